This design comes from an exercise in tuning for small area, a short achievable clock period and few clock cycles per item on the open sky130 flow, not from production work. Where RTL was checked, it was by simulation tests only, not by an equivalence proof against the original. The runs stand in the order in which they began. Some may have run side by side, so a run need not build on the results above it, and the first need not be the original design. Some runs may be left out. An edit can pass the tests and still lose a function that they never use. Function not checked in runs 5, 6, 8, 9, 16 and 18: the RTL went through the layout flow alone. Power is estimated from default activity; no workload was simulated.

### design/flow/config.mk
export PLATFORM = sky130hd
export DESIGN_NAME = tv_div
export DESIGN_NICKNAME = tv_div
export VERILOG_FILES = /design/flow/design.v
export SDC_FILE = /design/flow/constraint.sdc
export NUM_CORES = 4
export LEC_CHECK = 0
export CAP_MARGIN = 20
export CORE_MARGIN = 2
export CORE_UTILIZATION = 40
export SLEW_MARGIN = 20
### design/flow/constraint.sdc
create_clock -name core_clock -period 7.5 [get_ports {clk}]
set_input_delay 1.5000 -clock core_clock [delete_from_list [all_inputs] [get_ports {clk}]]
set_output_delay 1.5000 -clock core_clock [all_outputs]
set_load 0.01 [all_outputs]
### design/flow/design.v
localparam XLEN = 32;
localparam XLEN_BYTES = XLEN / 8;
localparam RESET_VECTOR = 32'h00000000;
localparam INSTR_LEN = 32;
localparam INSTR_LEN_BYTES = INSTR_LEN / 8;
localparam DATA_LEN = XLEN;
localparam DATA_LEN_BYTES = DATA_LEN / 8;
localparam INSTR_MEM_WIDTH = XLEN;
localparam INSTR_MEM_DEPTH = 1024;
localparam INSTR_MEM_ADDR_WIDTH = $clog2(INSTR_MEM_DEPTH * INSTR_MEM_WIDTH / 8);
localparam INSTR_MEM_TAG_WIDTH = XLEN;
localparam DATA_MEM_WIDTH = XLEN;
localparam DATA_MEM_DEPTH = 1024;
localparam DATA_MEM_ADDR_WIDTH = $clog2(DATA_MEM_DEPTH * DATA_MEM_WIDTH / 8);
localparam REG_FILE_DEPTH = 32;
localparam REG_FILE_ADDR_WIDTH = $clog2(REG_FILE_DEPTH);
typedef struct packed {
  logic [31:0]             instr;
  logic [XLEN-1:0]         instr_tag;
  logic [4:0]              rs1_addr;
  logic [4:0]              rs2_addr;
  logic [XLEN-1:0]         imm;
  logic                    imm_valid;
  logic [4:0]              rd_addr;
  logic [$clog2(XLEN)-1:0] shamt;
  logic                    predicted_taken;
  logic alu;
  logic rs1;
  logic rs2;
  logic imm12;
  logic rd;
  logic shimm5;
  logic imm20;
  logic pc;
  logic load;
  logic store;
  logic lsu;
  logic add;
  logic sub;
  logic land;
  logic lor;
  logic lxor;
  logic sll;
  logic sra;
  logic srl;
  logic slt;
  logic unsign;
  logic condbr;
  logic beq;
  logic bne;
  logic bge;
  logic blt;
  logic jal;
  logic by;
  logic half;
  logic word;
  logic mul;
  logic rs1_sign;
  logic rs2_sign;
  logic low;
  logic div;
  logic rem;
  logic mac;
  logic macrst;
  logic nop;
  logic legal;
} idu0_out_t;
typedef struct packed {
  logic alu;
  logic rs1;
  logic rs2;
  logic imm12;
  logic rd;
  logic shimm5;
  logic imm20;
  logic pc;
  logic load;
  logic store;
  logic lsu;
  logic add;
  logic sub;
  logic land;
  logic lor;
  logic lxor;
  logic sll;
  logic sra;
  logic srl;
  logic slt;
  logic unsign;
  logic condbr;
  logic beq;
  logic bne;
  logic bge;
  logic blt;
  logic jal;
  logic by;
  logic half;
  logic word;
  logic mul;
  logic rs1_sign;
  logic rs2_sign;
  logic low;
  logic div;
  logic rem;
  logic mac;
  logic macrst;
  logic nop;
  logic legal;
} decode_out_t;
typedef struct packed {
  logic [31:0]             instr;
  logic [XLEN-1:0]         instr_tag;
  logic [XLEN-1:0]         rs1_data;
  logic [XLEN-1:0]         rs2_data;
  logic [4:0]              rs1_addr;
  logic [4:0]              rs2_addr;
  logic [XLEN-1:0]         imm;
  logic                    imm_valid;
  logic [4:0]              rd_addr;
  logic [$clog2(XLEN)-1:0] shamt;
  logic                    predicted_taken;
  logic alu;
  logic rs1;
  logic rs2;
  logic imm12;
  logic rd;
  logic shimm5;
  logic imm20;
  logic pc;
  logic load;
  logic store;
  logic lsu;
  logic add;
  logic sub;
  logic land;
  logic lor;
  logic lxor;
  logic sll;
  logic sra;
  logic srl;
  logic slt;
  logic unsign;
  logic condbr;
  logic beq;
  logic bne;
  logic bge;
  logic blt;
  logic jal;
  logic by;
  logic half;
  logic word;
  logic mul;
  logic rs1_sign;
  logic rs2_sign;
  logic low;
  logic div;
  logic rem;
  logic mac;
  logic macrst;
  logic nop;
  logic legal;
} idu1_out_t;
typedef struct packed {
  logic [31:0] instr;
  logic [XLEN-1:0] instr_tag;
  logic [4:0] rs1_addr;
  logic [4:0] rs2_addr;
  logic [4:0] rd_addr;
  logic mul;
  logic mac;
  logic macrst;
  logic alu;
  logic div;
  logic lsu;
} last_issued_instr_t;
typedef enum logic [2:0] {
  LSU_IDLE,
  LSU_LOAD_1,
  LSU_LOAD_2,
  LSU_DONE
} lsu_state_t;
module dff #(
    parameter int WIDTH = 1
) (
    input logic [WIDTH-1:0] din,
    input logic             clk,
    output logic [WIDTH-1:0] dout
);
  always_ff @(posedge clk) begin
    dout[WIDTH-1:0] <= din[WIDTH-1:0];
  end
endmodule
module dff_rst #(
    parameter int WIDTH = 1,
    parameter logic [WIDTH-1:0] RESET_VAL = 0
) (
    input logic [WIDTH-1:0] din,
    input logic             clk,
    input logic             rst_n,
    output logic [WIDTH-1:0] dout
);
  always_ff @(posedge clk) begin
    if (!rst_n) dout[WIDTH-1:0] <= RESET_VAL[WIDTH-1:0];
    else dout[WIDTH-1:0] <= din[WIDTH-1:0];
  end
endmodule
module dff_rst_flush #(
    parameter int WIDTH = 1,
    parameter logic [WIDTH-1:0] RESET_VAL = 0
) (
    input logic [WIDTH-1:0] din,
    input logic             clk,
    input logic             rst_n,
    input logic             flush,
    output logic [WIDTH-1:0] dout
);
  logic [WIDTH-1:0] din_i;
  logic [WIDTH-1:0] dout_i;
  assign din_i[WIDTH-1:0] = (flush) ? RESET_VAL[WIDTH-1:0] : din[WIDTH-1:0];
  assign dout[WIDTH-1:0]  = (flush) ? RESET_VAL[WIDTH-1:0] : dout_i[WIDTH-1:0];
  dff_rst_en #(WIDTH, RESET_VAL) dff_rst_inst (
      .din(din_i[WIDTH-1:0]),
      .clk(clk),
      .rst_n(rst_n),
      .en(~flush),
      .dout(dout_i[WIDTH-1:0])
  );
endmodule
module dff_rst_vector #(
    parameter int WIDTH = 1,
    parameter logic [WIDTH-1:0] RESET_VAL = 0
) (
    input  logic [WIDTH-1:0] din,
    input  logic             clk,
    input  logic             rst_n,
    input  logic [WIDTH-1:0] reset_val,
    output logic [WIDTH-1:0] dout
);
  always_ff @(posedge clk) begin
    if (!rst_n) dout[WIDTH-1:0] <= reset_val[WIDTH-1:0];
    else dout[WIDTH-1:0] <= din[WIDTH-1:0];
  end
endmodule
module dff_rst_en #(
    parameter int WIDTH = 1,
    parameter logic [WIDTH-1:0] RESET_VAL = 0
) (
    input logic [WIDTH-1:0] din,
    input logic             clk,
    input logic             rst_n,
    input logic             en,
    output logic [WIDTH-1:0] dout
);
  dff_rst #(WIDTH, RESET_VAL) dff_rst_inst (
      .din((en) ? din[WIDTH-1:0] : dout[WIDTH-1:0]),
      .*
  );
endmodule
module dff_rst_en_flush #(
    parameter int WIDTH = 1,
    parameter logic [WIDTH-1:0] RESET_VAL = 0
) (
    input logic [WIDTH-1:0] din,
    input logic             clk,
    input logic             rst_n,
    input logic             en,
    input logic             flush,
    output logic [WIDTH-1:0] dout
);
  logic [WIDTH-1:0] din_i;
  logic [WIDTH-1:0] dout_i;
  assign din_i[WIDTH-1:0] = (flush) ? RESET_VAL[WIDTH-1:0] : din[WIDTH-1:0];
  assign dout[WIDTH-1:0]  = (flush) ? RESET_VAL[WIDTH-1:0] : dout_i[WIDTH-1:0];
  dff_rst_en #(WIDTH, RESET_VAL) dff_rst_en_inst (
      .din  (din_i[WIDTH-1:0]),
      .clk  (clk),
      .rst_n(rst_n),
      .en   (en),
      .dout (dout_i[WIDTH-1:0])
  );
endmodule
module dff_rst_en_vector #(
    parameter int WIDTH = 1,
    parameter logic [WIDTH-1:0] RESET_VAL = 0
) (
    input logic [WIDTH-1:0] din,
    input logic             clk,
    input logic             rst_n,
    input logic [WIDTH-1:0] reset_val,
    input logic             en,
    output logic [WIDTH-1:0] dout
);
  dff_rst_vector #(WIDTH, RESET_VAL) dff_rst_inst (
      .din((en) ? din[WIDTH-1:0] : dout[WIDTH-1:0]),
      .*
  );
endmodule
module pc #(
    parameter int PC_WIDTH = 32,
    parameter logic [PC_WIDTH-1:0] INC_AMOUNT = 4
) (
    input logic                  clk,
    input logic                  rst_n,
    input logic [PC_WIDTH-1:0]   reset_vector,
    input logic                  load,
    input logic                  inc,
    input logic                  stall,
    input logic                  predict_take_branch,
    input logic [PC_WIDTH-1:0]   predict_target_pc_in,
    input  logic [PC_WIDTH-1:0] pc_in,
    output logic [PC_WIDTH-1:0] pc_out,
    output logic                pc_out_valid
);
    logic [PC_WIDTH-1:0] pc_d, pc_q;
    logic update_pc;
    dff_rst_en_vector #(PC_WIDTH) pc_dff (
        .clk      (clk),
        .rst_n    (rst_n),
        .reset_val(reset_vector[PC_WIDTH-1:0]),
        .en       (update_pc),
        .din      (pc_d[PC_WIDTH-1:0]),
        .dout     (pc_q[PC_WIDTH-1:0])
    );
    logic [PC_WIDTH-1:0] last_pc;
    always_ff @(posedge clk) begin
        if (!rst_n) begin
            last_pc <= 'b0;
        end else if (!stall) begin
            last_pc <= pc_q;
        end
    end
  always_comb begin
        pc_out_valid = 1'b1;  
        if (load) begin
            update_pc = 1'b1;
            pc_d = pc_in;
        end else if (stall) begin
            update_pc = 1'b0;
            pc_d = 'b0;  
        end else if (predict_take_branch) begin
            update_pc = 1'b1;
            pc_d = predict_target_pc_in + 4;
        end else if (inc) begin
            update_pc = 1'b1;
            pc_d = pc_q + INC_AMOUNT;
        end else begin
            update_pc = 1'b0;
            pc_d = 'b0;  
            pc_out_valid = 1'b0;
        end
    end
    assign pc_out[PC_WIDTH-1:0] = (stall) ? last_pc[PC_WIDTH-1:0] : pc_q[PC_WIDTH-1:0];
endmodule
module twoscomp #(
    parameter WIDTH = 32
) (
    input logic [WIDTH-1:0] din,
    output logic [WIDTH-1:0] dout
);
  logic [WIDTH-1:1] dout_temp;   
  genvar i;
  for (i = 1; i < WIDTH; i++) begin : flip_after_first_one
    assign dout_temp[i] = (|din[i-1:0]) ? ~din[i] : din[i];
  end : flip_after_first_one
  assign dout[WIDTH-1:0] = {dout_temp[WIDTH-1:1], din[0]};
endmodule   
module div (
    input logic clk,    
    input logic rst_n,  
    input logic dec_tlu_fast_div_disable,   
    input idu1_out_t dp,   
    input logic flush_lower,   
    output logic valid_ff_e1,    
    output logic finish_early,   
    output logic finish,         
    output logic div_stall,      
    output logic [    31:0] out,             
    output logic [     4:0] out_addr,
    output logic            out_valid,
    output logic [XLEN-1:0] instr_tag_out,
    output logic [    31:0] instr_out
);
  logic run_in, run_state;
  logic [5:0] count_in, count;
  logic [32:0] m_ff;
  logic        qff_enable;
  logic        aff_enable;
  logic [32:0] q_in, q_ff;
  logic [32:0] a_in, a_ff;
  logic [32:0] m_eff;
  logic [32:0] a_shift;
  logic dividend_neg_ff, divisor_neg_ff;
  logic [31:0] dividend_comp;
  logic [31:0] dividend_eff;
  logic [31:0] q_ff_comp;
  logic [31:0] q_ff_eff;
  logic [31:0] a_ff_comp;
  logic [31:0] a_ff_eff;
  logic sign_ff, sign_eff;
  logic        rem_ff;
  logic        add;
  logic [32:0] a_eff;
  logic [64:0] a_eff_shift;
  logic        rem_correct;
  logic        flush_lower_ff;
  logic        valid_e1;
  logic smallnum_case, smallnum_case_ff;
  logic [3:0] smallnum, smallnum_ff;
  logic m_already_comp;
  logic [31:0] dividend;
  logic [31:0] divisor;
  assign dividend = dp.rs1_data;
  assign divisor  = dp.rs2_data;
  dff_rst #(1) flush_any_ff (
      .*,
      .din (flush_lower),
      .dout(flush_lower_ff)
  );
  dff_rst #(1) e1val_ff (
      .*,
      .din (dp.legal & dp.div & ~flush_lower_ff),
      .dout(valid_ff_e1)
  );
  dff_rst #(1) runff (
      .*,
      .din (run_in),
      .dout(run_state)
  );
  dff_rst #(6) countff (
      .*,
      .din (count_in[5:0]),
      .dout(count[5:0])
  );
  dff_rst_en #(4) miscf (
      .*,
      .din ({dividend[31], divisor[31], sign_eff, dp.rem}),
      .dout({dividend_neg_ff, divisor_neg_ff, sign_ff, rem_ff}),
      .en  (dp.legal & dp.div)
  );
  dff_rst #(5) smallnumff (
      .*,
      .din ({smallnum_case, smallnum[3:0]}),
      .dout({smallnum_case_ff, smallnum_ff[3:0]})
  );
  dff_rst_en #(33) mff (
      .*,
      .en  (dp.legal & dp.div),
      .din ({~dp.unsign & divisor[31], divisor[31:0]}),
      .dout(m_ff[32:0])
  );
  dff_rst_en #(33) qff (
      .*,
      .en  (qff_enable),
      .din (q_in[32:0]),
      .dout(q_ff[32:0])
  );
  dff_rst_en #(33) aff (
      .*,
      .en  (aff_enable),
      .din (a_in[32:0]),
      .dout(a_ff[32:0])
  );
  twoscomp #(32) dividend_c (
      .din (q_ff[31:0]),
      .dout(dividend_comp[31:0])
  );
  twoscomp #(32) q_ff_c (
      .din (q_ff[31:0]),
      .dout(q_ff_comp[31:0])
  );
  twoscomp #(32) a_ff_c (
      .din (a_ff[31:0]),
      .dout(a_ff_comp[31:0])
  );
  dff_rst_en #(5) out_addr_ff (
      .*,
      .en  (dp.legal & dp.div),
      .din (dp.rd_addr),
      .dout(out_addr)
  );
  dff_rst_en #(XLEN + INSTR_LEN) instr_tag_ff (
      .*,
      .en  (dp.legal & dp.div),
      .din ({dp.instr_tag, dp.instr}),
      .dout({instr_tag_out, instr_out})
  );
  assign valid_e1 = valid_ff_e1 & ~flush_lower_ff;
  assign smallnum_case           = ((q_ff[31:4] == 28'b0) & (m_ff[31:4] == 28'b0) & (m_ff[31:0] != 32'b0) & ~rem_ff & valid_e1 & ~dec_tlu_fast_div_disable) |
                                    ((q_ff[31:0] == 32'b0) &                         (m_ff[31:0] != 32'b0) & ~rem_ff & valid_e1 & ~dec_tlu_fast_div_disable);
  assign smallnum[3] = (q_ff[3] & ~m_ff[3] & ~m_ff[2] & ~m_ff[1]);
  assign smallnum[2]             = ( q_ff[3] &                                  ~m_ff[3] & ~m_ff[2] &            ~m_ff[0]) |
                                    ( q_ff[2] &                                  ~m_ff[3] & ~m_ff[2] & ~m_ff[1]           ) |
                                    ( q_ff[3] &  q_ff[2] &                       ~m_ff[3] & ~m_ff[2]                      );
  assign smallnum[1]             = ( q_ff[2] &                                  ~m_ff[3] & ~m_ff[2] &            ~m_ff[0]) |
                                    (                       q_ff[1] &            ~m_ff[3] & ~m_ff[2] & ~m_ff[1]           ) |
                                    ( q_ff[3] &                                  ~m_ff[3] &            ~m_ff[1] & ~m_ff[0]) |
                                    ( q_ff[3] & ~q_ff[2] &                       ~m_ff[3] & ~m_ff[2] &  m_ff[1] &  m_ff[0]) |
                                    (~q_ff[3] &  q_ff[2] &  q_ff[1] &            ~m_ff[3] & ~m_ff[2]                      ) |
                                    ( q_ff[3] &  q_ff[2] &                       ~m_ff[3] &                       ~m_ff[0]) |
                                    ( q_ff[3] &  q_ff[2] &                       ~m_ff[3] &  m_ff[2] & ~m_ff[1]           ) |
                                    ( q_ff[3] &             q_ff[1] & ~m_ff[3] &                       ~m_ff[1]           ) |
                                    ( q_ff[3] &  q_ff[2] &  q_ff[1] &            ~m_ff[3] &  m_ff[2]                      );
  assign smallnum[0]             = (            q_ff[2] &  q_ff[1] &  q_ff[0] & ~m_ff[3] &            ~m_ff[1]           ) |
                                    ( q_ff[3] & ~q_ff[2] &  q_ff[0] &            ~m_ff[3] &             m_ff[1] &  m_ff[0]) |
                                    (            q_ff[2] &                       ~m_ff[3] &            ~m_ff[1] & ~m_ff[0]) |
                                    (                       q_ff[1] &            ~m_ff[3] & ~m_ff[2] &            ~m_ff[0]) |
                                    (                                  q_ff[0] & ~m_ff[3] & ~m_ff[2] & ~m_ff[1]           ) |
                                    (~q_ff[3] &  q_ff[2] & ~q_ff[1] &            ~m_ff[3] & ~m_ff[2] &  m_ff[1] &  m_ff[0]) |
                                    (~q_ff[3] &  q_ff[2] &  q_ff[1] &            ~m_ff[3] &                       ~m_ff[0]) |
                                    ( q_ff[3] &                                             ~m_ff[2] & ~m_ff[1] & ~m_ff[0]) |
                                    ( q_ff[3] & ~q_ff[2] &                       ~m_ff[3] &  m_ff[2] &  m_ff[1]           ) |
                                    (~q_ff[3] &  q_ff[2] &  q_ff[1] &            ~m_ff[3] &  m_ff[2] & ~m_ff[1]           ) |
                                    (~q_ff[3] &  q_ff[2] &             q_ff[0] & ~m_ff[3] &            ~m_ff[1]           ) |
                                    ( q_ff[3] & ~q_ff[2] & ~q_ff[1] &            ~m_ff[3] &  m_ff[2] &             m_ff[0]) |
                                    (           ~q_ff[2] &  q_ff[1] &  q_ff[0] & ~m_ff[3] & ~m_ff[2]                      ) |
                                    ( q_ff[3] &  q_ff[2] &                                             ~m_ff[1] & ~m_ff[0]) |
                                    ( q_ff[3] &             q_ff[1] &                       ~m_ff[2] &            ~m_ff[0]) |
                                    (~q_ff[3] &  q_ff[2] &  q_ff[1] &  q_ff[0] & ~m_ff[3] &  m_ff[2]                      ) |
                                    ( q_ff[3] &  q_ff[2] &                        m_ff[3] & ~m_ff[2]                      ) |
                                    ( q_ff[3] &             q_ff[1] &             m_ff[3] & ~m_ff[2] & ~m_ff[1]           ) |
                                    ( q_ff[3] &                        q_ff[0] &            ~m_ff[2] & ~m_ff[1]           ) |
                                    ( q_ff[3] &            ~q_ff[1] &            ~m_ff[3] &  m_ff[2] &  m_ff[1] &  m_ff[0]) |
                                    ( q_ff[3] &  q_ff[2] &  q_ff[1] &             m_ff[3] &                       ~m_ff[0]) |
                                    ( q_ff[3] &  q_ff[2] &  q_ff[1] &             m_ff[3] &            ~m_ff[1]           ) |
                                    ( q_ff[3] &  q_ff[2] &             q_ff[0] &  m_ff[3] &            ~m_ff[1]           ) |
                                    ( q_ff[3] & ~q_ff[2] &  q_ff[1] &            ~m_ff[3] &             m_ff[1]           ) |
                                    ( q_ff[3] &             q_ff[1] &  q_ff[0] &            ~m_ff[2]                      ) |
                                    ( q_ff[3] &  q_ff[2] &  q_ff[1] &  q_ff[0] &  m_ff[3]                                 );
  logic [ 4:0] a_cls;
  logic [ 4:0] b_cls;
  logic [ 5:0] shortq;
  logic [ 5:0] shortq_shift;
  logic [ 5:0] shortq_shift_ff;
  logic        shortq_enable;
  logic        shortq_enable_ff;
  logic [32:0] short_dividend;
  assign short_dividend[31:0] = q_ff[31:0];
  assign short_dividend[32]   = sign_ff & q_ff[31];
  logic [3:0] shortq_raw;
  logic [3:0] shortq_shift_xx;
  assign a_cls[4:3] = 2'b0;
  assign a_cls[2]                =  (~short_dividend[32] & (short_dividend[31:24] != {8{1'b0}})) | ( short_dividend[32] & (short_dividend[31:23] != {9{1'b1}}));
  assign a_cls[1]                =  (~short_dividend[32] & (short_dividend[23:16] != {8{1'b0}})) | ( short_dividend[32] & (short_dividend[22:15] != {8{1'b1}}));
  assign a_cls[0]                =  (~short_dividend[32] & (short_dividend[15:08] != {8{1'b0}})) | ( short_dividend[32] & (short_dividend[14:07] != {8{1'b1}}));
  assign b_cls[4:3] = 2'b0;
  assign b_cls[2]                =  (~m_ff[32]           & (          m_ff[31:24] != {8{1'b0}})) | ( m_ff[32]           & (          m_ff[31:24] != {8{1'b1}}));
  assign b_cls[1]                =  (~m_ff[32]           & (          m_ff[23:16] != {8{1'b0}})) | ( m_ff[32]           & (          m_ff[23:16] != {8{1'b1}}));
  assign b_cls[0]                =  (~m_ff[32]           & (          m_ff[15:08] != {8{1'b0}})) | ( m_ff[32]           & (          m_ff[15:08] != {8{1'b1}}));
  assign shortq_raw[3] = ((a_cls[2:1] == 2'b01) & (b_cls[2] == 1'b1)) |   
      ( (a_cls[2:0] == 3'b001) & (b_cls[2]   == 1'b1  ) ) |
                                    ( (a_cls[2:0] == 3'b000) & (b_cls[2]   == 1'b1  ) ) |
                                    ( (a_cls[2:0] == 3'b001) & (b_cls[2:1] == 2'b01 ) ) |
                                    ( (a_cls[2:0] == 3'b000) & (b_cls[2:1] == 2'b01 ) ) |
                                    ( (a_cls[2:0] == 3'b000) & (b_cls[2:0] == 3'b001) );
  assign shortq_raw[2] = ((a_cls[2] == 1'b1) & (b_cls[2] == 1'b1)) |   
      ( (a_cls[2:1] == 2'b01 ) & (b_cls[2:1] == 2'b01 ) ) |
                                    ( (a_cls[2:0] == 3'b001) & (b_cls[2:0] == 3'b001) ) |
                                    ( (a_cls[2:0] == 3'b000) & (b_cls[2:0] == 3'b000) );
  assign shortq_raw[1] = ((a_cls[2] == 1'b1) & (b_cls[2:1] == 2'b01)) |   
      ( (a_cls[2:1] == 2'b01 ) & (b_cls[2:0] == 3'b001) ) |
                                    ( (a_cls[2:0] == 3'b001) & (b_cls[2:0] == 3'b000) );
  assign shortq_raw[0] = ((a_cls[2] == 1'b1) & (b_cls[2:0] == 3'b001)) |   
      ((a_cls[2:1] == 2'b01) & (b_cls[2:0] == 3'b000));
  assign shortq_enable = valid_ff_e1 & (m_ff[31:0] != 32'b0) & (shortq_raw[3:0] != 4'b0);
  assign shortq_shift[3:0] = ({4{shortq_enable}} & shortq_raw[3:0]);
  dff #(5) i_shortq_ff (
      .*,
      .din ({shortq_enable, shortq_shift[3:0]}),
      .dout({shortq_enable_ff, shortq_shift_xx[3:0]})
  );
  assign shortq_shift_ff[5:0] = ({6{shortq_shift_xx[3]}} & 6'b01_1111) |   
      ({6{shortq_shift_xx[2]}} & 6'b01_1000) |   
      ({6{shortq_shift_xx[1]}} & 6'b01_0000) |   
      ({6{shortq_shift_xx[0]}} & 6'b00_1000);   
  dff #(1) out_valid_ff (
      .*,
      .din (finish),
      .dout(out_valid)
  );
  assign div_stall = run_state;
  assign run_in = (dp.legal & dp.div | run_state) & ~finish & ~flush_lower_ff;
  assign count_in[5:0]           = {6{run_state & ~finish & ~flush_lower_ff & ~shortq_enable}} & (count[5:0] + shortq_shift_ff[5:0] + 6'd1);
  assign finish_early = smallnum_case;
  assign finish                  = (smallnum_case | ((~rem_ff) ? (count[5:0] == 6'd32) : (count[5:0] == 6'd33))) & ~flush_lower & ~flush_lower_ff;
  assign sign_eff = ~dp.unsign & (divisor[31:0] != 32'b0);
  assign q_in[32:0]              = ({33{~run_state                                   }} &  {1'b0,dividend[31:0]}) |
                                    ({33{ run_state &  (valid_ff_e1 | shortq_enable_ff)}} &  ({dividend_eff[31:0], ~a_in[32]} << shortq_shift_ff[5:0])) |
                                    ({33{ run_state & ~(valid_ff_e1 | shortq_enable_ff)}} &  {q_ff[31:0], ~a_in[32]});
  assign qff_enable = dp.legal & dp.div | (run_state & ~shortq_enable);
  assign dividend_eff[31:0] = (sign_ff & dividend_neg_ff) ? dividend_comp[31:0] : q_ff[31:0];
  assign m_eff[32:0] = (add) ? m_ff[32:0] : ~m_ff[32:0];
  assign a_eff_shift[64:0] = {33'b0, dividend_eff[31:0]} << shortq_shift_ff[5:0];
  assign a_eff[32:0]             = ({33{ rem_correct                    }} &  a_ff[32:0]           ) |
                                    ({33{~rem_correct & ~shortq_enable_ff}} & {a_ff[31:0], q_ff[32]}) |
                                    ({33{~rem_correct &  shortq_enable_ff}} &  a_eff_shift[64:32]   );
  assign a_shift[32:0] = {33{run_state}} & a_eff[32:0];
  assign a_in[32:0] = {33{run_state}} & (a_shift[32:0] + m_eff[32:0] + {32'b0, ~add});
  assign aff_enable = dp.legal & dp.div | (run_state & ~shortq_enable & (count[5:0] != 6'd33)) | rem_correct;
  assign m_already_comp = (divisor_neg_ff & sign_ff);
  assign add = (a_ff[32] | rem_correct) ^ m_already_comp;
  assign rem_correct = (count[5:0] == 6'd33) & rem_ff & a_ff[32];
  assign q_ff_eff[31:0]          = (sign_ff & (dividend_neg_ff ^ divisor_neg_ff)) ? q_ff_comp[31:0] : q_ff[31:0];
  assign a_ff_eff[31:0] = (sign_ff & dividend_neg_ff) ? a_ff_comp[31:0] : a_ff[31:0];
  assign out[31:0]               = ({32{ smallnum_case_ff          }} & {28'b0, smallnum_ff[3:0]}) |
                                    ({32{                     rem_ff}} &  a_ff_eff[31:0]          ) |
                                    ({32{~smallnum_case_ff & ~rem_ff}} &  q_ff_eff[31:0]          );
endmodule
module tv_div (
    input  logic        clk,
    input  logic        rst_n,
    input  logic        start,          
    input  logic        op_unsigned,    
    input  logic        op_rem,         
    input  logic [31:0] dividend,
    input  logic [31:0] divisor,
    output logic        busy,
    output logic        result_valid,
    output logic [31:0] result
);
  idu1_out_t dp;
  always_comb begin
    dp          = '0;
    dp.legal    = start;
    dp.div      = start;
    dp.unsign   = op_unsigned;
    dp.rem      = op_rem;
    dp.rs1_data = dividend;
    dp.rs2_data = divisor;
  end
  div div_inst (
      .clk                     (clk),
      .rst_n                   (rst_n),
      .dp                      (dp),
      .dec_tlu_fast_div_disable(1'b0),
      .flush_lower             (1'b0),
      .out                     (result),
      .out_addr                (),
      .out_valid               (result_valid),
      .finish                  (),
      .finish_early            (),
      .valid_ff_e1             (),
      .instr_out               (),
      .instr_tag_out           (),
      .div_stall               (busy)
  );
endmodule
### design/flow/run.sh
#!/bin/bash
# synth_recipe.tcl (not shown) runs the flow's synth.tcl, then flattens the netlist and writes it again
# the make line also repeats each setting of config.mk as NAME=value (left out here)
make -C /OpenROAD-flow-scripts/flow DESIGN_CONFIG=/design/flow/config.mk WORK_HOME=/design/flow/orfs CLKGATE_MAP_FILE= SYNTH_SCRIPT=/design/flow/synth_recipe.tcl finish
==> results of run 1 <==
cell usage in the layout (no fill, tap or decap), drive strengths merged, types with 27 or more instances in the layout:
master / count
dfxtp: 121
nor3: 38
buf: 31
nor4: 30
o22ai: 31
nand2: 135
a221oi: 27
mux2i: 45
xor2: 87
inv: 44
o21ai: 103
a211oi: 33
ha: 46
a21oi: 111
xnor2: 56
nor2: 190
clkdlybuf4s50: 101
worst max-delay path: cells and delay by family (launching register included):
family / cells / cell delay, ns
compound gates: 9 / 2.53
fa+ha+maj: 3 / 0.84
mux: 2 / 0.44
buf+inv: 4 / 0.80
simple gates: 5 / 1.70
flops: 1 / 0.44
power by group:
part           switching, mW  total (mW)  internal, mW
sequential             0.100       0.792         0.691
clock                  0.356       0.878         0.522
combinational          0.569       0.943         0.375
total                   1.02        2.61          1.59
per-layer routing:
layer / routed length [um] / share of wire, %
met3: 3909 / 8.8
met1: 19340 / 44
met2: 19430 / 44
met4: 1722 / 3.9
met5: 0 / 0
through the flow:
step                std cells  total power, mW  setup WS, ns  utilization, %
detailed placement       1908            1.722        0.8845           45.37
global route             1938            2.731        0.1922           47.57
floorplan                1533            1.390         2.446               -
CTS                      1938            2.594        0.8403           47.57
global placement         1908            1.720         1.096           45.37
finish                   1938            2.613        0.6683           47.57
cells by family (layout without fill, tap and decap cells):
kind of cell,count (synthesis),count (layout)
AND/OR/NAND/NOR,528,528
flip-flops,121,121
buffers and inverters,170,203
adder cells (fa/ha/maj),48,48
multiplexers,48,48
XOR/XNOR,144,144
AO/OA/AOI/OAI,474,474
sequential cells by signal, indices dropped and copies added (netlist names):
| register | count |
|---|---|
| div_inst.aff.dff_rst_inst.dout | 33 |
| div_inst.countff.dout | 6 |
| div_inst.e1val_ff.dout | 1 |
| div_inst.i_shortq_ff.dout | 5 |
| div_inst.mff.dff_rst_inst.dout | 33 |
| div_inst.miscf.dff_rst_inst.dout | 3 |
| div_inst.out_valid_ff.dout | 1 |
| div_inst.qff.dff_rst_inst.dout | 33 |
| div_inst.runff.dout | 1 |
| div_inst.smallnumff.dout | 5 |
cell type report:
class | instances | area (um^2)
Sequential cell | 121 | 2422
Clock buffer | 17 | 425.4
Clock inverter | 13 | 168.9
Tap cell | 372 | 465.4
Fill cell | 2795 | 14210
Timing Repair Buffer | 132 | 1241
Inverter | 41 | 153.9
Multi-Input combinational cell | 1242 | 8014
worst paths after layout:
kind                                                   startpoint                           endpoint  slack [ns]  cells after the start
worst min register to register  div_inst.aff.dff_rst_inst.dout[1]  div_inst.aff.dff_rst_inst.dout[1]        0.47                      2
worst max register to register  div_inst.qff.dff_rst_inst.dout[1]  div_inst.qff.dff_rst_inst.dout[0]        0.67                     23
worst max-delay path            div_inst.qff.dff_rst_inst.dout[1]  div_inst.qff.dff_rst_inst.dout[0]        0.67                     23
worst min-delay path            div_inst.aff.dff_rst_inst.dout[1]  div_inst.aff.dff_rst_inst.dout[1]        0.47                      2
==> run_results.csv, run 1 <==
group,metric,value,unit
yosys,syn_nets,1650,
clock_tree,holdBufCountCts,0,
global_routing,antenna_found_initial,0,
timing,whs,0.4659,ns
clock_tree,cts.sinks,121,
yosys,netlist_area,11100,um^2
detailed_routing,viasPerCell,6.232,
clock_tree,root_buffer,"clkbuf_16",
worst_setup_path,crit_chain,"inv_1, ha_1, or3b_2, inv_1, nand4_2, inv_1, ha_1, mux4_2, o2111ai_1, a31oi_1, nor2_1, o21bai_1, inv_1, fa_1, nand2b_1, a21oi_1, o21ai_0, a31oi_1, a22oi_1, mux2i_1, nor2_1, o311ai_0, a21oi_1",
timing,finalSetupViolCount,0,
placed_design,placement.io_buffers,102,
clock_tree,clk_pin_slew_worst_paths,0.06,ns
timing,rsz0062_at_grt,"false",
worst_setup_path,cp.arrival,7.19,ns
final_layout,drive_above_1_share,5.619,%
global_routing,grt_pass1_vias,11180,
global_routing,busiest_layer,"met2",
worst_setup_path,start_kind,"register",
worst_setup_path,path_max_fanout,13,
timing,period_share,91.09,%
floorplanning,ios,103,
global_routing,grt_pass1_wl,67210,um
yosys,yosysTopAreaCell,"dfxtp_1",
power,power.density,202.7,nW/um^2
timing,tightest_slew,1.094,ns
yosys,syn_inst,1533,
yosys,synth_most_common_cell,"nor2_1",
yosys,muxShareOfSynthArea,4.463,%
flow_run,max_cap_viol_count,0,
worst_setup_path,cpPeakStageDelay,0.52,ns
yosys,synth_edf_count,0,
detailed_routing,firstDrtPassIters,7,
global_routing,grt_overflow_total,0,
yosys,synthAdderAreaFrac,5.545,%
clock_tree,cts_tree,"done",
clock_tree,worstSkewPairLatency,0.44,ns
global_routing,grt_max_degree,71,
global_routing,use_met1,41.11,%
worst_setup_path,cp-end-kind,"register",
timing,skew,0.01510,ns
clock_tree,cts_made_buffers,17,
timing,fin_tns_setup,0,ns
detailed_routing,drt_wl_total,44410,um
global_routing,met3_usage,6.223,%
placed_design,hpwl,33870,um
clock_tree,cts_buffer_depth,2,
yosys,synth_top_family_by_area,"compound AO/OA/AOI/OAI gates",
clock_tree,ctsResizeCount,0,
final_layout,nNetsFinal,1672,
floorplanning,initial_core_util,40.96,%
power,peakVddDrop,0.0001513,V
timing,maxSlewHeadroom,27.07,%
detailed_routing,drcViolationCount,0,
yosys,ys.flop_type,"dfxtp_1",
global_routing,grt_usage,30.37,%
yosys,synthArstFlopShare,0,%
yosys,synth_top_cell_area_share,21.82,%
yosys,synth.avg_cell_area,7.242,um^2
timing,finalMaxSlewViolations,0,
yosys,synthTopCellsByArea,"dfxtp_1 (22%), xor2_1 (6.9%), nor2_1 (6.4%), ha_1 (5.2%), a21oi_1 (5.0%)",
clock_tree,h-tree-depth,4,
min_path,hp-class,"register to register",
floorplanning,dieArea,29100,um^2
floorplanning,dieHeight,170.6,um
yosys,ys_seq_elements,121,
timing,hold_viol,0,
floorplanning,die_w,170.6,um
worst_setup_path,critPathMostFrequentCell,"inv_1",
yosys,netlist_top_cells_count,"nor2_1 (189), nand2_1 (135), dfxtp_1 (121)",
detailed_routing,drt_iter0_markers,1546,
yosys,synth_compound_area_share,28.11,%
yosys,ys.warnings.count,10,
yosys,yosysSeqAreaShare,21.82,%
placed_design,place_congestion,0.9822,
yosys,synth_xor_area_share,11.48,%
detailed_routing,vias,12080,
floorplanning,rows,60,
placed_design,place_area,12300,um^2
power,p_leak,4.862,nW
worst_setup_path,crit_path_top_delay_cell,"or3b_2",
detailed_routing,wl_per_cell,22.91,um
yosys,yosys.area_share.simple,22.47,%
timing,timing.fmax,146.4,MHz
timing,fin_crit,6.832,ns
final_layout,final_area,12890,um^2
clock_tree,post_cts_buffers,0,
final_layout,antennaDiodeCount,0,
worst_setup_path,crit_type,"register to register",
detailed_routing,antenna_left,0,
global_routing,grt.met2_usage,47.19,%
floorplanning,core_area,27100,um^2
final_layout,area_growth,16.12,%
run_status,status,"finished clean",
yosys,synth_cell_types,81,
worst_setup_path,crit_required,7.86,ns
Testbench counts, summed over its fixed seeds: cycles 34,879, divides 2,400.
==> run 2, diff against run 1 <==
==> design/flow/design.v (replaced) <==
localparam XLEN = 32;
localparam XLEN_BYTES = XLEN / 8;
localparam RESET_VECTOR = 32'h00000000;
localparam INSTR_LEN = 32;
localparam INSTR_LEN_BYTES = INSTR_LEN / 8;
localparam DATA_LEN = XLEN;
localparam DATA_LEN_BYTES = DATA_LEN / 8;
localparam INSTR_MEM_WIDTH = XLEN;
localparam INSTR_MEM_DEPTH = 1024;
localparam INSTR_MEM_ADDR_WIDTH = $clog2(INSTR_MEM_DEPTH * INSTR_MEM_WIDTH / 8);
localparam INSTR_MEM_TAG_WIDTH = XLEN;
localparam DATA_MEM_WIDTH = XLEN;
localparam DATA_MEM_DEPTH = 1024;
localparam DATA_MEM_ADDR_WIDTH = $clog2(DATA_MEM_DEPTH * DATA_MEM_WIDTH / 8);
localparam REG_FILE_DEPTH = 32;
localparam REG_FILE_ADDR_WIDTH = $clog2(REG_FILE_DEPTH);
typedef struct packed {
  logic [31:0]             instr;
  logic [XLEN-1:0]         instr_tag;
  logic [4:0]              rs1_addr;
  logic [4:0]              rs2_addr;
  logic [XLEN-1:0]         imm;
  logic                    imm_valid;
  logic [4:0]              rd_addr;
  logic [$clog2(XLEN)-1:0] shamt;
  logic                    predicted_taken;
  logic alu;
  logic rs1;
  logic rs2;
  logic imm12;
  logic rd;
  logic shimm5;
  logic imm20;
  logic pc;
  logic load;
  logic store;
  logic lsu;
  logic add;
  logic sub;
  logic land;
  logic lor;
  logic lxor;
  logic sll;
  logic sra;
  logic srl;
  logic slt;
  logic unsign;
  logic condbr;
  logic beq;
  logic bne;
  logic bge;
  logic blt;
  logic jal;
  logic by;
  logic half;
  logic word;
  logic mul;
  logic rs1_sign;
  logic rs2_sign;
  logic low;
  logic div;
  logic rem;
  logic mac;
  logic macrst;
  logic nop;
  logic legal;
} idu0_out_t;
typedef struct packed {
  logic alu;
  logic rs1;
  logic rs2;
  logic imm12;
  logic rd;
  logic shimm5;
  logic imm20;
  logic pc;
  logic load;
  logic store;
  logic lsu;
  logic add;
  logic sub;
  logic land;
  logic lor;
  logic lxor;
  logic sll;
  logic sra;
  logic srl;
  logic slt;
  logic unsign;
  logic condbr;
  logic beq;
  logic bne;
  logic bge;
  logic blt;
  logic jal;
  logic by;
  logic half;
  logic word;
  logic mul;
  logic rs1_sign;
  logic rs2_sign;
  logic low;
  logic div;
  logic rem;
  logic mac;
  logic macrst;
  logic nop;
  logic legal;
} decode_out_t;
typedef struct packed {
  logic [31:0]             instr;
  logic [XLEN-1:0]         instr_tag;
  logic [XLEN-1:0]         rs1_data;
  logic [XLEN-1:0]         rs2_data;
  logic [4:0]              rs1_addr;
  logic [4:0]              rs2_addr;
  logic [XLEN-1:0]         imm;
  logic                    imm_valid;
  logic [4:0]              rd_addr;
  logic [$clog2(XLEN)-1:0] shamt;
  logic                    predicted_taken;
  logic alu;
  logic rs1;
  logic rs2;
  logic imm12;
  logic rd;
  logic shimm5;
  logic imm20;
  logic pc;
  logic load;
  logic store;
  logic lsu;
  logic add;
  logic sub;
  logic land;
  logic lor;
  logic lxor;
  logic sll;
  logic sra;
  logic srl;
  logic slt;
  logic unsign;
  logic condbr;
  logic beq;
  logic bne;
  logic bge;
  logic blt;
  logic jal;
  logic by;
  logic half;
  logic word;
  logic mul;
  logic rs1_sign;
  logic rs2_sign;
  logic low;
  logic div;
  logic rem;
  logic mac;
  logic macrst;
  logic nop;
  logic legal;
} idu1_out_t;
typedef struct packed {
  logic [31:0] instr;
  logic [XLEN-1:0] instr_tag;
  logic [4:0] rs1_addr;
  logic [4:0] rs2_addr;
  logic [4:0] rd_addr;
  logic mul;
  logic mac;
  logic macrst;
  logic alu;
  logic div;
  logic lsu;
} last_issued_instr_t;
typedef enum logic [2:0] {
  LSU_IDLE,
  LSU_LOAD_1,
  LSU_LOAD_2,
  LSU_DONE
} lsu_state_t;
module dff #(
    parameter int WIDTH = 1
) (
    input logic [WIDTH-1:0] din,
    input logic             clk,
    output logic [WIDTH-1:0] dout
);
  always_ff @(posedge clk) begin
    dout[WIDTH-1:0] <= din[WIDTH-1:0];
  end
endmodule
module dff_rst #(
    parameter int WIDTH = 1,
    parameter logic [WIDTH-1:0] RESET_VAL = 0
) (
    input logic [WIDTH-1:0] din,
    input logic             clk,
    input logic             rst_n,
    output logic [WIDTH-1:0] dout
);
  always_ff @(posedge clk) begin
    if (!rst_n) dout[WIDTH-1:0] <= RESET_VAL[WIDTH-1:0];
    else dout[WIDTH-1:0] <= din[WIDTH-1:0];
  end
endmodule
module dff_rst_flush #(
    parameter int WIDTH = 1,
    parameter logic [WIDTH-1:0] RESET_VAL = 0
) (
    input logic [WIDTH-1:0] din,
    input logic             clk,
    input logic             rst_n,
    input logic             flush,
    output logic [WIDTH-1:0] dout
);
  logic [WIDTH-1:0] din_i;
  logic [WIDTH-1:0] dout_i;
  assign din_i[WIDTH-1:0] = (flush) ? RESET_VAL[WIDTH-1:0] : din[WIDTH-1:0];
  assign dout[WIDTH-1:0]  = (flush) ? RESET_VAL[WIDTH-1:0] : dout_i[WIDTH-1:0];
  dff_rst_en #(WIDTH, RESET_VAL) dff_rst_inst (
      .din(din_i[WIDTH-1:0]),
      .clk(clk),
      .rst_n(rst_n),
      .en(~flush),
      .dout(dout_i[WIDTH-1:0])
  );
endmodule
module dff_rst_vector #(
    parameter int WIDTH = 1,
    parameter logic [WIDTH-1:0] RESET_VAL = 0
) (
    input  logic [WIDTH-1:0] din,
    input  logic             clk,
    input  logic             rst_n,
    input  logic [WIDTH-1:0] reset_val,
    output logic [WIDTH-1:0] dout
);
  always_ff @(posedge clk) begin
    if (!rst_n) dout[WIDTH-1:0] <= reset_val[WIDTH-1:0];
    else dout[WIDTH-1:0] <= din[WIDTH-1:0];
  end
endmodule
module dff_rst_en #(
    parameter int WIDTH = 1,
    parameter logic [WIDTH-1:0] RESET_VAL = 0
) (
    input logic [WIDTH-1:0] din,
    input logic             clk,
    input logic             rst_n,
    input logic             en,
    output logic [WIDTH-1:0] dout
);
  dff_rst #(WIDTH, RESET_VAL) dff_rst_inst (
      .din((en) ? din[WIDTH-1:0] : dout[WIDTH-1:0]),
      .*
  );
endmodule
module dff_rst_en_flush #(
    parameter int WIDTH = 1,
    parameter logic [WIDTH-1:0] RESET_VAL = 0
) (
    input logic [WIDTH-1:0] din,
    input logic             clk,
    input logic             rst_n,
    input logic             en,
    input logic             flush,
    output logic [WIDTH-1:0] dout
);
  logic [WIDTH-1:0] din_i;
  logic [WIDTH-1:0] dout_i;
  assign din_i[WIDTH-1:0] = (flush) ? RESET_VAL[WIDTH-1:0] : din[WIDTH-1:0];
  assign dout[WIDTH-1:0]  = (flush) ? RESET_VAL[WIDTH-1:0] : dout_i[WIDTH-1:0];
  dff_rst_en #(WIDTH, RESET_VAL) dff_rst_en_inst (
      .din  (din_i[WIDTH-1:0]),
      .clk  (clk),
      .rst_n(rst_n),
      .en   (en),
      .dout (dout_i[WIDTH-1:0])
  );
endmodule
module dff_rst_en_vector #(
    parameter int WIDTH = 1,
    parameter logic [WIDTH-1:0] RESET_VAL = 0
) (
    input logic [WIDTH-1:0] din,
    input logic             clk,
    input logic             rst_n,
    input logic [WIDTH-1:0] reset_val,
    input logic             en,
    output logic [WIDTH-1:0] dout
);
  dff_rst_vector #(WIDTH, RESET_VAL) dff_rst_inst (
      .din((en) ? din[WIDTH-1:0] : dout[WIDTH-1:0]),
      .*
  );
endmodule
module pc #(
    parameter int PC_WIDTH = 32,
    parameter logic [PC_WIDTH-1:0] INC_AMOUNT = 4
) (
    input logic                  clk,
    input logic                  rst_n,
    input logic [PC_WIDTH-1:0]   reset_vector,
    input logic                  load,
    input logic                  inc,
    input logic                  stall,
    input logic                  predict_take_branch,
    input logic [PC_WIDTH-1:0]   predict_target_pc_in,
    input  logic [PC_WIDTH-1:0] pc_in,
    output logic [PC_WIDTH-1:0] pc_out,
    output logic                pc_out_valid
);
    logic [PC_WIDTH-1:0] pc_d, pc_q;
    logic update_pc;
    dff_rst_en_vector #(PC_WIDTH) pc_dff (
        .clk      (clk),
        .rst_n    (rst_n),
        .reset_val(reset_vector[PC_WIDTH-1:0]),
        .en       (update_pc),
        .din      (pc_d[PC_WIDTH-1:0]),
        .dout     (pc_q[PC_WIDTH-1:0])
    );
    logic [PC_WIDTH-1:0] last_pc;
    always_ff @(posedge clk) begin
        if (!rst_n) begin
            last_pc <= 'b0;
        end else if (!stall) begin
            last_pc <= pc_q;
        end
    end
  always_comb begin
        pc_out_valid = 1'b1;  
        if (load) begin
            update_pc = 1'b1;
            pc_d = pc_in;
        end else if (stall) begin
            update_pc = 1'b0;
            pc_d = 'b0;  
        end else if (predict_take_branch) begin
            update_pc = 1'b1;
            pc_d = predict_target_pc_in + 4;
        end else if (inc) begin
            update_pc = 1'b1;
            pc_d = pc_q + INC_AMOUNT;
        end else begin
            update_pc = 1'b0;
            pc_d = 'b0;  
            pc_out_valid = 1'b0;
        end
    end
    assign pc_out[PC_WIDTH-1:0] = (stall) ? last_pc[PC_WIDTH-1:0] : pc_q[PC_WIDTH-1:0];
endmodule
module twoscomp #(
    parameter WIDTH = 32
) (
    input logic [WIDTH-1:0] din,
    output logic [WIDTH-1:0] dout
);
  logic [WIDTH-1:1] dout_temp;   
  genvar i;
  for (i = 1; i < WIDTH; i++) begin : flip_after_first_one
    assign dout_temp[i] = (|din[i-1:0]) ? ~din[i] : din[i];
  end : flip_after_first_one
  assign dout[WIDTH-1:0] = {dout_temp[WIDTH-1:1], din[0]};
endmodule   
module tv_div (
    input  logic        clk,
    input  logic        rst_n,
    input  logic        start,          
    input  logic        op_unsigned,    
    input  logic        op_rem,         
    input  logic [31:0] dividend,
    input  logic [31:0] divisor,
    output logic        busy,
    output logic        result_valid,
    output logic [31:0] result
);
  localparam int M  = 2;            
  localparam int LM = $clog2(M);
  localparam int DW = 32 + M - 1;   
  localparam logic [1:0] S_IDLE = 2'd0, S_ALIGN = 2'd1, S_ITER = 2'd2, S_DONE = 2'd3;
  logic [1:0]    state;
  logic [31:0]   r, q;
  logic [DW-1:0] d;
  logic [4:0]    cnt;
  logic          rem, neg;
  function automatic logic [5:0] lzc32(input logic [31:0] x);
    lzc32 = 6'd32;
    for (int i = 0; i < 32; i++) if (x[i]) lzc32 = 6'(31 - i);
  endfunction
  wire align = (state == S_ALIGN);
  wire iter  = (state == S_ITER);
  logic [31:0]   rs   [0:M];
  logic [M-1:0]  g;
  logic [DW:0]   diff [0:M-1];
  logic [5:0]    lz_r, lz_d;
  logic [5:0]    sh;
  logic          dz, lt, same;
  assign lz_r = lzc32(r);
  assign lz_d = lzc32(d[31:0]);
  assign sh   = lz_d - lz_r;          
  assign dz   = lz_d[5];              
  assign same = (lz_r == lz_d);
  always_comb begin
    rs[0] = r;
    for (int j = 0; j < M; j++) begin
      diff[j] = {1'b0, {(DW - 32){1'b0}}, rs[j]} - {1'b0, (d >> j)};
      if (j == 0) g[M-1-j] = ~diff[j][DW] & (iter | (align & same));
      else        g[M-1-j] = ~diff[j][DW] & iter;
      rs[j+1] = g[M-1-j] ? diff[j][31:0] : rs[j];
    end
  end
  assign lt = diff[0][DW];            
  wire done0  = align & lt;           
  wire signed_op = ~op_unsigned;
  assign busy         = (state == S_ITER) | (align & ~lt);
  assign result_valid = (state == S_DONE) | done0;
  wire cap = start & ~busy;
  wire [31:0] abs_a = (signed_op & dividend[31]) ? 32'(-dividend) : dividend;
  wire [31:0] abs_b = (signed_op & divisor[31]) ? 32'(-divisor) : divisor;
  logic [5:0] sh_pad;
  assign sh_pad = sh | 6'(M - 1);
  always_ff @(posedge clk) begin
    if (!rst_n) state <= S_IDLE;
    else begin
      case (state)
        S_ALIGN: state <= lt ? (cap ? S_ALIGN : S_IDLE) : ((dz | same) ? S_DONE : S_ITER);
        S_ITER:  state <= (cnt == 5'd0) ? S_DONE : S_ITER;
        default: state <= cap ? S_ALIGN : S_IDLE;
      endcase
    end
  end
  always_ff @(posedge clk) begin
    cnt <= align ? 5'(sh_pad >> LM) : cnt - 5'd1;
    if (cap) begin
      r   <= abs_a;
      d   <= DW'(abs_b);
      rem <= op_rem;
      neg <= signed_op & (op_rem ? dividend[31] : (dividend[31] ^ divisor[31]));
    end else begin
      r <= rs[M];
      d <= align ? (DW'(d[31:0]) << sh_pad[4:0]) : (d >> M);
      if (align & dz & ~rem) neg <= 1'b0;
    end
    q <= align ? {{31{dz}}, dz | g[M-1]} : {q[31-M:0], g};
  end
  wire [31:0] x = rem ? r : (align ? 32'd0 : q);
  assign result = neg ? -x : x;
endmodule
==> run 2 against run 1 <==
Effect of this change: critical path depth grew 4; non-clock buffer count grew 12; final cell count grew 13%; core utilization shrank 0.50 points; flip-flop and latch count shrank 15; critical endpoint is now r[12].
==> run_results.csv, run 2 <==
group,metric,value,unit
run_status,status,"finished clean",
final_layout,layout_common_cells,"nand2_1 (195), a21oi_1 (177), o21ai_0 (152)",
timing,fin_tns_setup,0,ns
timing,finalMaxSlewViolations,0,
timing,fin_crit,7.038,ns
clock_tree,clk_pin_slew_worst_paths,0.08,ns
global_routing,grt_overflow_total,0,
detailed_routing,firstDrtPassIters,5,
yosys,muxShareOfSynthArea,3.625,%
clock_tree,root_buffer,"clkbuf_16",
timing,period_share,93.84,%
yosys,synth_top_family_by_area,"compound AO/OA/AOI/OAI gates",
placed_design,place_congestion,0.9910,
yosys,netlist_top_cells_count,"nand2_1 (195), a21oi_1 (177), o21ai_0 (152)",
clock_tree,cts_buffer_depth,2,
placed_design,placedCellCount,2179,
clock_tree,cts_tree,"done",
floorplanning,core_area,29870,um^2
clock_tree,cts.sinks,106,
detailed_routing,vias,13450,
global_routing,grt_usage,29.11,%
floorplanning,rows,63,
yosys,synth_cell_types,79,
worst_setup_path,path_max_fanout,29,
global_routing,grt_pass1_vias,12070,
timing,tightest_slew,1.092,ns
yosys,netlist_area,12220,um^2
detailed_routing,wl_per_cell,21.28,um
yosys,yosys.area_share.simple,21.73,%
detailed_routing,drt_iter0_markers,1584,
placed_design,hpwl,37190,um
final_layout,antennaDiodeCount,0,
clock_tree,h-tree-depth,3,
yosys,ys.warnings.count,3,
yosys,yosysSeqAreaShare,17.53,%
final_layout,finalNonFillerCells,2195,
floorplanning,dieHeight,178.8,um
final_layout,largest_register_ffs,33,
yosys,syn_nets,1884,
placed_design,placement.io_buffers,102,
yosys,synthTopCellsByArea,"dfxtp_1 (17%), ha_1 (7.9%), a21oi_1 (7.3%), xnor2_1 (6.5%), o21ai_0 (6.2%)",
yosys,synth_most_common_cell,"nand2_1",
final_layout,reg_top3,"d x33, q x32, r x32",
detailed_routing,viasPerCell,6.127,
flow_run,max_cap_viol_count,0,
detailed_routing,drcViolationCount,0,
yosys,synth_top_cell_area_share,17.04,%
yosys,synth_compound_area_share,32.64,%
floorplanning,initial_core_util,40.90,%
worst_setup_path,cp.arrival,7.29,ns
yosys,synthAdderAreaFrac,8.377,%
global_routing,antenna_found_initial,0,
worst_setup_path,crit_required,7.76,ns
floorplanning,dieArea,31960,um^2
final_layout,area_growth,15.07,%
global_routing,grt_pass1_wl,71500,um
yosys,synth_edf_count,2,
final_layout,nNetsFinal,1949,
timing,skew,0.01385,ns
final_layout,drive_above_1_share,6.150,%
global_routing,grt_max_degree,52,
worst_setup_path,crit_type,"register to register",
detailed_routing,drt_wl_total,46720,um
timing,rsz0062_at_grt,"false",
yosys,ys.flop_type,"dfxtp_1",
timing,finalSetupViolCount,0,
timing,whs,0.4325,ns
timing,maxSlewHeadroom,27.02,%
yosys,yosysTopAreaCell,"dfxtp_1",
yosys,synth_xor_area_share,10.47,%
floorplanning,die_w,178.8,um
yosys,synthArstFlopShare,0,%
clock_tree,worstSkewPairLatency,0.37,ns
yosys,ys_seq_elements,106,
timing,timing.fmax,142.1,MHz
clock_tree,post_cts_buffers,0,
detailed_routing,antenna_left,0,
worst_setup_path,start_kind,"register",
yosys,synth.avg_cell_area,7.042,um^2
min_path,hp-class,"register to register",
yosys,syn_inst,1735,
final_layout,top_register,"d",
worst_setup_path,cp-end-kind,"register",
final_layout,layout_commonest_cell,"nand2_1",
timing,hold_viol,0,
floorplanning,ios,103,
clock_tree,cts_made_buffers,9,
-- run 2: cell count changes after synthesis, moves of 31 or more --
cell and delta:
nand2_1 +60, xor2_1 -31, clkbuf_1 -31, a21oi_1 +67
nor2_1 -47, inv_1 +50, o21ai_0 +64, ha_1 +31
xnor2_1 +34
-- run 2: layout make-up --
class,count,area [um^2]
fill,3106,15820
clock inverter,6,48.80
tap,390,488.0
inverter,91,341.6
multi-input combinational,1448,9439
clock buffer,10,239.0
sequential,106,2142
timing repair buffer,144,1361
-- run 2: cells by family (layout without fill, tap and decap cells) --
| group | Yosys count | in the layout |
|---|---|---|
| xor+xnor | 146 | 146 |
| flops | 106 | 106 |
| compound gates | 621 | 621 |
| mux | 37 | 37 |
| buf+inv | 181 | 251 |
| simple gates | 564 | 564 |
| fa+ha+maj | 80 | 80 |
-- run 2: worst paths after layout --
path	from	end	slack [ns]	depth (start not counted)
hold reg to reg	q[18]	q[20]	0.43	2
hold / removal	q[18]	q[20]	0.43	2
setup / recovery	d[3]	r[12]	0.46	27
setup reg to reg	d[3]	r[12]	0.46	27
-- run 2: per-stage QoR --
stage / utilization [%] / setup WS [ns] / cell area (um^2)
after floorplan: - / 1.371 / 12220
after detailed placement: 46.03 / 0.5524 / 13750
after global placement: 46.03 / 0.6468 / 13750
after CTS: 46.99 / 0.5111 / 14040
final: 47.06 / 0.4623 / 14060
after global routing: 47.06 / 0.02354 / 14060
-- run 2: repair_timing --
action                     4_1_cts  5_1_grt
setup endpoints to repair        0        6
hold buffers                     0        0
resized for setup                0        3
-- run 2: routing by layer --
| metal | routed length [um] | part of all wire (%) | global-route usage [%] | vias up |
|---|---|---|---|---|
| met1 | 22960 | 49 | 45.16 | 6306 |
| met5 | 0 | 0 | 0 | - |
| met2 | 18650 | 40 | 41.09 | 573 |
| met3 | 4442 | 9.5 | 5.768 | 45 |
| met4 | 666 | 1.4 | 5.352 | 0 |
| li1 | - | - | - | 6525 |
-- run 2: critical path, cell delays in order (launching register included) --
cell and delay, ns:
dfxtp_1 0.47, o311ai_0 0.18, a311oi_1 0.36, o311ai_0 0.16, a311oi_1 0.31, o311ai_0 0.19
a311oi_1 0.39, nor3_1 0.11, o31a_1 0.26, ha_1 0.30, and4_1 0.17, and3_1 0.26
a21oi_1 0.10, buf_4 0.24, o21ai_0 0.26, o21a_1 0.17, ha_1 0.17, inv_1 0.06
fa_1 0.42, a211oi_1 0.32, o21ai_0 0.22, a21oi_1 0.30, o41ai_2 0.14, a211oi_1 0.38
o31a_1 0.25, buf_12 0.19, nand2_1 0.17, o221a_2 0.35
Testbench counts for the RTL of run 2, summed over its fixed seeds: cycles 10,373, divides 2,400.
Power of run 2 is not shown: default switching activity piles up to over one toggle a cycle in this logic, so the estimate is an artifact.
==> run 3, diff against run 2 <==
--- a/design/flow/config.mk
+++ b/design/flow/config.mk
@@ -5,7 +5,9 @@
 export SDC_FILE = /design/flow/constraint.sdc
 export NUM_CORES = 4
 export LEC_CHECK = 0
+export ABC_AREA = 1
 export CAP_MARGIN = 20
 export CORE_MARGIN = 2
 export CORE_UTILIZATION = 40
+export SETUP_SLACK_MARGIN = 3.5
 export SLEW_MARGIN = 20
==> run 3 against run 2 <==
Effect of this change: worst hold slack improved by 0.025 ns; area after synthesis fell by 1.6%; final area rose by 14%; non-clock buffer count rose by 102; final cell count rose by 17%; clock skew fell by 0.0039 ns; synthesized cell count rose by 15%; highest routed layer unchanged; global-route usage rose by 1.2 points; critical path depth rose by 21; core utilization rose by 6.8 points.
==> run_results.csv, run 3 <==
group,metric,value,unit
run_status,status,"finished clean",
yosys,yosysTopAreaCell,"dfxtp_1",
final_layout,area_growth,32.74,%
yosys,syn_nets,2144,
placed_design,placedCellCount,2425,
placed_design,placement.io_buffers,102,
clock_tree,root_buffer,"clkbuf_16",
global_routing,grt_max_degree,78,
yosys,synthTopCellsByArea,"dfxtp_1 (17%), nand2_1 (14%), o21ai_0 (11%), ha_1 (8.0%), inv_1 (8.0%)",
detailed_routing,viasPerCell,5.558,
final_layout,top_register,"d",
worst_setup_path,cp.arrival,6.02,ns
final_layout,reg_top3,"d x33, q x32, r x32",
detailed_routing,drcViolationCount,0,
clock_tree,worstSkewPairLatency,0.37,ns
timing,timing.fmax,173.2,MHz
timing,period_share,77.00,%
final_layout,largest_register_ffs,33,
final_layout,drive_above_1_share,18.56,%
global_routing,grt_pass1_vias,13100,
yosys,synth.avg_cell_area,6.026,um^2
yosys,netlist_area,12020,um^2
clock_tree,cts_tree,"done",
floorplanning,ios,103,
worst_setup_path,critPathMostFrequentCell,"buf_6",
timing,fin_crit,5.775,ns
final_layout,nNetsFinal,2334,
yosys,synth_edf_count,2,
timing,fin_tns_setup,0,ns
worst_setup_path,crit_type,"register to register",
yosys,ys_seq_elements,106,
final_layout,layout_common_cells,"nand2_1 (408), inv_1 (244), o21ai_0 (194)",
timing,finalSetupViolCount,0,
min_path,hp-class,"register to register",
worst_setup_path,cpPeakStageDelay,0.38,ns
floorplanning,rows,63,
global_routing,grt_pass1_wl,73440,um
yosys,yosysSeqAreaShare,17.82,%
yosys,synthArstFlopShare,0,%
detailed_routing,drt_wl_total,48830,um
clock_tree,cts.sinks,106,
floorplanning,core_area,29640,um^2
worst_setup_path,path_max_fanout,5,
detailed_routing,drt_iter0_markers,1925,
clock_tree,h-tree-depth,3,
detailed_routing,vias,14330,
flow_run,max_cap_viol_count,0,
placed_design,place_congestion,0.9457,
yosys,ys.flop_type,"dfxtp_1",
floorplanning,dieArea,31460,um^2
timing,tightest_slew,0.8747,ns
yosys,synth_most_common_cell,"nand2_1",
worst_setup_path,cp-end-kind,"register",
final_layout,finalNonFillerCells,2579,
yosys,synth_cell_types,55,
worst_setup_path,crit_path_top_delay_cell,"dfxtp_4",
yosys,netlist_top_cells_count,"nand2_1 (435), o21ai_0 (274), inv_1 (255)",
yosys,ys.warnings.count,3,
worst_setup_path,path_buf_inv,16,
clock_tree,cts_buffer_depth,2,
timing,finalMaxSlewViolations,0,
detailed_routing,firstDrtPassIters,8,
yosys,syn_inst,1995,
global_routing,antenna_found_initial,1,
worst_setup_path,cp_top_family,"buffers and inverters",
timing,skew,0.009939,ns
yosys,synth_top_cell_area_share,17.32,%
timing,rsz0062_at_grt,"true",
timing,maxSlewHeadroom,41.54,%
timing,hold_viol,0,
floorplanning,initial_core_util,40.56,%
global_routing,grt_overflow_total,0,
timing,whs,0.4577,ns
detailed_routing,antenna_left,0,
floorplanning,dieHeight,177.4,um
placed_design,hpwl,33500,um
clock_tree,clk_pin_slew_worst_paths,0.07,ns
clock_tree,cts_made_buffers,9,
floorplanning,die_w,177.4,um
global_routing,grt_usage,30.26,%
worst_setup_path,start_kind,"register",
worst_setup_path,crit_required,7.75,ns
detailed_routing,wl_per_cell,18.93,um
final_layout,layout_commonest_cell,"nand2_1",
-- run 3: cell types whose count changed in the layout (fill, tap and decap cells not counted), sizes merged, moves of 41 or more --
cell   delta
a21oi    -68
buf      +98
inv     +173
nand2   +245
nor2     +53
o21ai   +198
xor2     +41
-- run 3: timing repair --
item | in CTS | in global routing
pin swaps | 76 | 36
hold buffers | 0 | 0
endpoints found under the setup margin | 103 | 97
cloned | 17 | 1
resized for setup | 263 | 144
setup buffers | 100 | 21
-- run 3: layer usage --
| metal | global-route usage (%) | vias to the layer above | wire length (um) |
|---|---|---|---|
| met3 | 4.670 | 116 | 4968 |
| li1 | - | 6941 | - |
| met5 | 0 | - | 0 |
| met2 | 45.38 | 771 | 20140 |
| met4 | 9.904 | 0 | 1677 |
| met1 | 43.98 | 6505 | 22040 |
-- run 3: metrics by stage --
step | setup WS [ns] | utilization [%] | instance area (um^2)
2_1_floorplan | 2.225 | - | 12150
3_3_place_gp | 1.132 | 45.16 | 13380
3_5_place_dp | 0.9283 | 45.16 | 13380
4_1_cts | 1.936 | 52.30 | 15500
5_1_grt | 1.256 | 53.85 | 15960
6_report | 1.725 | 53.85 | 15960
-- run 3: area by class of cell --
type / instances / area, um^2
diodes: 1 / 2.502
fillers: 3026 / 13680
inverters: 264 / 1047
well taps: 390 / 488.0
repair inverters: 7 / 75.07
multi-input cells: 1551 / 9412
repair buffers: 246 / 2475
clock buffers: 12 / 256.5
clock inverters: 2 / 37.54
flip-flops and latches: 106 / 2166
-- run 3: worst paths after layout --
kind,to,cells past startpoint,from,slack [ns]
hold reg to reg,q[12],2,q[10],0.46
setup reg to reg,r[4],48,d[1],1.73
setup / recovery,r[4],48,d[1],1.73
hold / removal,q[12],2,q[10],0.46
-- run 3: kinds of logic (layout without fill, tap and decap cells) --
family	after synthesis	after routing	share of synthesized area, %
compound gates	559	559	25.31
simple gates	760	761	26.13
other cells	0	1	0
mux	4	4	0.3330
flops	106	106	17.82
fa+ha+maj	80	80	8.513
buf+inv	339	531	11.12
xor+xnor	147	147	10.77
-- run 3: tightest hold or removal path: stages (launching register included) --
cell and delay, ns:
dfxtp_1 0.30, inv_1 0.05, o21ai_0 0.06
Power of run 3 is left out for the same reason.
==> run 4, diff against run 3 <==
--- a/design/flow/config.mk
+++ b/design/flow/config.mk
@@ -5,7 +5,6 @@
 export SDC_FILE = /design/flow/constraint.sdc
 export NUM_CORES = 4
 export LEC_CHECK = 0
-export ABC_AREA = 1
 export CAP_MARGIN = 20
 export CORE_MARGIN = 2
 export CORE_UTILIZATION = 40
==> run 4 against run 3 <==
Effect of this change: still clean; first-iteration DRC count down 8.5%; sequential share of layout area down 0.74 points; core utilization up 3.5 points; synthesized cell count down 13%; maximum frequency down 4.3%; flip-flop and latch count unchanged; setup slack worse by 0.26 ns; critical path depth down 21; final cell count down 8.5%; final area up 7.3%; clock skew up 0.0060 ns; highest routed layer is now met5.
==> run_results.csv, run 4 <==
group,metric,value,unit
run_status,status,"finished clean",
final_layout,reg_top3,"d x33, q x32, r x32",
timing,rsz0062_at_grt,"true",
yosys,synth_cell_types,79,
timing,finalSetupViolCount,0,
final_layout,layout_commonest_cell,"nand2_1",
yosys,netlist_top_cells_count,"nand2_1 (195), a21oi_1 (177), o21ai_0 (152)",
timing,fin_crit,6.035,ns
placed_design,place_congestion,0.9943,
placed_design,hpwl,38430,um
global_routing,grt_pass1_vias,13200,
floorplanning,dieArea,31960,um^2
floorplanning,ios,103,
flow_run,max_cap_viol_count,0,
clock_tree,h-tree-depth,3,
worst_setup_path,crit_required,7.78,ns
worst_setup_path,crit_path_top_delay_cell,"or4_1",
clock_tree,worstSkewPairLatency,0.37,ns
worst_setup_path,crit_type,"register to register",
global_routing,grt_usage,32.85,%
placed_design,placement.io_buffers,102,
final_layout,top_register,"d",
clock_tree,root_buffer,"clkbuf_16",
yosys,netlist_area,12220,um^2
yosys,ys_seq_elements,106,
timing,hold_viol,0,
yosys,syn_nets,1884,
final_layout,largest_register_ffs,33,
final_layout,final_area,17130,um^2
floorplanning,core_area,29870,um^2
timing,timing.fmax,165.7,MHz
yosys,ys.flop_type,"dfxtp_1",
yosys,synth.avg_cell_area,7.042,um^2
yosys,synthArstFlopShare,0,%
worst_setup_path,start_kind,"register",
final_layout,layout_common_cells,"nand2_1 (182), a21oi_1 (155), buf_4 (128)",
clock_tree,cts_tree,"done",
floorplanning,dieHeight,178.8,um
worst_setup_path,path_max_fanout,6,
global_routing,antenna_found_initial,2,
yosys,yosysTopAreaCell,"dfxtp_1",
final_layout,area_growth,40.16,%
placed_design,placedCellCount,2166,
worst_setup_path,cpPeakStageDelay,0.49,ns
timing,period_share,80.46,%
yosys,synth_most_common_cell,"nand2_1",
timing,skew,0.01589,ns
detailed_routing,firstDrtPassIters,5,
floorplanning,rows,63,
floorplanning,initial_core_util,40.90,%
timing,fin_tns_setup,0,ns
global_routing,grt_pass1_wl,80070,um
detailed_routing,viasPerCell,6.319,
detailed_routing,drt_iter0_markers,1761,
placed_design,place_area,13880,um^2
min_path,hp-class,"register to register",
final_layout,drive_above_1_share,26.05,%
global_routing,grt_overflow_total,0,
yosys,synth_edf_count,2,
detailed_routing,drcViolationCount,0,
final_layout,nNetsFinal,2113,
timing,maxSlewHeadroom,28.04,%
final_layout,finalNonFillerCells,2359,
worst_setup_path,cp.arrival,6.31,ns
worst_setup_path,cp-end-kind,"register",
yosys,synthTopCellsByArea,"dfxtp_1 (17%), ha_1 (7.9%), a21oi_1 (7.3%), xnor2_1 (6.5%), o21ai_0 (6.2%)",
clock_tree,cts.sinks,106,
floorplanning,die_w,178.8,um
yosys,ys.warnings.count,3,
detailed_routing,wl_per_cell,22.96,um
timing,tightest_slew,1.077,ns
yosys,syn_inst,1735,
clock_tree,clk_pin_slew_worst_paths,0.07,ns
detailed_routing,drt_wl_total,54160,um
clock_tree,cts_buffer_depth,2,
timing,finalMaxSlewViolations,0,
final_layout,antennaDiodeCount,0,
detailed_routing,antenna_left,0,
detailed_routing,vias,14910,
yosys,yosysSeqAreaShare,17.53,%
global_routing,grt_max_degree,55,
clock_tree,cts_made_buffers,9,
yosys,synth_top_cell_area_share,17.04,%
-- run 4: changes by cell type after synthesis, moves of 20 or more --
cell and change:
a21o_1 +27, a21oi_1 +68, inv_1 -166, mux2i_1 +20, nand2_1 -240, nand3_1 -26
nor2_1 -50, nor4_1 +24, o21ai_0 -122, o21ai_1 -69, xnor2_1 +40, xor2_1 -40
-- run 4: cell type report --
cell class	count	area, um^2
well taps	390	488.0
inverters	91	365.4
fillers	2727	12750
repair buffers	304	2897
multi-input cells	1452	10890
clock buffers	10	239.0
clock inverters	6	48.80
flip-flops and latches	106	2197
-- run 4: logic make-up after synthesis --
kind of cell,synth area share [%]
AO/OA/AOI/OAI,32.64
flip-flops,17.53
XOR/XNOR,10.47
adder cells (fa/ha/maj),8.377
multiplexers,3.625
buffers and inverters,5.632
AND/OR/NAND/NOR,21.73
-- run 4: path summary, 6_finish.rpt --
path	start	endpoint	slack [ns]	cells past startpoint
setup / recovery	d[0]	r[31]	1.47	27
hold / removal	q[28]	q[30]	0.44	2
hold reg to reg	q[28]	q[30]	0.44	2
setup reg to reg	d[0]	r[31]	1.47	27
-- run 4: through the flow --
| stage | util (%) | setup slack (ns) | hold WS, ns |
|---|---|---|---|
| floorplan | - | 2.036 | 0.4092 |
| global placement | 46.46 | 0.7636 | 0.4206 |
| finish | 57.32 | 1.465 | 0.4397 |
| detailed placement | 46.46 | 0.6416 | 0.4232 |
| global route | 57.32 | 1.274 | 0.4639 |
| CTS | 53.95 | 1.650 | 0.4411 |
-- run 4: worst max-delay path: cells and delay by family (launching register included) --
family	cells	cell delay, ns
DFF	1	0.36
adders and majority gates	2	0.48
AOI/OAI and AO/OA	13	2.51
muxes	1	0.31
and+or+nand+nor	9	1.98
buffers and inverters	2	0.31
-- run 4: what timing repair did --
item / in CTS / in global routing
pin swaps: 77 / 56
cloned: 8 / 0
setup buffers: 110 / 59
hold buffers: 0 / 0
gates resized for setup: 359 / 127
setup endpoints to repair: 99 / 98
hold endpoints to repair: 0 / 0
-- run 4: routing by layer --
| layer | GRT usage, % | share of wire, % |
|---|---|---|
| met1 | 48.37 | 45 |
| met2 | 49.13 | 42 |
| met3 | 5.047 | 9.7 |
| met4 | 9.383 | 3.1 |
| met5 | 0 | 0.015 |
Power of run 4 is left out for the same reason.
==> run 5, diff against run 4 <==
--- a/design/flow/design.v
+++ b/design/flow/design.v
@@ -386,8 +386,29 @@
   logic [4:0]    cnt;
   logic          rem, neg;
   function automatic logic [5:0] lzc32(input logic [31:0] x);
-    lzc32 = 6'd32;
-    for (int i = 0; i < 32; i++) if (x[i]) lzc32 = 6'(31 - i);
+    logic [15:0] v1; logic [15:0] c1;
+    logic [7:0]  v2; logic [1:0] c2 [8];
+    logic [3:0]  v3; logic [2:0] c3 [4];
+    logic [1:0]  v4; logic [3:0] c4 [2];
+    logic [4:0]  c5;
+    for (int i = 0; i < 16; i++) begin
+      v1[i] = x[2*i+1] | x[2*i];
+      c1[i] = ~x[2*i+1];
+    end
+    for (int i = 0; i < 8; i++) begin
+      v2[i] = v1[2*i+1] | v1[2*i];
+      c2[i] = v1[2*i+1] ? {1'b0, c1[2*i+1]} : {1'b1, c1[2*i]};
+    end
+    for (int i = 0; i < 4; i++) begin
+      v3[i] = v2[2*i+1] | v2[2*i];
+      c3[i] = v2[2*i+1] ? {1'b0, c2[2*i+1]} : {1'b1, c2[2*i]};
+    end
+    for (int i = 0; i < 2; i++) begin
+      v4[i] = v3[2*i+1] | v3[2*i];
+      c4[i] = v3[2*i+1] ? {1'b0, c3[2*i+1]} : {1'b1, c3[2*i]};
+    end
+    c5 = v4[1] ? {1'b0, c4[1]} : {1'b1, c4[0]};
+    lzc32 = (v4[1] | v4[0]) ? {1'b0, c5} : 6'd32;
   endfunction
   wire align = (state == S_ALIGN);
   wire iter  = (state == S_ITER);
--- a/design/flow/config.mk
+++ b/design/flow/config.mk
@@ -5,8 +5,8 @@
 export SDC_FILE = /design/flow/constraint.sdc
 export NUM_CORES = 4
 export LEC_CHECK = 0
+export ABC_AREA = 1
 export CAP_MARGIN = 20
 export CORE_MARGIN = 2
 export CORE_UTILIZATION = 40
-export SETUP_SLACK_MARGIN = 3.5
 export SLEW_MARGIN = 20
==> run 5 against run 4 <==
Effect of this change: via count is 12% higher; critical path depth is 5 higher; global-route usage is 1.9 points higher; clock skew hardly changed; final area is 10% lower; first-iteration DRC count is 18% higher; clock-buffer cell count is 1 lower; final cell count is 27% higher; largest cell class unchanged.
==> run_results.csv, run 5 <==
group,metric,value,unit
yosys,synthArstFlopShare,0,%
yosys,netlist_top_cells_count,"nand2_1 (819), inv_1 (320), nor2_1 (228)",
worst_setup_path,crit_required,7.72,ns
global_routing,grt_pass1_vias,15260,
clock_tree,cts.sinks,106,
timing,maxSlewHeadroom,27.73,%
final_layout,layout_common_cells,"nand2_1 (819), inv_1 (320), nor2_1 (227)",
detailed_routing,wl_per_cell,21.20,um
clock_tree,ctsResizeCount,0,
placed_design,placement.io_buffers,102,
placed_design,placedCellCount,2986,
floorplanning,die_w,189.3,um
timing,period_share,86.51,%
final_layout,reg_top3,"d x33, q x32, r x32",
timing,skew,0.01584,ns
detailed_routing,vias,16750,
flow_run,max_cap_viol_count,0,
yosys,ys.flop_type,"dfxtp_1",
yosys,synth_edf_count,2,
clock_tree,h-tree-depth,3,
yosys,ys_seq_elements,106,
clock_tree,cts_made_buffers,9,
timing,finalSetupViolCount,0,
placed_design,place_congestion,1.071,
floorplanning,dieArea,35830,um^2
worst_setup_path,cp-end-kind,"register",
yosys,syn_inst,2495,
clock_tree,root_buffer,"clkbuf_16",
run_status,status,"finished clean",
detailed_routing,firstDrtPassIters,7,
yosys,synth.avg_cell_area,5.504,um^2
final_layout,antennaDiodeCount,0,
timing,fin_crit,6.489,ns
floorplanning,initial_core_util,40.75,%
floorplanning,rows,67,
worst_setup_path,cp.arrival,6.71,ns
timing,whs,0.4496,ns
timing,tightest_slew,1.082,ns
yosys,yosysTopAreaCell,"nand2_1",
placed_design,hpwl,52220,um
detailed_routing,antenna_left,0,
global_routing,grt_overflow_total,0,
yosys,synthTopCellsByArea,"nand2_1 (22%), dfxtp_1 (15%), inv_1 (8.7%), nand3_1 (8.2%), ha_1 (7.0%)",
timing,rsz0062_at_grt,"false",
detailed_routing,drt_iter0_markers,2084,
worst_setup_path,crit_path_top_delay_cell,"dfxtp_1",
worst_setup_path,crit_type,"register to register",
timing,timing.fmax,154.1,MHz
final_layout,drive_above_1_share,2.703,%
global_routing,grt_usage,34.75,%
floorplanning,ios,103,
clock_tree,cts_tree,"done",
detailed_routing,viasPerCell,5.582,
yosys,synth_cell_types,53,
yosys,ys.warnings.count,9,
worst_setup_path,start_kind,"register",
clock_tree,cts_buffer_depth,2,
timing,fin_tns_setup,0,ns
worst_setup_path,critPathMostFrequentCell,"nand2_1",
final_layout,area_growth,11.98,%
global_routing,grt_pass1_wl,94120,um
worst_setup_path,path_max_fanout,34,
timing,hold_viol,0,
detailed_routing,drcViolationCount,0,
global_routing,grt_max_degree,65,
final_layout,layout_commonest_cell,"nand2_1",
clock_tree,clk_pin_slew_worst_paths,0.09,ns
yosys,synth_most_common_cell,"nand2_1",
min_path,hp-class,"register to register",
clock_tree,holdBufCountCts,0,
detailed_routing,drt_wl_total,63610,um
floorplanning,core_area,33700,um^2
yosys,synth_top_cell_area_share,22.39,%
floorplanning,dieHeight,189.3,um
clock_tree,worstSkewPairLatency,0.37,ns
yosys,yosysSeqAreaShare,15.60,%
yosys,netlist_area,13730,um^2
final_layout,largest_register_ffs,33,
final_layout,finalNonFillerCells,3001,
worst_setup_path,cpPeakStageDelay,0.55,ns
final_layout,top_register,"d",
yosys,syn_nets,2644,
clock_tree,post_cts_buffers,0,
global_routing,antenna_found_initial,1,
timing,finalMaxSlewViolations,0,
final_layout,nNetsFinal,2698,
run 5: worst max-delay path: cells and delay by family, from the launching register on:
kind,cells,cell delay (ns)
adders and majority gates,3,1.12
DFF,1,0.55
AOI/OAI and AO/OA,2,0.37
buffers and inverters,5,0.83
and+or+nand+nor,22,3.46
run 5: kinds of logic (layout without fill, tap and decap cells):
family,count (synthesis),count (layout),synth area share [%]
AND/OR/NAND/NOR,1382,1382,41.95
AO/OA/AOI/OAI,410,410,16.18
buffers and inverters,406,464,11.73
XOR/XNOR,109,109,6.952
flip-flops,106,106,15.60
adder cells (fa/ha/maj),80,80,7.453
multiplexers,2,2,0.1458
run 5: metal layers:
metal,vias up,part of all wire [%],GRT usage [%]
li1,8119,-,-
met1,7710,47,52.10
met2,853,41,50.89
met3,67,9.8,6.395
met4,2,2.4,7.692
met5,-,0.12,1.374
run 5: area by class of cell:
type / count / area (um^2)
tap: 448 / 560.5
sequential: 106 / 2142
inverter: 327 / 1227
clock buffer: 9 / 225.2
timing repair buffer: 122 / 1171
fill: 3788 / 18320
clock inverter: 6 / 51.30
multi-input combinational: 1983 / 10000
run 5: through the flow:
stage | area (um^2) | worst slack (ns) | util [%]
6_report | 15380 | 1.011 | 45.63
5_1_grt | 15380 | 0.7292 | 45.63
2_1_floorplan | 13730 | 3.150 | -
3_3_place_gp | 15100 | 1.178 | 44.81
4_1_cts | 15380 | 1.161 | 45.63
3_5_place_dp | 15100 | 1.221 | 44.81
run 5: path summary, 6_finish.rpt:
kind                            slack [ns]  endpoint  start  cells after the start
worst max-delay path                  1.01     r[19]  r[25]                     32
worst min-delay path                  0.45     q[26]  q[24]                      2
worst max register to register        1.01     r[19]  r[25]                     32
worst min register to register        0.45     q[26]  q[24]                      2
Power of run 5 is left out for the same reason.
==> run 6, diff against run 5 <==
--- a/design/flow/config.mk
+++ b/design/flow/config.mk
@@ -5,7 +5,6 @@
 export SDC_FILE = /design/flow/constraint.sdc
 export NUM_CORES = 4
 export LEC_CHECK = 0
-export ABC_AREA = 1
 export CAP_MARGIN = 20
 export CORE_MARGIN = 2
 export CORE_UTILIZATION = 40
==> run 6 against run 5 <==
Effect of this change: wire length shrank 30%; flip-flop and latch count unchanged; critical path depth fell by 6; maximum frequency decreased by 6.3%; final area is 9.2% lower; first-iteration DRC count decreased by 48%; clock-buffer cell count unchanged; worst hold slack got worse by 0.0044 ns; highest routed layer is now met4.
==> run_results.csv, run 6 <==
group,metric,value,unit
run_status,status,"finished clean",
clock_tree,h-tree-depth,3,
global_routing,grt_pass1_wl,68680,um
yosys,syn_inst,1707,
yosys,ys.warnings.count,9,
placed_design,place_congestion,0.9417,
floorplanning,rows,64,
detailed_routing,antenna_left,0,
final_layout,largest_register_ffs,33,
detailed_routing,viasPerCell,6.044,
worst_setup_path,timing.rr.end,"r[11]",
yosys,synth.avg_cell_area,7.216,um^2
detailed_routing,wl_per_cell,20.74,um
floorplanning,die_w,179.5,um
timing,timing.fmax,144.3,MHz
global_routing,met3_usage,3.079,%
final_layout,layout_common_cells,"nand2_1 (204), a21oi_1 (168), nor2_1 (152)",
yosys,ys_seq_elements,106,
clock_tree,cts_made_buffers,9,
global_routing,grt.met2_usage,40.54,%
yosys,syn_nets,1856,
floorplanning,dieHeight,179.5,um
final_layout,area_growth,13.40,%
final_layout,drive_above_1_share,5.669,%
timing,fin_crit,6.928,ns
final_layout,reg_top3,"d x33, q x32, r x32",
flow_run,max_cap_viol_count,0,
min_path,worst_hold_startpoint,"q[20]",
yosys,netlist_area,12320,um^2
yosys,yosysSeqAreaShare,17.39,%
worst_setup_path,path_max_fanout,15,
yosys,synth_most_common_cell,"nand2_1",
yosys,yosysTopAreaCell,"dfxtp_1",
yosys,synth_top_cell_area_share,16.90,%
timing,tightest_slew,1.106,ns
detailed_routing,firstDrtPassIters,6,
global_routing,busiest_layer,"met2",
detailed_routing,drt_wl_total,44790,um
worst_setup_path,cp.arrival,7.15,ns
worst_setup_path,ff2ff_setup_slack,0.57,ns
global_routing,use_met1,39.92,%
worst_setup_path,crit_type,"register to register",
placed_design,placement.io_buffers,102,
yosys,netlist_top_cells_count,"nand2_1 (205), a21oi_1 (168), nor2_1 (152)",
yosys,synth_edf_count,2,
clock_tree,root_buffer,"clkbuf_16",
timing,maxSlewHeadroom,25.91,%
min_path,hold_depth,2,
timing,finalMaxSlewViolations,0,
worst_setup_path,start_kind,"register",
clock_tree,ctsResizeCount,0,
yosys,ys.flop_type,"dfxtp_1",
global_routing,grt_max_degree,56,
global_routing,antenna_found_initial,0,
global_routing,grt_pass1_vias,12010,
global_routing,grt_usage,26.77,%
floorplanning,initial_core_util,40.48,%
detailed_routing,drt_iter0_markers,1087,
floorplanning,ios,103,
timing,period_share,92.37,%
yosys,synthArstFlopShare,0,%
detailed_routing,drcViolationCount,0,
min_path,hp-class,"register to register",
final_layout,top_register,"d",
min_path,hold-path-endpoint,"q[22]",
detailed_routing,vias,13060,
timing,hold_viol,0,
worst_setup_path,timing.rr.start,"d[7]",
timing,skew,0.01183,ns
timing,rsz0062_at_grt,"false",
yosys,synth_cell_types,87,
global_routing,grt_overflow_total,0,
clock_tree,cts.sinks,106,
yosys,synthTopCellsByArea,"dfxtp_1 (17%), ha_1 (7.8%), a21oi_1 (6.8%), xnor2_1 (6.8%), nand2_1 (6.2%)",
final_layout,antennaDiodeCount,0,
final_layout,layout_commonest_cell,"nand2_1",
floorplanning,core_area,30430,um^2
final_layout,nNetsFinal,1908,
worst_setup_path,crit_required,7.73,ns
clock_tree,cts_buffer_depth,2,
timing,finalSetupViolCount,0,
worst_setup_path,cp-end-kind,"register",
timing,fin_tns_setup,0,ns
clock_tree,post_cts_buffers,0,
worst_setup_path,rr_worst_depth,26,
clock_tree,clk_pin_slew_worst_paths,0.08,ns
floorplanning,dieArea,32210,um^2
clock_tree,holdBufCountCts,0,
clock_tree,worstSkewPairLatency,0.37,ns
clock_tree,cts_tree,"done",
placed_design,hpwl,35690,um
==> run 6: cell types whose count changed after synthesis, moves of 50 or more <==
cell / change
o21ai_0: -50
inv_1: -238
mux2i_1: +53
nand3_1: -187
nand2_1: -614
nor2_1: -76
==> run 6: how the worst max path moves through the flow <==
stage / start / endpoint / slack, ns / depth (start not counted)
after detailed placement: d[7] / r[11] / 0.82 / 26
final: d[7] / r[11] / 0.57 / 26
after global routing: d[7] / r[11] / 0.21 / 26
after CTS: d[7] / r[11] / 0.78 / 26
after floorplan: rem / result[30] / 1.99 / 15
after global placement: d[6] / r[3] / 1.01 / 26
==> run 6: stage by stage <==
step / hold slack [ns] / util [%] / std cells / cell area, um^2 / worst slack, ns
CTS: 0.4472 / 45.85 / 2159 / 13950 / 0.7769
global route: 0.4633 / 45.90 / 2160 / 13970 / 0.2055
detailed placement: 0.4282 / 44.91 / 2143 / 13660 / 0.8231
global placement: 0.4262 / 44.91 / 2143 / 13660 / 1.014
floorplan: 0.4092 / - / 1707 / 12320 / 1.992
finish: 0.4452 / 45.90 / 2160 / 13970 / 0.5722
==> run 6: critical path, cell delays in order (launching register included) <==
cell      delay (ns)
dfxtp_1         0.35
nor4_1          0.88
a221oi_1        0.21
o221a_2         0.29
nor2_1          0.11
o21ai_0         0.13
and3_1          0.25
a31oi_1         0.19
ha_1            0.25
and4_1          0.18
a41o_1          0.24
a21bo_2         0.42
mux2_2          0.39
ha_1            0.19
inv_1           0.07
fa_1            0.20
a21oi_1         0.09
nor2_1          0.17
o211ai_1        0.17
a21oi_1         0.33
o21ai_1         0.20
o21ai_1         0.17
buf_4           0.19
and2_1          0.44
buf_4           0.36
mux2i_1         0.22
mux2i_1         0.09
==> run 6: per-layer routing <==
metal  share of wire, %  vias to the layer above
li1                   -                     6323
met1                 47                     6142
met2                 43                      545
met3                8.2                       46
met4                2.2                        0
met5                  0                        -
==> run 6: cells by family after synthesis <==
family          after synthesis  share of synthesized area [%]
compound gates              545                          28.10
xor+xnor                    151                          10.74
fa+ha+maj                    80                          8.309
buf+inv                     166                          5.556
flops                       106                          17.39
mux                          82                          7.456
simple gates                577                          22.46
==> run 6: area by class of cell <==
cell class,count,area (um^2)
Multi-Input combinational cell,1435,9514
Timing Repair Buffer,124,1219
Clock inverter,7,61.31
Tap cell,396,495.5
Clock buffer,9,225.2
Sequential cell,106,2142
Inverter,83,311.5
Fill cell,3153,16460
Power of run 6 is left out for the same reason.
==> run 7, diff against run 6 <==
--- a/design/flow/design.v
+++ b/design/flow/design.v
@@ -410,6 +410,14 @@
     c5 = v4[1] ? {1'b0, c4[1]} : {1'b1, c4[0]};
     lzc32 = (v4[1] | v4[0]) ? {1'b0, c5} : 6'd32;
   endfunction
+  function automatic logic [31:0] cneg32(input logic [31:0] x, input logic s);
+    logic [31:0] o [6];   
+    o[0] = x;
+    for (int k = 0; k < 5; k++)
+      for (int i = 0; i < 32; i++)
+        o[k+1][i] = ((i >> k) & 1) ? (o[k][i] | o[k][((i >> k) << k) - 1]) : o[k][i];
+    cneg32 = x ^ ({32{s}} & {o[5][30:0], 1'b0});
+  endfunction
   wire align = (state == S_ALIGN);
   wire iter  = (state == S_ITER);
   logic [31:0]   rs   [0:M];
@@ -438,8 +446,8 @@
   assign busy         = (state == S_ITER) | (align & ~lt);
   assign result_valid = (state == S_DONE) | done0;
   wire cap = start & ~busy;
-  wire [31:0] abs_a = (signed_op & dividend[31]) ? 32'(-dividend) : dividend;
-  wire [31:0] abs_b = (signed_op & divisor[31]) ? 32'(-divisor) : divisor;
+  wire [31:0] abs_a = cneg32(dividend, signed_op & dividend[31]);
+  wire [31:0] abs_b = cneg32(divisor, signed_op & divisor[31]);
   logic [5:0] sh_pad;
   assign sh_pad = sh | 6'(M - 1);
   always_ff @(posedge clk) begin
@@ -464,8 +472,9 @@
       d <= align ? (DW'(d[31:0]) << sh_pad[4:0]) : (d >> M);
       if (align & dz & ~rem) neg <= 1'b0;
     end
-    q <= align ? {{31{dz}}, dz | g[M-1]} : {q[31-M:0], g};
+    if (cap) q <= 32'd0;
+    else     q <= {q[31-M:0], align ? {{(M-1){1'b0}}, g[M-1]} : g} | {32{align & dz}};
   end
-  wire [31:0] x = rem ? r : (align ? 32'd0 : q);
-  assign result = neg ? -x : x;
+  wire [31:0] x = rem ? r : q;
+  assign result = cneg32(x, neg);
 endmodule
--- a/design/flow/config.mk
+++ b/design/flow/config.mk
@@ -5,6 +5,7 @@
 export SDC_FILE = /design/flow/constraint.sdc
 export NUM_CORES = 4
 export LEC_CHECK = 0
+export ABC_AREA = 1
 export CAP_MARGIN = 20
 export CORE_MARGIN = 2
 export CORE_UTILIZATION = 40
==> run 7 against run 6 <==
Effect of this change: highest routed layer unchanged; largest cell class unchanged; clock skew up 0.0024 ns; critical path type unchanged; still clean on timing, DRC and antenna; global-route usage is 4.5 points higher; sequential share of layout area fell by 1.3 points; clock-buffer cell count is 1 higher.
==> run_results.csv, run 7 <==
group,metric,value,unit
run_status,status,"finished clean",
final_layout,seqCellArea,2142,um^2
worst_setup_path,timing.rr.start,"d[1]",
floorplanning,ios,103,
floorplanning,core_area,33700,um^2
yosys,yosysSeqAreaShare,15.58,%
worst_setup_path,crit_required,7.77,ns
placed_design,placement.io_buffers,102,
floorplanning,dieHeight,189.4,um
timing,maxSlewHeadroom,30.61,%
clock_tree,cts_buffer_depth,2,
min_path,worst_hold_startpoint,"q[5]",
min_path,hold-path-endpoint,"q[7]",
yosys,synthTopCellsByArea,"nand2_1 (23%), dfxtp_1 (15%), inv_1 (9.4%), nand3_1 (6.8%), ha_1 (6.6%)",
global_routing,antenna_found_initial,2,
timing,hold_viol,0,
clock_tree,holdBufCountCts,0,
worst_setup_path,timing.rr.end,"r[2]",
clock_tree,clk_pin_slew_worst_paths,0.08,ns
final_layout,drive_above_1_share,4.673,%
final_layout,reg_top3,"d x33, q x32, r x32",
detailed_routing,vias,15760,
timing,finalMaxSlewViolations,0,
final_layout,nFillCells,3782,
floorplanning,rows,67,
worst_setup_path,path_buf_inv,3,
worst_setup_path,critPathMostFrequentCell,"nand2_1",
worst_setup_path,cpPeakStageDelay,0.60,ns
yosys,ys.warnings.count,12,
final_layout,layout_commonest_cell,"nand2_1",
worst_setup_path,path_max_fanout,35,
clock_tree,root_buffer,"clkbuf_16",
detailed_routing,drt_iter0_markers,1328,
final_layout,area_growth,11.29,%
clock_tree,h-tree-depth,3,
yosys,synth_top_cell_area_share,22.90,%
yosys,ys.flop_type,"dfxtp_1",
timing,fin_crit,5.694,ns
detailed_routing,viasPerCell,5.300,
worst_setup_path,crit_type,"register to register",
final_layout,layout_common_cells,"nand2_1 (839), inv_1 (345), nor2_1 (202)",
yosys,yosysTopAreaCell,"nand2_1",
global_routing,grt_pass1_wl,85340,um
final_layout,top_register,"d",
timing,fin_tns_setup,0,ns
worst_setup_path,cp.arrival,5.97,ns
yosys,synth_edf_count,2,
clock_tree,ctsResizeCount,0,
detailed_routing,firstDrtPassIters,6,
flow_run,max_cap_viol_count,0,
yosys,syn_inst,2468,
worst_setup_path,cp_top_family,"simple AND/OR/NAND/NOR gates",
final_layout,largest_register_ffs,33,
yosys,synth.avg_cell_area,5.571,um^2
final_layout,multi_input_area,9788,um^2
clock_tree,cts_made_buffers,9,
worst_setup_path,start_kind,"register",
global_routing,grt_pass1_vias,15220,
global_routing,grt_max_degree,76,
floorplanning,dieArea,35870,um^2
worst_setup_path,ff2ff_setup_slack,1.81,ns
detailed_routing,drcViolationCount,0,
min_path,hp-class,"register to register",
placed_design,place_congestion,1.072,
timing,timing.fmax,175.6,MHz
timing,period_share,75.92,%
floorplanning,initial_core_util,40.80,%
timing,finalSetupViolCount,0,
final_layout,nNetsFinal,2665,
worst_setup_path,rr_worst_depth,32,
yosys,netlist_top_cells_count,"nand2_1 (839), inv_1 (345), nor2_1 (203)",
floorplanning,die_w,189.4,um
yosys,synth_most_common_cell,"nand2_1",
min_path,hold_depth,2,
global_routing,grt_overflow_total,0,
worst_setup_path,cp-end-kind,"register",
yosys,netlist_area,13750,um^2
global_routing,grt_usage,31.30,%
placed_design,hpwl,46590,um
timing,skew,0.01422,ns
clock_tree,post_cts_buffers,0,
detailed_routing,drt_wl_total,56360,um
yosys,syn_nets,2613,
clock_tree,cts_tree,"done",
detailed_routing,wl_per_cell,18.95,um
worst_setup_path,crit_path_top_delay_cell,"dfxtp_1",
yosys,ys_seq_elements,106,
timing,tightest_slew,1.040,ns
clock_tree,cts.sinks,106,
yosys,synth_cell_types,57,
yosys,synthArstFlopShare,0,%
detailed_routing,antenna_left,0,
timing,rsz0062_at_grt,"false",
clock_tree,worstSkewPairLatency,0.39,ns
==> run 7: changes by cell type after synthesis, moves of 31 or more <==
cell     before  now
a21o_1       36    5
a21oi_1     168  104
inv_1        82  345
mux2i_1      55    2
nand2_1     205  839
nand3_1      38  186
nor2_1      152  203
o21ai_0     128  172
xnor2_1      96   39
==> run 7: worst min-delay path, cell delays in order (launching register included) <==
cell and delay (ns):
dfxtp_1 0.33, o21ai_0 0.08, inv_1 0.05
==> run 7: layout make-up <==
cell class,count,area share [%]
inverter,371,9.101
clock inverter,6,0.3352
timing repair buffer,116,7.359
antenna,1,0.01635
sequential,106,14.00
multi-input combinational,1916,63.97
clock buffer,10,1.562
tap,448,3.663
==> run 7: cell families after synthesis <==
logic type | after synthesis | synth area share [%]
XOR/XNOR | 120 | 7.699
flip-flops | 106 | 15.58
AND/OR/NAND/NOR | 1340 | 41.06
buffers and inverters | 446 | 13.25
adder cells (fa/ha/maj) | 76 | 7.080
multiplexers | 3 | 0.2275
AO/OA/AOI/OAI | 377 | 15.11
==> run 7: how the worst max path moves through the flow <==
stage	start	end	slack [ns]	depth (start not counted)
floorplan	d[14]	r[14]	3.20	35
CTS	d[1]	r[29]	1.86	33
detailed placement	d[1]	r[29]	1.92	33
global placement	d[11]	r[29]	1.91	33
global route	r[13]	r[29]	1.32	35
finish	d[1]	r[2]	1.81	32
==> run 7: per-stage QoR <==
stage               cell area [um^2]  hold WS [ns]  utilization [%]  worst slack (ns)  cells
floorplan                      13750        0.4411                -             3.197   2468
global placement               15010        0.4643            44.54             1.906   2957
detailed placement             15010        0.4597            44.54             1.920   2957
CTS                            15300        0.4879            45.40             1.856   2973
global route                   15300        0.5086            45.40             1.320   2973
finish                         15300        0.4885            45.41             1.806   2974
==> run 7: metal layers <==
layer | track usage (%) | routed length (um) | vias to the layer above | share of wire [%]
met1 | 34.87 | 22530 | 7178 | 40
li1 | - | - | 7924 | -
met2 | 56.18 | 27510 | 509 | 49
met5 | 0 | 0 | - | 0
met4 | 17.14 | 3246 | 0 | 5.8
met3 | 5.728 | 3074 | 150 | 5.5
Testbench counts for the RTL of run 7, summed over its fixed seeds: cycles 10,373, divides 2,400.
Power of run 7 is left out for the same reason.
==> run 8, diff against run 7 <==
--- a/design/flow/design.v
+++ b/design/flow/design.v
@@ -376,7 +376,7 @@
     output logic        result_valid,
     output logic [31:0] result
 );
-  localparam int M  = 2;            
+  localparam int M  = 1;            
   localparam int LM = $clog2(M);
   localparam int DW = 32 + M - 1;   
   localparam logic [1:0] S_IDLE = 2'd0, S_ALIGN = 2'd1, S_ITER = 2'd2, S_DONE = 2'd3;
==> run 8 against run 7 <==
Effect of this change: sequential share of layout area grew 5.9 points; non-clock buffer count fell by 1; core utilization increased by 0.70 points; maximum frequency up 13%; via count fell by 25%; worst hold slack got worse by 0.013 ns; critical path depth is 11 lower; register-to-register slack improved by 0.65 ns; synthesized cell count is 27% lower.
==> run_results.csv, run 8 <==
group,metric,value,unit
worst_setup_path,cp.arrival,5.24,ns
yosys,synthTopCellsByArea,"nand2_1 (21%), dfxtp_1 (13%), edfxtp_1 (9.9%), o21ai_0 (7.8%), inv_1 (7.4%)",
timing,hold_viol,0,
clock_tree,clk_pin_slew_worst_paths,0.08,ns
timing,period_share,67.19,%
detailed_routing,antenna_left,0,
global_routing,use_met1,39.70,%
detailed_routing,drt_wl_total,37410,um
timing,timing.fmax,198.4,MHz
yosys,synth_top_cell_area_share,20.58,%
yosys,synth_most_common_cell,"nand2_1",
global_routing,grt_pass1_vias,10580,
worst_setup_path,cpPeakStageDelay,0.71,ns
floorplanning,die_w,169.0,um
worst_setup_path,crit_chain,"nor2_1, nand2_1, nor2_1, nand2_2, clkinv_1, nand2_2, inv_2, o2111ai_1, nand2_1, ha_1, inv_1, fa_1, xnor2_2, buf_4, clkinv_1, nand3_1, nand2_1, o21ai_0, o22ai_1, nand2_1, o21ai_0",
yosys,synth_cell_types,48,
detailed_routing,viasPerCell,5.322,
timing,rsz0062_at_grt,"false",
worst_setup_path,path_buf_inv,5,
flow_run,max_cap_viol_count,0,
final_layout,drive_above_1_share,3.690,%
timing,maxSlewHeadroom,39.96,%
floorplanning,dieHeight,169.0,um
final_layout,area_growth,13.77,%
min_path,hp-class,"register to register",
global_routing,grt_max_degree,70,
placed_design,hpwl,30040,um
yosys,synthArstFlopShare,0,%
final_layout,layout_common_cells,"nand2_1 (597), inv_1 (215), o21ai_0 (170)",
floorplanning,dieArea,28560,um^2
detailed_routing,vias,11770,
worst_setup_path,crit_path_top_delay_cell,"clkinv_1",
global_routing,busiest_layer,"met1",
yosys,ys.flop_type,"dfxtp_1",
global_routing,grt.met2_usage,38.31,%
final_layout,reg_top3,"d x32, q x32, r x32",
final_layout,nNetsFinal,1977,
final_layout,antennaDiodeCount,0,
worst_setup_path,path_max_fanout,38,
final_layout,nFillCells,2927,
clock_tree,cts.sinks,105,
floorplanning,rows,60,
worst_setup_path,ff2ff_setup_slack,2.46,ns
yosys,syn_inst,1805,
worst_setup_path,crit_type,"register to register",
timing,finalMaxSlewViolations,0,
global_routing,grt_usage,26.02,%
yosys,yosysSeqAreaShare,22.61,%
yosys,synth_edf_count,36,
worst_setup_path,start_kind,"register",
clock_tree,h-tree-depth,3,
clock_tree,post_cts_buffers,0,
floorplanning,ios,103,
clock_tree,cts_buffer_depth,2,
placed_design,place_congestion,1.016,
timing,skew,0.01235,ns
detailed_routing,firstDrtPassIters,5,
global_routing,grt_overflow_total,0,
worst_setup_path,critPathMostFrequentCell,"nand2_1",
timing,fin_tns_setup,0,ns
global_routing,grt_pass1_wl,58550,um
worst_setup_path,cp-end-kind,"register",
detailed_routing,drt_iter0_markers,1356,
global_routing,antenna_found_initial,1,
timing,finalSetupViolCount,0,
yosys,ys.warnings.count,12,
clock_tree,cts_made_buffers,9,
detailed_routing,drcViolationCount,0,
yosys,syn_nets,1917,
clock_tree,worstSkewPairLatency,0.36,ns
detailed_routing,wl_per_cell,16.92,um
global_routing,met3_usage,3.577,%
placed_design,placement.io_buffers,102,
clock_tree,root_buffer,"clkbuf_16",
timing,tightest_slew,0.8996,ns
floorplanning,core_area,26880,um^2
clock_tree,cts_tree,"done",
timing,fin_crit,5.039,ns
run_status,status,"finished clean",
yosys,synth.avg_cell_area,6.033,um^2
yosys,netlist_top_cells_count,"nand2_1 (597), inv_1 (215), o21ai_0 (170)",
floorplanning,initial_core_util,40.52,%
worst_setup_path,cp_top_family,"buffers and inverters",
yosys,ys_seq_elements,105,
clock_tree,holdBufCountCts,0,
yosys,netlist_area,10890,um^2
final_layout,layout_commonest_cell,"nand2_1",
yosys,yosysTopAreaCell,"nand2_1",
worst_setup_path,crit_required,7.70,ns
clock_tree,ctsResizeCount,0,
-- run 8: cell count changes after synthesis, sizes merged, moves of 19 or more --
cell,before,now
a21oi,105,82
dfxtp,104,69
edfxtp,2,36
ha,73,41
inv,368,219
nand2,850,611
nand3,193,107
nor2,228,147
o21ai,210,191
-- run 8: layer usage --
metal / wire length, um / vias up / part of all wire [%]
li1: - / 5945 / -
met5: 0 / - / 0
met1: 18210 / 5270 / 49
met3: 3254 / 38 / 8.7
met4: 671 / 0 / 1.8
met2: 15280 / 514 / 41
-- run 8: tightest hold or removal path: cells and delay by family, from the launching register on --
kind                   cells  cell delay (ns)
buffers and inverters      1             0.05
AOI/OAI and AO/OA          1             0.08
DFF                        1             0.32
-- run 8: through the flow --
stage                     setup WS [ns]  instance area, um^2  std cells  utilization [%]  hold slack (ns)
after global placement            2.562                12110       2195            45.06           0.4459
after CTS                         2.555                12390       2211            46.10           0.4790
after floorplan                   3.793                10890       1805                -           0.4411
final                             2.461                12390       2211            46.10           0.4751
after detailed placement          2.568                12110       2195            45.06           0.4590
after global routing              2.194                12390       2211            46.10           0.5024
-- run 8: worst paths after layout --
| check | start | endpoint | cells after the start |
|---|---|---|---|
| hold / removal | q[28] | q[29] | 2 |
| setup reg to reg | r[23] | d[12] | 21 |
| hold reg to reg | q[28] | q[29] | 2 |
| setup / recovery | r[23] | d[12] | 21 |
-- run 8: layout make-up --
type	count	area, um^2	area share, %
Multi-Input combinational cell	1412	7268	58.66
Sequential cell	105	2462	19.87
Timing Repair Buffer	115	1119	9.028
Inverter	222	833.3	6.725
Tap cell	341	426.7	3.443
Clock buffer	11	242.7	1.959
Clock inverter	5	38.79	0.3130
-- run 8: logic make-up after synthesis --
group                    after synthesis  share of synthesized area (%)
AND/OR/NAND/NOR                      906                          34.51
AO/OA/AOI/OAI                        346                          17.58
buffers and inverters                288                          10.72
XOR/XNOR                             109                          8.766
flip-flops                           105                          22.61
adder cells (fa/ha/maj)               43                          5.078
multiplexers                           8                         0.7353
Power of run 8 is left out for the same reason.
==> run 9, diff against run 8 <==
--- a/design/flow/config.mk
+++ b/design/flow/config.mk
@@ -9,4 +9,5 @@
 export CAP_MARGIN = 20
 export CORE_MARGIN = 2
 export CORE_UTILIZATION = 40
+export SETUP_SLACK_MARGIN = 3.0
 export SLEW_MARGIN = 20
==> run 9 against run 8 <==
Effect of this change: clock-buffer cell count is the same; highest routed layer unchanged; first-iteration DRC count fell by 9.7%; synthesized cell count did not move; final cell count grew 0.63%; clock skew down 0.0013 ns; wire length up 1.6%; final area increased by 2.4%; area after synthesis is the same; die area unchanged.
==> run_results.csv, run 9 <==
group,metric,value,unit
worst_setup_path,ff2ff_setup_slack,3.16,ns
timing,finalSetupViolCount,0,
final_layout,reg_top3,"d x32, q x32, r x32",
yosys,synth.avg_cell_area,6.033,um^2
clock_tree,cts.sinks,105,
detailed_routing,vias,11950,
worst_setup_path,cp-end-kind,"output port",
timing,timing.fmax,222.6,MHz
detailed_routing,top_layer_used,"met4",
detailed_routing,met1_length,18120,um
final_layout,area_growth,16.53,%
yosys,ys.warnings.count,12,
clock_tree,h-tree-depth,3,
timing,skew,0.01105,ns
floorplanning,rows,60,
final_layout,drive_above_1_share,5.839,%
timing,maxSlewHeadroom,50.54,%
min_path,hold-path-endpoint,"q[29]",
min_path,worst_hold_startpoint,"q[28]",
final_layout,layout_common_cells,"nand2_1 (595), inv_1 (213), o21ai_0 (163)",
timing,hold_viol,0,
placed_design,hpwl,30040,um
yosys,syn_inst,1805,
clock_tree,cts_tree,"done",
final_layout,utilization,47.22,%
clock_tree,cts_made_buffers,9,
worst_setup_path,crit_required,6.00,ns
yosys,synth_cell_types,48,
global_routing,grt_max_degree,70,
yosys,netlist_area,10890,um^2
floorplanning,initial_core_util,40.52,%
placed_design,placement.io_buffers,102,
detailed_routing,antenna_left,0,
worst_setup_path,cp.arrival,2.99,ns
detailed_routing,drt_iter0_markers,1224,
clock_tree,clk_pin_slew_worst_paths,0.08,ns
global_routing,grt_overflow_total,0,
floorplanning,die_w,169.0,um
timing,rsz0062_at_grt,"true",
detailed_routing,met3_wirelength,3588,um
clock_tree,cts_buffer_depth,2,
worst_setup_path,rr_worst_depth,23,
yosys,synthTopCellsByArea,"nand2_1 (21%), dfxtp_1 (13%), edfxtp_1 (9.9%), o21ai_0 (7.8%), inv_1 (7.4%)",
min_path,hold_depth,2,
final_layout,final_area,12690,um^2
worst_setup_path,crit_type,"register to output port",
detailed_routing,wl_met2,15700,um
yosys,syn_nets,1917,
final_layout,seqCellArea,2466,um^2
yosys,yosysSeqAreaShare,22.61,%
worst_setup_path,timing.rr.end,"d[27]",
floorplanning,core_area,26880,um^2
floorplanning,ios,103,
detailed_routing,viasPerCell,5.372,
final_layout,layout_commonest_cell,"nand2_1",
floorplanning,dieHeight,169.0,um
detailed_routing,firstDrtPassIters,6,
final_layout,nNetsFinal,1991,
yosys,yosysTopAreaCell,"nand2_1",
detailed_routing,drt_wl_total,38020,um
worst_setup_path,start_kind,"register",
timing,finalMaxSlewViolations,0,
yosys,ys_seq_elements,105,
global_routing,antenna_found_initial,0,
detailed_routing,drcViolationCount,0,
global_routing,grt_usage,26.20,%
placed_design,place_congestion,1.016,
yosys,ys.flop_type,"dfxtp_1",
timing,fin_crit,4.492,ns
worst_setup_path,timing.rr.start,"r[23]",
timing,fin_tns_setup,0,ns
timing,period_share,59.89,%
clock_tree,holdBufCountCts,0,
yosys,synth_edf_count,36,
global_routing,grt_pass1_vias,10610,
yosys,synthArstFlopShare,0,%
yosys,netlist_top_cells_count,"nand2_1 (597), inv_1 (215), o21ai_0 (170)",
yosys,synth_most_common_cell,"nand2_1",
final_layout,multi_input_area,7361,um^2
timing,tightest_slew,0.7420,ns
flow_run,max_cap_viol_count,0,
floorplanning,dieArea,28560,um^2
run_status,status,"finished clean",
final_layout,antennaDiodeCount,0,
min_path,hp-class,"register to register",
detailed_routing,wl_per_cell,17.09,um
final_layout,nFillCells,2902,
clock_tree,root_buffer,"clkbuf_16",
placed_design,place_area,12110,um^2
global_routing,grt_pass1_wl,58930,um
clock_tree,worstSkewPairLatency,0.36,ns
yosys,synth_top_cell_area_share,20.58,%
worst_setup_path,path_max_fanout,4,
[run 9: cell type report]
| cell class | count | share of cell area, % |
|---|---|---|
| clock buffers | 11 | 1.913 |
| clock inverters | 5 | 0.3056 |
| inverters | 222 | 6.615 |
| multi-input cells | 1412 | 58.00 |
| flip-flops and latches | 105 | 19.43 |
| well taps | 341 | 3.362 |
| repair buffers | 128 | 10.33 |
| repair inverters | 1 | 0.03944 |
[run 9: per-stage QoR]
step	cells	hold slack (ns)	setup WS, ns
final	2225	0.4750	3.008
after global routing	2225	0.5024	2.866
after CTS	2217	0.4790	2.985
after detailed placement	2195	0.4590	2.568
after global placement	2195	0.4459	2.562
after floorplan	1805	0.4411	3.793
[run 9: worst max-delay path by stage]
stage | cells past startpoint | start | end
final | 13 | r[0] | busy
after global routing | 13 | r[0] | busy
after CTS | 14 | rem | result[30]
after detailed placement | 21 | r[23] | d[12]
after global placement | 21 | r[23] | d[12]
after floorplan | 19 | r[15] | r[0]
[run 9: kinds of logic after synthesis]
group,Yosys count,share of synthesized area [%]
compound gates,346,17.58
xor+xnor,109,8.766
fa+ha+maj,43,5.078
buf+inv,288,10.72
flops,105,22.61
mux,8,0.7353
simple gates,906,34.51
[run 9: timing repair]
| item | 4_1_cts | 5_1_grt |
|---|---|---|
| setup buffers | 5 | 6 |
| gates resized for setup | 12 | 49 |
| setup endpoints to repair | 52 | 89 |
| gates cloned | 1 | 2 |
| pin swaps | 3 | 6 |
[run 9: worst max-delay path: stages, from the launching register on]
cell and delay (ns):
edfxtp_1 0.34, inv_1 0.05, ha_1 0.21, fa_1 0.42, o21ai_2 0.22, nand2_1 0.07, nand2_1 0.13, nand2_1 0.08
nand2_2 0.12, nand2_1 0.12, nand2_4 0.12, nand2_2 0.10, nand2_1 0.10, clkdlybuf4s50_1 0.54
[run 9: routing by layer]
metal,global-route usage (%),vias to the layer above
met5,0,-
met4,6.392,0
met3,3.414,41
met2,38.67,570
met1,40.06,5365
li1,-,5976
Power of run 9 is left out for the same reason.
==> run 10, diff against run 9 <==
--- a/design/flow/design.v
+++ b/design/flow/design.v
@@ -376,7 +376,7 @@
     output logic        result_valid,
     output logic [31:0] result
 );
-  localparam int M  = 1;            
+  localparam int M  = 2;            
   localparam int LM = $clog2(M);
   localparam int DW = 32 + M - 1;   
   localparam logic [1:0] S_IDLE = 2'd0, S_ALIGN = 2'd1, S_ITER = 2'd2, S_DONE = 2'd3;
--- a/design/flow/config.mk
+++ b/design/flow/config.mk
@@ -9,5 +9,5 @@
 export CAP_MARGIN = 20
 export CORE_MARGIN = 2
 export CORE_UTILIZATION = 40
-export SETUP_SLACK_MARGIN = 3.0
+export SETUP_SLACK_MARGIN = 3.5
 export SLEW_MARGIN = 20
==> run 10 against run 9 <==
Effect of this change: highest routed layer is now met5; via count up 45%; worst hold slack better by 0.0041 ns; still clean; final area grew 50%; die area rose by 26%; core utilization grew 9.3 points; largest cell class unchanged; register-to-register slack lost 0.26 ns; maximum frequency down 2.3%; critical path depth increased by 21; setup slack worse by 0.11 ns; flip-flop and latch count is 1 higher.
==> run_results.csv, run 10 <==
group,metric,value,unit
placed_design,place_congestion,0.9909,
floorplanning,die_w,189.4,um
clock_tree,h-tree-depth,3,
timing,tightest_slew,1.068,ns
detailed_routing,drcViolationCount,0,
flow_run,max_cap_viol_count,0,
timing,period_share,61.32,%
final_layout,final_area,19060,um^2
placed_design,placement.io_buffers,102,
worst_setup_path,crit_path_top_delay_cell,"dfxtp_4",
global_routing,grt_pass1_vias,16510,
clock_tree,cts_tree,"done",
global_routing,grt_pass1_wl,95340,um
worst_setup_path,cp-end-kind,"register",
worst_setup_path,path_max_fanout,7,
detailed_routing,firstDrtPassIters,6,
floorplanning,rows,67,
floorplanning,dieHeight,189.4,um
final_layout,top_register,"d",
detailed_routing,vias,17280,
yosys,synth_top_cell_area_share,22.90,%
yosys,netlist_top_cells_count,"nand2_1 (839), inv_1 (345), nor2_1 (203)",
placed_design,place_area,15000,um^2
final_layout,drive_above_1_share,25.97,%
worst_setup_path,start_kind,"register",
final_layout,area_growth,38.60,%
yosys,synth_cell_types,57,
yosys,syn_inst,2468,
yosys,ys_seq_elements,106,
clock_tree,cts.sinks,106,
floorplanning,core_area,33700,um^2
min_path,hp-class,"register to register",
final_layout,nFillCells,3470,
timing,rsz0062_at_grt,"true",
global_routing,grt_overflow_total,0,
timing,skew,0.01802,ns
floorplanning,dieArea,35870,um^2
yosys,synth_edf_count,2,
yosys,synth.avg_cell_area,5.571,um^2
timing,fin_crit,4.599,ns
yosys,synthArstFlopShare,0,%
detailed_routing,drt_iter0_markers,1535,
final_layout,layout_common_cells,"nand2_1 (757), inv_1 (290), nor2_1 (165)",
timing,fin_tns_setup,0,ns
worst_setup_path,critPathMostFrequentCell,"buf_4",
timing,maxSlewHeadroom,28.79,%
timing,timing.fmax,217.4,MHz
worst_setup_path,crit_type,"register to register",
run_status,status,"finished clean",
worst_setup_path,cpPeakStageDelay,0.38,ns
final_layout,nNetsFinal,2847,
yosys,ys.warnings.count,12,
yosys,ys.flop_type,"dfxtp_1",
final_layout,layout_commonest_cell,"nand2_1",
placed_design,hpwl,46370,um
detailed_routing,viasPerCell,5.476,
worst_setup_path,cp.arrival,4.93,ns
yosys,synthTopCellsByArea,"nand2_1 (23%), dfxtp_1 (15%), inv_1 (9.4%), nand3_1 (6.8%), ha_1 (6.6%)",
yosys,synth_most_common_cell,"nand2_1",
global_routing,grt_usage,35.39,%
clock_tree,worstSkewPairLatency,0.40,ns
floorplanning,initial_core_util,40.80,%
timing,setup_ws,2.901,ns
yosys,netlist_area,13750,um^2
final_layout,reg_top3,"d x33, q x32, r x32",
worst_setup_path,crit_required,7.83,ns
clock_tree,cts_buffer_depth,2,
yosys,yosysTopAreaCell,"nand2_1",
floorplanning,ios,103,
yosys,syn_nets,2613,
timing,hold_viol,0,
timing,finalSetupViolCount,0,
global_routing,antenna_found_initial,3,
detailed_routing,wl_per_cell,20.60,um
clock_tree,cts_made_buffers,9,
clock_tree,holdBufCountCts,0,
detailed_routing,antenna_left,0,
final_layout,largest_register_ffs,33,
yosys,yosysSeqAreaShare,15.58,%
clock_tree,root_buffer,"clkbuf_16",
detailed_routing,drt_wl_total,65010,um
global_routing,grt_max_degree,91,
clock_tree,clk_pin_slew_worst_paths,0.09,ns
placed_design,dp_slack,1.407,ns
timing,finalMaxSlewViolations,0,
[run 10: changes by cell type after synthesis, moves of 10 or more]
| cell | change |
|---|---|
| inv_2 | +19 |
| o22ai_1 | -12 |
| nor2_2 | +11 |
| nand2_1 | +242 |
| nand4_1 | +10 |
| o21ai_1 | +14 |
| a21oi_1 | +22 |
| dfxtp_1 | +35 |
| nand3_1 | +83 |
| nor2_1 | +68 |
| edfxtp_1 | -34 |
| inv_1 | +130 |
| ha_1 | +32 |
[run 10: logic make-up (layout without fill, tap and decap cells)]
logic type	after synthesis	after routing	share of synthesized area [%]
buffers and inverters	446	677	13.25
AND/OR/NAND/NOR	1340	1348	41.06
multiplexers	3	3	0.2275
adder cells (fa/ha/maj)	76	76	7.080
AO/OA/AOI/OAI	377	377	15.11
flip-flops	106	106	15.58
XOR/XNOR	120	120	7.699
other	0	1	0
[run 10: area by class of cell]
cell class	count	area (um^2)	area share [%]
Clock inverter	6	47.55	0.2495
Antenna cell	1	2.502	0.01313
Timing Repair Buffer	286	2611	13.70
Timing Repair inverter	4	48.80	0.2561
Sequential cell	106	2293	12.03
Tap cell	448	560.5	2.941
Inverter	371	1519	7.971
Multi-Input combinational cell	1924	11740	61.58
Clock buffer	10	239.0	1.254
[run 10: metrics by stage]
step,hold slack (ns),util [%],cells
6_report,0.4791,56.55,3156
5_1_grt,0.5055,56.55,3156
2_1_floorplan,0.4411,-,2468
3_5_place_dp,0.4613,44.52,2953
4_1_cts,0.4814,53.57,3120
3_3_place_gp,0.4573,44.52,2953
[run 10: timing repair]
action,4_1_cts,5_1_grt
cloned,14,1
setup buffers,137,34
pin swaps,100,99
resized for setup,489,200
endpoints found under the setup margin,96,92
[run 10: path summary, 6_finish.rpt]
| kind | slack (ns) | depth (start not counted) | endpoint | startpoint |
|---|---|---|---|---|
| setup / recovery | 2.90 | 34 | r[0] | r[27] |
| hold / removal | 0.48 | 2 | q[31] | q[29] |
| setup reg to reg | 2.90 | 34 | r[0] | r[27] |
| hold reg to reg | 0.48 | 2 | q[31] | q[29] |
[run 10: critical path, delay by kind of cell, from the launching register on]
family	cells	cell delay, ns
AO/OA/AOI/OAI	1	0.16
AND/OR/NAND/NOR	14	1.53
adder cells (fa/ha/maj)	1	0.34
flip-flops	1	0.38
buffers and inverters	18	2.12
[run 10: per-layer routing]
| layer | vias up | routed length [um] | GRT usage (%) |
|---|---|---|---|
| met5 | - | 47 | 0 |
| met4 | 6 | 4994 | 23.26 |
| met3 | 266 | 4931 | 7.933 |
| met2 | 730 | 29820 | 59.82 |
| met1 | 7928 | 25220 | 40.04 |
| li1 | 8351 | - | - |
Testbench counts for the RTL of run 10, summed over its fixed seeds: cycles 10,373, divides 2,400.
Power of run 10 is left out for the same reason.
==> run 11, diff against run 10 <==
==> design/flow/config.mk (replaced) <==
export PLATFORM = sky130hd
export DESIGN_NAME = tv_div
export DESIGN_NICKNAME = tv_div
export VERILOG_FILES = /design/flow/design.v
export SDC_FILE = /design/flow/constraint.sdc
export NUM_CORES = 4
export LEC_CHECK = 0
export CAP_MARGIN = 20
export CORE_MARGIN = 2
export CORE_UTILIZATION = 40
export SETUP_SLACK_MARGIN = 3.0
export SLEW_MARGIN = 20
==> run 11 against run 10 <==
Effect of this change: still clean on timing, DRC and antenna; clock skew down 0.0042 ns; critical path depth decreased by 6; wire length fell by 36%; setup slack worse by 1.1 ns; sequential share of layout area increased by 2.1 points; flip-flop and latch count did not move; final cell count fell by 32%; global-route usage down 8.9 points; die area fell by 16%; synthesized cell count shrank 36%; register-to-register slack lost 1.1 ns.
==> run_results.csv, run 11 <==
group,metric,value,unit
run_status,status,"finished clean",
detailed_routing,drt_wl_total,41450,um
timing,fin_tns_setup,0,ns
detailed_routing,drcViolationCount,0,
yosys,synthArstFlopShare,0,%
worst_setup_path,crit_path_top_delay_cell,"a221oi_1",
yosys,yosysTopAreaCell,"dfxtp_1",
global_routing,grt_max_degree,64,
min_path,hp-class,"register to register",
yosys,synth_most_common_cell,"nor2_1",
detailed_routing,firstDrtPassIters,6,
yosys,yosysSeqAreaShare,18.53,%
final_layout,final_area,15550,um^2
final_layout,area_growth,34.53,%
global_routing,grt_overflow_total,0,
yosys,synth_xor_area_share,11.44,%
clock_tree,clk_pin_slew_worst_paths,0.08,ns
final_layout,largest_register_ffs,33,
placed_design,hpwl,29610,um
floorplanning,core_area,28550,um^2
timing,rsz0062_at_grt,"true",
final_layout,finalNonFillerCells,2134,
detailed_routing,antenna_left,0,
timing,finalMaxSlewViolations,0,
timing,finalSetupViolCount,0,
clock_tree,root_buffer,"clkbuf_16",
worst_setup_path,cp-end-kind,"register",
floorplanning,dieHeight,174.0,um
yosys,ys.warnings.count,12,
global_routing,grt_pass1_wl,64030,um
floorplanning,die_w,174.0,um
floorplanning,ios,103,
timing,skew,0.01386,ns
final_layout,reg_top3,"d x33, q x32, r x32",
final_layout,top_register,"d",
yosys,ys_seq_elements,106,
yosys,ys.flop_type,"dfxtp_1",
clock_tree,h-tree-depth,3,
final_layout,layout_common_cells,"nor2_1 (208), a21oi_1 (147), nand2_1 (113)",
yosys,synth_cell_types,70,
yosys,netlist_area,11560,um^2
timing,tightest_slew,0.9618,ns
clock_tree,cts.sinks,106,
worst_setup_path,cp.arrival,6.01,ns
yosys,muxShareOfSynthArea,10.06,%
flow_run,max_cap_viol_count,0,
worst_setup_path,rr_worst_depth,28,
min_path,hold_depth,2,
yosys,synth_top_cell_area_share,18.01,%
floorplanning,rows,62,
worst_setup_path,cp_top_family,"compound AO/OA/AOI/OAI gates",
yosys,synthAdderAreaFrac,8.420,%
worst_setup_path,critPathMostFrequentCell,"buf_12",
detailed_routing,drt_iter0_markers,1159,
worst_setup_path,crit_type,"register to register",
final_layout,nFillCells,2751,
global_routing,antenna_found_initial,0,
final_layout,nNetsFinal,1890,
timing,hold_viol,0,
yosys,yosys.area_share.simple,20.92,%
clock_tree,cts_made_buffers,9,
floorplanning,initial_core_util,40.50,%
yosys,syn_nets,1735,
worst_setup_path,path_max_fanout,7,
yosys,synthTopCellsByArea,"dfxtp_1 (18%), ha_1 (7.9%), a21oi_1 (7.0%), nor2_1 (6.9%), xnor2_1 (6.1%)",
placed_design,placedCellCount,2019,
detailed_routing,vias,12560,
clock_tree,cts_buffer_depth,2,
timing,fin_crit,5.726,ns
yosys,syn_inst,1590,
clock_tree,worstSkewPairLatency,0.36,ns
global_routing,grt_usage,26.51,%
detailed_routing,viasPerCell,5.888,
placed_design,place_congestion,0.9375,
final_layout,antennaDiodeCount,0,
worst_setup_path,cpPeakStageDelay,0.43,ns
timing,period_share,76.35,%
floorplanning,dieArea,30280,um^2
final_layout,layout_commonest_cell,"nor2_1",
worst_setup_path,start_kind,"register",
worst_setup_path,critical_path_depth,28,
worst_setup_path,path_buf_inv,7,
final_layout,drive_above_1_share,23.14,%
yosys,netlist_top_cells_count,"nor2_1 (214), a21oi_1 (161), o21ai_0 (128)",
placed_design,placement.io_buffers,102,
yosys,synth_edf_count,2,
placed_design,place_area,13140,um^2
yosys,synth_compound_area_share,25.95,%
detailed_routing,wl_per_cell,19.42,um
timing,maxSlewHeadroom,35.59,%
global_routing,grt_pass1_vias,11820,
clock_tree,cts_tree,"done",
yosys,synth.avg_cell_area,7.271,um^2
yosys,synth_top_family_by_area,"compound AO/OA/AOI/OAI gates",
timing,timing.fmax,174.6,MHz
worst_setup_path,crit_required,7.78,ns
==> run 11: kinds of logic after synthesis <==
logic type	after synthesis
multiplexers	108
AO/OA/AOI/OAI	486
flip-flops	106
buffers and inverters	143
XOR/XNOR	151
AND/OR/NAND/NOR	520
adder cells (fa/ha/maj)	76
==> run 11: worst paths after layout <==
| path | start | endpoint | slack [ns] |
|---|---|---|---|
| setup reg to reg | d[3] | r[0] | 1.77 |
| setup / recovery | d[3] | r[0] | 1.77 |
| hold / removal | q[24] | q[26] | 0.47 |
| hold reg to reg | q[24] | q[26] | 0.47 |
==> run 11: worst register-to-register path: cells and delay by family (launching register included) <==
kind | cells | cell delay, ns
flip-flops | 1 | 0.38
adder cells (fa/ha/maj) | 2 | 0.55
multiplexers | 1 | 0.34
buffers and inverters | 7 | 1.08
AND/OR/NAND/NOR | 6 | 1.01
AO/OA/AOI/OAI | 12 | 2.30
==> run 11: layout make-up <==
class / instances / area (um^2) / share of cell area, %
Timing Repair Buffer: 215 / 2241 / 14.41
Tap cell: 384 / 480.5 / 3.089
Clock buffer: 12 / 236.5 / 1.520
Clock inverter: 4 / 52.55 / 0.3379
Multi-Input combinational cell: 1342 / 10060 / 64.70
Sequential cell: 106 / 2201 / 14.15
Inverter: 71 / 279.0 / 1.794
==> run 11: stage by stage <==
step           worst slack [ns]  util (%)  hold WS, ns
3_3_place_gp             0.9628     46.03       0.4524
2_1_floorplan             2.334         -       0.4352
6_report                  1.774     54.48       0.4683
4_1_cts                   1.892     51.81       0.4731
3_5_place_dp             0.9511     46.03       0.4559
5_1_grt                   1.578     54.48       0.4991
==> run 11: what timing repair did <==
action	CTS	global route
gates cloned	10	0
endpoints found under the hold margin	0	0
gates resized for setup	172	140
setup buffers	49	40
hold buffers	0	0
pin swaps	42	43
setup endpoints to repair	125	83
==> run 11: layer usage <==
metal	vias to the layer above	routed length, um	track usage, %
met1	5951	18610	35.00
met3	86	2561	3.521
met2	477	18830	43.81
met5	-	0	0
li1	6050	-	-
met4	0	1449	10.40
Power of run 11 is left out for the same reason.
==> run 12, diff against run 11 <==
--- a/design/flow/config.mk
+++ b/design/flow/config.mk
@@ -5,6 +5,7 @@
 export SDC_FILE = /design/flow/constraint.sdc
 export NUM_CORES = 4
 export LEC_CHECK = 0
+export ABC_AREA = 1
 export CAP_MARGIN = 20
 export CORE_MARGIN = 2
 export CORE_UTILIZATION = 40
==> run 12 against run 11 <==
Effect of this change: core utilization is 0.20 points higher; global-route usage is 6.9 points higher; die area is 18% higher; critical endpoint is now r[1]; maximum frequency is 27% higher; highest routed layer unchanged; worst hold slack better by 0.020 ns; clock skew is 0.00098 ns higher; via count is 34% higher.
==> run_results.csv, run 12 <==
group,metric,value,unit
clock_tree,root_buffer,"clkbuf_16",
yosys,synth_cell_types,57,
yosys,synth_top_cell_area_share,22.90,%
worst_setup_path,crit_type,"register to register",
final_layout,nFillCells,3433,
detailed_routing,wl_per_cell,20.13,um
timing,hold_viol,0,
clock_tree,clk_pin_slew_worst_paths,0.07,ns
timing,period_share,60.29,%
placed_design,placedCellCount,2957,
clock_tree,cts_buffer_depth,2,
yosys,yosys.area_share.simple,41.06,%
yosys,synthAdderAreaFrac,7.080,%
run_status,status,"finished clean",
timing,tightest_slew,0.9261,ns
yosys,synthArstFlopShare,0,%
yosys,synth.avg_cell_area,5.571,um^2
final_layout,finalNonFillerCells,3101,
timing,maxSlewHeadroom,38.19,%
placed_design,place_congestion,1.072,
final_layout,reg_top3,"d x33, q x32, r x32",
final_layout,largest_register_ffs,33,
placed_design,place_area,15010,um^2
floorplanning,die_w,189.4,um
final_layout,utilization,54.69,%
clock_tree,worstSkewPairLatency,0.39,ns
yosys,syn_inst,2468,
final_layout,layout_common_cells,"nand2_1 (780), inv_1 (295), nor2_1 (170)",
timing,rsz0062_at_grt,"true",
detailed_routing,vias,16830,
yosys,synthTopCellsByArea,"nand2_1 (23%), dfxtp_1 (15%), inv_1 (9.4%), nand3_1 (6.8%), ha_1 (6.6%)",
clock_tree,cts.sinks,106,
timing,fin_tns_setup,0,ns
timing,finalSetupViolCount,0,
global_routing,grt_pass1_wl,90490,um
final_layout,drive_above_1_share,23.11,%
global_routing,antenna_found_initial,2,
global_routing,grt_max_degree,76,
yosys,ys_seq_elements,106,
yosys,ys.warnings.count,12,
final_layout,nNetsFinal,2792,
placed_design,hpwl,46590,um
global_routing,grt_pass1_vias,15830,
clock_tree,cts_made_buffers,9,
floorplanning,rows,67,
floorplanning,dieArea,35870,um^2
floorplanning,core_area,33700,um^2
worst_setup_path,path_max_fanout,5,
yosys,syn_nets,2613,
floorplanning,dieHeight,189.4,um
clock_tree,h-tree-depth,3,
global_routing,grt_overflow_total,0,
clock_tree,cts_tree,"done",
worst_setup_path,cpPeakStageDelay,0.38,ns
worst_setup_path,cp.arrival,4.80,ns
timing,fin_crit,4.522,ns
global_routing,grt_usage,33.36,%
clock_tree,holdBufCountCts,0,
final_layout,layout_commonest_cell,"nand2_1",
worst_setup_path,start_kind,"register",
yosys,ys.flop_type,"dfxtp_1",
yosys,synth_compound_area_share,15.11,%
yosys,muxShareOfSynthArea,0.2275,%
floorplanning,initial_core_util,40.80,%
detailed_routing,drcViolationCount,0,
yosys,netlist_top_cells_count,"nand2_1 (839), inv_1 (345), nor2_1 (203)",
detailed_routing,drt_iter0_markers,1527,
detailed_routing,drt_wl_total,62420,um
detailed_routing,antenna_left,0,
worst_setup_path,crit_path_top_delay_cell,"dfxtp_4",
yosys,yosysTopAreaCell,"nand2_1",
detailed_routing,firstDrtPassIters,6,
placed_design,placement.io_buffers,102,
final_layout,top_register,"d",
yosys,synth_xor_area_share,7.699,%
worst_setup_path,critPathMostFrequentCell,"nand2_2",
detailed_routing,viasPerCell,5.427,
final_layout,final_area,18430,um^2
worst_setup_path,crit_required,7.77,ns
timing,timing.fmax,221.2,MHz
worst_setup_path,cp-end-kind,"register",
yosys,synth_edf_count,2,
yosys,synth_top_family_by_area,"simple AND/OR/NAND/NOR gates",
timing,skew,0.01485,ns
timing,finalMaxSlewViolations,0,
floorplanning,ios,103,
final_layout,area_growth,34.03,%
yosys,synth_most_common_cell,"nand2_1",
min_path,hp-class,"register to register",
yosys,yosysSeqAreaShare,15.58,%
yosys,netlist_area,13750,um^2
flow_run,max_cap_viol_count,0,
run 12: worst paths after layout:
kind                            start   end  slack (ns)  cells past startpoint
worst max-delay path             r[7]  r[1]        2.98                     33
worst min-delay path             q[5]  q[7]        0.49                      2
worst max register to register   r[7]  r[1]        2.98                     33
worst min register to register   q[5]  q[7]        0.49                      2
run 12: final cells by class:
class                   instances  area [um^2]  area share (%)
multi-input cells            1920        11500           62.42
flip-flops and latches        106         2300           12.48
repair buffers                238         2276           12.35
inverters                     371         1489           8.079
well taps                     448        560.5           3.042
clock buffers                  10        239.0           1.297
clock inverters                 6        51.30          0.2784
repair inverters                1        7.507         0.04074
diodes                          1        2.502         0.01358
run 12: logic make-up (layout without fill, tap and decap cells):
group	Yosys count	after routing
simple gates	1340	1344
xor+xnor	120	120
mux	3	3
compound gates	377	377
flops	106	106
fa+ha+maj	76	76
buf+inv	446	626
other cells	0	1
run 12: through the flow:
stage | worst slack (ns) | hold WS, ns
floorplan | 3.197 | 0.4411
detailed placement | 1.920 | 0.4597
global placement | 1.906 | 0.4643
finish | 2.978 | 0.4883
CTS | 2.938 | 0.4879
global route | 2.751 | 0.5086
run 12: critical path: cells and delay by family, from the launching register on:
kind | cells | cell delay [ns]
AND/OR/NAND/NOR | 20 | 2.01
buffers and inverters | 7 | 0.74
adder cells (fa/ha/maj) | 3 | 0.73
AO/OA/AOI/OAI | 3 | 0.56
flip-flops | 1 | 0.38
run 12: per-layer routing:
layer | vias up | GRT usage, % | wire [um]
met5 | - | 0 | 0
met4 | 0 | 19.41 | 4213
met3 | 201 | 5.171 | 3541
met2 | 629 | 58.00 | 29550
met1 | 7803 | 38.83 | 25120
li1 | 8196 | - | -
run 12: what timing repair did:
action / in CTS / in global routing
pin swaps: 26 / 106
cloned: 7 / 4
setup buffers: 58 / 58
resized for setup: 227 / 311
hold endpoints to repair: 0 / 0
endpoints found under the setup margin: 84 / 78
Power of run 12 is left out for the same reason.
==> run 13, diff against run 12 <==
--- a/design/flow/config.mk
+++ b/design/flow/config.mk
@@ -8,6 +8,7 @@
 export ABC_AREA = 1
 export CAP_MARGIN = 20
 export CORE_MARGIN = 2
-export CORE_UTILIZATION = 40
+export CORE_UTILIZATION = 60
+export PLACE_DENSITY = 0.7
 export SETUP_SLACK_MARGIN = 3.0
 export SLEW_MARGIN = 20
==> run 13 against run 12 <==
Effect of this change: largest cell class unchanged; final cell count down 6.3%; wire length fell by 5.6%; clock-buffer cell count down 1; die area shrank 33%; flip-flop and latch count did not move; area after synthesis did not move; final area fell by 5.2%; core utilization up 23 points.
==> run_results.csv, run 13 <==
group,metric,value,unit
final_layout,finalNonFillerCells,2907,
final_layout,area_growth,27.10,%
clock_tree,clk_pin_slew_worst_paths,0.09,ns
yosys,ys.warnings.count,12,
global_routing,grt_usage,44.17,%
flow_run,max_cap_viol_count,0,
detailed_routing,drt_iter0_markers,2678,
timing,whs,0.4866,ns
worst_setup_path,crit_type,"register to register",
timing,fin_crit,4.610,ns
final_layout,largest_register_ffs,33,
global_routing,antenna_found_initial,2,
detailed_routing,drt_wl_total,58900,um
detailed_routing,firstDrtPassIters,8,
placed_design,place_congestion,1.096,
detailed_routing,antenna_left,0,
final_layout,multi_input_area,11110,um^2
clock_tree,cts.sinks,106,
final_layout,nFillCells,1743,
worst_setup_path,path_max_fanout,9,
final_layout,reg_top3,"d x33, q x32, r x32",
yosys,synthTopCellsByArea,"nand2_1 (23%), dfxtp_1 (15%), inv_1 (9.4%), nand3_1 (6.8%), ha_1 (6.6%)",
detailed_routing,drcViolationCount,0,
worst_setup_path,start_kind,"register",
floorplanning,initial_core_util,60.91,%
worst_setup_path,cpPeakStageDelay,0.38,ns
worst_setup_path,critPathMostFrequentCell,"nand2_2",
clock_tree,cts_tree,"done",
timing,fin_tns_setup,0,ns
timing,tightest_slew,0.9595,ns
yosys,synth_top_cell_area_share,22.90,%
clock_tree,h-tree-depth,3,
timing,period_share,61.46,%
yosys,synth_cell_types,57,
placed_design,place_area,14780,um^2
placed_design,hpwl,42040,um
yosys,yosysSeqAreaShare,15.58,%
timing,timing.fmax,216.9,MHz
final_layout,seqCellArea,2261,um^2
clock_tree,worstSkewPairLatency,0.37,ns
final_layout,final_area,17480,um^2
final_layout,layout_commonest_cell,"nand2_1",
yosys,syn_nets,2613,
worst_setup_path,crit_path_top_delay_cell,"dfxtp_2",
floorplanning,die_w,155.4,um
yosys,yosysTopAreaCell,"nand2_1",
yosys,synth_most_common_cell,"nand2_1",
final_layout,top_register,"d",
timing,finalMaxSlewViolations,0,
detailed_routing,viasPerCell,6.189,
yosys,syn_inst,2468,
final_layout,drive_above_1_share,19.16,%
yosys,synthArstFlopShare,0,%
floorplanning,dieHeight,155.4,um
final_layout,nNetsFinal,2760,
yosys,ys.flop_type,"dfxtp_1",
final_layout,layout_common_cells,"nand2_1 (783), inv_1 (305), nand3_1 (173)",
yosys,netlist_top_cells_count,"nand2_1 (839), inv_1 (345), nor2_1 (203)",
floorplanning,ios,103,
clock_tree,cts_made_buffers,9,
clock_tree,holdBufCountCts,0,
timing,hold_viol,0,
global_routing,grt_overflow_total,0,
yosys,synth.avg_cell_area,5.571,um^2
clock_tree,root_buffer,"clkbuf_16",
placed_design,placedCellCount,2791,
timing,rsz0062_at_grt,"true",
timing,maxSlewHeadroom,36.03,%
floorplanning,core_area,22570,um^2
yosys,netlist_area,13750,um^2
global_routing,grt_pass1_wl,83460,um
worst_setup_path,cp.arrival,4.86,ns
worst_setup_path,cp-end-kind,"register",
min_path,hp-class,"register to register",
global_routing,grt_max_degree,91,
floorplanning,rows,55,
yosys,ys_seq_elements,106,
placed_design,placement.io_buffers,102,
detailed_routing,vias,17990,
worst_setup_path,crit_required,7.75,ns
detailed_routing,wl_per_cell,20.26,um
timing,skew,0.01606,ns
yosys,synth_edf_count,2,
floorplanning,dieArea,24140,um^2
timing,finalSetupViolCount,0,
global_routing,grt_pass1_vias,15470,
clock_tree,cts_buffer_depth,2,
run_status,status,"finished clean",
-- run 13: cell counts after synthesis --
Identical to the previous run, type by type.
-- run 13: logic make-up after synthesis --
logic type | share of synthesized area [%]
compound gates | 15.11
xor+xnor | 7.699
fa+ha+maj | 7.080
buf+inv | 13.25
flops | 15.58
mux | 0.2275
simple gates | 41.06
-- run 13: worst paths after layout --
check / from / to / slack, ns / depth (start not counted)
worst max-delay path: d[14] / r[18] / 2.89 / 33
worst min register to register: q[1] / q[3] / 0.49 / 2
worst min-delay path: q[1] / q[3] / 0.49 / 2
worst max register to register: d[14] / r[18] / 2.89 / 33
-- run 13: critical path: cells and delay by family (launching register included) --
| family | cells | cell delay (ns) |
|---|---|---|
| buffers and inverters | 5 | 0.52 |
| AO/OA/AOI/OAI | 2 | 0.44 |
| AND/OR/NAND/NOR | 23 | 2.39 |
| adder cells (fa/ha/maj) | 3 | 0.74 |
| flip-flops | 1 | 0.38 |
-- run 13: layout make-up --
type                       instances  share of cell area, %
multi-input combinational       1921                  63.57
sequential                       106                  12.94
timing repair buffer             204                  11.02
inverter                         371                  8.449
tap                              285                  2.041
clock buffer                       9                  1.289
clock inverter                     7                 0.5370
timing repair inverter             2                 0.1289
antenna                            2                0.02864
-- run 13: per-stage QoR --
step	utilization (%)	worst slack (ns)
after CTS	70.68	2.968
after global routing	77.40	2.752
after floorplan	-	3.197
final	77.42	2.890
after detailed placement	65.48	1.707
after global placement	65.48	1.864
-- run 13: timing repair --
| action | CTS | global route |
|---|---|---|
| gates resized for setup | 149 | 294 |
| cloned | 7 | 5 |
| buffers inserted | 32 | 54 |
| pin swaps | 17 | 45 |
| setup endpoints to repair | 59 | 70 |
-- run 13: metal layers --
metal	vias to the layer above	wire length, um	track usage [%]
met4	2	4613	21.71
li1	8129	-	-
met1	8045	21710	58.96
met3	349	8827	11.59
met5	-	13	0
met2	1467	23740	65.93
Power of run 13 is left out for the same reason.
==> run 14, diff against run 13 <==
==> design/flow/flow/run.sh (new file) <==
#!/bin/bash
# The standard layout, with the port buffers made of plain buffers (buf_4) instead of the
# default delay-buffer cell, and the resizer free to pick any cell footprint.
set -euo pipefail
bash standard.sh BUFFER_PORTS_ARGS="-buffer_cell sky130_fd_sc_hd__buf_4" MATCH_CELL_FOOTPRINT=0 finish > make_finish.log 2>&1
==> design/flow/standard.sh (new file) <==
#!/bin/bash
# synth_recipe.tcl (not shown) runs the flow's synth.tcl, then flattens the netlist and writes it again
# the make line also repeats each setting of config.mk as NAME=value (left out here)
make -C /OpenROAD-flow-scripts/flow DESIGN_CONFIG=/design/flow/config.mk WORK_HOME=/design/flow/orfs CLKGATE_MAP_FILE= SYNTH_SCRIPT=/design/flow/synth_recipe.tcl "${@:-finish}"
--- a/design/flow/config.mk
+++ b/design/flow/config.mk
@@ -8,7 +8,6 @@
 export ABC_AREA = 1
 export CAP_MARGIN = 20
 export CORE_MARGIN = 2
-export CORE_UTILIZATION = 60
-export PLACE_DENSITY = 0.7
+export CORE_UTILIZATION = 40
 export SETUP_SLACK_MARGIN = 3.0
 export SLEW_MARGIN = 20
removed: design/flow/run.sh
==> run 14 against run 13 <==
Effect of this change: register-to-register slack improved by 0.06 ns; global-route usage decreased by 9.5 points; still clean; worst hold slack got worse by 0.0081 ns; wire length increased by 9.5%; core utilization is 25 points lower; die area rose by 49%; sequential share of layout area down 0.25 points; clock-buffer cell count increased by 1; first-iteration DRC count down 52%; non-clock buffer count fell by 8.
==> run_results.csv, run 14 <==
group,metric,value,unit
worst_setup_path,start_kind,"register",
worst_setup_path,startpoint,"r[3]",
floorplanning,initial_core_util,40.80,%
global_routing,antenna_found_initial,0,
timing,fin_crit,4.553,ns
timing,finalMaxSlewViolations,0,
detailed_routing,vias,16780,
flow_run,max_cap_viol_count,0,
clock_tree,cts_made_buffers,9,
timing,timing.fmax,219.6,MHz
worst_setup_path,crit_path_top_delay_cell,"dfxtp_2",
yosys,synth_edf_count,2,
final_layout,nNetsFinal,2754,
yosys,synthTopCellsByArea,"nand2_1 (23%), dfxtp_1 (15%), inv_1 (9.4%), nand3_1 (6.8%), ha_1 (6.6%)",
yosys,netlist_area,13750,um^2
timing,skew,0.01540,ns
worst_setup_path,timing.rr.start,"r[3]",
min_path,hp-class,"register to register",
final_layout,antennaDiodeCount,0,
final_layout,finalNonFillerCells,3061,
detailed_routing,viasPerCell,5.482,
yosys,synth_cell_types,57,
yosys,ys.warnings.count,12,
worst_setup_path,cp.arrival,4.88,ns
final_layout,layout_commonest_cell,"nand2_1",
final_layout,drive_above_1_share,23.65,%
timing,tightest_slew,0.9925,ns
yosys,netlist_top_cells_count,"nand2_1 (839), inv_1 (345), nor2_1 (203)",
placed_design,place_congestion,1.027,
clock_tree,root_buffer,"clkbuf_16",
timing,hold_viol,0,
worst_setup_path,path_max_fanout,8,
timing,finalSetupViolCount,0,
worst_setup_path,critPathMostFrequentCell,"nand2_2",
worst_setup_path,cpPeakStageDelay,0.40,ns
yosys,yosysTopAreaCell,"nand2_1",
detailed_routing,wl_per_cell,21.08,um
worst_setup_path,crit_type,"register to register",
global_routing,grt_usage,34.68,%
floorplanning,core_area,33700,um^2
global_routing,grt_pass1_wl,92970,um
clock_tree,worstSkewPairLatency,0.39,ns
global_routing,grt_overflow_total,0,
detailed_routing,drt_iter0_markers,1279,
placed_design,hpwl,48490,um
placed_design,placedCellCount,2955,
floorplanning,die_w,189.4,um
final_layout,reg_top3,"d x33, q x32, r x32",
final_layout,largest_register_ffs,33,
timing,rsz0062_at_grt,"true",
detailed_routing,firstDrtPassIters,6,
clock_tree,cts.sinks,106,
clock_tree,h-tree-depth,3,
worst_setup_path,cp-end-kind,"register",
yosys,synth_xor_area_share,7.699,%
global_routing,grt_pass1_vias,15960,
yosys,synthAdderAreaFrac,7.080,%
floorplanning,dieHeight,189.4,um
yosys,synth_top_family_by_area,"simple AND/OR/NAND/NOR gates",
detailed_routing,drt_wl_total,64520,um
final_layout,layout_common_cells,"nand2_1 (774), inv_1 (312), buf_4 (182)",
detailed_routing,drcViolationCount,0,
timing,fin_tns_setup,0,ns
run_status,status,"finished clean",
yosys,synth_most_common_cell,"nand2_1",
yosys,ys_seq_elements,106,
final_layout,area_growth,28.40,%
timing,period_share,60.70,%
yosys,yosysSeqAreaShare,15.58,%
worst_setup_path,crit_required,7.83,ns
clock_tree,cts_buffer_depth,2,
yosys,syn_inst,2468,
yosys,synth_compound_area_share,15.11,%
floorplanning,ios,103,
yosys,synth.avg_cell_area,5.571,um^2
floorplanning,rows,67,
yosys,muxShareOfSynthArea,0.2275,%
clock_tree,clk_pin_slew_worst_paths,0.08,ns
yosys,ys.flop_type,"dfxtp_1",
detailed_routing,antenna_left,0,
yosys,yosys.area_share.simple,41.06,%
min_path,worst_hold_startpoint,"q[1]",
clock_tree,cts_tree,"done",
yosys,synthArstFlopShare,0,%
floorplanning,dieArea,35870,um^2
yosys,synth_top_cell_area_share,22.90,%
final_layout,top_register,"d",
yosys,syn_nets,2613,
placed_design,placement.io_buffers,102,
global_routing,grt_max_degree,70,
timing,maxSlewHeadroom,33.76,%
==> run 14: changes by cell type in the layout (fill, tap and decap cells not counted), moves of 8 or more <==
cell             delta
nor2_2             -13
ha_1               +15
nand3_2            +33
ha_4               -12
nand2_1             -9
nand3_1            -39
nand2_4            +19
nand2_2             -9
clkdlybuf4s50_1    -80
a21oi_2            +12
a21oi_1            -12
buf_4              +96
dlymetal6s2s_1      -8
inv_2               -8
==> run 14: layout make-up <==
class / count / area [um^2]
multi-input combinational: 1921 / 11390
fill: 3633 / 16050
inverter: 371 / 1470
clock buffer: 10 / 250.2
sequential: 106 / 2240
timing repair inverter: 4 / 73.82
clock inverter: 5 / 60.06
tap: 448 / 560.5
timing repair buffer: 196 / 1613
==> run 14: per-stage QoR <==
step / util, % / setup WS, ns / area [um^2] / hold WS (ns)
global route: 52.39 / 2.693 / 17650 / 0.5036
CTS: 47.34 / 3.001 / 15950 / 0.4774
floorplan: - / 3.197 / 13750 / 0.4411
finish: 52.39 / 2.947 / 17650 / 0.4785
detailed placement: 43.74 / 1.987 / 14740 / 0.4610
global placement: 43.74 / 1.990 / 14740 / 0.4535
==> run 14: timing repair <==
action | CTS | global route
hold buffers | 0 | 0
endpoints found under the setup margin | 54 | 82
resized for setup | 135 | 318
cloned | 12 | 2
pin swaps | 20 | 96
buffers inserted | 33 | 44
==> run 14: critical path, delay by kind of cell (launching register included) <==
kind / cells / cell delay (ns)
fa+ha+maj: 3 / 0.78
simple gates: 23 / 2.44
buf+inv: 4 / 0.35
compound gates: 2 / 0.49
flops: 1 / 0.40
==> run 14: cell families after synthesis <==
logic type	count (synthesis)
XOR/XNOR	120
AND/OR/NAND/NOR	1340
adder cells (fa/ha/maj)	76
flip-flops	106
buffers and inverters	446
multiplexers	3
AO/OA/AOI/OAI	377
==> run 14: worst paths after layout <==
check	to	slack [ns]	cells after the start
setup / recovery	r[15]	2.95	32
hold / removal	q[3]	0.48	2
setup reg to reg	r[15]	2.95	32
hold reg to reg	q[3]	0.48	2
==> run 14: metal layers <==
layer	share of wire [%]	vias to the layer above	track usage [%]	wire (um)
met1	40	7762	40.54	25540
met4	6.7	0	20.96	4322
met5	0	-	0	0
met3	6.2	196	5.023	3997
met2	48	694	59.96	30660
li1	-	8127	-	-
Power of run 14 is left out for the same reason.
==> run 15, diff against run 14 <==
--- a/design/flow/design.v
+++ b/design/flow/design.v
@@ -376,15 +376,13 @@
     output logic        result_valid,
     output logic [31:0] result
 );
-  localparam int M  = 2;            
-  localparam int LM = $clog2(M);
-  localparam int DW = 32 + M - 1;   
   localparam logic [1:0] S_IDLE = 2'd0, S_ALIGN = 2'd1, S_ITER = 2'd2, S_DONE = 2'd3;
-  logic [1:0]    state;
-  logic [31:0]   r, q;
-  logic [DW-1:0] d;
-  logic [4:0]    cnt;
-  logic          rem, neg;
+  logic [1:0]  state;
+  logic [31:0] r, q;
+  logic [34:0] n;        
+  logic        c;
+  logic [4:0]  cnt;
+  logic        rem, neg;
   function automatic logic [5:0] lzc32(input logic [31:0] x);
     logic [15:0] v1; logic [15:0] c1;
     logic [7:0]  v2; logic [1:0] c2 [8];
@@ -420,36 +418,28 @@
   endfunction
   wire align = (state == S_ALIGN);
   wire iter  = (state == S_ITER);
-  logic [31:0]   rs   [0:M];
-  logic [M-1:0]  g;
-  logic [DW:0]   diff [0:M-1];
-  logic [5:0]    lz_r, lz_d;
-  logic [5:0]    sh;
-  logic          dz, lt, same;
-  assign lz_r = lzc32(r);
-  assign lz_d = lzc32(d[31:0]);
-  assign sh   = lz_d - lz_r;          
-  assign dz   = lz_d[5];              
-  assign same = (lz_r == lz_d);
-  always_comb begin
-    rs[0] = r;
-    for (int j = 0; j < M; j++) begin
-      diff[j] = {1'b0, {(DW - 32){1'b0}}, rs[j]} - {1'b0, (d >> j)};
-      if (j == 0) g[M-1-j] = ~diff[j][DW] & (iter | (align & same));
-      else        g[M-1-j] = ~diff[j][DW] & iter;
-      rs[j+1] = g[M-1-j] ? diff[j][31:0] : rs[j];
-    end
-  end
-  assign lt = diff[0][DW];            
-  wire done0  = align & lt;           
   wire signed_op = ~op_unsigned;
-  assign busy         = (state == S_ITER) | (align & ~lt);
-  assign result_valid = (state == S_DONE) | done0;
+  wire [31:0] dm  = ~n[31:0];
+  wire [5:0]  lz_r = lzc32(r);
+  wire [5:0]  lz_d = lzc32(dm);
+  wire [5:0]  sh   = lz_d - lz_r;                  
+  wire        dz   = c & ~|dm;                     
+  wire        same = (lz_r == lz_d);
+  wire [4:0]  sh_odd = (sh[5] ? 5'd31 : sh[4:0]) | 5'd1;    
+  wire [65:0] n_fill = {n, {31{c}}} << sh_odd;     
+  wire [34:0] n_al   = n_fill[65:31];
+  wire [34:0] x0 = {3'b000, r} + n + {34'd0, c};
+  wire        g0 = ~x0[34] & (iter | (align & same));
+  wire [31:0] r1 = g0 ? x0[31:0] : r;
+  wire [34:0] x1 = {3'b000, r1} + {n[34], n[34:1]} + {34'd0, c};
+  wire        g1 = ~x1[34] & iter;
+  wire [31:0] r2 = g1 ? x1[31:0] : r1;
+  wire lt = x0[34];                   
+  assign busy         = iter | (align & ~lt);
+  assign result_valid = (state == S_DONE) | (align & lt);
   wire cap = start & ~busy;
   wire [31:0] abs_a = cneg32(dividend, signed_op & dividend[31]);
-  wire [31:0] abs_b = cneg32(divisor, signed_op & divisor[31]);
-  logic [5:0] sh_pad;
-  assign sh_pad = sh | 6'(M - 1);
+  wire        sb    = signed_op & divisor[31];
   always_ff @(posedge clk) begin
     if (!rst_n) state <= S_IDLE;
     else begin
@@ -461,19 +451,20 @@
     end
   end
   always_ff @(posedge clk) begin
-    cnt <= align ? 5'(sh_pad >> LM) : cnt - 5'd1;
+    cnt <= align ? {1'b0, sh_odd[4:1]} : cnt - 5'd1;
     if (cap) begin
       r   <= abs_a;
-      d   <= DW'(abs_b);
+      n   <= {3'b111, divisor ^ {32{~sb}}};
+      c   <= ~sb;
       rem <= op_rem;
       neg <= signed_op & (op_rem ? dividend[31] : (dividend[31] ^ divisor[31]));
     end else begin
-      r <= rs[M];
-      d <= align ? (DW'(d[31:0]) << sh_pad[4:0]) : (d >> M);
+      r <= r2;
+      n <= align ? n_al : {{2{n[34]}}, n[34:2]};
       if (align & dz & ~rem) neg <= 1'b0;
     end
     if (cap) q <= 32'd0;
-    else     q <= {q[31-M:0], align ? {{(M-1){1'b0}}, g[M-1]} : g} | {32{align & dz}};
+    else     q <= {q[29:0], align ? 2'b00 : {g0, g1}} | {31'd0, align & g0} | {32{align & dz}};
   end
   wire [31:0] x = rem ? r : q;
   assign result = cneg32(x, neg);
==> run 15 against run 14 <==
Effect of this change: final cell count is 9.8% lower; clock-buffer cell count is 1 lower; global-route usage is 1.4 points lower; final area is 1.5% lower; worst hold slack worse by 0.0098 ns; sequential share of layout area is 1.1 points higher; setup slack worse by 0.060 ns; wire length is 7.7% lower; register-to-register slack worse by 0.06 ns; critical endpoint is now r[10]; highest routed layer is now met5.
==> run_results.csv, run 15 <==
group,metric,value,unit
final_layout,top_register,"n",
min_path,hold_depth,2,
timing,timing.fmax,216.8,MHz
timing,finalSetupViolCount,0,
final_layout,multi_input_area,10830,um^2
timing,finalMaxSlewViolations,0,
detailed_routing,drt_iter0_markers,2187,
yosys,synth.avg_cell_area,5.986,um^2
final_layout,largest_register_ffs,35,
run_status,status,"finished clean",
worst_setup_path,crit_type,"register to register",
yosys,synthTopCellsByArea,"nand2_1 (17%), dfxtp_1 (17%), nand3_1 (12%), ha_1 (6.9%), xor2_1 (6.6%)",
floorplanning,rows,65,
detailed_routing,drcViolationCount,0,
yosys,netlist_area,12820,um^2
timing,tightest_slew,0.8553,ns
final_layout,layout_commonest_cell,"nand2_1",
yosys,synth_most_common_cell,"nand2_1",
timing,hold_viol,0,
final_layout,drive_above_1_share,28.27,%
final_layout,seqCellArea,2389,um^2
clock_tree,cts_buffer_depth,2,
final_layout,layout_common_cells,"nand2_1 (502), nand3_1 (285), buf_4 (237)",
clock_tree,cts_tree,"done",
worst_setup_path,timing.rr.start,"n[20]",
global_routing,grt_pass1_vias,14170,
detailed_routing,vias,15960,
clock_tree,cts_made_buffers,9,
final_layout,nFillCells,3139,
yosys,netlist_top_cells_count,"nand2_1 (577), nand3_1 (299), inv_1 (223)",
final_layout,finalNonFillerCells,2762,
yosys,syn_inst,2142,
timing,whs,0.4687,ns
placed_design,place_area,13780,um^2
yosys,syn_nets,2287,
min_path,worst_hold_startpoint,"cnt[4]",
placed_design,place_congestion,1.068,
floorplanning,dieArea,33500,um^2
worst_setup_path,crit_path_top_delay_cell,"dfxtp_4",
global_routing,grt_pass1_wl,84160,um
detailed_routing,antenna_left,0,
timing,skew,0.01693,ns
final_layout,nNetsFinal,2499,
yosys,synth_edf_count,3,
yosys,synthArstFlopShare,0,%
worst_setup_path,ff2ff_setup_slack,2.89,ns
global_routing,antenna_found_initial,0,
worst_setup_path,start_kind,"register",
floorplanning,dieHeight,183.0,um
placed_design,placement.io_buffers,102,
clock_tree,root_buffer,"clkbuf_16",
clock_tree,h-tree-depth,3,
floorplanning,core_area,31560,um^2
flow_run,max_cap_viol_count,0,
yosys,synth_cell_types,55,
detailed_routing,viasPerCell,5.777,
floorplanning,ios,103,
global_routing,grt_max_degree,62,
worst_setup_path,rr_worst_depth,28,
yosys,ys.warnings.count,9,
worst_setup_path,crit_required,7.74,ns
yosys,synth_top_cell_area_share,16.89,%
clock_tree,cts.sinks,109,
final_layout,area_growth,35.60,%
min_path,hp-class,"register to register",
clock_tree,clk_pin_slew_worst_paths,0.09,ns
worst_setup_path,timing.rr.end,"r[10]",
yosys,ys.flop_type,"dfxtp_1",
detailed_routing,firstDrtPassIters,8,
timing,period_share,61.50,%
timing,maxSlewHeadroom,42.85,%
global_routing,grt_usage,33.30,%
floorplanning,die_w,183.0,um
placed_design,hpwl,40210,um
yosys,yosysTopAreaCell,"nand2_1",
timing,fin_crit,4.612,ns
worst_setup_path,cpPeakStageDelay,0.42,ns
final_layout,final_area,17390,um^2
worst_setup_path,path_max_fanout,8,
placed_design,placedCellCount,2585,
detailed_routing,drt_wl_total,59560,um
min_path,hold-path-endpoint,"cnt[4]",
timing,fin_tns_setup,0,ns
clock_tree,worstSkewPairLatency,0.38,ns
yosys,ys_seq_elements,109,
detailed_routing,wl_per_cell,21.56,um
floorplanning,initial_core_util,40.63,%
yosys,yosysSeqAreaShare,17.25,%
timing,rsz0062_at_grt,"true",
final_layout,reg_top3,"n x35, q x32, r x32",
worst_setup_path,cp-end-kind,"register",
global_routing,grt_overflow_total,0,
worst_setup_path,cp.arrival,4.85,ns
run 15: final cells by class:
cell class | instances | share of cell area (%)
inverters | 232 | 5.210
repair inverters | 3 | 0.2375
repair buffers | 270 | 13.90
well taps | 402 | 2.893
flip-flops and latches | 109 | 13.74
multi-input cells | 1729 | 62.26
clock buffers | 9 | 1.295
clock inverters | 7 | 0.4462
diodes | 1 | 0.01439
run 15: critical path, delay by kind of cell (launching register included):
| family | cells | cell delay, ns |
|---|---|---|
| simple gates | 15 | 1.93 |
| compound gates | 7 | 0.92 |
| buf+inv | 4 | 0.64 |
| fa+ha+maj | 2 | 0.56 |
| flops | 1 | 0.42 |
run 15: cell families after synthesis:
kind of cell / synth area share (%)
buffers and inverters: 10.37
XOR/XNOR: 9.836
AND/OR/NAND/NOR: 38.47
AO/OA/AOI/OAI: 15.58
adder cells (fa/ha/maj): 7.709
flip-flops: 17.25
multiplexers: 0.7807
run 15: metrics by stage:
| stage | util (%) | setup WS [ns] |
|---|---|---|
| after floorplan | - | 2.998 |
| after global placement | 43.68 | 1.491 |
| after detailed placement | 43.68 | 1.499 |
| after CTS | 50.92 | 2.992 |
| after global routing | 55.09 | 2.704 |
| final | 55.10 | 2.888 |
run 15: what timing repair did:
| action | CTS | global route |
|---|---|---|
| setup endpoints to repair | 89 | 78 |
| pin swaps | 51 | 93 |
| gates cloned | 11 | 7 |
| resized for setup | 279 | 228 |
| hold buffers | 0 | 0 |
| setup buffers | 89 | 53 |
run 15: worst max-delay path by stage:
stage | startpoint | endpoint | slack, ns
2_1_floorplan | n[15] | r[28] | 3.00
3_3_place_gp | n[6] | r[9] | 1.49
3_5_place_dp | n[6] | r[9] | 1.50
4_1_cts | r[6] | r[9] | 2.99
5_1_grt | n[20] | r[14] | 2.70
6_report | n[20] | r[10] | 2.89
run 15: metal layers:
layer	GRT usage, %	part of all wire [%]	vias up
li1	-	-	7493
met1	46.50	43	7413
met2	47.77	41	885
met3	8.141	11	164
met4	15.62	5.2	2
met5	1.185	0.087	-
Testbench counts for the RTL of run 15, summed over its fixed seeds: cycles 10,379, divides 2,400.
Power of run 15 is not shown: the default activity estimate is doubtful for this run.
==> run 16, diff against run 15 <==
--- a/design/flow/design.v
+++ b/design/flow/design.v
@@ -376,7 +376,7 @@
     output logic        result_valid,
     output logic [31:0] result
 );
-  localparam logic [1:0] S_IDLE = 2'd0, S_ALIGN = 2'd1, S_ITER = 2'd2, S_DONE = 2'd3;
+  localparam logic [1:0] S_IDLE = 2'd0, S_ITER = 2'd1, S_DONE = 2'd2;
   logic [1:0]  state;
   logic [31:0] r, q;
   logic [34:0] n;        
@@ -416,55 +416,60 @@
         o[k+1][i] = ((i >> k) & 1) ? (o[k][i] | o[k][((i >> k) << k) - 1]) : o[k][i];
     cneg32 = x ^ ({32{s}} & {o[5][30:0], 1'b0});
   endfunction
-  wire align = (state == S_ALIGN);
-  wire iter  = (state == S_ITER);
+  wire iter = (state == S_ITER);
   wire signed_op = ~op_unsigned;
-  wire [31:0] dm  = ~n[31:0];
-  wire [5:0]  lz_r = lzc32(r);
-  wire [5:0]  lz_d = lzc32(dm);
-  wire [5:0]  sh   = lz_d - lz_r;                  
-  wire        dz   = c & ~|dm;                     
-  wire        same = (lz_r == lz_d);
-  wire [4:0]  sh_odd = (sh[5] ? 5'd31 : sh[4:0]) | 5'd1;    
-  wire [65:0] n_fill = {n, {31{c}}} << sh_odd;     
-  wire [34:0] n_al   = n_fill[65:31];
+  wire        sa = signed_op & dividend[31];
+  wire        sb = signed_op & divisor[31];
+  wire [31:0] a1 = dividend ^ {32{sa}};            
+  wire [31:0] b1 = divisor  ^ {32{sb}};            
+  wire [31:0] abs_a = cneg32(dividend, sa);
+  wire        dz = ~|divisor;
+  logic [31:0] hi [6];   
+  always_comb begin
+    hi[0] = {1'b0, a1[31:1]};
+    for (int k = 0; k < 5; k++)
+      for (int i = 0; i < 32; i++)
+        hi[k+1][i] = ((~i >> k) & 1) && ((((i >> k) | 1) << k) < 32)
+                     ? (hi[k][i] | hi[k][(((i >> k) | 1) << k)]) : hi[k][i];
+  end
+  wire pa = sa & ~|(hi[5] & ~a1);
+  wire [6:0] t  = 7'(lzc32(b1)) - 7'(lzc32(a1));
+  wire       z  = t[6] & ~((t == 7'h7f) & pa);       
+  wire [4:0] sh1 = t[6] ? 5'd1 : (t[4:0] | 5'd1);
+  wire       sh2 = ~t[6] & t[0] & pa;
+  wire [34:0] n_in  = {3'b111, ~b1};               
+  wire [65:0] n_f   = {n_in, {31{~sb}}} << sh1;    
+  wire [34:0] n_sh  = sh2 ? {n_f[63:31], {2{~sb}}} : n_f[65:31];
+  wire [4:0]  cnt_in = {1'b0, sh1[4:1]} + {4'd0, sh2};    
   wire [34:0] x0 = {3'b000, r} + n + {34'd0, c};
-  wire        g0 = ~x0[34] & (iter | (align & same));
+  wire        g0 = ~x0[34] & iter;
   wire [31:0] r1 = g0 ? x0[31:0] : r;
   wire [34:0] x1 = {3'b000, r1} + {n[34], n[34:1]} + {34'd0, c};
   wire        g1 = ~x1[34] & iter;
   wire [31:0] r2 = g1 ? x1[31:0] : r1;
-  wire lt = x0[34];                   
-  assign busy         = iter | (align & ~lt);
-  assign result_valid = (state == S_DONE) | (align & lt);
-  wire cap = start & ~busy;
-  wire [31:0] abs_a = cneg32(dividend, signed_op & dividend[31]);
-  wire        sb    = signed_op & divisor[31];
+  assign busy         = iter;
+  assign result_valid = (state == S_DONE);
+  wire cap = start & ~iter;
   always_ff @(posedge clk) begin
     if (!rst_n) state <= S_IDLE;
-    else begin
-      case (state)
-        S_ALIGN: state <= lt ? (cap ? S_ALIGN : S_IDLE) : ((dz | same) ? S_DONE : S_ITER);
-        S_ITER:  state <= (cnt == 5'd0) ? S_DONE : S_ITER;
-        default: state <= cap ? S_ALIGN : S_IDLE;
-      endcase
-    end
+    else if (iter) state <= (cnt == 5'd0) ? S_DONE : S_ITER;
+    else           state <= cap ? ((z | dz) ? S_DONE : S_ITER) : S_IDLE;
   end
   always_ff @(posedge clk) begin
-    cnt <= align ? {1'b0, sh_odd[4:1]} : cnt - 5'd1;
     if (cap) begin
       r   <= abs_a;
-      n   <= {3'b111, divisor ^ {32{~sb}}};
+      n   <= n_sh;
       c   <= ~sb;
+      cnt <= cnt_in;
+      q   <= {32{dz}};
       rem <= op_rem;
-      neg <= signed_op & (op_rem ? dividend[31] : (dividend[31] ^ divisor[31]));
+      neg <= signed_op & (op_rem ? dividend[31] : ((dividend[31] ^ divisor[31]) & ~dz));
     end else begin
-      r <= r2;
-      n <= align ? n_al : {{2{n[34]}}, n[34:2]};
-      if (align & dz & ~rem) neg <= 1'b0;
+      r   <= r2;                      
+      q   <= {q[29:0], g0, g1};
+      n   <= {{2{n[34]}}, n[34:2]};
+      cnt <= cnt - 5'd1;
     end
-    if (cap) q <= 32'd0;
-    else     q <= {q[29:0], align ? 2'b00 : {g0, g1}} | {31'd0, align & g0} | {32{align & dz}};
   end
   wire [31:0] x = rem ? r : q;
   assign result = cneg32(x, neg);
==> run 16 against run 15 <==
Effect of this change: critical path type is now input pin to register; sequential share of layout area is 2.2 points lower; flip-flop and latch count stayed put; clock-buffer cell count increased by 2; global-route usage rose by 0.66 points; area after synthesis is 11% higher; final cell count grew 17%; clock skew down 0.0011 ns; die area is 11% higher; worst hold slack worse by 0.024 ns; setup slack got worse by 0.31 ns; non-clock buffer count grew 3; register-to-register slack lost 0.098 ns.
==> run_results.csv, run 16 <==
group,metric,value,unit
min_path,worst_hold_startpoint,"q[29]",
final_layout,reg_top3,"n x35, q x32, r x32",
detailed_routing,firstDrtPassIters,6,
placed_design,place_congestion,0.9752,
final_layout,area_growth,36.59,%
global_routing,grt_pass1_wl,96320,um
placed_design,hpwl,46970,um
detailed_routing,drcViolationCount,0,
floorplanning,dieHeight,192.7,um
yosys,ys.warnings.count,10,
yosys,netlist_area,14240,um^2
yosys,ys_seq_elements,109,
clock_tree,cts_tree,"done",
worst_setup_path,crit_type,"input pin to register",
yosys,ys.flop_type,"dfxtp_1",
power,pwr-share-comb,79.1,%
placed_design,placement.io_buffers,102,
worst_setup_path,path_max_fanout,11,
clock_tree,clk_pin_slew_worst_paths,0.08,ns
global_routing,grt_overflow_total,0,
timing,finalMaxSlewViolations,0,
final_layout,antennaDiodeCount,0,
power,p_leak,9.571,nW
detailed_routing,drt_wl_total,65250,um
timing,maxSlewHeadroom,41.92,%
timing,whs,0.4452,ns
timing,timing.fmax,203.2,MHz
timing,finalSetupViolCount,0,
power,peakVddDrop,0.0001623,V
detailed_routing,met1_length,27270,um
yosys,synthTopCellsByArea,"nand2_1 (24%), dfxtp_1 (15%), nand3_1 (11%), inv_1 (7.4%), ha_1 (6.3%)",
flow_run,max_cap_viol_count,0,
detailed_routing,top_layer_used,"met4",
final_layout,layout_commonest_cell,"nand2_1",
power,p_seq_share,14.7,%
timing,fin_tns_setup,0,ns
floorplanning,dieArea,37120,um^2
floorplanning,ios,103,
run_status,status,"finished clean",
detailed_routing,antenna_left,0,
yosys,synth_top_cell_area_share,23.54,%
detailed_routing,viasPerCell,5.680,
final_layout,nNetsFinal,2911,
worst_setup_path,ff2ff_setup_slack,2.79,ns
timing,period_share,65.63,%
detailed_routing,wl_per_cell,20.20,um
clock_tree,cts_made_buffers,9,
global_routing,grt_max_degree,64,
min_path,hp-class,"register to register",
final_layout,drive_above_1_share,24.38,%
worst_setup_path,start_kind,"input pin",
detailed_routing,vias,18350,
final_layout,layout_common_cells,"nand2_1 (776), nand3_1 (271), inv_1 (260)",
yosys,synth_cell_types,54,
power,swShare,57.08,%
yosys,syn_nets,2700,
power,power.density,404.1,nW/um^2
floorplanning,initial_core_util,40.32,%
floorplanning,die_w,192.7,um
timing,rsz0062_at_grt,"true",
yosys,syn_inst,2554,
global_routing,grt_pass1_vias,16660,
yosys,yosysSeqAreaShare,15.61,%
clock_tree,root_buffer,"clkbuf_16",
worst_setup_path,rr_worst_depth,27,
worst_setup_path,crit_required,7.62,ns
final_layout,top_register,"n",
min_path,hold_depth,2,
worst_setup_path,cp.arrival,5.05,ns
yosys,synth.avg_cell_area,5.575,um^2
worst_setup_path,timing.rr.end,"r[6]",
yosys,yosysTopAreaCell,"nand2_1",
clock_tree,h-tree-depth,3,
min_path,hold-path-endpoint,"q[31]",
final_layout,largest_register_ffs,35,
floorplanning,core_area,35310,um^2
clock_tree,cts_buffer_depth,2,
detailed_routing,wl_met2,29200,um
yosys,synth_edf_count,4,
worst_setup_path,cp-end-kind,"register",
power,switching_power,4.485,mW
power,clkPwrFrac,6.2,%
detailed_routing,met3_wirelength,5035,um
yosys,netlist_top_cells_count,"nand2_1 (893), nand3_1 (316), inv_1 (281)",
timing,fin_crit,4.922,ns
global_routing,antenna_found_initial,0,
global_routing,grt_usage,33.96,%
floorplanning,rows,69,
timing,skew,0.01586,ns
clock_tree,worstSkewPairLatency,0.37,ns
yosys,synth_most_common_cell,"nand2_1",
worst_setup_path,timing.rr.start,"n[9]",
clock_tree,cts.sinks,109,
power,p_int,3.373,mW
timing,hold_viol,0,
detailed_routing,drt_iter0_markers,2168,
yosys,synthArstFlopShare,0,%
timing,tightest_slew,0.8620,ns
## run 16: changes by cell type after synthesis, sizes merged, moves of 12 or more
| cell | before | now |
|---|---|---|
| nand2 | 595 | 901 |
| inv | 230 | 288 |
| xor2 | 97 | 71 |
| clkbuf | 19 | 44 |
| nand3 | 302 | 318 |
| a21oi | 122 | 137 |
| and2 | 0 | 15 |
| buf | 60 | 45 |
| o22ai | 14 | 0 |
| nand3b | 3 | 15 |
## run 16: cell type report
| class | count | area [um^2] |
|---|---|---|
| sequential | 109 | 2241 |
| tap | 461 | 576.8 |
| clock inverter | 4 | 31.28 |
| fill | 3438 | 15860 |
| timing repair inverter | 4 | 30.03 |
| clock buffer | 11 | 242.7 |
| timing repair buffer | 273 | 2679 |
| inverter | 291 | 1179 |
| multi-input combinational | 2077 | 12470 |
## run 16: kinds of logic after synthesis
logic type                 share of synthesized area, %
DFF                                               15.61
xor gates and xnor gates                          7.048
AOI/OAI and AO/OA                                 13.64
buffers and inverters                             10.94
muxes                                            0.3603
and+or+nand+nor                                   45.37
adders and majority gates                         7.030
## run 16: how the worst max path moves through the flow
stage                       startpoint      to  slack [ns]  cells past startpoint
after global placement     op_unsigned   n[34]        1.13                     23
final                      op_unsigned   n[34]        2.58                     24
after detailed placement   op_unsigned   n[34]        1.03                     22
after floorplan           dividend[31]  cnt[1]        2.84                     27
after global routing       op_unsigned    n[2]        2.43                     28
after CTS                  op_unsigned   n[34]        2.82                     30
## run 16: worst max-delay path, stage by stage
cell        delay, ns
buf_12           0.13
clkinv_16        0.09
buf_12           0.13
nand2_8          0.08
buf_12           0.17
xor2_2           0.20
nand2_2          0.12
nor3_4           0.33
nand2_1          0.14
a21oi_2          0.17
a211oi_2         0.07
a22oi_2          0.25
fa_2             0.53
clkinvlp_4       0.13
buf_12           0.16
nand2_8          0.09
nand2_1          0.07
o21ai_1          0.09
nand2_1          0.10
nand2_2          0.05
nand2_1          0.06
o21ai_1          0.06
o21ai_1          0.19
o21ai_1          0.10
## run 16: what timing repair did
action / 4_1_cts / 5_1_grt
hold buffers: 0 / 0
buffers inserted: 114 / 29
pin swaps: 86 / 92
gates cloned: 24 / 4
resized for setup: 331 / 140
endpoints found under the setup margin: 94 / 86
endpoints found under the hold margin: 0 / 0
## run 16: through the flow
step	total power [mW]	instances	util, %	setup WS, ns	area (um^2)
2_1_floorplan	4.557	2554	-	2.843	14510
3_3_place_gp	6.083	3044	43.73	1.127	15440
3_5_place_dp	6.073	3044	43.74	1.031	15440
4_1_cts	7.481	3197	52.71	2.815	18610
5_1_grt	8.411	3230	55.07	2.435	19450
6_report	7.858	3230	55.07	2.578	19450
## run 16: layer usage
metal	up-vias	GRT usage [%]
li1	8727	-
met1	8466	44.18
met2	967	55.65
met3	187	3.983
met4	0	16.41
met5	-	0
## run 16: power by group through the flow
stage / clock network, mW / registers [mW] / logic, mW
after global routing: 0.502 / 1.15 / 6.76
final: 0.484 / 1.16 / 6.22
after detailed placement: 0 / 1.13 / 4.95
after CTS: 0.486 / 1.14 / 5.86
after global placement: 0 / 1.13 / 4.96
after floorplan: 0 / 0.899 / 3.66
==> run 17, diff against run 16 <==
==> design/flow/design.v: back to that of run 15 <==
==> design/flow/flow/run.sh (replaced) <==
#!/bin/bash
# The standard layout, with the port buffers made of plain buffers (buf_2) instead of the
# default delay-buffer cell, and the resizer free to pick any cell footprint.
set -euo pipefail
bash standard.sh BUFFER_PORTS_ARGS="-buffer_cell sky130_fd_sc_hd__buf_2" MATCH_CELL_FOOTPRINT=0 finish > make_finish.log 2>&1
==> run 17 against run 16 <==
Effect of this change: area after synthesis is 9.9% lower; flip-flop and latch count is the same; synthesized cell count shrank 16%; first-iteration DRC count shrank 9.5%; die area fell by 9.7%; setup slack improved by 0.28 ns; final cell count fell by 15%; global-route usage about the same; maximum frequency up 5.9%; critical path type is now register to register; worst hold slack gained 0.022 ns; still clean; clock skew up 0.0057 ns.
==> run_results.csv, run 17 <==
group,metric,value,unit
global_routing,grt_max_degree,63,
flow_run,max_cap_viol_count,0,
global_routing,grt_usage,34.01,%
yosys,synth.avg_cell_area,5.986,um^2
detailed_routing,viasPerCell,5.807,
detailed_routing,wl_per_cell,21.86,um
worst_setup_path,crit_type,"register to register",
yosys,ys_seq_elements,109,
yosys,synthArstFlopShare,0,%
yosys,ys.warnings.count,9,
timing,period_share,61.96,%
final_layout,reg_top3,"n x35, q x32, r x32",
clock_tree,clk_pin_slew_worst_paths,0.09,ns
worst_setup_path,start_kind,"register",
global_routing,grt_pass1_vias,14320,
yosys,synthTopCellsByArea,"nand2_1 (17%), dfxtp_1 (17%), nand3_1 (12%), ha_1 (6.9%), xor2_1 (6.6%)",
timing,rsz0062_at_grt,"true",
worst_setup_path,cpPeakStageDelay,0.42,ns
worst_setup_path,path_max_fanout,13,
final_layout,top_register,"n",
yosys,ys.flop_type,"dfxtp_1",
timing,hold_viol,0,
clock_tree,cts_tree,"done",
detailed_routing,antenna_left,0,
floorplanning,dieHeight,183.0,um
yosys,synth_top_cell_area_share,16.89,%
detailed_routing,vias,15960,
global_routing,antenna_found_initial,2,
clock_tree,cts_made_buffers,9,
yosys,synth_most_common_cell,"nand2_1",
worst_setup_path,crit_required,7.75,ns
floorplanning,dieArea,33500,um^2
timing,finalMaxSlewViolations,0,
timing,finalSetupViolCount,0,
placed_design,placement.io_buffers,102,
clock_tree,cts.sinks,109,
timing,tightest_slew,0.9049,ns
final_layout,layout_commonest_cell,"nand2_1",
final_layout,nNetsFinal,2486,
clock_tree,cts_buffer_depth,2,
clock_tree,worstSkewPairLatency,0.38,ns
global_routing,grt_pass1_wl,85970,um
detailed_routing,firstDrtPassIters,8,
placed_design,hpwl,40510,um
run_status,status,"finished clean",
placed_design,place_congestion,1.009,
min_path,hp-class,"register to register",
final_layout,nFillCells,3127,
timing,fin_crit,4.647,ns
floorplanning,ios,103,
yosys,netlist_area,12820,um^2
global_routing,grt_overflow_total,0,
yosys,yosysSeqAreaShare,17.25,%
floorplanning,rows,65,
yosys,yosysTopAreaCell,"nand2_1",
clock_tree,h-tree-depth,3,
detailed_routing,drt_iter0_markers,1961,
worst_setup_path,crit_path_top_delay_cell,"dfxtp_4",
worst_setup_path,cp.arrival,4.90,ns
yosys,synth_edf_count,3,
floorplanning,die_w,183.0,um
floorplanning,initial_core_util,40.63,%
final_layout,largest_register_ffs,35,
final_layout,seqCellArea,2374,um^2
timing,maxSlewHeadroom,39.53,%
detailed_routing,drcViolationCount,0,
yosys,syn_inst,2142,
detailed_routing,drt_wl_total,60080,um
yosys,netlist_top_cells_count,"nand2_1 (577), nand3_1 (299), inv_1 (223)",
floorplanning,core_area,31560,um^2
timing,skew,0.02153,ns
final_layout,utilization,54.69,%
final_layout,multi_input_area,11060,um^2
yosys,syn_nets,2287,
final_layout,drive_above_1_share,29.97,%
clock_tree,root_buffer,"clkbuf_16",
worst_setup_path,cp-end-kind,"register",
timing,fin_tns_setup,0,ns
timing,timing.fmax,215.2,MHz
final_layout,layout_common_cells,"nand2_1 (492), nand3_1 (272), inv_1 (203)",
final_layout,area_growth,34.58,%
yosys,synth_cell_types,55,
clock_tree,holdBufCountCts,0,
## run 17: changes by cell type after synthesis, sizes merged, moves of 16 or more
cell,delta
xor2,+26
nand2,-306
clkbuf,-25
nand3,-16
inv,-58
## run 17: cells by family after synthesis
family / after synthesis / share of synthesized area [%]
buffers and inverters: 311 / 10.37
xor gates and xnor gates: 144 / 9.836
AOI/OAI and AO/OA: 359 / 15.58
and+or+nand+nor: 1133 / 38.47
adders and majority gates: 76 / 7.709
DFF: 109 / 17.25
muxes: 10 / 0.7807
## run 17: final timing paths
check / startpoint / end / slack, ns / cells past startpoint
worst max-delay path: r[17] / r[9] / 2.85 / 27
worst min-delay path: cnt[4] / cnt[4] / 0.47 / 2
worst max register to register: r[17] / r[9] / 2.85 / 27
worst min register to register: cnt[4] / cnt[4] / 0.47 / 2
## run 17: stage by stage
| stage | instance area, um^2 | instances | hold WS (ns) | setup slack, ns |
|---|---|---|---|---|
| after detailed placement | 13520 | 2584 | 0.4556 | 1.370 |
| after floorplan | 12830 | 2142 | 0.4348 | 2.998 |
| after global placement | 13520 | 2584 | 0.4455 | 1.434 |
| after CTS | 15570 | 2684 | 0.4687 | 2.983 |
| after global routing | 17250 | 2748 | 0.4853 | 2.665 |
| final | 17260 | 2749 | 0.4667 | 2.853 |
## run 17: timing repair
item | CTS | global route
setup buffers | 75 | 59
gates resized for setup | 258 | 306
cloned | 9 | 5
setup endpoints to repair | 95 | 90
pin swaps | 43 | 118
## run 17: worst max-delay path, delay by kind of cell, from the launching register on
family                     cells  cell delay [ns]
AOI/OAI and AO/OA             12             1.74
adders and majority gates      2             0.53
buffers and inverters          6             0.84
DFF                            1             0.42
and+or+nand+nor                7             0.96
## run 17: per-layer routing
layer / vias up / GRT usage (%) / wire length [um]
li1: 7488 / - / -
met1: 7423 / 47.74 / 25320
met2: 881 / 50.24 / 24530
met3: 168 / 6.751 / 6792
met4: 4 / 15.01 / 3410
met5: - / 0 / 23
## run 17: final cells by class
class	instances	area share, %
Multi-Input combinational cell	1727	64.11
Sequential cell	109	13.75
Timing Repair Buffer	260	12.09
Inverter	232	5.235
Tap cell	402	2.915
Clock buffer	9	1.305
Clock inverter	7	0.4495
Timing Repair inverter	2	0.1305
Antenna cell	1	0.01450
Testbench counts for the RTL of run 17, summed over its fixed seeds: cycles 10,379, divides 2,400.
Power of run 17 is not shown: the default activity estimate is doubtful for this run.
==> run 18, diff against run 17 <==
--- a/design/flow/design.v
+++ b/design/flow/design.v
@@ -376,7 +376,7 @@
     output logic        result_valid,
     output logic [31:0] result
 );
-  localparam logic [1:0] S_IDLE = 2'd0, S_ALIGN = 2'd1, S_ITER = 2'd2, S_DONE = 2'd3;
+  localparam logic [1:0] S_IDLE = 2'd0, S_ITER = 2'd1, S_DONE = 2'd2;
   logic [1:0]  state;
   logic [31:0] r, q;
   logic [34:0] n;        
@@ -416,55 +416,50 @@
         o[k+1][i] = ((i >> k) & 1) ? (o[k][i] | o[k][((i >> k) << k) - 1]) : o[k][i];
     cneg32 = x ^ ({32{s}} & {o[5][30:0], 1'b0});
   endfunction
-  wire align = (state == S_ALIGN);
-  wire iter  = (state == S_ITER);
+  wire iter = (state == S_ITER);
   wire signed_op = ~op_unsigned;
-  wire [31:0] dm  = ~n[31:0];
-  wire [5:0]  lz_r = lzc32(r);
-  wire [5:0]  lz_d = lzc32(dm);
-  wire [5:0]  sh   = lz_d - lz_r;                  
-  wire        dz   = c & ~|dm;                     
-  wire        same = (lz_r == lz_d);
-  wire [4:0]  sh_odd = (sh[5] ? 5'd31 : sh[4:0]) | 5'd1;    
-  wire [65:0] n_fill = {n, {31{c}}} << sh_odd;     
-  wire [34:0] n_al   = n_fill[65:31];
+  wire        sa = signed_op & dividend[31];
+  wire        sb = signed_op & divisor[31];
+  wire [31:0] a2 = sa ? {~dividend[30:0], 1'b1} : dividend;
+  wire [31:0] b1 = divisor  ^ {32{sb}};            
+  wire [31:0] abs_a = cneg32(dividend, sa);
+  wire        dz = ~|divisor;
+  wire [6:0] s  = 7'(lzc32(b1)) - 7'(lzc32(a2));
+  wire       z  = s[6];
+  wire [4:0] sh = (s[5] ? 5'd31 : s[4:0]) | 5'd1;
+  wire [34:0] n_in  = {3'b111, ~b1};               
+  wire [65:0] n_f   = {n_in, {31{~sb}}} << sh;     
+  wire [34:0] n_sh  = n_f[65:31];
+  wire [4:0]  cnt_in = {1'b0, sh[4:1]};            
   wire [34:0] x0 = {3'b000, r} + n + {34'd0, c};
-  wire        g0 = ~x0[34] & (iter | (align & same));
+  wire        g0 = ~x0[34] & iter;
   wire [31:0] r1 = g0 ? x0[31:0] : r;
   wire [34:0] x1 = {3'b000, r1} + {n[34], n[34:1]} + {34'd0, c};
   wire        g1 = ~x1[34] & iter;
   wire [31:0] r2 = g1 ? x1[31:0] : r1;
-  wire lt = x0[34];                   
-  assign busy         = iter | (align & ~lt);
-  assign result_valid = (state == S_DONE) | (align & lt);
-  wire cap = start & ~busy;
-  wire [31:0] abs_a = cneg32(dividend, signed_op & dividend[31]);
-  wire        sb    = signed_op & divisor[31];
+  assign busy         = iter;
+  assign result_valid = (state == S_DONE);
+  wire cap = start & ~iter;
   always_ff @(posedge clk) begin
     if (!rst_n) state <= S_IDLE;
-    else begin
-      case (state)
-        S_ALIGN: state <= lt ? (cap ? S_ALIGN : S_IDLE) : ((dz | same) ? S_DONE : S_ITER);
-        S_ITER:  state <= (cnt == 5'd0) ? S_DONE : S_ITER;
-        default: state <= cap ? S_ALIGN : S_IDLE;
-      endcase
-    end
+    else if (iter) state <= (cnt == 5'd0) ? S_DONE : S_ITER;
+    else           state <= cap ? ((z | dz) ? S_DONE : S_ITER) : S_IDLE;
   end
   always_ff @(posedge clk) begin
-    cnt <= align ? {1'b0, sh_odd[4:1]} : cnt - 5'd1;
     if (cap) begin
       r   <= abs_a;
-      n   <= {3'b111, divisor ^ {32{~sb}}};
+      n   <= n_sh;
       c   <= ~sb;
+      cnt <= cnt_in;
+      q   <= {32{dz}};
       rem <= op_rem;
-      neg <= signed_op & (op_rem ? dividend[31] : (dividend[31] ^ divisor[31]));
+      neg <= signed_op & (op_rem ? dividend[31] : ((dividend[31] ^ divisor[31]) & ~dz));
     end else begin
-      r <= r2;
-      n <= align ? n_al : {{2{n[34]}}, n[34:2]};
-      if (align & dz & ~rem) neg <= 1'b0;
+      r   <= r2;                      
+      q   <= {q[29:0], g0, g1};
+      n   <= {{2{n[34]}}, n[34:2]};
+      cnt <= cnt - 5'd1;
     end
-    if (cap) q <= 32'd0;
-    else     q <= {q[29:0], align ? 2'b00 : {g0, g1}} | {31'd0, align & g0} | {32{align & dz}};
   end
   wire [31:0] x = rem ? r : q;
   assign result = cneg32(x, neg);
==> run 18 against run 17 <==
Effect of this change: flip-flop and latch count unchanged; via count increased by 2.4%; synthesized cell count decreased by 2.6%.
==> run_results.csv, run 18 <==
group,metric,value,unit
timing,period_share,64.11,%
global_routing,grt_pass1_vias,14120,
min_path,hp-class,"register to register",
worst_setup_path,crit_path_top_delay_cell,"inv_1",
yosys,netlist_top_cells_count,"nand2_1 (619), nand3_1 (245), inv_1 (205)",
floorplanning,core_area,30590,um^2
global_routing,grt_overflow_total,0,
detailed_routing,vias,16340,
clock_tree,holdBufCountCts,0,
clock_tree,clk_pin_slew_worst_paths,0.09,ns
final_layout,layout_common_cells,"nand2_1 (513), inv_1 (182), buf_4 (159)",
worst_setup_path,rr_worst_depth,26,
floorplanning,dieHeight,180.4,um
clock_tree,cts.sinks,109,
detailed_routing,drt_iter0_markers,1725,
worst_setup_path,cpPeakStageDelay,0.52,ns
final_layout,nFillCells,2687,
timing,fin_crit,4.808,ns
timing,whs,0.4468,ns
yosys,syn_inst,2086,
final_layout,drive_above_1_share,37.97,%
floorplanning,ios,103,
final_layout,top_register,"n",
yosys,ys.warnings.count,9,
clock_tree,root_buffer,"clkbuf_16",
flow_run,max_cap_viol_count,0,
final_layout,area_growth,53.36,%
run_status,status,"finished clean",
final_layout,largest_register_ffs,35,
min_path,hold_depth,2,
yosys,synthArstFlopShare,0,%
final_layout,layout_commonest_cell,"nand2_1",
detailed_routing,drcViolationCount,0,
power,power.density,428.4,nW/um^2
global_routing,antenna_found_initial,2,
worst_setup_path,path_max_fanout,13,
worst_setup_path,cp.arrival,5.06,ns
detailed_routing,drt_wl_total,58250,um
global_routing,grt_max_degree,65,
global_routing,grt_usage,31.18,%
yosys,yosysTopAreaCell,"nand2_1",
final_layout,utilization,62.37,%
timing,hold_viol,0,
yosys,syn_nets,2228,
worst_setup_path,start_kind,"input pin",
clock_tree,worstSkewPairLatency,0.38,ns
timing,timing.fmax,208.0,MHz
floorplanning,rows,64,
final_layout,reg_top3,"n x35, q x32, r x32",
detailed_routing,wl_per_cell,20.97,um
detailed_routing,antenna_left,0,
timing,finalMaxSlewViolations,0,
yosys,synth_most_common_cell,"nand2_1",
yosys,synthTopCellsByArea,"nand2_1 (19%), dfxtp_1 (17%), nand3_1 (9.9%), ha_1 (6.8%), o21ai_0 (6.8%)",
worst_setup_path,cp-end-kind,"register",
timing,rsz0062_at_grt,"true",
power,peakVddDrop,0.0001853,V
floorplanning,die_w,180.4,um
timing,finalSetupViolCount,0,
global_routing,grt_pass1_wl,80830,um
floorplanning,dieArea,32530,um^2
min_path,worst_hold_startpoint,"q[23]",
yosys,netlist_area,12440,um^2
yosys,ys_seq_elements,109,
min_path,hold-path-endpoint,"q[25]",
placed_design,placement.io_buffers,102,
worst_setup_path,cp_top_family,"simple AND/OR/NAND/NOR gates",
yosys,yosysSeqAreaShare,17.86,%
detailed_routing,firstDrtPassIters,8,
clock_tree,h-tree-depth,3,
worst_setup_path,timing.rr.end,"r[14]",
worst_setup_path,ff2ff_setup_slack,2.81,ns
final_layout,nNetsFinal,2518,
detailed_routing,viasPerCell,5.882,
timing,skew,0.01541,ns
worst_setup_path,path_buf_inv,8,
worst_setup_path,crit_required,7.76,ns
power,p_leak,8.803,nW
worst_setup_path,crit_type,"input pin to register",
timing,tightest_slew,1.235,ns
yosys,synth_edf_count,4,
worst_setup_path,timing.rr.start,"n[30]",
timing,maxSlewHeadroom,17.05,%
worst_setup_path,critical_path_depth,22,
floorplanning,initial_core_util,40.67,%
placed_design,place_congestion,0.9781,
clock_tree,cts_tree,"done",
clock_tree,cts_buffer_depth,2,
placed_design,hpwl,35810,um
worst_setup_path,crit_chain,"buf_16, clkinv_8, nor2_4, nand2_1, nand2_1, nor2_2, nand3_4, nor2_4, buf_4, nand2_2, inv_1, ha_1, inv_1, nand2_8, nand3b_4, buf_12, buf_12, clkinv_8, nand3_2, nand3_2, nand3_4, nand3_1",
clock_tree,cts_made_buffers,9,
yosys,ys.flop_type,"dfxtp_1",
yosys,synth_top_cell_area_share,18.68,%
yosys,synth.avg_cell_area,5.964,um^2
timing,fin_tns_setup,0,ns
yosys,synth_cell_types,53,
-- run 18: repair_timing --
action	CTS	global route
buffers inserted	121	79
endpoints found under the setup margin	89	77
cloned	28	21
pin swaps	106	139
gates resized for setup	403	412
-- run 18: routing by layer --
layer / routed length (um) / share of wire, % / track usage (%)
met1: 23220 / 40 / 42.01
met5: 12 / 0.021 / 0
met4: 3232 / 5.5 / 10.55
met3: 5376 / 9.2 / 4.951
met2: 26410 / 45 / 50.66
-- run 18: how the worst max path moves through the flow --
stage / from / endpoint / slack (ns)
after floorplan: op_unsigned / n[34] / 2.90
after global placement: dividend[31] / n[34] / 1.21
after detailed placement: dividend[31] / n[16] / 1.18
after CTS: c / r[21] / 2.98
after global routing: divisor[31] / n[20] / 2.65
final: divisor[31] / n[30] / 2.69
-- run 18: report_power, final --
group | internal [mW] | switching, mW
combinational | 2.75 | 3.70
clock | 0.269 | 0.276
sequential | 0.827 | 0.359
total | 3.84 | 4.33
-- run 18: worst reg2reg max path, stage by stage (launching register included) --
cell and delay (ns):
dfxtp_4 0.39, ha_4 0.27, nand4_1 0.25, nor4_4 0.50, nand2_1 0.15, nand3_2 0.10
nand2_2 0.07, nand3_4 0.17, buf_12 0.14, buf_6 0.17, nand2_1 0.07, o21ai_1 0.15
inv_1 0.08, ha_1 0.21, a21oi_1 0.14, inv_1 0.08, a21oi_2 0.16, o221a_2 0.23
nor2_1 0.05, nor2_2 0.18, nand4_1 0.18, nand2_4 0.17, buf_12 0.20, clkinv_16 0.10
nand2_1 0.06, o21ai_0 0.07, o21ai_1 0.25
-- run 18: logic make-up after synthesis --
family	after synthesis	synth area share, %
AOI/OAI and AO/OA	366	16.19
xor gates and xnor gates	112	8.006
adders and majority gates	73	7.644
buffers and inverters	295	9.907
DFF	109	17.86
muxes	16	1.297
and+or+nand+nor	1115	39.09
-- run 18: stage by stage --
stage / setup slack, ns / total power, mW / instance area, um^2 / std cells
after floorplan: 2.903 / 4.027 / 12520 / 2086
after global placement: 1.208 / 5.050 / 13140 / 2511
after detailed placement: 1.178 / 5.054 / 13140 / 2511
after CTS: 2.980 / 6.748 / 16380 / 2676
after global routing: 2.646 / 8.665 / 19080 / 2777
final: 2.692 / 8.175 / 19080 / 2778
-- run 18: final cells by class --
cell class,instances,area [um^2],area share (%)
Inverter,213,923.4,4.840
Timing Repair Buffer,327,2903,15.21
Antenna cell,1,2.502,0.01312
Clock buffer,9,225.2,1.180
Multi-Input combinational cell,1703,11960,62.66
Tap cell,396,495.5,2.597
Sequential cell,109,2322,12.17
Clock inverter,7,91.34,0.4787
Timing Repair inverter,13,161.4,0.8460
==> run 19, diff against run 18 <==
==> design/flow/design.v: back to that of run 7 <==
==> run 19 against run 18 <==
Effect of this change: setup slack better by 0.32 ns; wire length grew 3.0%; synthesized cell count up 18%; clock skew increased by 0.0050 ns; global-route usage increased by 1.5 points; clock-buffer cell count increased by 1; non-clock buffer count down 140.
==> run_results.csv, run 19 <==
group,metric,value,unit
run_status,status,"finished clean",
floorplanning,dieArea,35870,um^2
worst_setup_path,cp_top_family,"simple AND/OR/NAND/NOR gates",
yosys,ys.warnings.count,12,
placed_design,hpwl,46910,um
yosys,synth_compound_area_share,15.11,%
worst_setup_path,ff2ff_setup_slack,3.01,ns
worst_setup_path,startpoint,"r[8]",
detailed_routing,wl_per_cell,19.67,um
worst_setup_path,rr_worst_depth,32,
worst_setup_path,crit_path_top_delay_cell,"fa_2",
timing,finalMaxSlewViolations,0,
timing,hold_viol,0,
yosys,ys.flop_type,"dfxtp_1",
yosys,synth_cell_types,57,
timing,rsz0062_at_grt,"true",
final_layout,area_growth,22.07,%
yosys,netlist_top_cells_count,"nand2_1 (839), inv_1 (345), nor2_1 (203)",
placed_design,placement.io_buffers,102,
detailed_routing,antenna_left,0,
floorplanning,core_area,33700,um^2
floorplanning,rows,67,
final_layout,largest_register_ffs,33,
yosys,synth.avg_cell_area,5.571,um^2
flow_run,max_cap_viol_count,0,
yosys,synth_edf_count,2,
timing,tightest_slew,0.9545,ns
worst_setup_path,endpoint,"r[8]",
clock_tree,cts_buffer_depth,2,
global_routing,grt_pass1_wl,88320,um
clock_tree,cts_made_buffers,9,
yosys,synthAdderAreaFrac,7.080,%
yosys,yosys.area_share.simple,41.06,%
clock_tree,cts.sinks,106,
min_path,worst_hold_startpoint,"q[5]",
yosys,yosysTopAreaCell,"nand2_1",
yosys,netlist_area,13750,um^2
final_layout,top_register,"d",
worst_setup_path,path_buf_inv,5,
worst_setup_path,critical_path_depth,32,
yosys,synthTopCellsByArea,"nand2_1 (23%), dfxtp_1 (15%), inv_1 (9.4%), nand3_1 (6.8%), ha_1 (6.6%)",
worst_setup_path,crit_type,"register to register",
worst_setup_path,critPathMostFrequentCell,"nand2_2",
global_routing,grt_overflow_total,0,
floorplanning,die_w,189.4,um
worst_setup_path,path_max_fanout,8,
final_layout,antennaDiodeCount,0,
final_layout,nNetsFinal,2743,
clock_tree,cts_tree,"done",
timing,period_share,59.89,%
global_routing,antenna_found_initial,0,
worst_setup_path,start_kind,"register",
detailed_routing,vias,16470,
min_path,hp-class,"register to register",
floorplanning,ios,103,
timing,timing.fmax,222.6,MHz
detailed_routing,drt_wl_total,60010,um
clock_tree,h-tree-depth,3,
worst_setup_path,cp.arrival,4.78,ns
global_routing,grt_pass1_vias,15510,
timing,fin_tns_setup,0,ns
timing,skew,0.02037,ns
placed_design,place_congestion,1.036,
yosys,syn_nets,2613,
detailed_routing,firstDrtPassIters,8,
detailed_routing,viasPerCell,5.398,
clock_tree,holdBufCountCts,0,
worst_setup_path,timing.rr.start,"r[8]",
worst_setup_path,timing.rr.end,"r[8]",
worst_setup_path,cp-end-kind,"register",
yosys,synthArstFlopShare,0,%
yosys,synth_xor_area_share,7.699,%
final_layout,reg_top3,"d x33, q x32, r x32",
clock_tree,root_buffer,"clkbuf_16",
final_layout,layout_commonest_cell,"nand2_1",
timing,finalSetupViolCount,0,
detailed_routing,drcViolationCount,0,
yosys,ys_seq_elements,106,
yosys,syn_inst,2468,
timing,maxSlewHeadroom,36.29,%
detailed_routing,drt_iter0_markers,1478,
yosys,synth_top_family_by_area,"simple AND/OR/NAND/NOR gates",
yosys,muxShareOfSynthArea,0.2275,%
floorplanning,initial_core_util,40.80,%
clock_tree,worstSkewPairLatency,0.40,ns
yosys,synth_most_common_cell,"nand2_1",
global_routing,grt_max_degree,76,
clock_tree,clk_pin_slew_worst_paths,0.08,ns
floorplanning,dieHeight,189.4,um
worst_setup_path,crit_required,7.79,ns
global_routing,grt_usage,32.68,%
yosys,synth_top_cell_area_share,22.90,%
yosys,yosysSeqAreaShare,15.58,%
timing,fin_crit,4.492,ns
worst_setup_path,cpPeakStageDelay,0.38,ns
final_layout,drive_above_1_share,21.05,%
final_layout,layout_common_cells,"nand2_1 (791), inv_1 (314), nor2_1 (172)",
run 19: worst min path at each step:
stage | cells past startpoint | slack (ns) | to
after floorplan | 2 | 0.44 | q[25]
after global placement | 2 | 0.45 | q[31]
after detailed placement | 2 | 0.46 | q[11]
after CTS | 2 | 0.49 | q[28]
after global routing | 2 | 0.52 | q[21]
final | 2 | 0.49 | q[7]
run 19: stage by stage:
step / area (um^2) / util, % / std cells / worst slack [ns] / hold slack, ns
CTS: 15510 / 46.01 / 3009 / 3.003 / 0.4853
finish: 16780 / 49.80 / 3051 / 3.008 / 0.4859
global placement: 14490 / 43.00 / 2956 / 1.505 / 0.4538
global route: 16780 / 49.80 / 3051 / 2.779 / 0.5166
floorplan: 13750 / - / 2468 / 3.197 / 0.4411
detailed placement: 14490 / 43.00 / 2956 / 1.500 / 0.4566
run 19: tightest hold or removal path: stages, from the launching register on:
cell,delay [ns]
dfxtp_1,0.32
o21ai_0,0.08
inv_1,0.05
run 19: area by class of cell:
| type | instances | area [um^2] |
|---|---|---|
| clock buffer | 10 | 239.0 |
| clock inverter | 6 | 57.56 |
| fill | 3699 | 16920 |
| inverter | 371 | 1450 |
| multi-input combinational | 1920 | 10920 |
| sequential | 106 | 2246 |
| tap | 448 | 560.5 |
| timing repair buffer | 187 | 1276 |
| timing repair inverter | 3 | 37.54 |
run 19: metal layers:
metal  GRT usage, %  share of wire (%)
met1          37.63                 39
met2          56.42                 47
met3          5.116                6.5
met4          20.78                7.2
met5              0                  0
run 19: cells by family (layout without fill, tap and decap cells):
family | Yosys count | after routing
AOI/OAI and AO/OA | 377 | 377
DFF | 106 | 106
buffers and inverters | 446 | 577
muxes | 3 | 3
xor gates and xnor gates | 120 | 120
and+or+nand+nor | 1340 | 1344
adders and majority gates | 76 | 76
run 19: timing repair:
action / CTS / global route
pin swaps: 21 / 75
gates resized for setup: 113 / 246
cloned: 8 / 1
setup buffers: 29 / 41
setup endpoints to repair: 65 / 76
Testbench counts for the RTL of run 19, summed over its fixed seeds: cycles 10,373, divides 2,400.
Power of run 19 is not shown: default switching activity piles up to over one toggle a cycle in this logic, so the estimate is an artifact.
==> run 20, diff against run 19 <==
--- a/design/flow/config.mk
+++ b/design/flow/config.mk
@@ -8,6 +8,7 @@
 export ABC_AREA = 1
 export CAP_MARGIN = 20
 export CORE_MARGIN = 2
-export CORE_UTILIZATION = 40
+export CORE_UTILIZATION = 60
+export PLACE_DENSITY = 0.7
 export SETUP_SLACK_MARGIN = 3.0
 export SLEW_MARGIN = 20
==> run 20 against run 19 <==
Effect of this change: area after synthesis did not move; clock skew fell by 0.0057 ns; still clean; wire length fell by 8.2%; global-route usage rose by 10 points; flip-flop and latch count did not move; critical path depth fell by 1; setup slack got worse by 0.20 ns; final area fell by 3.7%; via count rose by 3.9%; die area fell by 33%.
==> run_results.csv, run 20 <==
group,metric,value,unit
floorplanning,initial_core_util,60.91,%
timing,finalMaxSlewViolations,0,
clock_tree,cts.sinks,106,
final_layout,largest_register_ffs,33,
floorplanning,die_w,155.4,um
worst_setup_path,crit_required,7.76,ns
detailed_routing,drt_iter0_markers,2534,
yosys,synth_edf_count,2,
global_routing,grt_max_degree,91,
clock_tree,cts_made_buffers,9,
clock_tree,cts_buffer_depth,2,
floorplanning,rows,55,
global_routing,grt_overflow_total,0,
detailed_routing,drt_wl_total,55110,um
detailed_routing,drcViolationCount,0,
placed_design,placedCellCount,2792,
placed_design,place_congestion,1.076,
min_path,hp-class,"register to register",
timing,period_share,62.62,%
floorplanning,ios,103,
timing,skew,0.01466,ns
timing,maxSlewHeadroom,37.81,%
yosys,netlist_top_cells_count,"nand2_1 (839), inv_1 (345), nor2_1 (203)",
worst_setup_path,path_buf_inv,6,
worst_setup_path,cp-end-kind,"register",
detailed_routing,viasPerCell,5.974,
worst_setup_path,cp.arrival,4.96,ns
final_layout,nNetsFinal,2717,
final_layout,nFillCells,1932,
flow_run,max_cap_viol_count,0,
worst_setup_path,timing.rr.start,"d[1]",
yosys,ys.flop_type,"dfxtp_1",
yosys,ys.warnings.count,12,
worst_setup_path,critPathMostFrequentCell,"nand2_2",
timing,timing.fmax,212.9,MHz
final_layout,top_register,"d",
worst_setup_path,ff2ff_setup_slack,2.80,ns
clock_tree,clk_pin_slew_worst_paths,0.09,ns
placed_design,dp_slack,1.906,ns
global_routing,grt_pass1_vias,14870,
yosys,syn_nets,2613,
final_layout,area_growth,17.59,%
floorplanning,dieHeight,155.4,um
timing,hold_viol,0,
clock_tree,worstSkewPairLatency,0.38,ns
global_routing,grt_pass1_wl,79900,um
yosys,netlist_area,13750,um^2
detailed_routing,antenna_left,0,
yosys,synth_cell_types,57,
worst_setup_path,start_kind,"register",
final_layout,layout_commonest_cell,"nand2_1",
global_routing,antenna_found_initial,0,
min_path,hold_depth,1,
worst_setup_path,crit_path_top_delay_cell,"dfxtp_1",
floorplanning,core_area,22570,um^2
timing,finalSetupViolCount,0,
timing,rsz0062_at_grt,"true",
timing,tightest_slew,0.9328,ns
final_layout,utilization,71.63,%
yosys,synthTopCellsByArea,"nand2_1 (23%), dfxtp_1 (15%), inv_1 (9.4%), nand3_1 (6.8%), ha_1 (6.6%)",
timing,setup_ws,2.804,ns
min_path,worst_hold_startpoint,"cnt[0]",
detailed_routing,wl_met2,22420,um
worst_setup_path,crit_type,"register to register",
worst_setup_path,rr_worst_depth,31,
detailed_routing,firstDrtPassIters,10,
timing,fin_tns_setup,0,ns
final_layout,finalNonFillerCells,2863,
global_routing,grt_usage,42.67,%
floorplanning,dieArea,24140,um^2
yosys,yosysTopAreaCell,"nand2_1",
worst_setup_path,cp_top_family,"simple AND/OR/NAND/NOR gates",
detailed_routing,wl_per_cell,19.25,um
final_layout,reg_top3,"d x33, q x32, r x32",
detailed_routing,vias,17100,
final_layout,layout_common_cells,"nand2_1 (801), inv_1 (320), nor2_1 (177)",
timing,fin_crit,4.696,ns
yosys,synth.avg_cell_area,5.571,um^2
min_path,hold-path-endpoint,"cnt[0]",
detailed_routing,top_layer_used,"met4",
detailed_routing,met3_wirelength,7794,um
worst_setup_path,timing.rr.end,"r[18]",
clock_tree,holdBufCountCts,0,
yosys,synth_most_common_cell,"nand2_1",
placed_design,placement.io_buffers,102,
clock_tree,h-tree-depth,3,
placed_design,hpwl,41110,um
yosys,ys_seq_elements,106,
yosys,synthArstFlopShare,0,%
worst_setup_path,cpPeakStageDelay,0.64,ns
yosys,syn_inst,2468,
detailed_routing,met1_length,21040,um
yosys,synth_top_cell_area_share,22.90,%
yosys,yosysSeqAreaShare,15.58,%
clock_tree,root_buffer,"clkbuf_16",
final_layout,drive_above_1_share,18.82,%
run_status,status,"finished clean",
clock_tree,cts_tree,"done",
worst_setup_path,path_max_fanout,7,
==> run 20: how the worst max path moves through the flow <==
stage               startpoint     to  slack [ns]  depth (start not counted)
floorplan                d[14]  r[14]        3.20                         35
global placement          r[6]   r[4]        2.08                         33
detailed placement        r[6]   r[4]        1.91                         33
CTS                       r[6]  r[22]        3.01                         35
global route              d[1]  r[21]        2.69                         25
finish                    d[1]  r[18]        2.80                         31
==> run 20: final cells by class <==
type | count | area [um^2] | area share, %
multi-input cells | 1921 | 10700 | 66.20
flip-flops and latches | 106 | 2233 | 13.81
clock buffers | 9 | 225.2 | 1.393
repair inverters | 4 | 41.29 | 0.2554
well taps | 285 | 356.6 | 2.206
repair buffers | 159 | 1059 | 6.547
clock inverters | 7 | 88.84 | 0.5495
inverters | 371 | 1458 | 9.016
diodes | 1 | 2.502 | 0.01548
==> run 20: metal layers <==
| layer | up-vias | GRT usage [%] |
|---|---|---|
| met5 | - | 0 |
| met1 | 7541 | 57.62 |
| met4 | 0 | 20.23 |
| met2 | 1270 | 64.41 |
| met3 | 253 | 9.666 |
| li1 | 8040 | - |
==> run 20: stage by stage <==
step / instance area [um^2] / hold WS [ns]
floorplan: 13750 / 0.4411
global placement: 14280 / 0.4486
detailed placement: 14280 / 0.4611
CTS: 15170 / 0.4790
global route: 16170 / 0.5091
finish: 16170 / 0.4811
==> run 20: cells by family after synthesis <==
family / after synthesis / share of synthesized area, %
XOR/XNOR: 120 / 7.699
flip-flops: 106 / 15.58
adder cells (fa/ha/maj): 76 / 7.080
buffers and inverters: 446 / 13.25
multiplexers: 3 / 0.2275
AND/OR/NAND/NOR: 1340 / 41.06
AO/OA/AOI/OAI: 377 / 15.11
==> run 20: what timing repair did <==
item,CTS,global route
cloned,5,8
pin swaps,10,56
setup buffers,27,14
resized for setup,93,205
endpoints found under the setup margin,34,57
Power of run 20 is left out for the same reason.
==> run 21, diff against run 20 <==
==> design/flow/config.mk (replaced) <==
export PLATFORM = sky130hd
export DESIGN_NAME = tv_div
export DESIGN_NICKNAME = tv_div
export VERILOG_FILES = /design/flow/design.v
export SDC_FILE = /design/flow/constraint.sdc
export NUM_CORES = 4
export LEC_CHECK = 0
export ABC_AREA = 1
export CAP_MARGIN = 0
export CORE_MARGIN = 2
export CORE_UTILIZATION = 40
export SETUP_SLACK_MARGIN = 3.0
export SLEW_MARGIN = 0
==> run 21 against run 20 <==
Effect of this change: final cell count rose by 6.6%; global-route usage fell by 10 points; flip-flop and latch count did not move; core utilization fell by 22 points.
==> run_results.csv, run 21 <==
group,metric,value,unit
timing,timing.fmax,222.6,MHz
placed_design,placement.io_buffers,102,
worst_setup_path,path_max_fanout,8,
final_layout,antennaDiodeCount,0,
final_layout,layout_common_cells,"nand2_1 (791), inv_1 (314), nor2_1 (172)",
floorplanning,dieHeight,189.4,um
run_status,status,"finished clean",
global_routing,grt_pass1_vias,15510,
final_layout,reg_top3,"d x33, q x32, r x32",
clock_tree,cts.sinks,106,
yosys,ys_seq_elements,106,
detailed_routing,wl_per_cell,19.67,um
final_layout,largest_register_ffs,33,
timing,skew,0.02037,ns
min_path,hp-class,"register to register",
clock_tree,worstSkewPairLatency,0.40,ns
detailed_routing,viasPerCell,5.398,
min_path,worst_hold_startpoint,"q[5]",
worst_setup_path,cp.arrival,4.78,ns
worst_setup_path,timing.rr.start,"r[8]",
global_routing,antenna_found_initial,0,
clock_tree,cts_buffer_depth,2,
worst_setup_path,cp-end-kind,"register",
detailed_routing,firstDrtPassIters,8,
floorplanning,ios,103,
worst_setup_path,crit_required,7.79,ns
final_layout,final_area,16780,um^2
timing,fin_tns_setup,0,ns
timing,hold_viol,0,
detailed_routing,drt_iter0_markers,1478,
placed_design,hpwl,46910,um
worst_setup_path,timing.rr.end,"r[8]",
detailed_routing,antenna_left,0,
timing,fin_crit,4.492,ns
clock_tree,clk_pin_slew_worst_paths,0.08,ns
final_layout,layout_commonest_cell,"nand2_1",
yosys,synthArstFlopShare,0,%
placed_design,place_congestion,1.036,
detailed_routing,vias,16470,
placed_design,placedCellCount,2956,
floorplanning,rows,67,
final_layout,nNetsFinal,2743,
floorplanning,initial_core_util,40.80,%
global_routing,grt_max_degree,76,
yosys,synth_cell_types,57,
timing,finalMaxSlewViolations,0,
global_routing,grt_pass1_wl,88320,um
clock_tree,cts_tree,"done",
timing,maxSlewHeadroom,36.29,%
worst_setup_path,cpPeakStageDelay,0.38,ns
flow_run,max_cap_viol_count,0,
floorplanning,die_w,189.4,um
clock_tree,root_buffer,"clkbuf_16",
floorplanning,dieArea,35870,um^2
global_routing,grt_usage,32.68,%
yosys,synth_edf_count,2,
yosys,ys.warnings.count,12,
worst_setup_path,crit_type,"register to register",
worst_setup_path,rr_worst_depth,32,
yosys,synthTopCellsByArea,"nand2_1 (23%), dfxtp_1 (15%), inv_1 (9.4%), nand3_1 (6.8%), ha_1 (6.6%)",
clock_tree,cts_made_buffers,9,
placed_design,place_area,14490,um^2
timing,tightest_slew,0.9545,ns
detailed_routing,drcViolationCount,0,
global_routing,grt_overflow_total,0,
yosys,synth_top_cell_area_share,22.90,%
yosys,syn_nets,2613,
clock_tree,holdBufCountCts,0,
min_path,hold-path-endpoint,"q[7]",
yosys,yosysSeqAreaShare,15.58,%
floorplanning,core_area,33700,um^2
min_path,hold_depth,2,
detailed_routing,drt_wl_total,60010,um
yosys,netlist_area,13750,um^2
yosys,ys.flop_type,"dfxtp_1",
yosys,syn_inst,2468,
worst_setup_path,start_kind,"register",
final_layout,area_growth,22.07,%
final_layout,drive_above_1_share,21.05,%
clock_tree,h-tree-depth,3,
worst_setup_path,crit_path_top_delay_cell,"fa_2",
worst_setup_path,critPathMostFrequentCell,"nand2_2",
worst_setup_path,ff2ff_setup_slack,3.01,ns
timing,period_share,59.89,%
yosys,synth.avg_cell_area,5.571,um^2
final_layout,top_register,"d",
yosys,yosysTopAreaCell,"nand2_1",
timing,rsz0062_at_grt,"true",
yosys,synth_most_common_cell,"nand2_1",
final_layout,finalNonFillerCells,3051,
yosys,netlist_top_cells_count,"nand2_1 (839), inv_1 (345), nor2_1 (203)",
timing,finalSetupViolCount,0,
final_layout,utilization,49.80,%
[run 21: cell counts after synthesis]
No cell type changed its count.
[run 21: worst max-delay path by stage]
stage               startpoint  endpoint  slack, ns  depth (start not counted)
finish                    r[8]      r[8]       3.01                         32
CTS                      d[29]      busy       3.00                         12
global placement          d[1]     r[27]       1.50                         34
detailed placement        r[6]     r[31]       1.50                         36
global route             d[11]     r[28]       2.78                         35
floorplan                d[14]     r[14]       3.20                         35
[run 21: cell type report]
| class | instances | area [um^2] |
|---|---|---|
| Fill cell | 3699 | 16920 |
| Multi-Input combinational cell | 1920 | 10920 |
| Sequential cell | 106 | 2246 |
| Inverter | 371 | 1450 |
| Timing Repair Buffer | 187 | 1276 |
| Tap cell | 448 | 560.5 |
| Clock buffer | 10 | 239.0 |
| Clock inverter | 6 | 57.56 |
| Timing Repair inverter | 3 | 37.54 |
[run 21: worst max-delay path, delay by kind of cell (launching register included)]
kind	cells	cell delay [ns]
simple gates	24	2.73
compound gates	1	0.15
flops	1	0.36
fa+ha+maj	2	0.58
buf+inv	5	0.53
[run 21: layer usage]
metal / GRT usage, % / up-vias / wire [um]
met5: 0 / - / 0
met4: 20.78 / 0 / 4342
met3: 5.116 / 199 / 3904
met2: 56.42 / 621 / 28400
met1: 37.63 / 7551 / 23370
li1: - / 8097 / -
[run 21: what timing repair did]
item                                   in CTS  in global routing
gates cloned                                8                  1
resized for setup                         113                246
buffers inserted                           29                 41
setup endpoints to repair                  65                 76
endpoints found under the hold margin       0                  0
pin swaps                                  21                 75
[run 21: logic make-up (layout without fill, tap and decap cells)]
family | after synthesis | count (layout) | synth area share (%)
compound gates | 377 | 377 | 15.11
mux | 3 | 3 | 0.2275
simple gates | 1340 | 1344 | 41.06
buf+inv | 446 | 577 | 13.25
flops | 106 | 106 | 15.58
fa+ha+maj | 76 | 76 | 7.080
xor+xnor | 120 | 120 | 7.699
[run 21: per-stage QoR]
| step | setup slack [ns] | hold WS, ns |
|---|---|---|
| 2_1_floorplan | 3.197 | 0.4411 |
| 3_3_place_gp | 1.505 | 0.4538 |
| 3_5_place_dp | 1.500 | 0.4566 |
| 4_1_cts | 3.003 | 0.4853 |
| 5_1_grt | 2.779 | 0.5166 |
| 6_report | 3.008 | 0.4859 |
Power of run 21 is left out for the same reason.
==> run 22, diff against run 21 <==
--- a/design/flow/config.mk
+++ b/design/flow/config.mk
@@ -6,8 +6,8 @@
 export NUM_CORES = 4
 export LEC_CHECK = 0
 export ABC_AREA = 1
-export CAP_MARGIN = 0
+export CAP_MARGIN = 20
 export CORE_MARGIN = 2
 export CORE_UTILIZATION = 40
-export SETUP_SLACK_MARGIN = 3.0
-export SLEW_MARGIN = 0
+export SETUP_SLACK_MARGIN = 2.5
+export SLEW_MARGIN = 20
==> run 22 against run 21 <==
Effect of this change: sequential share of layout area grew 0.69 points; setup slack lost 0.33 ns; largest cell class unchanged; critical path depth shrank 5; clock-buffer cell count is the same; still clean on timing, DRC and antenna.
==> run_results.csv, run 22 <==
group,metric,value,unit
clock_tree,cts.sinks,106,
floorplanning,dieArea,35870,um^2
yosys,syn_nets,2613,
worst_setup_path,start_kind,"register",
timing,timing.fmax,207.2,MHz
clock_tree,clk_pin_slew_worst_paths,0.09,ns
worst_setup_path,critical_path_depth,27,
yosys,synthArstFlopShare,0,%
worst_setup_path,cp-end-kind,"register",
run_status,status,"finished clean",
detailed_routing,met1_length,23500,um
min_path,hold_depth,2,
timing,maxSlewHeadroom,35.80,%
timing,finalSetupViolCount,0,
detailed_routing,viasPerCell,5.366,
worst_setup_path,path_max_fanout,14,
global_routing,grt_pass1_vias,15260,
placed_design,hpwl,46910,um
timing,whs,0.4839,ns
floorplanning,die_w,189.4,um
detailed_routing,drt_iter0_markers,1432,
worst_setup_path,cp.arrival,5.13,ns
timing,finalMaxSlewViolations,0,
clock_tree,worstSkewPairLatency,0.40,ns
global_routing,grt_max_degree,76,
yosys,synth_cell_types,57,
yosys,synth.avg_cell_area,5.571,um^2
min_path,hp-class,"register to register",
yosys,ys.flop_type,"dfxtp_1",
worst_setup_path,cp_top_family,"simple AND/OR/NAND/NOR gates",
final_layout,top_register,"d",
global_routing,grt_pass1_wl,86390,um
timing,hold_viol,0,
detailed_routing,met3_wirelength,3099,um
worst_setup_path,rr_worst_depth,27,
worst_setup_path,crit_type,"register to register",
yosys,synth_edf_count,2,
timing,tightest_slew,0.9620,ns
detailed_routing,vias,16150,
timing,rsz0062_at_grt,"false",
final_layout,largest_register_ffs,33,
detailed_routing,firstDrtPassIters,6,
final_layout,final_area,15410,um^2
detailed_routing,top_layer_used,"met4",
final_layout,layout_common_cells,"nand2_1 (829), inv_1 (338), nor2_1 (191)",
clock_tree,cts_buffer_depth,2,
detailed_routing,wl_met2,27900,um
placed_design,placement.io_buffers,102,
floorplanning,initial_core_util,40.80,%
floorplanning,ios,103,
detailed_routing,drcViolationCount,0,
final_layout,area_growth,12.11,%
worst_setup_path,path_buf_inv,4,
yosys,yosysSeqAreaShare,15.58,%
clock_tree,h-tree-depth,3,
floorplanning,core_area,33700,um^2
timing,fin_crit,4.826,ns
yosys,netlist_area,13750,um^2
clock_tree,cts_tree,"done",
placed_design,place_area,14490,um^2
worst_setup_path,crit_required,7.80,ns
clock_tree,root_buffer,"clkbuf_16",
floorplanning,rows,67,
worst_setup_path,crit_path_top_delay_cell,"dfxtp_4",
detailed_routing,wl_per_cell,19.36,um
clock_tree,holdBufCountCts,0,
placed_design,place_congestion,1.036,
yosys,yosysTopAreaCell,"nand2_1",
yosys,synthTopCellsByArea,"nand2_1 (23%), dfxtp_1 (15%), inv_1 (9.4%), nand3_1 (6.8%), ha_1 (6.6%)",
yosys,ys_seq_elements,106,
final_layout,drive_above_1_share,12.46,%
final_layout,finalNonFillerCells,3009,
yosys,ys.warnings.count,12,
timing,fin_tns_setup,0,ns
detailed_routing,antenna_left,0,
detailed_routing,drt_wl_total,58240,um
flow_run,max_cap_viol_count,0,
yosys,synth_top_cell_area_share,22.90,%
yosys,netlist_top_cells_count,"nand2_1 (839), inv_1 (345), nor2_1 (203)",
floorplanning,dieHeight,189.4,um
final_layout,antennaDiodeCount,0,
worst_setup_path,critPathMostFrequentCell,"nand2_1",
worst_setup_path,cpPeakStageDelay,0.39,ns
global_routing,grt_overflow_total,0,
timing,skew,0.01882,ns
yosys,syn_inst,2468,
global_routing,antenna_found_initial,0,
placed_design,placedCellCount,2956,
final_layout,reg_top3,"d x33, q x32, r x32",
final_layout,layout_commonest_cell,"nand2_1",
timing,period_share,64.34,%
final_layout,nNetsFinal,2701,
yosys,synth_most_common_cell,"nand2_1",
global_routing,grt_usage,31.92,%
clock_tree,cts_made_buffers,9,
-- run 22: changes by cell type in the layout (fill, tap and decap cells not counted), sizes merged --
| cell | before | now |
|---|---|---|
| clkinv | 6 | 7 |
| inv | 363 | 369 |
| clkinvlp | 11 | 3 |
| buf | 186 | 145 |
-- run 22: final cells by class --
| type | instances | area, um^2 |
|---|---|---|
| fillers | 3839 | 18290 |
| multi-input cells | 1920 | 10010 |
| flip-flops and latches | 106 | 2170 |
| inverters | 371 | 1419 |
| repair buffers | 146 | 935.9 |
| well taps | 448 | 560.5 |
| clock buffers | 10 | 239.0 |
| clock inverters | 6 | 57.56 |
| repair inverters | 2 | 25.02 |
-- run 22: worst reg2reg max path, stage by stage, from the launching register on --
cell and delay [ns]:
dfxtp_4 0.39, nor2_4 0.13, nand2_2 0.10, buf_4 0.15, a21oi_1 0.39, o211ai_1 0.22, ha_1 0.37, nand2_1 0.10
nor4_2 0.18, nand3_2 0.20, buf_4 0.18, buf_4 0.15, nand2_4 0.18, nand3_1 0.16, nand2_1 0.13, ha_1 0.27
a21oi_1 0.21, o21ai_0 0.21, a21oi_1 0.21, nand2_1 0.17, nand2_1 0.16, nand2_1 0.07, nand2_1 0.12, nand3_1 0.09
nand2_1 0.08, inv_1 0.04, nand2_1 0.05, nand2_1 0.04
-- run 22: worst paths after layout --
| path | from | to | slack, ns |
|---|---|---|---|
| worst max-delay path | r[6] | r[29] | 2.67 |
| worst min-delay path | q[26] | q[28] | 0.48 |
| worst max register to register | r[6] | r[29] | 2.67 |
| worst min register to register | q[26] | q[28] | 0.48 |
-- run 22: logic make-up after synthesis --
logic type | count (synthesis) | synth area share (%)
XOR/XNOR | 120 | 7.699
adder cells (fa/ha/maj) | 76 | 7.080
AND/OR/NAND/NOR | 1340 | 41.06
AO/OA/AOI/OAI | 377 | 15.11
flip-flops | 106 | 15.58
buffers and inverters | 446 | 13.25
multiplexers | 3 | 0.2275
-- run 22: through the flow --
step                utilization (%)  setup slack, ns
global route                  45.74            2.483
global placement              43.00            1.505
CTS                           44.23            2.506
finish                        45.74            2.674
detailed placement            43.00            1.500
floorplan                         -            3.197
-- run 22: what timing repair did --
action                     in CTS  in global routing
resized for setup              16                 79
setup endpoints to repair      45                 52
setup buffers                   3                 27
pin swaps                       3                 13
gates cloned                    3                  4
-- run 22: per-layer routing --
layer  track usage, %  vias up
met2            55.90      626
met5                0        -
met1            36.59     7331
met4            19.92        0
met3            4.486      182
li1                 -     8007
Power of run 22 is left out for the same reason.
==> run 23, diff against run 22 <==
--- a/design/flow/config.mk
+++ b/design/flow/config.mk
@@ -9,5 +9,5 @@
 export CAP_MARGIN = 20
 export CORE_MARGIN = 2
 export CORE_UTILIZATION = 40
-export SETUP_SLACK_MARGIN = 2.5
+export SETUP_SLACK_MARGIN = 2.0
 export SLEW_MARGIN = 20
==> run 23 against run 22 <==
Effect of this change: setup slack got worse by 0.38 ns; synthesized cell count did not move; register-to-register slack got worse by 0.38 ns; flip-flop and latch count did not move; final area fell by 3.3%; critical endpoint is now r[13]; area after synthesis did not move; final cell count fell by 1.0%; clock-buffer cell count did not move; sequential share of layout area rose by 0.30 points.
==> run_results.csv, run 23 <==
group,metric,value,unit
yosys,syn_inst,2468,
final_layout,layout_common_cells,"nand2_1 (838), inv_1 (344), nor2_1 (201)",
final_layout,largest_register_ffs,33,
final_layout,layout_commonest_cell,"nand2_1",
yosys,synth.avg_cell_area,5.571,um^2
floorplanning,rows,67,
placed_design,place_congestion,1.036,
placed_design,placement.io_buffers,102,
yosys,synth_compound_area_share,15.11,%
floorplanning,die_w,189.4,um
floorplanning,ios,103,
final_layout,top_register,"d",
timing,finalMaxSlewViolations,0,
clock_tree,holdBufCountCts,0,
final_layout,antennaDiodeCount,0,
global_routing,grt_overflow_total,0,
yosys,synthTopCellsByArea,"nand2_1 (23%), dfxtp_1 (15%), inv_1 (9.4%), nand3_1 (6.8%), ha_1 (6.6%)",
final_layout,utilization,44.22,%
detailed_routing,drcViolationCount,0,
floorplanning,initial_core_util,40.80,%
timing,timing.fmax,192.1,MHz
yosys,ys.flop_type,"dfxtp_1",
yosys,yosysSeqAreaShare,15.58,%
timing,whs,0.4826,ns
global_routing,grt_pass1_wl,85380,um
detailed_routing,antenna_left,0,
global_routing,antenna_found_initial,0,
timing,maxSlewHeadroom,38.11,%
clock_tree,cts_made_buffers,9,
global_routing,grt_max_degree,76,
detailed_routing,viasPerCell,5.333,
clock_tree,cts_buffer_depth,2,
final_layout,drive_above_1_share,9.091,%
min_path,hp-class,"register to register",
yosys,muxShareOfSynthArea,0.2275,%
clock_tree,clk_pin_slew_worst_paths,0.08,ns
global_routing,grt_usage,31.51,%
clock_tree,cts_tree,"done",
worst_setup_path,crit_path_top_delay_cell,"dfxtp_1",
worst_setup_path,ff2ff_setup_slack,2.29,ns
worst_setup_path,crit_type,"register to register",
timing,rsz0062_at_grt,"false",
yosys,netlist_area,13750,um^2
detailed_routing,wl_per_cell,19.26,um
yosys,synthArstFlopShare,0,%
timing,finalSetupViolCount,0,
final_layout,nNetsFinal,2670,
clock_tree,root_buffer,"clkbuf_16",
yosys,synth_most_common_cell,"nand2_1",
placed_design,hpwl,46910,um
yosys,synth_xor_area_share,7.699,%
timing,fin_tns_setup,0,ns
worst_setup_path,path_buf_inv,5,
yosys,yosys.area_share.simple,41.06,%
worst_setup_path,startpoint,"r[6]",
worst_setup_path,critPathMostFrequentCell,"nand2_1",
run_status,status,"finished clean",
timing,tightest_slew,0.9274,ns
worst_setup_path,cp_top_family,"simple AND/OR/NAND/NOR gates",
worst_setup_path,critical_path_depth,33,
worst_setup_path,start_kind,"register",
detailed_routing,drt_wl_total,57360,um
worst_setup_path,rr_worst_depth,33,
detailed_routing,vias,15880,
worst_setup_path,crit_required,7.78,ns
timing,hold_viol,0,
final_layout,finalNonFillerCells,2978,
detailed_routing,firstDrtPassIters,7,
clock_tree,cts.sinks,106,
floorplanning,core_area,33700,um^2
yosys,synth_cell_types,57,
floorplanning,dieArea,35870,um^2
yosys,ys.warnings.count,12,
yosys,yosysTopAreaCell,"nand2_1",
clock_tree,worstSkewPairLatency,0.40,ns
worst_setup_path,endpoint,"r[13]",
floorplanning,dieHeight,189.4,um
flow_run,max_cap_viol_count,0,
worst_setup_path,cp-end-kind,"register",
worst_setup_path,cpPeakStageDelay,0.40,ns
global_routing,grt_pass1_vias,15210,
yosys,syn_nets,2613,
yosys,netlist_top_cells_count,"nand2_1 (839), inv_1 (345), nor2_1 (203)",
yosys,ys_seq_elements,106,
timing,skew,0.01676,ns
yosys,synthAdderAreaFrac,7.080,%
timing,fin_crit,5.206,ns
worst_setup_path,timing.rr.end,"r[13]",
yosys,synth_edf_count,2,
clock_tree,h-tree-depth,3,
placed_design,placedCellCount,2956,
worst_setup_path,timing.rr.start,"r[6]",
timing,period_share,69.41,%
final_layout,reg_top3,"d x33, q x32, r x32",
final_layout,area_growth,8.381,%
yosys,synth_top_family_by_area,"simple AND/OR/NAND/NOR gates",
worst_setup_path,cp.arrival,5.48,ns
worst_setup_path,path_max_fanout,21,
detailed_routing,drt_iter0_markers,1209,
yosys,synth_top_cell_area_share,22.90,%
-- run 23: kinds of logic (layout without fill, tap and decap cells) --
| logic type | Yosys count | count (layout) |
|---|---|---|
| AOI/OAI and AO/OA | 377 | 377 |
| muxes | 3 | 3 |
| DFF | 106 | 106 |
| and+or+nand+nor | 1340 | 1343 |
| xor gates and xnor gates | 120 | 120 |
| adders and majority gates | 76 | 76 |
| buffers and inverters | 446 | 505 |
-- run 23: worst min-delay path by stage --
stage                     startpoint  endpoint  slack [ns]  cells past startpoint
after global placement         q[29]     q[31]        0.45                      2
after global routing           q[19]     q[21]        0.52                      2
final                          q[26]     q[28]        0.48                      2
after floorplan                q[23]     q[25]        0.44                      2
after CTS                      q[26]     q[28]        0.49                      2
after detailed placement        q[9]     q[11]        0.46                      2
-- run 23: worst register-to-register path, delay by kind of cell, from the launching register on --
kind / cells / cell delay, ns
AO/OA/AOI/OAI: 1 / 0.17
flip-flops: 1 / 0.40
AND/OR/NAND/NOR: 24 / 3.33
buffers and inverters: 5 / 0.49
adder cells (fa/ha/maj): 3 / 0.74
-- run 23: repair_timing --
item / 4_1_cts / 5_1_grt
buffers inserted: 0 / 3
cloned: 0 / 3
resized for setup: 7 / 8
endpoints found under the setup margin: 33 / 44
pin swaps: 0 / 3
-- run 23: cell type report --
class	instances	area, um^2
Clock buffer	10	239.0
Tap cell	448	560.5
Inverter	371	1401
Timing Repair Buffer	118	638.1
Fill cell	3872	18800
Sequential cell	106	2142
Clock inverter	6	57.56
Multi-Input combinational cell	1919	9863
-- run 23: per-layer routing --
metal,vias up,part of all wire (%),GRT usage [%]
met1,7179,40,36.02
met3,172,5.5,4.189
met2,592,48,55.56
li1,7939,-,-
met4,0,6.7,19.50
met5,-,0,0
-- run 23: through the flow --
| step | setup slack (ns) | cell area, um^2 |
|---|---|---|
| after floorplan | 3.197 | 13750 |
| after global placement | 1.505 | 14490 |
| after detailed placement | 1.500 | 14490 |
| after CTS | 2.051 | 14810 |
| after global routing | 2.022 | 14900 |
| final | 2.294 | 14900 |
Power of run 23 is left out for the same reason.
==> run 24, diff against run 23 <==
--- a/design/flow/config.mk
+++ b/design/flow/config.mk
@@ -9,5 +9,6 @@
 export CAP_MARGIN = 20
 export CORE_MARGIN = 2
 export CORE_UTILIZATION = 40
-export SETUP_SLACK_MARGIN = 2.0
+export SETUP_SLACK_MARGIN = 3.0
 export SLEW_MARGIN = 20
+export TNS_END_PERCENT = 10
==> run 24 against run 23 <==
Effect of this change: final cell count grew 2.5%; register-to-register slack better by 0.70 ns; die area stayed put; synthesized cell count did not move; global-route usage is 1.1 points higher; via count up 3.5%; critical path depth shrank 13; wire length is 5.3% higher; first-iteration DRC count up 15%; worst hold slack improved by 0.0022 ns; sequential share of layout area down 1.0 points; highest routed layer unchanged.
==> run_results.csv, run 24 <==
group,metric,value,unit
timing,tightest_slew,0.9736,ns
yosys,synth_compound_area_share,15.11,%
yosys,synth_most_common_cell,"nand2_1",
final_layout,nFillCells,3698,
clock_tree,holdBufCountCts,0,
timing,fin_crit,4.510,ns
yosys,muxShareOfSynthArea,0.2275,%
worst_setup_path,cp_top_family,"compound AO/OA/AOI/OAI gates",
yosys,ys.warnings.count,12,
yosys,yosysTopAreaCell,"nand2_1",
yosys,netlist_area,13750,um^2
yosys,netlist_top_cells_count,"nand2_1 (839), inv_1 (345), nor2_1 (203)",
flow_run,max_cap_viol_count,0,
floorplanning,dieArea,35870,um^2
timing,period_share,60.14,%
final_layout,layout_commonest_cell,"nand2_1",
run_status,status,"finished clean",
yosys,synthTopCellsByArea,"nand2_1 (23%), dfxtp_1 (15%), inv_1 (9.4%), nand3_1 (6.8%), ha_1 (6.6%)",
yosys,synth_top_family_by_area,"simple AND/OR/NAND/NOR gates",
yosys,syn_inst,2468,
yosys,synth_edf_count,2,
clock_tree,clk_pin_slew_worst_paths,0.09,ns
floorplanning,initial_core_util,40.80,%
placed_design,place_congestion,1.036,
timing,hold_viol,0,
worst_setup_path,start_kind,"register",
global_routing,grt_overflow_total,0,
detailed_routing,vias,16440,
yosys,yosysSeqAreaShare,15.58,%
placed_design,placedCellCount,2956,
final_layout,finalNonFillerCells,3052,
yosys,synth_top_cell_area_share,22.90,%
yosys,yosys.area_share.simple,41.06,%
yosys,synthArstFlopShare,0,%
floorplanning,core_area,33700,um^2
worst_setup_path,cp.arrival,4.80,ns
timing,timing.fmax,221.7,MHz
clock_tree,cts_made_buffers,9,
worst_setup_path,path_buf_inv,3,
final_layout,largest_register_ffs,33,
detailed_routing,drcViolationCount,0,
final_layout,reg_top3,"d x33, q x32, r x32",
placed_design,hpwl,46910,um
worst_setup_path,crit_type,"register to register",
final_layout,drive_above_1_share,21.05,%
worst_setup_path,crit_path_top_delay_cell,"fa_2",
timing,fin_tns_setup,0,ns
detailed_routing,drt_wl_total,60400,um
floorplanning,rows,67,
clock_tree,cts_buffer_depth,2,
detailed_routing,viasPerCell,5.387,
yosys,synth_cell_types,57,
worst_setup_path,path_max_fanout,34,
global_routing,antenna_found_initial,0,
global_routing,grt_pass1_vias,15490,
global_routing,grt_pass1_wl,88290,um
worst_setup_path,critPathMostFrequentCell,"nand2_1",
worst_setup_path,crit_chain,"nor2_4, nand2_4, o221ai_2, nand2_1, a21oi_2, o21ai_2, nand2_2, o21ai_2, ha_1, fa_2, buf_4, inv_1, nand2_1, o21ai_0, nand2_1, inv_1, o21ai_0, o22ai_1, o21ai_0, nand2_1",
timing,skew,0.02120,ns
clock_tree,cts.sinks,106,
global_routing,grt_max_degree,76,
detailed_routing,antenna_left,0,
timing,setup_ws,2.990,ns
worst_setup_path,cpPeakStageDelay,0.89,ns
yosys,syn_nets,2613,
timing,finalSetupViolCount,0,
final_layout,nNetsFinal,2743,
final_layout,layout_common_cells,"nand2_1 (787), inv_1 (314), nand3_1 (175)",
clock_tree,worstSkewPairLatency,0.40,ns
yosys,ys_seq_elements,106,
detailed_routing,wl_per_cell,19.79,um
timing,finalMaxSlewViolations,0,
detailed_routing,firstDrtPassIters,8,
worst_setup_path,crit_required,7.79,ns
yosys,synth_xor_area_share,7.699,%
global_routing,grt_usage,32.66,%
placed_design,placement.io_buffers,102,
timing,rsz0062_at_grt,"true",
detailed_routing,drt_iter0_markers,1388,
final_layout,area_growth,22.48,%
yosys,synthAdderAreaFrac,7.080,%
clock_tree,h-tree-depth,3,
final_layout,top_register,"d",
worst_setup_path,cp-end-kind,"register",
yosys,synth.avg_cell_area,5.571,um^2
floorplanning,dieHeight,189.4,um
floorplanning,die_w,189.4,um
clock_tree,root_buffer,"clkbuf_16",
clock_tree,cts_tree,"done",
floorplanning,ios,103,
yosys,ys.flop_type,"dfxtp_1",
placed_design,dp_slack,1.500,ns
min_path,hp-class,"register to register",
timing,maxSlewHeadroom,35.02,%
==> run 24: cell counts after synthesis <==
Identical to the previous run, type by type.
==> run 24: worst register-to-register path, stage by stage (launching register included) <==
cell	delay, ns
dfxtp_4	0.38
nor2_4	0.16
nand2_4	0.09
o221ai_2	0.17
nand2_1	0.09
a21oi_2	0.16
o21ai_2	0.11
nand2_2	0.08
o21ai_2	0.06
ha_1	0.25
fa_2	0.89
buf_4	0.42
inv_1	0.24
nand2_1	0.09
o21ai_0	0.11
nand2_1	0.09
inv_1	0.05
o21ai_0	0.60
o22ai_1	0.14
o21ai_0	0.19
nand2_1	0.06
==> run 24: logic make-up after synthesis <==
| logic type | Yosys count |
|---|---|
| xor gates and xnor gates | 120 |
| DFF | 106 |
| and+or+nand+nor | 1340 |
| muxes | 3 |
| buffers and inverters | 446 |
| AOI/OAI and AO/OA | 377 |
| adders and majority gates | 76 |
==> run 24: final timing paths <==
check                           start  cells past startpoint    end  slack, ns
worst max-delay path             r[7]                     20  d[27]       2.99
worst min-delay path            q[26]                      2  q[28]       0.48
worst max register to register   r[7]                     20  d[27]       2.99
worst min register to register  q[26]                      2  q[28]       0.48
==> run 24: metal layers <==
layer / vias to the layer above / part of all wire [%] / global-route usage [%] / wire [um]
met2: 628 / 47 / 56.52 / 28490
li1: 8103 / - / - / -
met5: - / 0 / 0 / 0
met3: 211 / 6.0 / 5.023 / 3611
met4: 0 / 7.1 / 20.54 / 4298
met1: 7499 / 40 / 37.64 / 24000
==> run 24: through the flow <==
stage	hold slack (ns)	utilization (%)	cell area, um^2
2_1_floorplan	0.4411	-	13750
3_3_place_gp	0.4538	43.00	14490
3_5_place_dp	0.4566	43.00	14490
4_1_cts	0.4853	45.97	15490
5_1_grt	0.5166	49.96	16840
6_report	0.4849	49.97	16840
==> run 24: cell type report <==
| class | instances | area [um^2] | share of cell area [%] |
|---|---|---|---|
| Clock buffer | 10 | 239.0 | 1.419 |
| Antenna cell | 1 | 2.502 | 0.01486 |
| Inverter | 371 | 1450 | 8.611 |
| Tap cell | 448 | 560.5 | 3.329 |
| Clock inverter | 6 | 57.56 | 0.3418 |
| Multi-Input combinational cell | 1921 | 10970 | 65.16 |
| Sequential cell | 106 | 2250 | 13.36 |
| Timing Repair Buffer | 186 | 1277 | 7.586 |
| Timing Repair inverter | 3 | 30.03 | 0.1783 |
==> run 24: repair_timing <==
action,4_1_cts,5_1_grt
endpoints found under the setup margin,65,76
gates cloned,8,3
buffers inserted,28,40
resized for setup,110,252
pin swaps,21,64
Power of run 24 is left out for the same reason.
==> run 25, diff against run 24 <==
==> design/flow/design.v: back to that of run 15 <==
--- a/design/flow/config.mk
+++ b/design/flow/config.mk
@@ -9,6 +9,5 @@
 export CAP_MARGIN = 20
 export CORE_MARGIN = 2
 export CORE_UTILIZATION = 40
-export SETUP_SLACK_MARGIN = 3.0
+export SETUP_SLACK_MARGIN = 2.5
 export SLEW_MARGIN = 20
-export TNS_END_PERCENT = 10
==> run 25 against run 24 <==
Effect of this change: still clean on timing, DRC and antenna; synthesized cell count fell by 13%; wire length shrank 9.3%; flip-flop and latch count grew 3; first-iteration DRC count grew 20%; via count decreased by 8.1%; clock-buffer cell count shrank 1; non-clock buffer count is 2 lower; critical path type unchanged.
==> run_results.csv, run 25 <==
group,metric,value,unit
run_status,status,"finished clean",
clock_tree,cts_made_buffers,9,
yosys,synthArstFlopShare,0,%
clock_tree,worstSkewPairLatency,0.38,ns
yosys,syn_nets,2287,
final_layout,seqCellArea,2323,um^2
final_layout,nNetsFinal,2407,
placed_design,hpwl,40720,um
yosys,synth_most_common_cell,"nand2_1",
global_routing,grt_overflow_total,0,
min_path,hp-class,"register to register",
floorplanning,ios,103,
final_layout,layout_common_cells,"nand2_1 (561), nand3_1 (294), inv_1 (216)",
yosys,synth_cell_types,55,
timing,period_share,65.11,%
yosys,ys.flop_type,"dfxtp_1",
clock_tree,cts.sinks,109,
yosys,netlist_top_cells_count,"nand2_1 (577), nand3_1 (299), inv_1 (223)",
final_layout,reg_top3,"n x35, q x32, r x32",
global_routing,grt_pass1_wl,80520,um
yosys,yosysTopAreaCell,"nand2_1",
floorplanning,rows,65,
worst_setup_path,crit_path_top_delay_cell,"o21ai_0",
yosys,ys_seq_elements,109,
detailed_routing,drt_iter0_markers,1672,
timing,finalSetupViolCount,0,
floorplanning,dieArea,33500,um^2
floorplanning,dieHeight,183.0,um
final_layout,area_growth,17.86,%
clock_tree,holdBufCountCts,0,
timing,hold_viol,0,
worst_setup_path,startpoint,"n[8]",
detailed_routing,wl_per_cell,20.52,um
yosys,synth_edf_count,3,
detailed_routing,drt_wl_total,54780,um
clock_tree,root_buffer,"clkbuf_16",
final_layout,layout_commonest_cell,"nand2_1",
global_routing,grt_max_degree,60,
timing,finalMaxSlewViolations,0,
floorplanning,core_area,31560,um^2
timing,maxSlewHeadroom,40.79,%
yosys,synth.avg_cell_area,5.986,um^2
yosys,syn_inst,2142,
clock_tree,h-tree-depth,3,
final_layout,largest_register_ffs,35,
clock_tree,cts_buffer_depth,2,
detailed_routing,antenna_left,0,
timing,timing.fmax,204.8,MHz
global_routing,antenna_found_initial,1,
worst_setup_path,start_kind,"register",
worst_setup_path,path_max_fanout,14,
clock_tree,cts_tree,"done",
final_layout,drive_above_1_share,17.34,%
global_routing,grt_usage,31.79,%
clock_tree,clk_pin_slew_worst_paths,0.09,ns
worst_setup_path,cp.arrival,5.12,ns
worst_setup_path,cp-end-kind,"register",
yosys,synthTopCellsByArea,"nand2_1 (17%), dfxtp_1 (17%), nand3_1 (12%), ha_1 (6.9%), xor2_1 (6.6%)",
detailed_routing,firstDrtPassIters,9,
detailed_routing,drcViolationCount,0,
flow_run,max_cap_viol_count,0,
timing,fin_tns_setup,0,ns
final_layout,top_register,"n",
worst_setup_path,cpPeakStageDelay,0.35,ns
yosys,yosysSeqAreaShare,17.25,%
placed_design,place_congestion,1.011,
final_layout,antennaDiodeCount,0,
global_routing,grt_pass1_vias,13360,
placed_design,placement.io_buffers,102,
worst_setup_path,critPathMostFrequentCell,"nand2_2",
worst_setup_path,crit_required,7.74,ns
final_layout,multi_input_area,9789,um^2
timing,fin_crit,4.883,ns
min_path,worst_hold_startpoint,"cnt[4]",
detailed_routing,viasPerCell,5.658,
detailed_routing,vias,15100,
yosys,netlist_area,12820,um^2
floorplanning,die_w,183.0,um
final_layout,nFillCells,3381,
floorplanning,initial_core_util,40.63,%
yosys,synth_top_cell_area_share,16.89,%
timing,tightest_slew,0.8860,ns
yosys,ys.warnings.count,9,
timing,rsz0062_at_grt,"true",
timing,skew,0.01577,ns
worst_setup_path,ff2ff_setup_slack,2.62,ns
worst_setup_path,crit_type,"register to register",
worst_setup_path,timing.rr.start,"n[8]",
-- run 25: final cells by class --
type	instances	area share, %
Clock buffer	9	1.490
Clock inverter	7	0.4305
Inverter	232	5.928
Multi-Input combinational cell	1725	64.78
Sequential cell	109	15.38
Tap cell	402	3.328
Timing Repair Buffer	184	8.594
Timing Repair inverter	1	0.07452
-- run 25: what timing repair did --
item | 4_1_cts | 5_1_grt
endpoints found under the hold margin | 0 | 0
buffers inserted | 18 | 41
cloned | 4 | 3
endpoints found under the setup margin | 33 | 70
pin swaps | 5 | 32
gates resized for setup | 75 | 145
-- run 25: layer usage --
| layer | part of all wire (%) | wire, um | vias to the layer above | GRT usage [%] |
|---|---|---|---|---|
| li1 | - | - | 7312 | - |
| met1 | 46 | 25060 | 6983 | 46.29 |
| met2 | 42 | 23040 | 716 | 47.86 |
| met3 | 9.5 | 5179 | 89 | 6.116 |
| met4 | 2.7 | 1479 | 2 | 8.000 |
| met5 | 0.024 | 13 | - | 0 |
-- run 25: cells by family after synthesis --
logic type / synth area share (%)
and+or+nand+nor: 38.47
AOI/OAI and AO/OA: 15.58
buffers and inverters: 10.37
xor gates and xnor gates: 9.836
DFF: 17.25
adders and majority gates: 7.709
muxes: 0.7807
-- run 25: worst paths after layout --
kind / end / depth (start not counted)
max: r[17] / 27
min: cnt[4] / 2
max reg2reg: r[17] / 27
min reg2reg: cnt[4] / 2
-- run 25: critical path, delay by kind of cell, from the launching register on --
family,cells,cell delay (ns)
AOI/OAI and AO/OA,8,1.40
adders and majority gates,2,0.56
buffers and inverters,5,0.65
DFF,1,0.34
and+or+nand+nor,12,1.77
-- run 25: per-stage QoR --
step | cell area [um^2] | setup WS [ns] | util, % | instances | hold slack (ns)
detailed placement | 13530 | 1.014 | 42.89 | 2587 | 0.4550
CTS | 14190 | 2.507 | 44.98 | 2625 | 0.4718
global placement | 13530 | 1.090 | 42.89 | 2587 | 0.4455
global route | 15110 | 2.416 | 47.89 | 2669 | 0.4988
floorplan | 12820 | 2.767 | - | 2142 | 0.4348
finish | 15110 | 2.617 | 47.89 | 2669 | 0.4701
Testbench counts for the RTL of run 25, summed over its fixed seeds: cycles 10,379, divides 2,400.
Power of run 25 is not shown: the default activity estimate is doubtful for this run.
==> run 26, diff against run 25 <==
--- a/design/flow/config.mk
+++ b/design/flow/config.mk
@@ -9,5 +9,7 @@
 export CAP_MARGIN = 20
 export CORE_MARGIN = 2
 export CORE_UTILIZATION = 40
+export GPL_ROUTABILITY_DRIVEN = 0
+export GPL_TIMING_DRIVEN = 0
 export SETUP_SLACK_MARGIN = 2.5
 export SLEW_MARGIN = 20
==> run 26 against run 25 <==
Effect of this change: global-route usage is 0.90 points lower; maximum frequency down 2.1%; highest routed layer is now met4; clock skew is 0.0011 ns higher; final cell count grew 2.1%.
==> run_results.csv, run 26 <==
group,metric,value,unit
run_status,status,"finished clean",
yosys,muxShareOfSynthArea,0.7806,%
clock_tree,root_buffer,"clkbuf_16",
timing,rsz0062_at_grt,"true",
worst_setup_path,critPathMostFrequentCell,"nand2_1",
final_layout,drive_above_1_share,18.10,%
timing,finalSetupViolCount,0,
worst_setup_path,crit_path_top_delay_cell,"dfxtp_4",
global_routing,grt_usage,30.89,%
clock_tree,h-tree-depth,3,
timing,maxSlewHeadroom,42.64,%
final_layout,reg_top3,"n x35, q x32, r x32",
yosys,yosysSeqAreaShare,17.25,%
flow_run,max_cap_viol_count,0,
detailed_routing,met3_wirelength,6052,um
detailed_routing,drt_iter0_markers,1981,
final_layout,largest_register_ffs,35,
clock_tree,cts_buffer_depth,2,
detailed_routing,wl_met2,20750,um
clock_tree,cts_tree,"done",
yosys,synthArstFlopShare,0,%
yosys,synthAdderAreaFrac,7.709,%
detailed_routing,antenna_left,0,
detailed_routing,viasPerCell,5.629,
worst_setup_path,path_buf_inv,5,
floorplanning,ios,103,
yosys,synth_edf_count,3,
yosys,syn_nets,2287,
yosys,synth.avg_cell_area,5.986,um^2
clock_tree,cts.sinks,109,
detailed_routing,top_layer_used,"met4",
yosys,synth_xor_area_share,9.836,%
timing,fin_crit,4.985,ns
detailed_routing,drcViolationCount,0,
timing,finalMaxSlewViolations,0,
global_routing,grt_pass1_wl,78180,um
min_path,hp-class,"register to register",
yosys,synth_most_common_cell,"nand2_1",
detailed_routing,drt_wl_total,53190,um
clock_tree,clk_pin_slew_worst_paths,0.08,ns
global_routing,grt_overflow_total,0,
timing,period_share,66.47,%
floorplanning,initial_core_util,40.63,%
worst_setup_path,start_kind,"register",
detailed_routing,vias,15330,
final_layout,nNetsFinal,2462,
clock_tree,worstSkewPairLatency,0.37,ns
global_routing,grt_max_degree,20,
timing,skew,0.01684,ns
worst_setup_path,cp_top_family,"simple AND/OR/NAND/NOR gates",
yosys,yosysTopAreaCell,"nand2_1",
worst_setup_path,crit_type,"register to register",
final_layout,layout_common_cells,"nand2_1 (569), nand3_1 (298), inv_1 (218)",
worst_setup_path,cpPeakStageDelay,0.42,ns
final_layout,top_register,"n",
worst_setup_path,cp.arrival,5.22,ns
yosys,ys.warnings.count,9,
yosys,synth_compound_area_share,15.58,%
worst_setup_path,ff2ff_setup_slack,2.51,ns
yosys,netlist_area,12820,um^2
yosys,syn_inst,2142,
global_routing,antenna_found_initial,1,
detailed_routing,wl_per_cell,19.53,um
detailed_routing,met1_length,22930,um
placed_design,placement.io_buffers,102,
timing,fin_tns_setup,0,ns
global_routing,grt_pass1_vias,13750,
floorplanning,core_area,31560,um^2
timing,timing.fmax,200.6,MHz
yosys,synth_top_family_by_area,"simple AND/OR/NAND/NOR gates",
yosys,netlist_top_cells_count,"nand2_1 (577), nand3_1 (299), inv_1 (223)",
yosys,synth_top_cell_area_share,16.89,%
floorplanning,rows,65,
final_layout,area_growth,17.68,%
floorplanning,die_w,183.0,um
timing,hold_viol,0,
yosys,yosys.area_share.simple,38.47,%
yosys,ys.flop_type,"dfxtp_1",
worst_setup_path,path_max_fanout,10,
final_layout,utilization,47.82,%
yosys,synth_cell_types,55,
yosys,ys_seq_elements,109,
clock_tree,cts_made_buffers,9,
floorplanning,dieArea,33500,um^2
floorplanning,dieHeight,183.0,um
placed_design,hpwl,41400,um
worst_setup_path,crit_required,7.74,ns
final_layout,layout_commonest_cell,"nand2_1",
final_layout,nFillCells,3380,
worst_setup_path,cp-end-kind,"register",
detailed_routing,firstDrtPassIters,8,
timing,tightest_slew,0.8604,ns
timing,setup_ws,2.515,ns
placed_design,dp_slack,1.223,ns
yosys,synthTopCellsByArea,"nand2_1 (17%), dfxtp_1 (17%), nand3_1 (12%), ha_1 (6.9%), xor2_1 (6.6%)",
run 26: cell counts after synthesis:
Identical to the previous run, type by type.
run 26: repair_timing:
action,4_1_cts,5_1_grt
pin swaps,4,22
setup endpoints to repair,33,33
setup buffers,18,44
hold buffers,0,0
resized for setup,91,133
gates cloned,0,0
run 26: through the flow:
stage / std cells / cell area, um^2 / hold slack [ns]
6_report: 2724 / 15090 / 0.4648
5_1_grt: 2723 / 15090 / 0.4922
4_1_cts: 2679 / 14400 / 0.4647
3_5_place_dp: 2646 / 13840 / 0.4519
3_3_place_gp: 2646 / 13840 / 0.4452
2_1_floorplan: 2142 / 12820 / 0.4348
run 26: worst register-to-register path: cells and delay by family, from the launching register on:
kind                     cells  cell delay, ns
adder cells (fa/ha/maj)      2            0.70
buffers and inverters        5            0.69
flip-flops                   1            0.42
AND/OR/NAND/NOR             19            2.56
AO/OA/AOI/OAI                4            0.50
run 26: path summary, 6_finish.rpt:
path / from / to / cells after the start
worst max-delay path: n[24] / r[26] / 30
worst min-delay path: cnt[4] / cnt[4] / 2
worst max register to register: n[24] / r[26] / 30
worst min register to register: cnt[4] / cnt[4] / 2
run 26: layout make-up:
cell class                 instances  area (um^2)  share of cell area, %
multi-input combinational       1722         9559                  63.35
sequential                       109         2371                  15.71
timing repair buffer             164        988.4                  6.551
inverter                         232        882.1                  5.846
tap                              402        503.0                  3.333
buffer                            79        501.7                  3.325
clock buffer                       9        225.2                  1.493
clock inverter                     6        56.30                 0.3731
antenna                            1        2.502                0.01658
run 26: cells by family after synthesis:
logic type | Yosys count
xor+xnor | 144
flops | 109
mux | 10
simple gates | 1133
buf+inv | 311
compound gates | 359
fa+ha+maj | 76
run 26: routing by layer:
| layer | vias to the layer above | track usage [%] |
|---|---|---|
| met5 | - | 0 |
| met2 | 863 | 44.18 |
| met1 | 6877 | 42.64 |
| li1 | 7402 | - |
| met3 | 192 | 7.049 |
| met4 | 0 | 17.12 |
Power of run 26 is not shown: the default activity estimate is doubtful for this run.
==> run 27, diff against run 26 <==
--- a/design/flow/config.mk
+++ b/design/flow/config.mk
@@ -10,6 +10,5 @@
 export CORE_MARGIN = 2
 export CORE_UTILIZATION = 40
 export GPL_ROUTABILITY_DRIVEN = 0
-export GPL_TIMING_DRIVEN = 0
-export SETUP_SLACK_MARGIN = 2.5
+export SETUP_SLACK_MARGIN = 2.8
 export SLEW_MARGIN = 20
==> run 27 against run 26 <==
Effect of this change: still clean; area after synthesis unchanged; flip-flop and latch count unchanged; synthesized cell count unchanged; critical path type unchanged.
==> run_results.csv, run 27 <==
group,metric,value,unit
detailed_routing,firstDrtPassIters,7,
clock_tree,cts_buffer_depth,2,
worst_setup_path,cp-end-kind,"register",
detailed_routing,drt_iter0_markers,2219,
final_layout,final_area,16260,um^2
clock_tree,cts.sinks,109,
global_routing,grt_usage,30.28,%
clock_tree,clk_pin_slew_worst_paths,0.08,ns
final_layout,top_register,"n",
final_layout,seqCellArea,2389,um^2
yosys,muxShareOfSynthArea,0.7806,%
final_layout,reg_top3,"n x35, q x32, r x32",
yosys,synth_edf_count,3,
final_layout,layout_common_cells,"nand2_1 (533), nand3_1 (293), inv_1 (209)",
timing,skew,0.01551,ns
final_layout,nFillCells,3168,
timing,finalSetupViolCount,0,
placed_design,place_area,13500,um^2
clock_tree,h-tree-depth,3,
clock_tree,holdBufCountCts,0,
min_path,hold_depth,1,
final_layout,area_growth,26.78,%
yosys,synth_xor_area_share,9.836,%
yosys,synth_top_family_by_area,"simple AND/OR/NAND/NOR gates",
yosys,ys_seq_elements,109,
floorplanning,rows,65,
yosys,netlist_top_cells_count,"nand2_1 (577), nand3_1 (299), inv_1 (223)",
final_layout,nNetsFinal,2449,
global_routing,grt_overflow_total,0,
final_layout,antennaDiodeCount,0,
worst_setup_path,timing.rr.start,"n[29]",
final_layout,drive_above_1_share,23.86,%
yosys,synth_top_cell_area_share,16.89,%
clock_tree,cts_tree,"done",
global_routing,antenna_found_initial,1,
timing,timing.fmax,209.8,MHz
worst_setup_path,crit_required,7.73,ns
min_path,hold-path-endpoint,"cnt[0]",
global_routing,grt_pass1_vias,13730,
floorplanning,core_area,31560,um^2
final_layout,largest_register_ffs,35,
timing,rsz0062_at_grt,"true",
final_layout,multi_input_area,10480,um^2
yosys,yosysTopAreaCell,"nand2_1",
detailed_routing,vias,15750,
yosys,ys.warnings.count,9,
timing,hold_viol,0,
floorplanning,ios,103,
yosys,yosysSeqAreaShare,17.25,%
placed_design,hpwl,37520,um
floorplanning,dieHeight,183.0,um
timing,fin_tns_setup,0,ns
yosys,syn_inst,2142,
detailed_routing,wl_per_cell,20.30,um
timing,tightest_slew,1.035,ns
min_path,hp-class,"register to register",
yosys,synthTopCellsByArea,"nand2_1 (17%), dfxtp_1 (17%), nand3_1 (12%), ha_1 (6.9%), xor2_1 (6.6%)",
yosys,synth_compound_area_share,15.58,%
global_routing,grt_pass1_wl,78290,um
flow_run,max_cap_viol_count,0,
timing,period_share,63.56,%
yosys,synthArstFlopShare,0,%
yosys,synth_cell_types,55,
clock_tree,root_buffer,"clkbuf_16",
timing,finalMaxSlewViolations,0,
worst_setup_path,start_kind,"register",
yosys,ys.flop_type,"dfxtp_1",
yosys,syn_nets,2287,
yosys,synth_most_common_cell,"nand2_1",
min_path,worst_hold_startpoint,"cnt[0]",
timing,maxSlewHeadroom,30.97,%
yosys,yosys.area_share.simple,38.47,%
worst_setup_path,rr_worst_depth,27,
detailed_routing,drt_wl_total,55040,um
worst_setup_path,timing.rr.end,"r[31]",
yosys,synth.avg_cell_area,5.986,um^2
worst_setup_path,ff2ff_setup_slack,2.73,ns
timing,fin_crit,4.767,ns
yosys,synthAdderAreaFrac,7.709,%
floorplanning,die_w,183.0,um
detailed_routing,drcViolationCount,0,
worst_setup_path,crit_type,"register to register",
floorplanning,dieArea,33500,um^2
clock_tree,cts_made_buffers,9,
worst_setup_path,path_max_fanout,7,
final_layout,layout_commonest_cell,"nand2_1",
floorplanning,initial_core_util,40.63,%
clock_tree,worstSkewPairLatency,0.37,ns
worst_setup_path,cp.arrival,5.00,ns
yosys,netlist_area,12820,um^2
placed_design,placement.io_buffers,102,
run_status,status,"finished clean",
detailed_routing,antenna_left,0,
detailed_routing,viasPerCell,5.809,
global_routing,grt_max_degree,64,
[run 27: changes by cell type in the layout (fill, tap and decap cells not counted), sizes merged]
cell,change
nand2,+6
bufinv,+1
clkinvlp,-1
clkinv,+4
nand3,+1
clkbuf,-12
diode,-1
buf,-11
[run 27: worst max path at each step]
stage	from	depth (start not counted)	slack (ns)	endpoint
4_1_cts	n[12]	31	2.80	r[31]
3_5_place_dp	n[6]	27	1.34	r[17]
2_1_floorplan	n[26]	29	2.87	r[28]
3_3_place_gp	n[6]	27	1.40	r[17]
5_1_grt	r[25]	25	2.52	r[31]
6_report	n[29]	27	2.73	r[31]
[run 27: cells by family after synthesis]
family | Yosys count
flip-flops | 109
adder cells (fa/ha/maj) | 76
XOR/XNOR | 144
AO/OA/AOI/OAI | 359
buffers and inverters | 311
AND/OR/NAND/NOR | 1133
multiplexers | 10
[run 27: final cells by class]
cell class	count	share of cell area, %
clock buffer	11	1.493
clock inverter	5	0.4002
inverter	232	5.503
multi-input combinational	1729	64.47
sequential	109	14.69
tap	402	3.094
timing repair buffer	218	9.968
timing repair inverter	5	0.3772
[run 27: worst max-delay path, cell delays in order, from the launching register on]
cell and delay (ns):
dfxtp_4 0.39, buf_4 0.18, ha_1 0.33, a21oi_1 0.19, o21ai_0 0.15, nand2_1 0.09, o21ai_0 0.08, a21oi_1 0.23
nand4_1 0.28, nand2_4 0.19, buf_12 0.20, nand2_4 0.11, o21ai_1 0.23, inv_1 0.11, ha_4 0.32, nand2_2 0.08
nor2_2 0.17, nand2_2 0.09, nor3_4 0.18, nand3_1 0.11, nand4_1 0.16, nand2_4 0.10, buf_4 0.17, buf_12 0.12
o21ai_1 0.13, inv_1 0.05, nand2_1 0.06, nand2_1 0.09
[run 27: repair_timing]
action	4_1_cts	5_1_grt
cloned	7	9
endpoints found under the setup margin	69	75
buffers inserted	33	64
gates resized for setup	149	257
pin swaps	19	58
[run 27: per-stage QoR]
stage               setup WS (ns)  cells  util [%]  hold slack (ns)
finish                      2.733   2711     51.51           0.4674
CTS                         2.800   2638     46.13           0.4749
global route                2.518   2711     51.51           0.4882
detailed placement          1.338   2582     42.77           0.4532
global placement            1.400   2582     42.77           0.4456
floorplan                   2.866   2142         -           0.4348
[run 27: per-layer routing]
metal	GRT usage [%]	vias up	share of wire (%)	wire, um
li1	-	7397	-	-
met1	43.42	7153	41	22630
met2	44.30	990	41	22430
met3	4.885	205	12	6764
met4	13.66	2	5.8	3200
met5	0	-	0.024	13
Power of run 27 is not shown: the default activity estimate is doubtful for this run.
==> run 28, diff against run 27 <==
--- a/design/flow/config.mk
+++ b/design/flow/config.mk
@@ -10,5 +10,5 @@
 export CORE_MARGIN = 2
 export CORE_UTILIZATION = 40
 export GPL_ROUTABILITY_DRIVEN = 0
-export SETUP_SLACK_MARGIN = 2.8
+export SETUP_SLACK_MARGIN = 2.5
 export SLEW_MARGIN = 20
==> run 28 against run 27 <==
Effect of this change: synthesized cell count did not move; critical path depth increased by 2; die area unchanged; non-clock buffer count is 48 lower; final area shrank 8.8%; worst hold slack improved by 0.011 ns; wire length shrank 7.5%; first-iteration DRC count shrank 18%; area after synthesis did not move; clock skew decreased by 0.0040 ns; clock-buffer cell count fell by 2; critical path type unchanged.
==> run_results.csv, run 28 <==
group,metric,value,unit
floorplanning,dieHeight,183.0,um
floorplanning,ios,103,
detailed_routing,wl_per_cell,19.18,um
timing,rsz0062_at_grt,"false",
placed_design,placedCellCount,2583,
placed_design,placement.io_buffers,102,
worst_setup_path,start_kind,"register",
timing,fin_tns_setup,0,ns
timing,timing.fmax,204.2,MHz
final_layout,finalNonFillerCells,2655,
final_layout,top_register,"n",
yosys,netlist_area,12820,um^2
worst_setup_path,timing.rr.end,"r[8]",
final_layout,nFillCells,3375,
worst_setup_path,cpPeakStageDelay,0.44,ns
worst_setup_path,crit_type,"register to register",
global_routing,antenna_found_initial,0,
final_layout,reg_top3,"n x35, q x32, r x32",
final_layout,layout_commonest_cell,"nand2_1",
yosys,synth_top_cell_area_share,16.89,%
floorplanning,core_area,31560,um^2
worst_setup_path,startpoint,"n[26]",
final_layout,antennaDiodeCount,0,
yosys,synth_edf_count,3,
global_routing,grt_max_degree,84,
yosys,synth_most_common_cell,"nand2_1",
yosys,syn_nets,2287,
clock_tree,clk_pin_slew_worst_paths,0.09,ns
final_layout,layout_common_cells,"nand2_1 (565), nand3_1 (299), inv_1 (219)",
detailed_routing,drt_wl_total,50910,um
clock_tree,cts.sinks,109,
final_layout,largest_register_ffs,35,
final_layout,nNetsFinal,2393,
detailed_routing,firstDrtPassIters,8,
clock_tree,h-tree-depth,3,
yosys,yosysTopAreaCell,"nand2_1",
clock_tree,cts_tree,"done",
yosys,synthArstFlopShare,0,%
worst_setup_path,ff2ff_setup_slack,2.60,ns
floorplanning,initial_core_util,40.63,%
yosys,ys_seq_elements,109,
yosys,syn_inst,2142,
clock_tree,root_buffer,"clkbuf_16",
clock_tree,worstSkewPairLatency,0.37,ns
worst_setup_path,rr_worst_depth,29,
timing,hold_viol,0,
flow_run,max_cap_viol_count,0,
run_status,status,"finished clean",
timing,maxSlewHeadroom,28.85,%
worst_setup_path,cp-end-kind,"register",
timing,finalMaxSlewViolations,0,
final_layout,area_growth,15.68,%
floorplanning,rows,65,
clock_tree,cts_buffer_depth,2,
yosys,synth_cell_types,55,
worst_setup_path,cp.arrival,5.11,ns
floorplanning,dieArea,33500,um^2
min_path,hp-class,"register to register",
clock_tree,cts_made_buffers,9,
timing,skew,0.01153,ns
worst_setup_path,crit_required,7.71,ns
timing,fin_crit,4.898,ns
detailed_routing,drt_iter0_markers,1823,
detailed_routing,viasPerCell,5.672,
detailed_routing,vias,15060,
global_routing,grt_pass1_vias,13560,
global_routing,grt_usage,29.41,%
yosys,yosysSeqAreaShare,17.25,%
final_layout,drive_above_1_share,16.29,%
yosys,synthTopCellsByArea,"nand2_1 (17%), dfxtp_1 (17%), nand3_1 (12%), ha_1 (6.9%), xor2_1 (6.6%)",
yosys,synth.avg_cell_area,5.986,um^2
global_routing,grt_overflow_total,0,
yosys,netlist_top_cells_count,"nand2_1 (577), nand3_1 (299), inv_1 (223)",
timing,tightest_slew,1.067,ns
placed_design,hpwl,37370,um
worst_setup_path,crit_path_top_delay_cell,"dfxtp_4",
timing,finalSetupViolCount,0,
detailed_routing,drcViolationCount,0,
detailed_routing,antenna_left,0,
floorplanning,die_w,183.0,um
worst_setup_path,timing.rr.start,"n[26]",
timing,period_share,65.31,%
yosys,ys.flop_type,"dfxtp_1",
worst_setup_path,path_max_fanout,10,
global_routing,grt_pass1_wl,76320,um
yosys,ys.warnings.count,9,
worst_setup_path,endpoint,"r[8]",
[run 28: worst min-delay path by stage]
stage,startpoint,end,slack [ns],depth (start not counted)
4_1_cts,cnt[4],cnt[4],0.48,2
3_3_place_gp,cnt[4],cnt[4],0.45,2
6_report,q[23],q[25],0.48,2
3_5_place_dp,q[12],q[14],0.46,2
2_1_floorplan,cnt[0],cnt[0],0.43,1
5_1_grt,q[28],q[30],0.50,2
[run 28: logic make-up after synthesis]
group | count (synthesis) | share of synthesized area (%)
AO/OA/AOI/OAI | 359 | 15.58
multiplexers | 10 | 0.7807
XOR/XNOR | 144 | 9.836
adder cells (fa/ha/maj) | 76 | 7.709
AND/OR/NAND/NOR | 1133 | 38.47
flip-flops | 109 | 17.25
buffers and inverters | 311 | 10.37
[run 28: critical path: cells and delay by family (launching register included)]
family / cells / cell delay [ns]
simple gates: 17 / 2.16
fa+ha+maj: 2 / 0.72
flops: 1 / 0.44
compound gates: 5 / 0.71
buf+inv: 5 / 0.68
[run 28: layout make-up]
class / instances / area (um^2) / area share (%)
sequential: 109 / 2327 / 15.69
tap: 402 / 503.0 / 3.391
multi-input combinational: 1725 / 9653 / 65.08
clock buffer: 9 / 225.2 / 1.518
timing repair buffer: 170 / 1162 / 7.836
timing repair inverter: 1 / 11.26 / 0.07592
clock inverter: 7 / 57.56 / 0.3880
inverter: 232 / 893.4 / 6.023
[run 28: per-stage QoR]
step / hold WS [ns] / util, % / setup slack (ns) / cell area, um^2
floorplan: 0.4348 / - / 2.767 / 12820
global placement: 0.4457 / 42.80 / 1.345 / 13500
detailed placement: 0.4595 / 42.80 / 1.236 / 13500
CTS: 0.4784 / 44.58 / 2.444 / 14070
global route: 0.4953 / 47.01 / 2.417 / 14830
finish: 0.4779 / 47.01 / 2.602 / 14830
[run 28: timing repair]
item                       in CTS  in global routing
cloned                          3                  4
pin swaps                       5                 21
hold buffers                    0                  0
setup buffers                  14                 34
setup endpoints to repair      39                 66
resized for setup              64                129
[run 28: layer usage]
layer  GRT usage [%]  wire (um)
met4           13.02       2375
met1           42.52      22380
met2           43.38      21090
met3           3.872       5065
met5               0          0
Power of run 28 is not shown: the default activity estimate is doubtful for this run.
==> run 29, diff against run 28 <==
==> design/flow/design.v: back to that of run 7 <==
==> run 29 against run 28 <==
Effect of this change: flip-flop and latch count fell by 3; register-to-register slack improved by 0.05 ns; maximum frequency rose by 1.1%; clock-buffer cell count rose by 1; core utilization fell by 1.4 points; final cell count rose by 13%; via count rose by 7.9%; area after synthesis rose by 7.2%; sequential share of layout area fell by 1.6 points; global-route usage fell by 0.28 points; critical path depth fell by 1; wire length rose by 5.2%; critical endpoint is now r[23].
==> run_results.csv, run 29 <==
group,metric,value,unit
timing,fin_crit,4.843,ns
floorplanning,rows,67,
worst_setup_path,critPathMostFrequentCell,"nand2_1",
timing,finalSetupViolCount,0,
floorplanning,initial_core_util,40.80,%
yosys,synthArstFlopShare,0,%
floorplanning,dieHeight,189.4,um
yosys,ys.flop_type,"dfxtp_1",
timing,timing.fmax,206.5,MHz
detailed_routing,drt_iter0_markers,1650,
timing,skew,0.01226,ns
clock_tree,cts_tree,"done",
floorplanning,core_area,33700,um^2
yosys,yosysSeqAreaShare,15.58,%
yosys,synth_top_cell_area_share,22.90,%
timing,hold_viol,0,
worst_setup_path,cp.arrival,5.10,ns
detailed_routing,antenna_left,0,
final_layout,layout_commonest_cell,"nand2_1",
worst_setup_path,cp-end-kind,"register",
yosys,synthAdderAreaFrac,7.080,%
global_routing,grt_pass1_vias,15140,
yosys,muxShareOfSynthArea,0.2275,%
placed_design,placement.io_buffers,102,
worst_setup_path,path_max_fanout,6,
yosys,ys.warnings.count,12,
yosys,synth_xor_area_share,7.699,%
detailed_routing,firstDrtPassIters,8,
floorplanning,dieArea,35870,um^2
yosys,synthTopCellsByArea,"nand2_1 (23%), dfxtp_1 (15%), inv_1 (9.4%), nand3_1 (6.8%), ha_1 (6.6%)",
global_routing,grt_overflow_total,0,
timing,maxSlewHeadroom,35.80,%
yosys,synth_edf_count,2,
timing,whs,0.4821,ns
clock_tree,worstSkewPairLatency,0.37,ns
detailed_routing,viasPerCell,5.405,
clock_tree,root_buffer,"clkbuf_16",
global_routing,antenna_found_initial,1,
detailed_routing,vias,16240,
yosys,synth.avg_cell_area,5.571,um^2
yosys,syn_nets,2613,
timing,period_share,64.58,%
run_status,status,"finished clean",
final_layout,top_register,"d",
floorplanning,die_w,189.4,um
global_routing,grt_pass1_wl,81350,um
final_layout,area_growth,11.79,%
yosys,syn_inst,2468,
worst_setup_path,cpPeakStageDelay,0.51,ns
yosys,synth_most_common_cell,"nand2_1",
detailed_routing,wl_per_cell,17.82,um
final_layout,nFillCells,3816,
timing,finalMaxSlewViolations,0,
yosys,netlist_area,13750,um^2
clock_tree,clk_pin_slew_worst_paths,0.08,ns
worst_setup_path,crit_required,7.76,ns
yosys,synth_cell_types,57,
floorplanning,ios,103,
global_routing,grt_max_degree,91,
timing,rsz0062_at_grt,"false",
timing,fin_tns_setup,0,ns
yosys,yosysTopAreaCell,"nand2_1",
final_layout,seqCellArea,2167,um^2
yosys,yosys.area_share.simple,41.06,%
clock_tree,cts_made_buffers,9,
min_path,hp-class,"register to register",
timing,tightest_slew,0.9630,ns
worst_setup_path,crit_type,"register to register",
final_layout,nNetsFinal,2697,
final_layout,antennaDiodeCount,0,
flow_run,max_cap_viol_count,0,
yosys,ys_seq_elements,106,
clock_tree,h-tree-depth,3,
clock_tree,cts_buffer_depth,2,
yosys,synth_top_family_by_area,"simple AND/OR/NAND/NOR gates",
worst_setup_path,crit_path_top_delay_cell,"dfxtp_1",
final_layout,reg_top3,"d x33, q x32, r x32",
detailed_routing,drcViolationCount,0,
final_layout,drive_above_1_share,11.89,%
detailed_routing,drt_wl_total,53560,um
yosys,synth_compound_area_share,15.11,%
global_routing,grt_usage,29.13,%
placed_design,hpwl,42390,um
yosys,netlist_top_cells_count,"nand2_1 (839), inv_1 (345), nor2_1 (203)",
clock_tree,cts.sinks,106,
final_layout,largest_register_ffs,33,
final_layout,layout_common_cells,"nand2_1 (833), inv_1 (336), nor2_1 (191)",
worst_setup_path,start_kind,"register",
final_layout,multi_input_area,10020,um^2
==> run 29: what timing repair did <==
item | 4_1_cts | 5_1_grt
hold buffers | 0 | 0
resized for setup | 21 | 65
cloned | 3 | 3
endpoints found under the setup margin | 44 | 42
buffers inserted | 1 | 27
pin swaps | 3 | 12
==> run 29: layout make-up <==
cell class                 count  share of cell area (%)
clock buffer                  10                   1.490
clock inverter                 6                  0.3744
inverter                     371                   9.231
multi-input combinational   1920                   65.21
sequential                   106                   14.10
tap                          448                   3.647
timing repair buffer         144                   5.950
==> run 29: stage by stage <==
| step | area [um^2] | std cells | setup slack [ns] | util [%] |
|---|---|---|---|---|
| after floorplan | 13750 | 2468 | 3.197 | - |
| after global placement | 14480 | 2955 | 1.787 | 42.98 |
| after CTS | 14890 | 2975 | 2.515 | 44.19 |
| final | 15370 | 3005 | 2.657 | 45.61 |
| after detailed placement | 14480 | 2955 | 1.763 | 42.98 |
| after global routing | 15370 | 3005 | 2.471 | 45.61 |
==> run 29: final timing paths <==
kind / to / startpoint / cells after the start / slack [ns]
hold reg to reg: q[31] / q[29] / 2 / 0.48
hold / removal: q[31] / q[29] / 2 / 0.48
setup / recovery: r[23] / r[8] / 28 / 2.66
setup reg to reg: r[23] / r[8] / 28 / 2.66
==> run 29: layer usage <==
| metal | vias up | part of all wire (%) | track usage (%) |
|---|---|---|---|
| met5 | - | 0 | 0 |
| met3 | 200 | 7.9 | 4.578 |
| li1 | 7993 | - | - |
| met2 | 802 | 46 | 49.97 |
| met4 | 0 | 6.7 | 17.83 |
| met1 | 7248 | 39 | 34.04 |
==> run 29: critical path, delay by kind of cell, from the launching register on <==
kind / cells / cell delay [ns]
adder cells (fa/ha/maj): 2 / 0.58
flip-flops: 1 / 0.51
AO/OA/AOI/OAI: 4 / 1.05
buffers and inverters: 5 / 0.73
AND/OR/NAND/NOR: 17 / 1.86
==> run 29: cell families after synthesis <==
logic type / Yosys count
adder cells (fa/ha/maj): 76
buffers and inverters: 446
XOR/XNOR: 120
multiplexers: 3
AND/OR/NAND/NOR: 1340
flip-flops: 106
AO/OA/AOI/OAI: 377
Testbench counts for the RTL of run 29, summed over its fixed seeds: cycles 10,373, divides 2,400.
Power of run 29 is not shown: default switching activity piles up to over one toggle a cycle in this logic, so the estimate is an artifact.
==> run 30, diff against run 29 <==
==> design/flow/design.v: back to that of run 15 <==
==> design/flow/flow/run.sh (replaced) <==
#!/bin/bash
# The standard layout, with the port buffers made of plain buffers (buf_1) instead of the
# default delay-buffer cell, and the resizer free to pick any cell footprint.
set -euo pipefail
bash standard.sh BUFFER_PORTS_ARGS="-buffer_cell sky130_fd_sc_hd__buf_1" MATCH_CELL_FOOTPRINT=0 finish > make_finish.log 2>&1
==> run 30 against run 29 <==
Effect of this change: via count is 8.6% lower; first-iteration DRC count up 5.2%; register-to-register slack lost 0.03 ns; largest cell class unchanged; die area shrank 6.6%; still clean; clock-buffer cell count rose by 2; core utilization grew 0.79 points; final area down 4.7%; final cell count is 12% lower; flip-flop and latch count increased by 3; synthesized cell count down 13%; worst hold slack got worse by 0.010 ns; sequential share of layout area rose by 1.9 points.
==> run_results.csv, run 30 <==
group,metric,value,unit
placed_design,placement.io_buffers,102,
worst_setup_path,crit_required,7.76,ns
global_routing,grt_pass1_wl,75360,um
yosys,netlist_area,12820,um^2
yosys,synth_edf_count,3,
timing,maxSlewHeadroom,25.40,%
worst_setup_path,start_kind,"register",
floorplanning,die_w,183.0,um
worst_setup_path,cp-end-kind,"register",
timing,finalSetupViolCount,0,
worst_setup_path,path_buf_inv,3,
yosys,yosys.area_share.simple,38.47,%
flow_run,max_cap_viol_count,0,
clock_tree,clk_pin_slew_worst_paths,0.08,ns
global_routing,antenna_found_initial,0,
worst_setup_path,rr_worst_depth,28,
final_layout,area_growth,14.19,%
final_layout,drive_above_1_share,11.02,%
yosys,syn_inst,2142,
min_path,hp-class,"register to register",
yosys,synth_most_common_cell,"nand2_1",
global_routing,grt_overflow_total,0,
clock_tree,cts_made_buffers,9,
yosys,synth_top_family_by_area,"simple AND/OR/NAND/NOR gates",
yosys,muxShareOfSynthArea,0.7806,%
yosys,netlist_top_cells_count,"nand2_1 (577), nand3_1 (299), inv_1 (223)",
floorplanning,dieHeight,183.0,um
yosys,synth_top_cell_area_share,16.89,%
clock_tree,cts.sinks,109,
global_routing,grt_usage,29.22,%
detailed_routing,firstDrtPassIters,6,
timing,period_share,64.94,%
yosys,synth.avg_cell_area,5.986,um^2
final_layout,layout_common_cells,"nand2_1 (567), nand3_1 (297), inv_1 (218)",
final_layout,reg_top3,"n x35, q x32, r x32",
clock_tree,worstSkewPairLatency,0.38,ns
final_layout,largest_register_ffs,35,
worst_setup_path,cp_top_family,"simple AND/OR/NAND/NOR gates",
final_layout,final_area,14640,um^2
timing,rsz0062_at_grt,"false",
global_routing,grt_max_degree,84,
timing,skew,0.01216,ns
yosys,syn_nets,2287,
yosys,synthArstFlopShare,0,%
clock_tree,holdBufCountCts,0,
worst_setup_path,cpPeakStageDelay,0.43,ns
timing,finalMaxSlewViolations,0,
placed_design,place_area,13380,um^2
floorplanning,rows,65,
worst_setup_path,timing.rr.end,"r[26]",
worst_setup_path,crit_path_top_delay_cell,"dfxtp_1",
floorplanning,core_area,31560,um^2
final_layout,nNetsFinal,2390,
clock_tree,root_buffer,"clkbuf_16",
yosys,synthTopCellsByArea,"nand2_1 (17%), dfxtp_1 (17%), nand3_1 (12%), ha_1 (6.9%), xor2_1 (6.6%)",
detailed_routing,antenna_left,0,
detailed_routing,wl_per_cell,18.94,um
floorplanning,dieArea,33500,um^2
min_path,worst_hold_startpoint,"q[28]",
detailed_routing,viasPerCell,5.595,
timing,timing.fmax,205.3,MHz
yosys,yosysTopAreaCell,"nand2_1",
timing,whs,0.4716,ns
yosys,synth_cell_types,55,
worst_setup_path,timing.rr.start,"r[31]",
worst_setup_path,cp.arrival,5.13,ns
clock_tree,cts_buffer_depth,2,
yosys,ys.warnings.count,9,
yosys,synth_compound_area_share,15.58,%
detailed_routing,drt_wl_total,50240,um
final_layout,antennaDiodeCount,0,
final_layout,layout_commonest_cell,"nand2_1",
worst_setup_path,crit_type,"register to register",
clock_tree,h-tree-depth,3,
yosys,synth_xor_area_share,9.836,%
timing,fin_crit,4.870,ns
min_path,hold_depth,2,
floorplanning,initial_core_util,40.63,%
run_status,status,"finished clean",
yosys,synthAdderAreaFrac,7.709,%
yosys,ys_seq_elements,109,
detailed_routing,drcViolationCount,0,
yosys,ys.flop_type,"dfxtp_1",
timing,fin_tns_setup,0,ns
timing,hold_viol,0,
global_routing,grt_pass1_vias,13380,
final_layout,top_register,"n",
detailed_routing,drt_iter0_markers,1735,
min_path,hold-path-endpoint,"q[30]",
yosys,yosysSeqAreaShare,17.25,%
floorplanning,ios,103,
worst_setup_path,path_max_fanout,14,
detailed_routing,vias,14840,
timing,tightest_slew,1.118,ns
clock_tree,cts_tree,"done",
placed_design,hpwl,37450,um
worst_setup_path,ff2ff_setup_slack,2.63,ns
## run 30: cell type report
| type | count | area, um^2 |
|---|---|---|
| clock inverter | 4 | 36.28 |
| sequential | 109 | 2336 |
| tap | 402 | 503.0 |
| fill | 3424 | 16910 |
| clock buffer | 12 | 266.5 |
| timing repair buffer | 168 | 977.2 |
| multi-input combinational | 1724 | 9612 |
| inverter | 232 | 899.6 |
| timing repair inverter | 1 | 11.26 |
## run 30: worst register-to-register path, delay by kind of cell, from the launching register on
family / cells / cell delay, ns
simple gates: 14 / 1.66
compound gates: 8 / 1.39
fa+ha+maj: 2 / 0.68
flops: 1 / 0.43
buf+inv: 3 / 0.39
xor+xnor: 1 / 0.21
## run 30: cell families (layout without fill, tap and decap cells)
group	count (synthesis)	after routing
multiplexers	10	10
AND/OR/NAND/NOR	1133	1135
flip-flops	109	109
XOR/XNOR	144	144
AO/OA/AOI/OAI	359	359
buffers and inverters	311	417
adder cells (fa/ha/maj)	76	76
## run 30: per-stage QoR
stage,worst slack (ns),std cells,util (%)
final,2.630,2652,46.40
after global routing,2.459,2652,46.40
after CTS,2.525,2616,44.29
after detailed placement,1.171,2584,42.41
after global placement,1.294,2584,42.41
after floorplan,2.767,2142,-
## run 30: worst max path at each step
stage	startpoint	slack, ns	depth (start not counted)	to
final	r[31]	2.63	28	r[26]
after global routing	n[26]	2.46	28	r[20]
after CTS	n[8]	2.52	29	r[20]
after detailed placement	n[6]	1.17	28	r[22]
after global placement	n[15]	1.29	28	r[17]
after floorplan	n[26]	2.77	29	r[28]
## run 30: timing repair
item | 4_1_cts | 5_1_grt
setup buffers | 13 | 34
pin swaps | 5 | 17
gates resized for setup | 70 | 116
endpoints found under the setup margin | 42 | 60
gates cloned | 3 | 2
## run 30: metal layers
| layer | wire (um) | share of wire [%] | up-vias | GRT usage, % |
|---|---|---|---|---|
| met2 | 20410 | 41 | 781 | 43.08 |
| li1 | - | - | 7248 | - |
| met5 | 0 | 0 | - | 0 |
| met4 | 2119 | 4.2 | 0 | 11.46 |
| met3 | 5539 | 11 | 119 | 5.322 |
| met1 | 22170 | 44 | 6691 | 41.94 |
Testbench counts for the RTL of run 30, summed over its fixed seeds: cycles 10,379, divides 2,400.
Power of run 30 is not shown: the default activity estimate is doubtful for this run.
==> run 31, diff against run 30 <==
--- a/design/flow/config.mk
+++ b/design/flow/config.mk
@@ -8,7 +8,7 @@
 export ABC_AREA = 1
 export CAP_MARGIN = 20
 export CORE_MARGIN = 2
-export CORE_UTILIZATION = 40
+export CORE_UTILIZATION = 50
 export GPL_ROUTABILITY_DRIVEN = 0
 export SETUP_SLACK_MARGIN = 2.5
 export SLEW_MARGIN = 20
==> run 31 against run 30 <==
Effect of this change: still clean; wire length rose by 1.0%; non-clock buffer count is 16 lower; synthesized cell count stayed put; maximum frequency decreased by 1.2%; worst hold slack worse by 0.0040 ns; setup slack got worse by 0.058 ns; sequential share of layout area rose by 0.13 points.
==> run_results.csv, run 31 <==
group,metric,value,unit
detailed_routing,vias,14890,
worst_setup_path,cpPeakStageDelay,0.45,ns
final_layout,finalNonFillerCells,2565,
yosys,yosysTopAreaCell,"nand2_1",
floorplanning,dieHeight,164.1,um
final_layout,largest_register_ffs,35,
final_layout,layout_common_cells,"nand2_1 (573), nand3_1 (299), inv_1 (220)",
yosys,syn_inst,2142,
detailed_routing,drt_wl_total,50740,um
yosys,synth_most_common_cell,"nand2_1",
clock_tree,cts.sinks,109,
timing,finalSetupViolCount,0,
clock_tree,cts_made_buffers,9,
floorplanning,core_area,25180,um^2
final_layout,final_area,14400,um^2
detailed_routing,top_layer_used,"met4",
final_layout,nFillCells,2637,
floorplanning,dieArea,26940,um^2
yosys,syn_nets,2287,
detailed_routing,firstDrtPassIters,6,
yosys,synth.avg_cell_area,5.986,um^2
yosys,synthArstFlopShare,0,%
timing,setup_ws,2.572,ns
yosys,yosysSeqAreaShare,17.25,%
clock_tree,cts_buffer_depth,2,
worst_setup_path,crit_path_top_delay_cell,"dfxtp_4",
global_routing,grt_pass1_vias,13240,
timing,skew,0.01790,ns
global_routing,grt_overflow_total,0,
clock_tree,clk_pin_slew_worst_paths,0.09,ns
placed_design,placement.io_buffers,102,
global_routing,grt_pass1_wl,75400,um
floorplanning,die_w,164.1,um
final_layout,reg_top3,"n x35, q x32, r x32",
final_layout,area_growth,12.29,%
clock_tree,worstSkewPairLatency,0.38,ns
worst_setup_path,cp.arrival,5.19,ns
final_layout,top_register,"n",
detailed_routing,antenna_left,0,
worst_setup_path,critPathMostFrequentCell,"nand2_1",
clock_tree,h-tree-depth,3,
yosys,ys.flop_type,"dfxtp_1",
global_routing,grt_max_degree,78,
yosys,ys_seq_elements,109,
final_layout,nNetsFinal,2375,
floorplanning,rows,58,
worst_setup_path,path_max_fanout,23,
global_routing,grt_usage,36.74,%
yosys,netlist_top_cells_count,"nand2_1 (577), nand3_1 (299), inv_1 (223)",
detailed_routing,wl_per_cell,19.78,um
timing,tightest_slew,0.8945,ns
timing,fin_tns_setup,0,ns
floorplanning,initial_core_util,50.92,%
min_path,hp-class,"register to register",
floorplanning,ios,103,
final_layout,antennaDiodeCount,0,
placed_design,place_area,13290,um^2
timing,rsz0062_at_grt,"true",
detailed_routing,viasPerCell,5.804,
timing,maxSlewHeadroom,40.37,%
placed_design,hpwl,37600,um
worst_setup_path,crit_required,7.76,ns
yosys,ys.warnings.count,9,
worst_setup_path,cp_top_family,"simple AND/OR/NAND/NOR gates",
detailed_routing,met3_wirelength,5850,um
yosys,synthTopCellsByArea,"nand2_1 (17%), dfxtp_1 (17%), nand3_1 (12%), ha_1 (6.9%), xor2_1 (6.6%)",
clock_tree,holdBufCountCts,0,
worst_setup_path,path_buf_inv,4,
yosys,synth_edf_count,3,
placed_design,placedCellCount,2512,
clock_tree,root_buffer,"clkbuf_16",
worst_setup_path,start_kind,"register",
clock_tree,cts_tree,"done",
detailed_routing,drt_iter0_markers,1878,
timing,finalMaxSlewViolations,0,
worst_setup_path,cp-end-kind,"register",
detailed_routing,drcViolationCount,0,
detailed_routing,met1_length,22350,um
timing,hold_viol,0,
yosys,synth_cell_types,55,
timing,period_share,65.71,%
detailed_routing,wl_met2,20420,um
worst_setup_path,crit_type,"register to register",
yosys,netlist_area,12820,um^2
final_layout,drive_above_1_share,10.11,%
final_layout,layout_commonest_cell,"nand2_1",
global_routing,antenna_found_initial,0,
timing,timing.fmax,202.9,MHz
flow_run,max_cap_viol_count,0,
run_status,status,"finished clean",
timing,fin_crit,4.928,ns
yosys,synth_top_cell_area_share,16.89,%
placed_design,dp_slack,1.123,ns
## run 31: cell counts after synthesis
No cell type changed its count.
## run 31: kinds of logic (layout without fill, tap and decap cells)
kind of cell,count (synthesis),after routing,share of synthesized area [%]
DFF,109,109,17.25
and+or+nand+nor,1133,1136,38.47
adders and majority gates,76,76,7.709
AOI/OAI and AO/OA,359,359,15.58
xor gates and xnor gates,144,144,9.836
buffers and inverters,311,401,10.37
muxes,10,10,0.7807
## run 31: worst reg2reg max path, delay by kind of cell, from the launching register on
kind | cells | cell delay, ns
flops | 1 | 0.45
compound gates | 8 | 1.11
fa+ha+maj | 2 | 0.71
buf+inv | 4 | 0.57
simple gates | 15 | 1.96
## run 31: metal layers
| metal | vias to the layer above | GRT usage [%] |
|---|---|---|
| met1 | 6722 | 52.52 |
| met4 | 0 | 15.23 |
| met5 | - | 0 |
| met3 | 123 | 9.545 |
| met2 | 782 | 51.71 |
| li1 | 7259 | - |
## run 31: what timing repair did
action	in CTS	in global routing
resized for setup	64	99
buffers inserted	9	20
pin swaps	5	15
endpoints found under the setup margin	38	35
gates cloned	2	6
## run 31: metrics by stage
step	hold WS, ns	util, %
after floorplan	0.4348	-
after global placement	0.4473	52.79
after detailed placement	0.4569	52.79
after CTS	0.4662	54.96
after global routing	0.4877	57.17
final	0.4677	57.17
## run 31: final timing paths
| kind | startpoint | end | slack [ns] | cells past startpoint |
|---|---|---|---|---|
| min reg2reg | cnt[4] | cnt[4] | 0.47 | 2 |
| max | n[14] | r[29] | 2.57 | 29 |
| min | cnt[4] | cnt[4] | 0.47 | 2 |
| max reg2reg | n[14] | r[29] | 2.57 | 29 |
## run 31: cell type report
type                    count  area, um^2  area share, %
clock buffers               9       225.2          1.564
clock inverters             7       78.83         0.5475
well taps                 330       412.9          2.868
flip-flops and latches    109        2316          16.09
repair buffers            152       902.1          6.266
multi-input cells        1725        9552          66.34
repair inverters            1       11.26        0.07821
inverters                 232       899.6          6.248
Power of run 31 is not shown: the default activity estimate is doubtful for this run.
==> run 32, diff against run 31 <==
==> design/flow/config.mk (replaced) <==
export PLATFORM = sky130hd
export DESIGN_NAME = tv_div
export DESIGN_NICKNAME = tv_div
export VERILOG_FILES = /design/flow/design.v
export SDC_FILE = /design/flow/constraint.sdc
export NUM_CORES = 4
export LEC_CHECK = 0
export CAP_MARGIN = 20
export CORE_MARGIN = 2
export CORE_UTILIZATION = 40
export GPL_ROUTABILITY_DRIVEN = 0
export SETUP_SLACK_MARGIN = 2.5
export SLEW_MARGIN = 20
==> run 32 against run 31 <==
Effect of this change: clock-buffer cell count is 3 higher; synthesized cell count is 22% lower; register-to-register slack worse by 1.0 ns; critical endpoint is now r[11]; largest cell class unchanged.
==> run_results.csv, run 32 <==
group,metric,value,unit
run_status,status,"finished clean",
clock_tree,cts_tree,"done",
flow_run,max_cap_viol_count,0,
final_layout,area_growth,27.36,%
yosys,netlist_area,12370,um^2
timing,fin_crit,5.943,ns
placed_design,dp_slack,0.5694,ns
global_routing,grt_overflow_total,0,
worst_setup_path,cp_top_family,"simple AND/OR/NAND/NOR gates",
floorplanning,initial_core_util,40.53,%
clock_tree,h-tree-depth,3,
global_routing,antenna_found_initial,0,
clock_tree,root_buffer,"clkbuf_16",
yosys,synthTopCellsByArea,"dfxtp_1 (17%), ha_1 (7.2%), nand2_1 (5.7%), nor2_1 (5.5%), xor2_1 (5.5%)",
placed_design,hpwl,36630,um
yosys,synth_edf_count,3,
final_layout,antennaDiodeCount,0,
final_layout,top_register,"n",
yosys,synth.avg_cell_area,7.379,um^2
yosys,syn_nets,1821,
yosys,synth_most_common_cell,"nand2_1",
timing,setup_ws,1.557,ns
placed_design,placement.io_buffers,102,
floorplanning,ios,103,
timing,tightest_slew,1.151,ns
floorplanning,dieHeight,179.8,um
min_path,hp-class,"register to register",
clock_tree,cts_buffer_depth,2,
detailed_routing,vias,14710,
timing,rsz0062_at_grt,"true",
clock_tree,cts_made_buffers,9,
global_routing,grt_pass1_vias,13310,
timing,fin_tns_setup,0,ns
global_routing,grt_pass1_wl,75860,um
detailed_routing,wl_met2,21930,um
detailed_routing,met1_length,21400,um
yosys,synth_cell_types,96,
detailed_routing,drt_iter0_markers,1918,
worst_setup_path,crit_path_top_delay_cell,"or4_4",
yosys,ys.warnings.count,9,
detailed_routing,viasPerCell,6.484,
floorplanning,rows,64,
detailed_routing,antenna_left,0,
min_path,worst_hold_startpoint,"cnt[0]",
worst_setup_path,crit_type,"register to register",
detailed_routing,top_layer_used,"met4",
global_routing,grt_max_degree,58,
final_layout,utilization,51.62,%
timing,period_share,79.24,%
detailed_routing,met3_wirelength,5954,um
yosys,synthArstFlopShare,0,%
worst_setup_path,critPathMostFrequentCell,"buf_4",
final_layout,nNetsFinal,2013,
timing,finalMaxSlewViolations,0,
worst_setup_path,start_kind,"register",
yosys,yosysSeqAreaShare,17.89,%
final_layout,drive_above_1_share,22.74,%
floorplanning,core_area,30510,um^2
worst_setup_path,startpoint,"n[9]",
clock_tree,worstSkewPairLatency,0.38,ns
floorplanning,die_w,179.8,um
worst_setup_path,cp.arrival,6.22,ns
worst_setup_path,cp-end-kind,"register",
worst_setup_path,path_buf_inv,5,
clock_tree,clk_pin_slew_worst_paths,0.09,ns
worst_setup_path,path_max_fanout,5,
yosys,synth_top_cell_area_share,17.16,%
yosys,netlist_top_cells_count,"nand2_1 (187), nor2_1 (182), o21ai_0 (119)",
detailed_routing,drcViolationCount,0,
yosys,syn_inst,1676,
detailed_routing,drt_wl_total,51700,um
detailed_routing,firstDrtPassIters,9,
worst_setup_path,timing.rr.start,"n[9]",
worst_setup_path,cpPeakStageDelay,0.59,ns
timing,finalSetupViolCount,0,
final_layout,reg_top3,"n x35, q x32, r x32",
detailed_routing,wl_per_cell,22.79,um
floorplanning,dieArea,32340,um^2
worst_setup_path,crit_required,7.77,ns
yosys,ys.flop_type,"dfxtp_1",
timing,skew,0.01650,ns
final_layout,layout_commonest_cell,"nand2_1",
final_layout,layout_common_cells,"nand2_1 (178), nor2_1 (171), buf_4 (135)",
global_routing,grt_usage,29.34,%
timing,timing.fmax,168.3,MHz
yosys,yosysTopAreaCell,"dfxtp_1",
timing,hold_viol,0,
timing,maxSlewHeadroom,23.24,%
clock_tree,cts.sinks,109,
yosys,ys_seq_elements,109,
final_layout,largest_register_ffs,35,
[run 32: cell families after synthesis]
group / share of synthesized area (%)
flops: 17.89
simple gates: 22.35
buf+inv: 4.330
mux: 6.040
compound gates: 31.27
fa+ha+maj: 7.993
xor+xnor: 10.13
[run 32: cell type report]
type / count / area, um^2
tap: 396 / 495.5
clock inverter: 4 / 32.53
multi-input combinational: 1436 / 10690
inverter: 51 / 191.4
clock buffer: 12 / 277.8
fill: 2906 / 14760
sequential: 109 / 2287
timing repair buffer: 261 / 1772
[run 32: worst paths after layout]
path | to | slack [ns] | cells past startpoint
worst max-delay path | r[11] | 1.56 | 25
worst min-delay path | cnt[0] | 0.46 | 1
worst max register to register | r[11] | 1.56 | 25
worst min register to register | cnt[0] | 0.46 | 1
[run 32: repair_timing]
item / in CTS / in global routing
gates resized for setup: 112 / 140
hold buffers: 0 / 0
setup buffers: 46 / 56
pin swaps: 33 / 57
endpoints found under the setup margin: 80 / 79
endpoints found under the hold margin: 0 / 0
gates cloned: 5 / 3
[run 32: through the flow]
stage,std cells,hold slack [ns],instance area [um^2]
2_1_floorplan,1676,0.4332,12530
3_3_place_gp,2143,0.4461,13440
3_5_place_dp,2143,0.4588,13440
4_1_cts,2210,0.4715,14740
5_1_grt,2269,0.4938,15750
6_report,2269,0.4637,15750
[run 32: routing by layer]
layer,global-route usage [%],up-vias
met5,0,-
met4,12.55,0
met3,5.673,191
met2,44.55,948
met1,40.40,6946
li1,-,6628
Power of run 32 is left out: the tool's default activity adds up to more than one toggle a clock period on the data nets, which glitch-free logic cannot reach.
==> run 33, diff against run 32 <==
--- a/design/flow/config.mk
+++ b/design/flow/config.mk
@@ -5,9 +5,10 @@
 export SDC_FILE = /design/flow/constraint.sdc
 export NUM_CORES = 4
 export LEC_CHECK = 0
+export ABC_AREA = 1
 export CAP_MARGIN = 20
 export CORE_MARGIN = 2
 export CORE_UTILIZATION = 40
 export GPL_ROUTABILITY_DRIVEN = 0
-export SETUP_SLACK_MARGIN = 2.5
+export SETUP_SLACK_MARGIN = 2.3
 export SLEW_MARGIN = 20
==> run 33 against run 32 <==
Effect of this change: register-to-register slack improved by 0.89 ns; flip-flop and latch count unchanged; final cell count up 16%; non-clock buffer count is 115 lower; critical path type unchanged.
==> run_results.csv, run 33 <==
group,metric,value,unit
floorplanning,die_w,183.0,um
timing,period_share,67.36,%
worst_setup_path,start_kind,"register",
yosys,synthTopCellsByArea,"nand2_1 (17%), dfxtp_1 (17%), nand3_1 (12%), ha_1 (6.9%), xor2_1 (6.6%)",
detailed_routing,drcViolationCount,0,
final_layout,area_growth,12.31,%
clock_tree,h-tree-depth,3,
yosys,ys.warnings.count,9,
detailed_routing,antenna_left,0,
timing,fin_crit,5.052,ns
worst_setup_path,crit_path_top_delay_cell,"dfxtp_1",
yosys,yosysTopAreaCell,"nand2_1",
yosys,syn_nets,2287,
clock_tree,cts_buffer_depth,2,
yosys,synth_most_common_cell,"nand2_1",
timing,tightest_slew,1.096,ns
worst_setup_path,path_max_fanout,11,
timing,finalMaxSlewViolations,0,
run_status,status,"finished clean",
clock_tree,cts_made_buffers,9,
clock_tree,cts_tree,"done",
floorplanning,rows,65,
final_layout,layout_common_cells,"nand2_1 (573), nand3_1 (299), inv_1 (221)",
timing,maxSlewHeadroom,26.85,%
yosys,ys.flop_type,"dfxtp_1",
detailed_routing,drt_wl_total,49990,um
detailed_routing,vias,14850,
worst_setup_path,cpPeakStageDelay,0.58,ns
yosys,synth.avg_cell_area,5.986,um^2
placed_design,placement.io_buffers,102,
global_routing,grt_overflow_total,0,
final_layout,drive_above_1_share,8.932,%
clock_tree,worstSkewPairLatency,0.38,ns
final_layout,layout_commonest_cell,"nand2_1",
floorplanning,ios,103,
timing,fin_tns_setup,0,ns
global_routing,grt_usage,28.57,%
final_layout,antennaDiodeCount,0,
final_layout,largest_register_ffs,35,
min_path,hp-class,"register to register",
timing,timing.fmax,197.9,MHz
detailed_routing,wl_per_cell,19.01,um
yosys,netlist_top_cells_count,"nand2_1 (577), nand3_1 (299), inv_1 (223)",
clock_tree,root_buffer,"clkbuf_16",
global_routing,grt_pass1_wl,73800,um
timing,skew,0.01169,ns
clock_tree,clk_pin_slew_worst_paths,0.08,ns
final_layout,reg_top3,"n x35, q x32, r x32",
floorplanning,initial_core_util,40.63,%
yosys,netlist_area,12820,um^2
final_layout,nNetsFinal,2368,
worst_setup_path,cp-end-kind,"register",
timing,hold_viol,0,
yosys,synth_edf_count,3,
global_routing,grt_max_degree,84,
yosys,synthArstFlopShare,0,%
yosys,ys_seq_elements,109,
global_routing,grt_pass1_vias,13280,
floorplanning,dieArea,33500,um^2
clock_tree,cts.sinks,109,
floorplanning,core_area,31560,um^2
worst_setup_path,crit_required,7.74,ns
yosys,syn_inst,2142,
worst_setup_path,cp.arrival,5.29,ns
yosys,yosysSeqAreaShare,17.25,%
global_routing,antenna_found_initial,0,
placed_design,hpwl,37450,um
timing,finalSetupViolCount,0,
detailed_routing,firstDrtPassIters,6,
yosys,synth_cell_types,55,
yosys,synth_top_cell_area_share,16.89,%
flow_run,max_cap_viol_count,0,
worst_setup_path,crit_type,"register to register",
detailed_routing,viasPerCell,5.648,
final_layout,top_register,"n",
timing,rsz0062_at_grt,"true",
floorplanning,dieHeight,183.0,um
detailed_routing,drt_iter0_markers,1997,
## run 33: final timing paths
kind	start	end	slack (ns)	cells after the start
worst min register to register	q[28]	q[30]	0.47	2
worst min-delay path	q[28]	q[30]	0.47	2
worst max-delay path	r[23]	r[17]	2.45	28
worst max register to register	r[23]	r[17]	2.45	28
## run 33: final cells by class
cell class	count	area, um^2
fillers	3441	17150
well taps	402	503.0
inverters	232	899.6
repair inverters	1	11.26
multi-input cells	1724	9567
repair buffers	146	825.8
clock inverters	4	36.28
clock buffers	12	266.5
flip-flops and latches	109	2292
## run 33: repair_timing
item,4_1_cts,5_1_grt
pin swaps,1,15
hold buffers,0,0
gates cloned,0,6
buffers inserted,3,21
resized for setup,42,98
setup endpoints to repair,35,33
## run 33: per-stage QoR
step	instances	worst slack (ns)	util, %	cell area, um^2	hold slack, ns
2_1_floorplan	2142	2.767	-	12820	0.4348
3_3_place_gp	2584	1.294	42.41	13380	0.4456
3_5_place_dp	2584	1.171	42.41	13380	0.4550
4_1_cts	2603	2.269	43.69	13790	0.4708
5_1_grt	2630	2.235	45.64	14400	0.4953
6_report	2630	2.448	45.64	14400	0.4711
## run 33: logic make-up (layout without fill, tap and decap cells)
| logic type | after synthesis | count (layout) | synth area share (%) |
|---|---|---|---|
| buf+inv | 311 | 395 | 10.37 |
| xor+xnor | 144 | 144 | 9.836 |
| fa+ha+maj | 76 | 76 | 7.709 |
| flops | 109 | 109 | 17.25 |
| simple gates | 1133 | 1135 | 38.47 |
| mux | 10 | 10 | 0.7807 |
| compound gates | 359 | 359 | 15.58 |
## run 33: worst max-delay path: cells and delay by family (launching register included)
family / cells / cell delay (ns)
and+or+nand+nor: 14 / 1.88
AOI/OAI and AO/OA: 7 / 1.12
buffers and inverters: 5 / 0.67
adders and majority gates: 2 / 0.66
DFF: 1 / 0.58
## run 33: per-layer routing
layer	global-route usage [%]	routed length [um]	vias to the layer above	part of all wire (%)
met2	41.89	20380	791	41
met3	5.064	5603	118	11
li1	-	-	7219	-
met5	0	0	-	0
met1	41.05	22000	6725	44
met4	11.74	2003	0	4.0
Power of run 33 is not shown: the default activity estimate is doubtful for this run.
==> run 34, diff against run 33 <==
--- a/design/flow/config.mk
+++ b/design/flow/config.mk
@@ -10,5 +10,6 @@
 export CORE_MARGIN = 2
 export CORE_UTILIZATION = 40
 export GPL_ROUTABILITY_DRIVEN = 0
-export SETUP_SLACK_MARGIN = 2.3
+export PLACE_DENSITY = 0.75
+export SETUP_SLACK_MARGIN = 2.5
 export SLEW_MARGIN = 20
==> run 34 against run 33 <==
Effect of this change: area after synthesis unchanged; global-route usage decreased by 0.057 points; synthesized cell count unchanged; final cell count increased by 0.34%; final area increased by 0.39%; via count increased by 3.8%; first-iteration DRC count increased by 23%; maximum frequency increased by 0.99%; setup slack improved by 0.050 ns; critical path depth decreased by 1; die area unchanged; largest cell class unchanged; register-to-register slack improved by 0.05 ns.
==> run_results.csv, run 34 <==
group,metric,value,unit
worst_setup_path,path_buf_inv,7,
yosys,syn_inst,2142,
timing,hold_viol,0,
yosys,synth_top_family_by_area,"simple AND/OR/NAND/NOR gates",
clock_tree,clk_pin_slew_worst_paths,0.08,ns
final_layout,top_register,"n",
timing,finalSetupViolCount,0,
yosys,yosysTopAreaCell,"nand2_1",
worst_setup_path,cpPeakStageDelay,0.42,ns
detailed_routing,firstDrtPassIters,6,
final_layout,antennaDiodeCount,0,
global_routing,met3_usage,8.102,%
detailed_routing,viasPerCell,5.839,
worst_setup_path,crit_required,7.71,ns
timing,rsz0062_at_grt,"true",
final_layout,area_growth,12.75,%
placed_design,hpwl,36870,um
placed_design,placement.io_buffers,102,
global_routing,grt_overflow_total,0,
yosys,ys.flop_type,"dfxtp_1",
global_routing,busiest_layer,"met2",
global_routing,grt.met2_usage,42.52,%
global_routing,use_met1,37.71,%
yosys,synth_cell_types,55,
yosys,synth_most_common_cell,"nand2_1",
detailed_routing,vias,15410,
floorplanning,ios,103,
worst_setup_path,crit_path_top_delay_cell,"dfxtp_1",
final_layout,largest_register_ffs,35,
timing,maxSlewHeadroom,32.26,%
worst_setup_path,cp-end-kind,"register",
yosys,muxShareOfSynthArea,0.7806,%
global_routing,grt_pass1_wl,75150,um
clock_tree,cts.sinks,109,
clock_tree,h-tree-depth,3,
floorplanning,initial_core_util,40.63,%
timing,period_share,66.70,%
yosys,netlist_top_cells_count,"nand2_1 (577), nand3_1 (299), inv_1 (223)",
clock_tree,cts_buffer_depth,2,
clock_tree,holdBufCountCts,0,
global_routing,grt_max_degree,79,
final_layout,reg_top3,"n x35, q x32, r x32",
timing,fin_crit,5.003,ns
detailed_routing,antenna_left,0,
worst_setup_path,crit_type,"register to register",
timing,timing.fmax,199.9,MHz
yosys,ys_seq_elements,109,
yosys,netlist_area,12820,um^2
yosys,synth_edf_count,3,
worst_setup_path,path_max_fanout,23,
yosys,yosys.area_share.simple,38.47,%
flow_run,max_cap_viol_count,0,
floorplanning,rows,65,
yosys,synthTopCellsByArea,"nand2_1 (17%), dfxtp_1 (17%), nand3_1 (12%), ha_1 (6.9%), xor2_1 (6.6%)",
global_routing,grt_usage,28.51,%
floorplanning,dieArea,33500,um^2
worst_setup_path,cp.arrival,5.22,ns
global_routing,grt_pass1_vias,13840,
timing,skew,0.01302,ns
detailed_routing,drcViolationCount,0,
final_layout,finalNonFillerCells,2639,
timing,fin_tns_setup,0,ns
run_status,status,"finished clean",
final_layout,nNetsFinal,2377,
floorplanning,core_area,31560,um^2
yosys,synth_compound_area_share,15.58,%
worst_setup_path,start_kind,"register",
clock_tree,worstSkewPairLatency,0.37,ns
timing,finalMaxSlewViolations,0,
global_routing,antenna_found_initial,1,
clock_tree,root_buffer,"clkbuf_16",
yosys,yosysSeqAreaShare,17.25,%
timing,tightest_slew,1.016,ns
placed_design,placedCellCount,2579,
yosys,synth_top_cell_area_share,16.89,%
clock_tree,cts_tree,"done",
yosys,ys.warnings.count,9,
final_layout,drive_above_1_share,10.28,%
yosys,synth.avg_cell_area,5.986,um^2
yosys,syn_nets,2287,
final_layout,layout_commonest_cell,"nand2_1",
worst_setup_path,cp_top_family,"compound AO/OA/AOI/OAI gates",
final_layout,layout_common_cells,"nand2_1 (568), nand3_1 (298), inv_1 (219)",
yosys,synthArstFlopShare,0,%
clock_tree,cts_made_buffers,9,
yosys,synth_xor_area_share,9.836,%
detailed_routing,drt_wl_total,49820,um
min_path,hp-class,"register to register",
yosys,synthAdderAreaFrac,7.709,%
floorplanning,dieHeight,183.0,um
detailed_routing,drt_iter0_markers,2454,
worst_setup_path,critPathMostFrequentCell,"inv_1",
detailed_routing,wl_per_cell,18.88,um
floorplanning,die_w,183.0,um
## run 34: cell counts after synthesis
No cell type changed its count.
## run 34: logic make-up (layout without fill, tap and decap cells)
| kind of cell | Yosys count | after routing |
|---|---|---|
| flip-flops | 109 | 109 |
| XOR/XNOR | 144 | 144 |
| adder cells (fa/ha/maj) | 76 | 76 |
| multiplexers | 10 | 10 |
| AND/OR/NAND/NOR | 1133 | 1134 |
| buffers and inverters | 311 | 405 |
| AO/OA/AOI/OAI | 359 | 359 |
## run 34: cell type report
class                           instances  area (um^2)
Inverter                              232        889.6
Sequential cell                       109         2346
Timing Repair Buffer                  156        845.8
Clock inverter                          5        62.56
Tap cell                              402        503.0
Multi-Input combinational cell       1723         9547
Timing Repair inverter                  1        11.26
Clock buffer                           11        252.7
Fill cell                            3268        17100
## run 34: routing by layer
layer  routed length [um]  part of all wire [%]
met1                19670                    39
met2                20520                    41
met3                 6627                    13
met4                 2998                   6.0
met5                   13                 0.026
## run 34: worst paths after layout
path	to	from	cells after the start	slack, ns
max	r[21]	r[21]	27	2.50
min	cnt[4]	cnt[4]	2	0.47
max reg2reg	r[21]	r[21]	27	2.50
min reg2reg	cnt[4]	cnt[4]	2	0.47
## run 34: repair_timing
item	4_1_cts	5_1_grt
gates cloned	2	0
setup endpoints to repair	48	65
pin swaps	3	22
endpoints found under the hold margin	0	0
gates resized for setup	66	109
setup buffers	7	35
## run 34: worst register-to-register path, cell delays in order (launching register included)
cell	delay (ns)
dfxtp_1	0.42
inv_1	0.15
o21ai_0	0.17
a31oi_1	0.06
o221ai_1	0.17
a21oi_1	0.11
o211ai_1	0.39
o31ai_4	0.17
ha_4	0.31
nand4_4	0.11
o21ai_4	0.19
buf_4	0.17
nand2_8	0.13
o21ai_1	0.37
inv_1	0.09
ha_1	0.34
inv_1	0.05
nor3_1	0.19
inv_1	0.10
nor3_2	0.26
nand3_1	0.10
nand4_1	0.10
nand2_1	0.10
buf_12	0.20
clkinv_8	0.12
o21ai_0	0.11
nand3_1	0.09
o21ai_1	0.09
## run 34: through the flow
stage               setup slack (ns)  instance area (um^2)  hold slack [ns]  utilization [%]
finish                         2.497                 14460           0.4701            45.82
global route                   2.277                 14460           0.4978            45.82
CTS                            2.469                 13870           0.4726            43.96
detailed placement             1.253                 13350           0.4548            42.30
global placement               1.445                 13350           0.4452            42.30
floorplan                      2.767                 12820           0.4348                -
Power of run 34 is not shown: the default activity estimate is doubtful for this run.
==> run 35, diff against run 34 <==
--- a/design/flow/config.mk
+++ b/design/flow/config.mk
@@ -10,6 +10,6 @@
 export CORE_MARGIN = 2
 export CORE_UTILIZATION = 40
 export GPL_ROUTABILITY_DRIVEN = 0
-export PLACE_DENSITY = 0.75
+export PLACE_DENSITY = 0.5
 export SETUP_SLACK_MARGIN = 2.5
 export SLEW_MARGIN = 20
==> run 35 against run 34 <==
Effect of this change: still clean; register-to-register slack improved by 0.18 ns; die area unchanged; clock skew increased by 0.0029 ns; area after synthesis stayed put; global-route usage rose by 2.2 points; core utilization rose by 0.78 points; synthesized cell count stayed put; clock-buffer cell count is 2 lower; maximum frequency increased by 3.7%; highest routed layer is now met4.
==> run_results.csv, run 35 <==
group,metric,value,unit
run_status,status,"finished clean",
timing,hold_viol,0,
floorplanning,die_w,183.0,um
worst_setup_path,cpPeakStageDelay,0.47,ns
clock_tree,clk_pin_slew_worst_paths,0.08,ns
final_layout,multi_input_area,9784,um^2
yosys,syn_inst,2142,
detailed_routing,vias,14690,
yosys,synth_edf_count,3,
clock_tree,cts.sinks,109,
clock_tree,worstSkewPairLatency,0.39,ns
worst_setup_path,start_kind,"register",
yosys,netlist_area,12820,um^2
min_path,hold-path-endpoint,"cnt[4]",
detailed_routing,antenna_left,0,
worst_setup_path,cp-end-kind,"register",
worst_setup_path,crit_type,"register to register",
final_layout,drive_above_1_share,11.03,%
clock_tree,cts_tree,"done",
global_routing,grt_usage,30.72,%
timing,finalSetupViolCount,0,
final_layout,area_growth,14.68,%
placed_design,hpwl,39580,um
final_layout,largest_register_ffs,35,
yosys,synthTopCellsByArea,"nand2_1 (17%), dfxtp_1 (17%), nand3_1 (12%), ha_1 (6.9%), xor2_1 (6.6%)",
yosys,synth_most_common_cell,"nand2_1",
global_routing,grt_max_degree,83,
placed_design,placedCellCount,2587,
yosys,synth_cell_types,55,
timing,maxSlewHeadroom,33.44,%
yosys,syn_nets,2287,
clock_tree,root_buffer,"clkbuf_16",
yosys,synthArstFlopShare,0,%
worst_setup_path,critical_path_depth,29,
floorplanning,core_area,31560,um^2
yosys,synth.avg_cell_area,5.986,um^2
worst_setup_path,cp.arrival,5.06,ns
worst_setup_path,ff2ff_setup_slack,2.68,ns
floorplanning,ios,103,
floorplanning,dieHeight,183.0,um
global_routing,grt_pass1_vias,13120,
detailed_routing,drcViolationCount,0,
worst_setup_path,crit_path_top_delay_cell,"dfxtp_2",
floorplanning,rows,65,
detailed_routing,drt_wl_total,52740,um
final_layout,reg_top3,"n x35, q x32, r x32",
worst_setup_path,cp_top_family,"simple AND/OR/NAND/NOR gates",
min_path,hold_depth,2,
global_routing,grt_overflow_total,0,
yosys,yosysTopAreaCell,"nand2_1",
timing,skew,0.01596,ns
timing,tightest_slew,0.9983,ns
worst_setup_path,timing.rr.end,"r[22]",
yosys,ys_seq_elements,109,
floorplanning,initial_core_util,40.63,%
yosys,synth_top_cell_area_share,16.89,%
final_layout,layout_common_cells,"nand2_1 (567), nand3_1 (298), inv_1 (218)",
final_layout,layout_commonest_cell,"nand2_1",
placed_design,placement.io_buffers,102,
yosys,ys.warnings.count,9,
timing,fin_crit,4.822,ns
final_layout,final_area,14700,um^2
detailed_routing,firstDrtPassIters,6,
clock_tree,h-tree-depth,3,
placed_design,place_area,13410,um^2
timing,period_share,64.29,%
flow_run,max_cap_viol_count,0,
timing,timing.fmax,207.4,MHz
yosys,yosysSeqAreaShare,17.25,%
detailed_routing,wl_per_cell,19.96,um
floorplanning,dieArea,33500,um^2
yosys,netlist_top_cells_count,"nand2_1 (577), nand3_1 (299), inv_1 (223)",
worst_setup_path,path_buf_inv,5,
global_routing,antenna_found_initial,0,
timing,finalMaxSlewViolations,0,
final_layout,nNetsFinal,2379,
timing,fin_tns_setup,0,ns
timing,rsz0062_at_grt,"true",
worst_setup_path,timing.rr.start,"n[24]",
global_routing,grt_pass1_wl,77970,um
min_path,hp-class,"register to register",
final_layout,nFillCells,3474,
detailed_routing,viasPerCell,5.561,
final_layout,finalNonFillerCells,2642,
yosys,ys.flop_type,"dfxtp_1",
detailed_routing,drt_iter0_markers,1908,
min_path,worst_hold_startpoint,"cnt[4]",
worst_setup_path,crit_required,7.74,ns
worst_setup_path,rr_worst_depth,29,
final_layout,top_register,"n",
clock_tree,cts_made_buffers,9,
final_layout,seqCellArea,2290,um^2
clock_tree,cts_buffer_depth,2,
worst_setup_path,path_max_fanout,14,
run 35: cell counts after synthesis:
No cell type changed its count.
run 35: worst reg2reg max path: cells and delay by family (launching register included):
family	cells	cell delay, ns
DFF	1	0.47
buffers and inverters	5	0.72
adders and majority gates	2	0.61
AOI/OAI and AO/OA	8	1.05
and+or+nand+nor	14	1.82
run 35: layout make-up:
class | instances | share of cell area, %
antenna | 1 | 0.01702
clock buffer | 9 | 1.532
clock inverter | 7 | 0.4340
inverter | 232 | 6.144
multi-input combinational | 1724 | 66.54
sequential | 109 | 15.57
tap | 402 | 3.421
timing repair buffer | 157 | 6.263
timing repair inverter | 1 | 0.07658
run 35: repair_timing:
action | CTS | global route
cloned | 3 | 1
hold buffers | 0 | 0
resized for setup | 73 | 118
endpoints found under the hold margin | 0 | 0
setup buffers | 12 | 22
setup endpoints to repair | 33 | 71
pin swaps | 6 | 25
run 35: kinds of logic (layout without fill, tap and decap cells):
logic type / Yosys count / in the layout / share of synthesized area, %
mux: 10 / 10 / 0.7807
xor+xnor: 144 / 144 / 9.836
compound gates: 359 / 359 / 15.58
buf+inv: 311 / 406 / 10.37
other cells: 0 / 1 / 0
flops: 109 / 109 / 17.25
simple gates: 1133 / 1135 / 38.47
fa+ha+maj: 76 / 76 / 7.709
run 35: metal layers:
| layer | track usage, % | wire [um] | vias to the layer above |
|---|---|---|---|
| li1 | - | - | 7247 |
| met1 | 45.98 | 24840 | 6727 |
| met2 | 45.06 | 21770 | 652 |
| met3 | 4.329 | 4583 | 67 |
| met4 | 9.568 | 1548 | 0 |
| met5 | 0 | 0 | - |
run 35: worst max path at each step:
stage / from / endpoint / slack, ns
floorplan: n[26] / r[28] / 2.77
global placement: n[15] / r[28] / 1.16
detailed placement: n[15] / r[28] / 1.07
CTS: n[12] / r[8] / 2.50
global route: n[12] / r[22] / 2.45
finish: n[24] / r[22] / 2.68
run 35: through the flow:
step,hold slack [ns],util [%],setup slack [ns]
2_1_floorplan,0.4348,-,2.767
3_3_place_gp,0.4466,42.49,1.162
4_1_cts,0.4652,44.44,2.501
6_report,0.4647,46.60,2.678
3_5_place_dp,0.4569,42.49,1.072
5_1_grt,0.4815,46.59,2.451
Power of run 35 is not shown: the default activity estimate is doubtful for this run.
==> run 36, diff against run 35 <==
--- a/design/flow/config.mk
+++ b/design/flow/config.mk
@@ -10,6 +10,6 @@
 export CORE_MARGIN = 2
 export CORE_UTILIZATION = 40
 export GPL_ROUTABILITY_DRIVEN = 0
-export PLACE_DENSITY = 0.5
+export PLACE_DENSITY = 0.42
 export SETUP_SLACK_MARGIN = 2.5
 export SLEW_MARGIN = 20
==> run 36 against run 35 <==
Effect of this change: still clean; non-clock buffer count rose by 6; synthesized cell count did not move; worst hold slack improved by 0.0087 ns; core utilization fell by 0.31 points; final area fell by 0.67%; setup slack got worse by 0.051 ns; clock skew barely moved; critical path depth rose by 3; first-iteration DRC count fell by 19%; die area did not move; clock-buffer cell count did not move; critical path type unchanged; critical endpoint is now r[27]; highest routed layer unchanged.
==> run_results.csv, run 36 <==
group,metric,value,unit
timing,fin_tns_setup,0,ns
timing,rsz0062_at_grt,"true",
yosys,syn_nets,2287,
floorplanning,rows,65,
detailed_routing,firstDrtPassIters,6,
detailed_routing,viasPerCell,5.561,
worst_setup_path,cp.arrival,5.18,ns
final_layout,final_area,14610,um^2
floorplanning,ios,103,
timing,tightest_slew,0.9227,ns
worst_setup_path,path_max_fanout,19,
worst_setup_path,critPathMostFrequentCell,"nand2_1",
detailed_routing,drcViolationCount,0,
global_routing,grt_pass1_wl,79740,um
final_layout,nFillCells,3510,
min_path,worst_hold_startpoint,"q[26]",
final_layout,multi_input_area,9588,um^2
yosys,yosysTopAreaCell,"nand2_1",
floorplanning,core_area,31560,um^2
final_layout,nNetsFinal,2385,
timing,maxSlewHeadroom,38.27,%
yosys,synth.avg_cell_area,5.986,um^2
worst_setup_path,crit_path_top_delay_cell,"dfxtp_1",
detailed_routing,top_layer_used,"met4",
placed_design,place_area,13400,um^2
timing,whs,0.4734,ns
placed_design,placement.io_buffers,102,
clock_tree,cts_tree,"done",
worst_setup_path,crit_required,7.80,ns
placed_design,hpwl,40300,um
timing,hold_viol,0,
yosys,ys_seq_elements,109,
final_layout,top_register,"n",
yosys,ys.warnings.count,9,
floorplanning,dieHeight,183.0,um
floorplanning,initial_core_util,40.63,%
detailed_routing,wl_met2,22640,um
clock_tree,holdBufCountCts,0,
clock_tree,clk_pin_slew_worst_paths,0.09,ns
worst_setup_path,crit_type,"register to register",
run_status,status,"finished clean",
yosys,synth_cell_types,55,
final_layout,area_growth,13.91,%
worst_setup_path,startpoint,"n[13]",
detailed_routing,antenna_left,0,
yosys,netlist_top_cells_count,"nand2_1 (577), nand3_1 (299), inv_1 (223)",
timing,skew,0.01561,ns
worst_setup_path,cp-end-kind,"register",
final_layout,antennaDiodeCount,0,
global_routing,antenna_found_initial,0,
yosys,synth_top_cell_area_share,16.89,%
timing,finalSetupViolCount,0,
clock_tree,root_buffer,"clkbuf_16",
yosys,synth_most_common_cell,"nand2_1",
worst_setup_path,cpPeakStageDelay,0.34,ns
yosys,synth_edf_count,3,
final_layout,seqCellArea,2316,um^2
detailed_routing,met1_length,25050,um
detailed_routing,drt_iter0_markers,1554,
detailed_routing,met3_wirelength,4913,um
detailed_routing,wl_per_cell,20.26,um
min_path,hp-class,"register to register",
yosys,ys.flop_type,"dfxtp_1",
final_layout,layout_commonest_cell,"nand2_1",
clock_tree,cts.sinks,109,
flow_run,max_cap_viol_count,0,
worst_setup_path,start_kind,"register",
clock_tree,h-tree-depth,3,
floorplanning,dieArea,33500,um^2
clock_tree,worstSkewPairLatency,0.39,ns
global_routing,grt_usage,31.48,%
global_routing,grt_pass1_vias,13130,
final_layout,layout_common_cells,"nand2_1 (573), nand3_1 (299), inv_1 (219)",
clock_tree,cts_buffer_depth,2,
final_layout,largest_register_ffs,35,
detailed_routing,drt_wl_total,53620,um
clock_tree,cts_made_buffers,9,
global_routing,grt_overflow_total,0,
final_layout,drive_above_1_share,10.47,%
final_layout,reg_top3,"n x35, q x32, r x32",
global_routing,grt_max_degree,68,
timing,timing.fmax,205.2,MHz
yosys,yosysSeqAreaShare,17.25,%
worst_setup_path,timing.rr.start,"n[13]",
timing,period_share,64.98,%
yosys,syn_inst,2142,
timing,fin_crit,4.873,ns
yosys,netlist_area,12820,um^2
yosys,synthArstFlopShare,0,%
detailed_routing,vias,14720,
yosys,synthTopCellsByArea,"nand2_1 (17%), dfxtp_1 (17%), nand3_1 (12%), ha_1 (6.9%), xor2_1 (6.6%)",
timing,finalMaxSlewViolations,0,
floorplanning,die_w,183.0,um
==> run 36: worst max-delay path: cells and delay by family (launching register included) <==
family | cells | cell delay [ns]
buffers and inverters | 9 | 1.14
AND/OR/NAND/NOR | 17 | 2.10
flip-flops | 1 | 0.34
adder cells (fa/ha/maj) | 2 | 0.56
AO/OA/AOI/OAI | 4 | 0.59
==> run 36: routing by layer <==
metal	vias up	global-route usage (%)
met5	-	0
li1	7261	-
met2	639	47.20
met1	6769	46.64
met4	0	7.712
met3	50	5.203
==> run 36: layout make-up <==
class,count,share of cell area [%]
multi-input combinational,1724,65.65
sequential,109,15.86
timing repair buffer,163,6.948
inverter,232,6.091
tap,402,3.444
clock buffer,9,1.542
clock inverter,7,0.3941
timing repair inverter,1,0.07710
==> run 36: kinds of logic after synthesis <==
logic type,count (synthesis),share of synthesized area (%)
buffers and inverters,311,10.37
muxes,10,0.7807
and+or+nand+nor,1133,38.47
adders and majority gates,76,7.709
xor gates and xnor gates,144,9.836
DFF,109,17.25
AOI/OAI and AO/OA,359,15.58
==> run 36: repair_timing <==
action,in CTS,in global routing
setup buffers,11,32
gates resized for setup,83,84
pin swaps,6,15
cloned,4,0
endpoints found under the setup margin,38,47
==> run 36: path summary, 6_finish.rpt <==
check / endpoint / slack (ns) / depth (start not counted)
setup / recovery: r[27] / 2.63 / 32
hold / removal: q[28] / 0.47 / 2
setup reg to reg: r[27] / 2.63 / 32
hold reg to reg: q[28] / 0.47 / 2
==> run 36: metrics by stage <==
step           instances  utilization (%)  setup slack (ns)
6_report            2647            46.28             2.627
5_1_grt             2647            46.28             2.434
4_1_cts             2615            44.47             2.489
3_5_place_dp        2584            42.46             1.156
3_3_place_gp        2584            42.46             1.225
2_1_floorplan       2142                -             2.767
Power of run 36 is not shown: the default activity estimate is doubtful for this run.

[port drivers added, routing unchanged]
In the flow no input, the clock included, has a driving cell. The finished layouts below were timed again as built, in two steps. Step 1 assumes that a clkbuf_16 drives the clock port and a buf_2 every other input. Step 2 adds t to the input delays and takes it off the output delays; t is the mean of the earliest and latest rising clock arrival at the registers after step 1. Input paths then give back, and output paths get back, about the clock's delay inside the block. Three values: ideal ports, drivers, drivers and shift; two values: the first two.
| run | t (ns) | slack for setup (ns) | slew at the worst register clock pin (ns) | pins driven straight from the clock port |
|---|---|---|---|---|
| run 1 | 0.485 | 0.668 / 0.668 / 0.668 | 0.07 / 0.07 | 1 |
| run 2 | 0.409 | 0.462 / 0.462 / 0.462 | 0.08 / 0.08 | 1 |
| run 3 | 0.410 | 1.725 / 1.725 / 1.725 | 0.08 / 0.08 | 1 |
| run 4 | 0.413 | 1.465 / 1.465 / 1.465 | 0.08 / 0.08 | 1 |
| run 5 | 0.409 | 1.011 / 1.011 / 1.011 | 0.09 / 0.09 | 1 |
| run 6 | 0.413 | 0.572 / 0.572 / 0.572 | 0.09 / 0.09 | 1 |
| run 7 | 0.434 | 1.806 / 1.806 / 1.806 | 0.08 / 0.08 | 1 |
| run 8 | 0.406 | 2.461 / 2.461 / 2.461 | 0.08 / 0.08 | 1 |
| run 9 | 0.404 | 3.008 / 2.960 / 3.159 | 0.08 / 0.08 | 1 |
| run 10 | 0.440 | 2.901 / 2.901 / 2.901 | 0.09 / 0.09 | 1 |
| run 11 | 0.410 | 1.774 / 1.774 / 1.774 | 0.08 / 0.08 | 1 |
| run 12 | 0.435 | 2.978 / 2.978 / 2.978 | 0.08 / 0.08 | 1 |
| run 13 | 0.411 | 2.890 / 2.890 / 2.890 | 0.09 / 0.09 | 1 |
| run 14 | 0.442 | 2.947 / 2.947 / 2.947 | 0.08 / 0.08 | 1 |
| run 15 | 0.427 | 2.888 / 2.888 / 2.888 | 0.09 / 0.09 | 1 |
| run 16 | 0.418 | 2.578 / 2.560 / 2.142 | 0.08 / 0.08 | 1 |
| run 17 | 0.429 | 2.853 / 2.853 / 2.853 | 0.10 / 0.10 | 1 |
| run 18 | 0.424 | 2.692 / 2.652 / 2.228 | 0.09 / 0.09 | 1 |
| run 19 | 0.442 | 3.008 / 3.008 / 3.008 | 0.09 / 0.09 | 1 |
| run 20 | 0.417 | 2.804 / 2.804 / 2.804 | 0.09 / 0.09 | 1 |
| run 21 | 0.442 | 3.008 / 3.008 / 3.008 | 0.09 / 0.09 | 1 |
| run 22 | 0.446 | 2.674 / 2.674 / 2.674 | 0.09 / 0.09 | 1 |
| run 23 | 0.443 | 2.294 / 2.294 / 2.294 | 0.09 / 0.09 | 1 |
| run 24 | 0.441 | 2.990 / 2.970 / 2.990 | 0.09 / 0.09 | 1 |
| run 25 | 0.424 | 2.617 / 2.617 / 2.617 | 0.09 / 0.09 | 1 |
| run 26 | 0.409 | 2.515 / 2.515 / 2.515 | 0.09 / 0.09 | 1 |
| run 27 | 0.421 | 2.733 / 2.733 / 2.733 | 0.09 / 0.09 | 1 |
| run 28 | 0.419 | 2.602 / 2.602 / 2.602 | 0.09 / 0.09 | 1 |
| run 29 | 0.420 | 2.657 / 2.657 / 2.657 | 0.09 / 0.09 | 1 |
| run 30 | 0.430 | 2.630 / 2.630 / 2.630 | 0.09 / 0.09 | 1 |
| run 31 | 0.430 | 2.572 / 2.572 / 2.572 | 0.09 / 0.09 | 1 |
| run 32 | 0.416 | 1.557 / 1.557 / 1.557 | 0.09 / 0.09 | 1 |
| run 33 | 0.428 | 2.448 / 2.448 / 2.448 | 0.09 / 0.09 | 1 |
| run 34 | 0.410 | 2.497 / 2.497 / 2.497 | 0.08 / 0.08 | 1 |
| run 35 | 0.435 | 2.678 / 2.678 / 2.678 | 0.09 / 0.09 | 1 |
| run 36 | 0.430 | 2.627 / 2.627 / 2.627 | 0.09 / 0.09 | 1 |
After both steps setup and hold are still met in every run listed. The setup slack of run 18, which loses most, moves by -0.040 ns with the drivers and by -0.464 ns with both steps.
